This is an optimization exercise on Yosys and OpenROAD, whose aim is small area, a short achievable clock period and few clock cycles per item, not a production implementation.
The RTL was checked by simulation tests, not by an equivalence proof against the original design.
Order is by start time. A run may have started before the one above it ended, and the first run may already hold edits.
The series may have gaps, and a smaller design here may also do less where the tests do not look.
No activity file was given, so power comes from the tool's default toggle rates.

## design.v

```verilog
module multiplier
( input  logic [15:0] multiplier_input_a, 
  input  logic [15:0] multiplier_input_b, 
  input  logic select_output,
  output logic [15:0] multiplier_output
);
  logic [31:0] multi_outcomes_32;
always_comb begin 
    multi_outcomes_32= multiplier_input_a * multiplier_input_b;
    if (select_output==1)
    multiplier_output = multi_outcomes_32[31:16];
    else
    multiplier_output = multi_outcomes_32[23:8];
end
endmodule
module reciprocal ( input  logic [15:0] x, 
                    output logic [8:0] y);
    always_comb begin
        case (x)
            16'h0001: y = 9'h100;  
            16'h0002: y = 9'h080;   
            16'h0003: y = 9'h055;   
            16'h0004: y = 9'h040;   
            16'h0005: y = 9'h033;   
            16'h0006: y = 9'h02A;   
            16'h0007: y = 9'h024;  
            16'h0008: y = 9'h020;  
            16'h0009: y = 9'h01C;  
            16'h000A: y = 9'h019;  
            16'h000B: y = 9'h017;  
            16'h000C: y = 9'h015;  
            16'h000D: y = 9'h013;  
            16'h000E: y = 9'h012;  
            16'h000F: y = 9'h011;  
            default: y = 9'h000;  
        endcase
    end
endmodule
module imc
  #(parameter INPUT_W = 16,
    parameter OUTPUT_W = 16)
(
    input  logic                   clk,
    input  logic                   rst_n,     
    input  logic                   start,
    input  logic [INPUT_W-1:0]     aIn,
    input  logic [INPUT_W-1:0]     bIn,
    input  logic [INPUT_W-1:0]     cIn,
    input  logic [INPUT_W-1:0]     dIn,
    output logic                   ready,
    output logic [OUTPUT_W-1:0]    aOut,
    output logic [OUTPUT_W-1:0]    bOut,
    output logic [OUTPUT_W-1:0]    cOut,
    output logic [OUTPUT_W-1:0]    dOut,
    output logic                   aOut_sign,
    output logic                   bOut_sign,
    output logic                   cOut_sign,
    output logic                   dOut_sign
);
  typedef enum logic [2:0] {
    S_IDLE,
    S_LOAD,
    S_DET,
    S_RECIP,
    S_OUT_0,    
    S_OUT_1,    
    S_DONE
  } state_t;
  state_t state, state_n;
  logic [15:0] a_r, b_r, c_r, d_r;
  logic [16:0] det_mag_wide;
  logic [15:0] det_abs;
  logic        det_sign;
  logic [8:0]  recip_q1_8;
  logic [15:0] recip_q1_8_expand_16bits;
  logic [15:0] numA_abs, numB_abs, numC_abs, numD_abs;
  logic        numA_sign, numB_sign, numC_sign, numD_sign;
  logic [15:0] aOut_r, bOut_r, cOut_r, dOut_r;
  logic        aSign_r, bSign_r, cSign_r, dSign_r;
  logic [15:0] mul1_in_a, mul1_in_b;
  logic [15:0] mul2_in_a, mul2_in_b;
  logic        mul_sel_det;  
  logic [15:0] mul1_out, mul2_out;
  logic [16:0] det_mag_comb;
  logic        det_sign_comb;
  multiplier u_mul1(
    .multiplier_input_a(mul1_in_a),
    .multiplier_input_b(mul1_in_b),
    .select_output     (mul_sel_det),
    .multiplier_output (mul1_out)
  );
  multiplier u_mul2(
    .multiplier_input_a(mul2_in_a),
    .multiplier_input_b(mul2_in_b),
    .select_output     (mul_sel_det),
    .multiplier_output (mul2_out)
  );
  always_comb begin
    det_sign_comb = (($signed({1'b0, mul1_out}) - $signed({1'b0, mul2_out})) < 0);
    det_mag_comb  = (mul1_out >= mul2_out) ? ({1'b0, mul1_out} - {1'b0, mul2_out}) : ({1'b0, mul2_out} - {1'b0, mul1_out});
  end
  always_comb begin
    state_n     = state;
    ready       = 1'b0;
    mul1_in_a   = 16'd0;
    mul1_in_b   = 16'd0;
    mul2_in_a   = 16'd0;
    mul2_in_b   = 16'd0;
    mul_sel_det = 1'b1;  
    case (state)
      S_IDLE: begin
        ready = 1'b1;
        if (start) state_n = S_LOAD;
      end
      S_LOAD: begin
        state_n = S_DET;
      end
      S_DET: begin
        mul1_in_a   = a_r;
        mul1_in_b   = d_r;
        mul2_in_a   = b_r;
        mul2_in_b   = c_r;
        mul_sel_det = 1'b1;  
        state_n     = S_RECIP;
      end
      S_RECIP: begin
        state_n = S_OUT_0;
      end
      S_OUT_0: begin
        mul_sel_det = 1'b0;
        mul1_in_a   = numA_abs << 8;        
        mul1_in_b   = recip_q1_8_expand_16bits;   
        mul2_in_a   = numB_abs << 8;          
        mul2_in_b   = recip_q1_8_expand_16bits;
        state_n     = S_OUT_1;
      end
      S_OUT_1: begin
        mul_sel_det = 1'b0;
        mul1_in_a   = numC_abs <<8 ;  
        mul1_in_b   = recip_q1_8_expand_16bits;  
        mul2_in_a   = numD_abs <<8 ;  
        mul2_in_b   = recip_q1_8_expand_16bits;  
        state_n     = S_DONE;
      end
      S_DONE: begin
        ready = 1'b1;
        if (start) state_n = S_LOAD;
      end
      default: state_n = S_IDLE;
    endcase
  end
  always_ff @(posedge clk or negedge rst_n) begin
    if (!rst_n) begin
      state <= S_IDLE;
      a_r <= '0; b_r <= '0; c_r <= '0; d_r <= '0;
      aOut_r <= '0; bOut_r <= '0; cOut_r <= '0; dOut_r <= '0;
      aSign_r <= 1'b0; bSign_r <= 1'b0; cSign_r <= 1'b0; dSign_r <= 1'b0;
      det_mag_wide <= 17'h0;
      det_abs <= 16'h0;
      end 
      else begin
      state <= state_n;
      case (state)
        S_LOAD: begin
          a_r <= aIn;
          b_r <= bIn;
          c_r <= cIn;
          d_r <= dIn;
        end
        S_DET: begin
          det_sign <= det_sign_comb;
          det_mag_wide <= det_mag_comb;
          det_abs <= det_mag_comb[15:0];
        end
        S_RECIP: begin
          numA_abs  <= (d_r[15] ? ((~d_r + 16'd1) >> 8) : (d_r >> 8));  
          numA_sign <= d_r[15];                                         
          numB_abs  <= (b_r[15] ? ((~b_r + 16'd1) >> 8) : (b_r >> 8));  
          numB_sign <= (b_r == 16'd0) ? 1'b0 : 1'b1;                    
          numC_abs  <= (c_r[15] ? ((~c_r + 16'd1) >> 8) : (c_r >> 8));  
          numC_sign <= (c_r == 16'd0) ? 1'b0 : 1'b1;                    
          numD_abs  <= (a_r[15] ? ((~a_r + 16'd1) >> 8) : (a_r >> 8));  
          numD_sign <= a_r[15];                                         
        end
        S_OUT_0: begin
          aOut_r <= mul1_out;  
          bOut_r <= mul2_out;  
          aSign_r <= (numA_sign ^ det_sign);  
          bSign_r <= (numB_sign ^ det_sign); 
        end
        S_OUT_1: begin
          cOut_r <= mul1_out;
          dOut_r <= mul2_out;
          cSign_r <= (numC_sign ^ det_sign);
          dSign_r <= (numD_sign ^ det_sign);
        end
        default: ;
      endcase
    end
  end
  reciprocal u_recip(
    .x(det_abs),
    .y(recip_q1_8)
  );
  assign recip_q1_8_expand_16bits = {7'b0, recip_q1_8};
  assign aOut = aOut_r;
  assign bOut = bOut_r;
  assign cOut = cOut_r;
  assign dOut = dOut_r;
  assign aOut_sign = aSign_r;
  assign bOut_sign = bSign_r;
  assign cOut_sign = cSign_r;
  assign dOut_sign = dSign_r;
endmodule
```

## run.sh

```bash
#!/bin/bash
# synth_recipe.tcl (not shown) runs the flow's synth.tcl, then flattens the netlist and writes it again
# the make line also repeats each setting of config.mk as NAME=value (left out here)
make -C /OpenROAD-flow-scripts/flow DESIGN_CONFIG=/design/flow/config.mk WORK_HOME=/design/flow/orfs CLKGATE_MAP_FILE= SYNTH_SCRIPT=/design/flow/synth_recipe.tcl finish
```

## config.mk

```make
export PLATFORM = sky130hd
export DESIGN_NAME = imc
export DESIGN_NICKNAME = imc
export VERILOG_FILES = /design/flow/design.v
export SDC_FILE = /design/flow/constraint.sdc
export NUM_CORES = 4
export LEC_CHECK = 0
export CAP_MARGIN = 20
export CORE_MARGIN = 2
export CORE_UTILIZATION = 40
export SLEW_MARGIN = 20
```

## constraint.sdc

```tcl
create_clock -name core_clock -period 11.0 [get_ports {clk}]
set_input_delay 2.2000 -clock core_clock [delete_from_list [all_inputs] [get_ports {clk}]]
set_output_delay 2.2000 -clock core_clock [all_outputs]
set_load 0.01 [all_outputs]
```

==> results of run 1 <==
-- worst min-delay path: cells and delay by family, from the launching register on --
family          cells  cell delay [ns]
flops               1             0.34
compound gates      1             0.06
simple gates        1             0.05
-- cell families after synthesis --
group / count (synthesis) / share of synthesized area, %
AND/OR/NAND/NOR: 927 / 15.6
buffers and inverters: 667 / 9.50
adder cells (fa/ha/maj): 621 / 39.7
AO/OA/AOI/OAI: 414 / 9.98
flip-flops: 188 / 18.2
multiplexers: 99 / 3.99
XOR/XNOR: 94 / 3.12
-- synthesized netlist by cell type, types with 18 or more instances --
cell	n	area [µm²]
and3_1	61	382
nor2_1	257	965
a21o_1	47	353
nand2b_1	25	156
and2_1	22	138
mux2_2	65	732
nand3_1	74	370
fa_1	388	7770
inv_1	534	2000
or2_2	18	113
o21ai_1	27	135
o21a_1	30	225
edfxtp_1	37	1110
xnor2_1	63	552
o21ai_0	121	606
mux2i_1	34	340
xor2_1	29	254
a21oi_1	87	435
dfrtp_1	151	3780
ha_1	230	2880
clkbuf_1	112	420
nand2_1	375	1410
-- cell type report --
class,instances,area (µm²)
clock inverter,15,173
tap,873,1090
inverter,534,2000
clock buffer,17,425
multi-input combinational,2155,19500
sequential,188,4890
timing repair buffer,232,2120
fill,6573,36700
antenna,1,2.50
-- layer usage --
layer  track usage (%)  wire length [µm]  vias up
met5                 0                 0        -
met4              6.01              1810        0
met3              4.64              6030       94
met2              34.5             34300      799
met1              35.4             38100    10500
li1                  -                 -     9810
-- registers in the layout (all words and copies together) (netlist names), 16 cells and up --
| name | cells |
|---|---|
| a_r | 16 |
| bOut_r | 16 |
| b_r | 16 |
| cOut_r | 16 |
| aOut_r | 16 |
| c_r | 16 |
| dOut_r | 16 |
| det_abs | 16 |
| d_r | 16 |
-- worst max-delay path by stage --
stage / from / end / slack, ns / cells after the start
2_1_floorplan: state[2] / det_abs[7] / 0.72 / 45
3_3_place_gp: det_abs[1] / det_abs[3] / 0.42 / 42
3_5_place_dp: det_abs[1] / det_abs[3] / 0.28 / 42
4_1_cts: det_abs[1] / det_abs[3] / 0.24 / 42
5_1_grt: det_abs[4] / det_abs[3] / 0.02 / 44
6_report: det_abs[4] / det_abs[3] / 0.58 / 40
-- repair_timing --
| action | 4_1_cts | 5_1_grt |
|---|---|---|
| buffers inserted | 0 | 4 |
| resized for setup | 0 | 18 |
| setup endpoints to repair | 0 | 15 |
-- stage by stage --
stage               util, %  setup slack, ns  instance area [µm²]  hold WS [ns]  cells
floorplan                 -            0.725                26900         0.423   3010
global placement       44.1            0.416                29500         0.461   3977
detailed placement     44.1            0.281                29500         0.470   3977
CTS                    45.0            0.240                30100         0.488   4009
global route           45.2           0.0153                30200         0.506   4014
finish                 45.2            0.581                30200         0.480   4015
==> impl_metrics.yaml, run 1 <==
timing:
  timing.final.crit_share_pct: 94.7
  grt_setup_unrepaired: "false"
  finClkSkew_ns: 0.0201
  setup_tns_ns: 0
  fin_crit_ns: 10.42
  drv_slew: 0
  relSlewSlack_pct: 32.5
  hold_viol_final: 0
  tightest_slew_ns: 1.01
  fmax_ghz: 0.0960
  setup_viol: 0
global_routing:
  grt_first_pass_wirelength_mm: 125
  grt.total_usage_pct: 23.5
  grt_overflow_total: 0
  antenna_found_initial: 0
  first_global_vias: 21000
  grt_max_degree: 67
floorplanning:
  dieArea_mm2: 0.0693
  die_w_um: 263
  num_io_pins: 136
  placementRows: 95
  core_mm2: 0.0669
  die_h_um: 263
  start_util_pct: 40.2
flow_run:
  maxCapViolCount: 0
synth:
  async_flop_share_pct: 80.3
  synth.avg_cell_area_um2: 8.94
  ys_seq_area_share_pct: 18.2
  synth.distinct_cells: 81
  synth-seq-cells: 188
  synth_cells: 3010
  ys_warn_count: 3
  ys.flop_type: "dfrtp_1"
  synth_edf_count: 37
  syn_area_mm2: 0.0269
drt:
  ant_nets: 0
  via_per_inst: 5.27
  drt-total-wl_mm: 80.3
  vias: 21200
  drt_iter0_markers: 1829
  first_pass_iters: 6
  wl_per_cell_um: 20.0
  drc: 0
critical_path:
  cp_num_buf_inv: 8
  critical-path-max-stage-delay_ns: 0.59
  rrSetupSlack_ns: 0.58
  crit_slowest_cell: "fa_1"
  rr_worst_depth: 40
  timing.rr.start: "det_abs[4]"
  cp_top_family: "adder cells"
  arrival_ns: 10.76
  cp-start-kind: "flip-flop"
  r2r_end: "det_abs[3]"
  cp_max_fo: 11
  crit_required_ns: 11.34
  crit_type: "reg -> reg"
  crit_path_end_kind: "flip-flop"
  crit_path_frequent_cell: "fa_1"
clocking:
  clk_latency_ns: 0.50
  cts_sinks: 188
  hold_buffers: 0
  cts.htree.levels: 4
  cts_buffers: 17
  path_clk_slew_ns: 0.08
  clk_path_buf_depth: 2
  ctsRootBufferMaster: "clkbuf_16"
  cts_tree: "done"
layout:
  drive_above_1_share_pct: 8.28
  layout_commonest_cell: "inv_1"
  finalNetCount: 3813
  syn_to_final_growth_pct: 12.4
  layout_common_cells: "inv_1 (534), fa_1 (388), nand2_1 (373), nor2_1 (256), ha_1 (230)"
min_path:
  min_to: "bOut_r[2]"
  min_path_type: "reg -> reg"
  holdPathStages: 2
  hp-start: "bOut_r[2]"
place:
  io_buffers: 135
  gp_congestion: 0.956
  dp_hpwl_mm: 64.7
outcome:
  status: "no timing/DRC/antenna violations"
Testbench counts, summed over its fixed seeds: cycles 19,200, items 3,200.
Power of run 1 is not shown: the default activity estimate is doubtful for this run.
==> inputs of run 2 (changes only) <==
==> design.v (replaced) <==
module det
( input  logic [15:0] a,
  input  logic [15:0] b,
  input  logic [15:0] c,
  input  logic [15:0] d,
  output logic [16:0] x,
  output logic [16:0] y,
  output logic        cp,
  output logic        cn
);
  wire t1, t2;
  fa u_t1 (.a(~(a[0] & d[2])), .b(~(a[1] & d[1])), .c(1'b1), .s(t1), .co(t2));
  wire t3, t4;
  fa u_t3 (.a(~(a[0] & d[3])), .b(~(a[1] & d[2])), .c(~(a[2] & d[1])), .s(t3), .co(t4));
  wire t5, t6;
  fa u_t5 (.a(~(a[3] & d[0])), .b(t2), .c(1'b1), .s(t5), .co(t6));
  wire t7, t8;
  fa u_t7 (.a(~(a[0] & d[4])), .b(~(a[1] & d[3])), .c(~(a[2] & d[2])), .s(t7), .co(t8));
  wire t9, t10;
  fa u_t9 (.a(~(a[3] & d[1])), .b(~(a[4] & d[0])), .c(t4), .s(t9), .co(t10));
  wire t11, t12;
  fa u_t11 (.a(t7), .b(t6), .c(1'b1), .s(t11), .co(t12));
  wire t13, t14;
  fa u_t13 (.a(~(a[0] & d[5])), .b(~(a[1] & d[4])), .c(~(a[2] & d[3])), .s(t13), .co(t14));
  wire t15, t16;
  fa u_t15 (.a(~(a[3] & d[2])), .b(~(a[4] & d[1])), .c(~(a[5] & d[0])), .s(t15), .co(t16));
  wire t17, t18;
  fa u_t17 (.a(t8), .b(t13), .c(t15), .s(t17), .co(t18));
  wire t19, t20;
  fa u_t19 (.a(t10), .b(t17), .c(1'b1), .s(t19), .co(t20));
  wire t21, t22;
  fa u_t21 (.a(~(a[0] & d[6])), .b(~(a[1] & d[5])), .c(~(a[2] & d[4])), .s(t21), .co(t22));
  wire t23, t24;
  fa u_t23 (.a(~(a[3] & d[3])), .b(~(a[4] & d[2])), .c(~(a[5] & d[1])), .s(t23), .co(t24));
  wire t25, t26;
  fa u_t25 (.a(~(a[6] & d[0])), .b(t14), .c(t16), .s(t25), .co(t26));
  wire t27, t28;
  fa u_t27 (.a(t21), .b(t23), .c(t25), .s(t27), .co(t28));
  wire t29, t30;
  fa u_t29 (.a(t18), .b(t20), .c(1'b1), .s(t29), .co(t30));
  wire t31, t32;
  fa u_t31 (.a(~(a[0] & d[7])), .b(~(a[1] & d[6])), .c(~(a[2] & d[5])), .s(t31), .co(t32));
  wire t33, t34;
  fa u_t33 (.a(~(a[3] & d[4])), .b(~(a[4] & d[3])), .c(~(a[5] & d[2])), .s(t33), .co(t34));
  wire t35, t36;
  fa u_t35 (.a(~(a[6] & d[1])), .b(~(a[7] & d[0])), .c(t22), .s(t35), .co(t36));
  wire t37, t38;
  fa u_t37 (.a(t24), .b(t31), .c(t33), .s(t37), .co(t38));
  wire t39, t40;
  fa u_t39 (.a(t26), .b(t35), .c(t37), .s(t39), .co(t40));
  wire t41, t42;
  fa u_t41 (.a(t28), .b(t39), .c(1'b1), .s(t41), .co(t42));
  wire t43, t44;
  fa u_t43 (.a(~(a[0] & d[8])), .b(~(a[1] & d[7])), .c(~(a[2] & d[6])), .s(t43), .co(t44));
  wire t45, t46;
  fa u_t45 (.a(~(a[3] & d[5])), .b(~(a[4] & d[4])), .c(~(a[5] & d[3])), .s(t45), .co(t46));
  wire t47, t48;
  fa u_t47 (.a(~(a[6] & d[2])), .b(~(a[7] & d[1])), .c(~(a[8] & d[0])), .s(t47), .co(t48));
  wire t49, t50;
  fa u_t49 (.a(t32), .b(t34), .c(t43), .s(t49), .co(t50));
  wire t51, t52;
  fa u_t51 (.a(t45), .b(t47), .c(t36), .s(t51), .co(t52));
  wire t53, t54;
  fa u_t53 (.a(t38), .b(t49), .c(t51), .s(t53), .co(t54));
  wire t55, t56;
  fa u_t55 (.a(t40), .b(t53), .c(1'b1), .s(t55), .co(t56));
  wire t57, t58;
  fa u_t57 (.a(~(a[0] & d[9])), .b(~(a[1] & d[8])), .c(~(a[2] & d[7])), .s(t57), .co(t58));
  wire t59, t60;
  fa u_t59 (.a(~(a[3] & d[6])), .b(~(a[4] & d[5])), .c(~(a[5] & d[4])), .s(t59), .co(t60));
  wire t61, t62;
  fa u_t61 (.a(~(a[6] & d[3])), .b(~(a[7] & d[2])), .c(~(a[8] & d[1])), .s(t61), .co(t62));
  wire t63, t64;
  fa u_t63 (.a(~(a[9] & d[0])), .b(t44), .c(t46), .s(t63), .co(t64));
  wire t65, t66;
  fa u_t65 (.a(t48), .b(t57), .c(t59), .s(t65), .co(t66));
  wire t67, t68;
  fa u_t67 (.a(t61), .b(t63), .c(t50), .s(t67), .co(t68));
  wire t69, t70;
  fa u_t69 (.a(t65), .b(t52), .c(t67), .s(t69), .co(t70));
  wire t71, t72;
  fa u_t71 (.a(t54), .b(t69), .c(1'b1), .s(t71), .co(t72));
  wire t73, t74;
  fa u_t73 (.a(~(a[0] & d[10])), .b(~(a[1] & d[9])), .c(~(a[2] & d[8])), .s(t73), .co(t74));
  wire t75, t76;
  fa u_t75 (.a(~(a[3] & d[7])), .b(~(a[4] & d[6])), .c(~(a[5] & d[5])), .s(t75), .co(t76));
  wire t77, t78;
  fa u_t77 (.a(~(a[6] & d[4])), .b(~(a[7] & d[3])), .c(~(a[8] & d[2])), .s(t77), .co(t78));
  wire t79, t80;
  fa u_t79 (.a(~(a[9] & d[1])), .b(~(a[10] & d[0])), .c(t58), .s(t79), .co(t80));
  wire t81, t82;
  fa u_t81 (.a(t60), .b(t62), .c(t73), .s(t81), .co(t82));
  wire t83, t84;
  fa u_t83 (.a(t75), .b(t77), .c(t64), .s(t83), .co(t84));
  wire t85, t86;
  fa u_t85 (.a(t79), .b(t66), .c(t81), .s(t85), .co(t86));
  wire t87, t88;
  fa u_t87 (.a(t68), .b(t83), .c(t85), .s(t87), .co(t88));
  wire t89, t90;
  fa u_t89 (.a(t70), .b(t87), .c(1'b1), .s(t89), .co(t90));
  wire t91, t92;
  fa u_t91 (.a(~(a[0] & d[11])), .b(~(a[1] & d[10])), .c(~(a[2] & d[9])), .s(t91), .co(t92));
  wire t93, t94;
  fa u_t93 (.a(~(a[3] & d[8])), .b(~(a[4] & d[7])), .c(~(a[5] & d[6])), .s(t93), .co(t94));
  wire t95, t96;
  fa u_t95 (.a(~(a[6] & d[5])), .b(~(a[7] & d[4])), .c(~(a[8] & d[3])), .s(t95), .co(t96));
  wire t97, t98;
  fa u_t97 (.a(~(a[9] & d[2])), .b(~(a[10] & d[1])), .c(~(a[11] & d[0])), .s(t97), .co(t98));
  wire t99, t100;
  fa u_t99 (.a(t74), .b(t76), .c(t78), .s(t99), .co(t100));
  wire t101, t102;
  fa u_t101 (.a(t91), .b(t93), .c(t95), .s(t101), .co(t102));
  wire t103, t104;
  fa u_t103 (.a(t97), .b(t80), .c(t99), .s(t103), .co(t104));
  wire t105, t106;
  fa u_t105 (.a(t82), .b(t101), .c(t84), .s(t105), .co(t106));
  wire t107, t108;
  fa u_t107 (.a(t86), .b(t103), .c(t105), .s(t107), .co(t108));
  wire t109, t110;
  fa u_t109 (.a(t88), .b(t107), .c(1'b1), .s(t109), .co(t110));
  wire t111, t112;
  fa u_t111 (.a(~(a[0] & d[12])), .b(~(a[1] & d[11])), .c(~(a[2] & d[10])), .s(t111), .co(t112));
  wire t113, t114;
  fa u_t113 (.a(~(a[3] & d[9])), .b(~(a[4] & d[8])), .c(~(a[5] & d[7])), .s(t113), .co(t114));
  wire t115, t116;
  fa u_t115 (.a(~(a[6] & d[6])), .b(~(a[7] & d[5])), .c(~(a[8] & d[4])), .s(t115), .co(t116));
  wire t117, t118;
  fa u_t117 (.a(~(a[9] & d[3])), .b(~(a[10] & d[2])), .c(~(a[11] & d[1])), .s(t117), .co(t118));
  wire t119, t120;
  fa u_t119 (.a(~(a[12] & d[0])), .b(t92), .c(t94), .s(t119), .co(t120));
  wire t121, t122;
  fa u_t121 (.a(t96), .b(t98), .c(t111), .s(t121), .co(t122));
  wire t123, t124;
  fa u_t123 (.a(t113), .b(t115), .c(t117), .s(t123), .co(t124));
  wire t125, t126;
  fa u_t125 (.a(t100), .b(t119), .c(t102), .s(t125), .co(t126));
  wire t127, t128;
  fa u_t127 (.a(t121), .b(t123), .c(t104), .s(t127), .co(t128));
  wire t129, t130;
  fa u_t129 (.a(t125), .b(t106), .c(t127), .s(t129), .co(t130));
  wire t131, t132;
  fa u_t131 (.a(t108), .b(t129), .c(1'b1), .s(t131), .co(t132));
  wire t133, t134;
  fa u_t133 (.a(~(a[0] & d[13])), .b(~(a[1] & d[12])), .c(~(a[2] & d[11])), .s(t133), .co(t134));
  wire t135, t136;
  fa u_t135 (.a(~(a[3] & d[10])), .b(~(a[4] & d[9])), .c(~(a[5] & d[8])), .s(t135), .co(t136));
  wire t137, t138;
  fa u_t137 (.a(~(a[6] & d[7])), .b(~(a[7] & d[6])), .c(~(a[8] & d[5])), .s(t137), .co(t138));
  wire t139, t140;
  fa u_t139 (.a(~(a[9] & d[4])), .b(~(a[10] & d[3])), .c(~(a[11] & d[2])), .s(t139), .co(t140));
  wire t141, t142;
  fa u_t141 (.a(~(a[12] & d[1])), .b(~(a[13] & d[0])), .c(t112), .s(t141), .co(t142));
  wire t143, t144;
  fa u_t143 (.a(t114), .b(t116), .c(t118), .s(t143), .co(t144));
  wire t145, t146;
  fa u_t145 (.a(t133), .b(t135), .c(t137), .s(t145), .co(t146));
  wire t147, t148;
  fa u_t147 (.a(t139), .b(t120), .c(t141), .s(t147), .co(t148));
  wire t149, t150;
  fa u_t149 (.a(t143), .b(t122), .c(t124), .s(t149), .co(t150));
  wire t151, t152;
  fa u_t151 (.a(t145), .b(t126), .c(t147), .s(t151), .co(t152));
  wire t153, t154;
  fa u_t153 (.a(t149), .b(t128), .c(t151), .s(t153), .co(t154));
  wire t155, t156;
  fa u_t155 (.a(t130), .b(t153), .c(1'b1), .s(t155), .co(t156));
  wire t157, t158;
  fa u_t157 (.a(~(a[0] & d[14])), .b(~(a[1] & d[13])), .c(~(a[2] & d[12])), .s(t157), .co(t158));
  wire t159, t160;
  fa u_t159 (.a(~(a[3] & d[11])), .b(~(a[4] & d[10])), .c(~(a[5] & d[9])), .s(t159), .co(t160));
  wire t161, t162;
  fa u_t161 (.a(~(a[6] & d[8])), .b(~(a[7] & d[7])), .c(~(a[8] & d[6])), .s(t161), .co(t162));
  wire t163, t164;
  fa u_t163 (.a(~(a[9] & d[5])), .b(~(a[10] & d[4])), .c(~(a[11] & d[3])), .s(t163), .co(t164));
  wire t165, t166;
  fa u_t165 (.a(~(a[12] & d[2])), .b(~(a[13] & d[1])), .c(~(a[14] & d[0])), .s(t165), .co(t166));
  wire t167, t168;
  fa u_t167 (.a(t134), .b(t136), .c(t138), .s(t167), .co(t168));
  wire t169, t170;
  fa u_t169 (.a(t140), .b(t157), .c(t159), .s(t169), .co(t170));
  wire t171, t172;
  fa u_t171 (.a(t161), .b(t163), .c(t165), .s(t171), .co(t172));
  wire t173, t174;
  fa u_t173 (.a(t142), .b(t144), .c(t167), .s(t173), .co(t174));
  wire t175, t176;
  fa u_t175 (.a(t146), .b(t169), .c(t171), .s(t175), .co(t176));
  wire t177, t178;
  fa u_t177 (.a(t148), .b(t150), .c(t173), .s(t177), .co(t178));
  wire t179, t180;
  fa u_t179 (.a(t175), .b(t152), .c(t177), .s(t179), .co(t180));
  wire t181, t182;
  fa u_t181 (.a(t154), .b(t179), .c(1'b1), .s(t181), .co(t182));
  wire t183, t184;
  fa u_t183 (.a(~(a[0] & d[15])), .b(~(a[1] & d[14])), .c(~(a[2] & d[13])), .s(t183), .co(t184));
  wire t185, t186;
  fa u_t185 (.a(~(a[3] & d[12])), .b(~(a[4] & d[11])), .c(~(a[5] & d[10])), .s(t185), .co(t186));
  wire t187, t188;
  fa u_t187 (.a(~(a[6] & d[9])), .b(~(a[7] & d[8])), .c(~(a[8] & d[7])), .s(t187), .co(t188));
  wire t189, t190;
  fa u_t189 (.a(~(a[9] & d[6])), .b(~(a[10] & d[5])), .c(~(a[11] & d[4])), .s(t189), .co(t190));
  wire t191, t192;
  fa u_t191 (.a(~(a[12] & d[3])), .b(~(a[13] & d[2])), .c(~(a[14] & d[1])), .s(t191), .co(t192));
  wire t193, t194;
  fa u_t193 (.a(~(a[15] & d[0])), .b(t158), .c(t160), .s(t193), .co(t194));
  wire t195, t196;
  fa u_t195 (.a(t162), .b(t164), .c(t166), .s(t195), .co(t196));
  wire t197, t198;
  fa u_t197 (.a(t183), .b(t185), .c(t187), .s(t197), .co(t198));
  wire t199, t200;
  fa u_t199 (.a(t189), .b(t191), .c(t168), .s(t199), .co(t200));
  wire t201, t202;
  fa u_t201 (.a(t193), .b(t195), .c(t170), .s(t201), .co(t202));
  wire t203, t204;
  fa u_t203 (.a(t172), .b(t197), .c(t174), .s(t203), .co(t204));
  wire t205, t206;
  fa u_t205 (.a(t199), .b(t176), .c(t201), .s(t205), .co(t206));
  wire t207, t208;
  fa u_t207 (.a(t178), .b(t203), .c(t205), .s(t207), .co(t208));
  wire t209, t210;
  fa u_t209 (.a(t180), .b(t207), .c(1'b1), .s(t209), .co(t210));
  wire [16:0] cy_ad_s = {1'b0, {~t182, ~t156, ~t132, ~t110, ~t90, ~t72, ~t56, ~t42, ~t30, ~t27, ~t12, ~t9, ~t3, (a[2] & d[0]), (a[0] & d[1]), (a[0] & d[0])}} + {1'b0, {~t209, ~t181, ~t155, ~t131, ~t109, ~t89, ~t71, ~t55, ~t41, ~t29, ~t19, ~t11, ~t5, ~t1, (a[1] & d[0]), 1'b0}};
  wire cy_ad = cy_ad_s[16];
  assign cp = cy_ad;
  wire t211, t212;
  fa u_t211 (.a(~(b[0] & c[2])), .b(~(b[1] & c[1])), .c(1'b1), .s(t211), .co(t212));
  wire t213, t214;
  fa u_t213 (.a(~(b[0] & c[3])), .b(~(b[1] & c[2])), .c(~(b[2] & c[1])), .s(t213), .co(t214));
  wire t215, t216;
  fa u_t215 (.a(~(b[3] & c[0])), .b(t212), .c(1'b1), .s(t215), .co(t216));
  wire t217, t218;
  fa u_t217 (.a(~(b[0] & c[4])), .b(~(b[1] & c[3])), .c(~(b[2] & c[2])), .s(t217), .co(t218));
  wire t219, t220;
  fa u_t219 (.a(~(b[3] & c[1])), .b(~(b[4] & c[0])), .c(t214), .s(t219), .co(t220));
  wire t221, t222;
  fa u_t221 (.a(t217), .b(t216), .c(1'b1), .s(t221), .co(t222));
  wire t223, t224;
  fa u_t223 (.a(~(b[0] & c[5])), .b(~(b[1] & c[4])), .c(~(b[2] & c[3])), .s(t223), .co(t224));
  wire t225, t226;
  fa u_t225 (.a(~(b[3] & c[2])), .b(~(b[4] & c[1])), .c(~(b[5] & c[0])), .s(t225), .co(t226));
  wire t227, t228;
  fa u_t227 (.a(t218), .b(t223), .c(t225), .s(t227), .co(t228));
  wire t229, t230;
  fa u_t229 (.a(t220), .b(t227), .c(1'b1), .s(t229), .co(t230));
  wire t231, t232;
  fa u_t231 (.a(~(b[0] & c[6])), .b(~(b[1] & c[5])), .c(~(b[2] & c[4])), .s(t231), .co(t232));
  wire t233, t234;
  fa u_t233 (.a(~(b[3] & c[3])), .b(~(b[4] & c[2])), .c(~(b[5] & c[1])), .s(t233), .co(t234));
  wire t235, t236;
  fa u_t235 (.a(~(b[6] & c[0])), .b(t224), .c(t226), .s(t235), .co(t236));
  wire t237, t238;
  fa u_t237 (.a(t231), .b(t233), .c(t235), .s(t237), .co(t238));
  wire t239, t240;
  fa u_t239 (.a(t228), .b(t230), .c(1'b1), .s(t239), .co(t240));
  wire t241, t242;
  fa u_t241 (.a(~(b[0] & c[7])), .b(~(b[1] & c[6])), .c(~(b[2] & c[5])), .s(t241), .co(t242));
  wire t243, t244;
  fa u_t243 (.a(~(b[3] & c[4])), .b(~(b[4] & c[3])), .c(~(b[5] & c[2])), .s(t243), .co(t244));
  wire t245, t246;
  fa u_t245 (.a(~(b[6] & c[1])), .b(~(b[7] & c[0])), .c(t232), .s(t245), .co(t246));
  wire t247, t248;
  fa u_t247 (.a(t234), .b(t241), .c(t243), .s(t247), .co(t248));
  wire t249, t250;
  fa u_t249 (.a(t236), .b(t245), .c(t247), .s(t249), .co(t250));
  wire t251, t252;
  fa u_t251 (.a(t238), .b(t249), .c(1'b1), .s(t251), .co(t252));
  wire t253, t254;
  fa u_t253 (.a(~(b[0] & c[8])), .b(~(b[1] & c[7])), .c(~(b[2] & c[6])), .s(t253), .co(t254));
  wire t255, t256;
  fa u_t255 (.a(~(b[3] & c[5])), .b(~(b[4] & c[4])), .c(~(b[5] & c[3])), .s(t255), .co(t256));
  wire t257, t258;
  fa u_t257 (.a(~(b[6] & c[2])), .b(~(b[7] & c[1])), .c(~(b[8] & c[0])), .s(t257), .co(t258));
  wire t259, t260;
  fa u_t259 (.a(t242), .b(t244), .c(t253), .s(t259), .co(t260));
  wire t261, t262;
  fa u_t261 (.a(t255), .b(t257), .c(t246), .s(t261), .co(t262));
  wire t263, t264;
  fa u_t263 (.a(t248), .b(t259), .c(t261), .s(t263), .co(t264));
  wire t265, t266;
  fa u_t265 (.a(t250), .b(t263), .c(1'b1), .s(t265), .co(t266));
  wire t267, t268;
  fa u_t267 (.a(~(b[0] & c[9])), .b(~(b[1] & c[8])), .c(~(b[2] & c[7])), .s(t267), .co(t268));
  wire t269, t270;
  fa u_t269 (.a(~(b[3] & c[6])), .b(~(b[4] & c[5])), .c(~(b[5] & c[4])), .s(t269), .co(t270));
  wire t271, t272;
  fa u_t271 (.a(~(b[6] & c[3])), .b(~(b[7] & c[2])), .c(~(b[8] & c[1])), .s(t271), .co(t272));
  wire t273, t274;
  fa u_t273 (.a(~(b[9] & c[0])), .b(t254), .c(t256), .s(t273), .co(t274));
  wire t275, t276;
  fa u_t275 (.a(t258), .b(t267), .c(t269), .s(t275), .co(t276));
  wire t277, t278;
  fa u_t277 (.a(t271), .b(t273), .c(t260), .s(t277), .co(t278));
  wire t279, t280;
  fa u_t279 (.a(t275), .b(t262), .c(t277), .s(t279), .co(t280));
  wire t281, t282;
  fa u_t281 (.a(t264), .b(t279), .c(1'b1), .s(t281), .co(t282));
  wire t283, t284;
  fa u_t283 (.a(~(b[0] & c[10])), .b(~(b[1] & c[9])), .c(~(b[2] & c[8])), .s(t283), .co(t284));
  wire t285, t286;
  fa u_t285 (.a(~(b[3] & c[7])), .b(~(b[4] & c[6])), .c(~(b[5] & c[5])), .s(t285), .co(t286));
  wire t287, t288;
  fa u_t287 (.a(~(b[6] & c[4])), .b(~(b[7] & c[3])), .c(~(b[8] & c[2])), .s(t287), .co(t288));
  wire t289, t290;
  fa u_t289 (.a(~(b[9] & c[1])), .b(~(b[10] & c[0])), .c(t268), .s(t289), .co(t290));
  wire t291, t292;
  fa u_t291 (.a(t270), .b(t272), .c(t283), .s(t291), .co(t292));
  wire t293, t294;
  fa u_t293 (.a(t285), .b(t287), .c(t274), .s(t293), .co(t294));
  wire t295, t296;
  fa u_t295 (.a(t289), .b(t276), .c(t291), .s(t295), .co(t296));
  wire t297, t298;
  fa u_t297 (.a(t278), .b(t293), .c(t295), .s(t297), .co(t298));
  wire t299, t300;
  fa u_t299 (.a(t280), .b(t297), .c(1'b1), .s(t299), .co(t300));
  wire t301, t302;
  fa u_t301 (.a(~(b[0] & c[11])), .b(~(b[1] & c[10])), .c(~(b[2] & c[9])), .s(t301), .co(t302));
  wire t303, t304;
  fa u_t303 (.a(~(b[3] & c[8])), .b(~(b[4] & c[7])), .c(~(b[5] & c[6])), .s(t303), .co(t304));
  wire t305, t306;
  fa u_t305 (.a(~(b[6] & c[5])), .b(~(b[7] & c[4])), .c(~(b[8] & c[3])), .s(t305), .co(t306));
  wire t307, t308;
  fa u_t307 (.a(~(b[9] & c[2])), .b(~(b[10] & c[1])), .c(~(b[11] & c[0])), .s(t307), .co(t308));
  wire t309, t310;
  fa u_t309 (.a(t284), .b(t286), .c(t288), .s(t309), .co(t310));
  wire t311, t312;
  fa u_t311 (.a(t301), .b(t303), .c(t305), .s(t311), .co(t312));
  wire t313, t314;
  fa u_t313 (.a(t307), .b(t290), .c(t309), .s(t313), .co(t314));
  wire t315, t316;
  fa u_t315 (.a(t292), .b(t311), .c(t294), .s(t315), .co(t316));
  wire t317, t318;
  fa u_t317 (.a(t296), .b(t313), .c(t315), .s(t317), .co(t318));
  wire t319, t320;
  fa u_t319 (.a(t298), .b(t317), .c(1'b1), .s(t319), .co(t320));
  wire t321, t322;
  fa u_t321 (.a(~(b[0] & c[12])), .b(~(b[1] & c[11])), .c(~(b[2] & c[10])), .s(t321), .co(t322));
  wire t323, t324;
  fa u_t323 (.a(~(b[3] & c[9])), .b(~(b[4] & c[8])), .c(~(b[5] & c[7])), .s(t323), .co(t324));
  wire t325, t326;
  fa u_t325 (.a(~(b[6] & c[6])), .b(~(b[7] & c[5])), .c(~(b[8] & c[4])), .s(t325), .co(t326));
  wire t327, t328;
  fa u_t327 (.a(~(b[9] & c[3])), .b(~(b[10] & c[2])), .c(~(b[11] & c[1])), .s(t327), .co(t328));
  wire t329, t330;
  fa u_t329 (.a(~(b[12] & c[0])), .b(t302), .c(t304), .s(t329), .co(t330));
  wire t331, t332;
  fa u_t331 (.a(t306), .b(t308), .c(t321), .s(t331), .co(t332));
  wire t333, t334;
  fa u_t333 (.a(t323), .b(t325), .c(t327), .s(t333), .co(t334));
  wire t335, t336;
  fa u_t335 (.a(t310), .b(t329), .c(t312), .s(t335), .co(t336));
  wire t337, t338;
  fa u_t337 (.a(t331), .b(t333), .c(t314), .s(t337), .co(t338));
  wire t339, t340;
  fa u_t339 (.a(t335), .b(t316), .c(t337), .s(t339), .co(t340));
  wire t341, t342;
  fa u_t341 (.a(t318), .b(t339), .c(1'b1), .s(t341), .co(t342));
  wire t343, t344;
  fa u_t343 (.a(~(b[0] & c[13])), .b(~(b[1] & c[12])), .c(~(b[2] & c[11])), .s(t343), .co(t344));
  wire t345, t346;
  fa u_t345 (.a(~(b[3] & c[10])), .b(~(b[4] & c[9])), .c(~(b[5] & c[8])), .s(t345), .co(t346));
  wire t347, t348;
  fa u_t347 (.a(~(b[6] & c[7])), .b(~(b[7] & c[6])), .c(~(b[8] & c[5])), .s(t347), .co(t348));
  wire t349, t350;
  fa u_t349 (.a(~(b[9] & c[4])), .b(~(b[10] & c[3])), .c(~(b[11] & c[2])), .s(t349), .co(t350));
  wire t351, t352;
  fa u_t351 (.a(~(b[12] & c[1])), .b(~(b[13] & c[0])), .c(t322), .s(t351), .co(t352));
  wire t353, t354;
  fa u_t353 (.a(t324), .b(t326), .c(t328), .s(t353), .co(t354));
  wire t355, t356;
  fa u_t355 (.a(t343), .b(t345), .c(t347), .s(t355), .co(t356));
  wire t357, t358;
  fa u_t357 (.a(t349), .b(t330), .c(t351), .s(t357), .co(t358));
  wire t359, t360;
  fa u_t359 (.a(t353), .b(t332), .c(t334), .s(t359), .co(t360));
  wire t361, t362;
  fa u_t361 (.a(t355), .b(t336), .c(t357), .s(t361), .co(t362));
  wire t363, t364;
  fa u_t363 (.a(t359), .b(t338), .c(t361), .s(t363), .co(t364));
  wire t365, t366;
  fa u_t365 (.a(t340), .b(t363), .c(1'b1), .s(t365), .co(t366));
  wire t367, t368;
  fa u_t367 (.a(~(b[0] & c[14])), .b(~(b[1] & c[13])), .c(~(b[2] & c[12])), .s(t367), .co(t368));
  wire t369, t370;
  fa u_t369 (.a(~(b[3] & c[11])), .b(~(b[4] & c[10])), .c(~(b[5] & c[9])), .s(t369), .co(t370));
  wire t371, t372;
  fa u_t371 (.a(~(b[6] & c[8])), .b(~(b[7] & c[7])), .c(~(b[8] & c[6])), .s(t371), .co(t372));
  wire t373, t374;
  fa u_t373 (.a(~(b[9] & c[5])), .b(~(b[10] & c[4])), .c(~(b[11] & c[3])), .s(t373), .co(t374));
  wire t375, t376;
  fa u_t375 (.a(~(b[12] & c[2])), .b(~(b[13] & c[1])), .c(~(b[14] & c[0])), .s(t375), .co(t376));
  wire t377, t378;
  fa u_t377 (.a(t344), .b(t346), .c(t348), .s(t377), .co(t378));
  wire t379, t380;
  fa u_t379 (.a(t350), .b(t367), .c(t369), .s(t379), .co(t380));
  wire t381, t382;
  fa u_t381 (.a(t371), .b(t373), .c(t375), .s(t381), .co(t382));
  wire t383, t384;
  fa u_t383 (.a(t352), .b(t354), .c(t377), .s(t383), .co(t384));
  wire t385, t386;
  fa u_t385 (.a(t356), .b(t379), .c(t381), .s(t385), .co(t386));
  wire t387, t388;
  fa u_t387 (.a(t358), .b(t360), .c(t383), .s(t387), .co(t388));
  wire t389, t390;
  fa u_t389 (.a(t385), .b(t362), .c(t387), .s(t389), .co(t390));
  wire t391, t392;
  fa u_t391 (.a(t364), .b(t389), .c(1'b1), .s(t391), .co(t392));
  wire t393, t394;
  fa u_t393 (.a(~(b[0] & c[15])), .b(~(b[1] & c[14])), .c(~(b[2] & c[13])), .s(t393), .co(t394));
  wire t395, t396;
  fa u_t395 (.a(~(b[3] & c[12])), .b(~(b[4] & c[11])), .c(~(b[5] & c[10])), .s(t395), .co(t396));
  wire t397, t398;
  fa u_t397 (.a(~(b[6] & c[9])), .b(~(b[7] & c[8])), .c(~(b[8] & c[7])), .s(t397), .co(t398));
  wire t399, t400;
  fa u_t399 (.a(~(b[9] & c[6])), .b(~(b[10] & c[5])), .c(~(b[11] & c[4])), .s(t399), .co(t400));
  wire t401, t402;
  fa u_t401 (.a(~(b[12] & c[3])), .b(~(b[13] & c[2])), .c(~(b[14] & c[1])), .s(t401), .co(t402));
  wire t403, t404;
  fa u_t403 (.a(~(b[15] & c[0])), .b(t368), .c(t370), .s(t403), .co(t404));
  wire t405, t406;
  fa u_t405 (.a(t372), .b(t374), .c(t376), .s(t405), .co(t406));
  wire t407, t408;
  fa u_t407 (.a(t393), .b(t395), .c(t397), .s(t407), .co(t408));
  wire t409, t410;
  fa u_t409 (.a(t399), .b(t401), .c(t378), .s(t409), .co(t410));
  wire t411, t412;
  fa u_t411 (.a(t403), .b(t405), .c(t380), .s(t411), .co(t412));
  wire t413, t414;
  fa u_t413 (.a(t382), .b(t407), .c(t384), .s(t413), .co(t414));
  wire t415, t416;
  fa u_t415 (.a(t409), .b(t386), .c(t411), .s(t415), .co(t416));
  wire t417, t418;
  fa u_t417 (.a(t388), .b(t413), .c(t415), .s(t417), .co(t418));
  wire t419, t420;
  fa u_t419 (.a(t390), .b(t417), .c(1'b1), .s(t419), .co(t420));
  wire [16:0] cy_bc_s = {1'b0, {~t392, ~t366, ~t342, ~t320, ~t300, ~t282, ~t266, ~t252, ~t240, ~t237, ~t222, ~t219, ~t213, (b[2] & c[0]), (b[0] & c[1]), (b[0] & c[0])}} + {1'b0, {~t419, ~t391, ~t365, ~t341, ~t319, ~t299, ~t281, ~t265, ~t251, ~t239, ~t229, ~t221, ~t215, ~t211, (b[1] & c[0]), 1'b0}};
  wire cy_bc = cy_bc_s[16];
  assign cn = cy_bc;
  wire t421, t422;
  ha u_t421 (.a(~(a[2] & d[14])), .b(~(a[1] & d[15])), .s(t421), .co(t422));
  wire t423, t424;
  fa u_t423 (.a(~(a[3] & d[13])), .b(~(a[4] & d[12])), .c(~(a[5] & d[11])), .s(t423), .co(t424));
  wire t425, t426;
  fa u_t425 (.a(~(a[6] & d[10])), .b(~(a[7] & d[9])), .c(~(a[8] & d[8])), .s(t425), .co(t426));
  wire t427, t428;
  fa u_t427 (.a(~(a[9] & d[7])), .b(~(a[10] & d[6])), .c(~(a[11] & d[5])), .s(t427), .co(t428));
  wire t429, t430;
  fa u_t429 (.a(~(a[12] & d[4])), .b(~(a[13] & d[3])), .c(~(a[14] & d[2])), .s(t429), .co(t430));
  wire t431, t432;
  fa u_t431 (.a(~(a[15] & d[1])), .b((b[1] & c[15])), .c((b[2] & c[14])), .s(t431), .co(t432));
  wire t433, t434;
  fa u_t433 (.a((b[3] & c[13])), .b((b[4] & c[12])), .c((b[5] & c[11])), .s(t433), .co(t434));
  wire t435, t436;
  fa u_t435 (.a((b[6] & c[10])), .b((b[7] & c[9])), .c((b[8] & c[8])), .s(t435), .co(t436));
  wire t437, t438;
  fa u_t437 (.a((b[9] & c[7])), .b((b[10] & c[6])), .c((b[11] & c[5])), .s(t437), .co(t438));
  wire t439, t440;
  fa u_t439 (.a((b[12] & c[4])), .b((b[13] & c[3])), .c((b[14] & c[2])), .s(t439), .co(t440));
  wire t441, t442;
  fa u_t441 (.a((b[15] & c[1])), .b(t421), .c(t184), .s(t441), .co(t442));
  wire t443, t444;
  fa u_t443 (.a(t186), .b(t188), .c(t190), .s(t443), .co(t444));
  wire t445, t446;
  fa u_t445 (.a(t394), .b(t396), .c(t398), .s(t445), .co(t446));
  wire t447, t448;
  fa u_t447 (.a(t192), .b(t423), .c(t425), .s(t447), .co(t448));
  wire t449, t450;
  fa u_t449 (.a(t427), .b(t429), .c(t431), .s(t449), .co(t450));
  wire t451, t452;
  fa u_t451 (.a(t433), .b(t435), .c(t437), .s(t451), .co(t452));
  wire t453, t454;
  fa u_t453 (.a(t400), .b(t402), .c(t404), .s(t453), .co(t454));
  wire t455, t456;
  fa u_t455 (.a(t439), .b(t194), .c(t196), .s(t455), .co(t456));
  wire t457, t458;
  fa u_t457 (.a(t441), .b(t443), .c(t198), .s(t457), .co(t458));
  wire t459, t460;
  fa u_t459 (.a(t406), .b(t445), .c(t408), .s(t459), .co(t460));
  wire t461, t462;
  fa u_t461 (.a(t447), .b(t449), .c(t451), .s(t461), .co(t462));
  wire t463, t464;
  fa u_t463 (.a(t200), .b(t202), .c(t455), .s(t463), .co(t464));
  wire t465, t466;
  fa u_t465 (.a(t410), .b(t412), .c(t453), .s(t465), .co(t466));
  wire t467, t468;
  fa u_t467 (.a(t457), .b(t461), .c(t204), .s(t467), .co(t468));
  wire t469, t470;
  fa u_t469 (.a(t459), .b(t414), .c(t465), .s(t469), .co(t470));
  wire t471, t472;
  fa u_t471 (.a(t463), .b(t206), .c(t467), .s(t471), .co(t472));
  wire t473, t474;
  fa u_t473 (.a(t416), .b(t418), .c(t469), .s(t473), .co(t474));
  wire t475, t476;
  fa u_t475 (.a(t208), .b(t471), .c(t210), .s(t475), .co(t476));
  wire t477, t478;
  ha u_t477 (.a(t420), .b(t473), .s(t477), .co(t478));
  wire t479, t480;
  ha u_t479 (.a(~(a[3] & d[14])), .b(~(a[2] & d[15])), .s(t479), .co(t480));
  wire t481, t482;
  fa u_t481 (.a(~(a[4] & d[13])), .b(~(a[5] & d[12])), .c(~(a[6] & d[11])), .s(t481), .co(t482));
  wire t483, t484;
  fa u_t483 (.a(~(a[7] & d[10])), .b(~(a[8] & d[9])), .c(~(a[9] & d[8])), .s(t483), .co(t484));
  wire t485, t486;
  fa u_t485 (.a(~(a[10] & d[7])), .b(~(a[11] & d[6])), .c(~(a[12] & d[5])), .s(t485), .co(t486));
  wire t487, t488;
  fa u_t487 (.a(~(a[13] & d[4])), .b(~(a[14] & d[3])), .c(~(a[15] & d[2])), .s(t487), .co(t488));
  wire t489, t490;
  fa u_t489 (.a((b[2] & c[15])), .b((b[3] & c[14])), .c((b[4] & c[13])), .s(t489), .co(t490));
  wire t491, t492;
  fa u_t491 (.a((b[5] & c[12])), .b((b[6] & c[11])), .c((b[7] & c[10])), .s(t491), .co(t492));
  wire t493, t494;
  fa u_t493 (.a((b[8] & c[9])), .b((b[9] & c[8])), .c((b[10] & c[7])), .s(t493), .co(t494));
  wire t495, t496;
  fa u_t495 (.a((b[11] & c[6])), .b((b[12] & c[5])), .c((b[13] & c[4])), .s(t495), .co(t496));
  wire t497, t498;
  fa u_t497 (.a((b[14] & c[3])), .b((b[15] & c[2])), .c(t422), .s(t497), .co(t498));
  wire t499, t500;
  fa u_t499 (.a(t479), .b(t424), .c(t426), .s(t499), .co(t500));
  wire t501, t502;
  fa u_t501 (.a(t428), .b(t430), .c(t432), .s(t501), .co(t502));
  wire t503, t504;
  fa u_t503 (.a(t434), .b(t436), .c(t438), .s(t503), .co(t504));
  wire t505, t506;
  fa u_t505 (.a(t440), .b(t481), .c(t483), .s(t505), .co(t506));
  wire t507, t508;
  fa u_t507 (.a(t485), .b(t487), .c(t489), .s(t507), .co(t508));
  wire t509, t510;
  fa u_t509 (.a(t491), .b(t493), .c(t495), .s(t509), .co(t510));
  wire t511, t512;
  fa u_t511 (.a(t497), .b(t442), .c(t444), .s(t511), .co(t512));
  wire t513, t514;
  fa u_t513 (.a(t499), .b(t501), .c(t503), .s(t513), .co(t514));
  wire t515, t516;
  fa u_t515 (.a(t448), .b(t450), .c(t452), .s(t515), .co(t516));
  wire t517, t518;
  fa u_t517 (.a(t505), .b(t507), .c(t509), .s(t517), .co(t518));
  wire t519, t520;
  fa u_t519 (.a(t446), .b(t454), .c(t460), .s(t519), .co(t520));
  wire t521, t522;
  fa u_t521 (.a(t456), .b(t458), .c(t511), .s(t521), .co(t522));
  wire t523, t524;
  fa u_t523 (.a(t462), .b(t513), .c(t515), .s(t523), .co(t524));
  wire t525, t526;
  fa u_t525 (.a(t517), .b(t464), .c(t521), .s(t525), .co(t526));
  wire t527, t528;
  fa u_t527 (.a(t466), .b(t519), .c(t470), .s(t527), .co(t528));
  wire t529, t530;
  fa u_t529 (.a(t523), .b(t468), .c(t525), .s(t529), .co(t530));
  wire t531, t532;
  fa u_t531 (.a(t474), .b(t527), .c(t478), .s(t531), .co(t532));
  wire t533, t534;
  fa u_t533 (.a(t472), .b(t529), .c(t476), .s(t533), .co(t534));
  wire t535, t536;
  fa u_t535 (.a(~(a[3] & d[15])), .b(~(a[4] & d[14])), .c(~(a[5] & d[13])), .s(t535), .co(t536));
  wire t537, t538;
  fa u_t537 (.a(~(a[6] & d[12])), .b(~(a[7] & d[11])), .c(~(a[8] & d[10])), .s(t537), .co(t538));
  wire t539, t540;
  fa u_t539 (.a(~(a[9] & d[9])), .b(~(a[10] & d[8])), .c(~(a[11] & d[7])), .s(t539), .co(t540));
  wire t541, t542;
  fa u_t541 (.a(~(a[12] & d[6])), .b(~(a[13] & d[5])), .c(~(a[14] & d[4])), .s(t541), .co(t542));
  wire t543, t544;
  fa u_t543 (.a(~(a[15] & d[3])), .b((b[3] & c[15])), .c((b[4] & c[14])), .s(t543), .co(t544));
  wire t545, t546;
  fa u_t545 (.a((b[5] & c[13])), .b((b[6] & c[12])), .c((b[7] & c[11])), .s(t545), .co(t546));
  wire t547, t548;
  fa u_t547 (.a((b[8] & c[10])), .b((b[9] & c[9])), .c((b[10] & c[8])), .s(t547), .co(t548));
  wire t549, t550;
  fa u_t549 (.a((b[11] & c[7])), .b((b[12] & c[6])), .c((b[13] & c[5])), .s(t549), .co(t550));
  wire t551, t552;
  fa u_t551 (.a((b[14] & c[4])), .b((b[15] & c[3])), .c(t480), .s(t551), .co(t552));
  wire t553, t554;
  fa u_t553 (.a(t482), .b(t484), .c(t486), .s(t553), .co(t554));
  wire t555, t556;
  fa u_t555 (.a(t488), .b(t490), .c(t492), .s(t555), .co(t556));
  wire t557, t558;
  fa u_t557 (.a(t494), .b(t496), .c(t535), .s(t557), .co(t558));
  wire t559, t560;
  fa u_t559 (.a(t537), .b(t539), .c(t541), .s(t559), .co(t560));
  wire t561, t562;
  fa u_t561 (.a(t543), .b(t545), .c(t547), .s(t561), .co(t562));
  wire t563, t564;
  fa u_t563 (.a(t549), .b(t498), .c(t551), .s(t563), .co(t564));
  wire t565, t566;
  fa u_t565 (.a(t500), .b(t502), .c(t504), .s(t565), .co(t566));
  wire t567, t568;
  fa u_t567 (.a(t553), .b(t555), .c(t506), .s(t567), .co(t568));
  wire t569, t570;
  fa u_t569 (.a(t508), .b(t510), .c(t557), .s(t569), .co(t570));
  wire t571, t572;
  fa u_t571 (.a(t559), .b(t561), .c(t563), .s(t571), .co(t572));
  wire t573, t574;
  fa u_t573 (.a(t512), .b(t514), .c(t516), .s(t573), .co(t574));
  wire t575, t576;
  fa u_t575 (.a(t565), .b(t518), .c(t567), .s(t575), .co(t576));
  wire t577, t578;
  fa u_t577 (.a(t569), .b(t571), .c(t522), .s(t577), .co(t578));
  wire t579, t580;
  fa u_t579 (.a(t573), .b(t524), .c(t575), .s(t579), .co(t580));
  wire t581, t582;
  fa u_t581 (.a(t526), .b(t577), .c(t579), .s(t581), .co(t582));
  wire t583, t584;
  fa u_t583 (.a(t520), .b(t528), .c(t532), .s(t583), .co(t584));
  wire t585, t586;
  fa u_t585 (.a(t530), .b(t581), .c(t534), .s(t585), .co(t586));
  wire t587, t588;
  fa u_t587 (.a(~(a[4] & d[15])), .b(~(a[5] & d[14])), .c(~(a[6] & d[13])), .s(t587), .co(t588));
  wire t589, t590;
  fa u_t589 (.a(~(a[7] & d[12])), .b(~(a[8] & d[11])), .c(~(a[9] & d[10])), .s(t589), .co(t590));
  wire t591, t592;
  fa u_t591 (.a(~(a[10] & d[9])), .b(~(a[11] & d[8])), .c(~(a[12] & d[7])), .s(t591), .co(t592));
  wire t593, t594;
  fa u_t593 (.a(~(a[13] & d[6])), .b(~(a[14] & d[5])), .c(~(a[15] & d[4])), .s(t593), .co(t594));
  wire t595, t596;
  fa u_t595 (.a((b[4] & c[15])), .b((b[5] & c[14])), .c((b[6] & c[13])), .s(t595), .co(t596));
  wire t597, t598;
  fa u_t597 (.a((b[7] & c[12])), .b((b[8] & c[11])), .c((b[9] & c[10])), .s(t597), .co(t598));
  wire t599, t600;
  fa u_t599 (.a((b[10] & c[9])), .b((b[11] & c[8])), .c((b[12] & c[7])), .s(t599), .co(t600));
  wire t601, t602;
  fa u_t601 (.a((b[13] & c[6])), .b((b[14] & c[5])), .c((b[15] & c[4])), .s(t601), .co(t602));
  wire t603, t604;
  fa u_t603 (.a(t536), .b(t538), .c(t540), .s(t603), .co(t604));
  wire t605, t606;
  fa u_t605 (.a(t542), .b(t544), .c(t546), .s(t605), .co(t606));
  wire t607, t608;
  fa u_t607 (.a(t548), .b(t550), .c(t587), .s(t607), .co(t608));
  wire t609, t610;
  fa u_t609 (.a(t589), .b(t591), .c(t593), .s(t609), .co(t610));
  wire t611, t612;
  fa u_t611 (.a(t595), .b(t597), .c(t599), .s(t611), .co(t612));
  wire t613, t614;
  fa u_t613 (.a(t601), .b(t552), .c(t554), .s(t613), .co(t614));
  wire t615, t616;
  fa u_t615 (.a(t556), .b(t603), .c(t605), .s(t615), .co(t616));
  wire t617, t618;
  fa u_t617 (.a(t558), .b(t560), .c(t562), .s(t617), .co(t618));
  wire t619, t620;
  fa u_t619 (.a(t607), .b(t609), .c(t611), .s(t619), .co(t620));
  wire t621, t622;
  fa u_t621 (.a(t564), .b(t566), .c(t568), .s(t621), .co(t622));
  wire t623, t624;
  fa u_t623 (.a(t613), .b(t570), .c(t615), .s(t623), .co(t624));
  wire t625, t626;
  fa u_t625 (.a(t617), .b(t619), .c(t572), .s(t625), .co(t626));
  wire t627, t628;
  fa u_t627 (.a(t574), .b(t621), .c(t576), .s(t627), .co(t628));
  wire t629, t630;
  fa u_t629 (.a(t623), .b(t625), .c(t578), .s(t629), .co(t630));
  wire t631, t632;
  fa u_t631 (.a(t580), .b(t627), .c(t629), .s(t631), .co(t632));
  wire t633, t634;
  fa u_t633 (.a(t582), .b(t631), .c(t586), .s(t633), .co(t634));
  wire t635, t636;
  fa u_t635 (.a(~(a[5] & d[15])), .b(~(a[6] & d[14])), .c(~(a[7] & d[13])), .s(t635), .co(t636));
  wire t637, t638;
  fa u_t637 (.a(~(a[8] & d[12])), .b(~(a[9] & d[11])), .c(~(a[10] & d[10])), .s(t637), .co(t638));
  wire t639, t640;
  fa u_t639 (.a(~(a[11] & d[9])), .b(~(a[12] & d[8])), .c(~(a[13] & d[7])), .s(t639), .co(t640));
  wire t641, t642;
  fa u_t641 (.a(~(a[14] & d[6])), .b(~(a[15] & d[5])), .c((b[5] & c[15])), .s(t641), .co(t642));
  wire t643, t644;
  fa u_t643 (.a((b[6] & c[14])), .b((b[7] & c[13])), .c((b[8] & c[12])), .s(t643), .co(t644));
  wire t645, t646;
  fa u_t645 (.a((b[9] & c[11])), .b((b[10] & c[10])), .c((b[11] & c[9])), .s(t645), .co(t646));
  wire t647, t648;
  fa u_t647 (.a((b[12] & c[8])), .b((b[13] & c[7])), .c((b[14] & c[6])), .s(t647), .co(t648));
  wire t649, t650;
  fa u_t649 (.a((b[15] & c[5])), .b(t588), .c(t590), .s(t649), .co(t650));
  wire t651, t652;
  fa u_t651 (.a(t592), .b(t594), .c(t596), .s(t651), .co(t652));
  wire t653, t654;
  fa u_t653 (.a(t598), .b(t600), .c(t602), .s(t653), .co(t654));
  wire t655, t656;
  fa u_t655 (.a(t635), .b(t637), .c(t639), .s(t655), .co(t656));
  wire t657, t658;
  fa u_t657 (.a(t641), .b(t643), .c(t645), .s(t657), .co(t658));
  wire t659, t660;
  fa u_t659 (.a(t647), .b(t604), .c(t606), .s(t659), .co(t660));
  wire t661, t662;
  fa u_t661 (.a(t649), .b(t651), .c(t653), .s(t661), .co(t662));
  wire t663, t664;
  fa u_t663 (.a(t608), .b(t610), .c(t612), .s(t663), .co(t664));
  wire t665, t666;
  fa u_t665 (.a(t655), .b(t657), .c(t614), .s(t665), .co(t666));
  wire t667, t668;
  fa u_t667 (.a(t616), .b(t618), .c(t659), .s(t667), .co(t668));
  wire t669, t670;
  fa u_t669 (.a(t620), .b(t661), .c(t663), .s(t669), .co(t670));
  wire t671, t672;
  fa u_t671 (.a(t622), .b(t665), .c(t624), .s(t671), .co(t672));
  wire t673, t674;
  fa u_t673 (.a(t667), .b(t669), .c(t626), .s(t673), .co(t674));
  wire t675, t676;
  fa u_t675 (.a(t628), .b(t671), .c(t673), .s(t675), .co(t676));
  wire t677, t678;
  fa u_t677 (.a(t630), .b(t675), .c(t632), .s(t677), .co(t678));
  wire t679, t680;
  fa u_t679 (.a(~(a[6] & d[15])), .b(~(a[7] & d[14])), .c(~(a[8] & d[13])), .s(t679), .co(t680));
  wire t681, t682;
  fa u_t681 (.a(~(a[9] & d[12])), .b(~(a[10] & d[11])), .c(~(a[11] & d[10])), .s(t681), .co(t682));
  wire t683, t684;
  fa u_t683 (.a(~(a[12] & d[9])), .b(~(a[13] & d[8])), .c(~(a[14] & d[7])), .s(t683), .co(t684));
  wire t685, t686;
  fa u_t685 (.a(~(a[15] & d[6])), .b((b[6] & c[15])), .c((b[7] & c[14])), .s(t685), .co(t686));
  wire t687, t688;
  fa u_t687 (.a((b[8] & c[13])), .b((b[9] & c[12])), .c((b[10] & c[11])), .s(t687), .co(t688));
  wire t689, t690;
  fa u_t689 (.a((b[11] & c[10])), .b((b[12] & c[9])), .c((b[13] & c[8])), .s(t689), .co(t690));
  wire t691, t692;
  fa u_t691 (.a((b[14] & c[7])), .b((b[15] & c[6])), .c(t636), .s(t691), .co(t692));
  wire t693, t694;
  fa u_t693 (.a(t638), .b(t640), .c(t642), .s(t693), .co(t694));
  wire t695, t696;
  fa u_t695 (.a(t644), .b(t646), .c(t648), .s(t695), .co(t696));
  wire t697, t698;
  fa u_t697 (.a(t679), .b(t681), .c(t683), .s(t697), .co(t698));
  wire t699, t700;
  fa u_t699 (.a(t685), .b(t687), .c(t689), .s(t699), .co(t700));
  wire t701, t702;
  fa u_t701 (.a(t650), .b(t652), .c(t654), .s(t701), .co(t702));
  wire t703, t704;
  fa u_t703 (.a(t691), .b(t693), .c(t695), .s(t703), .co(t704));
  wire t705, t706;
  fa u_t705 (.a(t656), .b(t658), .c(t697), .s(t705), .co(t706));
  wire t707, t708;
  fa u_t707 (.a(t699), .b(t660), .c(t662), .s(t707), .co(t708));
  wire t709, t710;
  fa u_t709 (.a(t664), .b(t701), .c(t703), .s(t709), .co(t710));
  wire t711, t712;
  fa u_t711 (.a(t705), .b(t666), .c(t668), .s(t711), .co(t712));
  wire t713, t714;
  fa u_t713 (.a(t707), .b(t670), .c(t709), .s(t713), .co(t714));
  wire t715, t716;
  fa u_t715 (.a(t672), .b(t711), .c(t713), .s(t715), .co(t716));
  wire t717, t718;
  fa u_t717 (.a(t674), .b(t715), .c(t676), .s(t717), .co(t718));
  wire t719, t720;
  fa u_t719 (.a(~(a[7] & d[15])), .b(~(a[8] & d[14])), .c(~(a[9] & d[13])), .s(t719), .co(t720));
  wire t721, t722;
  fa u_t721 (.a(~(a[10] & d[12])), .b(~(a[11] & d[11])), .c(~(a[12] & d[10])), .s(t721), .co(t722));
  wire t723, t724;
  fa u_t723 (.a(~(a[13] & d[9])), .b(~(a[14] & d[8])), .c(~(a[15] & d[7])), .s(t723), .co(t724));
  wire t725, t726;
  fa u_t725 (.a((b[7] & c[15])), .b((b[8] & c[14])), .c((b[9] & c[13])), .s(t725), .co(t726));
  wire t727, t728;
  fa u_t727 (.a((b[10] & c[12])), .b((b[11] & c[11])), .c((b[12] & c[10])), .s(t727), .co(t728));
  wire t729, t730;
  fa u_t729 (.a((b[13] & c[9])), .b((b[14] & c[8])), .c((b[15] & c[7])), .s(t729), .co(t730));
  wire t731, t732;
  fa u_t731 (.a(t680), .b(t682), .c(t684), .s(t731), .co(t732));
  wire t733, t734;
  fa u_t733 (.a(t686), .b(t688), .c(t690), .s(t733), .co(t734));
  wire t735, t736;
  fa u_t735 (.a(t719), .b(t721), .c(t723), .s(t735), .co(t736));
  wire t737, t738;
  fa u_t737 (.a(t725), .b(t727), .c(t729), .s(t737), .co(t738));
  wire t739, t740;
  fa u_t739 (.a(t692), .b(t694), .c(t696), .s(t739), .co(t740));
  wire t741, t742;
  fa u_t741 (.a(t731), .b(t733), .c(t698), .s(t741), .co(t742));
  wire t743, t744;
  fa u_t743 (.a(t700), .b(t735), .c(t737), .s(t743), .co(t744));
  wire t745, t746;
  fa u_t745 (.a(t702), .b(t704), .c(t739), .s(t745), .co(t746));
  wire t747, t748;
  fa u_t747 (.a(t706), .b(t741), .c(t743), .s(t747), .co(t748));
  wire t749, t750;
  fa u_t749 (.a(t708), .b(t710), .c(t745), .s(t749), .co(t750));
  wire t751, t752;
  fa u_t751 (.a(t747), .b(t712), .c(t714), .s(t751), .co(t752));
  wire t753, t754;
  fa u_t753 (.a(t749), .b(t716), .c(t751), .s(t753), .co(t754));
  wire t755, t756;
  fa u_t755 (.a(~(a[8] & d[15])), .b(~(a[9] & d[14])), .c(~(a[10] & d[13])), .s(t755), .co(t756));
  wire t757, t758;
  fa u_t757 (.a(~(a[11] & d[12])), .b(~(a[12] & d[11])), .c(~(a[13] & d[10])), .s(t757), .co(t758));
  wire t759, t760;
  fa u_t759 (.a(~(a[14] & d[9])), .b(~(a[15] & d[8])), .c((b[8] & c[15])), .s(t759), .co(t760));
  wire t761, t762;
  fa u_t761 (.a((b[9] & c[14])), .b((b[10] & c[13])), .c((b[11] & c[12])), .s(t761), .co(t762));
  wire t763, t764;
  fa u_t763 (.a((b[12] & c[11])), .b((b[13] & c[10])), .c((b[14] & c[9])), .s(t763), .co(t764));
  wire t765, t766;
  fa u_t765 (.a((b[15] & c[8])), .b(t720), .c(t722), .s(t765), .co(t766));
  wire t767, t768;
  fa u_t767 (.a(t724), .b(t726), .c(t728), .s(t767), .co(t768));
  wire t769, t770;
  fa u_t769 (.a(t730), .b(t755), .c(t757), .s(t769), .co(t770));
  wire t771, t772;
  fa u_t771 (.a(t759), .b(t761), .c(t763), .s(t771), .co(t772));
  wire t773, t774;
  fa u_t773 (.a(t732), .b(t734), .c(t765), .s(t773), .co(t774));
  wire t775, t776;
  fa u_t775 (.a(t767), .b(t736), .c(t738), .s(t775), .co(t776));
  wire t777, t778;
  fa u_t777 (.a(t769), .b(t771), .c(t740), .s(t777), .co(t778));
  wire t779, t780;
  fa u_t779 (.a(t742), .b(t744), .c(t773), .s(t779), .co(t780));
  wire t781, t782;
  fa u_t781 (.a(t775), .b(t746), .c(t777), .s(t781), .co(t782));
  wire t783, t784;
  fa u_t783 (.a(t779), .b(t748), .c(t750), .s(t783), .co(t784));
  wire t785, t786;
  fa u_t785 (.a(t781), .b(t752), .c(t783), .s(t785), .co(t786));
  wire t787, t788;
  fa u_t787 (.a(~(a[9] & d[15])), .b(~(a[10] & d[14])), .c(~(a[11] & d[13])), .s(t787), .co(t788));
  wire t789, t790;
  fa u_t789 (.a(~(a[12] & d[12])), .b(~(a[13] & d[11])), .c(~(a[14] & d[10])), .s(t789), .co(t790));
  wire t791, t792;
  fa u_t791 (.a(~(a[15] & d[9])), .b((b[9] & c[15])), .c((b[10] & c[14])), .s(t791), .co(t792));
  wire t793, t794;
  fa u_t793 (.a((b[11] & c[13])), .b((b[12] & c[12])), .c((b[13] & c[11])), .s(t793), .co(t794));
  wire t795, t796;
  fa u_t795 (.a((b[14] & c[10])), .b((b[15] & c[9])), .c(t756), .s(t795), .co(t796));
  wire t797, t798;
  fa u_t797 (.a(t758), .b(t760), .c(t762), .s(t797), .co(t798));
  wire t799, t800;
  fa u_t799 (.a(t764), .b(t787), .c(t789), .s(t799), .co(t800));
  wire t801, t802;
  fa u_t801 (.a(t791), .b(t793), .c(t766), .s(t801), .co(t802));
  wire t803, t804;
  fa u_t803 (.a(t768), .b(t795), .c(t797), .s(t803), .co(t804));
  wire t805, t806;
  fa u_t805 (.a(t770), .b(t772), .c(t799), .s(t805), .co(t806));
  wire t807, t808;
  fa u_t807 (.a(t774), .b(t776), .c(t801), .s(t807), .co(t808));
  wire t809, t810;
  fa u_t809 (.a(t803), .b(t805), .c(t778), .s(t809), .co(t810));
  wire t811, t812;
  fa u_t811 (.a(t780), .b(t807), .c(t782), .s(t811), .co(t812));
  wire t813, t814;
  fa u_t813 (.a(t809), .b(t784), .c(t811), .s(t813), .co(t814));
  wire t815, t816;
  fa u_t815 (.a(~(a[10] & d[15])), .b(~(a[11] & d[14])), .c(~(a[12] & d[13])), .s(t815), .co(t816));
  wire t817, t818;
  fa u_t817 (.a(~(a[13] & d[12])), .b(~(a[14] & d[11])), .c(~(a[15] & d[10])), .s(t817), .co(t818));
  wire t819, t820;
  fa u_t819 (.a((b[10] & c[15])), .b((b[11] & c[14])), .c((b[12] & c[13])), .s(t819), .co(t820));
  wire t821, t822;
  fa u_t821 (.a((b[13] & c[12])), .b((b[14] & c[11])), .c((b[15] & c[10])), .s(t821), .co(t822));
  wire t823, t824;
  fa u_t823 (.a(t788), .b(t790), .c(t792), .s(t823), .co(t824));
  wire t825, t826;
  fa u_t825 (.a(t794), .b(t815), .c(t817), .s(t825), .co(t826));
  wire t827, t828;
  fa u_t827 (.a(t819), .b(t821), .c(t796), .s(t827), .co(t828));
  wire t829, t830;
  fa u_t829 (.a(t798), .b(t823), .c(t800), .s(t829), .co(t830));
  wire t831, t832;
  fa u_t831 (.a(t825), .b(t802), .c(t804), .s(t831), .co(t832));
  wire t833, t834;
  fa u_t833 (.a(t827), .b(t806), .c(t829), .s(t833), .co(t834));
  wire t835, t836;
  fa u_t835 (.a(t808), .b(t831), .c(t833), .s(t835), .co(t836));
  wire t837, t838;
  fa u_t837 (.a(t810), .b(t835), .c(t812), .s(t837), .co(t838));
  wire t839, t840;
  fa u_t839 (.a(~(a[11] & d[15])), .b(~(a[12] & d[14])), .c(~(a[13] & d[13])), .s(t839), .co(t840));
  wire t841, t842;
  fa u_t841 (.a(~(a[14] & d[12])), .b(~(a[15] & d[11])), .c((b[11] & c[15])), .s(t841), .co(t842));
  wire t843, t844;
  fa u_t843 (.a((b[12] & c[14])), .b((b[13] & c[13])), .c((b[14] & c[12])), .s(t843), .co(t844));
  wire t845, t846;
  fa u_t845 (.a((b[15] & c[11])), .b(t816), .c(t818), .s(t845), .co(t846));
  wire t847, t848;
  fa u_t847 (.a(t820), .b(t822), .c(t839), .s(t847), .co(t848));
  wire t849, t850;
  fa u_t849 (.a(t841), .b(t843), .c(t824), .s(t849), .co(t850));
  wire t851, t852;
  fa u_t851 (.a(t845), .b(t826), .c(t847), .s(t851), .co(t852));
  wire t853, t854;
  fa u_t853 (.a(t828), .b(t830), .c(t849), .s(t853), .co(t854));
  wire t855, t856;
  fa u_t855 (.a(t851), .b(t832), .c(t853), .s(t855), .co(t856));
  wire t857, t858;
  fa u_t857 (.a(t834), .b(t836), .c(t855), .s(t857), .co(t858));
  wire t859, t860;
  fa u_t859 (.a(~(a[12] & d[15])), .b(~(a[13] & d[14])), .c(~(a[14] & d[13])), .s(t859), .co(t860));
  wire t861, t862;
  fa u_t861 (.a(~(a[15] & d[12])), .b((b[12] & c[15])), .c((b[13] & c[14])), .s(t861), .co(t862));
  wire t863, t864;
  fa u_t863 (.a((b[14] & c[13])), .b((b[15] & c[12])), .c(t840), .s(t863), .co(t864));
  wire t865, t866;
  fa u_t865 (.a(t842), .b(t844), .c(t859), .s(t865), .co(t866));
  wire t867, t868;
  fa u_t867 (.a(t861), .b(t846), .c(t863), .s(t867), .co(t868));
  wire t869, t870;
  fa u_t869 (.a(t848), .b(t865), .c(t850), .s(t869), .co(t870));
  wire t871, t872;
  fa u_t871 (.a(t852), .b(t867), .c(t854), .s(t871), .co(t872));
  wire t873, t874;
  fa u_t873 (.a(t869), .b(t856), .c(t871), .s(t873), .co(t874));
  wire t875, t876;
  fa u_t875 (.a(~(a[13] & d[15])), .b(~(a[14] & d[14])), .c(~(a[15] & d[13])), .s(t875), .co(t876));
  wire t877, t878;
  fa u_t877 (.a((b[13] & c[15])), .b((b[14] & c[14])), .c((b[15] & c[13])), .s(t877), .co(t878));
  wire t879, t880;
  fa u_t879 (.a(t860), .b(t862), .c(t875), .s(t879), .co(t880));
  wire t881, t882;
  fa u_t881 (.a(t877), .b(t864), .c(t866), .s(t881), .co(t882));
  wire t883, t884;
  fa u_t883 (.a(t879), .b(t868), .c(t881), .s(t883), .co(t884));
  wire t885, t886;
  fa u_t885 (.a(t870), .b(t883), .c(t872), .s(t885), .co(t886));
  wire t887, t888;
  fa u_t887 (.a(~(a[14] & d[15])), .b(~(a[15] & d[14])), .c((b[14] & c[15])), .s(t887), .co(t888));
  wire t889, t890;
  fa u_t889 (.a((b[15] & c[14])), .b(t876), .c(t878), .s(t889), .co(t890));
  wire t891, t892;
  fa u_t891 (.a(t887), .b(t889), .c(t880), .s(t891), .co(t892));
  wire t893, t894;
  fa u_t893 (.a(t882), .b(t891), .c(t884), .s(t893), .co(t894));
  wire t895, t896;
  fa u_t895 (.a(~(a[15] & d[15])), .b((b[15] & c[15])), .c(t888), .s(t895), .co(t896));
  wire t897, t898;
  fa u_t897 (.a(t890), .b(t895), .c(t892), .s(t897), .co(t898));
  assign x = {1'b1, t896, t897, t893, t874, t858, t857, t814, t786, t754, t753, t717, t677, t584, t583, t531, t477};
  assign y = {1'b0, t898, t894, t886, t885, t873, t838, t837, t813, t785, t718, t678, t634, t633, t585, t533, t475};
endmodule
module omul
( input  logic [7:0]  m,
  input  logic [8:0]  r,
  output logic [15:0] x,
  output logic [15:0] y
);
  wire u1, u2;
  fa u_u1 (.a(~(m[0] & r[2])), .b(~(m[1] & r[1])), .c(1'b1), .s(u1), .co(u2));
  wire u3, u4;
  fa u_u3 (.a(~(m[0] & r[3])), .b(~(m[1] & r[2])), .c(~(m[2] & r[1])), .s(u3), .co(u4));
  wire u5, u6;
  fa u_u5 (.a(~(m[3] & r[0])), .b(u2), .c(1'b1), .s(u5), .co(u6));
  wire u7, u8;
  fa u_u7 (.a(~(m[0] & r[4])), .b(~(m[1] & r[3])), .c(~(m[2] & r[2])), .s(u7), .co(u8));
  wire u9, u10;
  fa u_u9 (.a(~(m[3] & r[1])), .b(~(m[4] & r[0])), .c(u4), .s(u9), .co(u10));
  wire u11, u12;
  fa u_u11 (.a(u7), .b(u6), .c(1'b1), .s(u11), .co(u12));
  wire u13, u14;
  fa u_u13 (.a(~(m[1] & r[4])), .b(~(m[2] & r[3])), .c(~(m[3] & r[2])), .s(u13), .co(u14));
  wire u15, u16;
  fa u_u15 (.a(~(m[4] & r[1])), .b(~(m[5] & r[0])), .c(~((m[0] & r[5]))), .s(u15), .co(u16));
  wire u17, u18;
  fa u_u17 (.a(u8), .b(u13), .c(u15), .s(u17), .co(u18));
  wire u19, u20;
  fa u_u19 (.a(u10), .b(u17), .c(1'b1), .s(u19), .co(u20));
  wire u21, u22;
  fa u_u21 (.a(~(m[2] & r[4])), .b(~(m[3] & r[3])), .c(~(m[4] & r[2])), .s(u21), .co(u22));
  wire u23, u24;
  fa u_u23 (.a(~(m[5] & r[1])), .b(~(m[6] & r[0])), .c(~((m[0] & r[6]) | (m[1] & r[5]))), .s(u23), .co(u24));
  wire u25, u26;
  fa u_u25 (.a(u14), .b(u21), .c(u16), .s(u25), .co(u26));
  wire u27, u28;
  fa u_u27 (.a(u23), .b(u18), .c(u25), .s(u27), .co(u28));
  wire u29, u30;
  fa u_u29 (.a(~(m[3] & r[4])), .b(~(m[4] & r[3])), .c(~(m[5] & r[2])), .s(u29), .co(u30));
  wire u31, u32;
  fa u_u31 (.a(~(m[6] & r[1])), .b(~((m[0] & r[7]) | (m[1] & r[6]) | (m[2] & r[5]) | (m[7] & r[0]))), .c(u22), .s(u31), .co(u32));
  wire u33, u34;
  fa u_u33 (.a(u29), .b(u24), .c(u31), .s(u33), .co(u34));
  wire u35, u36;
  fa u_u35 (.a(u26), .b(u33), .c(1'b1), .s(u35), .co(u36));
  wire u37, u38;
  fa u_u37 (.a(~(m[4] & r[4])), .b(~(m[5] & r[3])), .c(~(m[6] & r[2])), .s(u37), .co(u38));
  wire u39, u40;
  fa u_u39 (.a(~((m[0] & r[8]) | (m[1] & r[7]) | (m[2] & r[6]) | (m[3] & r[5]) | (m[7] & r[1]))), .b(u30), .c(u37), .s(u39), .co(u40));
  wire u41, u42;
  fa u_u41 (.a(u32), .b(u39), .c(u34), .s(u41), .co(u42));
  wire u43, u44;
  fa u_u43 (.a(~(m[5] & r[4])), .b(~(m[6] & r[3])), .c(~((m[1] & r[8]) | (m[2] & r[7]) | (m[3] & r[6]) | (m[4] & r[5]) | (m[7] & r[2]))), .s(u43), .co(u44));
  wire u45, u46;
  fa u_u45 (.a(u38), .b(u43), .c(u40), .s(u45), .co(u46));
  wire u47, u48;
  fa u_u47 (.a(~(m[6] & r[4])), .b(~((m[2] & r[8]) | (m[3] & r[7]) | (m[4] & r[6]) | (m[5] & r[5]) | (m[7] & r[3]))), .c(u44), .s(u47), .co(u48));
  wire u49 = ~(m[0] & r[0]);
  wire u50 = ~(m[0] & r[1]);
  wire u51 = ~(m[1] & r[0]);
  wire u52 = ~(m[2] & r[0]);
  wire u53 = ~((m[3] & r[8]) | (m[4] & r[7]) | (m[5] & r[6]) | (m[6] & r[5]) | (m[7] & r[4]));
  wire u54 = ~((m[4] & r[8]) | (m[5] & r[7]) | (m[6] & r[6]) | (m[7] & r[5]));
  wire u55 = ~((m[5] & r[8]) | (m[6] & r[7]) | (m[7] & r[6]));
  wire u56 = ~((m[6] & r[8]) | (m[7] & r[7]));
  wire u57 = ~((m[7] & r[8]));
  assign x = {u57, u56, u55, u54, u53, u47, u45, u36, u28, u20, u12, u9, u3, u52, u50, u49};
  assign y = {1'b0, 1'b0, 1'b0, 1'b0, u48, u46, u42, u41, u35, u27, u19, u11, u5, u1, u51, 1'b0};
endmodule
module fa (input logic a, b, c, output logic s, co);
  assign s  = a ^ b ^ c;
  assign co = (a & b) | (a & c) | (b & c);
endmodule
module ha (input logic a, b, output logic s, co);
  assign s  = a ^ b;
  assign co = a & b;
endmodule
module reciprocal ( input  logic [3:0] x,
                    output logic [8:0] y);
    always_comb begin
        case (x)
            4'h1: y = 9'h100;
            4'h2: y = 9'h080;
            4'h3: y = 9'h055;
            4'h4: y = 9'h040;
            4'h5: y = 9'h033;
            4'h6: y = 9'h02A;
            4'h7: y = 9'h024;
            4'h8: y = 9'h020;
            4'h9: y = 9'h01C;
            4'hA: y = 9'h019;
            4'hB: y = 9'h017;
            4'hC: y = 9'h015;
            4'hD: y = 9'h013;
            4'hE: y = 9'h012;
            4'hF: y = 9'h011;
            default: y = 9'h000;
        endcase
    end
endmodule
module imc
  #(parameter INPUT_W = 16,
    parameter OUTPUT_W = 16)
(
    input  logic                   clk,
    input  logic                   rst_n,
    input  logic                   start,
    input  logic [INPUT_W-1:0]     aIn,
    input  logic [INPUT_W-1:0]     bIn,
    input  logic [INPUT_W-1:0]     cIn,
    input  logic [INPUT_W-1:0]     dIn,
    output logic                   ready,
    output logic [OUTPUT_W-1:0]    aOut,
    output logic [OUTPUT_W-1:0]    bOut,
    output logic [OUTPUT_W-1:0]    cOut,
    output logic [OUTPUT_W-1:0]    dOut,
    output logic                   aOut_sign,
    output logic                   bOut_sign,
    output logic                   cOut_sign,
    output logic                   dOut_sign
);
  logic [16:0] dx, dy;
  logic        cp, cn;
  det u_det (.a(aIn), .b(bIn), .c(cIn), .d(dIn), .x(dx), .y(dy), .cp(cp), .cn(cn));
  logic [15:0] nA, nB, nC, nD;
  assign nA = -dIn;
  assign nB = -bIn;
  assign nC = -cIn;
  assign nD = -aIn;
  logic        ready_r;
  logic [16:0] dx_r, dy_r;
  logic        cp_r, cn_r;
  logic [7:0]  mA_r, mB_r, mC_r, mD_r;
  logic        sA_r, sB_r, sC_r, sD_r;
  always_ff @(posedge clk or negedge rst_n) begin
    if (!rst_n) ready_r <= 1'b0;
    else        ready_r <= 1'b1;
  end
  always_ff @(posedge clk) begin
    if (start) begin
      dx_r <= dx;
      dy_r <= dy;
      cp_r <= cp;
      cn_r <= cn;
      mA_r <= dIn[15] ? nA[15:8] : dIn[15:8];
      mB_r <= bIn[15] ? nB[15:8] : bIn[15:8];
      mC_r <= cIn[15] ? nC[15:8] : cIn[15:8];
      mD_r <= aIn[15] ? nD[15:8] : aIn[15:8];
      sA_r <= dIn[15];
      sB_r <= bIn != 16'd0;
      sC_r <= cIn != 16'd0;
      sD_r <= aIn[15];
    end
  end
  logic [16:0] diff;
  logic        det_sign;
  logic [3:0]  k;           
  logic [8:0]  r;
  assign diff     = {1'b1, ~dx_r[15], ~dx_r[14], ~dx_r[13], ~dx_r[12], ~dx_r[11], ~dx_r[10], ~dx_r[9], ~dx_r[8], ~dx_r[7], ~dx_r[6], ~dx_r[5], ~dx_r[4], dx_r[3], dx_r[2], dx_r[1], dx_r[0]} + {1'b0, ~dy_r[15], ~dy_r[14], ~dy_r[13], ~dy_r[12], ~dy_r[11], ~dy_r[10], ~dy_r[9], ~dy_r[8], ~dy_r[7], ~dy_r[6], ~dy_r[5], ~dy_r[4], ~dy_r[3], ~dy_r[2], ~dy_r[1], ~dy_r[0]} + {16'd0, cp_r} - {16'd0, cn_r};
  assign det_sign = diff[16];
  always_comb begin
    if (diff[16:4] == 13'd0)
      k = diff[3:0];
    else if (diff[16:4] == 13'h1fff)
      k = -diff[3:0];
    else
      k = 4'd0;
  end
  reciprocal u_recip (.x(k), .y(r));
  logic [15:0] oax, oay, obx, oby, ocx, ocy, odx, ody;
  omul u_oa (.m(mA_r), .r(r), .x(oax), .y(oay));
  omul u_ob (.m(mB_r), .r(r), .x(obx), .y(oby));
  omul u_oc (.m(mC_r), .r(r), .x(ocx), .y(ocy));
  omul u_od (.m(mD_r), .r(r), .x(odx), .y(ody));
  assign aOut = {~oax[15], ~oax[14], ~oax[13], ~oax[12], ~oax[11], ~oax[10], ~oax[9], ~oax[8], ~oax[7], ~oax[6], ~oax[5], ~oax[4], ~oax[3], ~oax[2], ~oax[1], ~oax[0]} + {1'b0, 1'b0, 1'b0, 1'b0, ~oay[11], ~oay[10], ~oay[9], ~oay[8], ~oay[7], ~oay[6], ~oay[5], ~oay[4], ~oay[3], ~oay[2], ~oay[1], 1'b0};
  assign bOut = {~obx[15], ~obx[14], ~obx[13], ~obx[12], ~obx[11], ~obx[10], ~obx[9], ~obx[8], ~obx[7], ~obx[6], ~obx[5], ~obx[4], ~obx[3], ~obx[2], ~obx[1], ~obx[0]} + {1'b0, 1'b0, 1'b0, 1'b0, ~oby[11], ~oby[10], ~oby[9], ~oby[8], ~oby[7], ~oby[6], ~oby[5], ~oby[4], ~oby[3], ~oby[2], ~oby[1], 1'b0};
  assign cOut = {~ocx[15], ~ocx[14], ~ocx[13], ~ocx[12], ~ocx[11], ~ocx[10], ~ocx[9], ~ocx[8], ~ocx[7], ~ocx[6], ~ocx[5], ~ocx[4], ~ocx[3], ~ocx[2], ~ocx[1], ~ocx[0]} + {1'b0, 1'b0, 1'b0, 1'b0, ~ocy[11], ~ocy[10], ~ocy[9], ~ocy[8], ~ocy[7], ~ocy[6], ~ocy[5], ~ocy[4], ~ocy[3], ~ocy[2], ~ocy[1], 1'b0};
  assign dOut = {~odx[15], ~odx[14], ~odx[13], ~odx[12], ~odx[11], ~odx[10], ~odx[9], ~odx[8], ~odx[7], ~odx[6], ~odx[5], ~odx[4], ~odx[3], ~odx[2], ~odx[1], ~odx[0]} + {1'b0, 1'b0, 1'b0, 1'b0, ~ody[11], ~ody[10], ~ody[9], ~ody[8], ~ody[7], ~ody[6], ~ody[5], ~ody[4], ~ody[3], ~ody[2], ~ody[1], 1'b0};
  assign aOut_sign = sA_r ^ det_sign;
  assign bOut_sign = sB_r ^ det_sign;
  assign cOut_sign = sC_r ^ det_sign;
  assign dOut_sign = sD_r ^ det_sign;
  assign ready     = ready_r;
endmodule
--- a/config.mk
+++ b/config.mk
@@ -9,3 +9,4 @@
 export CORE_MARGIN = 2
 export CORE_UTILIZATION = 40
 export SLEW_MARGIN = 20
+export SYNTH_HIERARCHICAL = 1
==> impl_metrics.yaml, run 2 <==
timing:
  fmax_ghz: 0.0940
  relSlewSlack_pct: 21.5
  fin_crit_ns: 10.64
  timing.final.crit_share_pct: 96.7
  setup_viol: 0
  tightest_slew_ns: 1.18
  hold_viol_final: 0
  drv_slew: 0
clocking:
  cts_tree: "done"
  cts_sinks: 71
  cts.htree.levels: 3
  clk_path_buf_depth: 2
  cts_buffers: 9
  ctsRootBufferMaster: "clkbuf_16"
  path_clk_slew_ns: 0.06
critical_path:
  cp_top_family: "adder cells"
  arrival_ns: 8.44
  cp_num_buf_inv: 7
  crit_slowest_cell: "clkdlybuf4s50_1"
  cp_max_fo: 7
  critical-path-max-stage-delay_ns: 0.57
  cp-start-kind: "flip-flop"
  crit_required_ns: 8.80
  crit_path_end_kind: "output port"
  crit_type: "reg -> out"
place:
  gp_congestion: 0.881
  placed_area_mm2: 0.0250
  dp_hpwl_mm: 48.1
  io_buffers: 135
layout:
  layout_common_cells: "nand2_1 (620), fa_1 (546), inv_1 (223), and2_1 (127), clkdlybuf4s50_1 (118)"
  fin_area_mm2: 0.0255
  finalNetCount: 3201
  syn_to_final_growth_pct: 6.59
  layout_commonest_cell: "nand2_1"
  drive_above_1_share_pct: 5.01
synth:
  ys_warn_count: 8
  synth_cells: 2531
  synth.avg_cell_area_um2: 9.46
  syn_area_mm2: 0.0239
outcome:
  status: "no timing/DRC/antenna violations"
floorplanning:
  die_h_um: 249
  die_w_um: 249
  placementRows: 89
  start_util_pct: 40.5
  core_mm2: 0.0591
  num_io_pins: 136
  dieArea_mm2: 0.0618
drt:
  first_pass_iters: 25
  drt-total-wl_mm: 65.7
  via_per_inst: 5.42
  drt_iter0_markers: 1237
  ant_nets: 0
  wl_per_cell_um: 20.2
  drc: 0
  vias: 17600
global_routing:
  grt_first_pass_wirelength_mm: 104
  antenna_found_initial: 1
  first_global_vias: 19400
  grt.total_usage_pct: 21.4
  grt_max_degree: 71
  grt_overflow_total: 0
flow_run:
  maxCapViolCount: 0
min_path:
  min_path_type: "in -> async"
[run 2: routing by layer]
metal	global-route usage, %	up-vias	part of all wire [%]
met5	0	-	0
met1	26.5	9127	39
met4	8.02	0	3.3
met2	38.2	731	51
li1	-	7633	-
met3	2.64	136	6.5
[run 2: how the worst max path moves through the flow]
| stage | start | to | slack, ns | cells past startpoint |
|---|---|---|---|---|
| detailed placement | cn_r | dOut[14] | 0.10 | 29 |
| global route | cn_r | cOut[13] | -0.02 | 31 |
| finish | cn_r | cOut[13] | 0.36 | 31 |
| CTS | cn_r | dOut[14] | 0.008 | 31 |
| global placement | cn_r | aOut[14] | 0.36 | 29 |
| floorplan | cn_r | bOut[14] | 1.04 | 31 |
[run 2: timing repair]
| action | 4_1_cts | 5_1_grt |
|---|---|---|
| pin swaps | 1 | 6 |
| endpoints found under the setup margin | 6 | 32 |
| gates resized for setup | 8 | 50 |
| hold buffers | 0 | 0 |
| buffers inserted | 1 | 4 |
| cloned | 0 | 1 |
[run 2: stage by stage]
step	setup WS [ns]	hold slack (ns)	cells	utilization, %	TNS (ns)
global route	-0.0185	1.98	3251	43.2	-0.0226
detailed placement	0.103	2.35	3228	42.2	0
floorplan	1.04	1.90	2574	-	0
CTS	0.00793	1.97	3245	42.7	0
global placement	0.362	2.35	3228	42.2	0
finish	0.365	1.98	3252	43.2	0
[run 2: final cells by class]
cell class | instances | area, µm²
tap | 773 | 967
sequential | 71 | 2130
timing repair buffer | 196 | 1870
inverter | 225 | 845
clock buffer | 10 | 229
fill | 5633 | 33600
clock inverter | 6 | 45.0
antenna | 2 | 5.00
multi-input combinational | 1969 | 19400
Testbench counts for the RTL of run 2, summed over its fixed seeds: cycles 3,200, items 3,200.
Power of run 2 is left out: the tool's default activity adds up to more than one toggle a clock period on the data nets, which glitch-free logic cannot reach.
==> run 3: too many edits to list; what changed since run 2 <==
design.v: 1098 -> 1298 lines; modules unchanged: 3
  imc: edited, 84 -> 1267 lines, shown in part
  removed: det, omul
==> module imc, changes in run 3, first 34 of 1264 lines <==
@@ -20,8 +20,954 @@
     output logic                   dOut_sign
 );
   logic [16:0] dx, dy;
-  logic        cp, cn;
-  det u_det (.a(aIn), .b(bIn), .c(cIn), .d(dIn), .x(dx), .y(dy), .cp(cp), .cn(cn));
+  logic        cp;
+  wire t1, t2;
+  fa u_t1 (.a(~(aIn[0] & dIn[13])), .b(~(aIn[1] & dIn[12])), .c(1'b1), .s(t1), .co(t2));
+  wire t3, t4;
+  fa u_t3 (.a(~(aIn[0] & dIn[14])), .b(~(aIn[1] & dIn[13])), .c(~(aIn[2] & dIn[12])), .s(t3), .co(t4));
+  wire t5, t6;
+  fa u_t5 (.a(~(aIn[3] & dIn[11])), .b(~(aIn[4] & dIn[10])), .c(1'b1), .s(t5), .co(t6));
+  wire t7, t8;
+  fa u_t7 (.a(~(aIn[0] & dIn[15])), .b(~(aIn[1] & dIn[14])), .c(~(aIn[2] & dIn[13])), .s(t7), .co(t8));
+  wire t9, t10;
+  fa u_t9 (.a(~(aIn[3] & dIn[12])), .b(~(aIn[4] & dIn[11])), .c(~(aIn[5] & dIn[10])), .s(t9), .co(t10));
+  wire t11, t12;
+  fa u_t11 (.a(~(aIn[6] & dIn[9])), .b(~(aIn[7] & dIn[8])), .c(1'b1), .s(t11), .co(t12));
+  wire t13, t14;
+  fa u_t13 (.a(~(aIn[0] & dIn[9])), .b(~(aIn[1] & dIn[8])), .c(1'b1), .s(t13), .co(t14));
+  wire t15, t16;
+  fa u_t15 (.a(~(aIn[0] & dIn[10])), .b(~(aIn[1] & dIn[9])), .c(~(aIn[2] & dIn[8])), .s(t15), .co(t16));
+  wire t17, t18;
+  fa u_t17 (.a(~(aIn[3] & dIn[7])), .b(~(aIn[4] & dIn[6])), .c(1'b1), .s(t17), .co(t18));
+  wire t19, t20;
+  fa u_t19 (.a(~(aIn[0] & dIn[11])), .b(~(aIn[1] & dIn[10])), .c(~(aIn[2] & dIn[9])), .s(t19), .co(t20));
+  wire t21, t22;
+  fa u_t21 (.a(~(aIn[3] & dIn[8])), .b(~(aIn[4] & dIn[7])), .c(~(aIn[5] & dIn[6])), .s(t21), .co(t22));
+  wire t23, t24;
+  fa u_t23 (.a(~(aIn[6] & dIn[5])), .b(~(aIn[7] & dIn[4])), .c(1'b1), .s(t23), .co(t24));
+  wire t25, t26;
+  fa u_t25 (.a(~(aIn[0] & dIn[12])), .b(~(aIn[1] & dIn[11])), .c(~(aIn[2] & dIn[10])), .s(t25), .co(t26));
+  wire t27, t28;
--- a/config.mk
+++ b/config.mk
@@ -7,6 +7,7 @@
 export LEC_CHECK = 0
 export CAP_MARGIN = 20
 export CORE_MARGIN = 2
-export CORE_UTILIZATION = 40
+export CORE_UTILIZATION = 60
+export SETUP_SLACK_MARGIN = 3
 export SLEW_MARGIN = 20
 export SYNTH_HIERARCHICAL = 1
==> impl_metrics.yaml, run 3 <==
layout:
  drive_above_1_share_pct: 17.1
  layout_commonest_cell: "fa_1"
  regMostFlops: "dy_r"
  layout_common_cells: "fa_1 (562), nand2_1 (542), inv_1 (137), and2_1 (134), buf_4 (127)"
  syn_to_final_growth_pct: 19.3
  largest_register_ff_count: 17
  stdcell_count: 2960
  finalNetCount: 3200
  antenna_cells: 0
synth:
  ys.flop_type: "edfxtp_1"
  ys_warn_count: 8
  yosys-top-cells-count: "fa_1 (570), nand2_1 (559), inv_1 (139), and2_1 (134), clkbuf_1 (126)"
  syn_area_mm2: 0.0226
  synth.avg_cell_area_um2: 10.1
  ys_seq_area_share_pct: 9.40
  yosysMostFrequentCell: "fa_1"
  synth-seq-cells: 71
  yosysTopAreaCellShare_pct: 50.4
  async_flop_share_pct: 1.41
  synth_cells: 2232
  synth_area_leaders: "fa_1 (50%), edfxtp_1 (9.3%), nand2_1 (9.3%)"
  synth.distinct_cells: 64
  yosys.area.top_type: "fa_1"
  synth_edf_count: 70
power_and_ir_drop:
  power.internal_w: 0.00370
  worst_ir_drop_vdd_v: 0.000419
  power_frac_comb_pct: 86.6
  power.switching_w: 0.00373
  power_frac_seq_pct: 9.6
  power.density_mw_per_mm2: 275
  p_leak_nw: 10.4
  clkPwrFrac_pct: 3.8
  power.share.switching_pct: 50.2
critical_path:
  crit_path_frequent_cell: "fa_1"
  crit_required_ns: 8.80
  crit_chain: "inv_1 -> fa_2 -> fa_2 -> inv_2 -> ha_4 -> xnor2_4 -> buf_4 -> nor2b_4 -> a22o_1 -> a22o_4 -> buf_6 -> nand2_2 -> fa_1 -> fa_1 -> fa_1 -> ha_2 -> or3_4 -> o21a_1 -> a21o_1 -> a21o_1 -> a211o_4 -> buf_4 -> o31ai_2 -> buf_2"
  crit_slowest_cell: "fa_2"
  critical-path-max-stage-delay_ns: 0.64
  arrival_ns: 6.73
  cp_max_fo: 7
  crit_type: "reg -> out"
  cp-start-kind: "flip-flop"
  crit_path_start: "dy_r[0]"
  crit_path_end_kind: "output port"
place:
  dp_cells: 2818
  dp_hpwl_mm: 48.7
  gp_congestion: 0.907
  place_ws_ns: 1.24
  io_buffers: 135
clocking:
  hold_buffers: 0
  cts_sinks: 71
  path_clk_slew_ns: 0.06
  cts_tree: "done"
  cts_buffers: 9
  clk_path_buf_depth: 2
  cts.htree.levels: 3
  ctsRootBufferMaster: "clkbuf_16"
timing:
  drv_slew: 0
  tightest_slew_ns: 1.15
  grt_setup_unrepaired: "true"
  timing.final.crit_share_pct: 81.2
  hold_ws_ns: 2.00
  relSlewSlack_pct: 23.1
  fmax_ghz: 0.112
  setup_viol: 0
  worst_slack_ns: 2.07
  hold_viol_final: 0
  setup_tns_ns: 0
  fin_crit_ns: 8.93
min_path:
  min_path_type: "in -> async"
floorplanning:
  dieArea_mm2: 0.0393
  start_util_pct: 60.5
  placementRows: 71
  die_w_um: 198
  num_io_pins: 136
  core_mm2: 0.0374
  die_h_um: 198
global_routing:
  grt_max_degree: 71
  grt_first_pass_wirelength_mm: 111
  first_global_vias: 19700
  grt_overflow_total: 0
  grt.total_usage_pct: 37.8
  antenna_found_initial: 2
drt:
  wl_per_cell_um: 24.6
  ant_nets: 0
  vias: 18300
  first_pass_iters: 9
  drt-total-wl_mm: 72.7
  drt_iter0_markers: 1528
  drc: 0
  via_per_inst: 6.18
flow_run:
  maxCapViolCount: 0
outcome:
  status: "no timing/DRC/antenna violations"
run 3: logic make-up after synthesis:
group	Yosys count	share of synthesized area (%)
AOI/OAI and AO/OA	213	7.08
xor gates and xnor gates	94	3.67
adders and majority gates	689	57.0
buffers and inverters	315	5.56
DFF	71	9.40
muxes	12	0.675
other	1	0.0166
and+or+nand+nor	837	16.6
run 3: repair_timing:
| item | in CTS | in global routing |
|---|---|---|
| setup buffers | 89 | 29 |
| setup endpoints to repair | 53 | 48 |
| resized for setup | 299 | 101 |
| cloned | 8 | 0 |
| pin swaps | 88 | 72 |
run 3: power by group through the flow:
| stage | combinational (W) | clock, W | sequential, W |
|---|---|---|---|
| global route | 0.00691 | 0.000294 | 0.000722 |
| detailed placement | 0.00497 | 0 | 0.000710 |
| CTS | 0.00610 | 0.000286 | 0.000707 |
| global placement | 0.00485 | 0 | 0.000707 |
| floorplan | 0.00352 | 0 | 0.000663 |
| finish | 0.00643 | 0.000283 | 0.000710 |
run 3: area by class of cell:
cell class	instances	area, µm²
flip-flops and latches	71	2130
clock buffers	10	229
well taps	511	639
inverters	139	524
repair buffers	305	2630
clock inverters	6	61.3
multi-input cells	1918	20800
fillers	2706	10400
run 3: critical path: cells and delay by family (launching register included):
family | cells | cell delay [ns]
adder cells (fa/ha/maj) | 7 | 2.92
AO/OA/AOI/OAI | 7 | 1.54
flip-flops | 1 | 0.33
buffers and inverters | 6 | 0.73
XOR/XNOR | 1 | 0.28
AND/OR/NAND/NOR | 3 | 0.60
run 3: path summary, 6_finish.rpt:
kind | to | slack (ns) | cells past startpoint
worst max-delay path | aOut[15] | 2.07 | 24
worst min-delay path | ready_r | 2.00 | 1
max in group asynchronous | ready_r | 8.90 | 1
min in group core_clock | mC_r[2] | 2.52 | 2
run 3: modules after synthesis (local to each module, per instance):
module | flops+latches | cells inside | times used | area [µm²]
ha | 0 | 1 | 5 | 12.5
fa | 0 | 1 | 558 | 20.0
reciprocal | 0 | 30 | 2 | 254
imc | 71 | 1609 | 1 | 10900
run 3: routing by layer:
metal / up-vias / part of all wire [%] / wire (µm) / GRT usage [%]
li1: 7482 / - / - / -
met3: 243 / 9.4 / 6830 / 6.64
met5: - / 0.018 / 13 / 0
met1: 9415 / 37 / 26600 / 47.9
met2: 1151 / 49 / 35400 / 62.9
met4: 2 / 5.3 / 3860 / 19.5
run 3: metrics by stage:
stage / power [W] / utilization [%] / cell area [µm²]
CTS: 0.00709 / 70.7 / 26400
detailed placement: 0.00568 / 66.0 / 24700
global route: 0.00793 / 72.2 / 27000
floorplan: 0.00419 / - / 23100
global placement: 0.00556 / 66.0 / 24700
finish: 0.00743 / 72.2 / 27000
Testbench counts for the RTL of run 3, summed over its fixed seeds: cycles 3,200, items 3,200.
==> inputs of run 4 (changes only) <==
--- a/config.mk
+++ b/config.mk
@@ -8,6 +8,6 @@
 export CAP_MARGIN = 20
 export CORE_MARGIN = 2
 export CORE_UTILIZATION = 60
-export SETUP_SLACK_MARGIN = 3
+export SETUP_SLACK_MARGIN = 4
 export SLEW_MARGIN = 20
 export SYNTH_HIERARCHICAL = 1
==> impl_metrics.yaml, run 4 <==
outcome:
  status: "no timing/DRC/antenna violations"
timing:
  setup_viol: 0
  hold_viol_final: 0
  fmax_ghz: 0.112
  grt_setup_unrepaired: "true"
  timing.final.crit_share_pct: 80.9
  hold_ws_ns: 1.99
  setup_tns_ns: 0
  drv_slew: 0
  tightest_slew_ns: 1.24
  fin_crit_ns: 8.90
  relSlewSlack_pct: 17.4
drt:
  first_pass_iters: 9
  vias: 18700
  drt-total-wl_mm: 73.5
  ant_nets: 0
  drt_iter0_markers: 1849
  wl_per_cell_um: 24.3
  via_per_inst: 6.18
  drc: 0
place:
  gp_congestion: 0.894
  dp_hpwl_mm: 48.9
  io_buffers: 135
critical_path:
  cp-start-kind: "flip-flop"
  crit_required_ns: 8.80
  crit_type: "reg -> out"
  cp_max_fo: 14
  crit_path_end_kind: "output port"
  arrival_ns: 6.70
floorplanning:
  core_mm2: 0.0374
  die_w_um: 198
  num_io_pins: 136
  placementRows: 71
  start_util_pct: 60.5
  die_h_um: 198
  dieArea_mm2: 0.0393
power_and_ir_drop:
  p_leak_nw: 11.0
  power_frac_seq_pct: 9.0
  power.switching_w: 0.00400
  power_frac_comb_pct: 87.3
  clkPwrFrac_pct: 3.8
  power.density_mw_per_mm2: 282
  power.share.switching_pct: 50.2
  fin_total_pwr_w: 0.00797
  power.internal_w: 0.00396
  worst_ir_drop_vdd_v: 0.000436
synth:
  yosysMostFrequentCell: "fa_1"
  synth.avg_cell_area_um2: 10.1
  syn_area_mm2: 0.0226
  synth-seq-cells: 71
  yosys-top-cells-count: "fa_1 (570), nand2_1 (559), inv_1 (139), and2_1 (134), clkbuf_1 (126)"
  synth.distinct_cells: 64
  synth_cells: 2232
  ys.flop_type: "edfxtp_1"
  async_flop_share_pct: 1.41
  synth_edf_count: 70
  yosys.area.top_type: "fa_1"
  yosysTopAreaCellShare_pct: 50.4
  ys_warn_count: 8
  synth_area_leaders: "fa_1 (50%), edfxtp_1 (9.3%), nand2_1 (9.3%)"
  ys_seq_area_share_pct: 9.40
clocking:
  cts.htree.levels: 3
  cts_sinks: 71
  path_clk_slew_ns: 0.06
  clk_path_buf_depth: 2
  cts_buffers: 9
  ctsRootBufferMaster: "clkbuf_16"
  cts_tree: "done"
layout:
  layout_commonest_cell: "fa_1"
  syn_to_final_growth_pct: 25.0
  regMostFlops: "dy_r"
  layout_common_cells: "fa_1 (541), nand2_1 (537), buf_4 (151), inv_1 (135), and2_1 (132)"
  largest_register_ff_count: 17
  drive_above_1_share_pct: 22.5
  finalNetCount: 3262
min_path:
  min_path_type: "in -> async"
global_routing:
  grt_overflow_total: 0
  antenna_found_initial: 2
  grt.total_usage_pct: 37.4
  grt_first_pass_wirelength_mm: 110
  grt_max_degree: 71
  first_global_vias: 19700
flow_run:
  maxCapViolCount: 0
## run 4: changes by cell type in the layout (fill, tap and decap cells not counted), sizes merged
cell           before  now
clkbuf             12   19
dlymetal6s2s        6    9
clkdlybuf4s15       1   25
clkinv              4    2
xnor2              63   62
buf               209  281
diode               0    1
a22o               24   19
clkdlybuf4s50      86   41
clkinvlp            1    2
inv               139  141
dlygate4sd2         1    4
bufbuf              0    3
## run 4: Yosys stat by module, one instance, submodules excluded
| module | times used | flip-flops and latches | cells inside |
|---|---|---|---|
| fa | 558 | 0 | 1 |
| ha | 5 | 0 | 1 |
| reciprocal | 2 | 0 | 30 |
| imc | 1 | 71 | 1609 |
## run 4: power groups by stage
stage	Combinational (W)	Sequential [W]	Clock (W)
floorplan	0.00353	0.000663	0
global placement	0.00550	0.000711	0
detailed placement	0.00559	0.000714	0
CTS	0.00650	0.000712	0.000302
global route	0.00734	0.000727	0.000312
finish	0.00695	0.000714	0.000300
## run 4: kinds of logic after synthesis
group / count (synthesis) / synth area share [%]
simple gates: 837 / 16.6
fa+ha+maj: 689 / 57.0
buf+inv: 315 / 5.56
compound gates: 213 / 7.08
xor+xnor: 94 / 3.67
flops: 71 / 9.40
mux: 12 / 0.675
other cells: 1 / 0.0166
## run 4: worst paths after layout
| kind | from | endpoint | slack [ns] | depth (start not counted) |
|---|---|---|---|---|
| worst max-delay path | cp_r | aOut[15] | 2.10 | 23 |
| min in group core_clock | bIn[14] | sB_r | 2.36 | 3 |
| max in group asynchronous | rst_n | ready_r | 8.92 | 1 |
| worst min-delay path | rst_n | ready_r | 1.99 | 1 |
## run 4: metal layers
| layer | part of all wire [%] | vias up | global-route usage [%] |
|---|---|---|---|
| li1 | - | 7587 | - |
| met1 | 36 | 9573 | 47.4 |
| met2 | 49 | 1247 | 63.0 |
| met3 | 9.1 | 276 | 6.22 |
| met4 | 5.5 | 2 | 17.7 |
| met5 | 0.018 | - | 0.128 |
## run 4: worst max-delay path, cell delays in order (launching register included)
cell and delay, ns:
edfxtp_1 0.40, fa_2 0.43, fa_2 0.60, inv_2 0.05, ha_4 0.17, xnor2_4 0.30, buf_4 0.18, mux2i_2 0.24
nor2_2 0.10, a22o_4 0.27, buf_6 0.17, a22o_1 0.27, a221oi_4 0.25, fa_1 0.49, fa_1 0.49, ha_2 0.20
or3_4 0.37, o21a_1 0.19, a21o_1 0.15, a21o_1 0.17, a211o_1 0.32, o311ai_2 0.25, o31ai_2 0.10, buf_2 0.17
## run 4: repair_timing
item	in CTS	in global routing
setup buffers	114	66
gates resized for setup	496	154
hold buffers	0	0
hold endpoints to repair	0	0
pin swaps	79	84
setup endpoints to repair	73	63
cloned	7	5
## run 4: per-stage QoR
stage | std cells | setup WS [ns] | utilization, % | area (µm²)
floorplan | 2296 | 2.93 | - | 23300
global placement | 2813 | 1.48 | 66.5 | 24900
detailed placement | 2813 | 1.32 | 66.5 | 24900
CTS | 2950 | 2.22 | 72.6 | 27200
global route | 3022 | 1.92 | 75.6 | 28300
finish | 3023 | 2.10 | 75.6 | 28300
## run 4: cell type report
class | instances | area, µm²
Multi-Input combinational cell | 1912 | 20900
Sequential cell | 71 | 2130
Clock inverter | 7 | 80.1
Tap cell | 511 | 639
Antenna cell | 1 | 2.50
Inverter | 139 | 524
Timing Repair Buffer | 373 | 3750
Fill cell | 2547 | 9130
Clock buffer | 9 | 225
==> inputs of run 5 (changes only) <==
--- a/design.v
+++ b/design.v
@@ -1004,9 +1004,14 @@
   assign nB = -bIn;
   assign nC = -cIn;
   assign nD = -aIn;
+  logic [16:0] dxr, dyr;
+  logic [4:0]  lo;
+  assign dxr = {1'b0, dx[15], dx[14], dx[13], dx[12], dx[11], dx[10], dx[9], dx[8], dx[7], dx[6], dx[5], dx[4], dx[3], ~dx[2], ~dx[1], ~dx[0]};
+  assign dyr = {dy[16], dy[15], dy[14], dy[13], dy[12], dy[11], dy[10], dy[9], dy[8], dy[7], dy[6], dy[5], dy[4], ~dy[3], ~dy[2], ~dy[1], dy[0]};
+  assign lo  = ~({1'b0, dxr[3:0]} + {1'b0, dyr[3:0]} + {4'd0, ~cp});
   logic        ready_r;
-  logic [16:0] dx_r, dy_r;
-  logic        cp_r;
+  logic [16:4] dx_r, dy_r;
+  logic [4:0]  lo_r;
   logic [7:0]  mA_r, mB_r, mC_r, mD_r;
   logic        sA_r, sB_r, sC_r, sD_r;
   always_ff @(posedge clk or negedge rst_n) begin
@@ -1015,9 +1020,9 @@
   end
   always_ff @(posedge clk) begin
     if (start) begin
-      dx_r <= dx;
-      dy_r <= dy;
-      cp_r <= cp;
+      dx_r <= dx[16:4];
+      dy_r <= dy[16:4];
+      lo_r <= lo;
       mA_r <= dIn[15] ? nA[15:8] : dIn[15:8];
       mB_r <= bIn[15] ? nB[15:8] : bIn[15:8];
       mC_r <= cIn[15] ? nC[15:8] : cIn[15:8];
@@ -1028,26 +1033,24 @@
       sD_r <= aIn[15];
     end
   end
-  logic [16:0] dr, yr, dv, yv, diff;
+  logic [16:4] dr, yr, dv, yv, dhi;
   logic        det_sign;
-  logic [4:0]  lo;          
   logic [16:4] p, zc, oc;
   logic        all0, all1;
   logic [8:0]  r, rpos, rneg;
-  assign dr       = {1'b0, dx_r[15], dx_r[14], dx_r[13], dx_r[12], dx_r[11], dx_r[10], dx_r[9], dx_r[8], dx_r[7], dx_r[6], dx_r[5], dx_r[4], dx_r[3], ~dx_r[2], ~dx_r[1], ~dx_r[0]};
-  assign yr       = {dy_r[16], dy_r[15], dy_r[14], dy_r[13], dy_r[12], dy_r[11], dy_r[10], dy_r[9], dy_r[8], dy_r[7], dy_r[6], dy_r[5], dy_r[4], ~dy_r[3], ~dy_r[2], ~dy_r[1], dy_r[0]};
+  assign dr       = {1'b0, dx_r[15], dx_r[14], dx_r[13], dx_r[12], dx_r[11], dx_r[10], dx_r[9], dx_r[8], dx_r[7], dx_r[6], dx_r[5], dx_r[4]};
+  assign yr       = {dy_r[16], dy_r[15], dy_r[14], dy_r[13], dy_r[12], dy_r[11], dy_r[10], dy_r[9], dy_r[8], dy_r[7], dy_r[6], dy_r[5], dy_r[4]};
   assign dv       = ~dr;
   assign yv       = ~yr;
-  assign diff     = ~(dr + yr + {16'd0, ~cp_r});
-  assign det_sign = diff[16];
-  assign lo       = ~({1'b0, dr[3:0]} + {1'b0, yr[3:0]} + {4'd0, ~cp_r});
+  assign dhi      = ~(dr + yr + {12'd0, ~lo_r[4]});
+  assign det_sign = dhi[16];
   assign p  = dv[16:4] ^ yv[16:4];
-  assign zc = {dv[15:4] | yv[15:4], lo[4]};
-  assign oc = {dv[15:4] & yv[15:4], lo[4]};
+  assign zc = {dv[15:4] | yv[15:4], lo_r[4]};
+  assign oc = {dv[15:4] & yv[15:4], lo_r[4]};
   assign all0 = (p == zc);
   assign all1 = (~p == oc);
-  reciprocal u_rpos (.x(lo[3:0]), .y(rpos));
-  reciprocal u_rneg (.x(-lo[3:0]), .y(rneg));
+  reciprocal u_rpos (.x(lo_r[3:0]), .y(rpos));
+  reciprocal u_rneg (.x(-lo_r[3:0]), .y(rneg));
   assign r = ({9{all0}} & rpos) | ({9{all1}} & rneg);
   logic [15:0] oax, oay, obx, oby, ocx, ocy, odx, ody;
   wire oa_1, oa_2;
--- a/config.mk
+++ b/config.mk
@@ -8,6 +8,6 @@
 export CAP_MARGIN = 20
 export CORE_MARGIN = 2
 export CORE_UTILIZATION = 60
-export SETUP_SLACK_MARGIN = 4
+export SETUP_SLACK_MARGIN = 3
 export SLEW_MARGIN = 20
 export SYNTH_HIERARCHICAL = 1
==> impl_metrics.yaml, run 5 <==
floorplanning:
  dieArea_mm2: 0.0391
  die_h_um: 198
  num_io_pins: 136
  placementRows: 70
  core_mm2: 0.0368
  start_util_pct: 61.2
  die_w_um: 198
synth:
  synth.distinct_cells: 60
  ys_seq_area_share_pct: 8.91
  async_flop_share_pct: 1.49
  ys_warn_count: 8
  synth-seq-cells: 67
  synth_area_leaders: "fa_1 (51%), nand2_1 (9.3%), edfxtp_1 (8.8%)"
  yosysTopAreaCellShare_pct: 50.7
  synth.avg_cell_area_um2: 10.1
  yosysMostFrequentCell: "fa_1"
  yosys.area.top_type: "fa_1"
  synth_edf_count: 66
  synth_cells: 2241
  syn_area_mm2: 0.0225
  ys.flop_type: "edfxtp_1"
  yosys-top-cells-count: "fa_1 (570), nand2_1 (559), inv_1 (145), and2_1 (137), clkbuf_1 (133)"
critical_path:
  crit_path_end_kind: "output port"
  cp_num_buf_inv: 4
  cp_top_family: "adder cells"
  cp-start-kind: "flip-flop"
  crit_type: "reg -> out"
  arrival_ns: 5.93
  crit_required_ns: 8.80
  cp_max_fo: 8
  crit_slowest_cell: "fa_1"
  crit_path_frequent_cell: "fa_1"
  critical-path-max-stage-delay_ns: 0.53
  crit_chain: "ha_2 -> fa_1 -> nand4b_1 -> nor4_4 -> buf_6 -> a22o_4 -> buf_12 -> buf_12 -> nand2_1 -> fa_1 -> fa_1 -> fa_1 -> ha_4 -> or3_4 -> o2111ai_4 -> a31oi_4 -> o21a_1 -> nor3b_2 -> xnor2_2 -> buf_2"
  crit_path_start: "dr[10]"
timing:
  worst_slack_ns: 2.87
  relSlewSlack_pct: 41.1
  tightest_slew_ns: 0.881
  drv_slew: 0
  fmax_ghz: 0.123
  hold_viol_final: 0
  fin_crit_ns: 8.13
  setup_viol: 0
  setup_tns_ns: 0
  grt_setup_unrepaired: "true"
  hold_ws_ns: 1.99
  timing.final.crit_share_pct: 73.9
flow_run:
  maxCapViolCount: 0
drt:
  vias: 18000
  wl_met3_mm: 5.92
  via_per_inst: 6.30
  wl_met2_mm: 34.1
  drt_iter0_markers: 1625
  wl_met1_mm: 26.1
  ant_nets: 0
  drc: 0
  drt-total-wl_mm: 69.2
  wl_per_cell_um: 24.2
  top_layer: "met5"
  first_pass_iters: 9
layout:
  final_util_pct: 71.2
  antenna_cells: 0
  finalNetCount: 3140
  fillers: 2721
  seqCellArea_mm2: 0.00201
  drive_above_1_share_pct: 12.9
  syn_to_final_growth_pct: 16.2
  regMostFlops: "dy_r"
  multi_input_area_mm2: 0.0204
  largest_register_ff_count: 13
  layout_commonest_cell: "fa_1"
  layout_common_cells: "fa_1 (559), nand2_1 (542), inv_1 (145), and2_1 (135), ha_1 (91)"
place:
  io_buffers: 135
  dp_hpwl_mm: 48.3
  gp_congestion: 0.936
  place_ws_ns: 1.85
clocking:
  path_clk_slew_ns: 0.06
  ctsRootBufferMaster: "clkbuf_16"
  cts_tree: "done"
  cts_sinks: 67
  hold_buffers: 0
  cts.htree.levels: 3
  cts_buffers: 9
  clk_path_buf_depth: 2
global_routing:
  grt_first_pass_wirelength_mm: 106
  grt.total_usage_pct: 35.8
  antenna_found_initial: 2
  first_global_vias: 19300
  grt_overflow_total: 0
  grt_max_degree: 67
outcome:
  status: "no timing/DRC/antenna violations"
power_and_ir_drop:
  p_leak_nw: 10.2
  worst_ir_drop_vdd_v: 0.000988
  power.density_mw_per_mm2: 266
min_path:
  min_path_type: "in -> async"
## run 5: changes by cell type in the layout (fill, tap and decap cells not counted), sizes merged, moves of 8 or more
cell | previous run | this run
clkbuf | 19 | 35
clkdlybuf4s15 | 25 | 10
a22oi | 28 | 18
inv | 141 | 149
a21oi | 21 | 32
buf | 281 | 121
xor2 | 32 | 47
clkdlybuf4s50 | 41 | 66
xnor2 | 62 | 54
## run 5: cell families after synthesis
kind of cell               Yosys count  share of synthesized area [%]
adders and majority gates          689                           57.3
DFF                                 67                           8.91
AOI/OAI and AO/OA                  213                           6.87
xor gates and xnor gates           101                           3.93
and+or+nand+nor                    839                           16.9
other                                1                         0.0166
buffers and inverters              323                           5.62
muxes                                8                          0.478
## run 5: final cells by class
type                    count  area share (%)
flip-flops and latches     67            7.67
clock buffers               9           0.860
multi-input cells        1918            77.9
inverters                 145            2.08
clock inverters             7           0.220
well taps                 468            2.24
repair buffers            243            9.02
## run 5: per-layer routing
metal	track usage [%]	up-vias
met5	0	-
met4	15.0	2
met3	5.04	224
met2	60.3	1110
met1	47.0	9307
li1	-	7352
## run 5: what timing repair did
action / in CTS / in global routing
setup endpoints to repair: 48 / 36
endpoints found under the hold margin: 0 / 0
cloned: 4 / 3
resized for setup: 180 / 233
pin swaps: 32 / 78
setup buffers: 35 / 29
## run 5: path summary, 6_finish.rpt
kind | cells past startpoint | end | slack (ns)
max | 20 | cOut[14] | 2.87
min | 1 | ready_r | 1.99
max in group asynchronous | 1 | ready_r | 8.91
min in group core_clock | 2 | mA_r[7] | 2.36
## run 5: report_power, final
group	leakage [nW]	switching [W]	internal [W]
registers	0.657	0.0000892	0.000685
logic	9.39	0.00335	0.00257
clock network	0.135	0.000121	0.000156
## run 5: stage by stage
stage / std cells / total power (W) / cell area [µm²]
after floorplan: 2305 / 0.00441 / 22800
after global placement: 2770 / 0.00635 / 24300
after detailed placement: 2770 / 0.00650 / 24300
after CTS: 2825 / 0.00689 / 25300
after global routing: 2857 / 0.00759 / 26200
final: 2857 / 0.00697 / 26200
## run 5: modules after synthesis, one instance, submodules excluded
module      flip-flops and latches  copies in the design
imc                             67                     1
fa                               0                   558
reciprocal                       0                     2
ha                               0                     5
Testbench counts for the RTL of run 5, summed over its fixed seeds: cycles 3,200, items 3,200.
==> inputs of run 6 (changes only) <==
--- a/config.mk
+++ b/config.mk
@@ -5,6 +5,7 @@
 export SDC_FILE = /design/flow/constraint.sdc
 export NUM_CORES = 4
 export LEC_CHECK = 0
+export ABC_CLOCK_PERIOD_IN_PS = 5000
 export CAP_MARGIN = 20
 export CORE_MARGIN = 2
 export CORE_UTILIZATION = 60
==> impl_metrics.yaml, run 6 <==
outcome:
  status: "no timing/DRC/antenna violations"
drt:
  drc: 0
  vias: 18000
  via_per_inst: 6.30
  drt-total-wl_mm: 69.2
  first_pass_iters: 9
  wl_per_cell_um: 24.2
  ant_nets: 0
  drt_iter0_markers: 1625
synth:
  synth_area_leaders: "fa_1 (51%), nand2_1 (9.3%), edfxtp_1 (8.8%)"
  syn_area_mm2: 0.0225
  synth_top_family_by_area: "adder cells"
  yosysMostFrequentCell: "fa_1"
  synth_cells: 2241
  yosysTopAreaCellShare_pct: 50.7
  yosys.area.top_type: "fa_1"
  synth.distinct_cells: 60
  synth-compound-area-share_pct: 6.87
  synth-simple-area-share_pct: 16.9
  ys_warn_count: 8
  synth_xor_area_share_pct: 3.93
  synth_edf_count: 66
  ys.flop_type: "edfxtp_1"
  synth-seq-cells: 67
  async_flop_share_pct: 1.49
  yosys-top-cells-count: "fa_1 (570), nand2_1 (559), inv_1 (145), and2_1 (137), clkbuf_1 (133)"
  synthAdderAreaFrac_pct: 57.3
  synth.avg_cell_area_um2: 10.1
  ys_seq_area_share_pct: 8.91
  synth_mux_area_share_pct: 0.478
power_and_ir_drop:
  fin_total_pwr_w: 0.00697
  power.density_mw_per_mm2: 266
  p_leak_nw: 10.2
  worst_ir_drop_vdd_v: 0.000988
global_routing:
  grt_first_pass_wirelength_mm: 106
  first_global_vias: 19300
  grt_overflow_total: 0
  grt_max_degree: 67
  grt.total_usage_pct: 35.8
  antenna_found_initial: 2
timing:
  fin_crit_ns: 8.13
  fmax_ghz: 0.123
  relSlewSlack_pct: 41.1
  timing.final.crit_share_pct: 73.9
  tightest_slew_ns: 0.881
  setup_viol: 0
  grt_setup_unrepaired: "true"
  hold_viol_final: 0
  setup_tns_ns: 0
  drv_slew: 0
critical_path:
  cp-start-kind: "flip-flop"
  crit_path_start: "dr[10]"
  crit_required_ns: 8.80
  arrival_ns: 5.93
  crit_type: "reg -> out"
  crit_path_end_kind: "output port"
  cp_max_fo: 8
clocking:
  cts.htree.levels: 3
  cts_tree: "done"
  clk_path_buf_depth: 2
  cts_buffers: 9
  path_clk_slew_ns: 0.06
  hold_buffers: 0
  cts_sinks: 67
  ctsRootBufferMaster: "clkbuf_16"
floorplanning:
  die_h_um: 198
  die_w_um: 198
  num_io_pins: 136
  placementRows: 70
  core_mm2: 0.0368
  start_util_pct: 61.2
  dieArea_mm2: 0.0391
layout:
  fillers: 2721
  finalNetCount: 3140
  syn_to_final_growth_pct: 16.2
  multi_input_area_mm2: 0.0204
  largest_register_ff_count: 13
  antenna_cells: 0
  layout_commonest_cell: "fa_1"
  regMostFlops: "dy_r"
  seqCellArea_mm2: 0.00201
  layout_common_cells: "fa_1 (559), nand2_1 (542), inv_1 (145), and2_1 (135), ha_1 (91)"
  fin_area_mm2: 0.0262
  drive_above_1_share_pct: 12.9
place:
  dp_hpwl_mm: 48.3
  io_buffers: 135
  gp_congestion: 0.936
  placed_area_mm2: 0.0243
flow_run:
  maxCapViolCount: 0
min_path:
  min_path_type: "in -> async"
[run 6: cell counts after synthesis]
Identical to the previous run, type by type.
[run 6: cells by family (layout without fill, tap and decap cells)]
group,count (synthesis),after routing
adders and majority gates,689,689
AOI/OAI and AO/OA,213,216
and+or+nand+nor,839,839
muxes,8,8
DFF,67,67
xor gates and xnor gates,101,101
buffers and inverters,323,404
other,1,65
[run 6: through the flow]
stage          setup slack [ns]  util, %  hold WS (ns)  cells
2_1_floorplan              3.19        -          1.90   2305
3_3_place_gp               2.02     66.0          2.35   2770
3_5_place_dp               1.85     66.0          2.35   2770
4_1_cts                    2.96     68.8          1.99   2825
5_1_grt                    2.68     71.2          1.99   2857
6_report                   2.87     71.2          1.99   2857
[run 6: cell type report]
class,count,area share (%)
Clock buffer,9,0.860
Clock inverter,7,0.220
Inverter,145,2.08
Multi-Input combinational cell,1918,77.9
Sequential cell,67,7.67
Tap cell,468,2.24
Timing Repair Buffer,243,9.02
[run 6: power breakdown]
part	switching, W	internal (W)	total [W]
clock	0.000121	0.000156	0.000277
combinational	0.00335	0.00257	0.00592
sequential	0.0000892	0.000685	0.000774
total	0.00356	0.00341	0.00697
[run 6: Yosys stat by module (local to each module, per instance)]
module | cell area [µm²] | cells inside
ha | 12.5 | 1
reciprocal | 254 | 30
imc | 10800 | 1618
fa | 20.0 | 1
[run 6: repair_timing]
action,in CTS,in global routing
setup buffers,35,29
cloned,4,3
pin swaps,32,78
resized for setup,180,233
endpoints found under the hold margin,0,0
setup endpoints to repair,48,36
[run 6: path summary, 6_finish.rpt]
path	to	slack [ns]	cells past startpoint
setup / recovery	cOut[14]	2.87	20
hold / removal	ready_r	1.99	1
max in group asynchronous	ready_r	8.91	1
min in group core_clock	mA_r[7]	2.36	2
[run 6: layer usage]
| metal | track usage [%] | vias to the layer above | routed length (µm) |
|---|---|---|---|
| li1 | - | 7352 | - |
| met1 | 47.0 | 9307 | 26100 |
| met2 | 60.3 | 1110 | 34100 |
| met3 | 5.04 | 224 | 5920 |
| met4 | 15.0 | 2 | 3140 |
| met5 | 0 | - | 12 |
[run 6: worst max-delay path, stage by stage (launching register included)]
cell and delay, ns:
edfxtp_1 0.41, ha_2 0.21, fa_1 0.53, nand4b_1 0.16, nor4_4 0.29, buf_6 0.18, a22o_4 0.17, buf_12 0.12
buf_12 0.14, nand2_1 0.07, fa_1 0.51, fa_1 0.44, fa_1 0.50, ha_4 0.21, or3_4 0.41, o2111ai_4 0.26
a31oi_4 0.13, o21a_1 0.25, nor3b_2 0.24, xnor2_2 0.17, buf_2 0.17
--- run 7: outline of the changes from run 6 ---
design.v: 1301 -> 1353 lines; modules unchanged: 3
  imc: edited, 1270 -> 1322 lines, shown in part
==> module imc, changes in run 7, first 29 of 932 lines <==
@@ -456,15 +456,15 @@
   wire t429, t430;
   fa u_t429 (.a(~(aIn[13] & dIn[3])), .b(~(aIn[14] & dIn[2])), .c(~(aIn[15] & dIn[1])), .s(t429), .co(t430));
   wire t431, t432;
-  fa u_t431 (.a((bIn[1] & cIn[15])), .b((bIn[2] & cIn[14])), .c((bIn[3] & cIn[13])), .s(t431), .co(t432));
+  fa u_t431 (.a(~(bIn[1] & cIn[15])), .b(~(bIn[2] & cIn[14])), .c(~(bIn[3] & cIn[13])), .s(t431), .co(t432));
   wire t433, t434;
-  fa u_t433 (.a((bIn[4] & cIn[12])), .b((bIn[5] & cIn[11])), .c((bIn[6] & cIn[10])), .s(t433), .co(t434));
+  fa u_t433 (.a(~(bIn[4] & cIn[12])), .b(~(bIn[5] & cIn[11])), .c(~(bIn[6] & cIn[10])), .s(t433), .co(t434));
   wire t435, t436;
-  fa u_t435 (.a((bIn[7] & cIn[9])), .b((bIn[8] & cIn[8])), .c((bIn[9] & cIn[7])), .s(t435), .co(t436));
+  fa u_t435 (.a(~(bIn[7] & cIn[9])), .b(~(bIn[8] & cIn[8])), .c(~(bIn[9] & cIn[7])), .s(t435), .co(t436));
   wire t437, t438;
-  fa u_t437 (.a((bIn[10] & cIn[6])), .b((bIn[11] & cIn[5])), .c((bIn[12] & cIn[4])), .s(t437), .co(t438));
+  fa u_t437 (.a(~(bIn[10] & cIn[6])), .b(~(bIn[11] & cIn[5])), .c(~(bIn[12] & cIn[4])), .s(t437), .co(t438));
   wire t439, t440;
-  fa u_t439 (.a((bIn[13] & cIn[3])), .b((bIn[14] & cIn[2])), .c((bIn[15] & cIn[1])), .s(t439), .co(t440));
+  fa u_t439 (.a(~(bIn[13] & cIn[3])), .b(~(bIn[14] & cIn[2])), .c(~(bIn[15] & cIn[1])), .s(t439), .co(t440));
   wire t441, t442;
   fa u_t441 (.a(t50), .b(t52), .c(t8), .s(t441), .co(t442));
   wire t443, t444;
@@ -472,9 +472,9 @@
   wire t445, t446;
   fa u_t445 (.a(t10), .b(t12), .c(t421), .s(t445), .co(t446));
   wire t447, t448;
-  fa u_t447 (.a(t423), .b(t425), .c(t427), .s(t447), .co(t448));
+  fa u_t447 (.a(t220), .b(t222), .c(t431), .s(t447), .co(t448));
   wire t449, t450;
-  fa u_t449 (.a(t429), .b(t431), .c(t433), .s(t449), .co(t450));
==> config.mk (replaced) <==
export PLATFORM = sky130hd
export DESIGN_NAME = imc
export DESIGN_NICKNAME = imc
export VERILOG_FILES = /design/flow/design.v
export SDC_FILE = /design/flow/constraint.sdc
export NUM_CORES = 4
export LEC_CHECK = 0
export CAP_MARGIN = 20
export CORE_MARGIN = 2
export CORE_UTILIZATION = 75
export SETUP_SLACK_MARGIN = 3
export SLEW_MARGIN = 20
export SYNTH_HIERARCHICAL = 1
==> impl_metrics.yaml, run 7 <==
outcome:
  status: "no timing/DRC/antenna violations"
synth:
  synth_area_leaders: "fa_1 (49%), nand2_1 (11%), edfxtp_1 (9.0%)"
  async_flop_share_pct: 1.45
  synth_cells: 2370
  synth-seq-cells: 69
  ys.flop_type: "edfxtp_1"
  ys_warn_count: 8
  yosys.area.top_type: "fa_1"
  synth.avg_cell_area_um2: 9.62
  synth_edf_count: 68
  yosys-top-cells-count: "nand2_1 (692), fa_1 (558), inv_1 (196), clkbuf_1 (147), ha_1 (135)"
  syn_area_mm2: 0.0228
  yosysMostFrequentCell: "nand2_1"
  yosysTopAreaCellShare_pct: 49.0
  ys_seq_area_share_pct: 9.07
  synth.distinct_cells: 60
drt:
  wl_per_cell_um: 21.8
  drt_iter0_markers: 2278
  drt-total-wl_mm: 61.6
  vias: 18500
  drc: 0
  via_per_inst: 6.57
  ant_nets: 0
  first_pass_iters: 12
floorplanning:
  die_w_um: 178
  start_util_pct: 76.5
  die_h_um: 178
  core_mm2: 0.0298
  dieArea_mm2: 0.0318
  placementRows: 63
  num_io_pins: 136
layout:
  largest_register_ff_count: 13
  regMostFlops: "dy_r"
  layout_common_cells: "nand2_1 (692), fa_1 (555), inv_1 (196), ha_1 (120), clkdlybuf4s50_1 (76)"
  drive_above_1_share_pct: 7.07
  final_util_pct: 84.4
  syn_to_final_growth_pct: 10.3
  fin_area_mm2: 0.0251
  finalNetCount: 3189
  antenna_cells: 0
  layout_commonest_cell: "nand2_1"
timing:
  timing.final.crit_share_pct: 73.8
  fin_crit_ns: 8.12
  relSlewSlack_pct: 38.2
  hold_viol_final: 0
  drv_slew: 0
  setup_tns_ns: 0
  setup_viol: 0
  grt_setup_unrepaired: "true"
  tightest_slew_ns: 0.927
  fmax_ghz: 0.123
global_routing:
  grt_max_degree: 69
  grt_overflow_total: 0
  grt_first_pass_wirelength_mm: 99.4
  first_global_vias: 19700
  antenna_found_initial: 0
  grt.total_usage_pct: 40.4
critical_path:
  crit_required_ns: 8.80
  cp_max_fo: 16
  crit_type: "reg -> out"
  arrival_ns: 5.92
  crit_path_end_kind: "output port"
  cp-start-kind: "flip-flop"
clocking:
  cts_sinks: 69
  ctsRootBufferMaster: "clkbuf_16"
  path_clk_slew_ns: 0.06
  cts.htree.levels: 3
  clk_path_buf_depth: 2
  cts_tree: "done"
  cts_buffers: 9
place:
  dp_hpwl_mm: 44.5
  placed_area_mm2: 0.0243
  io_buffers: 135
  gp_congestion: 0.949
flow_run:
  maxCapViolCount: 0
min_path:
  min_path_type: "in -> async"
[run 7: cell types whose count changed in the layout (fill, tap and decap cells not counted), sizes merged, moves of 16 or more]
cell   change
buf       -68
a21oi     +18
and2     -121
ha        +16
nand2    +133
inv       +48
[run 7: how the worst max path moves through the flow]
| stage | endpoint | start | slack (ns) | cells after the start |
|---|---|---|---|---|
| detailed placement | aOut[12] | lo_r[0] | 1.89 | 18 |
| global route | dOut[12] | lo_r[0] | 2.68 | 19 |
| CTS | aOut[12] | lo_r[0] | 2.98 | 20 |
| finish | bOut[15] | lo_r[0] | 2.88 | 20 |
| global placement | aOut[12] | lo_r[0] | 2.13 | 18 |
| floorplan | lo_r[3] | aIn[8] | 3.33 | 17 |
[run 7: kinds of logic after synthesis]
kind of cell / Yosys count / synth area share (%)
multiplexers: 8 / 0.472
flip-flops: 69 / 9.07
buffers and inverters: 394 / 6.66
AO/OA/AOI/OAI: 259 / 8.22
AND/OR/NAND/NOR: 842 / 15.1
XOR/XNOR: 104 / 4.00
other: 1 / 0.0165
adder cells (fa/ha/maj): 693 / 56.4
[run 7: per-stage QoR]
step	hold slack, ns	instances	setup WS [ns]
final	2.00	2824	2.88
after global routing	2.00	2824	2.68
after CTS	1.99	2812	2.98
after detailed placement	2.36	2782	1.89
after global placement	2.35	2782	2.13
after floorplan	1.90	2427	3.33
[run 7: worst max-delay path, stage by stage (launching register included)]
cell and delay (ns):
edfxtp_1 0.44, buf_4 0.18, nor3_4 0.27, xnor2_4 0.20, buf_6 0.18, nand2b_1 0.09, a31oi_2 0.19, a32o_2 0.22
bufbuf_16 0.31, nand2_1 0.10, fa_1 0.60, fa_1 0.44, fa_1 0.50, ha_2 0.31, nor3_2 0.21, nor2_1 0.06
nand3_1 0.08, o21ai_1 0.10, or3_1 0.37, a32o_1 0.26, clkdlybuf4s50_1 0.47
[run 7: layout make-up]
class | count | area (µm²)
multi-input combinational | 1965 | 19800
fill | 1727 | 4660
sequential | 69 | 2070
timing repair buffer | 188 | 1720
inverter | 196 | 736
tap | 390 | 488
clock buffer | 9 | 225
clock inverter | 7 | 50.0
[run 7: per-layer routing]
metal	track usage (%)	up-vias	part of all wire (%)
met2	65.3	1451	48
li1	-	7597	-
met1	53.2	9151	35
met3	9.10	350	12
met4	17.9	0	5.3
met5	0	-	0
[run 7: what timing repair did]
action | CTS | global route
pin swaps | 7 | 17
endpoints found under the setup margin | 48 | 35
hold buffers | 0 | 0
setup buffers | 13 | 11
gates cloned | 1 | 1
resized for setup | 96 | 125
[run 7: Yosys stat by module (local to each module, per instance)]
module,cell area [µm²],copies in the design
ha,12.5,12
imc,11100,1
fa,20.0,551
reciprocal,254,2
Testbench counts for the RTL of run 7, summed over its fixed seeds: cycles 3,200, items 3,200.
Power of run 7 is left out: the tool's default activity adds up to more than one toggle a clock period on the data nets, which glitch-free logic cannot reach.
==> inputs of run 8 (changes only) <==
--- a/config.mk
+++ b/config.mk
@@ -7,7 +7,7 @@
 export LEC_CHECK = 0
 export CAP_MARGIN = 20
 export CORE_MARGIN = 2
-export CORE_UTILIZATION = 75
+export CORE_UTILIZATION = 60
 export SETUP_SLACK_MARGIN = 3
 export SLEW_MARGIN = 20
 export SYNTH_HIERARCHICAL = 1
==> impl_metrics.yaml, run 8 <==
drt:
  vias: 17600
  ant_nets: 0
  drc: 0
  via_per_inst: 5.96
  drt_iter0_markers: 1451
  wl_per_cell_um: 21.1
  drt-total-wl_mm: 62.4
  first_pass_iters: 6
clocking:
  ctsRootBufferMaster: "clkbuf_16"
  hold_buffers: 0
  clk_path_buf_depth: 2
  cts_buffers: 9
  cts_sinks: 69
  cts.htree.levels: 3
  path_clk_slew_ns: 0.06
  cts_tree: "done"
layout:
  layout_common_cells: "nand2_1 (692), fa_1 (553), inv_1 (196), ha_1 (117), edfxtp_1 (68)"
  finalNetCount: 3197
  syn_to_final_growth_pct: 11.9
  layout_commonest_cell: "nand2_1"
  fin_area_mm2: 0.0255
  final_util_pct: 67.9
  regMostFlops: "dy_r"
  largest_register_ff_count: 13
  drive_above_1_share_pct: 8.23
  antenna_cells: 0
global_routing:
  top_usage_layer: "met2"
  grtUsageMet3_pct: 4.95
  first_global_vias: 18500
  antenna_found_initial: 0
  grt_overflow_total: 0
  grt_max_degree: 69
  grt_first_pass_wirelength_mm: 99.4
  grt.total_usage_pct: 32.8
  grt_use_met1_pct: 45.1
  grt_use_met2_pct: 55.2
timing:
  fmax_ghz: 0.127
  timing.final.crit_share_pct: 71.4
  tightest_slew_ns: 0.891
  worst_slack_ns: 3.15
  drv_slew: 0
  relSlewSlack_pct: 40.6
  setup_viol: 0
  fin_crit_ns: 7.85
  grt_setup_unrepaired: "true"
  setup_tns_ns: 0
  hold_viol_final: 0
place:
  gp_congestion: 0.904
  io_buffers: 135
  dp_hpwl_mm: 46.5
  placed_area_mm2: 0.0245
  place_ws_ns: 2.11
synth:
  yosysTopAreaCellShare_pct: 49.0
  ys_seq_area_share_pct: 9.07
  synth-seq-cells: 69
  synth.distinct_cells: 60
  synth_area_leaders: "fa_1 (49%), nand2_1 (11%), edfxtp_1 (9.0%)"
  synth.avg_cell_area_um2: 9.62
  synth_cells: 2370
  yosysMostFrequentCell: "nand2_1"
  synth_edf_count: 68
  yosys.area.top_type: "fa_1"
  ys.flop_type: "edfxtp_1"
  ys_warn_count: 8
  syn_area_mm2: 0.0228
  async_flop_share_pct: 1.45
  yosys-top-cells-count: "nand2_1 (692), fa_1 (558), inv_1 (196), clkbuf_1 (147), ha_1 (135)"
critical_path:
  cp_max_fo: 16
  critPathCapture: "lo_r[4]"
  crit_path_start: "aIn[1]"
  crit_type: "in -> reg"
  crit_path_end_kind: "flip-flop"
  cp-start-kind: "primary input"
  crit_required_ns: 11.19
  arrival_ns: 8.04
flow_run:
  maxCapViolCount: 0
floorplanning:
  core_mm2: 0.0376
  die_w_um: 199
  placementRows: 71
  num_io_pins: 136
  dieArea_mm2: 0.0396
  die_h_um: 199
  start_util_pct: 60.7
min_path:
  min_path_type: "in -> async"
outcome:
  status: "no timing/DRC/antenna violations"
run 8: cell count changes in the layout (fill, tap and decap cells not counted), moves of 3 or more:
cell,before,now
clkdlybuf4s50_1,76,67
buf_6,6,14
dlygate4sd2_1,3,10
clkbuf_2,31,35
clkdlybuf4s15_1,6,2
nor2b_2,0,4
ha_1,120,117
nor3_1,12,9
nor3_2,3,6
run 8: through the flow:
stage	std cells	hold WS, ns
after floorplan	2427	1.90
after global placement	2910	2.35
after detailed placement	2910	2.35
after CTS	2934	1.99
after global routing	2953	1.99
final	2953	2.00
run 8: worst min-delay path by stage:
stage                     cells after the start  slack, ns      end
after floorplan                               0       1.90  ready_r
after global placement                        1       2.35  ready_r
after detailed placement                      1       2.35  ready_r
after CTS                                     1       1.99  ready_r
after global routing                          1       1.99  ready_r
final                                         1       2.00  ready_r
run 8: modules after synthesis (local to each module, per instance):
module      flip-flops and latches  cells inside
fa                               0             1
ha                               0             1
imc                             69          1747
reciprocal                       0            30
run 8: cells by family (layout without fill, tap and decap cells):
kind of cell	Yosys count	in the layout	synth area share [%]
xor+xnor	104	105	4.00
fa+ha+maj	693	693	56.4
other cells	1	58	0.0165
simple gates	842	842	15.1
mux	8	8	0.472
compound gates	259	260	8.22
buf+inv	394	407	6.66
flops	69	69	9.07
run 8: cell type report:
type	count	area (µm²)
clock buffer	9	225
clock inverter	7	97.6
fill	3042	12100
inverter	196	736
multi-input combinational	1966	19900
sequential	69	2070
tap	511	639
timing repair buffer	195	1800
run 8: layer usage:
| metal | routed length, µm | share of wire (%) |
|---|---|---|
| met5 | 0 | 0 |
| met4 | 1670 | 2.7 |
| met3 | 4820 | 7.7 |
| met2 | 31000 | 50 |
| met1 | 24800 | 40 |
run 8: critical path, stage by stage:
cell	delay (ns)
clkdlybuf4s15_1	0.69
nand2_1	0.17
fa_1	0.55
fa_1	0.43
fa_1	0.48
fa_1	0.40
fa_1	0.46
fa_1	0.42
fa_1	0.57
inv_1	0.07
fa_1	0.53
fa_2	0.23
inv_1	0.08
fa_1	0.41
a21o_1	0.20
a21oi_1	0.14
run 8: what timing repair did:
| action | 4_1_cts | 5_1_grt |
|---|---|---|
| cloned | 1 | 3 |
| gates resized for setup | 114 | 154 |
| endpoints found under the setup margin | 44 | 35 |
| buffers inserted | 7 | 16 |
| pin swaps | 10 | 19 |
Power of run 8 is left out for the same reason.
==> inputs of run 9 (changes only) <==
--- a/config.mk
+++ b/config.mk
@@ -8,6 +8,6 @@
 export CAP_MARGIN = 20
 export CORE_MARGIN = 2
 export CORE_UTILIZATION = 60
-export SETUP_SLACK_MARGIN = 3
+export SETUP_SLACK_MARGIN = 4
 export SLEW_MARGIN = 20
 export SYNTH_HIERARCHICAL = 1
==> impl_metrics.yaml, run 9 <==
global_routing:
  first_global_vias: 20400
  grt.total_usage_pct: 36.6
  grt_first_pass_wirelength_mm: 110
  grt_max_degree: 69
  grt_overflow_total: 0
  antenna_found_initial: 0
flow_run:
  maxCapViolCount: 0
synth:
  synth-simple-area-share_pct: 15.1
  synth_area_leaders: "fa_1 (49%), nand2_1 (11%), edfxtp_1 (9.0%)"
  synth_top_family_by_area: "adder cells"
  synth_edf_count: 68
  synth_mux_area_share_pct: 0.472
  synth_cells: 2370
  synth.distinct_cells: 60
  yosys.area.top_type: "fa_1"
  synth.avg_cell_area_um2: 9.62
  ys_seq_area_share_pct: 9.07
  ys_warn_count: 8
  yosys-top-cells-count: "nand2_1 (692), fa_1 (558), inv_1 (196), clkbuf_1 (147), ha_1 (135)"
  synth-compound-area-share_pct: 8.22
  syn_area_mm2: 0.0228
  async_flop_share_pct: 1.45
  synth_xor_area_share_pct: 4.00
  yosysMostFrequentCell: "nand2_1"
  ys.flop_type: "edfxtp_1"
  yosysTopAreaCellShare_pct: 49.0
  synth-seq-cells: 69
  synthAdderAreaFrac_pct: 56.4
timing:
  hold_ws_ns: 1.98
  hold_viol_final: 0
  grt_setup_unrepaired: "true"
  timing.final.crit_share_pct: 70.5
  fmax_ghz: 0.129
  drv_slew: 0
  tightest_slew_ns: 0.951
  relSlewSlack_pct: 36.6
  fin_crit_ns: 7.76
  setup_viol: 0
  worst_slack_ns: 3.24
  setup_tns_ns: 0
critical_path:
  crit_chain: "buf_6 -> nor3_4 -> buf_6 -> xnor2_4 -> nor2b_4 -> a22o_1 -> a32o_2 -> buf_12 -> buf_12 -> nand2_4 -> fa_1 -> fa_1 -> fa_1 -> ha_4 -> a211o_1 -> nor3_2 -> a21oi_2 -> a41oi_2 -> buf_4 -> nor2b_4 -> xnor2_2 -> buf_2"
  crit_path_end_kind: "output port"
  arrival_ns: 5.56
  crit_type: "reg -> out"
  crit_path_start: "lo_r[0]"
  cp-start-kind: "flip-flop"
  crit_slowest_cell: "fa_1"
  crit_required_ns: 8.80
  cp_max_fo: 6
  critPathCapture: "aOut[12]"
  crit_path_frequent_cell: "fa_1"
  critical-path-max-stage-delay_ns: 0.59
drt:
  first_pass_iters: 9
  drt-total-wl_mm: 70.0
  drc: 0
  via_per_inst: 6.16
  ant_nets: 0
  wl_per_cell_um: 22.6
  vias: 19000
  drt_iter0_markers: 1989
layout:
  fin_area_mm2: 0.0283
  layout_common_cells: "nand2_1 (663), fa_1 (438), inv_1 (182), buf_4 (136), fa_2 (120)"
  syn_to_final_growth_pct: 24.2
  finalNetCount: 3335
  layout_commonest_cell: "nand2_1"
  regMostFlops: "dy_r"
  drive_above_1_share_pct: 24.8
  largest_register_ff_count: 13
  fillers: 2620
  antenna_cells: 0
min_path:
  min_path_type: "in -> async"
clocking:
  hold_buffers: 0
  path_clk_slew_ns: 0.07
  ctsRootBufferMaster: "clkbuf_16"
  cts.htree.levels: 3
  cts_sinks: 69
  clk_path_buf_depth: 2
  cts_tree: "done"
  cts_buffers: 9
place:
  io_buffers: 135
  place_ws_ns: 1.92
  gp_congestion: 0.887
  placed_area_mm2: 0.0246
  dp_hpwl_mm: 46.1
floorplanning:
  die_h_um: 199
  start_util_pct: 60.7
  placementRows: 71
  die_w_um: 199
  dieArea_mm2: 0.0396
  core_mm2: 0.0376
  num_io_pins: 136
outcome:
  status: "no timing/DRC/antenna violations"
## run 9: cell counts after synthesis
Identical to the previous run, type by type.
## run 9: kinds of logic (layout without fill, tap and decap cells)
group,Yosys count,in the layout
and+or+nand+nor,842,842
AOI/OAI and AO/OA,259,263
DFF,69,69
buffers and inverters,394,542
muxes,8,8
xor gates and xnor gates,104,105
other,1,58
adders and majority gates,693,693
## run 9: layout make-up
type	count	area [µm²]	area share, %
clock buffer	9	225	0.795
sequential	69	2070	7.30
multi-input combinational	1969	21100	74.3
inverter	196	738	2.61
tap	511	639	2.26
timing repair buffer	330	3490	12.3
clock inverter	7	105	0.371
## run 9: worst max-delay path: cells and delay by family (launching register included)
kind | cells | cell delay, ns
XOR/XNOR | 2 | 0.27
AND/OR/NAND/NOR | 5 | 0.78
buffers and inverters | 6 | 0.87
adder cells (fa/ha/maj) | 4 | 1.80
flip-flops | 1 | 0.47
AO/OA/AOI/OAI | 5 | 0.99
## run 9: how the worst min path moves through the flow
stage | from | to | slack, ns | cells after the start
2_1_floorplan | rst_n | ready_r | 1.90 | 0
3_3_place_gp | rst_n | ready_r | 2.35 | 1
3_5_place_dp | rst_n | ready_r | 2.35 | 1
4_1_cts | rst_n | ready_r | 1.97 | 1
5_1_grt | rst_n | ready_r | 1.99 | 1
6_report | rst_n | ready_r | 1.98 | 1
## run 9: per-module statistics from Yosys (local to each module, per instance)
module      flip-flops and latches  copies in the design  cells  area [µm²]
imc                             69                     1   1747       11100
reciprocal                       0                     2     30         254
fa                               0                   551      1        20.0
ha                               0                    12      1        12.5
## run 9: per-layer routing
layer,GRT usage (%),up-vias,wire length [µm]
met3,6.02,215,6720
met1,49.5,9718,26900
met4,15.3,0,2670
met2,59.2,1183,33700
li1,-,7915,-
met5,0,-,0
## run 9: metrics by stage
| stage | std cells | utilization [%] |
|---|---|---|
| after floorplan | 2427 | - |
| after global placement | 2902 | 65.5 |
| after detailed placement | 2902 | 65.5 |
| after CTS | 3054 | 73.0 |
| after global routing | 3091 | 75.4 |
| final | 3091 | 75.4 |
## run 9: repair_timing
| item | 4_1_cts | 5_1_grt |
|---|---|---|
| buffers inserted | 123 | 35 |
| pin swaps | 176 | 149 |
| hold endpoints to repair | 0 | 0 |
| resized for setup | 779 | 216 |
| setup endpoints to repair | 68 | 56 |
| cloned | 13 | 2 |
Power of run 9 is left out for the same reason.
==> inputs of run 10 (changes only) <==
--- a/config.mk
+++ b/config.mk
@@ -8,6 +8,6 @@
 export CAP_MARGIN = 20
 export CORE_MARGIN = 2
 export CORE_UTILIZATION = 60
-export SETUP_SLACK_MARGIN = 4
+export SETUP_SLACK_MARGIN = 5
 export SLEW_MARGIN = 20
 export SYNTH_HIERARCHICAL = 1
==> impl_metrics.yaml, run 10 <==
timing:
  drv_slew: 0
  hold_ws_ns: 1.96
  worst_slack_ns: 3.17
  relSlewSlack_pct: 15.3
  timing.final.crit_share_pct: 71.2
  grt_setup_unrepaired: "true"
  fmax_ghz: 0.128
  tightest_slew_ns: 1.27
  fin_crit_ns: 7.83
  hold_viol_final: 0
  setup_tns_ns: 0
  setup_viol: 0
global_routing:
  first_global_vias: 21700
  grt_first_pass_wirelength_mm: 117
  grt.total_usage_pct: 39.1
  antenna_found_initial: 1
  grt_max_degree: 45
  grt_overflow_total: 0
synth:
  yosysTopAreaCellShare_pct: 49.0
  syn_area_mm2: 0.0228
  synth_top_family_by_area: "adder cells"
  synth-simple-area-share_pct: 15.1
  yosys.area.top_type: "fa_1"
  ys_warn_count: 8
  synth.avg_cell_area_um2: 9.62
  synthAdderAreaFrac_pct: 56.4
  synth-compound-area-share_pct: 8.22
  synth-seq-cells: 69
  yosysMostFrequentCell: "nand2_1"
  synth_area_leaders: "fa_1 (49%), nand2_1 (11%), edfxtp_1 (9.0%)"
  ys.flop_type: "edfxtp_1"
  synth_cells: 2370
  synth_xor_area_share_pct: 4.00
  synth.distinct_cells: 60
  ys_seq_area_share_pct: 9.07
  async_flop_share_pct: 1.45
  yosys-top-cells-count: "nand2_1 (692), fa_1 (558), inv_1 (196), clkbuf_1 (147), ha_1 (135)"
  synth_mux_area_share_pct: 0.472
  synth_edf_count: 68
clocking:
  ctsRootBufferMaster: "clkbuf_16"
  cts_tree: "done"
  cts_sinks: 69
  cts.htree.levels: 3
  clk_path_buf_depth: 2
  path_clk_slew_ns: 0.07
  hold_buffers: 0
  cts_buffers: 9
layout:
  largest_register_ff_count: 13
  final_util_pct: 80.7
  seqCellArea_mm2: 0.00207
  regMostFlops: "dy_r"
  fillers: 2236
  syn_to_final_growth_pct: 33.1
  multi_input_area_mm2: 0.0220
  drive_above_1_share_pct: 35.2
  layout_commonest_cell: "nand2_1"
  finalNetCount: 3485
  antenna_cells: 0
  layout_common_cells: "nand2_1 (619), fa_1 (383), buf_4 (235), fa_2 (175), inv_1 (171)"
drt:
  drt-total-wl_mm: 78.7
  ant_nets: 0
  first_pass_iters: 15
  drc: 0
  wl_per_cell_um: 24.3
  drt_iter0_markers: 2515
  vias: 20600
  via_per_inst: 6.35
floorplanning:
  die_h_um: 199
  num_io_pins: 136
  die_w_um: 199
  placementRows: 71
  dieArea_mm2: 0.0396
  core_mm2: 0.0376
  start_util_pct: 60.7
critical_path:
  crit_chain: "buf_4 -> nor2b_1 -> a22o_4 -> a32o_4 -> buf_12 -> nand2_4 -> fa_1 -> fa_1 -> fa_1 -> ha_4 -> o211ai_1 -> o21ai_4 -> a211oi_4 -> o21ai_2 -> or3_1 -> a32o_2 -> buf_6"
  arrival_ns: 5.63
  cp_max_fo: 11
  critical-path-max-stage-delay_ns: 0.61
  crit_path_end_kind: "output port"
  cp-start-kind: "flip-flop"
  crit_path_frequent_cell: "fa_1"
  crit_required_ns: 8.80
  crit_type: "reg -> out"
  crit_slowest_cell: "fa_1"
place:
  place_ws_ns: 2.09
  gp_congestion: 0.883
  dp_hpwl_mm: 46.4
  io_buffers: 135
outcome:
  status: "no timing/DRC/antenna violations"
flow_run:
  maxCapViolCount: 0
min_path:
  min_path_type: "in -> async"
==> run 10: cell counts after synthesis <==
No cell type changed its count.
==> run 10: logic make-up after synthesis <==
family | count (synthesis)
AO/OA/AOI/OAI | 259
XOR/XNOR | 104
adder cells (fa/ha/maj) | 693
buffers and inverters | 394
flip-flops | 69
multiplexers | 8
other | 1
AND/OR/NAND/NOR | 842
==> run 10: layout make-up <==
cell class | count | share of cell area (%)
sequential | 69 | 6.81
multi-input combinational | 1976 | 72.5
tap | 511 | 2.11
clock buffer | 9 | 0.742
timing repair buffer | 473 | 15.2
inverter | 196 | 2.44
clock inverter | 7 | 0.243
==> run 10: per-module statistics from Yosys (local to each module, per instance) <==
module / cells inside / flops+latches / times used / cell area (µm²)
fa: 1 / 0 / 551 / 20.0
ha: 1 / 0 / 12 / 12.5
imc: 1747 / 69 / 1 / 11100
reciprocal: 30 / 0 / 2 / 254
==> run 10: metrics by stage <==
stage | instances | area [µm²]
after global placement | 2901 | 25300
after detailed placement | 2901 | 25300
final | 3241 | 30300
after CTS | 3154 | 29000
after global routing | 3241 | 30300
after floorplan | 2427 | 24900
==> run 10: routing by layer <==
layer | share of wire [%] | global-route usage [%] | vias up
li1 | - | - | 8216
met1 | 35 | 49.6 | 10400
met2 | 48 | 64.6 | 1570
met3 | 11 | 8.44 | 375
met4 | 5.6 | 18.3 | 2
met5 | 0.020 | 0 | -
==> run 10: worst max path at each step <==
stage,start,endpoint,cells past startpoint
6_report,lo_r[3],bOut[15],17
5_1_grt,lo_r[0],dOut[12],23
4_1_cts,lo_r[0],aOut[12],19
3_5_place_dp,lo_r[0],dOut[12],17
3_3_place_gp,lo_r[2],dOut[12],17
2_1_floorplan,dIn[3],lo_r[3],17
==> run 10: what timing repair did <==
| item | CTS | global route |
|---|---|---|
| endpoints found under the setup margin | 89 | 72 |
| hold endpoints to repair | 0 | 0 |
| setup buffers | 221 | 85 |
| pin swaps | 238 | 195 |
| gates cloned | 16 | 2 |
| gates resized for setup | 911 | 197 |
==> run 10: critical path, delay by kind of cell (launching register included) <==
family | cells | cell delay, ns
compound gates | 7 | 1.43
fa+ha+maj | 4 | 1.88
buf+inv | 3 | 0.56
flops | 1 | 0.60
simple gates | 3 | 0.80
Power of run 10 is left out for the same reason.
==> inputs of run 11 (changes only) <==
==> flow/run.sh (new file) <==
#!/bin/bash
# The standard layout (standard.sh, all ORFS steps from synthesis
# to finish), except that buffer_ports puts a buf_2 on every input and
# output port instead of the cell it picks on its own (a slow delay cell,
# clkdlybuf4s50_1). Timing repair still resizes port buffers as it needs.
# make's output goes to flow_make.log; ORFS keeps each step's log under
# orfs/logs.
set -euo pipefail
bash standard.sh "BUFFER_PORTS_ARGS=-buffer_cell sky130_fd_sc_hd__buf_2" finish > flow_make.log 2>&1
==> standard.sh (new file) <==
#!/bin/bash
# synth_recipe.tcl (not shown) runs the flow's synth.tcl, then flattens the netlist and writes it again
# the make line also repeats each setting of config.mk as NAME=value (left out here)
make -C /OpenROAD-flow-scripts/flow DESIGN_CONFIG=/design/flow/config.mk WORK_HOME=/design/flow/orfs CLKGATE_MAP_FILE= SYNTH_SCRIPT=/design/flow/synth_recipe.tcl "${@:-finish}"
--- a/config.mk
+++ b/config.mk
@@ -8,6 +8,6 @@
 export CAP_MARGIN = 20
 export CORE_MARGIN = 2
 export CORE_UTILIZATION = 60
-export SETUP_SLACK_MARGIN = 5
+export SETUP_SLACK_MARGIN = 3
 export SLEW_MARGIN = 20
 export SYNTH_HIERARCHICAL = 1
removed: run.sh
==> impl_metrics.yaml, run 11 <==
drt:
  ant_nets: 0
  vias: 17400
  drt_iter0_markers: 1545
  via_per_inst: 5.97
  drc: 0
  wl_per_cell_um: 21.2
  drt-total-wl_mm: 61.7
  first_pass_iters: 8
global_routing:
  grt_overflow_total: 0
  grt.total_usage_pct: 32.5
  grt_max_degree: 69
  grt_first_pass_wirelength_mm: 98.6
  antenna_found_initial: 0
  first_global_vias: 18200
timing:
  grt_setup_unrepaired: "true"
  setup_viol: 0
  drv_slew: 0
  hold_ws_ns: 1.62
  setup_tns_ns: 0
  fmax_ghz: 0.127
  fin_crit_ns: 7.89
  timing.final.crit_share_pct: 71.8
  relSlewSlack_pct: 41.2
  hold_viol_final: 0
  tightest_slew_ns: 0.882
synth:
  yosysMostFrequentCell: "nand2_1"
  synth_xor_area_share_pct: 4.00
  syn_area_mm2: 0.0228
  synth.avg_cell_area_um2: 9.62
  synth_edf_count: 68
  synth_cells: 2370
  synth.distinct_cells: 60
  synth_mux_area_share_pct: 0.472
  synth-compound-area-share_pct: 8.22
  synth-simple-area-share_pct: 15.1
  synth_top_family_by_area: "adder cells"
  ys_warn_count: 8
  ys.flop_type: "edfxtp_1"
  ys_seq_area_share_pct: 9.07
  synth_area_leaders: "fa_1 (49%), nand2_1 (11%), edfxtp_1 (9.0%)"
  synth-seq-cells: 69
  synthAdderAreaFrac_pct: 56.4
  yosys-top-cells-count: "nand2_1 (692), fa_1 (558), inv_1 (196), clkbuf_1 (147), ha_1 (135)"
  async_flop_share_pct: 1.45
  yosys.area.top_type: "fa_1"
  yosysTopAreaCellShare_pct: 49.0
clocking:
  path_clk_slew_ns: 0.06
  cts.htree.levels: 3
  cts_sinks: 69
  cts_tree: "done"
  ctsRootBufferMaster: "clkbuf_16"
  clk_path_buf_depth: 2
  cts_buffers: 9
layout:
  fin_area_mm2: 0.0243
  stdcell_count: 2913
  regMostFlops: "dy_r"
  syn_to_final_growth_pct: 6.56
  antenna_cells: 0
  layout_commonest_cell: "nand2_1"
  largest_register_ff_count: 13
  layout_common_cells: "nand2_1 (692), fa_1 (557), inv_1 (196), buf_2 (135), ha_1 (134)"
  finalNetCount: 3158
  drive_above_1_share_pct: 8.53
critical_path:
  crit_path_frequent_cell: "fa_1"
  cp-start-kind: "flip-flop"
  crit_type: "reg -> out"
  cp_num_buf_inv: 4
  crit_slowest_cell: "fa_1"
  crit_required_ns: 8.80
  critical-path-max-stage-delay_ns: 0.57
  crit_path_end_kind: "output port"
  crit_chain: "buf_4 -> nor3_4 -> xnor2_4 -> buf_4 -> nand2b_1 -> a31oi_1 -> a32o_2 -> buf_12 -> nand2_1 -> fa_1 -> fa_1 -> fa_1 -> ha_1 -> a21oi_1 -> o21ai_1 -> a211oi_2 -> o21ai_0 -> or3_1 -> a32o_1 -> buf_2"
  cp_max_fo: 16
  arrival_ns: 5.69
  cp_top_family: "adder cells"
floorplanning:
  die_h_um: 199
  num_io_pins: 136
  dieArea_mm2: 0.0396
  core_mm2: 0.0376
  placementRows: 71
  start_util_pct: 60.7
  die_w_um: 199
place:
  placed_area_mm2: 0.0236
  gp_congestion: 0.896
  dp_cells: 2884
  io_buffers: 135
  dp_hpwl_mm: 45.0
outcome:
  status: "no timing/DRC/antenna violations"
flow_run:
  maxCapViolCount: 0
min_path:
  min_path_type: "in -> async"
[run 11: cell counts after synthesis]
Identical to the previous run, type by type.
[run 11: stage by stage]
step	worst slack [ns]	util (%)
after floorplan	3.33	-
after global placement	2.71	62.8
after detailed placement	2.47	62.8
after CTS	3.00	64.1
after global routing	2.89	64.6
final	3.11	64.6
[run 11: what timing repair did]
action / 4_1_cts / 5_1_grt
gates resized for setup: 16 / 29
pin swaps: 1 / 2
hold buffers: 0 / 0
endpoints found under the setup margin: 32 / 23
setup buffers: 5 / 6
gates cloned: 0 / 3
[run 11: per-module statistics from Yosys, one instance, submodules excluded]
module / cells inside / flops+latches
imc: 1747 / 69
ha: 1 / 0
fa: 1 / 0
reciprocal: 30 / 0
[run 11: final timing paths]
path	from	end	slack, ns	depth (start not counted)
max in group asynchronous	rst_n	ready_r	9.30	1
setup / recovery	lo_r[1]	bOut[15]	3.11	20
min in group core_clock	dIn[15]	sA_r	2.39	1
hold / removal	rst_n	ready_r	1.62	1
[run 11: cell families (layout without fill, tap and decap cells)]
kind of cell               after synthesis  in the layout
muxes                                    8              8
buffers and inverters                  394            367
AOI/OAI and AO/OA                      259            260
DFF                                     69             69
xor gates and xnor gates               104            104
adders and majority gates              693            693
other                                    1             58
and+or+nand+nor                        842            843
[run 11: cell type report]
cell class,instances,area (µm²)
Fill cell,3204,13300
Inverter,196,736
Clock inverter,6,113
Tap cell,511,639
Clock buffer,9,225
Sequential cell,69,2070
Multi-Input combinational cell,1966,19600
Timing Repair Buffer,156,886
[run 11: per-layer routing]
metal  share of wire (%)  track usage, %  vias up
met5                   0               0        -
met1                  42            46.4     8993
met2                  49            54.1      780
li1                    -               -     7525
met3                 7.0            3.58       89
met4                 1.9            7.57        0
Power of run 11 is left out for the same reason.
==> run 12: too many edits to list; what changed since run 11 <==
design.v: 1353 -> 1336 lines; modules unchanged: 3
  imc: edited, 1322 -> 1305 lines, shown in part
==> module imc, changes in run 12, first 32 of 801 lines <==
@@ -564,7 +564,7 @@
   wire t537, t538;
   fa u_t537 (.a(~(bIn[8] & cIn[12])), .b(~(bIn[9] & cIn[11])), .c(~(bIn[10] & cIn[10])), .s(t537), .co(t538));
   wire t539, t540;
-  fa u_t539 (.a(~(aIn[14] & dIn[6])), .b(~(aIn[15] & dIn[5])), .c(1'b1), .s(t539), .co(t540));
+  ha u_t539 (.a(~(bIn[11] & cIn[9])), .b(~(bIn[12] & cIn[8])), .s(t539), .co(t540));
   wire t541, t542;
   fa u_t541 (.a(~(aIn[6] & dIn[15])), .b(~(aIn[7] & dIn[14])), .c(~(aIn[8] & dIn[13])), .s(t541), .co(t542));
   wire t543, t544;
@@ -576,7 +576,7 @@
   wire t549, t550;
   fa u_t549 (.a(~(aIn[7] & dIn[15])), .b(~(aIn[8] & dIn[14])), .c(~(aIn[9] & dIn[13])), .s(t549), .co(t550));
   wire t551, t552;
-  fa u_t551 (.a(~(aIn[10] & dIn[12])), .b(~(aIn[11] & dIn[11])), .c(1'b1), .s(t551), .co(t552));
+  ha u_t551 (.a(~(bIn[7] & cIn[15])), .b(~(bIn[8] & cIn[14])), .s(t551), .co(t552));
   wire t553, t554;
   fa u_t553 (.a(t266), .b(t473), .c(t447), .s(t553), .co(t554));
   wire t555, t556;
@@ -618,412 +618,405 @@
   wire t591, t592;
   fa u_t591 (.a(t525), .b(t527), .c(t512), .s(t591), .co(t592));
   wire t593, t594;
-  fa u_t593 (.a(~(bIn[11] & cIn[9])), .b(~(bIn[12] & cIn[8])), .c(~(bIn[13] & cIn[7])), .s(t593), .co(t594));
+  fa u_t593 (.a(~(bIn[13] & cIn[7])), .b(~(bIn[14] & cIn[6])), .c(~(bIn[15] & cIn[5])), .s(t593), .co(t594));
   wire t595, t596;
-  fa u_t595 (.a(~(bIn[14] & cIn[6])), .b(~(bIn[15] & cIn[5])), .c(t522), .s(t595), .co(t596));
+  fa u_t595 (.a(~(aIn[14] & dIn[6])), .b(~(aIn[15] & dIn[5])), .c(t514), .s(t595), .co(t596));
   wire t597, t598;
-  fa u_t597 (.a(t514), .b(t516), .c(t518), .s(t597), .co(t598));
+  fa u_t597 (.a(t516), .b(t518), .c(t520), .s(t597), .co(t598));
   wire t599, t600;
-  fa u_t599 (.a(t524), .b(t526), .c(t528), .s(t599), .co(t600));
==> impl_metrics.yaml, run 12 <==
critical_path:
  crit_type: "in -> reg"
  crit_path_end_kind: "flip-flop"
  cp_num_buf_inv: 4
  crit_path_frequent_cell: "fa_1"
  cp_max_fo: 18
  arrival_ns: 7.86
  crit_chain: "buf_4 -> nand2_1 -> fa_1 -> fa_1 -> fa_1 -> fa_1 -> fa_1 -> fa_1 -> fa_1 -> fa_1 -> inv_1 -> ha_1 -> nor2b_1 -> o21ai_1 -> nand2b_1 -> buf_4 -> buf_4 -> xnor2_1"
  cp-start-kind: "primary input"
  crit_slowest_cell: "fa_1"
  critical-path-max-stage-delay_ns: 0.56
  crit_required_ns: 11.06
  cp_top_family: "adder cells"
place:
  io_buffers: 135
  gp_congestion: 0.864
  placed_area_mm2: 0.0225
  place_ws_ns: 2.17
  dp_hpwl_mm: 43.5
floorplanning:
  placementRows: 69
  num_io_pins: 136
  core_mm2: 0.0357
  die_h_um: 195
  start_util_pct: 61.2
  dieArea_mm2: 0.0379
  die_w_um: 195
synth:
  async_flop_share_pct: 2.22
  synth-seq-cells: 45
  yosys.area.top_type: "fa_1"
  yosys-top-cells-count: "nand2_1 (678), fa_1 (560), inv_1 (164), clkbuf_1 (134), ha_1 (129)"
  synth_edf_count: 44
  ys_seq_area_share_pct: 6.17
  synth_area_leaders: "fa_1 (51%), nand2_1 (12%), ha_1 (7.4%)"
  ys_warn_count: 8
  yosysTopAreaCellShare_pct: 51.4
  ys.flop_type: "edfxtp_1"
  yosysMostFrequentCell: "nand2_1"
  synth_cells: 2274
  syn_area_mm2: 0.0218
  synth.avg_cell_area_um2: 9.60
  synth.distinct_cells: 65
layout:
  syn_to_final_growth_pct: 8.69
  layout_commonest_cell: "nand2_1"
  fin_area_mm2: 0.0237
  layout_common_cells: "nand2_1 (676), fa_1 (551), inv_1 (164), ha_1 (124), buf_2 (72)"
  drive_above_1_share_pct: 10.5
  antenna_cells: 0
  finalNetCount: 3066
timing:
  setup_viol: 0
  setup_tns_ns: 0
  timing.final.crit_share_pct: 70.9
  grt_setup_unrepaired: "true"
  fin_crit_ns: 7.80
  fmax_ghz: 0.128
  hold_ws_ns: 1.66
  relSlewSlack_pct: 35.0
  worst_slack_ns: 3.20
  tightest_slew_ns: 0.975
  drv_slew: 0
  hold_viol_final: 0
global_routing:
  antenna_found_initial: 1
  grt_max_degree: 45
  first_global_vias: 17900
  grt.total_usage_pct: 32.0
  grt_overflow_total: 0
  grt_first_pass_wirelength_mm: 95.4
clocking:
  hold_buffers: 0
  cts_sinks: 45
  ctsRootBufferMaster: "clkbuf_16"
  cts_tree: "done"
  path_clk_slew_ns: 0.07
  cts.htree.levels: 2
  clk_path_buf_depth: 2
  cts_buffers: 5
min_path:
  min_path_type: "in -> async"
flow_run:
  maxCapViolCount: 0
drt:
  drt-total-wl_mm: 58.2
  first_pass_iters: 7
  drc: 0
  ant_nets: 0
  wl_per_cell_um: 21.0
  drt_iter0_markers: 1296
  vias: 16800
  via_per_inst: 6.05
outcome:
  status: "no timing/DRC/antenna violations"
==> run 12: modules after synthesis (local to each module, per instance) <==
| module | area (µm²) | copies in the design | cells |
|---|---|---|---|
| imc | 10200 | 1 | 1651 |
| reciprocal | 254 | 2 | 30 |
| ha | 12.5 | 15 | 1 |
| fa | 20.0 | 548 | 1 |
==> run 12: cells by family (layout without fill, tap and decap cells) <==
group	after synthesis	after routing	share of synthesized area [%]
adder cells (fa/ha/maj)	689	689	58.8
XOR/XNOR	102	102	4.09
other	1	55	0.0172
AND/OR/NAND/NOR	831	831	15.9
AO/OA/AOI/OAI	239	240	8.04
flip-flops	45	45	6.17
multiplexers	8	8	0.493
buffers and inverters	359	341	6.56
==> run 12: repair_timing <==
action	4_1_cts	5_1_grt
gates resized for setup	79	153
endpoints found under the setup margin	39	22
buffers inserted	8	16
pin swaps	5	11
cloned	1	1
==> run 12: worst max-delay path by stage <==
stage | from | endpoint | slack [ns] | depth (start not counted)
after floorplan | cIn[12] | dsign_r | 3.01 | 19
after global placement | dIn[8] | dsign_r | 2.39 | 23
after detailed placement | lo_r[0] | dOut[14] | 2.17 | 19
after CTS | aIn[0] | dsign_r | 2.97 | 23
after global routing | lo_r[0] | dOut[15] | 2.95 | 20
final | bIn[11] | lo_r[4] | 3.20 | 18
==> run 12: layer usage <==
layer	track usage [%]	up-vias	share of wire (%)
li1	-	7211	-
met1	45.4	8668	41
met2	52.4	782	48
met3	4.82	109	8.3
met4	8.21	0	2.5
met5	0	-	0
==> run 12: layout make-up <==
class / count / area [µm²]
multi-input combinational: 1925 / 19500
clock inverter: 3 / 41.3
fill: 2938 / 11900
timing repair buffer: 169 / 1470
tap: 461 / 577
inverter: 164 / 616
clock buffer: 5 / 125
sequential: 45 / 1350
==> run 12: per-stage QoR <==
step / utilization, % / cells
final: 66.5 / 2772
after global routing: 66.5 / 2772
after CTS: 64.7 / 2755
after detailed placement: 63.2 / 2738
after global placement: 63.2 / 2738
after floorplan: - / 2328
Testbench counts for the RTL of run 12, summed over its fixed seeds: cycles 3,200, items 3,200.
Power of run 12 is left out for the same reason.
==> inputs of run 13 (changes only) <==
--- a/design.v
+++ b/design.v
@@ -51,7 +51,7 @@
     output logic                   dOut_sign
 );
   logic [16:0] dx, dy;
-  logic        cp;
+  logic        cp, cn;
   wire t1, t2;
   fa u_t1 (.a(~(aIn[0] & dIn[13])), .b(~(aIn[1] & dIn[12])), .c(1'b1), .s(t1), .co(t2));
   wire t3, t4;
@@ -1035,19 +1035,27 @@
   wire t977, t978;
   ha u_t977 (.a(t887), .b(t931), .s(t977), .co(t978));
   assign dx = {1'b1, t977, t973, t972, t967, t966, t963, t958, t957, t952, t949, t946, t943, t940, t937, t934, t933};
-  assign dy = {t978, t976, t975, t970, t969, t964, t961, t960, t955, t954, t951, t948, t945, t942, t939, t936, tcy_bc};
+  assign dy = {t978, t976, t975, t970, t969, t964, t961, t960, t955, t954, t951, t948, t945, t942, t939, t936, 1'b0};
   assign cp = tcy_ad;
+  assign cn = tcy_bc;
   logic [15:0] nA, nB, nC, nD;
   assign nA = -dIn;
   assign nB = -bIn;
   assign nC = -cIn;
   assign nD = -aIn;
-  logic [16:0] dxr, dyr, diff;
+  logic [16:0] dxr, dyr, A;
+  logic [1:0]  tc;
+  logic [4:0]  a0, a1, a2, dlo;       
   logic        det_sign;
-  assign dxr      = {1'b0, ~dx[15], ~dx[14], ~dx[13], ~dx[12], ~dx[11], ~dx[10], ~dx[9], ~dx[8], ~dx[7], ~dx[6], ~dx[5], ~dx[4], ~dx[3], ~dx[2], ~dx[1], ~dx[0]};
-  assign dyr      = {~dy[16], ~dy[15], ~dy[14], ~dy[13], ~dy[12], ~dy[11], ~dy[10], ~dy[9], ~dy[8], ~dy[7], ~dy[6], ~dy[5], ~dy[4], ~dy[3], ~dy[2], ~dy[1], dy[0]};
-  assign diff     = ~(dxr + dyr + {16'd0, ~cp});
-  assign det_sign = diff[16];
+  assign dxr = {1'b0, ~dx[15], ~dx[14], ~dx[13], ~dx[12], ~dx[11], ~dx[10], ~dx[9], ~dx[8], ~dx[7], ~dx[6], ~dx[5], ~dx[4], ~dx[3], ~dx[2], ~dx[1], ~dx[0]};
+  assign dyr = {~dy[16], ~dy[15], ~dy[14], ~dy[13], ~dy[12], ~dy[11], ~dy[10], ~dy[9], ~dy[8], ~dy[7], ~dy[6], ~dy[5], ~dy[4], ~dy[3], ~dy[2], ~dy[1], 1'b1};
+  assign A   = ~(dxr + dyr + 17'd1);
+  assign tc  = {1'b0, cp} + {1'b0, ~cn};
+  assign a0  = A[4:0];
+  assign a1  = A[4:0] + 5'd1;
+  assign a2  = A[4:0] + 5'd2;
+  assign dlo = tc[1] ? a2 : tc[0] ? a1 : a0;
+  assign det_sign = A[16] ^ ((tc == 2'd1) & (&A[15:0]) | (tc == 2'd2) & (&A[15:1]));
   logic [16:4] dvw, yvw, pw;
   logic        up0, up1;
   assign dvw = ~dxr[16:4];
@@ -1066,7 +1074,7 @@
   end
   always_ff @(posedge clk) begin
     if (start) begin
-      lo_r    <= diff[4:0];
+      lo_r    <= dlo;
       up0_r   <= up0;
       up1_r   <= up1;
       dsign_r <= det_sign;
==> impl_metrics.yaml, run 13 <==
synth:
  synth.distinct_cells: 64
  synth_edf_count: 44
  yosys.area.top_type: "fa_1"
  ys_seq_area_share_pct: 6.04
  yosysTopAreaCellShare_pct: 50.7
  synth_area_leaders: "fa_1 (51%), nand2_1 (12%), ha_1 (7.5%)"
  yosysMostFrequentCell: "nand2_1"
  yosys-top-cells-count: "nand2_1 (696), fa_1 (564), inv_1 (184), clkbuf_1 (159), ha_1 (133)"
  synth-seq-cells: 45
  syn_area_mm2: 0.0223
  synth_cells: 2365
  ys.flop_type: "edfxtp_1"
  synth.avg_cell_area_um2: 9.42
  async_flop_share_pct: 2.22
  ys_warn_count: 8
timing:
  grt_setup_unrepaired: "true"
  hold_viol_final: 0
  fmax_ghz: 0.116
  setup_tns_ns: 0
  drv_slew: 0
  timing.final.crit_share_pct: 78.4
  tightest_slew_ns: 1.06
  fin_crit_ns: 8.63
  setup_viol: 0
  relSlewSlack_pct: 29.4
  worst_slack_ns: 2.37
drt:
  drt_iter0_markers: 1455
  ant_nets: 0
  vias: 17500
  wl_per_cell_um: 21.5
  drt-total-wl_mm: 61.7
  first_pass_iters: 6
  drc: 0
  via_per_inst: 6.11
critical_path:
  arrival_ns: 8.69
  crit_path_end_kind: "flip-flop"
  cp-start-kind: "primary input"
  crit_type: "in -> reg"
  crit_required_ns: 11.06
  cp_max_fo: 17
clocking:
  ctsRootBufferMaster: "clkbuf_16"
  cts_tree: "done"
  cts_buffers: 5
  hold_buffers: 0
  cts_sinks: 45
  cts.htree.levels: 2
  path_clk_slew_ns: 0.08
  clk_path_buf_depth: 2
layout:
  antenna_cells: 0
  syn_to_final_growth_pct: 10.6
  layout_commonest_cell: "nand2_1"
  finalNetCount: 3161
  drive_above_1_share_pct: 11.6
  layout_common_cells: "nand2_1 (688), fa_1 (524), inv_1 (182), ha_1 (125), buf_2 (70)"
  fin_area_mm2: 0.0246
global_routing:
  grt_first_pass_wirelength_mm: 99.5
  grt_max_degree: 45
  grt_overflow_total: 0
  first_global_vias: 18700
  grt.total_usage_pct: 33.3
  antenna_found_initial: 0
outcome:
  status: "no timing/DRC/antenna violations"
floorplanning:
  placementRows: 70
  core_mm2: 0.0366
  dieArea_mm2: 0.0387
  die_w_um: 197
  start_util_pct: 60.8
  die_h_um: 197
  num_io_pins: 136
place:
  io_buffers: 135
  placed_area_mm2: 0.0231
  place_ws_ns: 1.69
  dp_hpwl_mm: 45.7
  gp_congestion: 0.910
flow_run:
  maxCapViolCount: 0
min_path:
  min_path_type: "in -> async"
-- run 13: changes by cell type after synthesis, moves of 9 or more --
cell      delta
clkbuf_1    +25
inv_1       +20
nand2_1     +18
xor2_1      -18
o21ai_0     +14
a22o_1      +12
nand4_1     +12
nor2_1      -11
nor3_1      +11
xnor2_1     +10
nand2b_1     +9
-- run 13: path summary, 6_finish.rpt --
path / from / end / slack [ns] / cells after the start
min in group core_clock: dIn[15] / sA_r / 2.18 / 1
max: cIn[4] / dsign_r / 2.37 / 22
min: rst_n / ready_r / 1.66 / 1
max in group asynchronous: rst_n / ready_r / 9.26 / 1
-- run 13: layer usage --
| layer | up-vias | global-route usage (%) | wire length [µm] |
|---|---|---|---|
| met1 | 8991 | 45.5 | 24400 |
| met2 | 859 | 56.3 | 30700 |
| met3 | 135 | 3.71 | 4670 |
| met5 | - | 0 | 0 |
| li1 | 7536 | - | - |
| met4 | 0 | 10.9 | 1950 |
-- run 13: area by class of cell --
cell class                 instances  area (µm²)
timing repair buffer             175        1830
clock inverter                     3        41.3
multi-input combinational       1985       20000
fill                            2923       12000
inverter                         185         694
clock buffer                       5         125
sequential                        45        1350
tap                              468         586
-- run 13: critical path, stage by stage --
cell	delay, ns
buf_6	0.19
nand2_1	0.12
fa_1	0.40
fa_1	0.48
fa_2	0.59
fa_2	0.45
fa_2	0.56
ha_4	0.21
fa_1	0.46
fa_1	0.50
ha_2	0.17
inv_1	0.06
fa_2	0.41
a211oi_4	0.30
buf_6	0.16
o2111ai_2	0.11
o2111a_2	0.21
a2111oi_4	0.35
o2111ai_2	0.17
o21a_1	0.13
a211o_1	0.28
xor2_1	0.14
-- run 13: Yosys stat by module (local to each module, per instance) --
| module | cells | copies in the design | flip-flops and latches | area, µm² |
|---|---|---|---|---|
| fa | 1 | 548 | 0 | 20.0 |
| ha | 1 | 15 | 0 | 12.5 |
| imc | 1742 | 1 | 45 | 10600 |
| reciprocal | 30 | 2 | 0 | 254 |
-- run 13: cell families (layout without fill, tap and decap cells) --
group | after synthesis | after routing | synth area share, %
other cells | 1 | 55 | 0.0168
compound gates | 254 | 254 | 8.35
fa+ha+maj | 697 | 697 | 58.2
xor+xnor | 94 | 94 | 3.70
simple gates | 874 | 874 | 16.5
flops | 45 | 45 | 6.04
mux | 11 | 11 | 0.618
buf+inv | 389 | 368 | 6.66
-- run 13: stage by stage --
| stage | instances | hold WS [ns] | utilization [%] |
|---|---|---|---|
| after floorplan | 2419 | 1.90 | - |
| after global placement | 2828 | 1.98 | 63.1 |
| after detailed placement | 2828 | 1.98 | 63.1 |
| after CTS | 2852 | 1.65 | 66.6 |
| after global routing | 2866 | 1.65 | 67.3 |
| final | 2866 | 1.66 | 67.3 |
-- run 13: what timing repair did --
item | CTS | global route
gates resized for setup | 254 | 39
setup endpoints to repair | 38 | 21
setup buffers | 14 | 14
cloned | 2 | 0
pin swaps | 22 | 15
Testbench counts for the RTL of run 13, summed over its fixed seeds: cycles 3,200, items 3,200.
Power of run 13 is left out for the same reason.
==> inputs of run 14 (changes only) <==
--- a/design.v
+++ b/design.v
@@ -51,7 +51,7 @@
     output logic                   dOut_sign
 );
   logic [16:0] dx, dy;
-  logic        cp, cn;
+  logic        cp;
   wire t1, t2;
   fa u_t1 (.a(~(aIn[0] & dIn[13])), .b(~(aIn[1] & dIn[12])), .c(1'b1), .s(t1), .co(t2));
   wire t3, t4;
@@ -1035,27 +1035,19 @@
   wire t977, t978;
   ha u_t977 (.a(t887), .b(t931), .s(t977), .co(t978));
   assign dx = {1'b1, t977, t973, t972, t967, t966, t963, t958, t957, t952, t949, t946, t943, t940, t937, t934, t933};
-  assign dy = {t978, t976, t975, t970, t969, t964, t961, t960, t955, t954, t951, t948, t945, t942, t939, t936, 1'b0};
+  assign dy = {t978, t976, t975, t970, t969, t964, t961, t960, t955, t954, t951, t948, t945, t942, t939, t936, tcy_bc};
   assign cp = tcy_ad;
-  assign cn = tcy_bc;
   logic [15:0] nA, nB, nC, nD;
   assign nA = -dIn;
   assign nB = -bIn;
   assign nC = -cIn;
   assign nD = -aIn;
-  logic [16:0] dxr, dyr, A;
-  logic [1:0]  tc;
-  logic [4:0]  a0, a1, a2, dlo;       
+  logic [16:0] dxr, dyr, diff;
   logic        det_sign;
-  assign dxr = {1'b0, ~dx[15], ~dx[14], ~dx[13], ~dx[12], ~dx[11], ~dx[10], ~dx[9], ~dx[8], ~dx[7], ~dx[6], ~dx[5], ~dx[4], ~dx[3], ~dx[2], ~dx[1], ~dx[0]};
-  assign dyr = {~dy[16], ~dy[15], ~dy[14], ~dy[13], ~dy[12], ~dy[11], ~dy[10], ~dy[9], ~dy[8], ~dy[7], ~dy[6], ~dy[5], ~dy[4], ~dy[3], ~dy[2], ~dy[1], 1'b1};
-  assign A   = ~(dxr + dyr + 17'd1);
-  assign tc  = {1'b0, cp} + {1'b0, ~cn};
-  assign a0  = A[4:0];
-  assign a1  = A[4:0] + 5'd1;
-  assign a2  = A[4:0] + 5'd2;
-  assign dlo = tc[1] ? a2 : tc[0] ? a1 : a0;
-  assign det_sign = A[16] ^ ((tc == 2'd1) & (&A[15:0]) | (tc == 2'd2) & (&A[15:1]));
+  assign dxr      = {1'b0, ~dx[15], ~dx[14], ~dx[13], ~dx[12], ~dx[11], ~dx[10], ~dx[9], ~dx[8], ~dx[7], ~dx[6], ~dx[5], ~dx[4], ~dx[3], ~dx[2], ~dx[1], ~dx[0]};
+  assign dyr      = {~dy[16], ~dy[15], ~dy[14], ~dy[13], ~dy[12], ~dy[11], ~dy[10], ~dy[9], ~dy[8], ~dy[7], ~dy[6], ~dy[5], ~dy[4], ~dy[3], ~dy[2], ~dy[1], dy[0]};
+  assign diff     = ~(dxr + dyr + {16'd0, ~cp});
+  assign det_sign = diff[16];
   logic [16:4] dvw, yvw, pw;
   logic        up0, up1;
   assign dvw = ~dxr[16:4];
@@ -1074,7 +1066,7 @@
   end
   always_ff @(posedge clk) begin
     if (start) begin
-      lo_r    <= dlo;
+      lo_r    <= diff[4:0];
       up0_r   <= up0;
       up1_r   <= up1;
       dsign_r <= det_sign;
--- a/config.mk
+++ b/config.mk
@@ -8,6 +8,6 @@
 export CAP_MARGIN = 20
 export CORE_MARGIN = 2
 export CORE_UTILIZATION = 60
-export SETUP_SLACK_MARGIN = 3
+export SETUP_SLACK_MARGIN = 3.5
 export SLEW_MARGIN = 20
 export SYNTH_HIERARCHICAL = 1
==> impl_metrics.yaml, run 14 <==
synth:
  synth.distinct_cells: 65
  yosysMostFrequentCell: "nand2_1"
  yosysTopAreaCellShare_pct: 51.4
  ys.flop_type: "edfxtp_1"
  synth-seq-cells: 45
  ys_seq_area_share_pct: 6.17
  synth.avg_cell_area_um2: 9.60
  synth_edf_count: 44
  yosys.area.top_type: "fa_1"
  async_flop_share_pct: 2.22
  yosys-top-cells-count: "nand2_1 (678), fa_1 (560), inv_1 (164), clkbuf_1 (134), ha_1 (129)"
  synth_area_leaders: "fa_1 (51%), nand2_1 (12%), ha_1 (7.4%)"
  synth_cells: 2274
  ys_warn_count: 8
  syn_area_mm2: 0.0218
timing:
  setup_viol: 0
  hold_viol_final: 0
  tightest_slew_ns: 0.983
  relSlewSlack_pct: 34.5
  timing.final.crit_share_pct: 70.7
  drv_slew: 0
  setup_tns_ns: 0
  fin_crit_ns: 7.78
  grt_setup_unrepaired: "true"
  fmax_ghz: 0.129
floorplanning:
  dieArea_mm2: 0.0379
  start_util_pct: 61.2
  core_mm2: 0.0357
  num_io_pins: 136
  die_h_um: 195
  die_w_um: 195
  placementRows: 69
clocking:
  ctsRootBufferMaster: "clkbuf_16"
  hold_buffers: 0
  clk_path_buf_depth: 2
  cts_buffers: 5
  cts_tree: "done"
  cts.htree.levels: 2
  cts_sinks: 45
  path_clk_slew_ns: 0.06
layout:
  fillers: 2592
  finalNetCount: 3156
  layout_commonest_cell: "nand2_1"
  antenna_cells: 0
  layout_common_cells: "nand2_1 (650), fa_1 (495), inv_1 (155), ha_1 (102), buf_4 (81)"
  drive_above_1_share_pct: 20.8
  syn_to_final_growth_pct: 18.7
global_routing:
  grt_overflow_total: 0
  grt_max_degree: 45
  antenna_found_initial: 0
  first_global_vias: 18400
  grt.total_usage_pct: 32.8
  grt_first_pass_wirelength_mm: 97.6
critical_path:
  arrival_ns: 5.58
  crit_type: "reg -> out"
  crit_path_end_kind: "output port"
  cp_max_fo: 6
  crit_required_ns: 8.80
  cp-start-kind: "flip-flop"
drt:
  via_per_inst: 6.18
  drt_iter0_markers: 1703
  vias: 17700
  drc: 0
  ant_nets: 0
  drt-total-wl_mm: 63.8
  first_pass_iters: 10
  wl_per_cell_um: 22.3
place:
  io_buffers: 135
  gp_congestion: 0.894
  dp_hpwl_mm: 43.2
flow_run:
  maxCapViolCount: 0
outcome:
  status: "no timing/DRC/antenna violations"
min_path:
  min_path_type: "in -> async"
[run 14: modules after synthesis (local to each module, per instance)]
module | copies in the design | cells inside | flops+latches
fa | 548 | 1 | 0
ha | 15 | 1 | 0
imc | 1 | 1651 | 45
reciprocal | 2 | 30 | 0
[run 14: per-stage QoR]
step	setup slack [ns]	hold slack [ns]	std cells	area (µm²)	utilization, %
floorplan	3.25	1.90	2328	22700	-
global placement	2.56	1.97	2737	22600	63.5
detailed placement	2.35	1.98	2737	22600	63.5
CTS	3.30	1.67	2801	24400	68.4
global route	3.05	1.68	2862	25900	72.6
finish	3.22	1.68	2862	25900	72.6
[run 14: final cells by class]
type / instances / area [µm²] / area share (%)
Clock buffer: 5 / 125 / 0.483
Clock inverter: 3 / 22.5 / 0.0870
Inverter: 164 / 626 / 2.42
Multi-Input combinational cell: 1928 / 20500 / 79.0
Sequential cell: 45 / 1350 / 5.20
Tap cell: 461 / 577 / 2.23
Timing Repair Buffer: 256 / 2740 / 10.6
[run 14: what timing repair did]
item                                    in CTS  in global routing
pin swaps                                   46                106
resized for setup                          255                214
buffers inserted                            48                 56
gates cloned                                 8                  5
endpoints found under the setup margin      52                 26
[run 14: worst max-delay path, cell delays in order, from the launching register on]
cell,delay [ns]
edfxtp_1,0.42
buf_6,0.15
inv_4,0.05
ha_4,0.15
xnor2_4,0.08
buf_6,0.13
buf_4,0.14
nor2b_4,0.13
a22o_1,0.20
a32o_4,0.33
buf_12,0.14
buf_4,0.16
buf_4,0.14
nand2_1,0.11
fa_1,0.45
fa_1,0.44
fa_2,0.42
ha_4,0.27
and2_2,0.23
a22o_4,0.25
a31o_4,0.22
a311oi_2,0.29
xnor2_1,0.20
buf_2,0.18
[run 14: kinds of logic (layout without fill, tap and decap cells)]
| logic type | after synthesis | after routing | share of synthesized area (%) |
|---|---|---|---|
| AOI/OAI and AO/OA | 239 | 242 | 8.04 |
| xor gates and xnor gates | 102 | 103 | 4.09 |
| adders and majority gates | 689 | 689 | 58.8 |
| buffers and inverters | 359 | 428 | 6.56 |
| DFF | 45 | 45 | 6.17 |
| muxes | 8 | 8 | 0.493 |
| other | 1 | 55 | 0.0172 |
| and+or+nand+nor | 831 | 831 | 15.9 |
[run 14: per-layer routing]
layer / global-route usage [%] / part of all wire, %
met4: 10.7 / 3.5
met1: 46.2 / 40
met2: 53.5 / 49
met5: 0 / 0
met3: 3.99 / 8.2
[run 14: worst max-delay path by stage]
stage	to	from	slack (ns)
final	bOut[13]	lo_r[0]	3.22
after global routing	dsign_r	aIn[0]	3.05
after CTS	dsign_r	aIn[0]	3.30
after detailed placement	dOut[15]	lo_r[0]	2.35
after global placement	dsign_r	dIn[9]	2.56
after floorplan	dsign_r	dIn[14]	3.25
Testbench counts for the RTL of run 14, summed over its fixed seeds: cycles 3,200, items 3,200.
Power of run 14 is left out for the same reason.
==> inputs of run 15 (changes only) <==
--- a/config.mk
+++ b/config.mk
@@ -7,7 +7,7 @@
 export LEC_CHECK = 0
 export CAP_MARGIN = 20
 export CORE_MARGIN = 2
-export CORE_UTILIZATION = 60
-export SETUP_SLACK_MARGIN = 3.5
+export CORE_UTILIZATION = 50
+export SETUP_SLACK_MARGIN = 3.3
 export SLEW_MARGIN = 20
 export SYNTH_HIERARCHICAL = 1
==> impl_metrics.yaml, run 15 <==
critical_path:
  crit_chain: "buf_6 -> buf_4 -> inv_2 -> ha_2 -> a22o_1 -> a32o_2 -> buf_12 -> buf_4 -> nand2_1 -> fa_2 -> fa_1 -> fa_1 -> ha_4 -> o211ai_1 -> o21ai_2 -> a211oi_2 -> o41ai_4 -> o311ai_1 -> o31ai_1 -> buf_2"
  cp_max_fo: 8
  cp-start-kind: "flip-flop"
  crit_type: "reg -> out"
  arrival_ns: 5.43
  crit_required_ns: 8.80
  crit_path_end_kind: "output port"
  cp_num_buf_inv: 6
  crit_slowest_cell: "fa_1"
  cp_top_family: "adder cells"
  critPathCapture: "cOut[15]"
  critical-path-max-stage-delay_ns: 0.52
  crit_path_start: "lo_r[0]"
  path_depth: 20
synth:
  ys.flop_type: "edfxtp_1"
  synth_top_family_by_area: "adder cells"
  ys_seq_area_share_pct: 6.17
  synth_edf_count: 44
  synth.avg_cell_area_um2: 9.60
  syn_area_mm2: 0.0218
  yosys-top-cells-count: "nand2_1 (678), fa_1 (560), inv_1 (164), clkbuf_1 (134), ha_1 (129)"
  synth_cells: 2274
  yosysMostFrequentCell: "nand2_1"
  synth_xor_area_share_pct: 4.09
  synthAdderAreaFrac_pct: 58.8
  ys_warn_count: 8
  yosysTopAreaCellShare_pct: 51.4
  async_flop_share_pct: 2.22
  synth_area_leaders: "fa_1 (51%), nand2_1 (12%), ha_1 (7.4%)"
  synth-seq-cells: 45
  synth.distinct_cells: 65
  synth-compound-area-share_pct: 8.04
  yosys.area.top_type: "fa_1"
  synth-simple-area-share_pct: 15.9
  synth_mux_area_share_pct: 0.493
layout:
  finalNetCount: 3106
  syn_to_final_growth_pct: 14.5
  layout_commonest_cell: "nand2_1"
  layout_common_cells: "nand2_1 (671), fa_1 (522), inv_1 (159), ha_1 (108), buf_2 (71)"
  drive_above_1_share_pct: 15.3
  final_util_pct: 58.0
  antenna_cells: 0
  fillers: 3673
timing:
  grt_setup_unrepaired: "true"
  hold_ws_ns: 1.67
  fmax_ghz: 0.131
  relSlewSlack_pct: 35.6
  setup_viol: 0
  drv_slew: 0
  hold_viol_final: 0
  timing.final.crit_share_pct: 69.4
  fin_crit_ns: 7.63
  setup_tns_ns: 0
  tightest_slew_ns: 0.966
drt:
  drt-total-wl_mm: 61.3
  vias: 16900
  drt_iter0_markers: 1188
  drc: 0
  ant_nets: 0
  via_per_inst: 5.75
  wl_per_cell_um: 20.9
  first_pass_iters: 7
clocking:
  hold_buffers: 0
  clk_path_buf_depth: 2
  cts.htree.levels: 2
  cts_sinks: 45
  ctsRootBufferMaster: "clkbuf_16"
  cts_buffers: 5
  path_clk_slew_ns: 0.06
  cts_tree: "done"
floorplanning:
  core_mm2: 0.0431
  die_h_um: 213
  dieArea_mm2: 0.0453
  die_w_um: 213
  num_io_pins: 136
  placementRows: 76
  start_util_pct: 50.7
global_routing:
  grt_overflow_total: 0
  grt_max_degree: 45
  grt.total_usage_pct: 27.5
  first_global_vias: 17900
  grt_first_pass_wirelength_mm: 96.6
  antenna_found_initial: 0
min_path:
  min_path_type: "in -> async"
place:
  gp_congestion: 0.872
  io_buffers: 135
  dp_hpwl_mm: 43.6
flow_run:
  maxCapViolCount: 0
outcome:
  status: "no timing/DRC/antenna violations"
## run 15: cell count changes in the layout (fill, tap and decap cells not counted), sizes merged
cell and change:
buf -44, bufbuf -5, clkbuf +2, a32o -3, clkinvlp -2, bufinv +1
clkinv +1
## run 15: worst min-delay path by stage
stage               startpoint      end  slack, ns  cells past startpoint
floorplan                rst_n  ready_r       1.90                      0
global placement         rst_n  ready_r       1.97                      1
detailed placement       rst_n  ready_r       1.98                      1
CTS                      rst_n  ready_r       1.67                      1
global route             rst_n  ready_r       1.67                      1
finish                   rst_n  ready_r       1.67                      1
## run 15: final cells by class
| type | count | area, µm² | share of cell area, % |
|---|---|---|---|
| Inverter | 164 | 618 | 2.47 |
| Tap cell | 585 | 732 | 2.93 |
| Multi-Input combinational cell | 1925 | 19900 | 79.7 |
| Timing Repair Buffer | 209 | 2210 | 8.84 |
| Sequential cell | 45 | 1350 | 5.39 |
| Clock inverter | 3 | 41.3 | 0.165 |
| Clock buffer | 5 | 125 | 0.501 |
## run 15: per-stage QoR
| step | setup WS, ns | instance area [µm²] | cells |
|---|---|---|---|
| after floorplan | 3.25 | 22300 | 2328 |
| after global placement | 2.58 | 22700 | 2862 |
| after detailed placement | 2.47 | 22700 | 2862 |
| after CTS | 3.29 | 23800 | 2896 |
| after global routing | 3.16 | 25000 | 2936 |
| final | 3.37 | 25000 | 2936 |
## run 15: metal layers
metal	GRT usage, %	part of all wire [%]	vias up
li1	-	-	7295
met1	36.5	39	8758
met2	47.3	51	741
met3	3.41	7.1	100
met4	8.44	2.5	0
met5	0	0	-
## run 15: what timing repair did
action | CTS | global route
pin swaps | 10 | 65
endpoints found under the setup margin | 41 | 23
setup buffers | 26 | 33
cloned | 0 | 7
gates resized for setup | 199 | 178
## run 15: cells by family after synthesis
logic type / count (synthesis)
xor+xnor: 102
flops: 45
other cells: 1
compound gates: 239
simple gates: 831
mux: 8
buf+inv: 359
fa+ha+maj: 689
## run 15: Yosys stat by module, one instance, submodules excluded
module / cell area, µm² / times used / cells
imc: 10200 / 1 / 1651
reciprocal: 254 / 2 / 30
ha: 12.5 / 15 / 1
fa: 20.0 / 548 / 1
Power of run 15 is left out for the same reason.
==> inputs of run 16 (changes only) <==
--- a/design.v
+++ b/design.v
@@ -6,25 +6,40 @@
   assign s  = a ^ b;
   assign co = a & b;
 endmodule
-module reciprocal ( input  logic [3:0] x,
+module reciprocal ( input  logic [4:0] x,
                     output logic [8:0] y);
     always_comb begin
         case (x)
-            4'h1: y = 9'h100;
-            4'h2: y = 9'h080;
-            4'h3: y = 9'h055;
-            4'h4: y = 9'h040;
-            4'h5: y = 9'h033;
-            4'h6: y = 9'h02A;
-            4'h7: y = 9'h024;
-            4'h8: y = 9'h020;
-            4'h9: y = 9'h01C;
-            4'hA: y = 9'h019;
-            4'hB: y = 9'h017;
-            4'hC: y = 9'h015;
-            4'hD: y = 9'h013;
-            4'hE: y = 9'h012;
-            4'hF: y = 9'h011;
+            5'h01: y = 9'h100;   
+            5'h02: y = 9'h080;   
+            5'h03: y = 9'h055;   
+            5'h04: y = 9'h040;   
+            5'h05: y = 9'h033;   
+            5'h06: y = 9'h02A;   
+            5'h07: y = 9'h024;   
+            5'h08: y = 9'h020;   
+            5'h09: y = 9'h01C;   
+            5'h0A: y = 9'h019;   
+            5'h0B: y = 9'h017;   
+            5'h0C: y = 9'h015;   
+            5'h0D: y = 9'h013;   
+            5'h0E: y = 9'h012;   
+            5'h0F: y = 9'h011;   
+            5'h11: y = 9'h011;   
+            5'h12: y = 9'h012;   
+            5'h13: y = 9'h013;   
+            5'h14: y = 9'h015;   
+            5'h15: y = 9'h017;   
+            5'h16: y = 9'h019;   
+            5'h17: y = 9'h01C;   
+            5'h18: y = 9'h020;   
+            5'h19: y = 9'h024;   
+            5'h1A: y = 9'h02A;   
+            5'h1B: y = 9'h033;   
+            5'h1C: y = 9'h040;   
+            5'h1D: y = 9'h055;   
+            5'h1E: y = 9'h080;   
+            5'h1F: y = 9'h100;   
             default: y = 9'h000;
         endcase
     end
@@ -1080,13 +1095,11 @@
       sD_r <= aIn[15];
     end
   end
-  logic        all0, all1;
-  logic [8:0]  r, rpos, rneg;
-  assign all0 = up0_r & ~lo_r[4];
-  assign all1 = up1_r & lo_r[4];
-  reciprocal u_rpos (.x(lo_r[3:0]), .y(rpos));
-  reciprocal u_rneg (.x(-lo_r[3:0]), .y(rneg));
-  assign r = ({9{all0}} & rpos) | ({9{all1}} & rneg);
+  logic        inrange;
+  logic [8:0]  r, rlut;
+  assign inrange = lo_r[4] ? up1_r : up0_r;
+  reciprocal u_recip (.x(lo_r), .y(rlut));
+  assign r = {9{inrange}} & rlut;
   logic [15:0] oax, oay, obx, oby, ocx, ocy, odx, ody;
   wire oa_1, oa_2;
   fa u_oa_1 (.a(~(mA_r[0] & r[4])), .b(~(mA_r[1] & r[3])), .c(1'b1), .s(oa_1), .co(oa_2));
--- a/config.mk
+++ b/config.mk
@@ -7,7 +7,7 @@
 export LEC_CHECK = 0
 export CAP_MARGIN = 20
 export CORE_MARGIN = 2
-export CORE_UTILIZATION = 50
-export SETUP_SLACK_MARGIN = 3.3
+export CORE_UTILIZATION = 60
+export SETUP_SLACK_MARGIN = 3
 export SLEW_MARGIN = 20
 export SYNTH_HIERARCHICAL = 1
==> impl_metrics.yaml, run 16 <==
outcome:
  status: "no timing/DRC/antenna violations"
timing:
  hold_viol_final: 0
  relSlewSlack_pct: 33.8
  fmax_ghz: 0.128
  grt_setup_unrepaired: "true"
  timing.final.crit_share_pct: 71.1
  fin_crit_ns: 7.82
  tightest_slew_ns: 0.992
  setup_viol: 0
  setup_tns_ns: 0
  drv_slew: 0
global_routing:
  grt.total_usage_pct: 31.7
  grt_max_degree: 45
  grt_overflow_total: 0
  grt_first_pass_wirelength_mm: 94.5
  first_global_vias: 18100
  antenna_found_initial: 0
synth:
  synth_cells: 2268
  ys_warn_count: 8
  yosys-top-cells-count: "nand2_1 (706), fa_1 (560), clkbuf_1 (152), inv_1 (149), ha_1 (121)"
  synth.avg_cell_area_um2: 9.52
  yosysTopAreaCellShare_pct: 51.9
  syn_area_mm2: 0.0216
  yosys.area.top_type: "fa_1"
  yosysMostFrequentCell: "nand2_1"
  ys_seq_area_share_pct: 6.24
  synth_area_leaders: "fa_1 (52%), nand2_1 (12%), ha_1 (7.0%)"
  ys.flop_type: "edfxtp_1"
  synth-seq-cells: 45
  synth.distinct_cells: 74
  async_flop_share_pct: 2.22
  synth_edf_count: 44
floorplanning:
  die_h_um: 194
  num_io_pins: 136
  core_mm2: 0.0355
  dieArea_mm2: 0.0375
  start_util_pct: 60.8
  placementRows: 69
  die_w_um: 194
layout:
  final_util_pct: 64.7
  antenna_cells: 0
  layout_commonest_cell: "nand2_1"
  stdcell_count: 2755
  layout_common_cells: "nand2_1 (706), fa_1 (560), inv_1 (149), ha_1 (120), buf_2 (79)"
  fin_area_mm2: 0.0229
  finalNetCount: 3041
  drive_above_1_share_pct: 9.07
  syn_to_final_growth_pct: 6.28
drt:
  via_per_inst: 6.03
  wl_per_cell_um: 20.9
  ant_nets: 0
  drt-total-wl_mm: 57.7
  vias: 16600
  drt_iter0_markers: 1453
  first_pass_iters: 6
  drc: 0
clocking:
  cts_buffers: 5
  clk_path_buf_depth: 2
  path_clk_slew_ns: 0.07
  hold_buffers: 0
  cts_tree: "done"
  cts_sinks: 45
  ctsRootBufferMaster: "clkbuf_16"
  cts.htree.levels: 2
place:
  dp_cells: 2731
  dp_hpwl_mm: 43.4
  io_buffers: 135
  gp_congestion: 0.887
  placed_area_mm2: 0.0223
critical_path:
  cp_max_fo: 16
  arrival_ns: 7.96
  cp-start-kind: "primary input"
  crit_required_ns: 11.14
  crit_type: "in -> reg"
  crit_path_end_kind: "flip-flop"
min_path:
  min_path_type: "in -> async"
flow_run:
  maxCapViolCount: 0
run 16: final cells by class:
class,count,area (µm²)
Sequential cell,45,1350
Inverter,150,563
Tap cell,461,577
Multi-Input combinational cell,1929,19200
Timing Repair Buffer,162,1070
Clock buffer,5,125
Clock inverter,3,21.3
Fill cell,2957,12500
run 16: critical path, cell delays in order:
cell and delay, ns:
buf_4 0.21, nand2_1 0.12, fa_1 0.44, fa_1 0.54, fa_1 0.44, fa_1 0.40
fa_1 0.47, fa_1 0.41, fa_1 0.50, inv_1 0.06, fa_1 0.47, fa_1 0.47
fa_1 0.41, nor2b_1 0.13, o21ai_0 0.11, a21oi_1 0.16, o21ai_0 0.12, nand4_1 0.11
nor3b_1 0.18
run 16: logic make-up (layout without fill, tap and decap cells):
family | Yosys count | after routing | share of synthesized area [%]
simple gates | 866 | 866 | 16.8
fa+ha+maj | 681 | 681 | 58.9
buf+inv | 348 | 320 | 6.24
compound gates | 219 | 219 | 7.28
xor+xnor | 101 | 101 | 4.10
flops | 45 | 45 | 6.24
mux | 7 | 7 | 0.359
other cells | 1 | 55 | 0.0174
run 16: timing repair:
action                                  CTS  global route
pin swaps                                 1             0
endpoints found under the setup margin   21            14
resized for setup                        22            88
buffers inserted                          7             9
run 16: metal layers:
layer / wire (µm) / vias to the layer above / share of wire [%] / GRT usage, %
met5: 0 / - / 0 / 0
met2: 28700 / 820 / 50 / 53.4
met3: 4850 / 118 / 8.4 / 4.68
li1: - / 7160 / - / -
met1: 22400 / 8524 / 39 / 42.8
met4: 1730 / 0 / 3.0 / 10.2
run 16: per-module statistics from Yosys, one instance, submodules excluded:
module      times used  cells inside
ha                  15             1
fa                 548             1
reciprocal           1            50
imc                  1          1655
run 16: worst paths after layout:
| kind | end | slack, ns | startpoint | cells past startpoint |
|---|---|---|---|---|
| max | dsign_r | 3.18 | aIn[1] | 19 |
| min | ready_r | 1.65 | rst_n | 1 |
| max in group asynchronous | ready_r | 9.27 | rst_n | 1 |
| min in group core_clock | sA_r | 2.25 | dIn[15] | 1 |
run 16: stage by stage:
stage	hold WS, ns	setup WS [ns]
6_report	1.65	3.18
5_1_grt	1.65	2.91
4_1_cts	1.65	3.00
3_5_place_dp	1.98	2.46
3_3_place_gp	1.98	2.52
2_1_floorplan	1.90	3.00
Testbench counts for the RTL of run 16, summed over its fixed seeds: cycles 3,200, items 3,200.
Power of run 16 is left out for the same reason.
==> inputs of run 17 (changes only) <==
--- a/design.v
+++ b/design.v
@@ -1100,7 +1100,7 @@
   assign inrange = lo_r[4] ? up1_r : up0_r;
   reciprocal u_recip (.x(lo_r), .y(rlut));
   assign r = {9{inrange}} & rlut;
-  logic [15:0] oax, oay, obx, oby, ocx, ocy, odx, ody;
+  logic [13:0] oax, oay, obx, oby, ocx, ocy, odx, ody;
   wire oa_1, oa_2;
   fa u_oa_1 (.a(~(mA_r[0] & r[4])), .b(~(mA_r[1] & r[3])), .c(1'b1), .s(oa_1), .co(oa_2));
   wire oa_3, oa_4;
@@ -1114,7 +1114,7 @@
   wire oa_11, oa_12;
   fa u_oa_11 (.a(~(mA_r[3] & r[4])), .b(~(mA_r[4] & r[3])), .c(~(mA_r[5] & r[2])), .s(oa_11), .co(oa_12));
   wire oa_13, oa_14;
-  fa u_oa_13 (.a(~(mA_r[6] & r[1])), .b(~((mA_r[0] & r[7]) | (mA_r[1] & r[6]) | (mA_r[2] & r[5]) | (mA_r[7] & r[0]))), .c(1'b1), .s(oa_13), .co(oa_14));
+  fa u_oa_13 (.a(~(mA_r[6] & r[1])), .b(~((mA_r[1] & r[6]) | (mA_r[2] & r[5]) | (mA_r[7] & r[0]))), .c(1'b1), .s(oa_13), .co(oa_14));
   wire oa_15, oa_16;
   fa u_oa_15 (.a(~(mA_r[4] & r[4])), .b(~(mA_r[5] & r[3])), .c(~(mA_r[6] & r[2])), .s(oa_15), .co(oa_16));
   wire oa_17, oa_18;
@@ -1128,9 +1128,9 @@
   wire oa_25, oa_26;
   fa u_oa_25 (.a(oa_8), .b(oa_11), .c(oa_10), .s(oa_25), .co(oa_26));
   wire oa_27, oa_28;
-  fa u_oa_27 (.a(~((mA_r[0] & r[8]) | (mA_r[1] & r[7]) | (mA_r[2] & r[6]) | (mA_r[3] & r[5]) | (mA_r[7] & r[1]))), .b(oa_12), .c(oa_15), .s(oa_27), .co(oa_28));
+  fa u_oa_27 (.a(~((mA_r[2] & r[6]) | (mA_r[3] & r[5]) | (mA_r[7] & r[1]))), .b(oa_12), .c(oa_15), .s(oa_27), .co(oa_28));
   wire oa_29, oa_30;
-  fa u_oa_29 (.a(~(mA_r[5] & r[4])), .b(~(mA_r[6] & r[3])), .c(~((mA_r[1] & r[8]) | (mA_r[2] & r[7]) | (mA_r[3] & r[6]) | (mA_r[4] & r[5]) | (mA_r[7] & r[2]))), .s(oa_29), .co(oa_30));
+  fa u_oa_29 (.a(~(mA_r[5] & r[4])), .b(~(mA_r[6] & r[3])), .c(~((mA_r[3] & r[6]) | (mA_r[4] & r[5]) | (mA_r[7] & r[2]))), .s(oa_29), .co(oa_30));
   wire oa_31, oa_32;
   fa u_oa_31 (.a(~(mA_r[0] & r[2])), .b(~(mA_r[1] & r[1])), .c(1'b1), .s(oa_31), .co(oa_32));
   wire oa_33, oa_34;
@@ -1148,18 +1148,16 @@
   wire oa_45, oa_46;
   fa u_oa_45 (.a(oa_16), .b(oa_29), .c(oa_28), .s(oa_45), .co(oa_46));
   wire oa_47, oa_48;
-  fa u_oa_47 (.a(~(mA_r[6] & r[4])), .b(~((mA_r[2] & r[8]) | (mA_r[3] & r[7]) | (mA_r[4] & r[6]) | (mA_r[5] & r[5]) | (mA_r[7] & r[3]))), .c(oa_30), .s(oa_47), .co(oa_48));
+  fa u_oa_47 (.a(~(mA_r[6] & r[4])), .b(~((mA_r[4] & r[6]) | (mA_r[5] & r[5]) | (mA_r[7] & r[3]))), .c(oa_30), .s(oa_47), .co(oa_48));
   wire oa_49 = ~(mA_r[0] & r[0]);
   wire oa_50 = ~(mA_r[0] & r[1]);
   wire oa_51 = ~(mA_r[1] & r[0]);
   wire oa_52 = ~(mA_r[2] & r[0]);
-  wire oa_53 = ~((mA_r[3] & r[8]) | (mA_r[4] & r[7]) | (mA_r[5] & r[6]) | (mA_r[6] & r[5]) | (mA_r[7] & r[4]));
-  wire oa_54 = ~((mA_r[4] & r[8]) | (mA_r[5] & r[7]) | (mA_r[6] & r[6]) | (mA_r[7] & r[5]));
-  wire oa_55 = ~((mA_r[5] & r[8]) | (mA_r[6] & r[7]) | (mA_r[7] & r[6]));
-  wire oa_56 = ~((mA_r[6] & r[8]) | (mA_r[7] & r[7]));
-  wire oa_57 = ~((mA_r[7] & r[8]));
-  assign oax = {oa_57, oa_56, oa_55, oa_54, oa_53, oa_47, oa_45, oa_42, oa_40, oa_38, oa_36, oa_34, oa_32, oa_52, oa_50, oa_49};
-  assign oay = {1'b0, 1'b0, 1'b0, 1'b0, oa_48, oa_46, oa_44, oa_43, oa_41, oa_39, oa_37, oa_35, oa_33, oa_31, oa_51, 1'b0};
+  wire oa_53 = ~((mA_r[5] & r[6]) | (mA_r[6] & r[5]) | (mA_r[7] & r[4]));
+  wire oa_54 = ~((mA_r[6] & r[6]) | (mA_r[7] & r[5]));
+  wire oa_55 = ~((mA_r[7] & r[6]));
+  assign oax = {oa_55, oa_54, oa_53, oa_47, oa_45, oa_42, oa_40, oa_38, oa_36, oa_34, oa_32, oa_52, oa_50, oa_49};
+  assign oay = {1'b0, 1'b0, oa_48, oa_46, oa_44, oa_43, oa_41, oa_39, oa_37, oa_35, oa_33, oa_31, oa_51, 1'b0};
   wire ob_1, ob_2;
   fa u_ob_1 (.a(~(mB_r[0] & r[4])), .b(~(mB_r[1] & r[3])), .c(1'b1), .s(ob_1), .co(ob_2));
   wire ob_3, ob_4;
@@ -1173,7 +1171,7 @@
   wire ob_11, ob_12;
   fa u_ob_11 (.a(~(mB_r[3] & r[4])), .b(~(mB_r[4] & r[3])), .c(~(mB_r[5] & r[2])), .s(ob_11), .co(ob_12));
   wire ob_13, ob_14;
-  fa u_ob_13 (.a(~(mB_r[6] & r[1])), .b(~((mB_r[0] & r[7]) | (mB_r[1] & r[6]) | (mB_r[2] & r[5]) | (mB_r[7] & r[0]))), .c(1'b1), .s(ob_13), .co(ob_14));
+  fa u_ob_13 (.a(~(mB_r[6] & r[1])), .b(~((mB_r[1] & r[6]) | (mB_r[2] & r[5]) | (mB_r[7] & r[0]))), .c(1'b1), .s(ob_13), .co(ob_14));
   wire ob_15, ob_16;
   fa u_ob_15 (.a(~(mB_r[4] & r[4])), .b(~(mB_r[5] & r[3])), .c(~(mB_r[6] & r[2])), .s(ob_15), .co(ob_16));
   wire ob_17, ob_18;
@@ -1187,9 +1185,9 @@
   wire ob_25, ob_26;
   fa u_ob_25 (.a(ob_8), .b(ob_11), .c(ob_10), .s(ob_25), .co(ob_26));
   wire ob_27, ob_28;
-  fa u_ob_27 (.a(~((mB_r[0] & r[8]) | (mB_r[1] & r[7]) | (mB_r[2] & r[6]) | (mB_r[3] & r[5]) | (mB_r[7] & r[1]))), .b(ob_12), .c(ob_15), .s(ob_27), .co(ob_28));
+  fa u_ob_27 (.a(~((mB_r[2] & r[6]) | (mB_r[3] & r[5]) | (mB_r[7] & r[1]))), .b(ob_12), .c(ob_15), .s(ob_27), .co(ob_28));
   wire ob_29, ob_30;
-  fa u_ob_29 (.a(~(mB_r[5] & r[4])), .b(~(mB_r[6] & r[3])), .c(~((mB_r[1] & r[8]) | (mB_r[2] & r[7]) | (mB_r[3] & r[6]) | (mB_r[4] & r[5]) | (mB_r[7] & r[2]))), .s(ob_29), .co(ob_30));
+  fa u_ob_29 (.a(~(mB_r[5] & r[4])), .b(~(mB_r[6] & r[3])), .c(~((mB_r[3] & r[6]) | (mB_r[4] & r[5]) | (mB_r[7] & r[2]))), .s(ob_29), .co(ob_30));
   wire ob_31, ob_32;
   fa u_ob_31 (.a(~(mB_r[0] & r[2])), .b(~(mB_r[1] & r[1])), .c(1'b1), .s(ob_31), .co(ob_32));
   wire ob_33, ob_34;
@@ -1207,18 +1205,16 @@
   wire ob_45, ob_46;
   fa u_ob_45 (.a(ob_16), .b(ob_29), .c(ob_28), .s(ob_45), .co(ob_46));
   wire ob_47, ob_48;
-  fa u_ob_47 (.a(~(mB_r[6] & r[4])), .b(~((mB_r[2] & r[8]) | (mB_r[3] & r[7]) | (mB_r[4] & r[6]) | (mB_r[5] & r[5]) | (mB_r[7] & r[3]))), .c(ob_30), .s(ob_47), .co(ob_48));
+  fa u_ob_47 (.a(~(mB_r[6] & r[4])), .b(~((mB_r[4] & r[6]) | (mB_r[5] & r[5]) | (mB_r[7] & r[3]))), .c(ob_30), .s(ob_47), .co(ob_48));
   wire ob_49 = ~(mB_r[0] & r[0]);
   wire ob_50 = ~(mB_r[0] & r[1]);
   wire ob_51 = ~(mB_r[1] & r[0]);
   wire ob_52 = ~(mB_r[2] & r[0]);
-  wire ob_53 = ~((mB_r[3] & r[8]) | (mB_r[4] & r[7]) | (mB_r[5] & r[6]) | (mB_r[6] & r[5]) | (mB_r[7] & r[4]));
-  wire ob_54 = ~((mB_r[4] & r[8]) | (mB_r[5] & r[7]) | (mB_r[6] & r[6]) | (mB_r[7] & r[5]));
-  wire ob_55 = ~((mB_r[5] & r[8]) | (mB_r[6] & r[7]) | (mB_r[7] & r[6]));
-  wire ob_56 = ~((mB_r[6] & r[8]) | (mB_r[7] & r[7]));
-  wire ob_57 = ~((mB_r[7] & r[8]));
-  assign obx = {ob_57, ob_56, ob_55, ob_54, ob_53, ob_47, ob_45, ob_42, ob_40, ob_38, ob_36, ob_34, ob_32, ob_52, ob_50, ob_49};
-  assign oby = {1'b0, 1'b0, 1'b0, 1'b0, ob_48, ob_46, ob_44, ob_43, ob_41, ob_39, ob_37, ob_35, ob_33, ob_31, ob_51, 1'b0};
+  wire ob_53 = ~((mB_r[5] & r[6]) | (mB_r[6] & r[5]) | (mB_r[7] & r[4]));
+  wire ob_54 = ~((mB_r[6] & r[6]) | (mB_r[7] & r[5]));
+  wire ob_55 = ~((mB_r[7] & r[6]));
+  assign obx = {ob_55, ob_54, ob_53, ob_47, ob_45, ob_42, ob_40, ob_38, ob_36, ob_34, ob_32, ob_52, ob_50, ob_49};
+  assign oby = {1'b0, 1'b0, ob_48, ob_46, ob_44, ob_43, ob_41, ob_39, ob_37, ob_35, ob_33, ob_31, ob_51, 1'b0};
   wire oc_1, oc_2;
   fa u_oc_1 (.a(~(mC_r[0] & r[4])), .b(~(mC_r[1] & r[3])), .c(1'b1), .s(oc_1), .co(oc_2));
   wire oc_3, oc_4;
@@ -1232,7 +1228,7 @@
   wire oc_11, oc_12;
   fa u_oc_11 (.a(~(mC_r[3] & r[4])), .b(~(mC_r[4] & r[3])), .c(~(mC_r[5] & r[2])), .s(oc_11), .co(oc_12));
   wire oc_13, oc_14;
-  fa u_oc_13 (.a(~(mC_r[6] & r[1])), .b(~((mC_r[0] & r[7]) | (mC_r[1] & r[6]) | (mC_r[2] & r[5]) | (mC_r[7] & r[0]))), .c(1'b1), .s(oc_13), .co(oc_14));
+  fa u_oc_13 (.a(~(mC_r[6] & r[1])), .b(~((mC_r[1] & r[6]) | (mC_r[2] & r[5]) | (mC_r[7] & r[0]))), .c(1'b1), .s(oc_13), .co(oc_14));
   wire oc_15, oc_16;
   fa u_oc_15 (.a(~(mC_r[4] & r[4])), .b(~(mC_r[5] & r[3])), .c(~(mC_r[6] & r[2])), .s(oc_15), .co(oc_16));
   wire oc_17, oc_18;
@@ -1246,9 +1242,9 @@
   wire oc_25, oc_26;
   fa u_oc_25 (.a(oc_8), .b(oc_11), .c(oc_10), .s(oc_25), .co(oc_26));
   wire oc_27, oc_28;
-  fa u_oc_27 (.a(~((mC_r[0] & r[8]) | (mC_r[1] & r[7]) | (mC_r[2] & r[6]) | (mC_r[3] & r[5]) | (mC_r[7] & r[1]))), .b(oc_12), .c(oc_15), .s(oc_27), .co(oc_28));
+  fa u_oc_27 (.a(~((mC_r[2] & r[6]) | (mC_r[3] & r[5]) | (mC_r[7] & r[1]))), .b(oc_12), .c(oc_15), .s(oc_27), .co(oc_28));
   wire oc_29, oc_30;
-  fa u_oc_29 (.a(~(mC_r[5] & r[4])), .b(~(mC_r[6] & r[3])), .c(~((mC_r[1] & r[8]) | (mC_r[2] & r[7]) | (mC_r[3] & r[6]) | (mC_r[4] & r[5]) | (mC_r[7] & r[2]))), .s(oc_29), .co(oc_30));
+  fa u_oc_29 (.a(~(mC_r[5] & r[4])), .b(~(mC_r[6] & r[3])), .c(~((mC_r[3] & r[6]) | (mC_r[4] & r[5]) | (mC_r[7] & r[2]))), .s(oc_29), .co(oc_30));
   wire oc_31, oc_32;
   fa u_oc_31 (.a(~(mC_r[0] & r[2])), .b(~(mC_r[1] & r[1])), .c(1'b1), .s(oc_31), .co(oc_32));
   wire oc_33, oc_34;
@@ -1266,18 +1262,16 @@
   wire oc_45, oc_46;
   fa u_oc_45 (.a(oc_16), .b(oc_29), .c(oc_28), .s(oc_45), .co(oc_46));
   wire oc_47, oc_48;
-  fa u_oc_47 (.a(~(mC_r[6] & r[4])), .b(~((mC_r[2] & r[8]) | (mC_r[3] & r[7]) | (mC_r[4] & r[6]) | (mC_r[5] & r[5]) | (mC_r[7] & r[3]))), .c(oc_30), .s(oc_47), .co(oc_48));
+  fa u_oc_47 (.a(~(mC_r[6] & r[4])), .b(~((mC_r[4] & r[6]) | (mC_r[5] & r[5]) | (mC_r[7] & r[3]))), .c(oc_30), .s(oc_47), .co(oc_48));
   wire oc_49 = ~(mC_r[0] & r[0]);
   wire oc_50 = ~(mC_r[0] & r[1]);
   wire oc_51 = ~(mC_r[1] & r[0]);
   wire oc_52 = ~(mC_r[2] & r[0]);
-  wire oc_53 = ~((mC_r[3] & r[8]) | (mC_r[4] & r[7]) | (mC_r[5] & r[6]) | (mC_r[6] & r[5]) | (mC_r[7] & r[4]));
-  wire oc_54 = ~((mC_r[4] & r[8]) | (mC_r[5] & r[7]) | (mC_r[6] & r[6]) | (mC_r[7] & r[5]));
-  wire oc_55 = ~((mC_r[5] & r[8]) | (mC_r[6] & r[7]) | (mC_r[7] & r[6]));
-  wire oc_56 = ~((mC_r[6] & r[8]) | (mC_r[7] & r[7]));
-  wire oc_57 = ~((mC_r[7] & r[8]));
-  assign ocx = {oc_57, oc_56, oc_55, oc_54, oc_53, oc_47, oc_45, oc_42, oc_40, oc_38, oc_36, oc_34, oc_32, oc_52, oc_50, oc_49};
-  assign ocy = {1'b0, 1'b0, 1'b0, 1'b0, oc_48, oc_46, oc_44, oc_43, oc_41, oc_39, oc_37, oc_35, oc_33, oc_31, oc_51, 1'b0};
+  wire oc_53 = ~((mC_r[5] & r[6]) | (mC_r[6] & r[5]) | (mC_r[7] & r[4]));
+  wire oc_54 = ~((mC_r[6] & r[6]) | (mC_r[7] & r[5]));
+  wire oc_55 = ~((mC_r[7] & r[6]));
+  assign ocx = {oc_55, oc_54, oc_53, oc_47, oc_45, oc_42, oc_40, oc_38, oc_36, oc_34, oc_32, oc_52, oc_50, oc_49};
+  assign ocy = {1'b0, 1'b0, oc_48, oc_46, oc_44, oc_43, oc_41, oc_39, oc_37, oc_35, oc_33, oc_31, oc_51, 1'b0};
   wire od_1, od_2;
   fa u_od_1 (.a(~(mD_r[0] & r[4])), .b(~(mD_r[1] & r[3])), .c(1'b1), .s(od_1), .co(od_2));
   wire od_3, od_4;
@@ -1291,7 +1285,7 @@
   wire od_11, od_12;
   fa u_od_11 (.a(~(mD_r[3] & r[4])), .b(~(mD_r[4] & r[3])), .c(~(mD_r[5] & r[2])), .s(od_11), .co(od_12));
   wire od_13, od_14;
-  fa u_od_13 (.a(~(mD_r[6] & r[1])), .b(~((mD_r[0] & r[7]) | (mD_r[1] & r[6]) | (mD_r[2] & r[5]) | (mD_r[7] & r[0]))), .c(1'b1), .s(od_13), .co(od_14));
+  fa u_od_13 (.a(~(mD_r[6] & r[1])), .b(~((mD_r[1] & r[6]) | (mD_r[2] & r[5]) | (mD_r[7] & r[0]))), .c(1'b1), .s(od_13), .co(od_14));
   wire od_15, od_16;
   fa u_od_15 (.a(~(mD_r[4] & r[4])), .b(~(mD_r[5] & r[3])), .c(~(mD_r[6] & r[2])), .s(od_15), .co(od_16));
   wire od_17, od_18;
@@ -1305,9 +1299,9 @@
   wire od_25, od_26;
   fa u_od_25 (.a(od_8), .b(od_11), .c(od_10), .s(od_25), .co(od_26));
   wire od_27, od_28;
-  fa u_od_27 (.a(~((mD_r[0] & r[8]) | (mD_r[1] & r[7]) | (mD_r[2] & r[6]) | (mD_r[3] & r[5]) | (mD_r[7] & r[1]))), .b(od_12), .c(od_15), .s(od_27), .co(od_28));
+  fa u_od_27 (.a(~((mD_r[2] & r[6]) | (mD_r[3] & r[5]) | (mD_r[7] & r[1]))), .b(od_12), .c(od_15), .s(od_27), .co(od_28));
   wire od_29, od_30;
-  fa u_od_29 (.a(~(mD_r[5] & r[4])), .b(~(mD_r[6] & r[3])), .c(~((mD_r[1] & r[8]) | (mD_r[2] & r[7]) | (mD_r[3] & r[6]) | (mD_r[4] & r[5]) | (mD_r[7] & r[2]))), .s(od_29), .co(od_30));
+  fa u_od_29 (.a(~(mD_r[5] & r[4])), .b(~(mD_r[6] & r[3])), .c(~((mD_r[3] & r[6]) | (mD_r[4] & r[5]) | (mD_r[7] & r[2]))), .s(od_29), .co(od_30));
   wire od_31, od_32;
   fa u_od_31 (.a(~(mD_r[0] & r[2])), .b(~(mD_r[1] & r[1])), .c(1'b1), .s(od_31), .co(od_32));
   wire od_33, od_34;
@@ -1325,22 +1319,25 @@
   wire od_45, od_46;
   fa u_od_45 (.a(od_16), .b(od_29), .c(od_28), .s(od_45), .co(od_46));
   wire od_47, od_48;
-  fa u_od_47 (.a(~(mD_r[6] & r[4])), .b(~((mD_r[2] & r[8]) | (mD_r[3] & r[7]) | (mD_r[4] & r[6]) | (mD_r[5] & r[5]) | (mD_r[7] & r[3]))), .c(od_30), .s(od_47), .co(od_48));
+  fa u_od_47 (.a(~(mD_r[6] & r[4])), .b(~((mD_r[4] & r[6]) | (mD_r[5] & r[5]) | (mD_r[7] & r[3]))), .c(od_30), .s(od_47), .co(od_48));
   wire od_49 = ~(mD_r[0] & r[0]);
   wire od_50 = ~(mD_r[0] & r[1]);
   wire od_51 = ~(mD_r[1] & r[0]);
   wire od_52 = ~(mD_r[2] & r[0]);
-  wire od_53 = ~((mD_r[3] & r[8]) | (mD_r[4] & r[7]) | (mD_r[5] & r[6]) | (mD_r[6] & r[5]) | (mD_r[7] & r[4]));
-  wire od_54 = ~((mD_r[4] & r[8]) | (mD_r[5] & r[7]) | (mD_r[6] & r[6]) | (mD_r[7] & r[5]));
-  wire od_55 = ~((mD_r[5] & r[8]) | (mD_r[6] & r[7]) | (mD_r[7] & r[6]));
-  wire od_56 = ~((mD_r[6] & r[8]) | (mD_r[7] & r[7]));
-  wire od_57 = ~((mD_r[7] & r[8]));
-  assign odx = {od_57, od_56, od_55, od_54, od_53, od_47, od_45, od_42, od_40, od_38, od_36, od_34, od_32, od_52, od_50, od_49};
-  assign ody = {1'b0, 1'b0, 1'b0, 1'b0, od_48, od_46, od_44, od_43, od_41, od_39, od_37, od_35, od_33, od_31, od_51, 1'b0};
-  assign aOut = ~({oax[15], oax[14], oax[13], oax[12], oax[11], oax[10], oax[9], oax[8], oax[7], oax[6], oax[5], oax[4], oax[3], oax[2], oax[1], oax[0]} + {1'b1, 1'b1, 1'b1, 1'b1, oay[11], oay[10], oay[9], oay[8], oay[7], oay[6], oay[5], oay[4], oay[3], oay[2], oay[1], 1'b1} + 16'd1);
-  assign bOut = ~({obx[15], obx[14], obx[13], obx[12], obx[11], obx[10], obx[9], obx[8], obx[7], obx[6], obx[5], obx[4], obx[3], obx[2], obx[1], obx[0]} + {1'b1, 1'b1, 1'b1, 1'b1, oby[11], oby[10], oby[9], oby[8], oby[7], oby[6], oby[5], oby[4], oby[3], oby[2], oby[1], 1'b1} + 16'd1);
-  assign cOut = ~({ocx[15], ocx[14], ocx[13], ocx[12], ocx[11], ocx[10], ocx[9], ocx[8], ocx[7], ocx[6], ocx[5], ocx[4], ocx[3], ocx[2], ocx[1], ocx[0]} + {1'b1, 1'b1, 1'b1, 1'b1, ocy[11], ocy[10], ocy[9], ocy[8], ocy[7], ocy[6], ocy[5], ocy[4], ocy[3], ocy[2], ocy[1], 1'b1} + 16'd1);
-  assign dOut = ~({odx[15], odx[14], odx[13], odx[12], odx[11], odx[10], odx[9], odx[8], odx[7], odx[6], odx[5], odx[4], odx[3], odx[2], odx[1], odx[0]} + {1'b1, 1'b1, 1'b1, 1'b1, ody[11], ody[10], ody[9], ody[8], ody[7], ody[6], ody[5], ody[4], ody[3], ody[2], ody[1], 1'b1} + 16'd1);
+  wire od_53 = ~((mD_r[5] & r[6]) | (mD_r[6] & r[5]) | (mD_r[7] & r[4]));
+  wire od_54 = ~((mD_r[6] & r[6]) | (mD_r[7] & r[5]));
+  wire od_55 = ~((mD_r[7] & r[6]));
+  assign odx = {od_55, od_54, od_53, od_47, od_45, od_42, od_40, od_38, od_36, od_34, od_32, od_52, od_50, od_49};
+  assign ody = {1'b0, 1'b0, od_48, od_46, od_44, od_43, od_41, od_39, od_37, od_35, od_33, od_31, od_51, 1'b0};
+  logic [13:0] pa, pb, pc, pd;
+  assign pa = ~({oax[13], oax[12], oax[11], oax[10], oax[9], oax[8], oax[7], oax[6], oax[5], oax[4], oax[3], oax[2], oax[1], oax[0]} + {1'b1, 1'b1, oay[11], oay[10], oay[9], oay[8], oay[7], oay[6], oay[5], oay[4], oay[3], oay[2], oay[1], 1'b1} + 14'd1);
+  assign pb = ~({obx[13], obx[12], obx[11], obx[10], obx[9], obx[8], obx[7], obx[6], obx[5], obx[4], obx[3], obx[2], obx[1], obx[0]} + {1'b1, 1'b1, oby[11], oby[10], oby[9], oby[8], oby[7], oby[6], oby[5], oby[4], oby[3], oby[2], oby[1], 1'b1} + 14'd1);
+  assign pc = ~({ocx[13], ocx[12], ocx[11], ocx[10], ocx[9], ocx[8], ocx[7], ocx[6], ocx[5], ocx[4], ocx[3], ocx[2], ocx[1], ocx[0]} + {1'b1, 1'b1, ocy[11], ocy[10], ocy[9], ocy[8], ocy[7], ocy[6], ocy[5], ocy[4], ocy[3], ocy[2], ocy[1], 1'b1} + 14'd1);
+  assign pd = ~({odx[13], odx[12], odx[11], odx[10], odx[9], odx[8], odx[7], odx[6], odx[5], odx[4], odx[3], odx[2], odx[1], odx[0]} + {1'b1, 1'b1, ody[11], ody[10], ody[9], ody[8], ody[7], ody[6], ody[5], ody[4], ody[3], ody[2], ody[1], 1'b1} + 14'd1);
+  assign aOut = {2'b00, pa} | ({16{r[8]}} & {mA_r, 8'd0}) | ({16{r[7]}} & {1'b0, mA_r, 7'd0});
+  assign bOut = {2'b00, pb} | ({16{r[8]}} & {mB_r, 8'd0}) | ({16{r[7]}} & {1'b0, mB_r, 7'd0});
+  assign cOut = {2'b00, pc} | ({16{r[8]}} & {mC_r, 8'd0}) | ({16{r[7]}} & {1'b0, mC_r, 7'd0});
+  assign dOut = {2'b00, pd} | ({16{r[8]}} & {mD_r, 8'd0}) | ({16{r[7]}} & {1'b0, mD_r, 7'd0});
   assign aOut_sign = sA_r ^ dsign_r;
   assign bOut_sign = sB_r ^ dsign_r;
   assign cOut_sign = sC_r ^ dsign_r;
==> impl_metrics.yaml, run 17 <==
outcome:
  status: "no timing/DRC/antenna violations"
drt:
  drc: 0
  via_per_inst: 6.06
  vias: 16800
  ant_nets: 0
  wl_per_cell_um: 21.2
  drt_iter0_markers: 1285
  first_pass_iters: 23
  drt-total-wl_mm: 58.7
global_routing:
  grt_overflow_total: 0
  grt_max_degree: 45
  grt_first_pass_wirelength_mm: 95.1
  antenna_found_initial: 0
  first_global_vias: 18100
  grt.total_usage_pct: 32.0
synth:
  ys_seq_area_share_pct: 6.19
  synth-seq-cells: 45
  yosys.area.top_type: "fa_1"
  synth_area_leaders: "fa_1 (52%), nand2_1 (12%), ha_1 (7.0%)"
  synth.distinct_cells: 73
  syn_area_mm2: 0.0217
  yosysMostFrequentCell: "nand2_1"
  async_flop_share_pct: 2.22
  synth_edf_count: 44
  synth.avg_cell_area_um2: 9.49
  yosysTopAreaCellShare_pct: 51.6
  yosys-top-cells-count: "nand2_1 (697), fa_1 (560), inv_1 (154), clkbuf_1 (133), ha_1 (121)"
  ys.flop_type: "edfxtp_1"
  synth_cells: 2291
  ys_warn_count: 8
floorplanning:
  core_mm2: 0.0357
  die_w_um: 194
  start_util_pct: 61.0
  dieArea_mm2: 0.0378
  die_h_um: 194
  placementRows: 69
  num_io_pins: 136
critical_path:
  crit_type: "in -> reg"
  cp_max_fo: 17
  arrival_ns: 7.97
  crit_path_end_kind: "flip-flop"
  crit_required_ns: 11.09
  cp-start-kind: "primary input"
  crit_path_start: "bIn[5]"
  critPathCapture: "up0_r"
place:
  dp_hpwl_mm: 43.9
  dp_cells: 2750
  gp_congestion: 0.923
  io_buffers: 135
flow_run:
  maxCapViolCount: 0
clocking:
  cts_sinks: 45
  cts.htree.levels: 2
  path_clk_slew_ns: 0.07
  ctsRootBufferMaster: "clkbuf_16"
  clk_path_buf_depth: 2
  hold_buffers: 0
  cts_buffers: 5
  cts_tree: "done"
layout:
  final_util_pct: 64.2
  syn_to_final_growth_pct: 5.20
  stdcell_count: 2770
  drive_above_1_share_pct: 8.53
  layout_common_cells: "nand2_1 (697), fa_1 (557), inv_1 (154), ha_1 (121), buf_2 (80)"
  layout_commonest_cell: "nand2_1"
  finalNetCount: 3056
  antenna_cells: 0
timing:
  tightest_slew_ns: 1.07
  fin_crit_ns: 7.88
  relSlewSlack_pct: 28.7
  hold_ws_ns: 1.65
  grt_setup_unrepaired: "false"
  timing.final.crit_share_pct: 71.7
  setup_viol: 0
  setup_tns_ns: 0
  drv_slew: 0
  fmax_ghz: 0.127
  hold_viol_final: 0
min_path:
  min_path_type: "in -> async"
run 17: changes by cell type in the layout (fill, tap and decap cells not counted), sizes merged, moves of 11 or more:
cell | previous run | this run
o21ai | 25 | 39
a22o | 4 | 18
nand2 | 708 | 697
a221oi | 28 | 16
xnor2 | 58 | 40
nor2 | 27 | 44
run 17: how the worst min path moves through the flow:
stage,cells past startpoint,end,start,slack [ns]
2_1_floorplan,0,ready_r,rst_n,1.90
3_3_place_gp,1,ready_r,rst_n,1.98
3_5_place_dp,1,ready_r,rst_n,1.98
4_1_cts,1,ready_r,rst_n,1.65
5_1_grt,1,ready_r,rst_n,1.65
6_report,1,ready_r,rst_n,1.65
run 17: per-stage QoR:
stage / instance area [µm²] / worst slack (ns)
2_1_floorplan: 22000 / 3.00
3_3_place_gp: 22400 / 2.67
3_5_place_dp: 22400 / 2.54
4_1_cts: 22600 / 2.99
5_1_grt: 22900 / 2.97
6_report: 22900 / 3.12
run 17: cell families after synthesis:
logic type | Yosys count | synth area share (%)
and+or+nand+nor | 884 | 17.1
adders and majority gates | 681 | 58.5
buffers and inverters | 353 | 6.59
AOI/OAI and AO/OA | 237 | 7.81
xor gates and xnor gates | 74 | 3.01
DFF | 45 | 6.19
muxes | 16 | 0.765
other | 1 | 0.0172
run 17: area by class of cell:
| class | instances | area [µm²] |
|---|---|---|
| clock buffers | 5 | 125 |
| fillers | 2995 | 12800 |
| well taps | 461 | 577 |
| repair buffers | 153 | 1000 |
| flip-flops and latches | 45 | 1350 |
| clock inverters | 3 | 21.3 |
| inverters | 155 | 584 |
| multi-input cells | 1948 | 19200 |
run 17: worst max-delay path, cell delays in order:
cell and delay, ns:
buf_2 0.38, nand2_1 0.16, fa_1 0.58, fa_1 0.44
fa_1 0.43, fa_1 0.43, fa_1 0.48, fa_1 0.41
fa_1 0.43, fa_1 0.54, inv_1 0.05, ha_1 0.17
inv_1 0.07, fa_1 0.44, and4b_1 0.28, nand3_1 0.10
nor4_2 0.37
run 17: what timing repair did:
action                                  4_1_cts  5_1_grt
hold endpoints to repair                      0        0
resized for setup                            23       72
endpoints found under the setup margin       17       18
setup buffers                                 1       10
pin swaps                                     1        0
cloned                                        0        1
run 17: modules after synthesis, one instance, submodules excluded:
| module | area, µm² | cells inside |
|---|---|---|
| ha | 12.5 | 1 |
| reciprocal | 418 | 55 |
| fa | 20.0 | 1 |
| imc | 10200 | 1673 |
run 17: layer usage:
layer	GRT usage [%]	up-vias	routed length [µm]
met4	9.03	0	1310
li1	-	7230	-
met3	5.50	91	4740
met5	0	-	0
met2	54.4	759	29500
met1	42.7	8705	23100
Testbench counts for the RTL of run 17, summed over its fixed seeds: cycles 3,200, items 3,200.
Power of run 17 is left out for the same reason.
==> inputs of run 18 (changes only) <==
--- a/design.v
+++ b/design.v
@@ -1057,16 +1057,16 @@
   assign nB = -bIn;
   assign nC = -cIn;
   assign nD = -aIn;
-  logic [16:0] dxr, dyr, diff;
+  logic [16:0] dxv, dyv, diff;
   logic        det_sign;
-  assign dxr      = {1'b0, ~dx[15], ~dx[14], ~dx[13], ~dx[12], ~dx[11], ~dx[10], ~dx[9], ~dx[8], ~dx[7], ~dx[6], ~dx[5], ~dx[4], ~dx[3], ~dx[2], ~dx[1], ~dx[0]};
-  assign dyr      = {~dy[16], ~dy[15], ~dy[14], ~dy[13], ~dy[12], ~dy[11], ~dy[10], ~dy[9], ~dy[8], ~dy[7], ~dy[6], ~dy[5], ~dy[4], ~dy[3], ~dy[2], ~dy[1], dy[0]};
-  assign diff     = ~(dxr + dyr + {16'd0, ~cp});
+  assign dxv      = {1'b1, dx[15], dx[14], dx[13], dx[12], dx[11], dx[10], dx[9], dx[8], dx[7], dx[6], dx[5], dx[4], dx[3], dx[2], dx[1], dx[0]};
+  assign dyv      = {dy[16], dy[15], dy[14], dy[13], dy[12], dy[11], dy[10], dy[9], dy[8], dy[7], dy[6], dy[5], dy[4], dy[3], dy[2], dy[1], ~dy[0]};
+  assign diff     = dxv + dyv + {16'd0, cp};
   assign det_sign = diff[16];
   logic [16:4] dvw, yvw, pw;
   logic        up0, up1;
-  assign dvw = ~dxr[16:4];
-  assign yvw = ~dyr[16:4];
+  assign dvw = dxv[16:4];
+  assign yvw = dyv[16:4];
   assign pw  = dvw ^ yvw;
   assign up0 = (pw[16:5] == (dvw[15:4] | yvw[15:4]));
   assign up1 = (~pw[16:5] == (dvw[15:4] & yvw[15:4]));
==> impl_metrics.yaml, run 18 <==
place:
  dp_hpwl_mm: 44.0
  gp_congestion: 0.922
  io_buffers: 135
critical_path:
  cp_max_fo: 18
  cp-start-kind: "primary input"
  crit_slowest_cell: "fa_1"
  crit_path_end_kind: "flip-flop"
  crit_path_start: "aIn[9]"
  critical-path-max-stage-delay_ns: 0.62
  crit_required_ns: 11.04
  crit_chain: "buf_4 -> nand2_1 -> fa_1 -> fa_1 -> fa_1 -> fa_1 -> fa_1 -> fa_1 -> inv_1 -> fa_1 -> fa_1 -> fa_2 -> a211oi_2 -> o21ai_0 -> a41o_1 -> a211oi_2 -> xor2_1"
  arrival_ns: 7.89
  crit_type: "in -> reg"
  crit_path_frequent_cell: "fa_1"
outcome:
  status: "no timing/DRC/antenna violations"
synth:
  synth.avg_cell_area_um2: 9.55
  yosys-top-cells-count: "nand2_1 (686), fa_1 (560), inv_1 (149), clkbuf_1 (131), ha_1 (121)"
  yosys.area.top_type: "fa_1"
  yosysMostFrequentCell: "nand2_1"
  synth_edf_count: 44
  synth_area_leaders: "fa_1 (52%), nand2_1 (12%), ha_1 (7.0%)"
  yosysTopAreaCellShare_pct: 51.8
  synth-seq-cells: 45
  async_flop_share_pct: 2.22
  syn_area_mm2: 0.0216
  synth.distinct_cells: 71
  synth_cells: 2265
  ys.flop_type: "edfxtp_1"
  ys_seq_area_share_pct: 6.23
  ys_warn_count: 8
timing:
  fin_crit_ns: 7.85
  tightest_slew_ns: 0.994
  hold_viol_final: 0
  fmax_ghz: 0.127
  setup_tns_ns: 0
  drv_slew: 0
  grt_setup_unrepaired: "false"
  relSlewSlack_pct: 33.7
  timing.final.crit_share_pct: 71.3
  setup_viol: 0
global_routing:
  first_global_vias: 18100
  grt_max_degree: 45
  grt_first_pass_wirelength_mm: 96.9
  grt_overflow_total: 0
  antenna_found_initial: 0
  grt.total_usage_pct: 32.8
drt:
  drt_iter0_markers: 1422
  ant_nets: 0
  wl_per_cell_um: 21.8
  vias: 16600
  drt-total-wl_mm: 59.7
  first_pass_iters: 7
  drc: 0
  via_per_inst: 6.08
clocking:
  path_clk_slew_ns: 0.07
  ctsRootBufferMaster: "clkbuf_16"
  cts_buffers: 5
  cts.htree.levels: 2
  cts_sinks: 45
  hold_buffers: 0
  cts_tree: "done"
  clk_path_buf_depth: 2
floorplanning:
  num_io_pins: 136
  die_w_um: 194
  dieArea_mm2: 0.0376
  start_util_pct: 60.8
  core_mm2: 0.0356
  die_h_um: 194
  placementRows: 69
layout:
  fillers: 2975
  layout_common_cells: "nand2_1 (686), fa_1 (556), inv_1 (149), ha_1 (121), buf_2 (77)"
  layout_commonest_cell: "nand2_1"
  syn_to_final_growth_pct: 5.68
  antenna_cells: 0
  finalNetCount: 3021
  drive_above_1_share_pct: 8.22
min_path:
  min_path_type: "in -> async"
flow_run:
  maxCapViolCount: 0
==> run 18: cell count changes after synthesis, sizes merged, moves of 11 or more <==
cell   previous run  this run
xnor2            40        51
nand2           697       686
a21oi            48        68
nor2             44        11
a21o             20        33
==> run 18: metal layers <==
layer	part of all wire (%)	wire length, µm	global-route usage (%)	vias up
li1	-	-	-	7161
met1	38	22900	43.6	8599
met2	51	30400	56.1	765
met3	7.1	4260	3.84	113
met4	3.4	2030	11.9	2
met5	0.15	88	1.66	-
==> run 18: final cells by class <==
type                    instances  area, µm²  share of cell area [%]
clock buffers                   5        125                   0.547
repair buffers                145       1020                    4.45
clock inverters                 3       68.8                   0.301
inverters                     150        566                    2.47
multi-input cells            1926      19200                    83.8
well taps                     461        577                    2.52
flip-flops and latches         45       1350                    5.89
==> run 18: through the flow <==
stage	area, µm²	instances	setup WS, ns	hold WS (ns)	util [%]
2_1_floorplan	21900	2319	3.00	1.90	-
3_3_place_gp	22300	2726	2.64	1.97	62.8
3_5_place_dp	22300	2726	2.49	1.98	62.8
4_1_cts	22600	2734	2.96	1.66	63.6
5_1_grt	22900	2735	2.99	1.66	64.3
6_report	22900	2735	3.15	1.67	64.3
==> run 18: how the worst max path moves through the flow <==
stage	end	slack, ns	cells past startpoint
after global routing	dsign_r	2.99	22
after floorplan	dsign_r	3.00	23
after detailed placement	dsign_r	2.49	22
final	dsign_r	3.15	17
after CTS	cOut[9]	2.96	17
after global placement	dsign_r	2.64	22
==> run 18: modules after synthesis (local to each module, per instance) <==
module | flip-flops and latches | area, µm²
fa | 0 | 20.0
ha | 0 | 12.5
imc | 45 | 10100
reciprocal | 0 | 418
==> run 18: cells by family (layout without fill, tap and decap cells) <==
family | after synthesis | after routing | synth area share [%]
AO/OA/AOI/OAI | 262 | 262 | 8.38
XOR/XNOR | 78 | 78 | 3.19
adder cells (fa/ha/maj) | 681 | 681 | 58.8
buffers and inverters | 348 | 303 | 6.39
flip-flops | 45 | 45 | 6.23
multiplexers | 9 | 9 | 0.440
other | 1 | 55 | 0.0173
AND/OR/NAND/NOR | 841 | 841 | 16.5
==> run 18: timing repair <==
action                                  4_1_cts  5_1_grt
resized for setup                            33       74
buffers inserted                              0        1
endpoints found under the setup margin       26       23
endpoints found under the hold margin         0        0
gates cloned                                  0        0
pin swaps                                     0        7
==> run 18: worst max-delay path: cells and delay by family <==
| family | cells | cell delay [ns] |
|---|---|---|
| AOI/OAI and AO/OA | 4 | 0.80 |
| and+or+nand+nor | 1 | 0.12 |
| buffers and inverters | 2 | 0.31 |
| xor gates and xnor gates | 1 | 0.09 |
| adders and majority gates | 9 | 4.35 |
Testbench counts for the RTL of run 18, summed over its fixed seeds: cycles 3,200, items 3,200.
Power of run 18 is left out for the same reason.
==> inputs of run 19 (changes only) <==
--- a/design.v
+++ b/design.v
@@ -1062,7 +1062,13 @@
   assign dxv      = {1'b1, dx[15], dx[14], dx[13], dx[12], dx[11], dx[10], dx[9], dx[8], dx[7], dx[6], dx[5], dx[4], dx[3], dx[2], dx[1], dx[0]};
   assign dyv      = {dy[16], dy[15], dy[14], dy[13], dy[12], dy[11], dy[10], dy[9], dy[8], dy[7], dy[6], dy[5], dy[4], dy[3], dy[2], dy[1], ~dy[0]};
   assign diff     = dxv + dyv + {16'd0, cp};
-  assign det_sign = diff[16];
+  logic        c4, ghi, phi;
+  logic [12:0] shi;
+  assign c4       = diff[4] ^ dxv[4] ^ dyv[4];
+  assign shi      = {1'b0, dxv[15:4]} + {1'b0, dyv[15:4]};
+  assign ghi      = shi[12];
+  assign phi      = &(dxv[15:4] | dyv[15:4]);
+  assign det_sign = dxv[16] ^ dyv[16] ^ (ghi | (phi & c4));
   logic [16:4] dvw, yvw, pw;
   logic        up0, up1;
   assign dvw = dxv[16:4];
==> impl_metrics.yaml, run 19 <==
synth:
  synth_cells: 2230
  ys_seq_area_share_pct: 6.28
  synth_edf_count: 44
  yosys-top-cells-count: "nand2_1 (683), fa_1 (560), inv_1 (148), clkbuf_1 (121), ha_1 (121)"
  synth.avg_cell_area_um2: 9.62
  yosys.area.top_type: "fa_1"
  ys_warn_count: 8
  synth.distinct_cells: 67
  yosysMostFrequentCell: "nand2_1"
  synth-seq-cells: 45
  async_flop_share_pct: 2.22
  synth_area_leaders: "fa_1 (52%), nand2_1 (12%), ha_1 (7.1%)"
  syn_area_mm2: 0.0214
  ys.flop_type: "edfxtp_1"
  yosysTopAreaCellShare_pct: 52.3
place:
  io_buffers: 135
  placed_area_mm2: 0.0222
  dp_cells: 2702
  dp_hpwl_mm: 42.9
  gp_congestion: 0.897
drt:
  drc: 0
  via_per_inst: 6.01
  drt_iter0_markers: 1261
  wl_per_cell_um: 20.8
  ant_nets: 0
  first_pass_iters: 6
  vias: 16300
  drt-total-wl_mm: 56.7
timing:
  timing.final.crit_share_pct: 71.2
  hold_ws_ns: 1.67
  hold_viol_final: 0
  grt_setup_unrepaired: "false"
  tightest_slew_ns: 0.966
  setup_viol: 0
  fmax_ghz: 0.128
  setup_tns_ns: 0
  relSlewSlack_pct: 35.6
  fin_crit_ns: 7.84
  drv_slew: 0
layout:
  fin_area_mm2: 0.0229
  layout_commonest_cell: "nand2_1"
  drive_above_1_share_pct: 8.90
  seqCellArea_mm2: 0.00135
  multi_input_area_mm2: 0.0190
  layout_common_cells: "nand2_1 (683), fa_1 (556), inv_1 (148), ha_1 (121), buf_2 (73)"
  stdcell_count: 2719
  syn_to_final_growth_pct: 6.59
  fillers: 2898
  finalNetCount: 3005
  antenna_cells: 0
clocking:
  clk_path_buf_depth: 2
  cts_sinks: 45
  cts_tree: "done"
  cts.htree.levels: 2
  ctsRootBufferMaster: "clkbuf_16"
  path_clk_slew_ns: 0.07
  hold_buffers: 0
  cts_buffers: 5
floorplanning:
  die_h_um: 193
  die_w_um: 193
  dieArea_mm2: 0.0373
  placementRows: 69
  start_util_pct: 60.6
  core_mm2: 0.0354
  num_io_pins: 136
critical_path:
  crit_path_frequent_cell: "fa_1"
  arrival_ns: 7.87
  crit_chain: "buf_4 -> nand2_1 -> fa_1 -> fa_1 -> fa_1 -> fa_1 -> inv_1 -> fa_1 -> fa_1 -> inv_1 -> fa_1 -> fa_1 -> ha_1 -> inv_1 -> fa_1 -> inv_1 -> a311oi_1 -> o31ai_1 -> a41oi_1 -> o21ai_1 -> xnor2_1"
  cp-start-kind: "primary input"
  cp_num_buf_inv: 5
  cp_max_fo: 17
  crit_path_end_kind: "flip-flop"
  crit_required_ns: 11.03
  crit_type: "in -> reg"
  critical-path-max-stage-delay_ns: 0.55
  crit_slowest_cell: "fa_1"
  cp_top_family: "adder cells"
global_routing:
  grt_first_pass_wirelength_mm: 91.0
  first_global_vias: 17000
  antenna_found_initial: 0
  grt_max_degree: 45
  grt_overflow_total: 0
  grt.total_usage_pct: 31.5
min_path:
  min_path_type: "in -> async"
flow_run:
  maxCapViolCount: 0
outcome:
  status: "no timing/DRC/antenna violations"
==> run 19: cell types whose count changed after synthesis, sizes merged, moves of 8 or more <==
cell / before / now
a21oi: 68 / 46
nor2: 11 / 28
clkbuf: 131 / 123
or3: 5 / 13
a21o: 33 / 22
nand3: 21 / 13
a221o: 7 / 15
and3: 23 / 1
nor2b: 8 / 19
a22oi: 21 / 10
o21ai: 39 / 51
==> run 19: repair_timing <==
action / in CTS / in global routing
setup buffers: 1 / 8
resized for setup: 43 / 107
pin swaps: 0 / 1
setup endpoints to repair: 6 / 9
==> run 19: cell families (layout without fill, tap and decap cells) <==
family / Yosys count / after routing / synth area share (%)
buffers and inverters: 337 / 311 / 6.23
adder cells (fa/ha/maj): 681 / 681 / 59.3
flip-flops: 45 / 45 / 6.28
XOR/XNOR: 84 / 84 / 3.47
other: 1 / 55 / 0.0175
AO/OA/AOI/OAI: 245 / 245 / 8.09
AND/OR/NAND/NOR: 830 / 830 / 16.3
multiplexers: 7 / 7 / 0.333
==> run 19: worst paths after layout <==
kind,from,endpoint,slack [ns],cells after the start
setup / recovery,bIn[4],dsign_r,3.16,21
hold / removal,rst_n,ready_r,1.67,1
max in group asynchronous,rst_n,ready_r,9.24,1
min in group core_clock,dIn[15],sA_r,2.24,1
==> run 19: per-module statistics from Yosys, one instance, submodules excluded <==
module | flops+latches | times used
reciprocal | 0 | 1
fa | 0 | 548
ha | 0 | 15
imc | 45 | 1
==> run 19: metal layers <==
metal  routed length (µm)  vias up  GRT usage, %
li1                     -     7032             -
met1                24300     8525          46.4
met2                27500      707          50.8
met3                 3910       76          3.40
met4                  968        0          7.28
met5                    0        -             0
==> run 19: stage by stage <==
stage                     worst slack [ns]  util (%)
after floorplan                       3.00         -
after global routing                  2.99      64.6
after detailed placement              2.46      62.8
after global placement                2.63      62.8
final                                 3.16      64.6
after CTS                             3.01      63.6
==> run 19: area by class of cell <==
class | instances | area share, %
multi-input combinational | 1902 | 83.2
sequential | 45 | 5.89
timing repair buffer | 154 | 5.16
tap | 461 | 2.52
inverter | 149 | 2.46
clock buffer | 5 | 0.547
clock inverter | 3 | 0.192
Testbench counts for the RTL of run 19, summed over its fixed seeds: cycles 3,200, items 3,200.
Power of run 19 is left out for the same reason.
==> inputs of run 20 (changes only) <==
==> flow/run.sh (replaced) <==
#!/bin/bash
# The standard layout (standard.sh, all ORFS steps from synthesis
# to finish), except that buffer_ports puts a buf_1 on every input and
# output port instead of the cell it picks on its own (a slow delay cell,
# clkdlybuf4s50_1). Timing repair still resizes port buffers as it needs.
# make's output goes to flow_make.log; ORFS keeps each step's log under
# orfs/logs.
set -euo pipefail
bash standard.sh "BUFFER_PORTS_ARGS=-buffer_cell sky130_fd_sc_hd__buf_1" finish > flow_make.log 2>&1
==> impl_metrics.yaml, run 20 <==
outcome:
  status: "no timing/DRC/antenna violations"
floorplanning:
  dieArea_mm2: 0.0373
  die_w_um: 193
  core_mm2: 0.0354
  num_io_pins: 136
  start_util_pct: 60.6
  die_h_um: 193
  placementRows: 69
synth:
  synth.distinct_cells: 67
  synth_area_leaders: "fa_1 (52%), nand2_1 (12%), ha_1 (7.1%)"
  ys_seq_area_share_pct: 6.28
  yosysTopAreaCellShare_pct: 52.3
  ys.flop_type: "edfxtp_1"
  synth.avg_cell_area_um2: 9.62
  syn_area_mm2: 0.0214
  ys_warn_count: 8
  yosysMostFrequentCell: "nand2_1"
  yosys.area.top_type: "fa_1"
  async_flop_share_pct: 2.22
  synth_edf_count: 44
  synth-seq-cells: 45
  synth_cells: 2230
  yosys-top-cells-count: "nand2_1 (683), fa_1 (560), inv_1 (148), clkbuf_1 (121), ha_1 (121)"
flow_run:
  maxCapViolCount: 0
global_routing:
  first_global_vias: 17300
  grt_max_degree: 45
  antenna_found_initial: 0
  grt_overflow_total: 0
  grt_first_pass_wirelength_mm: 90.6
  grt.total_usage_pct: 31.3
critical_path:
  critical-path-max-stage-delay_ns: 0.56
  arrival_ns: 7.96
  crit_path_frequent_cell: "fa_1"
  cp-start-kind: "primary input"
  crit_path_end_kind: "flip-flop"
  critPathCapture: "dsign_r"
  crit_required_ns: 11.05
  crit_chain: "buf_4 -> nand2_1 -> fa_1 -> fa_1 -> fa_1 -> fa_1 -> fa_1 -> fa_2 -> inv_1 -> ha_1 -> nand4_1 -> nor2_1 -> a21oi_1 -> o21ai_1 -> fa_2 -> fa_2 -> a21o_1 -> a21oi_2 -> xnor2_2 -> xnor2_1 -> o21ai_0 -> xnor2_1"
  crit_path_start: "aIn[2]"
  crit_slowest_cell: "fa_2"
  cp_max_fo: 17
  crit_type: "in -> reg"
timing:
  grt_setup_unrepaired: "true"
  drv_slew: 0
  worst_slack_ns: 3.09
  setup_tns_ns: 0
  tightest_slew_ns: 0.987
  hold_viol_final: 0
  relSlewSlack_pct: 34.2
  setup_viol: 0
  timing.final.crit_share_pct: 71.9
  fmax_ghz: 0.126
  fin_crit_ns: 7.91
place:
  dp_cells: 2731
  dp_hpwl_mm: 42.4
  gp_congestion: 0.898
  place_ws_ns: 1.98
  io_buffers: 135
drt:
  ant_nets: 0
  drt-total-wl_mm: 56.7
  vias: 16500
  drc: 0
  wl_per_cell_um: 20.6
  drt_iter0_markers: 1123
  first_pass_iters: 6
  via_per_inst: 5.99
clocking:
  cts.htree.levels: 2
  cts_buffers: 5
  path_clk_slew_ns: 0.07
  hold_buffers: 0
  cts_sinks: 45
  clk_path_buf_depth: 2
  cts_tree: "done"
  ctsRootBufferMaster: "clkbuf_16"
layout:
  antenna_cells: 0
  finalNetCount: 3037
  layout_common_cells: "nand2_1 (683), fa_1 (557), inv_1 (148), ha_1 (121), buf_1 (99)"
  stdcell_count: 2751
  layout_commonest_cell: "nand2_1"
  drive_above_1_share_pct: 5.76
  syn_to_final_growth_pct: 6.25
min_path:
  min_path_type: "in -> async"
## run 20: changes by cell type in the layout (fill, tap and decap cells not counted), sizes merged
cell	previous run	this run
buf	151	179
clkbuf	8	12
bufinv	1	2
clkinv	1	0
## run 20: metrics by stage
stage | hold slack (ns) | cell area, µm² | utilization, %
floorplan | 1.90 | 21700 | -
global placement | 1.96 | 22300 | 62.9
detailed placement | 1.97 | 22300 | 63.0
CTS | 1.66 | 22700 | 64.0
global route | 1.66 | 22800 | 64.4
finish | 1.66 | 22800 | 64.4
## run 20: kinds of logic after synthesis
logic type,count (synthesis),synth area share [%]
and+or+nand+nor,830,16.3
buffers and inverters,337,6.23
other,1,0.0175
muxes,7,0.333
xor gates and xnor gates,84,3.47
DFF,45,6.28
adders and majority gates,681,59.3
AOI/OAI and AO/OA,245,8.09
## run 20: metal layers
layer | routed length, µm | global-route usage, %
met3 | 3690 | 2.50
met1 | 22900 | 43.4
met2 | 28600 | 53.0
met4 | 1590 | 9.94
met5 | 0 | 0
## run 20: Yosys stat by module, one instance, submodules excluded
module | times used | cell area, µm² | cells | flops+latches
fa | 548 | 20.0 | 1 | 0
ha | 15 | 12.5 | 1 | 0
imc | 1 | 9870 | 1612 | 45
reciprocal | 1 | 418 | 55 | 0
## run 20: critical path, delay by kind of cell
kind                     cells  cell delay (ns)
adder cells (fa/ha/maj)      9             3.87
AO/OA/AOI/OAI                5             0.82
XOR/XNOR                     3             0.46
buffers and inverters        2             0.33
AND/OR/NAND/NOR              3             0.26
## run 20: worst min-delay path by stage
stage               endpoint   from  depth (start not counted)
finish               ready_r  rst_n                          1
global placement     ready_r  rst_n                          1
global route         ready_r  rst_n                          1
floorplan            ready_r  rst_n                          0
detailed placement   ready_r  rst_n                          1
CTS                  ready_r  rst_n                          1
## run 20: area by class of cell
type / instances / area [µm²]
Clock inverter: 3 / 68.8
Multi-Input combinational cell: 1902 / 19000
Inverter: 149 / 562
Tap cell: 461 / 577
Clock buffer: 5 / 125
Timing Repair Buffer: 186 / 1080
Fill cell: 3042 / 12600
Sequential cell: 45 / 1350
## run 20: repair_timing
item | CTS | global route
buffers inserted | 3 | 9
pin swaps | 0 | 1
setup endpoints to repair | 4 | 14
resized for setup | 144 | 50
Power of run 20 is left out for the same reason.
==> inputs of run 21 (changes only) <==
--- a/design.v
+++ b/design.v
@@ -277,8 +277,35 @@
   fa u_t207 (.a(t178), .b(t179), .c(t151), .s(t207), .co(t208));
   wire t209, t210;
   fa u_t209 (.a(t180), .b(t155), .c(t181), .s(t209), .co(t210));
-  wire [16:0] tcy_ad_s = {1'b0, {~t208, ~t206, ~t204, ~t202, ~t200, ~t198, ~t196, ~t194, ~t192, ~t190, ~t188, ~t186, ~t184, ~t183, (aIn[0] & dIn[1]), (aIn[0] & dIn[0])}} + {1'b0, {~t209, ~t207, ~t205, ~t203, ~t201, ~t199, ~t197, ~t195, ~t193, ~t191, ~t189, ~t187, ~t185, (aIn[2] & dIn[0]), (aIn[1] & dIn[0]), 1'b0}};
-  wire tcy_ad = tcy_ad_s[16];
+  wire [15:0] tcy_ad_p = {~t208, ~t206, ~t204, ~t202, ~t200, ~t198, ~t196, ~t194, ~t192, ~t190, ~t188, ~t186, ~t184, ~t183, (aIn[0] & dIn[1]), (aIn[0] & dIn[0])} | {~t209, ~t207, ~t205, ~t203, ~t201, ~t199, ~t197, ~t195, ~t193, ~t191, ~t189, ~t187, ~t185, (aIn[2] & dIn[0]), (aIn[1] & dIn[0]), 1'b0};
+  wire [15:0] tcy_ad_g = {~t208, ~t206, ~t204, ~t202, ~t200, ~t198, ~t196, ~t194, ~t192, ~t190, ~t188, ~t186, ~t184, ~t183, (aIn[0] & dIn[1]), (aIn[0] & dIn[0])} & {~t209, ~t207, ~t205, ~t203, ~t201, ~t199, ~t197, ~t195, ~t193, ~t191, ~t189, ~t187, ~t185, (aIn[2] & dIn[0]), (aIn[1] & dIn[0]), 1'b0};
+  wire tcy_ad_G1_0 = tcy_ad_g[1] | (tcy_ad_p[1] & tcy_ad_g[0]);
+  wire tcy_ad_G3_2 = tcy_ad_g[3] | (tcy_ad_p[3] & tcy_ad_g[2]);
+  wire tcy_ad_P3_2 = tcy_ad_p[3] & tcy_ad_p[2];
+  wire tcy_ad_G3_0 = tcy_ad_G3_2 | (tcy_ad_P3_2 & tcy_ad_G1_0);
+  wire tcy_ad_G5_4 = tcy_ad_g[5] | (tcy_ad_p[5] & tcy_ad_g[4]);
+  wire tcy_ad_P5_4 = tcy_ad_p[5] & tcy_ad_p[4];
+  wire tcy_ad_G7_6 = tcy_ad_g[7] | (tcy_ad_p[7] & tcy_ad_g[6]);
+  wire tcy_ad_P7_6 = tcy_ad_p[7] & tcy_ad_p[6];
+  wire tcy_ad_G7_4 = tcy_ad_G7_6 | (tcy_ad_P7_6 & tcy_ad_G5_4);
+  wire tcy_ad_P7_4 = tcy_ad_P7_6 & tcy_ad_P5_4;
+  wire tcy_ad_G7_0 = tcy_ad_G7_4 | (tcy_ad_P7_4 & tcy_ad_G3_0);
+  wire tcy_ad_G9_8 = tcy_ad_g[9] | (tcy_ad_p[9] & tcy_ad_g[8]);
+  wire tcy_ad_P9_8 = tcy_ad_p[9] & tcy_ad_p[8];
+  wire tcy_ad_G11_10 = tcy_ad_g[11] | (tcy_ad_p[11] & tcy_ad_g[10]);
+  wire tcy_ad_P11_10 = tcy_ad_p[11] & tcy_ad_p[10];
+  wire tcy_ad_G11_8 = tcy_ad_G11_10 | (tcy_ad_P11_10 & tcy_ad_G9_8);
+  wire tcy_ad_P11_8 = tcy_ad_P11_10 & tcy_ad_P9_8;
+  wire tcy_ad_G13_12 = tcy_ad_g[13] | (tcy_ad_p[13] & tcy_ad_g[12]);
+  wire tcy_ad_P13_12 = tcy_ad_p[13] & tcy_ad_p[12];
+  wire tcy_ad_G15_14 = tcy_ad_g[15] | (tcy_ad_p[15] & tcy_ad_g[14]);
+  wire tcy_ad_P15_14 = tcy_ad_p[15] & tcy_ad_p[14];
+  wire tcy_ad_G15_12 = tcy_ad_G15_14 | (tcy_ad_P15_14 & tcy_ad_G13_12);
+  wire tcy_ad_P15_12 = tcy_ad_P15_14 & tcy_ad_P13_12;
+  wire tcy_ad_G15_8 = tcy_ad_G15_12 | (tcy_ad_P15_12 & tcy_ad_G11_8);
+  wire tcy_ad_P15_8 = tcy_ad_P15_12 & tcy_ad_P11_8;
+  wire tcy_ad_G15_0 = tcy_ad_G15_8 | (tcy_ad_P15_8 & tcy_ad_G7_0);
+  wire tcy_ad = tcy_ad_G15_0;
   wire t211, t212;
   fa u_t211 (.a(~(bIn[0] & cIn[13])), .b(~(bIn[1] & cIn[12])), .c(1'b1), .s(t211), .co(t212));
   wire t213, t214;
@@ -489,8 +516,35 @@
   fa u_t417 (.a(t388), .b(t389), .c(t361), .s(t417), .co(t418));
   wire t419, t420;
   fa u_t419 (.a(t390), .b(t365), .c(t391), .s(t419), .co(t420));
-  wire [16:0] tcy_bc_s = {1'b0, {~t418, ~t416, ~t414, ~t412, ~t410, ~t408, ~t406, ~t404, ~t402, ~t400, ~t398, ~t396, ~t394, ~t393, (bIn[0] & cIn[1]), (bIn[0] & cIn[0])}} + {1'b0, {~t419, ~t417, ~t415, ~t413, ~t411, ~t409, ~t407, ~t405, ~t403, ~t401, ~t399, ~t397, ~t395, (bIn[2] & cIn[0]), (bIn[1] & cIn[0]), 1'b0}};
-  wire tcy_bc = tcy_bc_s[16];
+  wire [15:0] tcy_bc_p = {~t418, ~t416, ~t414, ~t412, ~t410, ~t408, ~t406, ~t404, ~t402, ~t400, ~t398, ~t396, ~t394, ~t393, (bIn[0] & cIn[1]), (bIn[0] & cIn[0])} | {~t419, ~t417, ~t415, ~t413, ~t411, ~t409, ~t407, ~t405, ~t403, ~t401, ~t399, ~t397, ~t395, (bIn[2] & cIn[0]), (bIn[1] & cIn[0]), 1'b0};
+  wire [15:0] tcy_bc_g = {~t418, ~t416, ~t414, ~t412, ~t410, ~t408, ~t406, ~t404, ~t402, ~t400, ~t398, ~t396, ~t394, ~t393, (bIn[0] & cIn[1]), (bIn[0] & cIn[0])} & {~t419, ~t417, ~t415, ~t413, ~t411, ~t409, ~t407, ~t405, ~t403, ~t401, ~t399, ~t397, ~t395, (bIn[2] & cIn[0]), (bIn[1] & cIn[0]), 1'b0};
+  wire tcy_bc_G1_0 = tcy_bc_g[1] | (tcy_bc_p[1] & tcy_bc_g[0]);
+  wire tcy_bc_G3_2 = tcy_bc_g[3] | (tcy_bc_p[3] & tcy_bc_g[2]);
+  wire tcy_bc_P3_2 = tcy_bc_p[3] & tcy_bc_p[2];
+  wire tcy_bc_G3_0 = tcy_bc_G3_2 | (tcy_bc_P3_2 & tcy_bc_G1_0);
+  wire tcy_bc_G5_4 = tcy_bc_g[5] | (tcy_bc_p[5] & tcy_bc_g[4]);
+  wire tcy_bc_P5_4 = tcy_bc_p[5] & tcy_bc_p[4];
+  wire tcy_bc_G7_6 = tcy_bc_g[7] | (tcy_bc_p[7] & tcy_bc_g[6]);
+  wire tcy_bc_P7_6 = tcy_bc_p[7] & tcy_bc_p[6];
+  wire tcy_bc_G7_4 = tcy_bc_G7_6 | (tcy_bc_P7_6 & tcy_bc_G5_4);
+  wire tcy_bc_P7_4 = tcy_bc_P7_6 & tcy_bc_P5_4;
+  wire tcy_bc_G7_0 = tcy_bc_G7_4 | (tcy_bc_P7_4 & tcy_bc_G3_0);
+  wire tcy_bc_G9_8 = tcy_bc_g[9] | (tcy_bc_p[9] & tcy_bc_g[8]);
+  wire tcy_bc_P9_8 = tcy_bc_p[9] & tcy_bc_p[8];
+  wire tcy_bc_G11_10 = tcy_bc_g[11] | (tcy_bc_p[11] & tcy_bc_g[10]);
+  wire tcy_bc_P11_10 = tcy_bc_p[11] & tcy_bc_p[10];
+  wire tcy_bc_G11_8 = tcy_bc_G11_10 | (tcy_bc_P11_10 & tcy_bc_G9_8);
+  wire tcy_bc_P11_8 = tcy_bc_P11_10 & tcy_bc_P9_8;
+  wire tcy_bc_G13_12 = tcy_bc_g[13] | (tcy_bc_p[13] & tcy_bc_g[12]);
+  wire tcy_bc_P13_12 = tcy_bc_p[13] & tcy_bc_p[12];
+  wire tcy_bc_G15_14 = tcy_bc_g[15] | (tcy_bc_p[15] & tcy_bc_g[14]);
+  wire tcy_bc_P15_14 = tcy_bc_p[15] & tcy_bc_p[14];
+  wire tcy_bc_G15_12 = tcy_bc_G15_14 | (tcy_bc_P15_14 & tcy_bc_G13_12);
+  wire tcy_bc_P15_12 = tcy_bc_P15_14 & tcy_bc_P13_12;
+  wire tcy_bc_G15_8 = tcy_bc_G15_12 | (tcy_bc_P15_12 & tcy_bc_G11_8);
+  wire tcy_bc_P15_8 = tcy_bc_P15_12 & tcy_bc_P11_8;
+  wire tcy_bc_G15_0 = tcy_bc_G15_8 | (tcy_bc_P15_8 & tcy_bc_G7_0);
+  wire tcy_bc = tcy_bc_G15_0;
   wire t421, t422;
   fa u_t421 (.a(~(aIn[1] & dIn[15])), .b(~(aIn[2] & dIn[14])), .c(~(aIn[3] & dIn[13])), .s(t421), .co(t422));
   wire t423, t424;
@@ -1336,10 +1390,166 @@
   assign odx = {od_55, od_54, od_53, od_47, od_45, od_42, od_40, od_38, od_36, od_34, od_32, od_52, od_50, od_49};
   assign ody = {1'b0, 1'b0, od_48, od_46, od_44, od_43, od_41, od_39, od_37, od_35, od_33, od_31, od_51, 1'b0};
   logic [13:0] pa, pb, pc, pd;
-  assign pa = ~({oax[13], oax[12], oax[11], oax[10], oax[9], oax[8], oax[7], oax[6], oax[5], oax[4], oax[3], oax[2], oax[1], oax[0]} + {1'b1, 1'b1, oay[11], oay[10], oay[9], oay[8], oay[7], oay[6], oay[5], oay[4], oay[3], oay[2], oay[1], 1'b1} + 14'd1);
-  assign pb = ~({obx[13], obx[12], obx[11], obx[10], obx[9], obx[8], obx[7], obx[6], obx[5], obx[4], obx[3], obx[2], obx[1], obx[0]} + {1'b1, 1'b1, oby[11], oby[10], oby[9], oby[8], oby[7], oby[6], oby[5], oby[4], oby[3], oby[2], oby[1], 1'b1} + 14'd1);
-  assign pc = ~({ocx[13], ocx[12], ocx[11], ocx[10], ocx[9], ocx[8], ocx[7], ocx[6], ocx[5], ocx[4], ocx[3], ocx[2], ocx[1], ocx[0]} + {1'b1, 1'b1, ocy[11], ocy[10], ocy[9], ocy[8], ocy[7], ocy[6], ocy[5], ocy[4], ocy[3], ocy[2], ocy[1], 1'b1} + 14'd1);
-  assign pd = ~({odx[13], odx[12], odx[11], odx[10], odx[9], odx[8], odx[7], odx[6], odx[5], odx[4], odx[3], odx[2], odx[1], odx[0]} + {1'b1, 1'b1, ody[11], ody[10], ody[9], ody[8], ody[7], ody[6], ody[5], ody[4], ody[3], ody[2], ody[1], 1'b1} + 14'd1);
+  wire [13:0] sa_p = {oax[13], oax[12], oax[11], oax[10], oax[9], oax[8], oax[7], oax[6], oax[5], oax[4], oax[3], oax[2], oax[1], oax[0]} ^ {1'b1, 1'b1, oay[11], oay[10], oay[9], oay[8], oay[7], oay[6], oay[5], oay[4], oay[3], oay[2], oay[1], 1'b1};
+  wire [13:0] sa_g = {oax[13], oax[12], oax[11], oax[10], oax[9], oax[8], oax[7], oax[6], oax[5], oax[4], oax[3], oax[2], oax[1], oax[0]} & {1'b1, 1'b1, oay[11], oay[10], oay[9], oay[8], oay[7], oay[6], oay[5], oay[4], oay[3], oay[2], oay[1], 1'b1};
+  wire sa_G1_0 = sa_g[1] | (sa_p[1] & (sa_g[0] | sa_p[0]));
+  wire sa_G3_2 = sa_g[3] | (sa_p[3] & sa_g[2]);
+  wire sa_P3_2 = sa_p[3] & sa_p[2];
+  wire sa_G5_4 = sa_g[5] | (sa_p[5] & sa_g[4]);
+  wire sa_P5_4 = sa_p[5] & sa_p[4];
+  wire sa_G7_6 = sa_g[7] | (sa_p[7] & sa_g[6]);
+  wire sa_P7_6 = sa_p[7] & sa_p[6];
+  wire sa_G9_8 = sa_g[9] | (sa_p[9] & sa_g[8]);
+  wire sa_P9_8 = sa_p[9] & sa_p[8];
+  wire sa_G11_10 = sa_g[11] | (sa_p[11] & sa_g[10]);
+  wire sa_P11_10 = sa_p[11] & sa_p[10];
+  wire sa_G13_12 = sa_g[13] | (sa_p[13] & sa_g[12]);
+  wire sa_P13_12 = sa_p[13] & sa_p[12];
+  wire sa_G2_0 = sa_g[2] | (sa_p[2] & sa_G1_0);
+  wire sa_G3_0 = sa_G3_2 | (sa_P3_2 & sa_G1_0);
+  wire sa_G6_4 = sa_g[6] | (sa_p[6] & sa_G5_4);
+  wire sa_P6_4 = sa_p[6] & sa_P5_4;
+  wire sa_G7_4 = sa_G7_6 | (sa_P7_6 & sa_G5_4);
+  wire sa_P7_4 = sa_P7_6 & sa_P5_4;
+  wire sa_G10_8 = sa_g[10] | (sa_p[10] & sa_G9_8);
+  wire sa_P10_8 = sa_p[10] & sa_P9_8;
+  wire sa_G11_8 = sa_G11_10 | (sa_P11_10 & sa_G9_8);
+  wire sa_P11_8 = sa_P11_10 & sa_P9_8;
+  wire sa_G4_0 = sa_g[4] | (sa_p[4] & sa_G3_0);
+  wire sa_G5_0 = sa_G5_4 | (sa_P5_4 & sa_G3_0);
+  wire sa_G6_0 = sa_G6_4 | (sa_P6_4 & sa_G3_0);
+  wire sa_G7_0 = sa_G7_4 | (sa_P7_4 & sa_G3_0);
+  wire sa_G12_8 = sa_g[12] | (sa_p[12] & sa_G11_8);
+  wire sa_P12_8 = sa_p[12] & sa_P11_8;
+  wire sa_G13_8 = sa_G13_12 | (sa_P13_12 & sa_G11_8);
+  wire sa_P13_8 = sa_P13_12 & sa_P11_8;
+  wire sa_G8_0 = sa_g[8] | (sa_p[8] & sa_G7_0);
+  wire sa_G9_0 = sa_G9_8 | (sa_P9_8 & sa_G7_0);
+  wire sa_G10_0 = sa_G10_8 | (sa_P10_8 & sa_G7_0);
+  wire sa_G11_0 = sa_G11_8 | (sa_P11_8 & sa_G7_0);
+  wire sa_G12_0 = sa_G12_8 | (sa_P12_8 & sa_G7_0);
+  wire sa_G13_0 = sa_G13_8 | (sa_P13_8 & sa_G7_0);
+  assign pa = ~{(sa_p[13] ^ sa_G12_0), (sa_p[12] ^ sa_G11_0), (sa_p[11] ^ sa_G10_0), (sa_p[10] ^ sa_G9_0), (sa_p[9] ^ sa_G8_0), (sa_p[8] ^ sa_G7_0), (sa_p[7] ^ sa_G6_0), (sa_p[6] ^ sa_G5_0), (sa_p[5] ^ sa_G4_0), (sa_p[4] ^ sa_G3_0), (sa_p[3] ^ sa_G2_0), (sa_p[2] ^ sa_G1_0), (sa_p[1] ^ (sa_g[0] | sa_p[0])), (sa_p[0] ^ 1'b1)};
+  wire [13:0] sb_p = {obx[13], obx[12], obx[11], obx[10], obx[9], obx[8], obx[7], obx[6], obx[5], obx[4], obx[3], obx[2], obx[1], obx[0]} ^ {1'b1, 1'b1, oby[11], oby[10], oby[9], oby[8], oby[7], oby[6], oby[5], oby[4], oby[3], oby[2], oby[1], 1'b1};
+  wire [13:0] sb_g = {obx[13], obx[12], obx[11], obx[10], obx[9], obx[8], obx[7], obx[6], obx[5], obx[4], obx[3], obx[2], obx[1], obx[0]} & {1'b1, 1'b1, oby[11], oby[10], oby[9], oby[8], oby[7], oby[6], oby[5], oby[4], oby[3], oby[2], oby[1], 1'b1};
+  wire sb_G1_0 = sb_g[1] | (sb_p[1] & (sb_g[0] | sb_p[0]));
+  wire sb_G3_2 = sb_g[3] | (sb_p[3] & sb_g[2]);
+  wire sb_P3_2 = sb_p[3] & sb_p[2];
+  wire sb_G5_4 = sb_g[5] | (sb_p[5] & sb_g[4]);
+  wire sb_P5_4 = sb_p[5] & sb_p[4];
+  wire sb_G7_6 = sb_g[7] | (sb_p[7] & sb_g[6]);
+  wire sb_P7_6 = sb_p[7] & sb_p[6];
+  wire sb_G9_8 = sb_g[9] | (sb_p[9] & sb_g[8]);
+  wire sb_P9_8 = sb_p[9] & sb_p[8];
+  wire sb_G11_10 = sb_g[11] | (sb_p[11] & sb_g[10]);
+  wire sb_P11_10 = sb_p[11] & sb_p[10];
+  wire sb_G13_12 = sb_g[13] | (sb_p[13] & sb_g[12]);
+  wire sb_P13_12 = sb_p[13] & sb_p[12];
+  wire sb_G2_0 = sb_g[2] | (sb_p[2] & sb_G1_0);
+  wire sb_G3_0 = sb_G3_2 | (sb_P3_2 & sb_G1_0);
+  wire sb_G6_4 = sb_g[6] | (sb_p[6] & sb_G5_4);
+  wire sb_P6_4 = sb_p[6] & sb_P5_4;
+  wire sb_G7_4 = sb_G7_6 | (sb_P7_6 & sb_G5_4);
+  wire sb_P7_4 = sb_P7_6 & sb_P5_4;
+  wire sb_G10_8 = sb_g[10] | (sb_p[10] & sb_G9_8);
+  wire sb_P10_8 = sb_p[10] & sb_P9_8;
+  wire sb_G11_8 = sb_G11_10 | (sb_P11_10 & sb_G9_8);
+  wire sb_P11_8 = sb_P11_10 & sb_P9_8;
+  wire sb_G4_0 = sb_g[4] | (sb_p[4] & sb_G3_0);
+  wire sb_G5_0 = sb_G5_4 | (sb_P5_4 & sb_G3_0);
+  wire sb_G6_0 = sb_G6_4 | (sb_P6_4 & sb_G3_0);
+  wire sb_G7_0 = sb_G7_4 | (sb_P7_4 & sb_G3_0);
+  wire sb_G12_8 = sb_g[12] | (sb_p[12] & sb_G11_8);
+  wire sb_P12_8 = sb_p[12] & sb_P11_8;
+  wire sb_G13_8 = sb_G13_12 | (sb_P13_12 & sb_G11_8);
+  wire sb_P13_8 = sb_P13_12 & sb_P11_8;
+  wire sb_G8_0 = sb_g[8] | (sb_p[8] & sb_G7_0);
+  wire sb_G9_0 = sb_G9_8 | (sb_P9_8 & sb_G7_0);
+  wire sb_G10_0 = sb_G10_8 | (sb_P10_8 & sb_G7_0);
+  wire sb_G11_0 = sb_G11_8 | (sb_P11_8 & sb_G7_0);
+  wire sb_G12_0 = sb_G12_8 | (sb_P12_8 & sb_G7_0);
+  wire sb_G13_0 = sb_G13_8 | (sb_P13_8 & sb_G7_0);
+  assign pb = ~{(sb_p[13] ^ sb_G12_0), (sb_p[12] ^ sb_G11_0), (sb_p[11] ^ sb_G10_0), (sb_p[10] ^ sb_G9_0), (sb_p[9] ^ sb_G8_0), (sb_p[8] ^ sb_G7_0), (sb_p[7] ^ sb_G6_0), (sb_p[6] ^ sb_G5_0), (sb_p[5] ^ sb_G4_0), (sb_p[4] ^ sb_G3_0), (sb_p[3] ^ sb_G2_0), (sb_p[2] ^ sb_G1_0), (sb_p[1] ^ (sb_g[0] | sb_p[0])), (sb_p[0] ^ 1'b1)};
+  wire [13:0] sc_p = {ocx[13], ocx[12], ocx[11], ocx[10], ocx[9], ocx[8], ocx[7], ocx[6], ocx[5], ocx[4], ocx[3], ocx[2], ocx[1], ocx[0]} ^ {1'b1, 1'b1, ocy[11], ocy[10], ocy[9], ocy[8], ocy[7], ocy[6], ocy[5], ocy[4], ocy[3], ocy[2], ocy[1], 1'b1};
+  wire [13:0] sc_g = {ocx[13], ocx[12], ocx[11], ocx[10], ocx[9], ocx[8], ocx[7], ocx[6], ocx[5], ocx[4], ocx[3], ocx[2], ocx[1], ocx[0]} & {1'b1, 1'b1, ocy[11], ocy[10], ocy[9], ocy[8], ocy[7], ocy[6], ocy[5], ocy[4], ocy[3], ocy[2], ocy[1], 1'b1};
+  wire sc_G1_0 = sc_g[1] | (sc_p[1] & (sc_g[0] | sc_p[0]));
+  wire sc_G3_2 = sc_g[3] | (sc_p[3] & sc_g[2]);
+  wire sc_P3_2 = sc_p[3] & sc_p[2];
+  wire sc_G5_4 = sc_g[5] | (sc_p[5] & sc_g[4]);
+  wire sc_P5_4 = sc_p[5] & sc_p[4];
+  wire sc_G7_6 = sc_g[7] | (sc_p[7] & sc_g[6]);
+  wire sc_P7_6 = sc_p[7] & sc_p[6];
+  wire sc_G9_8 = sc_g[9] | (sc_p[9] & sc_g[8]);
+  wire sc_P9_8 = sc_p[9] & sc_p[8];
+  wire sc_G11_10 = sc_g[11] | (sc_p[11] & sc_g[10]);
+  wire sc_P11_10 = sc_p[11] & sc_p[10];
+  wire sc_G13_12 = sc_g[13] | (sc_p[13] & sc_g[12]);
+  wire sc_P13_12 = sc_p[13] & sc_p[12];
+  wire sc_G2_0 = sc_g[2] | (sc_p[2] & sc_G1_0);
+  wire sc_G3_0 = sc_G3_2 | (sc_P3_2 & sc_G1_0);
+  wire sc_G6_4 = sc_g[6] | (sc_p[6] & sc_G5_4);
+  wire sc_P6_4 = sc_p[6] & sc_P5_4;
+  wire sc_G7_4 = sc_G7_6 | (sc_P7_6 & sc_G5_4);
+  wire sc_P7_4 = sc_P7_6 & sc_P5_4;
+  wire sc_G10_8 = sc_g[10] | (sc_p[10] & sc_G9_8);
+  wire sc_P10_8 = sc_p[10] & sc_P9_8;
+  wire sc_G11_8 = sc_G11_10 | (sc_P11_10 & sc_G9_8);
+  wire sc_P11_8 = sc_P11_10 & sc_P9_8;
+  wire sc_G4_0 = sc_g[4] | (sc_p[4] & sc_G3_0);
+  wire sc_G5_0 = sc_G5_4 | (sc_P5_4 & sc_G3_0);
+  wire sc_G6_0 = sc_G6_4 | (sc_P6_4 & sc_G3_0);
+  wire sc_G7_0 = sc_G7_4 | (sc_P7_4 & sc_G3_0);
+  wire sc_G12_8 = sc_g[12] | (sc_p[12] & sc_G11_8);
+  wire sc_P12_8 = sc_p[12] & sc_P11_8;
+  wire sc_G13_8 = sc_G13_12 | (sc_P13_12 & sc_G11_8);
+  wire sc_P13_8 = sc_P13_12 & sc_P11_8;
+  wire sc_G8_0 = sc_g[8] | (sc_p[8] & sc_G7_0);
+  wire sc_G9_0 = sc_G9_8 | (sc_P9_8 & sc_G7_0);
+  wire sc_G10_0 = sc_G10_8 | (sc_P10_8 & sc_G7_0);
+  wire sc_G11_0 = sc_G11_8 | (sc_P11_8 & sc_G7_0);
+  wire sc_G12_0 = sc_G12_8 | (sc_P12_8 & sc_G7_0);
+  wire sc_G13_0 = sc_G13_8 | (sc_P13_8 & sc_G7_0);
+  assign pc = ~{(sc_p[13] ^ sc_G12_0), (sc_p[12] ^ sc_G11_0), (sc_p[11] ^ sc_G10_0), (sc_p[10] ^ sc_G9_0), (sc_p[9] ^ sc_G8_0), (sc_p[8] ^ sc_G7_0), (sc_p[7] ^ sc_G6_0), (sc_p[6] ^ sc_G5_0), (sc_p[5] ^ sc_G4_0), (sc_p[4] ^ sc_G3_0), (sc_p[3] ^ sc_G2_0), (sc_p[2] ^ sc_G1_0), (sc_p[1] ^ (sc_g[0] | sc_p[0])), (sc_p[0] ^ 1'b1)};
+  wire [13:0] sd_p = {odx[13], odx[12], odx[11], odx[10], odx[9], odx[8], odx[7], odx[6], odx[5], odx[4], odx[3], odx[2], odx[1], odx[0]} ^ {1'b1, 1'b1, ody[11], ody[10], ody[9], ody[8], ody[7], ody[6], ody[5], ody[4], ody[3], ody[2], ody[1], 1'b1};
+  wire [13:0] sd_g = {odx[13], odx[12], odx[11], odx[10], odx[9], odx[8], odx[7], odx[6], odx[5], odx[4], odx[3], odx[2], odx[1], odx[0]} & {1'b1, 1'b1, ody[11], ody[10], ody[9], ody[8], ody[7], ody[6], ody[5], ody[4], ody[3], ody[2], ody[1], 1'b1};
+  wire sd_G1_0 = sd_g[1] | (sd_p[1] & (sd_g[0] | sd_p[0]));
+  wire sd_G3_2 = sd_g[3] | (sd_p[3] & sd_g[2]);
+  wire sd_P3_2 = sd_p[3] & sd_p[2];
+  wire sd_G5_4 = sd_g[5] | (sd_p[5] & sd_g[4]);
+  wire sd_P5_4 = sd_p[5] & sd_p[4];
+  wire sd_G7_6 = sd_g[7] | (sd_p[7] & sd_g[6]);
+  wire sd_P7_6 = sd_p[7] & sd_p[6];
+  wire sd_G9_8 = sd_g[9] | (sd_p[9] & sd_g[8]);
+  wire sd_P9_8 = sd_p[9] & sd_p[8];
+  wire sd_G11_10 = sd_g[11] | (sd_p[11] & sd_g[10]);
+  wire sd_P11_10 = sd_p[11] & sd_p[10];
+  wire sd_G13_12 = sd_g[13] | (sd_p[13] & sd_g[12]);
+  wire sd_P13_12 = sd_p[13] & sd_p[12];
+  wire sd_G2_0 = sd_g[2] | (sd_p[2] & sd_G1_0);
+  wire sd_G3_0 = sd_G3_2 | (sd_P3_2 & sd_G1_0);
+  wire sd_G6_4 = sd_g[6] | (sd_p[6] & sd_G5_4);
+  wire sd_P6_4 = sd_p[6] & sd_P5_4;
+  wire sd_G7_4 = sd_G7_6 | (sd_P7_6 & sd_G5_4);
+  wire sd_P7_4 = sd_P7_6 & sd_P5_4;
+  wire sd_G10_8 = sd_g[10] | (sd_p[10] & sd_G9_8);
+  wire sd_P10_8 = sd_p[10] & sd_P9_8;
+  wire sd_G11_8 = sd_G11_10 | (sd_P11_10 & sd_G9_8);
+  wire sd_P11_8 = sd_P11_10 & sd_P9_8;
+  wire sd_G4_0 = sd_g[4] | (sd_p[4] & sd_G3_0);
+  wire sd_G5_0 = sd_G5_4 | (sd_P5_4 & sd_G3_0);
+  wire sd_G6_0 = sd_G6_4 | (sd_P6_4 & sd_G3_0);
+  wire sd_G7_0 = sd_G7_4 | (sd_P7_4 & sd_G3_0);
+  wire sd_G12_8 = sd_g[12] | (sd_p[12] & sd_G11_8);
+  wire sd_P12_8 = sd_p[12] & sd_P11_8;
+  wire sd_G13_8 = sd_G13_12 | (sd_P13_12 & sd_G11_8);
+  wire sd_P13_8 = sd_P13_12 & sd_P11_8;
+  wire sd_G8_0 = sd_g[8] | (sd_p[8] & sd_G7_0);
+  wire sd_G9_0 = sd_G9_8 | (sd_P9_8 & sd_G7_0);
+  wire sd_G10_0 = sd_G10_8 | (sd_P10_8 & sd_G7_0);
+  wire sd_G11_0 = sd_G11_8 | (sd_P11_8 & sd_G7_0);
+  wire sd_G12_0 = sd_G12_8 | (sd_P12_8 & sd_G7_0);
+  wire sd_G13_0 = sd_G13_8 | (sd_P13_8 & sd_G7_0);
+  assign pd = ~{(sd_p[13] ^ sd_G12_0), (sd_p[12] ^ sd_G11_0), (sd_p[11] ^ sd_G10_0), (sd_p[10] ^ sd_G9_0), (sd_p[9] ^ sd_G8_0), (sd_p[8] ^ sd_G7_0), (sd_p[7] ^ sd_G6_0), (sd_p[6] ^ sd_G5_0), (sd_p[5] ^ sd_G4_0), (sd_p[4] ^ sd_G3_0), (sd_p[3] ^ sd_G2_0), (sd_p[2] ^ sd_G1_0), (sd_p[1] ^ (sd_g[0] | sd_p[0])), (sd_p[0] ^ 1'b1)};
   assign aOut = {2'b00, pa} | ({16{r[8]}} & {mA_r, 8'd0}) | ({16{r[7]}} & {1'b0, mA_r, 7'd0});
   assign bOut = {2'b00, pb} | ({16{r[8]}} & {mB_r, 8'd0}) | ({16{r[7]}} & {1'b0, mB_r, 7'd0});
   assign cOut = {2'b00, pc} | ({16{r[8]}} & {mC_r, 8'd0}) | ({16{r[7]}} & {1'b0, mC_r, 7'd0});
==> flow/run.sh (replaced) <==
#!/bin/bash
# The standard layout (standard.sh, all ORFS steps from synthesis
# to finish), except that buffer_ports puts a buf_2 on every input and
# output port instead of the cell it picks on its own (a slow delay cell,
# clkdlybuf4s50_1). Timing repair still resizes port buffers as it needs.
# make's output goes to flow_make.log; ORFS keeps each step's log under
# orfs/logs.
set -euo pipefail
bash standard.sh "BUFFER_PORTS_ARGS=-buffer_cell sky130_fd_sc_hd__buf_2" finish > flow_make.log 2>&1
==> impl_metrics.yaml, run 21 <==
timing:
  fmax_ghz: 0.127
  grt_setup_unrepaired: "true"
  hold_viol_final: 0
  fin_crit_ns: 7.89
  timing.final.crit_share_pct: 71.7
  drv_slew: 0
  tightest_slew_ns: 0.989
  relSlewSlack_pct: 34.1
  setup_tns_ns: 0
  setup_viol: 0
floorplanning:
  die_w_um: 191
  placementRows: 68
  die_h_um: 191
  start_util_pct: 60.7
  num_io_pins: 136
  core_mm2: 0.0345
  dieArea_mm2: 0.0364
place:
  dp_hpwl_mm: 42.6
  gp_congestion: 0.893
  placed_area_mm2: 0.0217
  io_buffers: 135
clocking:
  path_clk_slew_ns: 0.06
  cts.htree.levels: 2
  ctsRootBufferMaster: "clkbuf_16"
  hold_buffers: 0
  cts_tree: "done"
  clk_path_buf_depth: 2
  cts_sinks: 45
  cts_buffers: 5
drt:
  via_per_inst: 6.12
  vias: 16000
  first_pass_iters: 6
  ant_nets: 0
  drc: 0
  wl_per_cell_um: 21.6
  drt-total-wl_mm: 56.5
  drt_iter0_markers: 1223
synth:
  ys_seq_area_share_pct: 6.43
  synth_area_leaders: "fa_1 (54%), nand2_1 (12%), edfxtp_1 (6.3%)"
  syn_area_mm2: 0.0209
  synth.avg_cell_area_um2: 9.80
  synth_edf_count: 44
  yosys-top-cells-count: "nand2_1 (678), fa_1 (568), clkbuf_1 (139), ha_1 (93), inv_1 (92)"
  synth-seq-cells: 45
  ys_warn_count: 8
  ys.flop_type: "edfxtp_1"
  synth.distinct_cells: 71
  synth_cells: 2135
  yosysTopAreaCellShare_pct: 54.3
  yosys.area.top_type: "fa_1"
  yosysMostFrequentCell: "nand2_1"
  async_flop_share_pct: 2.22
layout:
  fillers: 2829
  drive_above_1_share_pct: 9.62
  layout_commonest_cell: "nand2_1"
  fin_area_mm2: 0.0225
  antenna_cells: 0
  syn_to_final_growth_pct: 7.32
  layout_common_cells: "nand2_1 (678), fa_1 (557), ha_1 (92), inv_1 (91), buf_2 (73)"
  finalNetCount: 2889
critical_path:
  crit_required_ns: 11.04
  crit_path_end_kind: "flip-flop"
  cp_top_family: "adder cells"
  arrival_ns: 7.93
  crit_type: "in -> reg"
  cp_num_buf_inv: 1
  critical-path-max-stage-delay_ns: 0.58
  cp-start-kind: "primary input"
  crit_chain: "buf_6 -> nand2_1 -> fa_1 -> fa_1 -> fa_1 -> fa_2 -> fa_1 -> fa_2 -> o31ai_1 -> nand2_1 -> o221ai_4 -> a221oi_4 -> a22oi_2 -> fa_2 -> fa_2 -> a21o_1 -> a21oi_2 -> xnor2_2 -> xnor2_1 -> o21ai_1 -> xnor2_1"
  crit_slowest_cell: "fa_2"
  cp_max_fo: 17
global_routing:
  antenna_found_initial: 0
  grt_overflow_total: 0
  first_global_vias: 17300
  grt_max_degree: 45
  grt.total_usage_pct: 32.2
  grt_first_pass_wirelength_mm: 91.6
outcome:
  status: "no timing/DRC/antenna violations"
min_path:
  min_path_type: "in -> async"
flow_run:
  maxCapViolCount: 0
-- run 21: cell types whose count changed after synthesis, moves of 8 or more --
cell,change
inv_1,-56
ha_1,-28
clkbuf_1,+18
a21oi_1,-17
and3_1,+17
a21o_1,-16
a22oi_1,+13
nor2b_1,-11
o21ai_0,-11
xor2_1,-10
and2_1,-8
fa_1,+8
nand2b_1,+8
nor2_1,-8
-- run 21: timing repair --
action | in CTS | in global routing
gates resized for setup | 56 | 116
setup buffers | 5 | 12
pin swaps | 5 | 12
setup endpoints to repair | 27 | 18
-- run 21: stage by stage --
step | setup slack (ns) | std cells | util, % | hold WS [ns]
6_report | 3.11 | 2617 | 65.2 | 1.67
5_1_grt | 2.89 | 2617 | 65.2 | 1.67
4_1_cts | 3.00 | 2605 | 63.9 | 1.67
3_5_place_dp | 2.23 | 2592 | 62.9 | 1.98
3_3_place_gp | 2.30 | 2592 | 62.9 | 1.97
2_1_floorplan | 3.00 | 2189 | - | 1.90
-- run 21: final cells by class --
cell class / instances / area [µm²] / area share, %
multi-input combinational: 1855 / 18800 / 83.6
sequential: 45 / 1350 / 5.99
timing repair buffer: 162 / 1260 / 5.60
tap: 455 / 569 / 2.53
inverter: 92 / 345 / 1.54
clock buffer: 5 / 125 / 0.557
clock inverter: 3 / 43.8 / 0.195
-- run 21: kinds of logic (layout without fill, tap and decap cells) --
logic type      Yosys count  count (layout)  share of synthesized area, %
buf+inv                 289             262                          5.43
simple gates            826             826                          16.5
mux                       6               6                         0.293
other cells               1              55                        0.0179
xor+xnor                 76              76                          3.22
compound gates          229             229                          8.08
fa+ha+maj               663             663                          60.0
flops                    45              45                          6.43
-- run 21: path summary, 6_finish.rpt --
path,from,to,slack [ns],depth (start not counted)
worst min-delay path,rst_n,ready_r,1.67,1
max in group asynchronous,rst_n,ready_r,9.24,1
min in group core_clock,aIn[15],sD_r,2.23,1
worst max-delay path,aIn[2],dsign_r,3.11,21
-- run 21: per-module statistics from Yosys (local to each module, per instance) --
| module | area [µm²] | times used | flops+latches |
|---|---|---|---|
| ha | 12.5 | 15 | 0 |
| fa | 20.0 | 548 | 0 |
| reciprocal | 399 | 1 | 0 |
| imc | 9370 | 1 | 45 |
-- run 21: per-layer routing --
| layer | up-vias | routed length (µm) | global-route usage, % |
|---|---|---|---|
| met5 | - | 0 | 0 |
| met4 | 0 | 1350 | 8.35 |
| met3 | 78 | 3950 | 3.75 |
| met2 | 749 | 28300 | 53.7 |
| met1 | 8371 | 22900 | 45.4 |
| li1 | 6830 | - | - |
Testbench counts for the RTL of run 21, summed over its fixed seeds: cycles 3,200, items 3,200.
Power of run 21 is left out for the same reason.
==> inputs of run 22 (changes only) <==
--- a/design.v
+++ b/design.v
@@ -1106,11 +1106,22 @@
   assign dx = {1'b1, t977, t973, t972, t967, t966, t963, t958, t957, t952, t949, t946, t943, t940, t937, t934, t933};
   assign dy = {t978, t976, t975, t970, t969, t964, t961, t960, t955, t954, t951, t948, t945, t942, t939, t936, tcy_bc};
   assign cp = tcy_ad;
-  logic [15:0] nA, nB, nC, nD;
-  assign nA = -dIn;
-  assign nB = -bIn;
-  assign nC = -cIn;
-  assign nD = -aIn;
+  logic [7:0]  mA, mB, mC, mD;
+  logic [8:0]  cA, cB, cC, cD;
+  assign cA[0] = dIn[15] & ~|dIn[7:0];
+  assign cB[0] = bIn[15] & ~|bIn[7:0];
+  assign cC[0] = cIn[15] & ~|cIn[7:0];
+  assign cD[0] = aIn[15] & ~|aIn[7:0];
+  for (genvar i = 0; i < 8; i++) begin : g_mag
+    assign mA[i]   = dIn[8+i] ^ dIn[15] ^ cA[i];
+    assign cA[i+1] = cA[i] & ~dIn[8+i];
+    assign mB[i]   = bIn[8+i] ^ bIn[15] ^ cB[i];
+    assign cB[i+1] = cB[i] & ~bIn[8+i];
+    assign mC[i]   = cIn[8+i] ^ cIn[15] ^ cC[i];
+    assign cC[i+1] = cC[i] & ~cIn[8+i];
+    assign mD[i]   = aIn[8+i] ^ aIn[15] ^ cD[i];
+    assign cD[i+1] = cD[i] & ~aIn[8+i];
+  end
   logic [16:0] dxv, dyv, diff;
   logic        det_sign;
   assign dxv      = {1'b1, dx[15], dx[14], dx[13], dx[12], dx[11], dx[10], dx[9], dx[8], dx[7], dx[6], dx[5], dx[4], dx[3], dx[2], dx[1], dx[0]};
@@ -1145,10 +1156,10 @@
       up0_r   <= up0;
       up1_r   <= up1;
       dsign_r <= det_sign;
-      mA_r <= dIn[15] ? nA[15:8] : dIn[15:8];
-      mB_r <= bIn[15] ? nB[15:8] : bIn[15:8];
-      mC_r <= cIn[15] ? nC[15:8] : cIn[15:8];
-      mD_r <= aIn[15] ? nD[15:8] : aIn[15:8];
+      mA_r <= mA;
+      mB_r <= mB;
+      mC_r <= mC;
+      mD_r <= mD;
       sA_r <= dIn[15];
       sB_r <= bIn != 16'd0;
       sC_r <= cIn != 16'd0;
==> impl_metrics.yaml, run 22 <==
drt:
  vias: 16000
  drt_iter0_markers: 1248
  drt-total-wl_mm: 56.7
  wl_per_cell_um: 21.6
  ant_nets: 0
  via_per_inst: 6.09
  drc: 0
  first_pass_iters: 9
layout:
  syn_to_final_growth_pct: 7.88
  layout_commonest_cell: "nand2_1"
  antenna_cells: 0
  finalNetCount: 2896
  final_util_pct: 65.4
  drive_above_1_share_pct: 10.4
  layout_common_cells: "nand2_1 (685), fa_1 (563), inv_1 (102), ha_1 (92), buf_2 (78)"
timing:
  fmax_ghz: 0.126
  drv_slew: 0
  tightest_slew_ns: 1.09
  relSlewSlack_pct: 27.0
  setup_tns_ns: 0
  hold_viol_final: 0
  setup_viol: 0
  fin_crit_ns: 7.91
  timing.final.crit_share_pct: 71.9
  grt_setup_unrepaired: "true"
synth:
  ys_warn_count: 8
  async_flop_share_pct: 2.22
  ys.flop_type: "edfxtp_1"
  synth_area_leaders: "fa_1 (55%), nand2_1 (12%), edfxtp_1 (6.3%)"
  synth.avg_cell_area_um2: 9.80
  synth.distinct_cells: 62
  synth_edf_count: 44
  yosys-top-cells-count: "nand2_1 (688), fa_1 (568), clkbuf_1 (121), inv_1 (102), ha_1 (95)"
  yosys.area.top_type: "fa_1"
  ys_seq_area_share_pct: 6.46
  synth-seq-cells: 45
  yosysMostFrequentCell: "nand2_1"
  syn_area_mm2: 0.0208
  yosysTopAreaCellShare_pct: 54.5
  synth_cells: 2127
clocking:
  cts_tree: "done"
  ctsRootBufferMaster: "clkbuf_16"
  path_clk_slew_ns: 0.08
  cts_buffers: 5
  cts.htree.levels: 2
  cts_sinks: 45
  hold_buffers: 0
  clk_path_buf_depth: 2
critical_path:
  cp_max_fo: 16
  crit_required_ns: 11.06
  cp-start-kind: "primary input"
  crit_path_end_kind: "flip-flop"
  crit_type: "in -> reg"
  crit_path_start: "aIn[0]"
  arrival_ns: 7.97
floorplanning:
  start_util_pct: 60.6
  num_io_pins: 136
  die_w_um: 190
  dieArea_mm2: 0.0362
  core_mm2: 0.0344
  die_h_um: 190
  placementRows: 68
min_path:
  min_path_type: "in -> async"
global_routing:
  grt_first_pass_wirelength_mm: 91.1
  grt_overflow_total: 0
  grt.total_usage_pct: 32.4
  antenna_found_initial: 2
  first_global_vias: 16900
  grt_max_degree: 45
flow_run:
  maxCapViolCount: 0
outcome:
  status: "no timing/DRC/antenna violations"
place:
  dp_hpwl_mm: 42.4
  io_buffers: 135
  gp_congestion: 0.905
[run 22: cell count changes after synthesis, moves of 9 or more]
cell	delta
nand2_1	+10
and3_1	-13
buf_1	+12
clkbuf_1	-18
a21oi_1	+12
inv_1	+10
o21a_1	-9
xor2_1	+10
[run 22: final cells by class]
| cell class | count | area (µm²) |
|---|---|---|
| clock buffers | 5 | 125 |
| clock inverters | 3 | 25.0 |
| fillers | 2836 | 11900 |
| inverters | 102 | 383 |
| multi-input cells | 1841 | 18700 |
| flip-flops and latches | 45 | 1350 |
| well taps | 455 | 569 |
| repair buffers | 171 | 1330 |
[run 22: through the flow]
step,setup slack (ns),std cells,area [µm²],hold slack [ns]
6_report,3.09,2622,22500,1.67
5_1_grt,2.93,2622,22500,1.66
4_1_cts,3.00,2614,22100,1.66
3_5_place_dp,2.28,2588,21600,1.98
3_3_place_gp,2.41,2588,21600,1.97
2_1_floorplan,3.02,2181,21200,1.90
[run 22: worst max-delay path, cell delays in order]
cell      delay (ns)
buf_8           0.14
nand2_1         0.09
fa_1            0.57
fa_1            0.45
fa_1            0.48
fa_2            0.36
fa_1            0.46
fa_2            0.37
fa_1            0.50
inv_1           0.05
fa_1            0.47
fa_2            0.42
fa_2            0.36
a21o_1          0.17
a21oi_2         0.18
xnor2_2         0.13
xnor2_2         0.27
o221ai_2        0.14
xnor2_1         0.14
[run 22: cells by family (layout without fill, tap and decap cells)]
family | Yosys count | count (layout) | synth area share, %
other cells | 1 | 55 | 0.0180
mux | 7 | 7 | 0.336
compound gates | 226 | 226 | 7.76
buf+inv | 295 | 281 | 5.50
xor+xnor | 85 | 85 | 3.61
flops | 45 | 45 | 6.46
simple gates | 803 | 803 | 16.0
fa+ha+maj | 665 | 665 | 60.3
[run 22: what timing repair did]
item                       4_1_cts  5_1_grt
setup buffers                   18        6
cloned                           0        2
resized for setup               57       83
pin swaps                        2        7
setup endpoints to repair       19       10
[run 22: path summary, 6_finish.rpt]
kind,to,slack [ns]
max,dsign_r,3.09
min,ready_r,1.67
max in group asynchronous,ready_r,9.25
min in group core_clock,sA_r,2.25
[run 22: Yosys stat by module, one instance, submodules excluded]
module      area [µm²]  cells inside
imc               9290          1509
reciprocal         399            55
fa                20.0             1
ha                12.5             1
[run 22: routing by layer]
| layer | wire, µm | global-route usage, % | share of wire [%] |
|---|---|---|---|
| met1 | 22900 | 45.2 | 40 |
| met2 | 28200 | 54.4 | 50 |
| met3 | 4000 | 3.74 | 7.0 |
| met4 | 1510 | 8.91 | 2.7 |
| met5 | 27 | 0 | 0.048 |
Testbench counts for the RTL of run 22, summed over its fixed seeds: cycles 3,200, items 3,200.
Power of run 22 is left out for the same reason.
==> inputs of run 23 (changes only) <==
--- a/design.v
+++ b/design.v
@@ -1126,12 +1126,39 @@
   logic        det_sign;
   assign dxv      = {1'b1, dx[15], dx[14], dx[13], dx[12], dx[11], dx[10], dx[9], dx[8], dx[7], dx[6], dx[5], dx[4], dx[3], dx[2], dx[1], dx[0]};
   assign dyv      = {dy[16], dy[15], dy[14], dy[13], dy[12], dy[11], dy[10], dy[9], dy[8], dy[7], dy[6], dy[5], dy[4], dy[3], dy[2], dy[1], ~dy[0]};
-  assign diff     = dxv + dyv + {16'd0, cp};
+  wire [4:0] dl_p = {dx[4], dx[3], dx[2], dx[1], dx[0]} ^ {dy[4], dy[3], dy[2], dy[1], ~dy[0]};
+  wire [4:0] dl_g = {dx[4], dx[3], dx[2], dx[1], dx[0]} & {dy[4], dy[3], dy[2], dy[1], ~dy[0]};
+  wire dl_G1_0 = dl_g[1] | (dl_p[1] & (dl_g[0] | (dl_p[0] & cp)));
+  wire dl_G3_2 = dl_g[3] | (dl_p[3] & dl_g[2]);
+  wire dl_P3_2 = dl_p[3] & dl_p[2];
+  wire dl_G2_0 = dl_g[2] | (dl_p[2] & dl_G1_0);
+  wire dl_G3_0 = dl_G3_2 | (dl_P3_2 & dl_G1_0);
+  wire dl_G4_0 = dl_g[4] | (dl_p[4] & dl_G3_0);
+  assign diff     = {12'd0, (dl_p[4] ^ dl_G3_0), (dl_p[3] ^ dl_G2_0), (dl_p[2] ^ dl_G1_0), (dl_p[1] ^ (dl_g[0] | (dl_p[0] & cp))), (dl_p[0] ^ cp)};
   logic        c4, ghi, phi;
-  logic [12:0] shi;
   assign c4       = diff[4] ^ dxv[4] ^ dyv[4];
-  assign shi      = {1'b0, dxv[15:4]} + {1'b0, dyv[15:4]};
-  assign ghi      = shi[12];
+  wire [11:0] gh_p = {dxv[15], dxv[14], dxv[13], dxv[12], dxv[11], dxv[10], dxv[9], dxv[8], dxv[7], dxv[6], dxv[5], dxv[4]} | {dyv[15], dyv[14], dyv[13], dyv[12], dyv[11], dyv[10], dyv[9], dyv[8], dyv[7], dyv[6], dyv[5], dyv[4]};
+  wire [11:0] gh_g = {dxv[15], dxv[14], dxv[13], dxv[12], dxv[11], dxv[10], dxv[9], dxv[8], dxv[7], dxv[6], dxv[5], dxv[4]} & {dyv[15], dyv[14], dyv[13], dyv[12], dyv[11], dyv[10], dyv[9], dyv[8], dyv[7], dyv[6], dyv[5], dyv[4]};
+  wire gh_G2_1 = gh_g[2] | (gh_p[2] & gh_g[1]);
+  wire gh_P2_1 = gh_p[2] & gh_p[1];
+  wire gh_G2_0 = gh_G2_1 | (gh_P2_1 & gh_g[0]);
+  wire gh_G5_4 = gh_g[5] | (gh_p[5] & gh_g[4]);
+  wire gh_P5_4 = gh_p[5] & gh_p[4];
+  wire gh_G5_3 = gh_G5_4 | (gh_P5_4 & gh_g[3]);
+  wire gh_P5_3 = gh_P5_4 & gh_p[3];
+  wire gh_G5_0 = gh_G5_3 | (gh_P5_3 & gh_G2_0);
+  wire gh_G8_7 = gh_g[8] | (gh_p[8] & gh_g[7]);
+  wire gh_P8_7 = gh_p[8] & gh_p[7];
+  wire gh_G8_6 = gh_G8_7 | (gh_P8_7 & gh_g[6]);
+  wire gh_P8_6 = gh_P8_7 & gh_p[6];
+  wire gh_G11_10 = gh_g[11] | (gh_p[11] & gh_g[10]);
+  wire gh_P11_10 = gh_p[11] & gh_p[10];
+  wire gh_G11_9 = gh_G11_10 | (gh_P11_10 & gh_g[9]);
+  wire gh_P11_9 = gh_P11_10 & gh_p[9];
+  wire gh_G11_6 = gh_G11_9 | (gh_P11_9 & gh_G8_6);
+  wire gh_P11_6 = gh_P11_9 & gh_P8_6;
+  wire gh_G11_0 = gh_G11_6 | (gh_P11_6 & gh_G5_0);
+  assign ghi      = gh_G11_0;
   assign phi      = &(dxv[15:4] | dyv[15:4]);
   assign det_sign = dxv[16] ^ dyv[16] ^ (ghi | (phi & c4));
   logic [16:4] dvw, yvw, pw;
==> impl_metrics.yaml, run 23 <==
outcome:
  status: "no timing/DRC/antenna violations"
timing:
  hold_viol_final: 0
  timing.final.crit_share_pct: 73.8
  setup_viol: 0
  fin_crit_ns: 8.12
  relSlewSlack_pct: 51.4
  worst_slack_ns: 2.88
  tightest_slew_ns: 0.721
  grt_setup_unrepaired: "true"
  fmax_ghz: 0.123
  setup_tns_ns: 0
  drv_slew: 0
critical_path:
  critical-path-max-stage-delay_ns: 0.56
  crit_path_end_kind: "flip-flop"
  crit_slowest_cell: "fa_1"
  crit_type: "in -> reg"
  arrival_ns: 8.17
  cp_max_fo: 16
  crit_path_start: "bIn[0]"
  crit_chain: "buf_8 -> nand2_1 -> fa_1 -> fa_1 -> fa_1 -> fa_2 -> fa_1 -> fa_1 -> a222oi_1 -> nand2_1 -> o31a_1 -> fa_2 -> fa_2 -> a21o_1 -> a21oi_4 -> xnor3_1 -> a221o_1 -> a221oi_2 -> xor2_1"
  crit_required_ns: 11.04
  cp-start-kind: "primary input"
  crit_path_frequent_cell: "fa_1"
floorplanning:
  die_w_um: 190
  die_h_um: 190
  dieArea_mm2: 0.0361
  num_io_pins: 136
  placementRows: 68
  start_util_pct: 60.5
  core_mm2: 0.0343
global_routing:
  grt.total_usage_pct: 33.0
  grt_overflow_total: 0
  first_global_vias: 17200
  antenna_found_initial: 2
  grt_max_degree: 45
  grt_first_pass_wirelength_mm: 92.4
synth:
  synth-simple-area-share_pct: 15.8
  syn_area_mm2: 0.0207
  synth.avg_cell_area_um2: 9.80
  synth-compound-area-share_pct: 8.10
  synthAdderAreaFrac_pct: 60.4
  ys_seq_area_share_pct: 6.49
  synth_mux_area_share_pct: 0.338
  async_flop_share_pct: 2.22
  synth_cells: 2116
  synth_top_family_by_area: "adder cells"
  yosys.area.top_type: "fa_1"
  ys.flop_type: "edfxtp_1"
  synth_area_leaders: "fa_1 (55%), nand2_1 (13%), edfxtp_1 (6.4%)"
  yosysTopAreaCellShare_pct: 54.7
  yosysMostFrequentCell: "nand2_1"
  ys_warn_count: 8
  synth_edf_count: 44
  yosys-top-cells-count: "nand2_1 (692), fa_1 (567), clkbuf_1 (135), inv_1 (102), ha_1 (94)"
  synth-seq-cells: 45
  synth_xor_area_share_pct: 3.40
  synth.distinct_cells: 60
clocking:
  cts.htree.levels: 2
  cts_tree: "done"
  cts_buffers: 5
  ctsRootBufferMaster: "clkbuf_16"
  path_clk_slew_ns: 0.08
  hold_buffers: 0
  clk_path_buf_depth: 2
  cts_sinks: 45
flow_run:
  maxCapViolCount: 0
layout:
  layout_common_cells: "nand2_1 (690), fa_1 (561), inv_1 (102), ha_1 (94), buf_2 (73)"
  syn_to_final_growth_pct: 7.55
  drive_above_1_share_pct: 9.81
  layout_commonest_cell: "nand2_1"
  finalNetCount: 2878
drt:
  vias: 15800
  drc: 0
  via_per_inst: 6.08
  ant_nets: 0
  first_pass_iters: 8
  drt-total-wl_mm: 56.2
  wl_per_cell_um: 21.6
  drt_iter0_markers: 1435
place:
  dp_hpwl_mm: 42.0
  place_ws_ns: 2.22
  io_buffers: 135
  gp_congestion: 0.914
min_path:
  min_path_type: "in -> async"
==> run 23: changes by cell type in the layout (fill, tap and decap cells not counted), sizes merged, moves of 7 or more <==
cell and change:
nand3 -8, a22o +7, buf +17, clkbuf -22, a211oi -7, a21o +9
==> run 23: cell type report <==
type,instances,area (µm²)
diodes,2,5.00
clock buffers,5,125
clock inverters,3,46.3
fillers,2860,12000
inverters,102,383
multi-input cells,1830,18500
flip-flops and latches,45,1350
well taps,455,569
repair buffers,166,1300
==> run 23: worst max path at each step <==
stage | slack, ns | depth (start not counted) | to
finish | 2.88 | 19 | dsign_r
CTS | 2.89 | 17 | dsign_r
floorplan | 2.61 | 20 | dsign_r
detailed placement | 2.22 | 19 | dsign_r
global placement | 2.28 | 19 | dsign_r
global route | 2.55 | 21 | dsign_r
==> run 23: what timing repair did <==
action,in CTS,in global routing
endpoints found under the hold margin,0,0
endpoints found under the setup margin,12,24
setup buffers,4,16
pin swaps,14,4
gates resized for setup,118,12
==> run 23: cell families after synthesis <==
| kind of cell | Yosys count |
|---|---|
| buf+inv | 295 |
| flops | 45 |
| other cells | 1 |
| simple gates | 799 |
| xor+xnor | 78 |
| fa+ha+maj | 661 |
| compound gates | 230 |
| mux | 7 |
==> run 23: critical path, delay by kind of cell <==
kind                     cells  cell delay, ns
AO/OA/AOI/OAI                6            1.75
XOR/XNOR                     2            0.35
AND/OR/NAND/NOR              2            0.21
adder cells (fa/ha/maj)      8            3.51
buffers and inverters        1            0.14
==> run 23: metal layers <==
layer	part of all wire (%)	vias to the layer above	GRT usage, %
li1	-	6714	-
met1	40	8232	45.5
met2	49	789	54.4
met3	8.0	109	5.50
met4	2.8	0	10.1
met5	0	-	0
==> run 23: metrics by stage <==
step                      utilization (%)  instances  area [µm²]  hold slack [ns]
final                                65.1       2608       22300             1.66
after global routing                 65.0       2606       22300             1.65
after CTS                            64.5       2590       22100             1.65
after detailed placement             62.9       2578       21600             1.98
after global placement               62.9       2578       21600             1.98
after floorplan                         -       2170       21200             1.90
==> run 23: per-module statistics from Yosys (local to each module, per instance) <==
module,cell area (µm²),flip-flops and latches,copies in the design
imc,9180,45,1
reciprocal,399,0,1
fa,20.0,0,548
ha,12.5,0,15
Testbench counts for the RTL of run 23, summed over its fixed seeds: cycles 3,200, items 3,200.
Power of run 23 is left out for the same reason.
==> inputs of run 24 (changes only) <==
==> design.v: back to that of run 21 <==
--- a/config.mk
+++ b/config.mk
@@ -8,6 +8,7 @@
 export CAP_MARGIN = 20
 export CORE_MARGIN = 2
 export CORE_UTILIZATION = 60
+export PLACE_DENSITY = 0.75
 export SETUP_SLACK_MARGIN = 3
 export SLEW_MARGIN = 20
 export SYNTH_HIERARCHICAL = 1
==> impl_metrics.yaml, run 24 <==
outcome:
  status: "no timing/DRC/antenna violations"
timing:
  timing.final.crit_share_pct: 71.5
  hold_viol_final: 0
  relSlewSlack_pct: 33.3
  fin_crit_ns: 7.87
  worst_slack_ns: 3.13
  setup_tns_ns: 0
  drv_slew: 0
  grt_setup_unrepaired: "false"
  fmax_ghz: 0.127
  setup_viol: 0
  tightest_slew_ns: 1.00
global_routing:
  grt_max_degree: 45
  grt_first_pass_wirelength_mm: 91.7
  first_global_vias: 17500
  grt_overflow_total: 0
  grt.total_usage_pct: 32.2
  antenna_found_initial: 0
critical_path:
  crit_required_ns: 11.04
  crit_path_frequent_cell: "fa_1"
  crit_slowest_cell: "fa_2"
  crit_path_start: "aIn[0]"
  cp_top_family: "adder cells"
  cp-start-kind: "primary input"
  cp_max_fo: 16
  arrival_ns: 7.91
  crit_path_end_kind: "flip-flop"
  critical-path-max-stage-delay_ns: 0.57
  crit_type: "in -> reg"
  cp_num_buf_inv: 1
  crit_chain: "buf_8 -> nand2_1 -> fa_1 -> fa_1 -> fa_1 -> fa_1 -> fa_1 -> fa_2 -> o31ai_1 -> nand2_1 -> o221ai_2 -> a221oi_2 -> a22oi_2 -> fa_2 -> fa_2 -> a21o_1 -> a21oi_2 -> xnor2_2 -> xnor2_2 -> o21ai_1 -> xnor2_1"
synth:
  ys_seq_area_share_pct: 6.43
  yosys.area.top_type: "fa_1"
  yosysTopAreaCellShare_pct: 54.3
  synth_edf_count: 44
  synth_area_leaders: "fa_1 (54%), nand2_1 (12%), edfxtp_1 (6.3%)"
  synth.distinct_cells: 71
  yosys-top-cells-count: "nand2_1 (678), fa_1 (568), clkbuf_1 (139), ha_1 (93), inv_1 (92)"
  ys_warn_count: 8
  synth.avg_cell_area_um2: 9.80
  async_flop_share_pct: 2.22
  synth_cells: 2135
  yosysMostFrequentCell: "nand2_1"
  synth-seq-cells: 45
  ys.flop_type: "edfxtp_1"
  syn_area_mm2: 0.0209
min_path:
  min_path_type: "in -> async"
clocking:
  ctsRootBufferMaster: "clkbuf_16"
  cts_buffers: 5
  cts_tree: "done"
  clk_path_buf_depth: 2
  cts.htree.levels: 2
  path_clk_slew_ns: 0.07
  cts_sinks: 45
layout:
  finalNetCount: 2888
  syn_to_final_growth_pct: 6.68
  layout_common_cells: "nand2_1 (678), fa_1 (564), inv_1 (92), ha_1 (92), buf_2 (73)"
  fin_area_mm2: 0.0223
  drive_above_1_share_pct: 9.21
  antenna_cells: 0
  layout_commonest_cell: "nand2_1"
  fillers: 2752
place:
  io_buffers: 135
  placed_area_mm2: 0.0217
  dp_hpwl_mm: 42.3
  place_ws_ns: 2.16
  gp_congestion: 0.966
drt:
  ant_nets: 0
  wl_per_cell_um: 21.7
  drc: 0
  vias: 16400
  via_per_inst: 6.29
  drt-total-wl_mm: 56.7
  drt_iter0_markers: 1833
  first_pass_iters: 7
floorplanning:
  die_h_um: 191
  num_io_pins: 136
  dieArea_mm2: 0.0364
  die_w_um: 191
  placementRows: 68
  start_util_pct: 60.7
  core_mm2: 0.0345
flow_run:
  maxCapViolCount: 0
==> run 24: changes by cell type after synthesis, moves of 7 or more <==
cell / previous run / this run
a21o_1: 15 / 6
nand3_1: 1 / 17
a31oi_1: 13 / 5
nand2_1: 692 / 678
or3_1: 0 / 8
a22oi_1: 12 / 23
o31ai_1: 8 / 15
a22o_1: 25 / 16
a21oi_1: 37 / 29
nor2b_1: 15 / 8
and3_1: 3 / 18
inv_1: 102 / 92
o21a_1: 5 / 15
==> run 24: worst max-delay path by stage <==
stage / end / slack [ns] / depth (start not counted)
floorplan: dsign_r / 3.00 / 19
global placement: dsign_r / 2.27 / 21
detailed placement: dsign_r / 2.16 / 21
CTS: dOut[9] / 3.00 / 21
global route: dsign_r / 3.00 / 19
finish: dsign_r / 3.13 / 21
==> run 24: logic make-up after synthesis <==
kind of cell | after synthesis | share of synthesized area (%)
AND/OR/NAND/NOR | 826 | 16.5
other | 1 | 0.0179
adder cells (fa/ha/maj) | 663 | 60.0
buffers and inverters | 289 | 5.43
multiplexers | 6 | 0.293
flip-flops | 45 | 6.43
AO/OA/AOI/OAI | 229 | 8.08
XOR/XNOR | 76 | 3.22
==> run 24: layout make-up <==
type / instances / area, µm² / share of cell area [%]
inverter: 92 / 345 / 1.55
clock inverter: 3 / 68.8 / 0.308
tap: 455 / 569 / 2.55
clock buffer: 5 / 125 / 0.560
timing repair buffer: 161 / 1160 / 5.18
sequential: 45 / 1350 / 6.03
multi-input combinational: 1855 / 18700 / 83.8
==> run 24: per-layer routing <==
metal / track usage [%] / share of wire (%) / vias to the layer above
met5: 0 / 0 / -
met2: 53.3 / 50 / 1035
met1: 44.3 / 38 / 8421
met4: 10.6 / 3.1 / 0
met3: 4.32 / 9.4 / 164
li1: - / - / 6828
==> run 24: per-stage QoR <==
stage	util, %	cells	hold WS (ns)
floorplan	-	2189	1.90
global placement	62.9	2592	1.97
detailed placement	62.9	2592	1.99
CTS	63.9	2605	1.69
global route	64.8	2616	1.68
finish	64.8	2616	1.69
==> run 24: repair_timing <==
| action | 4_1_cts | 5_1_grt |
|---|---|---|
| setup buffers | 5 | 11 |
| gates cloned | 0 | 0 |
| setup endpoints to repair | 23 | 17 |
| hold buffers | 0 | 0 |
| gates resized for setup | 40 | 96 |
| pin swaps | 2 | 7 |
==> run 24: Yosys stat by module (local to each module, per instance) <==
module      cells inside  cell area (µm²)
fa                     1             20.0
reciprocal            55              399
ha                     1             12.5
imc                 1517             9370
Testbench counts for the RTL of run 24, summed over its fixed seeds: cycles 3,200, items 3,200.
Power of run 24 is left out for the same reason.
==> inputs of run 25 (changes only) <==
--- a/design.v
+++ b/design.v
@@ -1106,21 +1106,59 @@
   assign dx = {1'b1, t977, t973, t972, t967, t966, t963, t958, t957, t952, t949, t946, t943, t940, t937, t934, t933};
   assign dy = {t978, t976, t975, t970, t969, t964, t961, t960, t955, t954, t951, t948, t945, t942, t939, t936, tcy_bc};
   assign cp = tcy_ad;
-  logic [15:0] nA, nB, nC, nD;
-  assign nA = -dIn;
-  assign nB = -bIn;
-  assign nC = -cIn;
-  assign nD = -aIn;
+  logic [7:0]  mA, mB, mC, mD;
+  logic [8:0]  cA, cB, cC, cD;
+  assign cA[0] = dIn[15] & ~|dIn[7:0];
+  assign cB[0] = bIn[15] & ~|bIn[7:0];
+  assign cC[0] = cIn[15] & ~|cIn[7:0];
+  assign cD[0] = aIn[15] & ~|aIn[7:0];
+  for (genvar i = 0; i < 8; i++) begin : g_mag
+    assign mA[i]   = dIn[8+i] ^ dIn[15] ^ cA[i];
+    assign cA[i+1] = cA[i] & ~dIn[8+i];
+    assign mB[i]   = bIn[8+i] ^ bIn[15] ^ cB[i];
+    assign cB[i+1] = cB[i] & ~bIn[8+i];
+    assign mC[i]   = cIn[8+i] ^ cIn[15] ^ cC[i];
+    assign cC[i+1] = cC[i] & ~cIn[8+i];
+    assign mD[i]   = aIn[8+i] ^ aIn[15] ^ cD[i];
+    assign cD[i+1] = cD[i] & ~aIn[8+i];
+  end
   logic [16:0] dxv, dyv, diff;
   logic        det_sign;
   assign dxv      = {1'b1, dx[15], dx[14], dx[13], dx[12], dx[11], dx[10], dx[9], dx[8], dx[7], dx[6], dx[5], dx[4], dx[3], dx[2], dx[1], dx[0]};
   assign dyv      = {dy[16], dy[15], dy[14], dy[13], dy[12], dy[11], dy[10], dy[9], dy[8], dy[7], dy[6], dy[5], dy[4], dy[3], dy[2], dy[1], ~dy[0]};
-  assign diff     = dxv + dyv + {16'd0, cp};
+  wire [4:0] dl_p = {dx[4], dx[3], dx[2], dx[1], dx[0]} ^ {dy[4], dy[3], dy[2], dy[1], ~dy[0]};
+  wire [4:0] dl_g = {dx[4], dx[3], dx[2], dx[1], dx[0]} & {dy[4], dy[3], dy[2], dy[1], ~dy[0]};
+  wire dl_G1_0 = dl_g[1] | (dl_p[1] & (dl_g[0] | (dl_p[0] & cp)));
+  wire dl_G3_2 = dl_g[3] | (dl_p[3] & dl_g[2]);
+  wire dl_P3_2 = dl_p[3] & dl_p[2];
+  wire dl_G2_0 = dl_g[2] | (dl_p[2] & dl_G1_0);
+  wire dl_G3_0 = dl_G3_2 | (dl_P3_2 & dl_G1_0);
+  wire dl_G4_0 = dl_g[4] | (dl_p[4] & dl_G3_0);
+  assign diff     = {12'd0, (dl_p[4] ^ dl_G3_0), (dl_p[3] ^ dl_G2_0), (dl_p[2] ^ dl_G1_0), (dl_p[1] ^ (dl_g[0] | (dl_p[0] & cp))), (dl_p[0] ^ cp)};
   logic        c4, ghi, phi;
-  logic [12:0] shi;
-  assign c4       = diff[4] ^ dxv[4] ^ dyv[4];
-  assign shi      = {1'b0, dxv[15:4]} + {1'b0, dyv[15:4]};
-  assign ghi      = shi[12];
+  assign c4       = dl_G3_0;
+  wire [11:0] gh_p = {dxv[15], dxv[14], dxv[13], dxv[12], dxv[11], dxv[10], dxv[9], dxv[8], dxv[7], dxv[6], dxv[5], dxv[4]} | {dyv[15], dyv[14], dyv[13], dyv[12], dyv[11], dyv[10], dyv[9], dyv[8], dyv[7], dyv[6], dyv[5], dyv[4]};
+  wire [11:0] gh_g = {dxv[15], dxv[14], dxv[13], dxv[12], dxv[11], dxv[10], dxv[9], dxv[8], dxv[7], dxv[6], dxv[5], dxv[4]} & {dyv[15], dyv[14], dyv[13], dyv[12], dyv[11], dyv[10], dyv[9], dyv[8], dyv[7], dyv[6], dyv[5], dyv[4]};
+  wire gh_G2_1 = gh_g[2] | (gh_p[2] & gh_g[1]);
+  wire gh_P2_1 = gh_p[2] & gh_p[1];
+  wire gh_G2_0 = gh_G2_1 | (gh_P2_1 & gh_g[0]);
+  wire gh_G5_4 = gh_g[5] | (gh_p[5] & gh_g[4]);
+  wire gh_P5_4 = gh_p[5] & gh_p[4];
+  wire gh_G5_3 = gh_G5_4 | (gh_P5_4 & gh_g[3]);
+  wire gh_P5_3 = gh_P5_4 & gh_p[3];
+  wire gh_G5_0 = gh_G5_3 | (gh_P5_3 & gh_G2_0);
+  wire gh_G8_7 = gh_g[8] | (gh_p[8] & gh_g[7]);
+  wire gh_P8_7 = gh_p[8] & gh_p[7];
+  wire gh_G8_6 = gh_G8_7 | (gh_P8_7 & gh_g[6]);
+  wire gh_P8_6 = gh_P8_7 & gh_p[6];
+  wire gh_G11_10 = gh_g[11] | (gh_p[11] & gh_g[10]);
+  wire gh_P11_10 = gh_p[11] & gh_p[10];
+  wire gh_G11_9 = gh_G11_10 | (gh_P11_10 & gh_g[9]);
+  wire gh_P11_9 = gh_P11_10 & gh_p[9];
+  wire gh_G11_6 = gh_G11_9 | (gh_P11_9 & gh_G8_6);
+  wire gh_P11_6 = gh_P11_9 & gh_P8_6;
+  wire gh_G11_0 = gh_G11_6 | (gh_P11_6 & gh_G5_0);
+  assign ghi      = gh_G11_0;
   assign phi      = &(dxv[15:4] | dyv[15:4]);
   assign det_sign = dxv[16] ^ dyv[16] ^ (ghi | (phi & c4));
   logic [16:4] dvw, yvw, pw;
@@ -1145,10 +1183,10 @@
       up0_r   <= up0;
       up1_r   <= up1;
       dsign_r <= det_sign;
-      mA_r <= dIn[15] ? nA[15:8] : dIn[15:8];
-      mB_r <= bIn[15] ? nB[15:8] : bIn[15:8];
-      mC_r <= cIn[15] ? nC[15:8] : cIn[15:8];
-      mD_r <= aIn[15] ? nD[15:8] : aIn[15:8];
+      mA_r <= mA;
+      mB_r <= mB;
+      mC_r <= mC;
+      mD_r <= mD;
       sA_r <= dIn[15];
       sB_r <= bIn != 16'd0;
       sC_r <= cIn != 16'd0;
--- a/config.mk
+++ b/config.mk
@@ -8,7 +8,6 @@
 export CAP_MARGIN = 20
 export CORE_MARGIN = 2
 export CORE_UTILIZATION = 60
-export PLACE_DENSITY = 0.75
 export SETUP_SLACK_MARGIN = 3
 export SLEW_MARGIN = 20
 export SYNTH_HIERARCHICAL = 1
==> impl_metrics.yaml, run 25 <==
critical_path:
  cp_top_family: "adder cells"
  cp_max_fo: 18
  critical-path-max-stage-delay_ns: 0.56
  crit_slowest_cell: "fa_1"
  crit_path_end_kind: "flip-flop"
  crit_path_start: "cIn[14]"
  path_depth: 22
  crit_type: "in -> reg"
  crit_required_ns: 11.04
  crit_path_frequent_cell: "fa_1"
  critPathCapture: "dsign_r"
  cp-start-kind: "primary input"
  cp_num_buf_inv: 1
  crit_chain: "buf_12 -> nand2_2 -> fa_1 -> fa_1 -> fa_1 -> fa_2 -> fa_1 -> fa_1 -> a222oi_1 -> a21boi_2 -> nand3_2 -> o311ai_2 -> a221oi_2 -> fa_2 -> fa_2 -> a21o_1 -> a21oi_2 -> nor2_1 -> o21ai_1 -> a211o_1 -> a21oi_1 -> xnor2_1"
  arrival_ns: 7.96
floorplanning:
  core_mm2: 0.0343
  num_io_pins: 136
  start_util_pct: 60.5
  placementRows: 68
  die_w_um: 190
  dieArea_mm2: 0.0361
  die_h_um: 190
layout:
  seqCellArea_mm2: 0.00135
  layout_commonest_cell: "nand2_1"
  syn_to_final_growth_pct: 5.76
  antenna_cells: 0
  fin_area_mm2: 0.0219
  final_util_pct: 64.0
  finalNetCount: 2848
  multi_input_area_mm2: 0.0185
  layout_common_cells: "nand2_1 (684), fa_1 (564), ha_1 (94), inv_1 (93), buf_2 (90)"
  drive_above_1_share_pct: 9.81
  fillers: 2843
timing:
  tightest_slew_ns: 0.958
  fmax_ghz: 0.126
  hold_viol_final: 0
  grt_setup_unrepaired: "true"
  timing.final.crit_share_pct: 72.0
  setup_tns_ns: 0
  setup_viol: 0
  fin_crit_ns: 7.92
  drv_slew: 0
  relSlewSlack_pct: 36.2
drt:
  drt-total-wl_mm: 55.6
  ant_nets: 0
  wl_per_cell_um: 21.6
  vias: 15600
  drc: 0
  first_pass_iters: 8
  drt_iter0_markers: 1307
  via_per_inst: 6.07
synth:
  synth_edf_count: 44
  yosysMostFrequentCell: "nand2_1"
  syn_area_mm2: 0.0208
  synth_cells: 2100
  synth.distinct_cells: 66
  ys_seq_area_share_pct: 6.49
  synth_area_leaders: "fa_1 (55%), nand2_1 (12%), edfxtp_1 (6.4%)"
  yosysTopAreaCellShare_pct: 54.7
  ys_warn_count: 8
  yosys.area.top_type: "fa_1"
  ys.flop_type: "edfxtp_1"
  synth.avg_cell_area_um2: 9.88
  async_flop_share_pct: 2.22
  synth-seq-cells: 45
  yosys-top-cells-count: "nand2_1 (685), fa_1 (567), clkbuf_1 (126), ha_1 (94), inv_1 (93)"
min_path:
  min_path_type: "in -> async"
global_routing:
  antenna_found_initial: 0
  grt.total_usage_pct: 32.6
  grt_max_degree: 45
  grt_first_pass_wirelength_mm: 91.0
  grt_overflow_total: 0
  first_global_vias: 16800
clocking:
  path_clk_slew_ns: 0.06
  cts.htree.levels: 2
  cts_buffers: 5
  hold_buffers: 0
  cts_tree: "done"
  clk_path_buf_depth: 2
  ctsRootBufferMaster: "clkbuf_16"
  cts_sinks: 45
outcome:
  status: "no timing/DRC/antenna violations"
flow_run:
  maxCapViolCount: 0
place:
  gp_congestion: 0.893
  dp_hpwl_mm: 41.4
  io_buffers: 135
  placed_area_mm2: 0.0215
## run 25: cell count changes in the layout (fill, tap and decap cells not counted), moves of 10 or more
cell,before,now
and3_1,18,1
buf_4,39,19
buf_2,73,90
clkbuf_4,19,31
nand3_1,17,7
buf_6,25,3
## run 25: worst min path at each step
stage	startpoint	end	slack, ns	cells past startpoint
2_1_floorplan	rst_n	ready_r	1.90	0
3_3_place_gp	rst_n	ready_r	1.97	1
3_5_place_dp	rst_n	ready_r	1.98	1
4_1_cts	rst_n	ready_r	1.67	1
5_1_grt	rst_n	ready_r	1.67	1
6_report	rst_n	ready_r	1.67	1
## run 25: cells by family after synthesis
logic type	count (synthesis)	share of synthesized area, %
xor gates and xnor gates	82	3.57
buffers and inverters	285	5.55
adders and majority gates	664	60.5
and+or+nand+nor	814	16.5
other	1	0.0181
muxes	3	0.145
AOI/OAI and AO/OA	206	7.19
DFF	45	6.49
## run 25: routing by layer
layer,GRT usage [%],share of wire (%),up-vias,wire length [µm]
met5,0,0,-,0
met1,46.0,40,8150,22300
met2,53.5,49,781,27200
met3,4.17,8.2,96,4570
li1,-,-,6606,-
met4,9.90,2.8,0,1570
## run 25: stage by stage
| stage | hold WS [ns] | instances | setup slack [ns] |
|---|---|---|---|
| after global routing | 1.67 | 2576 | 2.84 |
| final | 1.67 | 2576 | 3.08 |
| after global placement | 1.97 | 2562 | 2.53 |
| after floorplan | 1.90 | 2154 | 2.95 |
| after detailed placement | 1.98 | 2562 | 2.43 |
| after CTS | 1.67 | 2570 | 3.01 |
## run 25: modules after synthesis (local to each module, per instance)
module / cells inside / flops+latches / area, µm²
fa: 1 / 0 / 20.0
ha: 1 / 0 / 12.5
imc: 1482 / 45 / 9200
reciprocal: 55 / 0 / 399
## run 25: cell type report
class                   count  share of cell area, %
multi-input cells        1824                   84.4
repair buffers            151                   4.56
inverters                  93                   1.59
flip-flops and latches     45                   6.13
well taps                 455                   2.59
clock buffers               6                  0.587
clock inverters             2                  0.154
## run 25: what timing repair did
action                                  in CTS  in global routing
pin swaps                                    1                  2
buffers inserted                             0                  6
resized for setup                           17                 55
cloned                                       0                  0
endpoints found under the setup margin       1                 13
Testbench counts for the RTL of run 25, summed over its fixed seeds: cycles 3,200, items 3,200.
Power of run 25 is left out for the same reason.
==> inputs of run 26 (changes only) <==
==> design.v: back to that of run 21 <==
--- a/config.mk
+++ b/config.mk
@@ -7,7 +7,7 @@
 export LEC_CHECK = 0
 export CAP_MARGIN = 20
 export CORE_MARGIN = 2
-export CORE_UTILIZATION = 60
+export CORE_UTILIZATION = 70
 export SETUP_SLACK_MARGIN = 3
 export SLEW_MARGIN = 20
 export SYNTH_HIERARCHICAL = 1
==> impl_metrics.yaml, run 26 <==
timing:
  grt_setup_unrepaired: "false"
  setup_tns_ns: 0
  tightest_slew_ns: 0.992
  drv_slew: 0
  fin_crit_ns: 7.83
  hold_ws_ns: 1.67
  hold_viol_final: 0
  relSlewSlack_pct: 33.8
  setup_viol: 0
  timing.final.crit_share_pct: 71.2
  fmax_ghz: 0.128
critical_path:
  cp_max_fo: 18
  cp-start-kind: "primary input"
  arrival_ns: 7.87
  crit_path_end_kind: "flip-flop"
  critPathCapture: "dsign_r"
  crit_type: "in -> reg"
  crit_path_start: "cIn[10]"
  crit_required_ns: 11.04
clocking:
  cts_sinks: 45
  hold_buffers: 0
  ctsRootBufferMaster: "clkbuf_16"
  clk_path_buf_depth: 2
  cts.htree.levels: 2
  cts_tree: "done"
  path_clk_slew_ns: 0.06
  cts_buffers: 5
place:
  io_buffers: 135
  gp_congestion: 0.930
  dp_hpwl_mm: 41.9
drt:
  drt_iter0_markers: 1966
  drt-total-wl_mm: 56.4
  wl_per_cell_um: 22.1
  drc: 0
  via_per_inst: 6.49
  ant_nets: 0
  vias: 16600
  first_pass_iters: 9
global_routing:
  grt_overflow_total: 0
  antenna_found_initial: 0
  grt_first_pass_wirelength_mm: 89.5
  grt_max_degree: 45
  first_global_vias: 17600
  grt.total_usage_pct: 36.8
synth:
  synth_area_leaders: "fa_1 (54%), nand2_1 (12%), edfxtp_1 (6.3%)"
  synth.avg_cell_area_um2: 9.80
  synth-seq-cells: 45
  yosysMostFrequentCell: "nand2_1"
  yosys-top-cells-count: "nand2_1 (678), fa_1 (568), clkbuf_1 (139), ha_1 (93), inv_1 (92)"
  ys.flop_type: "edfxtp_1"
  synth.distinct_cells: 71
  yosys.area.top_type: "fa_1"
  synth_edf_count: 44
  async_flop_share_pct: 2.22
  ys_warn_count: 8
  yosysTopAreaCellShare_pct: 54.3
  syn_area_mm2: 0.0209
  ys_seq_area_share_pct: 6.43
  synth_cells: 2135
min_path:
  min_path_type: "in -> async"
outcome:
  status: "no timing/DRC/antenna violations"
layout:
  fillers: 2040
  finalNetCount: 2892
  layout_commonest_cell: "nand2_1"
  syn_to_final_growth_pct: 7.99
  antenna_cells: 0
  drive_above_1_share_pct: 10.1
  layout_common_cells: "nand2_1 (677), fa_1 (552), inv_1 (92), ha_1 (92), buf_2 (73)"
floorplanning:
  num_io_pins: 136
  core_mm2: 0.0296
  die_w_um: 177
  placementRows: 63
  dieArea_mm2: 0.0313
  die_h_um: 177
  start_util_pct: 70.8
flow_run:
  maxCapViolCount: 0
## run 26: layer usage
layer,vias up,global-route usage (%),wire length [µm]
met5,-,0,0
met3,201,5.22,5240
li1,6840,-,-
met4,0,13.0,2120
met1,8461,49.2,20400
met2,1091,62.3,28700
## run 26: worst max-delay path, cell delays in order
cell and delay [ns]:
buf_6 0.18, nand2_1 0.11, fa_1 0.59, fa_1 0.45, fa_1 0.40, fa_1 0.52
fa_1 0.44, a222oi_1 0.46, a22oi_1 0.17, maj3_1 0.41, o211ai_1 0.13, o21ai_2 0.12
fa_2 0.39, fa_2 0.36, a21o_1 0.17, a21oi_2 0.18, xnor2_2 0.17, xnor2_1 0.15
o21ai_1 0.09, xnor2_1 0.14
## run 26: kinds of logic after synthesis
family / after synthesis / synth area share (%)
and+or+nand+nor: 826 / 16.5
adders and majority gates: 663 / 60.0
other: 1 / 0.0179
DFF: 45 / 6.43
xor gates and xnor gates: 76 / 3.22
AOI/OAI and AO/OA: 229 / 8.08
muxes: 6 / 0.293
buffers and inverters: 289 / 5.43
## run 26: timing repair
action / in CTS / in global routing
setup endpoints to repair: 13 / 22
gates cloned: 0 / 0
pin swaps: 1 / 13
endpoints found under the hold margin: 0 / 0
setup buffers: 0 / 20
gates resized for setup: 52 / 170
## run 26: modules after synthesis (local to each module, per instance)
module | cells inside | times used | flip-flops and latches | cell area (µm²)
imc | 1517 | 1 | 45 | 9370
reciprocal | 55 | 1 | 0 | 399
fa | 1 | 548 | 0 | 20.0
ha | 1 | 15 | 0 | 12.5
## run 26: through the flow
step	instances	area [µm²]	setup WS (ns)	util, %
2_1_floorplan	2189	21200	3.00	-
3_3_place_gp	2527	21600	2.43	73.0
3_5_place_dp	2527	21600	2.42	73.0
4_1_cts	2535	21900	2.96	74.2
5_1_grt	2555	22600	2.94	76.5
6_report	2555	22600	3.17	76.5
## run 26: worst min-delay path by stage
| stage | slack (ns) | startpoint | cells past startpoint | to |
|---|---|---|---|---|
| 2_1_floorplan | 1.90 | rst_n | 0 | ready_r |
| 3_3_place_gp | 1.97 | rst_n | 1 | ready_r |
| 3_5_place_dp | 1.98 | rst_n | 1 | ready_r |
| 4_1_cts | 1.67 | rst_n | 1 | ready_r |
| 5_1_grt | 1.66 | rst_n | 1 | ready_r |
| 6_report | 1.67 | rst_n | 1 | ready_r |
## run 26: final cells by class
cell class,instances,area [µm²],area share [%]
multi-input combinational,1855,18800,83.0
clock inverter,3,68.8,0.304
sequential,45,1350,5.96
tap,390,488,2.16
clock buffer,5,125,0.554
inverter,92,345,1.53
timing repair buffer,165,1460,6.45
Testbench counts for the RTL of run 26, summed over its fixed seeds: cycles 3,200, items 3,200.
Power of run 26 is left out for the same reason.
==> inputs of run 27 (changes only) <==
==> design.v: back to that of run 25 <==
--- a/config.mk
+++ b/config.mk
@@ -7,7 +7,8 @@
 export LEC_CHECK = 0
 export CAP_MARGIN = 20
 export CORE_MARGIN = 2
-export CORE_UTILIZATION = 70
+export CORE_UTILIZATION = 60
+export PLACE_DENSITY = 0.75
 export SETUP_SLACK_MARGIN = 3
 export SLEW_MARGIN = 20
 export SYNTH_HIERARCHICAL = 1
==> impl_metrics.yaml, run 27 <==
critical_path:
  crit_type: "in -> reg"
  crit_path_frequent_cell: "fa_1"
  cp_max_fo: 17
  arrival_ns: 8.00
  crit_chain: "buf_2 -> nand2_1 -> fa_1 -> fa_1 -> fa_1 -> fa_1 -> fa_1 -> a222oi_1 -> a21boi_2 -> nand3_2 -> o311ai_2 -> a221oi_2 -> fa_2 -> fa_2 -> a21o_1 -> a21oi_2 -> nor2_1 -> o21ai_0 -> a211o_1 -> a21oi_1 -> xnor2_1"
  crit_slowest_cell: "fa_1"
  crit_required_ns: 11.03
  cp-start-kind: "primary input"
  critical-path-max-stage-delay_ns: 0.57
  crit_path_end_kind: "flip-flop"
synth:
  async_flop_share_pct: 2.22
  synth_area_leaders: "fa_1 (55%), nand2_1 (12%), edfxtp_1 (6.4%)"
  syn_area_mm2: 0.0208
  yosysMostFrequentCell: "nand2_1"
  synth_cells: 2100
  synth.avg_cell_area_um2: 9.88
  yosysTopAreaCellShare_pct: 54.7
  synth-seq-cells: 45
  synth.distinct_cells: 66
  yosys-top-cells-count: "nand2_1 (685), fa_1 (567), clkbuf_1 (126), ha_1 (94), inv_1 (93)"
  synth_edf_count: 44
  yosys.area.top_type: "fa_1"
  ys_seq_area_share_pct: 6.49
  ys.flop_type: "edfxtp_1"
  ys_warn_count: 8
layout:
  layout_commonest_cell: "nand2_1"
  layout_common_cells: "nand2_1 (684), fa_1 (564), buf_2 (95), ha_1 (94), inv_1 (93)"
  antenna_cells: 0
  finalNetCount: 2848
  fillers: 2699
  drive_above_1_share_pct: 9.90
  syn_to_final_growth_pct: 5.81
clocking:
  clk_path_buf_depth: 2
  cts.htree.levels: 2
  hold_buffers: 0
  cts_tree: "done"
  cts_sinks: 45
  cts_buffers: 5
  ctsRootBufferMaster: "clkbuf_16"
  path_clk_slew_ns: 0.06
timing:
  timing.final.crit_share_pct: 72.4
  hold_viol_final: 0
  grt_setup_unrepaired: "true"
  setup_tns_ns: 0
  tightest_slew_ns: 0.981
  setup_viol: 0
  fmax_ghz: 0.125
  drv_slew: 0
  fin_crit_ns: 7.97
  relSlewSlack_pct: 34.6
place:
  io_buffers: 135
  gp_congestion: 0.911
  dp_hpwl_mm: 40.1
floorplanning:
  core_mm2: 0.0343
  die_w_um: 190
  start_util_pct: 60.5
  placementRows: 68
  die_h_um: 190
  dieArea_mm2: 0.0361
  num_io_pins: 136
drt:
  ant_nets: 0
  drc: 0
  drt_iter0_markers: 1648
  first_pass_iters: 10
  vias: 16100
  drt-total-wl_mm: 54.2
  wl_per_cell_um: 21.1
  via_per_inst: 6.23
global_routing:
  grt_max_degree: 45
  grt_overflow_total: 0
  grt.total_usage_pct: 31.0
  grt_first_pass_wirelength_mm: 88.0
  antenna_found_initial: 0
  first_global_vias: 17200
flow_run:
  maxCapViolCount: 0
min_path:
  min_path_type: "in -> async"
outcome:
  status: "no timing/DRC/antenna violations"
-- run 27: layer usage --
| layer | up-vias | track usage, % | part of all wire, % |
|---|---|---|---|
| met5 | - | 0 | 0 |
| met2 | 1060 | 51.2 | 49 |
| li1 | 6614 | - | - |
| met1 | 8195 | 41.2 | 37 |
| met3 | 190 | 5.02 | 9.9 |
| met4 | 0 | 12.8 | 4.2 |
-- run 27: critical path: cells and delay by family --
kind            cells  cell delay [ns]
fa+ha+maj           7             3.18
compound gates      9             1.74
buf+inv             1             0.37
simple gates        3             0.35
xor+xnor            1             0.14
-- run 27: worst paths after layout --
kind,from,end,slack [ns],cells after the start
setup / recovery,bIn[4],dsign_r,3.03,21
hold / removal,rst_n,ready_r,1.68,1
max in group asynchronous,rst_n,ready_r,9.24,1
min in group core_clock,cIn[13],sC_r,2.27,3
-- run 27: cells by family (layout without fill, tap and decap cells) --
logic type | count (synthesis) | after routing | share of synthesized area [%]
AND/OR/NAND/NOR | 814 | 814 | 16.5
adder cells (fa/ha/maj) | 664 | 664 | 60.5
buffers and inverters | 285 | 252 | 5.55
AO/OA/AOI/OAI | 206 | 206 | 7.19
XOR/XNOR | 82 | 82 | 3.57
flip-flops | 45 | 45 | 6.49
multiplexers | 3 | 3 | 0.145
other | 1 | 55 | 0.0181
-- run 27: area by class of cell --
type	instances	area (µm²)	area share [%]
clock buffer	5	125	0.570
multi-input combinational	1824	18500	84.3
inverter	93	349	1.59
timing repair buffer	151	978	4.46
sequential	45	1350	6.13
clock inverter	3	68.8	0.313
tap	455	569	2.59
-- run 27: Yosys stat by module, one instance, submodules excluded --
module	area, µm²	times used
ha	12.5	15
imc	9200	1
reciprocal	399	1
fa	20.0	548
-- run 27: metrics by stage --
stage                     utilization [%]  cells  instance area (µm²)  hold WS (ns)  setup slack, ns
final                                64.0   2576                22000          1.68             3.03
after floorplan                         -   2154                21000          1.90             2.95
after detailed placement             62.7   2562                21500          1.98             2.39
after global routing                 64.0   2576                22000          1.67             2.79
after CTS                            63.6   2571                21800          1.68             3.01
after global placement               62.7   2562                21500          1.97             2.60
-- run 27: repair_timing --
action / 4_1_cts / 5_1_grt
endpoints found under the setup margin: 1 / 11
endpoints found under the hold margin: 0 / 0
gates resized for setup: 32 / 31
buffers inserted: 1 / 5
pin swaps: 3 / 4
Testbench counts for the RTL of run 27, summed over its fixed seeds: cycles 3,200, items 3,200.
Power of run 27 is left out for the same reason.
==> inputs of run 28 (changes only) <==
--- a/design.v
+++ b/design.v
@@ -1170,7 +1170,7 @@
   assign up1 = (~pw[16:5] == (dvw[15:4] & yvw[15:4]));
   logic        ready_r;
   logic [4:0]  lo_r;        
-  logic        up0_r, up1_r, dsign_r;
+  logic        inrange_r, dsign_r;
   logic [7:0]  mA_r, mB_r, mC_r, mD_r;
   logic        sA_r, sB_r, sC_r, sD_r;
   always_ff @(posedge clk or negedge rst_n) begin
@@ -1180,8 +1180,7 @@
   always_ff @(posedge clk) begin
     if (start) begin
       lo_r    <= diff[4:0];
-      up0_r   <= up0;
-      up1_r   <= up1;
+      inrange_r <= diff[4] ? up1 : up0;
       dsign_r <= det_sign;
       mA_r <= mA;
       mB_r <= mB;
@@ -1193,11 +1192,9 @@
       sD_r <= aIn[15];
     end
   end
-  logic        inrange;
   logic [8:0]  r, rlut;
-  assign inrange = lo_r[4] ? up1_r : up0_r;
   reciprocal u_recip (.x(lo_r), .y(rlut));
-  assign r = {9{inrange}} & rlut;
+  assign r = {9{inrange_r}} & rlut;
   logic [13:0] oax, oay, obx, oby, ocx, ocy, odx, ody;
   wire oa_1, oa_2;
   fa u_oa_1 (.a(~(mA_r[0] & r[4])), .b(~(mA_r[1] & r[3])), .c(1'b1), .s(oa_1), .co(oa_2));
==> impl_metrics.yaml, run 28 <==
floorplanning:
  die_w_um: 190
  core_mm2: 0.0344
  num_io_pins: 136
  die_h_um: 190
  start_util_pct: 60.6
  placementRows: 68
  dieArea_mm2: 0.0362
synth:
  synth.distinct_cells: 66
  synth-seq-cells: 44
  yosys-top-cells-count: "nand2_1 (683), fa_1 (567), clkbuf_1 (123), ha_1 (94), inv_1 (94)"
  yosys.area.top_type: "fa_1"
  synth.avg_cell_area_um2: 9.80
  yosysTopAreaCellShare_pct: 54.5
  ys_seq_area_share_pct: 6.32
  async_flop_share_pct: 2.27
  ys_warn_count: 8
  synth_area_leaders: "fa_1 (54%), nand2_1 (12%), edfxtp_1 (6.2%)"
  synth_edf_count: 43
  synth_cells: 2127
  yosysMostFrequentCell: "nand2_1"
  syn_area_mm2: 0.0208
  ys.flop_type: "edfxtp_1"
critical_path:
  crit_type: "in -> reg"
  cp_max_fo: 18
  crit_required_ns: 11.04
  arrival_ns: 8.13
  crit_path_end_kind: "flip-flop"
  cp-start-kind: "primary input"
global_routing:
  first_global_vias: 17600
  grt_first_pass_wirelength_mm: 90.1
  antenna_found_initial: 0
  grt_overflow_total: 0
  grt_max_degree: 44
  grt.total_usage_pct: 31.7
outcome:
  status: "no timing/DRC/antenna violations"
drt:
  drt_iter0_markers: 1704
  via_per_inst: 6.20
  first_pass_iters: 5
  wl_per_cell_um: 21.2
  drc: 0
  ant_nets: 0
  vias: 16200
  drt-total-wl_mm: 55.4
timing:
  fmax_ghz: 0.124
  grt_setup_unrepaired: "true"
  hold_viol_final: 0
  timing.final.crit_share_pct: 73.6
  relSlewSlack_pct: 35.0
  drv_slew: 0
  setup_viol: 0
  fin_crit_ns: 8.09
  tightest_slew_ns: 0.976
  setup_tns_ns: 0
clocking:
  ctsRootBufferMaster: "clkbuf_16"
  hold_buffers: 0
  path_clk_slew_ns: 0.06
  clk_path_buf_depth: 2
  cts.htree.levels: 2
  cts_buffers: 5
  cts_tree: "done"
  cts_sinks: 44
layout:
  drive_above_1_share_pct: 10.7
  layout_common_cells: "nand2_1 (683), fa_1 (561), inv_1 (94), ha_1 (94), buf_2 (73)"
  fin_area_mm2: 0.0223
  syn_to_final_growth_pct: 7.16
  layout_commonest_cell: "nand2_1"
  antenna_cells: 0
  finalNetCount: 2884
  stdcell_count: 2612
flow_run:
  maxCapViolCount: 0
place:
  dp_hpwl_mm: 40.8
  dp_cells: 2583
  gp_congestion: 0.944
  placed_area_mm2: 0.0216
  io_buffers: 135
min_path:
  min_path_type: "in -> async"
-- run 28: Yosys stat by module, one instance, submodules excluded --
| module | flip-flops and latches | cell area, µm² |
|---|---|---|
| imc | 44 | 9280 |
| reciprocal | 0 | 399 |
| fa | 0 | 20.0 |
| ha | 0 | 12.5 |
-- run 28: logic make-up (layout without fill, tap and decap cells) --
| kind of cell | after synthesis | in the layout | share of synthesized area [%] |
|---|---|---|---|
| flops | 44 | 44 | 6.32 |
| mux | 3 | 3 | 0.144 |
| compound gates | 215 | 215 | 7.39 |
| fa+ha+maj | 663 | 663 | 60.2 |
| simple gates | 833 | 833 | 17.0 |
| xor+xnor | 78 | 78 | 3.39 |
| buf+inv | 290 | 266 | 5.57 |
| other cells | 1 | 55 | 0.0180 |
-- run 28: metrics by stage --
step                      util, %  hold WS (ns)  setup WS [ns]
after floorplan                 -          1.90           2.92
after global placement       62.7          1.97           2.59
after detailed placement     62.7          1.98           2.39
after CTS                    63.8          1.67           2.95
after global routing         65.0          1.67           2.61
final                        65.0          1.67           2.91
-- run 28: worst max-delay path, cell delays in order --
cell	delay (ns)
buf_8	0.15
nand2_1	0.10
fa_1	0.57
fa_1	0.43
fa_1	0.47
fa_2	0.36
fa_1	0.52
fa_1	0.44
a222oi_1	0.40
a21boi_2	0.26
nand3_2	0.12
o311ai_2	0.29
a211oi_2	0.09
fa_2	0.37
fa_2	0.38
a21o_1	0.17
a21oi_2	0.16
nor4b_1	0.07
o31ai_1	0.23
nand2_1	0.10
a21oi_2	0.15
xor2_1	0.08
-- run 28: worst paths after layout --
| check | startpoint | to | slack, ns | cells past startpoint |
|---|---|---|---|---|
| min in group core_clock | aIn[15] | sD_r | 2.26 | 1 |
| worst min-delay path | rst_n | ready_r | 1.67 | 1 |
| max in group asynchronous | rst_n | ready_r | 9.24 | 1 |
| worst max-delay path | cIn[14] | dsign_r | 2.91 | 22 |
-- run 28: cell type report --
cell class / count / area [µm²]
clock buffers: 5 / 125
clock inverters: 3 / 47.5
fillers: 2678 / 12000
inverters: 94 / 353
multi-input cells: 1847 / 18700
flip-flops and latches: 44 / 1320
well taps: 455 / 569
repair buffers: 164 / 1250
-- run 28: routing by layer --
layer	wire length, µm	global-route usage, %	up-vias	share of wire, %
li1	-	-	6723	-
met1	21200	43.0	8331	38
met2	27000	51.9	961	49
met3	4650	4.21	187	8.4
met4	2530	13.2	0	4.6
met5	0	0	-	0
-- run 28: timing repair --
item,in CTS,in global routing
endpoints found under the setup margin,27,19
pin swaps,7,3
buffers inserted,10,11
endpoints found under the hold margin,0,0
gates resized for setup,42,126
Testbench counts for the RTL of run 28, summed over its fixed seeds: cycles 3,200, items 3,200.
Power of run 28 is left out for the same reason.
==> inputs of run 29 (changes only) <==
--- a/design.v
+++ b/design.v
@@ -1126,15 +1126,18 @@
   logic        det_sign;
   assign dxv      = {1'b1, dx[15], dx[14], dx[13], dx[12], dx[11], dx[10], dx[9], dx[8], dx[7], dx[6], dx[5], dx[4], dx[3], dx[2], dx[1], dx[0]};
   assign dyv      = {dy[16], dy[15], dy[14], dy[13], dy[12], dy[11], dy[10], dy[9], dy[8], dy[7], dy[6], dy[5], dy[4], dy[3], dy[2], dy[1], ~dy[0]};
-  wire [4:0] dl_p = {dx[4], dx[3], dx[2], dx[1], dx[0]} ^ {dy[4], dy[3], dy[2], dy[1], ~dy[0]};
-  wire [4:0] dl_g = {dx[4], dx[3], dx[2], dx[1], dx[0]} & {dy[4], dy[3], dy[2], dy[1], ~dy[0]};
-  wire dl_G1_0 = dl_g[1] | (dl_p[1] & (dl_g[0] | (dl_p[0] & cp)));
-  wire dl_G3_2 = dl_g[3] | (dl_p[3] & dl_g[2]);
-  wire dl_P3_2 = dl_p[3] & dl_p[2];
+  wire dl_b0c = (dx[0] & ~dy[0]) | (dx[0] & cp) | (~dy[0] & cp);
+  wire [2:0] dl_p = {dx[3], dx[2], dx[1]} ^ {dy[3], dy[2], dy[1]};
+  wire [2:0] dl_g = {dx[3], dx[2], dx[1]} & {dy[3], dy[2], dy[1]};
+  wire dl_G1_0 = dl_g[1] | (dl_p[1] & dl_g[0]);
+  wire dl_P1_0 = dl_p[1] & dl_p[0];
   wire dl_G2_0 = dl_g[2] | (dl_p[2] & dl_G1_0);
-  wire dl_G3_0 = dl_G3_2 | (dl_P3_2 & dl_G1_0);
-  wire dl_G4_0 = dl_g[4] | (dl_p[4] & dl_G3_0);
-  assign diff     = {12'd0, (dl_p[4] ^ dl_G3_0), (dl_p[3] ^ dl_G2_0), (dl_p[2] ^ dl_G1_0), (dl_p[1] ^ (dl_g[0] | (dl_p[0] & cp))), (dl_p[0] ^ cp)};
+  wire dl_P2_0 = dl_p[2] & dl_P1_0;
+  wire dl_c1 = dl_g[0] | (dl_p[0] & dl_b0c);
+  wire dl_c2 = dl_G1_0 | (dl_P1_0 & dl_b0c);
+  wire dl_c3 = dl_G2_0 | (dl_P2_0 & dl_b0c);
+  assign diff     = {12'd0, (dx[4] ^ dy[4] ^ dl_c3), (dl_p[2] ^ dl_c2), (dl_p[1] ^ dl_c1), (dl_p[0] ^ dl_b0c), (dx[0] ^ ~dy[0] ^ cp)};
+  wire dl_G3_0 = dl_c3;
   logic        c4, ghi, phi;
   assign c4       = dl_G3_0;
   wire [11:0] gh_p = {dxv[15], dxv[14], dxv[13], dxv[12], dxv[11], dxv[10], dxv[9], dxv[8], dxv[7], dxv[6], dxv[5], dxv[4]} | {dyv[15], dyv[14], dyv[13], dyv[12], dyv[11], dyv[10], dyv[9], dyv[8], dyv[7], dyv[6], dyv[5], dyv[4]};
==> impl_metrics.yaml, run 29 <==
timing:
  grt_setup_unrepaired: "true"
  timing.final.crit_share_pct: 71.8
  fmax_ghz: 0.127
  drv_slew: 0
  hold_viol_final: 0
  fin_crit_ns: 7.89
  relSlewSlack_pct: 26.6
  setup_tns_ns: 0
  worst_slack_ns: 3.11
  tightest_slew_ns: 1.10
  setup_viol: 0
global_routing:
  grt_first_pass_wirelength_mm: 92.8
  grt_max_degree: 44
  grt.total_usage_pct: 32.6
  first_global_vias: 17500
  antenna_found_initial: 0
  grt_overflow_total: 0
floorplanning:
  dieArea_mm2: 0.0363
  die_h_um: 191
  num_io_pins: 136
  start_util_pct: 60.7
  placementRows: 68
  core_mm2: 0.0344
  die_w_um: 191
synth:
  syn_area_mm2: 0.0209
  yosys-top-cells-count: "nand2_1 (700), fa_1 (566), clkbuf_1 (135), inv_1 (100), ha_1 (95)"
  ys.flop_type: "edfxtp_1"
  synth.distinct_cells: 64
  synth-seq-cells: 44
  ys_warn_count: 8
  yosysMostFrequentCell: "nand2_1"
  synth_area_leaders: "fa_1 (54%), nand2_1 (13%), edfxtp_1 (6.2%)"
  ys_seq_area_share_pct: 6.30
  synth_edf_count: 43
  synth_cells: 2160
  yosysTopAreaCellShare_pct: 54.3
  yosys.area.top_type: "fa_1"
  synth.avg_cell_area_um2: 9.67
  async_flop_share_pct: 2.27
clocking:
  cts_sinks: 44
  cts_tree: "done"
  clk_path_buf_depth: 2
  hold_buffers: 0
  cts_buffers: 5
  path_clk_slew_ns: 0.06
  ctsRootBufferMaster: "clkbuf_16"
  cts.htree.levels: 2
layout:
  antenna_cells: 0
  finalNetCount: 2904
  fillers: 2776
  layout_commonest_cell: "nand2_1"
  fin_area_mm2: 0.0221
  syn_to_final_growth_pct: 5.76
  final_util_pct: 64.2
  layout_common_cells: "nand2_1 (700), fa_1 (564), inv_1 (100), ha_1 (95), buf_2 (75)"
  drive_above_1_share_pct: 8.64
drt:
  wl_met3_mm: 5.13
  via_per_inst: 6.22
  wl_met1_mm: 22.4
  drt-total-wl_mm: 56.6
  first_pass_iters: 5
  drt_iter0_markers: 1719
  top_layer: "met4"
  vias: 16400
  drc: 0
  ant_nets: 0
  wl_met2_mm: 27.3
  wl_per_cell_um: 21.5
flow_run:
  maxCapViolCount: 0
place:
  place_ws_ns: 2.22
  placed_area_mm2: 0.0216
  gp_congestion: 0.937
  dp_hpwl_mm: 42.6
  io_buffers: 135
outcome:
  status: "no timing/DRC/antenna violations"
critical_path:
  crit_path_end_kind: "flip-flop"
  cp_max_fo: 17
  crit_required_ns: 11.04
  arrival_ns: 7.93
  crit_type: "in -> reg"
  cp-start-kind: "primary input"
min_path:
  min_path_type: "in -> async"
-- run 29: cell types whose count changed after synthesis, moves of 6 or more --
| cell | change |
|---|---|
| clkbuf_1 | +12 |
| nand3_1 | +14 |
| nor3_1 | -7 |
| nand2_1 | +17 |
| xor2_1 | +12 |
| and3_1 | -15 |
| nor2_1 | +9 |
| xnor2_1 | -12 |
| o21ai_0 | +7 |
| a21oi_1 | +15 |
| inv_1 | +6 |
| buf_1 | -8 |
-- run 29: kinds of logic after synthesis --
kind of cell | synth area share [%]
compound gates | 7.81
xor+xnor | 3.22
fa+ha+maj | 60.0
buf+inv | 5.58
flops | 6.30
mux | 0.0959
other cells | 0.0180
simple gates | 17.0
-- run 29: worst paths after layout --
kind | startpoint | endpoint | slack [ns]
setup / recovery | bIn[7] | dsign_r | 3.11
hold / removal | rst_n | ready_r | 1.68
max in group asynchronous | rst_n | ready_r | 9.24
min in group core_clock | dIn[15] | sA_r | 2.25
-- run 29: routing by layer --
layer  up-vias  GRT usage (%)
met2      1003           52.4
met5         -              0
met4         0           11.4
li1       6813              -
met3       141           5.21
met1      8411           45.7
-- run 29: modules after synthesis (local to each module, per instance) --
module | flip-flops and latches | cell area (µm²) | cells inside
reciprocal | 0 | 399 | 55
fa | 0 | 20.0 | 1
imc | 44 | 9320 | 1542
ha | 0 | 12.5 | 1
-- run 29: layout make-up --
type	instances	area (µm²)	area share, %
clock buffer	5	125	0.567
sequential	44	1320	5.96
timing repair buffer	151	1000	4.54
inverter	100	375	1.70
tap	455	569	2.58
multi-input combinational	1874	18600	84.4
clock inverter	3	46.3	0.210
-- run 29: repair_timing --
item,4_1_cts,5_1_grt
cloned,0,1
pin swaps,1,11
endpoints found under the setup margin,18,19
buffers inserted,1,7
resized for setup,6,110
-- run 29: critical path, stage by stage --
cell,delay [ns]
buf_2,0.40
nand2_1,0.18
fa_1,0.42
fa_1,0.45
fa_1,0.41
fa_1,0.43
fa_1,0.53
fa_1,0.48
fa_1,0.47
fa_1,0.52
ha_1,0.22
fa_1,0.36
a21o_1,0.17
a21oi_1,0.18
o22ai_1,0.14
nor4bb_1,0.29
nor3b_1,0.08
-- run 29: stage by stage --
stage / cells / hold slack (ns)
2_1_floorplan: 2214 / 1.90
3_3_place_gp: 2615 / 1.98
3_5_place_dp: 2615 / 1.98
4_1_cts: 2624 / 1.67
5_1_grt: 2632 / 1.67
6_report: 2632 / 1.68
Testbench counts for the RTL of run 29, summed over its fixed seeds: cycles 3,200, items 3,200.
Power of run 29 is left out for the same reason.
==> inputs of run 30 (changes only) <==
--- a/design.v
+++ b/design.v
@@ -1173,7 +1173,7 @@
   assign up1 = (~pw[16:5] == (dvw[15:4] & yvw[15:4]));
   logic        ready_r;
   logic [4:0]  lo_r;        
-  logic        inrange_r, dsign_r;
+  logic        up0_r, up1_r, dsign_r;
   logic [7:0]  mA_r, mB_r, mC_r, mD_r;
   logic        sA_r, sB_r, sC_r, sD_r;
   always_ff @(posedge clk or negedge rst_n) begin
@@ -1183,7 +1183,8 @@
   always_ff @(posedge clk) begin
     if (start) begin
       lo_r    <= diff[4:0];
-      inrange_r <= diff[4] ? up1 : up0;
+      up0_r   <= up0;
+      up1_r   <= up1;
       dsign_r <= det_sign;
       mA_r <= mA;
       mB_r <= mB;
@@ -1195,9 +1196,11 @@
       sD_r <= aIn[15];
     end
   end
+  logic        inrange;
   logic [8:0]  r, rlut;
+  assign inrange = lo_r[4] ? up1_r : up0_r;
   reciprocal u_recip (.x(lo_r), .y(rlut));
-  assign r = {9{inrange_r}} & rlut;
+  assign r = {9{inrange}} & rlut;
   logic [13:0] oax, oay, obx, oby, ocx, ocy, odx, ody;
   wire oa_1, oa_2;
   fa u_oa_1 (.a(~(mA_r[0] & r[4])), .b(~(mA_r[1] & r[3])), .c(1'b1), .s(oa_1), .co(oa_2));
--- a/config.mk
+++ b/config.mk
@@ -8,7 +8,6 @@
 export CAP_MARGIN = 20
 export CORE_MARGIN = 2
 export CORE_UTILIZATION = 60
-export PLACE_DENSITY = 0.75
 export SETUP_SLACK_MARGIN = 3
 export SLEW_MARGIN = 20
 export SYNTH_HIERARCHICAL = 1
==> impl_metrics.yaml, run 30 <==
outcome:
  status: "no timing/DRC/antenna violations"
timing:
  timing.final.crit_share_pct: 71.1
  worst_slack_ns: 3.18
  grt_setup_unrepaired: "false"
  fmax_ghz: 0.128
  setup_viol: 0
  hold_viol_final: 0
  tightest_slew_ns: 0.991
  relSlewSlack_pct: 32.2
  fin_crit_ns: 7.82
  drv_slew: 0
  hold_ws_ns: 1.66
  setup_tns_ns: 0
clocking:
  path_clk_slew_ns: 0.06
  clk_path_buf_depth: 2
  cts.htree.levels: 2
  cts_buffers: 5
  ctsRootBufferMaster: "clkbuf_16"
  cts_tree: "done"
  cts_sinks: 45
layout:
  layout_commonest_cell: "nand2_1"
  antenna_cells: 0
  syn_to_final_growth_pct: 5.71
  seqCellArea_mm2: 0.00135
  fin_area_mm2: 0.0223
  drive_above_1_share_pct: 9.20
  multi_input_area_mm2: 0.0188
  fillers: 2858
  finalNetCount: 2923
  layout_common_cells: "nand2_1 (679), fa_1 (566), inv_1 (105), ha_1 (94), buf_2 (78)"
synth:
  yosysTopAreaCellShare_pct: 53.7
  synth_cells: 2167
  synth_edf_count: 44
  synth_area_leaders: "fa_1 (54%), nand2_1 (12%), edfxtp_1 (6.3%)"
  ys.flop_type: "edfxtp_1"
  ys_seq_area_share_pct: 6.39
  yosys.area.top_type: "fa_1"
  synth-seq-cells: 45
  yosysMostFrequentCell: "nand2_1"
  synth.distinct_cells: 65
  syn_area_mm2: 0.0211
  async_flop_share_pct: 2.22
  synth.avg_cell_area_um2: 9.73
  yosys-top-cells-count: "nand2_1 (679), fa_1 (566), clkbuf_1 (115), inv_1 (105), ha_1 (95)"
  ys_warn_count: 8
floorplanning:
  placementRows: 68
  die_h_um: 191
  num_io_pins: 136
  core_mm2: 0.0345
  die_w_um: 191
  start_util_pct: 61.0
  dieArea_mm2: 0.0367
drt:
  drc: 0
  drt-total-wl_mm: 56.2
  wl_per_cell_um: 21.2
  vias: 16100
  drt_iter0_markers: 1398
  ant_nets: 0
  first_pass_iters: 6
  via_per_inst: 6.06
critical_path:
  critical-path-max-stage-delay_ns: 0.57
  cp_top_family: "adder cells"
  crit_chain: "clkbuf_4 -> nand2_1 -> fa_1 -> fa_1 -> fa_1 -> fa_1 -> inv_1 -> fa_1 -> fa_1 -> fa_1 -> fa_1 -> ha_1 -> fa_1 -> nor2b_1 -> o21ai_1 -> o211ai_1 -> o22ai_1 -> xor2_1"
  path_depth: 18
  crit_path_end_kind: "flip-flop"
  crit_slowest_cell: "fa_1"
  crit_path_frequent_cell: "fa_1"
  crit_required_ns: 11.03
  cp_num_buf_inv: 2
  cp_max_fo: 25
  arrival_ns: 7.85
  crit_type: "in -> reg"
  cp-start-kind: "primary input"
global_routing:
  antenna_found_initial: 0
  grt_max_degree: 45
  grt_first_pass_wirelength_mm: 92.0
  grt.total_usage_pct: 32.4
  first_global_vias: 17200
  grt_overflow_total: 0
min_path:
  min_path_type: "in -> async"
flow_run:
  maxCapViolCount: 0
place:
  place_ws_ns: 2.68
  gp_congestion: 0.972
  placed_area_mm2: 0.0218
  io_buffers: 135
  dp_hpwl_mm: 42.6
## run 30: stage by stage
| step | std cells | util [%] |
|---|---|---|
| floorplan | 2221 | - |
| global placement | 2631 | 63.2 |
| detailed placement | 2631 | 63.2 |
| CTS | 2639 | 63.7 |
| global route | 2651 | 64.5 |
| finish | 2651 | 64.5 |
## run 30: worst max-delay path by stage
stage / endpoint / slack (ns) / startpoint
floorplan: dsign_r / 3.01 / dIn[11]
global placement: dsign_r / 2.83 / dIn[9]
detailed placement: dsign_r / 2.68 / aIn[13]
CTS: dsign_r / 3.00 / aIn[7]
global route: dOut[9] / 2.98 / lo_r[0]
finish: dsign_r / 3.18 / aIn[15]
## run 30: routing by layer
layer  track usage (%)  routed length (µm)  vias to the layer above  part of all wire [%]
met5                 0                   0                        -                     0
met4              8.02                 987                        0                   1.8
met3              5.03                4600                       73                   8.2
met2              53.7               27900                      736                    50
met1              45.3               22700                     8395                    40
li1                  -                   -                     6863                     -
## run 30: timing repair
action,in CTS,in global routing
hold buffers,0,0
setup buffers,0,12
resized for setup,4,85
hold endpoints to repair,0,0
pin swaps,0,1
endpoints found under the setup margin,1,8
## run 30: area by class of cell
| cell class | count | share of cell area, % |
|---|---|---|
| clock inverters | 2 | 0.168 |
| clock buffers | 6 | 0.623 |
| well taps | 455 | 2.55 |
| flip-flops and latches | 45 | 6.04 |
| repair buffers | 157 | 4.55 |
| multi-input cells | 1881 | 84.3 |
| inverters | 105 | 1.77 |
## run 30: modules after synthesis (local to each module, per instance)
module,copies in the design,cells,flip-flops and latches,area (µm²)
ha,15,1,0,12.5
imc,1,1549,45,9530
reciprocal,1,55,0,399
fa,548,1,0,20.0
## run 30: cell families after synthesis
logic type | share of synthesized area (%)
simple gates | 17.2
fa+ha+maj | 59.9
buf+inv | 5.67
compound gates | 7.54
xor+xnor | 2.90
flops | 6.39
mux | 0.392
other cells | 0.0178
Testbench counts for the RTL of run 30, summed over its fixed seeds: cycles 3,200, items 3,200.
Power of run 30 is left out for the same reason.
==> inputs of run 31 (changes only) <==
--- a/config.mk
+++ b/config.mk
@@ -8,6 +8,6 @@
 export CAP_MARGIN = 20
 export CORE_MARGIN = 2
 export CORE_UTILIZATION = 60
-export SETUP_SLACK_MARGIN = 3
+export SETUP_SLACK_MARGIN = 3.2
 export SLEW_MARGIN = 20
 export SYNTH_HIERARCHICAL = 1
==> impl_metrics.yaml, run 31 <==
outcome:
  status: "no timing/DRC/antenna violations"
synth:
  synth-seq-cells: 45
  synth.avg_cell_area_um2: 9.73
  yosys.area.top_type: "fa_1"
  ys_seq_area_share_pct: 6.39
  yosys-top-cells-count: "nand2_1 (679), fa_1 (566), clkbuf_1 (115), inv_1 (105), ha_1 (95)"
  ys.flop_type: "edfxtp_1"
  yosysTopAreaCellShare_pct: 53.7
  async_flop_share_pct: 2.22
  synth.distinct_cells: 65
  yosysMostFrequentCell: "nand2_1"
  synth_area_leaders: "fa_1 (54%), nand2_1 (12%), edfxtp_1 (6.3%)"
  ys_warn_count: 8
  synth_cells: 2167
  syn_area_mm2: 0.0211
  synth_edf_count: 44
critical_path:
  crit_type: "in -> reg"
  crit_chain: "buf_2 -> nand2_1 -> fa_1 -> fa_1 -> fa_1 -> fa_1 -> fa_1 -> fa_1 -> fa_1 -> fa_1 -> ha_1 -> fa_1 -> nor2b_1 -> o21ai_0 -> o211ai_1 -> o22ai_1 -> xor2_1"
  crit_required_ns: 11.04
  arrival_ns: 7.86
  crit_path_end_kind: "flip-flop"
  cp-start-kind: "primary input"
  critical-path-max-stage-delay_ns: 0.48
  crit_slowest_cell: "fa_1"
  crit_path_frequent_cell: "fa_1"
  cp_max_fo: 17
timing:
  drv_slew: 0
  setup_viol: 0
  fmax_ghz: 0.128
  grt_setup_unrepaired: "true"
  fin_crit_ns: 7.82
  relSlewSlack_pct: 23.3
  timing.final.crit_share_pct: 71.1
  hold_ws_ns: 1.67
  setup_tns_ns: 0
  tightest_slew_ns: 1.12
  hold_viol_final: 0
layout:
  layout_commonest_cell: "nand2_1"
  final_util_pct: 64.8
  drive_above_1_share_pct: 9.29
  stdcell_count: 2651
  finalNetCount: 2923
  syn_to_final_growth_pct: 6.15
  layout_common_cells: "nand2_1 (679), fa_1 (566), inv_1 (105), ha_1 (93), buf_2 (80)"
  antenna_cells: 0
drt:
  drt_iter0_markers: 1187
  ant_nets: 0
  wl_per_cell_um: 21.5
  drc: 0
  vias: 16000
  via_per_inst: 6.05
  first_pass_iters: 6
  drt-total-wl_mm: 56.9
floorplanning:
  num_io_pins: 136
  core_mm2: 0.0345
  die_h_um: 191
  die_w_um: 191
  start_util_pct: 61.0
  dieArea_mm2: 0.0367
  placementRows: 68
place:
  io_buffers: 135
  gp_congestion: 0.951
  dp_cells: 2630
  dp_hpwl_mm: 43.4
global_routing:
  grt_max_degree: 45
  grt_overflow_total: 0
  top_usage_layer: "met2"
  antenna_found_initial: 0
  grt.total_usage_pct: 32.7
  grt_use_met2_pct: 54.2
  grt_use_met1_pct: 44.4
  first_global_vias: 17200
  grtUsageMet3_pct: 6.39
  grt_first_pass_wirelength_mm: 91.9
clocking:
  clk_path_buf_depth: 2
  path_clk_slew_ns: 0.06
  cts_tree: "done"
  ctsRootBufferMaster: "clkbuf_16"
  cts.htree.levels: 2
  cts_buffers: 5
  cts_sinks: 45
flow_run:
  maxCapViolCount: 0
min_path:
  min_path_type: "in -> async"
[run 31: logic make-up after synthesis]
kind of cell	synth area share, %
AOI/OAI and AO/OA	7.54
xor gates and xnor gates	2.90
adders and majority gates	59.9
buffers and inverters	5.67
DFF	6.39
muxes	0.392
other	0.0178
and+or+nand+nor	17.2
[run 31: final timing paths]
check | from | endpoint | slack [ns]
worst max-delay path | bIn[7] | dsign_r | 3.18
worst min-delay path | rst_n | ready_r | 1.67
max in group asynchronous | rst_n | ready_r | 9.25
min in group core_clock | dIn[15] | sA_r | 2.26
[run 31: worst max-delay path: cells and delay by family]
kind	cells	cell delay, ns
buf+inv	1	0.39
compound gates	3	0.71
simple gates	2	0.28
fa+ha+maj	10	4.17
xor+xnor	1	0.10
[run 31: per-stage QoR]
step | setup slack [ns] | instance area, µm²
after floorplan | 3.20 | 21400
after global placement | 2.81 | 21800
after detailed placement | 2.73 | 21800
after CTS | 3.20 | 22200
after global routing | 3.00 | 22400
final | 3.18 | 22400
[run 31: per-module statistics from Yosys (local to each module, per instance)]
module	copies in the design	flops+latches	cells
ha	15	0	1
reciprocal	1	0	55
imc	1	45	1549
fa	548	0	1
[run 31: repair_timing]
| item | 4_1_cts | 5_1_grt |
|---|---|---|
| cloned | 0 | 1 |
| pin swaps | 0 | 3 |
| setup endpoints to repair | 16 | 11 |
| hold buffers | 0 | 0 |
| gates resized for setup | 48 | 42 |
| hold endpoints to repair | 0 | 0 |
| buffers inserted | 4 | 8 |
[run 31: cell type report]
type	instances	area, µm²
multi-input cells	1881	18800
fillers	2879	12200
flip-flops and latches	45	1350
repair buffers	157	1070
well taps	455	569
inverters	105	394
clock buffers	7	143
clock inverters	1	30.0
[run 31: per-layer routing]
| layer | wire length [µm] | share of wire [%] | up-vias |
|---|---|---|---|
| met2 | 28300 | 50 | 726 |
| met4 | 1180 | 2.1 | 0 |
| met1 | 22700 | 40 | 8348 |
| li1 | - | - | 6874 |
| met5 | 0 | 0 | - |
| met3 | 4750 | 8.3 | 79 |
Power of run 31 is left out for the same reason.
==> inputs of run 32 (changes only) <==
--- a/design.v
+++ b/design.v
@@ -1173,7 +1173,7 @@
   assign up1 = (~pw[16:5] == (dvw[15:4] & yvw[15:4]));
   logic        ready_r;
   logic [4:0]  lo_r;        
-  logic        up0_r, up1_r, dsign_r;
+  logic        inrange_r, dsign_r;
   logic [7:0]  mA_r, mB_r, mC_r, mD_r;
   logic        sA_r, sB_r, sC_r, sD_r;
   always_ff @(posedge clk or negedge rst_n) begin
@@ -1183,8 +1183,7 @@
   always_ff @(posedge clk) begin
     if (start) begin
       lo_r    <= diff[4:0];
-      up0_r   <= up0;
-      up1_r   <= up1;
+      inrange_r <= diff[4] ? up1 : up0;
       dsign_r <= det_sign;
       mA_r <= mA;
       mB_r <= mB;
@@ -1196,11 +1195,9 @@
       sD_r <= aIn[15];
     end
   end
-  logic        inrange;
   logic [8:0]  r, rlut;
-  assign inrange = lo_r[4] ? up1_r : up0_r;
   reciprocal u_recip (.x(lo_r), .y(rlut));
-  assign r = {9{inrange}} & rlut;
+  assign r = {9{inrange_r}} & rlut;
   logic [13:0] oax, oay, obx, oby, ocx, ocy, odx, ody;
   wire oa_1, oa_2;
   fa u_oa_1 (.a(~(mA_r[0] & r[4])), .b(~(mA_r[1] & r[3])), .c(1'b1), .s(oa_1), .co(oa_2));
--- a/config.mk
+++ b/config.mk
@@ -8,6 +8,7 @@
 export CAP_MARGIN = 20
 export CORE_MARGIN = 2
 export CORE_UTILIZATION = 60
+export PLACE_DENSITY = 0.75
 export SETUP_SLACK_MARGIN = 3.2
 export SLEW_MARGIN = 20
 export SYNTH_HIERARCHICAL = 1
==> impl_metrics.yaml, run 32 <==
synth:
  yosys-top-cells-count: "nand2_1 (700), fa_1 (566), clkbuf_1 (135), inv_1 (100), ha_1 (95)"
  yosysMostFrequentCell: "nand2_1"
  yosys.area.top_type: "fa_1"
  synth.avg_cell_area_um2: 9.67
  synth_cells: 2160
  async_flop_share_pct: 2.27
  synth_area_leaders: "fa_1 (54%), nand2_1 (13%), edfxtp_1 (6.2%)"
  ys_seq_area_share_pct: 6.30
  synth.distinct_cells: 64
  synth_edf_count: 43
  synth-seq-cells: 44
  yosysTopAreaCellShare_pct: 54.3
  syn_area_mm2: 0.0209
  ys_warn_count: 8
  ys.flop_type: "edfxtp_1"
drt:
  drc: 0
  drt-total-wl_mm: 58.6
  ant_nets: 0
  vias: 16700
  first_pass_iters: 6
  via_per_inst: 6.27
  drt_iter0_markers: 1803
  wl_per_cell_um: 22.0
timing:
  drv_slew: 0
  grt_setup_unrepaired: "true"
  fin_crit_ns: 7.81
  tightest_slew_ns: 1.10
  setup_tns_ns: 0
  timing.final.crit_share_pct: 71.0
  hold_viol_final: 0
  relSlewSlack_pct: 26.5
  fmax_ghz: 0.128
  setup_viol: 0
global_routing:
  grt_overflow_total: 0
  antenna_found_initial: 0
  first_global_vias: 17800
  grt.total_usage_pct: 32.5
  grt_first_pass_wirelength_mm: 92.3
  grt_max_degree: 44
floorplanning:
  dieArea_mm2: 0.0363
  start_util_pct: 60.7
  die_h_um: 191
  die_w_um: 191
  core_mm2: 0.0344
  num_io_pins: 136
  placementRows: 68
clocking:
  cts_tree: "done"
  cts_sinks: 44
  cts.htree.levels: 2
  cts_buffers: 5
  path_clk_slew_ns: 0.06
  ctsRootBufferMaster: "clkbuf_16"
  hold_buffers: 0
  clk_path_buf_depth: 2
place:
  dp_hpwl_mm: 41.4
  io_buffers: 135
  gp_congestion: 0.945
outcome:
  status: "no timing/DRC/antenna violations"
min_path:
  min_path_type: "in -> async"
critical_path:
  crit_chain: "buf_12 -> nand2_4 -> fa_1 -> fa_1 -> fa_1 -> fa_2 -> fa_1 -> fa_1 -> a222oi_1 -> nand4_1 -> nor3_1 -> a31oi_1 -> o311ai_1 -> a21oi_2 -> fa_2 -> a21o_1 -> a21o_1 -> a21oi_2 -> nor4_2 -> nor4bb_1 -> nor3b_1"
  crit_path_end_kind: "flip-flop"
  crit_path_start: "bIn[0]"
  cp_max_fo: 8
  crit_path_frequent_cell: "fa_1"
  cp-start-kind: "primary input"
  crit_type: "in -> reg"
  crit_slowest_cell: "fa_1"
  crit_required_ns: 11.04
  critical-path-max-stage-delay_ns: 0.59
  arrival_ns: 7.85
layout:
  finalNetCount: 2939
  syn_to_final_growth_pct: 8.87
  fillers: 2607
  seqCellArea_mm2: 0.00132
  drive_above_1_share_pct: 10.8
  layout_commonest_cell: "nand2_1"
  multi_input_area_mm2: 0.0187
  antenna_cells: 0
  layout_common_cells: "nand2_1 (698), fa_1 (554), inv_1 (100), ha_1 (94), buf_2 (73)"
flow_run:
  maxCapViolCount: 0
[run 32: changes by cell type in the layout (fill, tap and decap cells not counted), sizes merged, moves of 7 or more]
cell / delta
maj3: -10
xnor2: +13
and2: -7
o211ai: -8
a22o: +11
and3: +12
clkbuf: -16
a222oi: -10
a21o: -9
buf: +43
o31ai: +7
nand2: +24
[run 32: cell families after synthesis]
kind of cell / after synthesis / synth area share [%]
AND/OR/NAND/NOR: 846 / 17.0
adder cells (fa/ha/maj): 661 / 60.0
buffers and inverters: 297 / 5.58
AO/OA/AOI/OAI: 233 / 7.81
XOR/XNOR: 76 / 3.22
flip-flops: 44 / 6.30
multiplexers: 2 / 0.0959
other: 1 / 0.0180
[run 32: how the worst max path moves through the flow]
stage | endpoint | depth (start not counted)
floorplan | dsign_r | 18
global placement | inrange_r | 17
detailed placement | dsign_r | 18
CTS | dOut[9] | 19
global route | dsign_r | 21
finish | dsign_r | 21
[run 32: worst max-delay path, delay by kind of cell]
| kind | cells | cell delay [ns] |
|---|---|---|
| AOI/OAI and AO/OA | 7 | 1.38 |
| adders and majority gates | 7 | 3.22 |
| buffers and inverters | 1 | 0.10 |
| and+or+nand+nor | 6 | 0.96 |
[run 32: final cells by class]
type                            count  share of cell area [%]
Multi-Input combinational cell   1874                    82.3
Clock buffer                        5                   0.550
Inverter                          100                    1.65
Timing Repair Buffer              186                    6.97
Sequential cell                    44                    5.79
Tap cell                          455                    2.50
Clock inverter                      3                   0.204
[run 32: routing by layer]
metal | routed length (µm) | share of wire [%] | track usage (%) | vias up
li1 | - | - | - | 6884
met1 | 21600 | 37 | 44.3 | 8445
met2 | 28700 | 49 | 53.1 | 1182
met3 | 5830 | 9.9 | 4.36 | 219
met4 | 2470 | 4.2 | 13.5 | 0
met5 | 0 | 0 | 0 | -
[run 32: per-stage QoR]
step / std cells / cell area (µm²) / hold WS (ns) / setup WS (ns) / util, %
4_1_cts: 2628 / 22100 / 1.67 / 3.20 / 64.2
3_5_place_dp: 2615 / 21600 / 1.98 / 2.32 / 62.9
3_3_place_gp: 2615 / 21600 / 1.98 / 2.51 / 62.9
2_1_floorplan: 2214 / 21400 / 1.90 / 3.20 / -
5_1_grt: 2667 / 22700 / 1.67 / 3.00 / 66.1
6_report: 2667 / 22700 / 1.67 / 3.19 / 66.1
[run 32: Yosys stat by module, one instance, submodules excluded]
module,cells inside,flip-flops and latches,area (µm²),copies in the design
imc,1542,44,9320,1
reciprocal,55,0,399,1
fa,1,0,20.0,548
ha,1,0,12.5,15
[run 32: timing repair]
action / CTS / global route
setup endpoints to repair: 28 / 19
cloned: 0 / 1
setup buffers: 5 / 38
pin swaps: 4 / 14
resized for setup: 80 / 99
Testbench counts for the RTL of run 32, summed over its fixed seeds: cycles 3,200, items 3,200.
Power of run 32 is left out for the same reason.
==> inputs of run 33 (changes only) <==
--- a/config.mk
+++ b/config.mk
@@ -8,7 +8,8 @@
 export CAP_MARGIN = 20
 export CORE_MARGIN = 2
 export CORE_UTILIZATION = 60
+export GPL_ROUTABILITY_DRIVEN = 0
 export PLACE_DENSITY = 0.75
-export SETUP_SLACK_MARGIN = 3.2
+export SETUP_SLACK_MARGIN = 3
 export SLEW_MARGIN = 20
 export SYNTH_HIERARCHICAL = 1
==> impl_metrics.yaml, run 33 <==
outcome:
  status: "no timing/DRC/antenna violations"
global_routing:
  first_global_vias: 17900
  grt_overflow_total: 0
  antenna_found_initial: 0
  grt_max_degree: 44
  grt_first_pass_wirelength_mm: 91.3
  grt.total_usage_pct: 32.2
critical_path:
  cp_max_fo: 17
  cp_top_family: "adder cells"
  arrival_ns: 7.93
  crit_type: "in -> reg"
  crit_path_start: "dIn[4]"
  cp_num_buf_inv: 2
  crit_chain: "buf_4 -> nand2_1 -> fa_1 -> fa_1 -> fa_1 -> fa_1 -> fa_1 -> fa_1 -> inv_1 -> fa_1 -> fa_1 -> ha_1 -> a21o_1 -> a21o_1 -> a21oi_2 -> nor4_2 -> nor4bb_1 -> nor3b_1"
  crit_path_end_kind: "flip-flop"
  crit_path_frequent_cell: "fa_1"
  critical-path-max-stage-delay_ns: 0.58
  crit_slowest_cell: "fa_1"
  crit_required_ns: 11.04
  cp-start-kind: "primary input"
place:
  io_buffers: 135
  dp_cells: 2615
  dp_hpwl_mm: 42.2
synth:
  synth.avg_cell_area_um2: 9.67
  yosysMostFrequentCell: "nand2_1"
  synth-seq-cells: 44
  ys_warn_count: 8
  ys.flop_type: "edfxtp_1"
  ys_seq_area_share_pct: 6.30
  synth_cells: 2160
  yosys-top-cells-count: "nand2_1 (700), fa_1 (566), clkbuf_1 (135), inv_1 (100), ha_1 (95)"
  async_flop_share_pct: 2.27
  synth_top_family_by_area: "adder cells"
  syn_area_mm2: 0.0209
  synth_area_leaders: "fa_1 (54%), nand2_1 (13%), edfxtp_1 (6.2%)"
  synthAdderAreaFrac_pct: 60.0
  synth-simple-area-share_pct: 17.0
  synth-compound-area-share_pct: 7.81
  synth_edf_count: 43
  synth.distinct_cells: 64
  synth_mux_area_share_pct: 0.0959
  yosys.area.top_type: "fa_1"
  synth_xor_area_share_pct: 3.22
  yosysTopAreaCellShare_pct: 54.3
clocking:
  clk_path_buf_depth: 2
  hold_buffers: 0
  ctsRootBufferMaster: "clkbuf_16"
  cts_tree: "done"
  path_clk_slew_ns: 0.07
  cts.htree.levels: 2
  cts_buffers: 5
  cts_sinks: 44
timing:
  fmax_ghz: 0.127
  timing.final.crit_share_pct: 71.7
  tightest_slew_ns: 1.13
  drv_slew: 0
  relSlewSlack_pct: 24.5
  grt_setup_unrepaired: "false"
  setup_tns_ns: 0
  fin_crit_ns: 7.89
  hold_viol_final: 0
  setup_viol: 0
layout:
  fillers: 2708
  drive_above_1_share_pct: 8.94
  finalNetCount: 2907
  layout_common_cells: "nand2_1 (700), fa_1 (565), inv_1 (100), ha_1 (95), buf_2 (80)"
  stdcell_count: 2635
  layout_commonest_cell: "nand2_1"
  seqCellArea_mm2: 0.00132
  multi_input_area_mm2: 0.0187
  syn_to_final_growth_pct: 5.84
  antenna_cells: 0
drt:
  wl_per_cell_um: 21.4
  vias: 16300
  drt_iter0_markers: 1720
  drt-total-wl_mm: 56.4
  first_pass_iters: 6
  ant_nets: 0
  via_per_inst: 6.17
  drc: 0
floorplanning:
  dieArea_mm2: 0.0363
  num_io_pins: 136
  core_mm2: 0.0344
  start_util_pct: 60.7
  die_h_um: 191
  placementRows: 68
  die_w_um: 191
min_path:
  min_path_type: "in -> async"
flow_run:
  maxCapViolCount: 0
==> run 33: repair_timing <==
action | in CTS | in global routing
resized for setup | 17 | 81
hold endpoints to repair | 0 | 0
pin swaps | 3 | 5
cloned | 0 | 1
setup buffers | 2 | 9
setup endpoints to repair | 25 | 10
==> run 33: logic make-up (layout without fill, tap and decap cells) <==
kind of cell    after synthesis  after routing
compound gates              233            233
xor+xnor                     76             76
fa+ha+maj                   661            661
buf+inv                     297            262
flops                        44             44
mux                           2              2
other cells                   1             55
simple gates                846            847
==> run 33: final cells by class <==
cell class                 instances  area share [%]
multi-input combinational       1874            84.5
sequential                        44            5.96
timing repair buffer             154            4.51
tap                              455            2.58
inverter                         100            1.70
clock buffer                       5           0.566
clock inverter                     3           0.209
==> run 33: worst max path at each step <==
stage          slack (ns)  endpoint  cells after the start
6_report             3.11   dsign_r                     18
3_5_place_dp         2.43   dsign_r                     18
4_1_cts              3.01   dsign_r                     18
3_3_place_gp         2.67   dsign_r                     18
5_1_grt              2.97   dsign_r                     19
2_1_floorplan        3.00   dsign_r                     22
==> run 33: per-stage QoR <==
| stage | hold slack, ns | cell area (µm²) | setup slack (ns) | utilization, % |
|---|---|---|---|---|
| floorplan | 1.90 | 21100 | 3.00 | - |
| global placement | 1.97 | 21600 | 2.67 | 62.8 |
| detailed placement | 1.98 | 21600 | 2.43 | 62.8 |
| CTS | 1.67 | 21800 | 3.01 | 63.5 |
| global route | 1.66 | 22100 | 2.97 | 64.3 |
| finish | 1.67 | 22100 | 3.11 | 64.3 |
==> run 33: metal layers <==
| layer | GRT usage [%] | part of all wire, % | vias up |
|---|---|---|---|
| li1 | - | - | 6811 |
| met1 | 42.8 | 38 | 8316 |
| met2 | 52.6 | 48 | 959 |
| met3 | 6.26 | 9.7 | 167 |
| met4 | 12.8 | 3.6 | 0 |
| met5 | 0 | 0 | - |
==> run 33: per-module statistics from Yosys, one instance, submodules excluded <==
| module | flops+latches | times used |
|---|---|---|
| ha | 0 | 15 |
| reciprocal | 0 | 1 |
| imc | 44 | 1 |
| fa | 0 | 548 |
Power of run 33 is left out for the same reason.
==> inputs of run 34 (changes only) <==
==> design.v: back to that of run 25 <==
--- a/config.mk
+++ b/config.mk
@@ -9,7 +9,6 @@
 export CORE_MARGIN = 2
 export CORE_UTILIZATION = 60
 export GPL_ROUTABILITY_DRIVEN = 0
-export PLACE_DENSITY = 0.75
 export SETUP_SLACK_MARGIN = 3
 export SLEW_MARGIN = 20
 export SYNTH_HIERARCHICAL = 1
==> impl_metrics.yaml, run 34 <==
critical_path:
  crit_type: "in -> reg"
  crit_slowest_cell: "fa_1"
  cp_num_buf_inv: 2
  crit_required_ns: 11.04
  arrival_ns: 8.03
  crit_path_frequent_cell: "fa_1"
  cp_max_fo: 20
  critical-path-max-stage-delay_ns: 0.57
  cp_top_family: "adder cells"
  crit_chain: "buf_2 -> nand2_1 -> fa_1 -> fa_1 -> fa_1 -> fa_1 -> fa_1 -> fa_1 -> inv_1 -> fa_1 -> fa_1 -> fa_2 -> a21o_1 -> a21oi_2 -> nor2_1 -> o21ai_1 -> a211o_1 -> a21oi_1 -> xnor2_1"
  cp-start-kind: "primary input"
  crit_path_end_kind: "flip-flop"
layout:
  antenna_cells: 0
  drive_above_1_share_pct: 10.3
  layout_common_cells: "nand2_1 (683), fa_1 (564), buf_2 (104), ha_1 (94), inv_1 (93)"
  syn_to_final_growth_pct: 5.77
  layout_commonest_cell: "nand2_1"
  finalNetCount: 2856
drt:
  first_pass_iters: 7
  drt_iter0_markers: 1521
  drc: 0
  drt-total-wl_mm: 56.3
  ant_nets: 0
  wl_per_cell_um: 21.8
  via_per_inst: 6.06
  vias: 15700
synth:
  synth_cells: 2100
  synthAdderAreaFrac_pct: 60.5
  yosys-top-cells-count: "nand2_1 (685), fa_1 (567), clkbuf_1 (126), ha_1 (94), inv_1 (93)"
  synth_mux_area_share_pct: 0.145
  yosysMostFrequentCell: "nand2_1"
  synth-seq-cells: 45
  synth_xor_area_share_pct: 3.57
  synth_top_family_by_area: "adder cells"
  ys_warn_count: 8
  async_flop_share_pct: 2.22
  yosysTopAreaCellShare_pct: 54.7
  synth.avg_cell_area_um2: 9.88
  ys.flop_type: "edfxtp_1"
  synth_area_leaders: "fa_1 (55%), nand2_1 (12%), edfxtp_1 (6.4%)"
  ys_seq_area_share_pct: 6.49
  synth.distinct_cells: 66
  synth_edf_count: 44
  yosys.area.top_type: "fa_1"
  syn_area_mm2: 0.0208
  synth-compound-area-share_pct: 7.19
  synth-simple-area-share_pct: 16.5
global_routing:
  antenna_found_initial: 0
  first_global_vias: 17100
  grt_overflow_total: 0
  grt.total_usage_pct: 33.0
  grt_max_degree: 45
  grt_first_pass_wirelength_mm: 92.1
timing:
  fmax_ghz: 0.125
  setup_viol: 0
  setup_tns_ns: 0
  fin_crit_ns: 7.99
  grt_setup_unrepaired: "true"
  timing.final.crit_share_pct: 72.7
  relSlewSlack_pct: 37.6
  drv_slew: 0
  tightest_slew_ns: 0.936
  worst_slack_ns: 3.01
  hold_viol_final: 0
clocking:
  cts.htree.levels: 2
  ctsRootBufferMaster: "clkbuf_16"
  clk_path_buf_depth: 2
  hold_buffers: 0
  cts_buffers: 5
  path_clk_slew_ns: 0.06
  cts_sinks: 45
  cts_tree: "done"
place:
  dp_hpwl_mm: 41.1
  io_buffers: 135
  place_ws_ns: 2.29
floorplanning:
  start_util_pct: 60.5
  die_h_um: 190
  die_w_um: 190
  placementRows: 68
  dieArea_mm2: 0.0361
  num_io_pins: 136
  core_mm2: 0.0343
flow_run:
  maxCapViolCount: 0
min_path:
  min_path_type: "in -> async"
outcome:
  status: "no timing/DRC/antenna violations"
[run 34: worst max-delay path by stage]
| stage | start | end | slack (ns) | depth (start not counted) |
|---|---|---|---|---|
| 3_3_place_gp | cIn[14] | dsign_r | 2.52 | 22 |
| 3_5_place_dp | cIn[13] | dsign_r | 2.29 | 22 |
| 2_1_floorplan | cIn[14] | dsign_r | 2.95 | 23 |
| 6_report | aIn[8] | dsign_r | 3.01 | 19 |
| 4_1_cts | cIn[14] | dsign_r | 2.99 | 22 |
| 5_1_grt | bIn[0] | dsign_r | 2.74 | 22 |
[run 34: modules after synthesis (local to each module, per instance)]
module      cells  flops+latches
imc          1482             45
reciprocal     55              0
fa              1              0
ha              1              0
[run 34: logic make-up (layout without fill, tap and decap cells)]
family          after synthesis  after routing
simple gates                814            814
fa+ha+maj                   664            664
buf+inv                     285            260
compound gates              206            206
xor+xnor                     82             82
flops                        45             45
mux                           3              3
other cells                   1             55
[run 34: final cells by class]
class                      instances  area, µm²
clock buffer                       5        125
multi-input combinational       1824      18500
clock inverter                     3       17.5
timing repair buffer             159       1010
sequential                        45       1350
tap                              455        569
fill                            2894      12300
inverter                          93        349
[run 34: per-stage QoR]
stage | std cells | util, % | hold slack, ns | cell area, µm²
2_1_floorplan | 2154 | - | 1.90 | 21000
3_3_place_gp | 2562 | 62.7 | 1.97 | 21500
3_5_place_dp | 2562 | 62.7 | 1.98 | 21500
4_1_cts | 2573 | 63.6 | 1.66 | 21800
5_1_grt | 2584 | 64.0 | 1.67 | 21900
6_report | 2584 | 64.0 | 1.67 | 21900
[run 34: routing by layer]
metal,vias up,wire (µm),track usage [%]
li1,6631,-,-
met1,8160,22800,46.7
met2,783,27800,54.9
met3,92,4560,4.19
met4,0,1170,7.81
met5,-,0,0
[run 34: repair_timing]
| action | in CTS | in global routing |
|---|---|---|
| setup endpoints to repair | 9 | 11 |
| resized for setup | 40 | 19 |
| pin swaps | 3 | 4 |
| gates cloned | 0 | 0 |
| setup buffers | 3 | 11 |
Testbench counts for the RTL of run 34, summed over its fixed seeds: cycles 3,200, items 3,200.
Power of run 34 is left out for the same reason.
==> inputs of run 35 (changes only) <==
--- a/design.v
+++ b/design.v
@@ -1126,15 +1126,18 @@
   logic        det_sign;
   assign dxv      = {1'b1, dx[15], dx[14], dx[13], dx[12], dx[11], dx[10], dx[9], dx[8], dx[7], dx[6], dx[5], dx[4], dx[3], dx[2], dx[1], dx[0]};
   assign dyv      = {dy[16], dy[15], dy[14], dy[13], dy[12], dy[11], dy[10], dy[9], dy[8], dy[7], dy[6], dy[5], dy[4], dy[3], dy[2], dy[1], ~dy[0]};
-  wire [4:0] dl_p = {dx[4], dx[3], dx[2], dx[1], dx[0]} ^ {dy[4], dy[3], dy[2], dy[1], ~dy[0]};
-  wire [4:0] dl_g = {dx[4], dx[3], dx[2], dx[1], dx[0]} & {dy[4], dy[3], dy[2], dy[1], ~dy[0]};
-  wire dl_G1_0 = dl_g[1] | (dl_p[1] & (dl_g[0] | (dl_p[0] & cp)));
-  wire dl_G3_2 = dl_g[3] | (dl_p[3] & dl_g[2]);
-  wire dl_P3_2 = dl_p[3] & dl_p[2];
+  wire dl_b0c = (dx[0] & ~dy[0]) | (dx[0] & cp) | (~dy[0] & cp);
+  wire [2:0] dl_p = {dx[3], dx[2], dx[1]} ^ {dy[3], dy[2], dy[1]};
+  wire [2:0] dl_g = {dx[3], dx[2], dx[1]} & {dy[3], dy[2], dy[1]};
+  wire dl_G1_0 = dl_g[1] | (dl_p[1] & dl_g[0]);
+  wire dl_P1_0 = dl_p[1] & dl_p[0];
   wire dl_G2_0 = dl_g[2] | (dl_p[2] & dl_G1_0);
-  wire dl_G3_0 = dl_G3_2 | (dl_P3_2 & dl_G1_0);
-  wire dl_G4_0 = dl_g[4] | (dl_p[4] & dl_G3_0);
-  assign diff     = {12'd0, (dl_p[4] ^ dl_G3_0), (dl_p[3] ^ dl_G2_0), (dl_p[2] ^ dl_G1_0), (dl_p[1] ^ (dl_g[0] | (dl_p[0] & cp))), (dl_p[0] ^ cp)};
+  wire dl_P2_0 = dl_p[2] & dl_P1_0;
+  wire dl_c1 = dl_g[0] | (dl_p[0] & dl_b0c);
+  wire dl_c2 = dl_G1_0 | (dl_P1_0 & dl_b0c);
+  wire dl_c3 = dl_G2_0 | (dl_P2_0 & dl_b0c);
+  assign diff     = {12'd0, (dx[4] ^ dy[4] ^ dl_c3), (dl_p[2] ^ dl_c2), (dl_p[1] ^ dl_c1), (dl_p[0] ^ dl_b0c), (dx[0] ^ ~dy[0] ^ cp)};
+  wire dl_G3_0 = dl_c3;
   logic        c4, ghi, phi;
   assign c4       = dl_G3_0;
   wire [11:0] gh_p = {dxv[15], dxv[14], dxv[13], dxv[12], dxv[11], dxv[10], dxv[9], dxv[8], dxv[7], dxv[6], dxv[5], dxv[4]} | {dyv[15], dyv[14], dyv[13], dyv[12], dyv[11], dyv[10], dyv[9], dyv[8], dyv[7], dyv[6], dyv[5], dyv[4]};
@@ -1170,7 +1173,7 @@
   assign up1 = (~pw[16:5] == (dvw[15:4] & yvw[15:4]));
   logic        ready_r;
   logic [4:0]  lo_r;        
-  logic        up0_r, up1_r, dsign_r;
+  logic        inrange_r, dsign_r;
   logic [7:0]  mA_r, mB_r, mC_r, mD_r;
   logic        sA_r, sB_r, sC_r, sD_r;
   always_ff @(posedge clk or negedge rst_n) begin
@@ -1180,8 +1183,7 @@
   always_ff @(posedge clk) begin
     if (start) begin
       lo_r    <= diff[4:0];
-      up0_r   <= up0;
-      up1_r   <= up1;
+      inrange_r <= diff[4] ? up1 : up0;
       dsign_r <= det_sign;
       mA_r <= mA;
       mB_r <= mB;
@@ -1193,11 +1195,9 @@
       sD_r <= aIn[15];
     end
   end
-  logic        inrange;
   logic [8:0]  r, rlut;
-  assign inrange = lo_r[4] ? up1_r : up0_r;
   reciprocal u_recip (.x(lo_r), .y(rlut));
-  assign r = {9{inrange}} & rlut;
+  assign r = {9{inrange_r}} & rlut;
   logic [13:0] oax, oay, obx, oby, ocx, ocy, odx, ody;
   wire oa_1, oa_2;
   fa u_oa_1 (.a(~(mA_r[0] & r[4])), .b(~(mA_r[1] & r[3])), .c(1'b1), .s(oa_1), .co(oa_2));
@@ -1443,30 +1443,22 @@
   wire sa_P11_10 = sa_p[11] & sa_p[10];
   wire sa_G13_12 = sa_g[13] | (sa_p[13] & sa_g[12]);
   wire sa_P13_12 = sa_p[13] & sa_p[12];
-  wire sa_G2_0 = sa_g[2] | (sa_p[2] & sa_G1_0);
   wire sa_G3_0 = sa_G3_2 | (sa_P3_2 & sa_G1_0);
-  wire sa_G6_4 = sa_g[6] | (sa_p[6] & sa_G5_4);
-  wire sa_P6_4 = sa_p[6] & sa_P5_4;
   wire sa_G7_4 = sa_G7_6 | (sa_P7_6 & sa_G5_4);
   wire sa_P7_4 = sa_P7_6 & sa_P5_4;
-  wire sa_G10_8 = sa_g[10] | (sa_p[10] & sa_G9_8);
-  wire sa_P10_8 = sa_p[10] & sa_P9_8;
   wire sa_G11_8 = sa_G11_10 | (sa_P11_10 & sa_G9_8);
   wire sa_P11_8 = sa_P11_10 & sa_P9_8;
-  wire sa_G4_0 = sa_g[4] | (sa_p[4] & sa_G3_0);
-  wire sa_G5_0 = sa_G5_4 | (sa_P5_4 & sa_G3_0);
-  wire sa_G6_0 = sa_G6_4 | (sa_P6_4 & sa_G3_0);
   wire sa_G7_0 = sa_G7_4 | (sa_P7_4 & sa_G3_0);
-  wire sa_G12_8 = sa_g[12] | (sa_p[12] & sa_G11_8);
-  wire sa_P12_8 = sa_p[12] & sa_P11_8;
-  wire sa_G13_8 = sa_G13_12 | (sa_P13_12 & sa_G11_8);
-  wire sa_P13_8 = sa_P13_12 & sa_P11_8;
-  wire sa_G8_0 = sa_g[8] | (sa_p[8] & sa_G7_0);
-  wire sa_G9_0 = sa_G9_8 | (sa_P9_8 & sa_G7_0);
-  wire sa_G10_0 = sa_G10_8 | (sa_P10_8 & sa_G7_0);
   wire sa_G11_0 = sa_G11_8 | (sa_P11_8 & sa_G7_0);
-  wire sa_G12_0 = sa_G12_8 | (sa_P12_8 & sa_G7_0);
-  wire sa_G13_0 = sa_G13_8 | (sa_P13_8 & sa_G7_0);
+  wire sa_G5_0 = sa_G5_4 | (sa_P5_4 & sa_G3_0);
+  wire sa_G9_0 = sa_G9_8 | (sa_P9_8 & sa_G7_0);
+  wire sa_G13_0 = sa_G13_12 | (sa_P13_12 & sa_G11_0);
+  wire sa_G2_0 = sa_g[2] | (sa_p[2] & sa_G1_0);
+  wire sa_G4_0 = sa_g[4] | (sa_p[4] & sa_G3_0);
+  wire sa_G6_0 = sa_g[6] | (sa_p[6] & sa_G5_0);
+  wire sa_G8_0 = sa_g[8] | (sa_p[8] & sa_G7_0);
+  wire sa_G10_0 = sa_g[10] | (sa_p[10] & sa_G9_0);
+  wire sa_G12_0 = sa_g[12] | (sa_p[12] & sa_G11_0);
   assign pa = ~{(sa_p[13] ^ sa_G12_0), (sa_p[12] ^ sa_G11_0), (sa_p[11] ^ sa_G10_0), (sa_p[10] ^ sa_G9_0), (sa_p[9] ^ sa_G8_0), (sa_p[8] ^ sa_G7_0), (sa_p[7] ^ sa_G6_0), (sa_p[6] ^ sa_G5_0), (sa_p[5] ^ sa_G4_0), (sa_p[4] ^ sa_G3_0), (sa_p[3] ^ sa_G2_0), (sa_p[2] ^ sa_G1_0), (sa_p[1] ^ (sa_g[0] | sa_p[0])), (sa_p[0] ^ 1'b1)};
   wire [13:0] sb_p = {obx[13], obx[12], obx[11], obx[10], obx[9], obx[8], obx[7], obx[6], obx[5], obx[4], obx[3], obx[2], obx[1], obx[0]} ^ {1'b1, 1'b1, oby[11], oby[10], oby[9], oby[8], oby[7], oby[6], oby[5], oby[4], oby[3], oby[2], oby[1], 1'b1};
   wire [13:0] sb_g = {obx[13], obx[12], obx[11], obx[10], obx[9], obx[8], obx[7], obx[6], obx[5], obx[4], obx[3], obx[2], obx[1], obx[0]} & {1'b1, 1'b1, oby[11], oby[10], oby[9], oby[8], oby[7], oby[6], oby[5], oby[4], oby[3], oby[2], oby[1], 1'b1};
@@ -1483,30 +1475,22 @@
   wire sb_P11_10 = sb_p[11] & sb_p[10];
   wire sb_G13_12 = sb_g[13] | (sb_p[13] & sb_g[12]);
   wire sb_P13_12 = sb_p[13] & sb_p[12];
-  wire sb_G2_0 = sb_g[2] | (sb_p[2] & sb_G1_0);
   wire sb_G3_0 = sb_G3_2 | (sb_P3_2 & sb_G1_0);
-  wire sb_G6_4 = sb_g[6] | (sb_p[6] & sb_G5_4);
-  wire sb_P6_4 = sb_p[6] & sb_P5_4;
   wire sb_G7_4 = sb_G7_6 | (sb_P7_6 & sb_G5_4);
   wire sb_P7_4 = sb_P7_6 & sb_P5_4;
-  wire sb_G10_8 = sb_g[10] | (sb_p[10] & sb_G9_8);
-  wire sb_P10_8 = sb_p[10] & sb_P9_8;
   wire sb_G11_8 = sb_G11_10 | (sb_P11_10 & sb_G9_8);
   wire sb_P11_8 = sb_P11_10 & sb_P9_8;
-  wire sb_G4_0 = sb_g[4] | (sb_p[4] & sb_G3_0);
-  wire sb_G5_0 = sb_G5_4 | (sb_P5_4 & sb_G3_0);
-  wire sb_G6_0 = sb_G6_4 | (sb_P6_4 & sb_G3_0);
   wire sb_G7_0 = sb_G7_4 | (sb_P7_4 & sb_G3_0);
-  wire sb_G12_8 = sb_g[12] | (sb_p[12] & sb_G11_8);
-  wire sb_P12_8 = sb_p[12] & sb_P11_8;
-  wire sb_G13_8 = sb_G13_12 | (sb_P13_12 & sb_G11_8);
-  wire sb_P13_8 = sb_P13_12 & sb_P11_8;
-  wire sb_G8_0 = sb_g[8] | (sb_p[8] & sb_G7_0);
-  wire sb_G9_0 = sb_G9_8 | (sb_P9_8 & sb_G7_0);
-  wire sb_G10_0 = sb_G10_8 | (sb_P10_8 & sb_G7_0);
   wire sb_G11_0 = sb_G11_8 | (sb_P11_8 & sb_G7_0);
-  wire sb_G12_0 = sb_G12_8 | (sb_P12_8 & sb_G7_0);
-  wire sb_G13_0 = sb_G13_8 | (sb_P13_8 & sb_G7_0);
+  wire sb_G5_0 = sb_G5_4 | (sb_P5_4 & sb_G3_0);
+  wire sb_G9_0 = sb_G9_8 | (sb_P9_8 & sb_G7_0);
+  wire sb_G13_0 = sb_G13_12 | (sb_P13_12 & sb_G11_0);
+  wire sb_G2_0 = sb_g[2] | (sb_p[2] & sb_G1_0);
+  wire sb_G4_0 = sb_g[4] | (sb_p[4] & sb_G3_0);
+  wire sb_G6_0 = sb_g[6] | (sb_p[6] & sb_G5_0);
+  wire sb_G8_0 = sb_g[8] | (sb_p[8] & sb_G7_0);
+  wire sb_G10_0 = sb_g[10] | (sb_p[10] & sb_G9_0);
+  wire sb_G12_0 = sb_g[12] | (sb_p[12] & sb_G11_0);
   assign pb = ~{(sb_p[13] ^ sb_G12_0), (sb_p[12] ^ sb_G11_0), (sb_p[11] ^ sb_G10_0), (sb_p[10] ^ sb_G9_0), (sb_p[9] ^ sb_G8_0), (sb_p[8] ^ sb_G7_0), (sb_p[7] ^ sb_G6_0), (sb_p[6] ^ sb_G5_0), (sb_p[5] ^ sb_G4_0), (sb_p[4] ^ sb_G3_0), (sb_p[3] ^ sb_G2_0), (sb_p[2] ^ sb_G1_0), (sb_p[1] ^ (sb_g[0] | sb_p[0])), (sb_p[0] ^ 1'b1)};
   wire [13:0] sc_p = {ocx[13], ocx[12], ocx[11], ocx[10], ocx[9], ocx[8], ocx[7], ocx[6], ocx[5], ocx[4], ocx[3], ocx[2], ocx[1], ocx[0]} ^ {1'b1, 1'b1, ocy[11], ocy[10], ocy[9], ocy[8], ocy[7], ocy[6], ocy[5], ocy[4], ocy[3], ocy[2], ocy[1], 1'b1};
   wire [13:0] sc_g = {ocx[13], ocx[12], ocx[11], ocx[10], ocx[9], ocx[8], ocx[7], ocx[6], ocx[5], ocx[4], ocx[3], ocx[2], ocx[1], ocx[0]} & {1'b1, 1'b1, ocy[11], ocy[10], ocy[9], ocy[8], ocy[7], ocy[6], ocy[5], ocy[4], ocy[3], ocy[2], ocy[1], 1'b1};
@@ -1523,30 +1507,22 @@
   wire sc_P11_10 = sc_p[11] & sc_p[10];
   wire sc_G13_12 = sc_g[13] | (sc_p[13] & sc_g[12]);
   wire sc_P13_12 = sc_p[13] & sc_p[12];
-  wire sc_G2_0 = sc_g[2] | (sc_p[2] & sc_G1_0);
   wire sc_G3_0 = sc_G3_2 | (sc_P3_2 & sc_G1_0);
-  wire sc_G6_4 = sc_g[6] | (sc_p[6] & sc_G5_4);
-  wire sc_P6_4 = sc_p[6] & sc_P5_4;
   wire sc_G7_4 = sc_G7_6 | (sc_P7_6 & sc_G5_4);
   wire sc_P7_4 = sc_P7_6 & sc_P5_4;
-  wire sc_G10_8 = sc_g[10] | (sc_p[10] & sc_G9_8);
-  wire sc_P10_8 = sc_p[10] & sc_P9_8;
   wire sc_G11_8 = sc_G11_10 | (sc_P11_10 & sc_G9_8);
   wire sc_P11_8 = sc_P11_10 & sc_P9_8;
-  wire sc_G4_0 = sc_g[4] | (sc_p[4] & sc_G3_0);
-  wire sc_G5_0 = sc_G5_4 | (sc_P5_4 & sc_G3_0);
-  wire sc_G6_0 = sc_G6_4 | (sc_P6_4 & sc_G3_0);
   wire sc_G7_0 = sc_G7_4 | (sc_P7_4 & sc_G3_0);
-  wire sc_G12_8 = sc_g[12] | (sc_p[12] & sc_G11_8);
-  wire sc_P12_8 = sc_p[12] & sc_P11_8;
-  wire sc_G13_8 = sc_G13_12 | (sc_P13_12 & sc_G11_8);
-  wire sc_P13_8 = sc_P13_12 & sc_P11_8;
-  wire sc_G8_0 = sc_g[8] | (sc_p[8] & sc_G7_0);
-  wire sc_G9_0 = sc_G9_8 | (sc_P9_8 & sc_G7_0);
-  wire sc_G10_0 = sc_G10_8 | (sc_P10_8 & sc_G7_0);
   wire sc_G11_0 = sc_G11_8 | (sc_P11_8 & sc_G7_0);
-  wire sc_G12_0 = sc_G12_8 | (sc_P12_8 & sc_G7_0);
-  wire sc_G13_0 = sc_G13_8 | (sc_P13_8 & sc_G7_0);
+  wire sc_G5_0 = sc_G5_4 | (sc_P5_4 & sc_G3_0);
+  wire sc_G9_0 = sc_G9_8 | (sc_P9_8 & sc_G7_0);
+  wire sc_G13_0 = sc_G13_12 | (sc_P13_12 & sc_G11_0);
+  wire sc_G2_0 = sc_g[2] | (sc_p[2] & sc_G1_0);
+  wire sc_G4_0 = sc_g[4] | (sc_p[4] & sc_G3_0);
+  wire sc_G6_0 = sc_g[6] | (sc_p[6] & sc_G5_0);
+  wire sc_G8_0 = sc_g[8] | (sc_p[8] & sc_G7_0);
+  wire sc_G10_0 = sc_g[10] | (sc_p[10] & sc_G9_0);
+  wire sc_G12_0 = sc_g[12] | (sc_p[12] & sc_G11_0);
   assign pc = ~{(sc_p[13] ^ sc_G12_0), (sc_p[12] ^ sc_G11_0), (sc_p[11] ^ sc_G10_0), (sc_p[10] ^ sc_G9_0), (sc_p[9] ^ sc_G8_0), (sc_p[8] ^ sc_G7_0), (sc_p[7] ^ sc_G6_0), (sc_p[6] ^ sc_G5_0), (sc_p[5] ^ sc_G4_0), (sc_p[4] ^ sc_G3_0), (sc_p[3] ^ sc_G2_0), (sc_p[2] ^ sc_G1_0), (sc_p[1] ^ (sc_g[0] | sc_p[0])), (sc_p[0] ^ 1'b1)};
   wire [13:0] sd_p = {odx[13], odx[12], odx[11], odx[10], odx[9], odx[8], odx[7], odx[6], odx[5], odx[4], odx[3], odx[2], odx[1], odx[0]} ^ {1'b1, 1'b1, ody[11], ody[10], ody[9], ody[8], ody[7], ody[6], ody[5], ody[4], ody[3], ody[2], ody[1], 1'b1};
   wire [13:0] sd_g = {odx[13], odx[12], odx[11], odx[10], odx[9], odx[8], odx[7], odx[6], odx[5], odx[4], odx[3], odx[2], odx[1], odx[0]} & {1'b1, 1'b1, ody[11], ody[10], ody[9], ody[8], ody[7], ody[6], ody[5], ody[4], ody[3], ody[2], ody[1], 1'b1};
@@ -1563,30 +1539,22 @@
   wire sd_P11_10 = sd_p[11] & sd_p[10];
   wire sd_G13_12 = sd_g[13] | (sd_p[13] & sd_g[12]);
   wire sd_P13_12 = sd_p[13] & sd_p[12];
-  wire sd_G2_0 = sd_g[2] | (sd_p[2] & sd_G1_0);
   wire sd_G3_0 = sd_G3_2 | (sd_P3_2 & sd_G1_0);
-  wire sd_G6_4 = sd_g[6] | (sd_p[6] & sd_G5_4);
-  wire sd_P6_4 = sd_p[6] & sd_P5_4;
   wire sd_G7_4 = sd_G7_6 | (sd_P7_6 & sd_G5_4);
   wire sd_P7_4 = sd_P7_6 & sd_P5_4;
-  wire sd_G10_8 = sd_g[10] | (sd_p[10] & sd_G9_8);
-  wire sd_P10_8 = sd_p[10] & sd_P9_8;
   wire sd_G11_8 = sd_G11_10 | (sd_P11_10 & sd_G9_8);
   wire sd_P11_8 = sd_P11_10 & sd_P9_8;
-  wire sd_G4_0 = sd_g[4] | (sd_p[4] & sd_G3_0);
-  wire sd_G5_0 = sd_G5_4 | (sd_P5_4 & sd_G3_0);
-  wire sd_G6_0 = sd_G6_4 | (sd_P6_4 & sd_G3_0);
   wire sd_G7_0 = sd_G7_4 | (sd_P7_4 & sd_G3_0);
-  wire sd_G12_8 = sd_g[12] | (sd_p[12] & sd_G11_8);
-  wire sd_P12_8 = sd_p[12] & sd_P11_8;
-  wire sd_G13_8 = sd_G13_12 | (sd_P13_12 & sd_G11_8);
-  wire sd_P13_8 = sd_P13_12 & sd_P11_8;
-  wire sd_G8_0 = sd_g[8] | (sd_p[8] & sd_G7_0);
-  wire sd_G9_0 = sd_G9_8 | (sd_P9_8 & sd_G7_0);
-  wire sd_G10_0 = sd_G10_8 | (sd_P10_8 & sd_G7_0);
   wire sd_G11_0 = sd_G11_8 | (sd_P11_8 & sd_G7_0);
-  wire sd_G12_0 = sd_G12_8 | (sd_P12_8 & sd_G7_0);
-  wire sd_G13_0 = sd_G13_8 | (sd_P13_8 & sd_G7_0);
+  wire sd_G5_0 = sd_G5_4 | (sd_P5_4 & sd_G3_0);
+  wire sd_G9_0 = sd_G9_8 | (sd_P9_8 & sd_G7_0);
+  wire sd_G13_0 = sd_G13_12 | (sd_P13_12 & sd_G11_0);
+  wire sd_G2_0 = sd_g[2] | (sd_p[2] & sd_G1_0);
+  wire sd_G4_0 = sd_g[4] | (sd_p[4] & sd_G3_0);
+  wire sd_G6_0 = sd_g[6] | (sd_p[6] & sd_G5_0);
+  wire sd_G8_0 = sd_g[8] | (sd_p[8] & sd_G7_0);
+  wire sd_G10_0 = sd_g[10] | (sd_p[10] & sd_G9_0);
+  wire sd_G12_0 = sd_g[12] | (sd_p[12] & sd_G11_0);
   assign pd = ~{(sd_p[13] ^ sd_G12_0), (sd_p[12] ^ sd_G11_0), (sd_p[11] ^ sd_G10_0), (sd_p[10] ^ sd_G9_0), (sd_p[9] ^ sd_G8_0), (sd_p[8] ^ sd_G7_0), (sd_p[7] ^ sd_G6_0), (sd_p[6] ^ sd_G5_0), (sd_p[5] ^ sd_G4_0), (sd_p[4] ^ sd_G3_0), (sd_p[3] ^ sd_G2_0), (sd_p[2] ^ sd_G1_0), (sd_p[1] ^ (sd_g[0] | sd_p[0])), (sd_p[0] ^ 1'b1)};
   assign aOut = {2'b00, pa} | ({16{r[8]}} & {mA_r, 8'd0}) | ({16{r[7]}} & {1'b0, mA_r, 7'd0});
   assign bOut = {2'b00, pb} | ({16{r[8]}} & {mB_r, 8'd0}) | ({16{r[7]}} & {1'b0, mB_r, 7'd0});
--- a/config.mk
+++ b/config.mk
@@ -8,7 +8,7 @@
 export CAP_MARGIN = 20
 export CORE_MARGIN = 2
 export CORE_UTILIZATION = 60
-export GPL_ROUTABILITY_DRIVEN = 0
+export PLACE_DENSITY = 0.75
 export SETUP_SLACK_MARGIN = 3
 export SLEW_MARGIN = 20
 export SYNTH_HIERARCHICAL = 1
==> impl_metrics.yaml, run 35 <==
timing:
  hold_viol_final: 0
  hold_ws_ns: 1.67
  setup_viol: 0
  timing.final.crit_share_pct: 72.4
  fin_crit_ns: 7.97
  drv_slew: 0
  fmax_ghz: 0.126
  relSlewSlack_pct: 37.1
  setup_tns_ns: 0
  grt_setup_unrepaired: "true"
  tightest_slew_ns: 0.944
critical_path:
  crit_type: "in -> reg"
  crit_path_end_kind: "flip-flop"
  crit_required_ns: 11.04
  arrival_ns: 8.00
  cp_max_fo: 18
  cp-start-kind: "primary input"
drt:
  drt-total-wl_mm: 55.7
  drc: 0
  vias: 16200
  via_per_inst: 6.19
  ant_nets: 0
  wl_per_cell_um: 21.3
  drt_iter0_markers: 1627
  first_pass_iters: 5
layout:
  seqCellArea_mm2: 0.00132
  drive_above_1_share_pct: 8.95
  layout_common_cells: "nand2_1 (685), fa_1 (574), inv_1 (107), ha_1 (99), buf_2 (95)"
  syn_to_final_growth_pct: 5.81
  antenna_cells: 0
  fillers: 2752
  finalNetCount: 2895
  multi_input_area_mm2: 0.0186
  layout_commonest_cell: "nand2_1"
flow_run:
  maxCapViolCount: 0
clocking:
  cts.htree.levels: 2
  hold_buffers: 0
  cts_tree: "done"
  cts_buffers: 5
  cts_sinks: 44
  clk_path_buf_depth: 2
  path_clk_slew_ns: 0.06
  ctsRootBufferMaster: "clkbuf_16"
synth:
  synth_cells: 2133
  synth-seq-cells: 44
  ys.flop_type: "edfxtp_1"
  ys_seq_area_share_pct: 6.29
  async_flop_share_pct: 2.27
  yosys-top-cells-count: "nand2_1 (685), fa_1 (574), clkbuf_1 (129), inv_1 (107), ha_1 (99)"
  yosys.area.top_type: "fa_1"
  yosysTopAreaCellShare_pct: 54.9
  synth.distinct_cells: 59
  synth_area_leaders: "fa_1 (55%), nand2_1 (12%), edfxtp_1 (6.2%)"
  syn_area_mm2: 0.0209
  synth.avg_cell_area_um2: 9.81
  synth_edf_count: 43
  ys_warn_count: 8
  yosysMostFrequentCell: "nand2_1"
global_routing:
  grt.total_usage_pct: 31.7
  grt_max_degree: 44
  antenna_found_initial: 0
  grt_first_pass_wirelength_mm: 89.7
  first_global_vias: 17400
  grt_overflow_total: 0
floorplanning:
  die_h_um: 191
  core_mm2: 0.0345
  dieArea_mm2: 0.0364
  num_io_pins: 136
  die_w_um: 191
  start_util_pct: 60.7
  placementRows: 68
place:
  io_buffers: 135
  gp_congestion: 0.954
  dp_hpwl_mm: 41.1
min_path:
  min_path_type: "in -> async"
outcome:
  status: "no timing/DRC/antenna violations"
## run 35: cell type report
class | instances | share of cell area, %
Clock inverter | 3 | 0.209
Inverter | 107 | 1.81
Clock buffer | 5 | 0.565
Multi-Input combinational cell | 1837 | 84.2
Sequential cell | 44 | 5.95
Tap cell | 455 | 2.57
Timing Repair Buffer | 160 | 4.70
## run 35: logic make-up after synthesis
family | Yosys count | synth area share [%]
simple gates | 813 | 16.0
compound gates | 213 | 7.47
mux | 2 | 0.0957
flops | 44 | 6.29
buf+inv | 306 | 5.81
xor+xnor | 81 | 3.43
fa+ha+maj | 673 | 60.8
other cells | 1 | 0.0179
## run 35: critical path, stage by stage
cell	delay (ns)
buf_4	0.24
nand2_1	0.13
fa_1	0.57
fa_1	0.43
fa_1	0.46
fa_1	0.39
fa_1	0.46
fa_1	0.44
fa_1	0.53
inv_1	0.07
fa_1	0.47
fa_1	0.50
a211oi_1	0.30
o21bai_1	0.18
a221oi_1	0.34
o21bai_1	0.14
xnor2_1	0.14
## run 35: timing repair
action,CTS,global route
setup endpoints to repair,26,17
pin swaps,1,3
setup buffers,1,16
resized for setup,26,49
## run 35: per-stage QoR
stage                     instances  cell area, µm²  utilization, %  setup slack (ns)
after floorplan                2187           21100               -              3.00
after global placement         2585           21600            62.7              2.48
after detailed placement       2585           21600            62.7              2.35
after CTS                      2594           21900            63.4              3.00
after global routing           2611           22100            64.2              2.94
final                          2611           22100            64.2              3.03
## run 35: layer usage
metal  track usage (%)  up-vias  share of wire [%]
met2              53.3     1033                 49
li1                  -     6703                  -
met4              12.2        0                3.3
met3              4.88      152                9.2
met1              41.9     8268                 38
met5                 0        -                  0
## run 35: per-module statistics from Yosys (local to each module, per instance)
module,cells,flip-flops and latches,times used
ha,1,0,15
imc,1515,44,1
reciprocal,55,0,1
fa,1,0,548
## run 35: path summary, 6_finish.rpt
path | startpoint | endpoint | depth (start not counted)
max in group asynchronous | rst_n | ready_r | 1
max | dIn[14] | dsign_r | 17
min | rst_n | ready_r | 1
min in group core_clock | dIn[15] | sA_r | 1
Testbench counts for the RTL of run 35, summed over its fixed seeds: cycles 3,200, items 3,200.
Power of run 35 is left out for the same reason.

==> afterwards: timing with drivers on the ports <==
How much do the figures lean on ideal ports? The routed layouts below were timed once more, with nothing changed but the port constraints.
Step 1 assumes that a clkbuf_16 drives the clock port and a buf_2 every other input.
Step 2 also shifts input and output timing later by t, the mid clock arrival at the registers, as if the neighbouring blocks saw the same clock.
Slacks: ideal / step 1 / step 2; pairs: ideal / step 1.
| run | t, ns | setup slack, ns | hold WS [ns] | pins driven straight from the clock port |
|---|---|---|---|---|
| run 1 | 0.547 | 0.581 / 0.581 / 0.581 | 0.480 / 0.480 / 0.480 | 1 |
| run 2 | 0.397 | 0.365 / 0.319 / 0.716 | 1.983 / 1.963 / 2.360 | 1 |
| run 3 | 0.375 | 2.073 / 2.033 / 2.408 | 2.003 / 1.995 / 2.370 | 1 |
| run 4 | 0.390 | 2.105 / 2.058 / 2.447 | 1.988 / 1.965 / 2.354 | 1 |
| run 5 | 0.386 | 2.875 / 2.829 / 2.718 | 1.994 / 1.976 / 2.361 | 1 |
| run 6 | 0.386 | 2.875 / 2.829 / 2.718 | 1.994 / 1.976 / 2.361 | 1 |
| run 7 | 0.374 | 2.877 / 2.840 / 2.725 | 2.004 / 2.000 / 2.375 | 1 |
| run 8 | 0.385 | 3.145 / 3.140 / 2.768 | 1.996 / 1.973 / 2.358 | 1 |
| run 9 | 0.396 | 3.244 / 3.194 / 3.505 | 1.977 / 1.962 / 2.358 | 1 |
| run 10 | 0.408 | 3.167 / 3.120 / 3.477 | 1.965 / 1.942 / 2.350 | 1 |
| run 11 | 0.387 | 3.105 / 3.059 / 2.926 | 1.615 / 1.590 / 1.976 | 1 |
| run 12 | 0.337 | 3.198 / 3.172 / 2.854 | 1.662 / 1.648 / 1.984 | 1 |
| run 13 | 0.351 | 2.372 / 2.288 / 1.937 | 1.658 / 1.631 / 1.983 | 1 |
| run 14 | 0.327 | 3.224 / 3.153 / 2.826 | 1.678 / 1.673 / 2.000 | 1 |
| run 15 | 0.338 | 3.367 / 3.318 / 3.091 | 1.669 / 1.643 / 1.981 | 1 |
| run 16 | 0.337 | 3.178 / 3.142 / 2.835 | 1.652 / 1.634 / 1.971 | 1 |
| run 17 | 0.348 | 3.118 / 3.144 / 2.796 | 1.651 / 1.630 / 1.978 | 1 |
| run 18 | 0.336 | 3.154 / 3.179 / 2.843 | 1.669 / 1.641 / 1.977 | 1 |
| run 19 | 0.316 | 3.163 / 3.167 / 2.851 | 1.674 / 1.667 / 1.983 | 1 |
| run 20 | 0.329 | 3.088 / 3.098 / 2.770 | 1.663 / 1.652 / 1.981 | 1 |
| run 21 | 0.323 | 3.109 / 3.087 / 2.764 | 1.673 / 1.659 / 1.982 | 1 |
| run 22 | 0.336 | 3.092 / 3.070 / 2.734 | 1.668 / 1.656 / 1.992 | 1 |
| run 23 | 0.336 | 2.877 / 2.852 / 2.516 | 1.655 / 1.637 / 1.973 | 1 |
| run 24 | 0.324 | 3.131 / 3.080 / 2.757 | 1.688 / 1.670 / 1.993 | 1 |
| run 25 | 0.328 | 3.083 / 3.052 / 2.724 | 1.674 / 1.655 / 1.983 | 1 |
| run 26 | 0.324 | 3.170 / 3.157 / 2.833 | 1.669 / 1.655 / 1.979 | 1 |
| run 27 | 0.318 | 3.031 / 3.025 / 2.707 | 1.679 / 1.663 / 1.981 | 1 |
| run 28 | 0.322 | 2.907 / 2.893 / 2.571 | 1.674 / 1.656 / 1.978 | 1 |
| run 29 | 0.323 | 3.106 / 3.112 / 2.790 | 1.676 / 1.663 / 1.986 | 1 |
| run 30 | 0.336 | 3.178 / 3.173 / 2.850 | 1.664 / 1.647 / 1.982 | 1 |
| run 31 | 0.335 | 3.182 / 3.202 / 2.867 | 1.670 / 1.648 / 1.983 | 1 |
| run 32 | 0.322 | 3.188 / 3.115 / 2.793 | 1.672 / 1.657 / 1.979 | 1 |
| run 33 | 0.330 | 3.112 / 3.130 / 2.800 | 1.671 / 1.655 / 1.985 | 1 |
| run 34 | 0.332 | 3.005 / 3.014 / 2.682 | 1.668 / 1.646 / 1.978 | 1 |
| run 35 | 0.325 | 3.035 / 3.009 / 2.684 | 1.671 / 1.656 / 1.981 | 1 |
After both steps setup and hold are still met in every run listed. For run 13, which loses most, drivers alone change the setup slack by -0.084 ns; drivers and shift together by -0.435 ns.
